What follows belongs to an exercise in optimizing a design on an open flow for small area and a short achievable clock period; a production flow would make more cautious choices.
Where RTL was checked, it was by simulation tests only, not by an equivalence proof against the original.
Order is by start time. A run may have started before the one above it ended, and the first run may already hold edits.
Not every run is shown, and edits may drop behaviour that the tests do not exercise.
Function not checked in runs 16, 17, 24, 31, 33 and 36: the RTL went through the layout flow alone.
The clock port is modelled as an ideal driver; clocking choices that lean on that would not hold on a real chip.
Power and IR drop assume default switching activity.

`design/flow/constraint.sdc`:
```
create_clock -name core_clock -period 10.0 [get_ports {clk}]
set_input_delay 2.0000 -clock core_clock [delete_from_list [all_inputs] [get_ports {clk}]]
set_output_delay 2.0000 -clock core_clock [all_outputs]
set_load 0.01 [all_outputs]
```
`design/flow/config.mk`:
```
export PLATFORM = sky130hd
export DESIGN_NAME = Lowpass
export DESIGN_NICKNAME = Lowpass
export VERILOG_FILES = /design/flow/design.v
export SDC_FILE = /design/flow/constraint.sdc
export NUM_CORES = 4
export LEC_CHECK = 0
export CAP_MARGIN = 20
export CORE_MARGIN = 2
export CORE_UTILIZATION = 40
export SLEW_MARGIN = 20
```
`design/flow/design.v`:
```
module Lowpass(input clk, input rst, input en, input [15:0] in, output [15:0] out);
	reg [15:0] ff [31:0];
	reg [15:0] acc;
	assign out = en ? {6'b0, acc[15:6]} : 16'b0;
	integer i;
	always @(posedge clk or posedge rst) begin
		if (rst) begin
			for (i = 0; i < 32; i = i + 1)
				ff[i] <= 16'b0;
			acc <= 16'b0;
		end else if (en) begin
			ff[0] <= in;
			for (i = 1; i < 32; i = i + 1)
				ff[i] <= ff[i-1];
			acc <= acc + in - ff[31];
		end
	end
endmodule
```
`design/flow/run.sh`:
```
#!/bin/bash
# synth_recipe.tcl (not shown) runs the flow's synth.tcl, then flattens the netlist and writes it again
# the make line also repeats each setting of config.mk as NAME=value (left out here)
make -C /OpenROAD-flow-scripts/flow DESIGN_CONFIG=/design/flow/config.mk WORK_HOME=/design/flow/orfs CLKGATE_MAP_FILE= SYNTH_SCRIPT=/design/flow/synth_recipe.tcl finish
```
==> results of run 1 <==
[final cells by class]
| class | count | area [um^2] | area share, % |
|---|---|---|---|
| flip-flops and latches | 528 | 13200 | 56.1 |
| multi-input cells | 673 | 7040 | 29.9 |
| clock buffers | 82 | 1610 | 6.82 |
| well taps | 680 | 851 | 3.61 |
| repair buffers | 39 | 393 | 1.67 |
| inverters | 63 | 240 | 1.02 |
| clock inverters | 16 | 215 | 0.914 |
| diodes | 1 | 2.50 | 0.0106 |
[worst reg2reg max path, stage by stage (launching register included)]
cell,delay [ps]
sky130_fd_sc_hd__dfrtp_1,350
sky130_fd_sc_hd__inv_1,60
sky130_fd_sc_hd__fa_1,570
sky130_fd_sc_hd__inv_1,60
sky130_fd_sc_hd__ha_1,310
sky130_fd_sc_hd__a211oi_1,450
sky130_fd_sc_hd__o21ai_1,130
sky130_fd_sc_hd__a21oi_1,290
sky130_fd_sc_hd__o21ai_1,140
sky130_fd_sc_hd__xnor2_1,170
sky130_fd_sc_hd__mux2i_1,100
[through the flow]
step / setup slack, ps / utilization [%]
floorplan: 824 / -
global placement: 4080 / 42.4
detailed placement: 4040 / 42.4
CTS: 4040 / 45.9
global route: 3900 / 45.9
finish: 4140 / 45.9
[cells in the mapped netlist (all sizes together) (2+ instances only)]
master | number | area, um^2
a211o | 2 | 17.5
a211oi | 4 | 30.0
a21o | 9 | 67.6
a21oi | 10 | 53.8
buf | 31 | 165
clkbuf | 41 | 154
dfrtp | 528 | 13200
fa | 15 | 300
ha | 16 | 200
inv | 63 | 236
mux2 | 514 | 5790
mux2i | 2 | 20.0
nand2 | 17 | 63.8
nand3 | 3 | 15.0
nand4 | 4 | 25.0
nor2 | 20 | 75.1
nor2b | 2 | 12.5
nor3 | 5 | 25.0
o21a | 3 | 22.5
o21ai | 13 | 65.1
o31ai | 2 | 15.0
xnor2 | 5 | 43.8
xor2 | 5 | 43.8
[power groups by stage]
stage,Combinational [uW],Sequential (uW),Clock [uW]
floorplan,1330,3280,0
global placement,1520,3380,0
global route,1750,3480,2200
finish,1560,3360,2040
CTS,1580,3370,2110
detailed placement,1570,3410,0
[sequential cells by signal, summed over array words and instances, names as in the netlist]
| name | cells |
|---|---|
| ff | 512 |
| acc | 16 |
[final timing paths]
check                      slack, ps         end  depth (start not counted)
min                              480     acc[15]                          1
max                             4140      out[0]                          4
max in group asynchronous       6110  ff[17][11]                          4
max reg2reg                     7230      acc[9]                         10
min reg2reg                      480     acc[15]                          1
min in group asynchronous       1860   ff[14][1]                          2
[routing by layer]
metal / vias up / GRT usage (%) / wire [um] / share of wire [%]
met5: - / 0 / 0 / 0
met4: 0 / 4.47 / 860 / 2.9
met3: 62 / 2.23 / 1030 / 3.5
met2: 96 / 17.5 / 12900 / 44
met1: 5086 / 16.6 / 14600 / 50
li1: 4710 / - / - / -
[cell families after synthesis]
| family | synth area share [%] |
|---|---|
| other cells | 0.0180 |
| fa+ha+maj | 2.41 |
| simple gates | 1.19 |
| xor+xnor | 0.421 |
| mux | 27.9 |
| compound gates | 1.78 |
| flops | 63.6 |
| buf+inv | 2.67 |
==> metrics.md, run 1 <==
| Metric | Value |
|---|---|
| Grt total ovfl | 0 |
| Clock edge transition at the registers on the reported setup and hold paths | 60 ps |
| Final Net Count | 1409 |
| Slew margin rel. | 24.8% |
| Setup skew after layout | 13.9 ps |
| Period utilisation layout | 58.6% |
| Root Driver | sky130_fd_sc_hd__clkbuf_16 |
| Post-detailed-route count of antenna-violating nets | 0 |
| Post-route total power | 6950 uW |
| Source-to-sink clock delay at the later pin of the worst-skew pair | 580 ps |
| Max stage delay cell, worst path | sky130_fd_sc_hd__clkdlybuf4s50_1 |
| Boundary pin count | 35 |
| Global-route wire length before repair | 52500 um |
| Post-detailed-route via-to-cell ratio | 4.78 |
| Vias in the first global route | 10600 |
| Final Instance Count excl. Fillers | 2082 |
| Cell class contributing the biggest share of worst-path delay | buffers and inverters |
| Post-synthesis to final-layout area growth | 13.3% |
| Worst r2r src | acc[1] |
| Maximum frequency from static timing analysis | 171 MHz |
| Cell area power density | 295 nW/um^2 |
| Worst Hold Slack | 477 ps |
| Average cell area after synthesis | 15.6 um^2 |
| Via count | 9954 |
| Average routed wire per standard cell | 14.1 um |
| Clock network power share | 29.3% |
| YS warnings | 2 |
| Synthesized netlist cell count | 1331 |
| Largest net degree at the start of global routing | 206 |
| Maximum net fanout on the critical path | 116 |
| Most common flop cell mapped by yosys | sky130_fd_sc_hd__dfrtp_1 |
| RSZ-0062 raised after global routing | no |
| Portion of total power attributed to combinational logic | 22.4% |
| Startpoint of the most critical hold path | acc[15] |
| Number of antenna violations at the first check in global routing | 0 |
| Detailed Routing Iterations Pass 1 | 4 |
| Design area | 23600 um^2 |
| Count of final hold-check violations | 0 |
| Site Rows | 83 |
| Maximum root-to-sink buffer count | 3 |
| Cell-internal power | 5120 uW |
| CP Launch Type | input pin |
| Distinct cell type count of the synthesized netlist | 46 |
| Die Y-Extent | 232 um |
| Static leakage | 0.0107 uW |
| Post-synth design cell area | 20800 um^2 |
| Status | timing/DRC/antenna clean |
| Element type at the critical path end | output pin |
| Number of DRC markers in iteration 0 | 498 |
| Crit path time final | 5860 ps |
| # fillers | 4526 |
| Clock tree from TritonCTS | built |
| Gates resized, CTS repair | 0 |
| X dimension of the die | 232 um |
| Number of flops mapped to enable cells by yosys | 0 |
| Total buffers and inverters traversed by the critical path | 3 |
| Aggregate routed wire length | 29300 um |
| Final number of max-transition violations | 0 |
| Fraction of final layout cells with drive strength greater than 1 | 43.6% |
| Largest stage delay on the critical path | 550 ps |
| Transition time at the pin with the least slew margin | 1130 ps |
| Share of flip-flops with an asynchronous set or reset after synthesis | 100% |
| Most common library cell in the layout ignoring fill and taps | sky130_fd_sc_hd__dfrtp_1 |
| Number of CTS-inserted buffers | 54 |
| Total of max-cap violations | 0 |
| Classification of the worst setup path | in2out |
| Post-detailed-placement half-perimeter wirelength | 17300 um |
| Critical path, cell by cell | buf_8, inv_1, nor2_1, clkdlybuf4s50_1 |
| Core Region | 51300 um^2 |
| Required time reported for the critical path endpoint | 8000 ps |
| Flops & latches, synth | 528 |
| Worst setup path startpoint | en |
| IO buf count | 28 |
| Top library cells by usage in the layout, fill and taps aside | 528 x sky130_fd_sc_hd__dfrtp_1, 513 x sky130_fd_sc_hd__mux2_2, 62 x sky130_fd_sc_hd__inv_1 |
| Die footprint | 53800 um^2 |
| Final number of setup-violating endpoints | 0 |
| Placed instance area | 21700 um^2 |
| Starting Density | 40.5% |
| Number of levels in the clock H-tree | 2 |
| Setup Fix Bufs, Post-CTS | 0 |
| Total number of clock tree sinks | 528 |
| Post-synthesis sequential area ratio | 63.6% |
| Net switching fraction of the power | 26.3% |
| Count of placed standard cells including taps | 1983 |
| Maximum vdd drop | 0.000132 V |
| Type of the worst min-delay path | reg2reg |
| Gr usage total | 11.6% |
| Arrival time reported for the critical path endpoint | 3860 ps |
| Final estimated routing congestion in global placement | 0.792 |
| Accumulated negative setup slack | 0 ps |
| NetSw | 1830 uW |
| Number of remaining DRC errors | 0 |
| Number of hold buffers added after CTS | 0 |
| Flop pwr share | 48.3% |
==> run 2: changes to the inputs <==
==> design/flow/design.v (replaced) <==
module Lowpass(input clk, input rst, input en, input [15:0] in, output [15:0] out);
	reg [15:0] ff [31:0];
	reg [15:0] acc;
	reg [4:0]  cnt;
	reg        full;
	wire [15:0] old = full ? ff[31] : 16'b0;
	assign out = en ? {6'b0, acc[15:6]} : 16'b0;
	integer i;
	always @(posedge clk) begin
		if (en) begin
			ff[0] <= in;
			for (i = 1; i < 32; i = i + 1)
				ff[i] <= ff[i-1];
		end
	end
	always @(posedge clk or posedge rst) begin
		if (rst) begin
			acc  <= 16'b0;
			cnt  <= 5'b0;
			full <= 1'b0;
		end else if (en) begin
			acc <= acc + in - old;
			cnt <= cnt + 5'd1;
			if (cnt == 5'd31)
				full <= 1'b1;
		end
	end
endmodule
==> run 2 against run 1 <==
Effect of this change:
- clock skew rose by 6.1 ps
- area after synthesis is 15% lower
- via count down 32%
- first-iteration DRC count rose by 23%
- synthesized cell count is 40% lower
- critical path depth is the same
- critical path type unchanged
- utilization up 0.45 points
- fmax is 2.1% higher
==> metrics.md, run 2 <==
| Metric | Value |
|---|---|
| Registers with the most flip-flops | ff: 512 flops, acc: 16 flops, cnt: 5 flops |
| Crit path time final | 5730 ps |
| Aggregate routed wire length | 23400 um |
| Flip-flop count of the largest register after layout | 512 |
| Post-synthesis sequential area ratio | 89.9% |
| Fraction of final layout cells with drive strength greater than 1 | 8.97% |
| Final number of setup-violating endpoints | 0 |
| Maximum root-to-sink buffer count | 3 |
| Average routed wire per standard cell | 15.5 um |
| Element type at the critical path end | output pin |
| Accumulated negative setup slack | 0 ps |
| Type of the worst min-delay path | reg2reg |
| Post-detailed-route count of antenna-violating nets | 0 |
| Count of final hold-check violations | 0 |
| Final Net Count | 925 |
| Clock tree from TritonCTS | built |
| Starting Density | 40.3% |
| Yosys top cell area share | 86.8% |
| Most common flop cell mapped by yosys | sky130_fd_sc_hd__edfxtp_1 |
| Number of hold buffers added after CTS | 0 |
| YS warnings | 2 |
| Die Y-Extent | 214 um |
| Post-detailed-route via-to-cell ratio | 4.48 |
| Vias in the first global route | 6670 |
| Number of remaining DRC errors | 0 |
| Cell accounting for the most synthesized area | sky130_fd_sc_hd__edfxtp_1 |
| Transition time at the pin with the least slew margin | 1060 ps |
| Gates resized, CTS repair | 0 |
| Setup Fix Bufs, Post-CTS | 0 |
| CP Launch Type | input pin |
| Count leader, synth | sky130_fd_sc_hd__edfxtp_1 |
| IO buf count | 28 |
| Detailed Routing Iterations Pass 1 | 4 |
| X dimension of the die | 214 um |
| Total of max-cap violations | 0 |
| Number of antenna violations at the first check in global routing | 0 |
| Final estimated routing congestion in global placement | 0.705 |
| Slew margin rel. | 29.6% |
| Largest stage delay on the critical path | 550 ps |
| Post-detailed-placement half-perimeter wirelength | 11900 um |
| Gr usage total | 10.2% |
| Number of CTS-inserted buffers | 50 |
| Critical path, cell by cell | buf_8, inv_2, nor2_1, clkdlybuf4s50_1 |
| Synth top cells by count | 512 x sky130_fd_sc_hd__edfxtp_1, 64 x sky130_fd_sc_hd__inv_1, 22 x sky130_fd_sc_hd__dfrtp_1 |
| Maximum frequency from static timing analysis | 174 MHz |
| Total number of clock tree sinks | 534 |
| Top library cells by usage in the layout, fill and taps aside | 512 x sky130_fd_sc_hd__edfxtp_1, 63 x sky130_fd_sc_hd__inv_1, 51 x sky130_fd_sc_hd__clkbuf_16 |
| Top cells by area, synth | sky130_fd_sc_hd__edfxtp_1 87%, sky130_fd_sc_hd__dfrtp_1 3.1%, sky130_fd_sc_hd__fa_1 1.7%, sky130_fd_sc_hd__inv_1 1.4%, sky130_fd_sc_hd__ha_1 1.3% |
| Site Rows | 77 |
| Arrival time reported for the critical path endpoint | 3730 ps |
| Via count | 6745 |
| Static leakage | 0.00714 uW |
| Clock edge transition at the registers on the reported setup and hold paths | 60 ps |
| Number of levels in the clock H-tree | 2 |
| Average cell area after synthesis | 22.2 um^2 |
| Setup skew after layout | 20.0 ps |
| Layout Utilization | 46.4% |
| Boundary pin count | 35 |
| Maximum vdd drop | 0.000164 V |
| Largest net degree at the start of global routing | 189 |
| Status | timing/DRC/antenna clean |
| Grt total ovfl | 0 |
| Post-synthesis to final-layout area growth | 14.9% |
| Max stage delay cell, worst path | sky130_fd_sc_hd__clkdlybuf4s50_1 |
| Worst Hold Slack | 409 ps |
| Number of flops mapped to enable cells by yosys | 512 |
| Post-synth design cell area | 17700 um^2 |
| Maximum net fanout on the critical path | 96 |
| Most common library cell in the layout ignoring fill and taps | sky130_fd_sc_hd__edfxtp_1 |
| Distinct cell type count of the synthesized netlist | 47 |
| Core Region | 43900 um^2 |
| Classification of the worst setup path | in2out |
| Synthesized netlist cell count | 798 |
| Die footprint | 46000 um^2 |
| Cell area power density | 265 nW/um^2 |
| Number of antenna diodes | 0 |
| Source-to-sink clock delay at the later pin of the worst-skew pair | 570 ps |
| Period utilisation layout | 57.3% |
| Root Driver | sky130_fd_sc_hd__clkbuf_16 |
| Required time reported for the critical path endpoint | 8000 ps |
| Share of flip-flops with an asynchronous set or reset after synthesis | 4.12% |
| Number of DRC markers in iteration 0 | 614 |
| Global-route wire length before repair | 37100 um |
| Register with the most flip-flops | ff |
| Flops & latches, synth | 534 |
| Final number of max-transition violations | 0 |
| RSZ-0062 raised after global routing | no |
==> run 2: report_power, final <==
group | switching, uW | internal [uW] | total, uW
Combinational | 512 | 353 | 865
Sequential | 60.3 | 2640 | 2700
Clock | 765 | 1070 | 1840
==> run 2: kinds of logic (layout without fill, tap and decap cells) <==
logic type	count (synthesis)	count (layout)	share of synthesized area [%]
and+or+nand+nor	76	76	2.18
buffers and inverters	80	191	1.86
DFF	534	534	89.9
adders and majority gates	33	33	2.97
AOI/OAI and AO/OA	56	56	2.15
xor gates and xnor gates	12	12	0.593
muxes	6	6	0.353
other	1	6	0.0212
==> run 2: metrics by stage <==
step           area [um^2]  instances  total power [uW]  setup slack (ps)
6_report             20400       1506              5410              4270
5_1_grt              20400       1506              5700              4130
4_1_cts              20300       1505              5490              4240
3_5_place_dp         18700       1412              3610              4230
3_3_place_gp         18700       1412              3590              4280
2_1_floorplan        17700        803              3360              5260
==> run 2: area by class of cell <==
class	instances	area, um^2
Fill cell	3702	23600
Multi-Input combinational cell	189	1480
Clock buffer	65	1340
Inverter	65	244
Timing Repair Buffer	33	359
Tap cell	592	741
Sequential cell	534	15900
Clock inverter	28	278
==> run 2: worst paths after layout <==
path | from | end | slack [ps] | cells after the start
worst min-delay path | ff[30][4] | ff[31][4] | 410 | 0
min in group asynchronous | rst | acc[8] | 1810 | 2
worst min register to register | ff[30][4] | ff[31][4] | 410 | 0
max in group asynchronous | rst | cnt[3] | 7780 | 3
worst max register to register | full | acc[14] | 6510 | 10
worst max-delay path | en | out[6] | 4270 | 4
==> run 2: layer usage <==
| layer | vias to the layer above | track usage [%] | wire length [um] |
|---|---|---|---|
| met5 | - | 0 | 0 |
| met1 | 3435 | 16.1 | 12100 |
| met2 | 103 | 13.9 | 9940 |
| met3 | 44 | 2.26 | 892 |
| li1 | 3163 | - | - |
| met4 | 0 | 3.29 | 470 |
==> run 2: worst max-delay path: cells and delay by family <==
family	cells	cell delay (ps)
buffers and inverters	3	1490
AND/OR/NAND/NOR	1	200
==> run 3: changes to the inputs <==
--- a/design/flow/config.mk
+++ b/design/flow/config.mk
@@ -8,4 +8,5 @@
 export CAP_MARGIN = 20
 export CORE_MARGIN = 2
 export CORE_UTILIZATION = 40
+export SETUP_SLACK_MARGIN = 5
 export SLEW_MARGIN = 20
==> run 3 against run 2 <==
Effect of this change:
- power is essentially flat
- sequential power is essentially flat
- combinational power about the same
- die area stayed put
- setup slack gained 780 ps
- cell area increased by 0.47%
- clock-buffer cell count did not move
- synthesized cell count stayed put
- clock skew fell by 1.2 ps
==> metrics.md, run 3 <==
| Metric | Value |
|---|---|
| Number of antenna diodes | 0 |
| Starting Density | 40.3% |
| Distinct cell type count of the synthesized netlist | 47 |
| Accumulated negative setup slack | 0 ps |
| Aggregate routed wire length | 23600 um |
| Required time reported for the critical path endpoint | 8000 ps |
| Root Driver | sky130_fd_sc_hd__clkbuf_16 |
| Slew margin rel. | 29.0% |
| Element type at the critical path end | output pin |
| Number of hold buffers added after CTS | 0 |
| Post-route total power | 5410 uW |
| Storage cell area | 15900 um^2 |
| Total number of clock tree sinks | 534 |
| Post-detailed-route count of antenna-violating nets | 0 |
| Synthesized netlist cell count | 798 |
| Post-synthesis to final-layout area growth | 15.5% |
| Number of flops mapped to enable cells by yosys | 512 |
| Die footprint | 46000 um^2 |
| IO buf count | 28 |
| Count of final hold-check violations | 0 |
| Share of flip-flops with an asynchronous set or reset after synthesis | 4.12% |
| Clock tree from TritonCTS | built |
| Worst Setup Slack, final | 5050 ps |
| Top library cells by usage in the layout, fill and taps aside | 512 x sky130_fd_sc_hd__edfxtp_1, 63 x sky130_fd_sc_hd__inv_1, 51 x sky130_fd_sc_hd__clkbuf_16 |
| Synth top cells by count | 512 x sky130_fd_sc_hd__edfxtp_1, 64 x sky130_fd_sc_hd__inv_1, 22 x sky130_fd_sc_hd__dfrtp_1 |
| Most common flop cell mapped by yosys | sky130_fd_sc_hd__edfxtp_1 |
| Static leakage | 0.00724 uW |
| Period utilisation layout | 49.5% |
| RSZ-0062 raised after global routing | no |
| Post-synth design cell area | 17700 um^2 |
| Detailed Routing Iterations Pass 1 | 4 |
| Cell accounting for the most synthesized area | sky130_fd_sc_hd__edfxtp_1 |
| Most common library cell in the layout ignoring fill and taps | sky130_fd_sc_hd__edfxtp_1 |
| Total of max-cap violations | 0 |
| Number of levels in the clock H-tree | 2 |
| Yosys top cell area share | 86.8% |
| # fillers | 3687 |
| Largest net degree at the start of global routing | 189 |
| Average routed wire per standard cell | 15.7 um |
| Transition time at the pin with the least slew margin | 1060 ps |
| Die Y-Extent | 214 um |
| Number of antenna violations at the first check in global routing | 0 |
| Site Rows | 77 |
| Post-placement setup slack | 4230 ps |
| Arrival time reported for the critical path endpoint | 2950 ps |
| Count of placed standard cells including taps | 1412 |
| Grt total ovfl | 0 |
| Flops & latches, synth | 534 |
| Final estimated routing congestion in global placement | 0.705 |
| Post-detailed-placement half-perimeter wirelength | 11900 um |
| Number of CTS-inserted buffers | 50 |
| Maximum vdd drop | 0.000164 V |
| Flip-flop count of the largest register after layout | 512 |
| Clock edge transition at the registers on the reported setup and hold paths | 60 ps |
| Registers with the most flip-flops | ff: 512 flops, acc: 16 flops, cnt: 5 flops |
| Final Instance Count excl. Fillers | 1508 |
| Cell area power density | 264 nW/um^2 |
| Number of remaining DRC errors | 0 |
| Classification of the worst setup path | in2out |
| Maximum frequency from static timing analysis | 202 MHz |
| Boundary pin count | 35 |
| Maximum root-to-sink buffer count | 3 |
| Number of DRC markers in iteration 0 | 623 |
| Global-route wire length before repair | 37500 um |
| Final Net Count | 927 |
| Vias in the first global route | 6720 |
| Final number of setup-violating endpoints | 0 |
| Setup Fix Bufs, Post-CTS | 0 |
| Source-to-sink clock delay at the later pin of the worst-skew pair | 570 ps |
| Count leader, synth | sky130_fd_sc_hd__edfxtp_1 |
| Final number of max-transition violations | 0 |
| YS warnings | 2 |
| Crit path time final | 4950 ps |
| Post-detailed-route via-to-cell ratio | 4.50 |
| Top cells by area, synth | sky130_fd_sc_hd__edfxtp_1 87%, sky130_fd_sc_hd__dfrtp_1 3.1%, sky130_fd_sc_hd__fa_1 1.7%, sky130_fd_sc_hd__inv_1 1.4%, sky130_fd_sc_hd__ha_1 1.3% |
| Type of the worst min-delay path | reg2reg |
| Post-synthesis sequential area ratio | 89.9% |
| Area of combinational cells with multiple inputs | 1480 um^2 |
| Register with the most flip-flops | ff |
| CP Launch Type | input pin |
| Fraction of final layout cells with drive strength greater than 1 | 9.17% |
| X dimension of the die | 214 um |
| Status | timing/DRC/antenna clean |
| Setup skew after layout | 18.7 ps |
| Via count | 6792 |
| Core Region | 43900 um^2 |
| Average cell area after synthesis | 22.2 um^2 |
| Maximum net fanout on the critical path | 24 |
| Gr usage total | 10.3% |
[run 3: logic make-up after synthesis]
| group | count (synthesis) | share of synthesized area [%] |
|---|---|---|
| flip-flops | 534 | 89.9 |
| buffers and inverters | 80 | 1.86 |
| AND/OR/NAND/NOR | 76 | 2.18 |
| AO/OA/AOI/OAI | 56 | 2.15 |
| adder cells (fa/ha/maj) | 33 | 2.97 |
| XOR/XNOR | 12 | 0.593 |
| multiplexers | 6 | 0.353 |
| other | 1 | 0.0212 |
[run 3: path summary, 6_finish.rpt]
path | cells past startpoint | slack (ps) | start | endpoint
worst max-delay path | 4 | 5050 | en | out[1]
worst min register to register | 0 | 410 | ff[21][6] | ff[22][6]
min in group asynchronous | 2 | 1810 | rst | acc[8]
worst min-delay path | 0 | 410 | ff[21][6] | ff[22][6]
worst max register to register | 10 | 6530 | full | acc[14]
max in group asynchronous | 3 | 7790 | rst | cnt[3]
[run 3: area by class of cell]
| type | instances | share of cell area [%] |
|---|---|---|
| tap | 592 | 3.62 |
| timing repair buffer | 35 | 2.18 |
| inverter | 65 | 1.23 |
| sequential | 534 | 77.8 |
| clock buffer | 65 | 6.54 |
| clock inverter | 28 | 1.36 |
| multi-input combinational | 189 | 7.25 |
[run 3: power by group]
part | internal [uW] | switching (uW)
Combinational | 356 | 512
Sequential | 2640 | 60.1
Clock | 1070 | 765
[run 3: critical path, cell delays in order]
cell                              delay [ps]
sky130_fd_sc_hd__buf_16                  170
sky130_fd_sc_hd__inv_8                   100
sky130_fd_sc_hd__nor2_1                  120
sky130_fd_sc_hd__clkdlybuf4s50_1         530
[run 3: stage by stage]
| stage | hold slack [ps] | utilization, % | area [um^2] |
|---|---|---|---|
| after floorplan | 400 | - | 17700 |
| after global placement | 400 | 42.6 | 18700 |
| after detailed placement | 405 | 42.6 | 18700 |
| after CTS | 408 | 46.5 | 20400 |
| after global routing | 422 | 46.6 | 20500 |
| final | 409 | 46.6 | 20500 |
[run 3: per-layer routing]
layer,track usage [%],share of wire [%],up-vias
met1,16.2,51,3471
met3,2.26,3.9,42
li1,-,-,3171
met4,3.29,1.9,0
met2,14.2,43,108
met5,0,0,-
[run 3: repair_timing]
action                                 CTS  global route
setup endpoints to repair               10             9
pin swaps                                0             0
endpoints found under the hold margin    0             0
cloned                                   2             0
resized for setup                        4             5
==> run 4: changes to the inputs <==
--- a/design/flow/config.mk
+++ b/design/flow/config.mk
@@ -5,8 +5,10 @@
 export SDC_FILE = /design/flow/constraint.sdc
 export NUM_CORES = 4
 export LEC_CHECK = 0
+export ABC_CLOCK_PERIOD_IN_PS = 2000
 export CAP_MARGIN = 20
 export CORE_MARGIN = 2
-export CORE_UTILIZATION = 40
+export CORE_UTILIZATION = 60
+export CTS_BUF_LIST = sky130_fd_sc_hd__clkbuf_8
 export SETUP_SLACK_MARGIN = 5
 export SLEW_MARGIN = 20
==> run 4 against run 3 <==
Effect of this change:
- utilization up 23 points
- cell area is 1.8% lower
- clock power fell by 9%
- critical path type unchanged
- combinational power down 0.9%
- global-route usage increased by 5.7 points
- area after synthesis stayed put
- setup slack got worse by 8.8 ps
- via count rose by 1.9%
- worst hold slack worse by 9.7 ps
- die area down 33%
- flip-flop and latch count stayed put
- critical endpoint unchanged
- sequential share of layout area is 1.4 points higher
==> metrics.md, run 4 <==
| Metric | Value |
|---|---|
| Period utilisation layout | 49.6% |
| Number of hold buffers added after CTS | 0 |
| Post-detailed-route count of antenna-violating nets | 0 |
| Die Y-Extent | 176 um |
| Number of levels in the clock H-tree | 3 |
| Most common flop cell mapped by yosys | sky130_fd_sc_hd__edfxtp_1 |
| Cell accounting for the most synthesized area | sky130_fd_sc_hd__edfxtp_1 |
| Clock tree from TritonCTS | built |
| Portion of total power attributed to combinational logic | 16.4% |
| Root Driver | sky130_fd_sc_hd__clkbuf_8 |
| Crit path time final | 4960 ps |
| Max stage delay cell, worst path | sky130_fd_sc_hd__clkdlybuf4s50_1 |
| Flops & latches, synth | 534 |
| Classification of the worst setup path | in2out |
| IO buf count | 28 |
| Count of final hold-check violations | 0 |
| Maximum root-to-sink buffer count | 3 |
| Top library cells by usage in the layout, fill and taps aside | 512 x sky130_fd_sc_hd__edfxtp_1, 85 x sky130_fd_sc_hd__clkbuf_8, 81 x sky130_fd_sc_hd__inv_1 |
| Die footprint | 30900 um^2 |
| Layout Utilization | 69.6% |
| Register with the most flip-flops | ff |
| Post-synth design cell area | 17700 um^2 |
| Detailed Routing Iterations Pass 1 | 6 |
| Final number of max-transition violations | 0 |
| Required time reported for the critical path endpoint | 8000 ps |
| Synth top cells by count | 512 x sky130_fd_sc_hd__edfxtp_1, 64 x sky130_fd_sc_hd__inv_1, 22 x sky130_fd_sc_hd__dfrtp_1 |
| Largest stage delay on the critical path | 540 ps |
| Setup Fix Bufs, Post-CTS | 0 |
| Post-detailed-route via-to-cell ratio | 5.12 |
| Post-synthesis sequential area ratio | 89.9% |
| Number of antenna diodes | 0 |
| Aggregate routed wire length | 23500 um |
| Flop pwr share | 51.6% |
| Cell area power density | 261 nW/um^2 |
| Status | timing/DRC/antenna clean |
| Post-synthesis to final-layout area growth | 13.4% |
| Fraction of final layout cells with drive strength greater than 1 | 12.3% |
| Total of max-cap violations | 0 |
| RSZ-0062 raised after global routing | no |
| Count leader, synth | sky130_fd_sc_hd__edfxtp_1 |
| Grt total ovfl | 0 |
| Total number of clock tree sinks | 534 |
| NetSw | 1350 uW |
| Slew margin rel. | 27.8% |
| Post-detailed-placement half-perimeter wirelength | 11400 um |
| Number of DRC markers in iteration 0 | 611 |
| Setup skew after layout | 40.9 ps |
| Share of flip-flops with an asynchronous set or reset after synthesis | 4.12% |
| Maximum net fanout on the critical path | 25 |
| Number of CTS-inserted buffers | 81 |
| Accumulated negative setup slack | 0 ps |
| Boundary pin count | 35 |
| YS warnings | 2 |
| Number of flops mapped to enable cells by yosys | 512 |
| Final estimated routing congestion in global placement | 0.746 |
| Average routed wire per standard cell | 17.4 um |
| Most common library cell in the layout ignoring fill and taps | sky130_fd_sc_hd__edfxtp_1 |
| Distinct cell type count of the synthesized netlist | 47 |
| Clock edge transition at the registers on the reported setup and hold paths | 70 ps |
| Average cell area after synthesis | 22.2 um^2 |
| Final Net Count | 957 |
| Gr usage total | 16.0% |
| Synthesized netlist cell count | 798 |
| Flip-flop count of the largest register after layout | 512 |
| X dimension of the die | 176 um |
| Maximum vdd drop | 0.000165 V |
| Via count | 6918 |
| Number of antenna violations at the first check in global routing | 0 |
| Source-to-sink clock delay at the later pin of the worst-skew pair | 600 ps |
| Number of remaining DRC errors | 0 |
| Global-route wire length before repair | 37900 um |
| Largest net degree at the start of global routing | 208 |
| Vias in the first global route | 7117 |
| Starting Density | 61.4% |
| Critical path, cell by cell | buf_16, inv_6, nor2_1, clkdlybuf4s50_1 |
| Static leakage | 0.00731 uW |
| Maximum frequency from static timing analysis | 202 MHz |
| Transition time at the pin with the least slew margin | 1080 ps |
| Top cells by area, synth | sky130_fd_sc_hd__edfxtp_1 87%, sky130_fd_sc_hd__dfrtp_1 3.1%, sky130_fd_sc_hd__fa_1 1.7%, sky130_fd_sc_hd__inv_1 1.4%, sky130_fd_sc_hd__ha_1 1.3% |
| Site Rows | 62 |
| Element type at the critical path end | output pin |
| Cell-internal power | 3890 uW |
| Clock network power share | 32.0% |
| CP Launch Type | input pin |
| Arrival time reported for the critical path endpoint | 2960 ps |
| Core Region | 28900 um^2 |
| Type of the worst min-delay path | reg2reg |
| Registers with the most flip-flops | ff: 512 flops, acc: 16 flops, cnt: 5 flops |
| Final number of setup-violating endpoints | 0 |
| Yosys top cell area share | 86.8% |
| Net switching fraction of the power | 25.8% |
[run 4: cell count changes in the layout (fill, tap and decap cells not counted), sizes merged]
cell           before  now
bufinv              5    4
clkinv             23   33
clkdlybuf4s50      23   21
clkinvlp            1    2
clkbuf             65   85
dlygate4sd2         0    2
inv                64   85
buf                 6    5
[run 4: kinds of logic after synthesis]
kind of cell    count (synthesis)  share of synthesized area [%]
mux                             6                          0.353
flops                         534                           89.9
simple gates                   76                           2.18
other cells                     1                         0.0212
compound gates                 56                           2.15
fa+ha+maj                      33                           2.97
buf+inv                        80                           1.86
xor+xnor                       12                          0.593
[run 4: power by group through the flow]
stage,registers (uW),clock network [uW],logic (uW)
finish,2700,1680,860
global route,2720,1840,981
CTS,2710,1750,863
detailed placement,2750,0,853
global placement,2750,0,832
floorplan,2720,0,645
[run 4: final cells by class]
cell class,instances,area (um^2)
Clock buffer,85,1170
Clock inverter,59,372
Fill cell,1779,8760
Inverter,65,249
Multi-Input combinational cell,189,1480
Sequential cell,534,15900
Tap cell,384,480
Timing Repair Buffer,34,417
[run 4: timing repair]
item / CTS / global route
pin swaps: 0 / 0
gates cloned: 2 / 0
resized for setup: 6 / 4
setup endpoints to repair: 10 / 4
[run 4: final timing paths]
check | slack [ps] | depth (start not counted) | endpoint | start
max | 5040 | 4 | out[1] | en
min | 400 | 0 | ff[18][12] | ff[17][12]
max reg2reg | 6540 | 10 | acc[14] | full
min reg2reg | 400 | 0 | ff[18][12] | ff[17][12]
max in group asynchronous | 7380 | 2 | acc[5] | rst
min in group asynchronous | 2020 | 2 | acc[11] | rst
[run 4: worst max-delay path, delay by kind of cell]
kind / cells / cell delay (ps)
buffers and inverters: 3 / 820
and+or+nand+nor: 1 / 130
[run 4: stage by stage]
step | cells | power, uW | setup slack [ps] | hold WS (ps) | cell area, um^2
6_report | 1350 | 5240 | 5040 | 400 | 20100
4_1_cts | 1350 | 5320 | 5000 | 394 | 20100
3_3_place_gp | 1204 | 3580 | 4310 | 404 | 18500
3_5_place_dp | 1204 | 3600 | 4230 | 405 | 18500
5_1_grt | 1350 | 5550 | 5000 | 401 | 20100
2_1_floorplan | 803 | 3360 | 5260 | 400 | 17700
[run 4: metal layers]
metal | track usage [%] | up-vias | share of wire, %
met4 | 6.68 | 0 | 2.1
met2 | 21.9 | 149 | 44
met3 | 3.87 | 38 | 4.5
li1 | - | 3244 | -
met5 | 0 | - | 0
met1 | 25.1 | 3487 | 50
==> run 5: changes to the inputs <==
--- a/design/flow/config.mk
+++ b/design/flow/config.mk
@@ -5,10 +5,11 @@
 export SDC_FILE = /design/flow/constraint.sdc
 export NUM_CORES = 4
 export LEC_CHECK = 0
-export ABC_CLOCK_PERIOD_IN_PS = 2000
 export CAP_MARGIN = 20
 export CORE_MARGIN = 2
 export CORE_UTILIZATION = 60
 export CTS_BUF_LIST = sky130_fd_sc_hd__clkbuf_8
+export CTS_CLUSTER_DIAMETER = 60
+export CTS_CLUSTER_SIZE = 24
 export SETUP_SLACK_MARGIN = 5
 export SLEW_MARGIN = 20
==> run 5 against run 4 <==
Effect of this change:
- clock-buffer cell count is 46 lower
- die area unchanged
- worst hold slack improved by 3.2 ps
- wire length is 5.4% lower
- power is 11% lower
- still clean on timing, DRC and antenna
- utilization is 2.6 points lower
- largest power group unchanged
- critical path depth unchanged
- clock power shrank 34%
- critical endpoint unchanged
- cell area is 3.8% lower
- flip-flop and latch count did not move
- area after synthesis stayed put
==> metrics.md, run 5 <==
| Metric | Value |
|---|---|
| Share of flip-flops with an asynchronous set or reset after synthesis | 4.12% |
| Setup skew after layout | 25.5 ps |
| Global-route wire length before repair | 35700 um |
| Cell depth of the worst hold path | 0 |
| Period utilisation layout | 49.6% |
| Distinct cell type count of the synthesized netlist | 47 |
| Synthesized netlist cell count | 798 |
| Synth top cells by count | 512 x sky130_fd_sc_hd__edfxtp_1, 64 x sky130_fd_sc_hd__inv_1, 22 x sky130_fd_sc_hd__dfrtp_1 |
| Net switching fraction of the power | 26.5% |
| Clock edge transition at the registers on the reported setup and hold paths | 120 ps |
| Element type at the critical path end | output pin |
| Number of antenna diodes | 0 |
| Cell class contributing the biggest share of worst-path delay | buffers and inverters |
| Top library cells by usage in the layout, fill and taps aside | 512 x sky130_fd_sc_hd__edfxtp_1, 64 x sky130_fd_sc_hd__inv_1, 39 x sky130_fd_sc_hd__clkbuf_8 |
| Maximum root-to-sink buffer count | 3 |
| Number of flops mapped to enable cells by yosys | 512 |
| Design area | 19300 um^2 |
| Gr usage total | 14.9% |
| Final Net Count | 910 |
| NetSw | 1240 uW |
| Total of max-cap violations | 0 |
| Crit path time final | 4960 ps |
| Portion of total power attributed to combinational logic | 18.4% |
| Cell-internal power | 3430 uW |
| Registers with the most flip-flops | ff: 512 flops, acc: 16 flops, cnt: 5 flops |
| Number of remaining DRC errors | 0 |
| Maximum net fanout on the critical path | 25 |
| YS warnings | 2 |
| Final number of max-transition violations | 0 |
| Classification of the worst setup path | in2out |
| Root Driver | sky130_fd_sc_hd__clkbuf_8 |
| Destination of the worst register-to-register timing path | acc[14] |
| R2R cell count | 10 |
| Largest net degree at the start of global routing | 208 |
| Clock network power share | 23.8% |
| Average routed wire per standard cell | 17.6 um |
| Arrival time reported for the critical path endpoint | 2960 ps |
| Number of antenna violations at the first check in global routing | 0 |
| Accumulated negative setup slack | 0 ps |
| Detailed Routing Iterations Pass 1 | 5 |
| Aggregate routed wire length | 22200 um |
| Top cells by area, synth | sky130_fd_sc_hd__edfxtp_1 87%, sky130_fd_sc_hd__dfrtp_1 3.1%, sky130_fd_sc_hd__fa_1 1.7%, sky130_fd_sc_hd__inv_1 1.4%, sky130_fd_sc_hd__ha_1 1.3% |
| Grt total ovfl | 0 |
| Number of DRC markers in iteration 0 | 591 |
| Startpoint of the most critical hold path | ff[10][10] |
| Static leakage | 0.00685 uW |
| Count of final hold-check violations | 0 |
| Post-detailed-placement half-perimeter wirelength | 11400 um |
| Boundary pin count | 35 |
| Critical path, cell by cell | buf_16, inv_6, nor2_1, clkdlybuf4s50_1 |
| Source-to-sink clock delay at the later pin of the worst-skew pair | 560 ps |
| Max stage delay cell, worst path | sky130_fd_sc_hd__clkdlybuf4s50_1 |
| Reg-to-reg setup timing slack | 6560 ps |
| RSZ-0062 raised after global routing | no |
| Count leader, synth | sky130_fd_sc_hd__edfxtp_1 |
| Via count | 6627 |
| Post-detailed-route count of antenna-violating nets | 0 |
| Fraction of final layout cells with drive strength greater than 1 | 8.39% |
| Die footprint | 30900 um^2 |
| Register with the most flip-flops | ff |
| Final estimated routing congestion in global placement | 0.746 |
| Yosys top cell area share | 86.8% |
| Flops & latches, synth | 534 |
| Final number of setup-violating endpoints | 0 |
| Die Y-Extent | 176 um |
| Most common library cell in the layout ignoring fill and taps | sky130_fd_sc_hd__edfxtp_1 |
| Largest stage delay on the critical path | 540 ps |
| Hold-critical path endpoint | ff[11][10] |
| Cell area power density | 241 nW/um^2 |
| IO buf count | 28 |
| Vias in the first global route | 6522 |
| Total number of clock tree sinks | 534 |
| Status | timing/DRC/antenna clean |
| Transition time at the pin with the least slew margin | 1200 ps |
| Required time reported for the critical path endpoint | 8000 ps |
| Post-synthesis to final-layout area growth | 9.14% |
| Flip-flop count of the largest register after layout | 512 |
| Cell accounting for the most synthesized area | sky130_fd_sc_hd__edfxtp_1 |
| Slew margin rel. | 19.9% |
| Clock tree from TritonCTS | built |
| Placed instance area | 18500 um^2 |
| Core Region | 28900 um^2 |
| Number of levels in the clock H-tree | 2 |
| Maximum frequency from static timing analysis | 202 MHz |
| Site Rows | 62 |
| Average cell area after synthesis | 22.2 um^2 |
| CP Launch Type | input pin |
| Post-synth design cell area | 17700 um^2 |
| Post-detailed-route via-to-cell ratio | 5.23 |
| Maximum vdd drop | 0.000146 V |
| Starting Density | 61.4% |
| Most common flop cell mapped by yosys | sky130_fd_sc_hd__edfxtp_1 |
| Post-synthesis sequential area ratio | 89.9% |
| Total buffers and inverters traversed by the critical path | 3 |
| X dimension of the die | 176 um |
| Type of the worst min-delay path | reg2reg |
| Flop pwr share | 57.8% |
| Worst r2r src | full |
| Number of CTS-inserted buffers | 34 |
==> run 5: cell counts after synthesis <==
No cell type changed its count.
==> run 5: area by class of cell <==
type / count / area [um^2]
clock buffers: 39 / 537
repair buffers: 34 / 420
fillers: 1863 / 9520
clock inverters: 21 / 245
flip-flops and latches: 534 / 15900
inverters: 65 / 249
well taps: 384 / 480
multi-input cells: 189 / 1480
==> run 5: how the worst max path moves through the flow <==
stage / start / to / slack (ps) / cells after the start
after floorplan: en / out[9] / 5260 / 3
after global placement: en / out[2] / 4310 / 4
after detailed placement: en / out[3] / 4230 / 4
after CTS: en / out[6] / 5000 / 4
after global routing: en / out[1] / 5000 / 4
final: en / out[1] / 5040 / 4
==> run 5: routing by layer <==
layer | wire (um) | global-route usage, %
met5 | 0 | 0
met4 | 405 | 4.10
met3 | 883 | 2.81
met2 | 9720 | 21.0
met1 | 11200 | 24.6
==> run 5: through the flow <==
stage / total power (uW) / hold WS [ps] / setup WS (ps) / utilization [%] / cells
global placement: 3580 / 404 / 4310 / 64.0 / 1204
detailed placement: 3600 / 405 / 4230 / 64.0 / 1204
CTS: 4730 / 404 / 5000 / 67.0 / 1266
floorplan: 3360 / 400 / 5260 / - / 803
global route: 4940 / 402 / 5000 / 67.0 / 1266
finish: 4670 / 403 / 5040 / 67.0 / 1266
==> run 5: worst reg2reg max path: cells and delay by family (launching register included) <==
family,cells,cell delay [ps]
buffers and inverters,1,40
adders and majority gates,2,850
and+or+nand+nor,3,750
AOI/OAI and AO/OA,4,1080
DFF,1,600
==> run 5: logic make-up (layout without fill, tap and decap cells) <==
family	after synthesis	after routing	synth area share [%]
buffers and inverters	80	159	1.86
XOR/XNOR	12	12	0.593
AND/OR/NAND/NOR	76	76	2.18
flip-flops	534	534	89.9
AO/OA/AOI/OAI	56	56	2.15
multiplexers	6	6	0.353
adder cells (fa/ha/maj)	33	33	2.97
other	1	6	0.0212
==> run 5: power groups by stage <==
stage               Clock (uW)  Combinational (uW)  Sequential [uW]
floorplan                    0                 645             2720
global placement             0                 832             2750
detailed placement           0                 853             2750
CTS                       1160                 863             2700
global route              1240                 979             2720
finish                    1110                 859             2700
==> run 5: what timing repair did <==
item                                    in CTS  in global routing
hold buffers                                 0                  0
endpoints found under the setup margin      10                  5
resized for setup                            5                  5
buffers inserted                             0                  0
cloned                                       2                  0
==> run 6: changes to the inputs <==
--- a/design/flow/config.mk
+++ b/design/flow/config.mk
@@ -8,8 +8,8 @@
 export CAP_MARGIN = 20
 export CORE_MARGIN = 2
 export CORE_UTILIZATION = 60
-export CTS_BUF_LIST = sky130_fd_sc_hd__clkbuf_8
-export CTS_CLUSTER_DIAMETER = 60
-export CTS_CLUSTER_SIZE = 24
+export CTS_BUF_LIST = sky130_fd_sc_hd__clkbuf_4
+export CTS_CLUSTER_DIAMETER = 40
+export CTS_CLUSTER_SIZE = 12
 export SETUP_SLACK_MARGIN = 5
 export SLEW_MARGIN = 20
==> run 6 against run 5 <==
Effect of this change:
- still clean on timing, DRC and antenna
- utilization rose by 0.31 points
- clock skew rose by 9.4 ps
- worst hold slack improved by 12 ps
- power rose by 2.1%
- via count rose by 2.7%
- die area did not move
- sequential power barely moved
- flip-flop and latch count did not move
==> metrics.md, run 6 <==
| Metric | Value |
|---|---|
| Type of the worst min-delay path | reg2reg |
| Post-synth design cell area | 17700 um^2 |
| Required time reported for the critical path endpoint | 8000 ps |
| Flops & latches, synth | 534 |
| Setup Fix Bufs, Post-CTS | 0 |
| Distinct cell type count of the synthesized netlist | 47 |
| Slew margin rel. | 20.8% |
| Site Rows | 62 |
| Element type at the critical path end | output pin |
| Average cell area after synthesis | 22.2 um^2 |
| Cell accounting for the most synthesized area | sky130_fd_sc_hd__edfxtp_1 |
| Number of remaining DRC errors | 0 |
| Post-synthesis to final-layout area growth | 9.65% |
| Setup skew after layout | 34.9 ps |
| Arrival time reported for the critical path endpoint | 2960 ps |
| Number of CTS-inserted buffers | 56 |
| Most common flop cell mapped by yosys | sky130_fd_sc_hd__edfxtp_1 |
| Gr usage total | 15.5% |
| Number of hold buffers added after CTS | 0 |
| Aggregate routed wire length | 23000 um |
| Clock edge transition at the registers on the reported setup and hold paths | 120 ps |
| Flop pwr share | 56.6% |
| Average routed wire per standard cell | 17.6 um |
| Vias in the first global route | 6811 |
| CP Launch Type | input pin |
| Count leader, synth | sky130_fd_sc_hd__edfxtp_1 |
| Largest net degree at the start of global routing | 208 |
| Clock tree from TritonCTS | built |
| Number of flops mapped to enable cells by yosys | 512 |
| Synthesized netlist cell count | 798 |
| Total number of clock tree sinks | 534 |
| Core Region | 28900 um^2 |
| Die Y-Extent | 176 um |
| Yosys top cell area share | 86.8% |
| Number of DRC markers in iteration 0 | 651 |
| Root Driver | sky130_fd_sc_hd__clkbuf_4 |
| Status | timing/DRC/antenna clean |
| Cell-internal power | 3540 uW |
| Final Net Count | 932 |
| Static leakage | 0.00696 uW |
| Register with the most flip-flops | ff |
| Top library cells by usage in the layout, fill and taps aside | 512 x sky130_fd_sc_hd__edfxtp_1, 78 x sky130_fd_sc_hd__clkbuf_4, 64 x sky130_fd_sc_hd__inv_1 |
| Final estimated routing congestion in global placement | 0.746 |
| RSZ-0062 raised after global routing | no |
| Post-route total power | 4770 uW |
| Grt total ovfl | 0 |
| Starting Density | 61.4% |
| Maximum frequency from static timing analysis | 202 MHz |
| Crit path time final | 4960 ps |
| Total of max-cap violations | 0 |
| Number of levels in the clock H-tree | 2 |
| Synth top cells by count | 512 x sky130_fd_sc_hd__edfxtp_1, 64 x sky130_fd_sc_hd__inv_1, 22 x sky130_fd_sc_hd__dfrtp_1 |
| Post-synthesis sequential area ratio | 89.9% |
| Post-detailed-placement half-perimeter wirelength | 11400 um |
| Detailed Routing Iterations Pass 1 | 6 |
| Via count | 6803 |
| Fraction of final layout cells with drive strength greater than 1 | 11.9% |
| Die footprint | 30900 um^2 |
| IO buf count | 28 |
| Maximum root-to-sink buffer count | 3 |
| X dimension of the die | 176 um |
| Transition time at the pin with the least slew margin | 1190 ps |
| NetSw | 1230 uW |
| Flip-flop count of the largest register after layout | 512 |
| Boundary pin count | 35 |
| Global-route wire length before repair | 37000 um |
| Portion of total power attributed to combinational logic | 18.0% |
| Most common library cell in the layout ignoring fill and taps | sky130_fd_sc_hd__edfxtp_1 |
| Number of antenna violations at the first check in global routing | 1 |
| Final number of max-transition violations | 0 |
| Clock network power share | 25.4% |
| Cell area power density | 245 nW/um^2 |
| Final number of setup-violating endpoints | 0 |
| Classification of the worst setup path | in2out |
| Post-detailed-route via-to-cell ratio | 5.21 |
| Source-to-sink clock delay at the later pin of the worst-skew pair | 720 ps |
| Share of flip-flops with an asynchronous set or reset after synthesis | 4.12% |
| YS warnings | 2 |
| Maximum net fanout on the critical path | 25 |
| Registers with the most flip-flops | ff: 512 flops, acc: 16 flops, cnt: 5 flops |
| Count of final hold-check violations | 0 |
| Post-detailed-route count of antenna-violating nets | 0 |
| Maximum vdd drop | 0.000143 V |
| Net switching fraction of the power | 25.7% |
| Top cells by area, synth | sky130_fd_sc_hd__edfxtp_1 87%, sky130_fd_sc_hd__dfrtp_1 3.1%, sky130_fd_sc_hd__fa_1 1.7%, sky130_fd_sc_hd__inv_1 1.4%, sky130_fd_sc_hd__ha_1 1.3% |
| Accumulated negative setup slack | 0 ps |
| Period utilisation layout | 49.6% |
[run 6: cell count changes in the layout (fill, tap and decap cells not counted), moves of 2 or more]
cell and change:
sky130_fd_sc_hd__bufinv_16 +5, sky130_fd_sc_hd__clkbuf_4 +78, sky130_fd_sc_hd__clkbuf_8 -39, sky130_fd_sc_hd__clkinv_1 +3
sky130_fd_sc_hd__clkinv_8 -4, sky130_fd_sc_hd__clkinvlp_4 -3, sky130_fd_sc_hd__dlygate4sd2_1 +2, sky130_fd_sc_hd__inv_12 -2
sky130_fd_sc_hd__inv_6 -2
[run 6: layer usage]
layer | GRT usage (%) | up-vias | share of wire, %
met3 | 3.55 | 45 | 4.6
met5 | 0 | - | 0
met4 | 4.72 | 0 | 2.1
met1 | 24.9 | 3421 | 50
met2 | 21.8 | 138 | 43
li1 | - | 3199 | -
[run 6: worst max-delay path, stage by stage]
cell and delay [ps]:
sky130_fd_sc_hd__buf_16 170, sky130_fd_sc_hd__inv_6 120, sky130_fd_sc_hd__nor2_1 120, sky130_fd_sc_hd__clkdlybuf4s50_1 540
[run 6: worst paths after layout]
path	from	end	slack, ps	cells after the start
worst max register to register	full	acc[14]	6520	10
worst min register to register	ff[2][0]	ff[3][0]	410	0
min in group asynchronous	rst	acc[4]	1890	2
max in group asynchronous	rst	acc[3]	7530	2
worst min-delay path	ff[2][0]	ff[3][0]	410	0
worst max-delay path	en	out[7]	5040	4
[run 6: cells by family after synthesis]
group / count (synthesis) / share of synthesized area [%]
AO/OA/AOI/OAI: 56 / 2.15
XOR/XNOR: 12 / 0.593
adder cells (fa/ha/maj): 33 / 2.97
buffers and inverters: 80 / 1.86
flip-flops: 534 / 89.9
multiplexers: 6 / 0.353
other: 1 / 0.0212
AND/OR/NAND/NOR: 76 / 2.18
[run 6: power by group through the flow]
stage | logic [uW] | clock network (uW) | registers [uW]
floorplan | 645 | 0 | 2720
global placement | 832 | 0 | 2750
detailed placement | 853 | 0 | 2750
CTS | 863 | 1270 | 2700
global route | 981 | 1350 | 2720
finish | 859 | 1210 | 2700
[run 6: timing repair]
item                       in CTS  in global routing
hold endpoints to repair        0                  0
gates cloned                    2                  0
gates resized for setup         7                  4
setup endpoints to repair      10                  4
pin swaps                       0                  0
[run 6: layout make-up]
class	instances	area, um^2
inverter	65	249
multi-input combinational	189	1480
tap	384	480
clock inverter	21	289
clock buffer	78	586
timing repair buffer	34	415
sequential	534	15900
fill	1886	9430
antenna	1	2.50
[run 6: per-stage QoR]
| stage | std cells | hold slack (ps) | utilization (%) | setup WS [ps] | instance area, um^2 |
|---|---|---|---|---|---|
| 4_1_cts | 1305 | 409 | 67.3 | 5000 | 19400 |
| 3_5_place_dp | 1204 | 405 | 64.0 | 4230 | 18500 |
| 3_3_place_gp | 1204 | 404 | 64.0 | 4310 | 18500 |
| 2_1_floorplan | 803 | 400 | - | 5260 | 17700 |
| 6_report | 1306 | 415 | 67.3 | 5040 | 19400 |
| 5_1_grt | 1306 | 404 | 67.3 | 5000 | 19400 |
==> run 7: changes to the inputs <==
==> design/flow/flow/run.sh (new file) <==
#!/bin/bash
# The standard layout, with a larger setup margin for timing repair and
# stronger port buffers. make's output goes to flow_make.log.
set -euo pipefail
bash standard.sh SETUP_SLACK_MARGIN=6 "BUFFER_PORTS_ARGS=-buffer_cell sky130_fd_sc_hd__buf_2" finish > flow_make.log 2>&1
==> design/flow/standard.sh (new file) <==
#!/bin/bash
# synth_recipe.tcl (not shown) runs the flow's synth.tcl, then flattens the netlist and writes it again
# the make line also repeats each setting of config.mk as NAME=value (left out here)
make -C /OpenROAD-flow-scripts/flow DESIGN_CONFIG=/design/flow/config.mk WORK_HOME=/design/flow/orfs CLKGATE_MAP_FILE= SYNTH_SCRIPT=/design/flow/synth_recipe.tcl "${@:-finish}"
--- a/design/flow/config.mk
+++ b/design/flow/config.mk
@@ -8,8 +8,8 @@
 export CAP_MARGIN = 20
 export CORE_MARGIN = 2
 export CORE_UTILIZATION = 60
-export CTS_BUF_LIST = sky130_fd_sc_hd__clkbuf_4
-export CTS_CLUSTER_DIAMETER = 40
-export CTS_CLUSTER_SIZE = 12
+export CTS_BUF_LIST = sky130_fd_sc_hd__clkbuf_16
+export CTS_CLUSTER_DIAMETER = 60
+export CTS_CLUSTER_SIZE = 24
 export SETUP_SLACK_MARGIN = 5
 export SLEW_MARGIN = 20
removed: design/flow/run.sh
==> run 7 against run 6 <==
Effect of this change:
- setup slack improved by 460 ps
- die area did not move
- critical path depth did not move
- first-iteration DRC count down 0.46%
- global-route usage rose by 0.22 points
- cell count is 1.7% lower
- critical path type unchanged
==> metrics.md, run 7 <==
| Metric | Value |
|---|---|
| Top cells by area, synth | sky130_fd_sc_hd__edfxtp_1 87%, sky130_fd_sc_hd__dfrtp_1 3.1%, sky130_fd_sc_hd__fa_1 1.7%, sky130_fd_sc_hd__inv_1 1.4%, sky130_fd_sc_hd__ha_1 1.3% |
| RSZ-0062 raised after global routing | yes |
| Source-to-sink clock delay at the later pin of the worst-skew pair | 520 ps |
| Transition time at the pin with the least slew margin | 970 ps |
| Flip-flop count of the largest register after layout | 512 |
| Cell depth of the worst hold path | 0 |
| Layout Utilization | 69.2% |
| Final number of max-transition violations | 0 |
| Element type at the critical path end | output pin |
| Post-detailed-placement half-perimeter wirelength | 12100 um |
| Storage cell area | 15900 um^2 |
| YS warnings | 2 |
| Post-placement setup slack | 4130 ps |
| Global-route wire length before repair | 37200 um |
| Arrival time reported for the critical path endpoint | 2490 ps |
| Status | timing/DRC/antenna clean |
| Detailed Routing Iterations Pass 1 | 6 |
| Final number of setup-violating endpoints | 0 |
| Aggregate routed wire length | 23300 um |
| Final estimated routing congestion in global placement | 0.764 |
| Worst Setup Slack, final | 5510 ps |
| Registers with the most flip-flops | ff: 512 flops, acc: 16 flops, cnt: 5 flops |
| CP Launch Type | input pin |
| Cell accounting for the most synthesized area | sky130_fd_sc_hd__edfxtp_1 |
| Maximum vdd drop | 0.000152 V |
| Distinct cell type count of the synthesized netlist | 47 |
| Fraction of final layout cells with drive strength greater than 1 | 15.8% |
| Accumulated negative setup slack | 0 ps |
| Final Net Count | 926 |
| Slew margin rel. | 35.3% |
| Gr usage total | 15.8% |
| Number of antenna diodes | 0 |
| Synthesized netlist cell count | 798 |
| Grt total ovfl | 0 |
| Maximum root-to-sink buffer count | 3 |
| Crit path time final | 4490 ps |
| Number of remaining DRC errors | 0 |
| Site Rows | 62 |
| Area of combinational cells with multiple inputs | 1680 um^2 |
| Number of antenna violations at the first check in global routing | 0 |
| Synth top cells by count | 512 x sky130_fd_sc_hd__edfxtp_1, 64 x sky130_fd_sc_hd__inv_1, 22 x sky130_fd_sc_hd__dfrtp_1 |
| Period utilisation layout | 44.9% |
| Clock edge transition at the registers on the reported setup and hold paths | 80 ps |
| IO buf count | 28 |
| Vias in the first global route | 6744 |
| Die footprint | 30900 um^2 |
| Number of flops mapped to enable cells by yosys | 512 |
| Number of DRC markers in iteration 0 | 648 |
| Core Region | 28900 um^2 |
| Most common library cell in the layout ignoring fill and taps | sky130_fd_sc_hd__edfxtp_1 |
| Count leader, synth | sky130_fd_sc_hd__edfxtp_1 |
| Die Y-Extent | 176 um |
| Boundary pin count | 35 |
| Total of max-cap violations | 0 |
| Top library cells by usage in the layout, fill and taps aside | 512 x sky130_fd_sc_hd__edfxtp_1, 64 x sky130_fd_sc_hd__inv_1, 37 x sky130_fd_sc_hd__clkbuf_16 |
| Post-synth design cell area | 17700 um^2 |
| Register with the most flip-flops | ff |
| Maximum net fanout on the critical path | 4 |
| Count of final hold-check violations | 0 |
| X dimension of the die | 176 um |
| Number of hold buffers added after CTS | 0 |
| Root Driver | sky130_fd_sc_hd__clkbuf_16 |
| Post-synthesis sequential area ratio | 89.9% |
| Total number of clock tree sinks | 534 |
| # fillers | 1817 |
| Flops & latches, synth | 534 |
| Cell area power density | 259 nW/um^2 |
| Most common flop cell mapped by yosys | sky130_fd_sc_hd__edfxtp_1 |
| Classification of the worst setup path | in2out |
| Starting Density | 61.4% |
| Average routed wire per standard cell | 18.1 um |
| Post-detailed-route via-to-cell ratio | 5.23 |
| R2R cell count | 11 |
| Number of levels in the clock H-tree | 2 |
| Clock tree from TritonCTS | built |
| Yosys top cell area share | 86.8% |
| Maximum frequency from static timing analysis | 223 MHz |
| Setup skew after layout | 20.5 ps |
| Post-synthesis to final-layout area growth | 12.8% |
| Share of flip-flops with an asynchronous set or reset after synthesis | 4.12% |
| Static leakage | 0.00711 uW |
| Required time reported for the critical path endpoint | 8000 ps |
| Average cell area after synthesis | 22.2 um^2 |
| Largest net degree at the start of global routing | 102 |
| Number of CTS-inserted buffers | 35 |
| Post-detailed-route count of antenna-violating nets | 0 |
| Type of the worst min-delay path | reg2reg |
| Via count | 6718 |
-- run 7: cell count changes in the layout (fill, tap and decap cells not counted), moves of 7 or more --
cell and delta:
sky130_fd_sc_hd__buf_2 +25, sky130_fd_sc_hd__clkbuf_4 -78, sky130_fd_sc_hd__clkbuf_16 +37, sky130_fd_sc_hd__ha_1 -7, sky130_fd_sc_hd__clkdlybuf4s50_1 -20, sky130_fd_sc_hd__nor2_1 -9
sky130_fd_sc_hd__nor2_4 +9, sky130_fd_sc_hd__buf_4 +12
-- run 7: critical path: stages --
cell,delay [ps]
sky130_fd_sc_hd__buf_16,130
sky130_fd_sc_hd__buf_16,120
sky130_fd_sc_hd__and2_4,120
sky130_fd_sc_hd__buf_6,110
-- run 7: where the power goes --
| part | switching [uW] | total [uW] | internal (uW) | leakage, uW |
|---|---|---|---|---|
| clock network | 711 | 1440 | 726 | 0.000570 |
| registers | 55.7 | 2690 | 2640 | 0.00527 |
| logic | 588 | 1040 | 450 | 0.00127 |
| total | 1350 | 5170 | 3810 | 0.00711 |
-- run 7: logic make-up after synthesis --
group           synth area share, %
buf+inv                        1.86
fa+ha+maj                      2.97
compound gates                 2.15
xor+xnor                      0.593
flops                          89.9
simple gates                   2.18
other cells                  0.0212
mux                           0.353
-- run 7: cell type report --
cell class	count	area share, %
clock buffers	37	4.63
well taps	384	2.40
multi-input cells	189	8.38
flip-flops and latches	534	79.7
repair buffers	49	2.41
inverters	65	1.34
clock inverters	26	1.13
-- run 7: metal layers --
layer	track usage, %	share of wire (%)	wire, um	vias up
met5	0	0	0	-
met4	4.55	2.0	471	0
met3	2.81	3.8	896	35
met2	22.4	44	10200	132
met1	25.6	50	11800	3398
li1	-	-	-	3153
-- run 7: repair_timing --
item	in CTS	in global routing
resized for setup	21	5
setup buffers	8	2
pin swaps	9	3
cloned	5	0
endpoints found under the setup margin	111	13
-- run 7: metrics by stage --
step | instances | total power (uW) | hold WS, ps | area, um^2
CTS | 1282 | 5190 | 416 | 19900
global placement | 1206 | 3650 | 403 | 18500
global route | 1284 | 5440 | 424 | 20000
floorplan | 803 | 3440 | 400 | 17900
detailed placement | 1206 | 3690 | 405 | 18500
finish | 1284 | 5170 | 415 | 20000
-- run 7: worst paths after layout --
| kind | start | end | slack [ps] |
|---|---|---|---|
| max | en | out[9] | 5510 |
| min | ff[7][6] | ff[8][6] | 410 |
| max reg2reg | full | acc[14] | 6870 |
| min reg2reg | ff[7][6] | ff[8][6] | 410 |
| max in group asynchronous | rst | acc[2] | 7970 |
| min in group asynchronous | rst | acc[12] | 1580 |
==> run 8: changes to the inputs <==
--- a/design/flow/config.mk
+++ b/design/flow/config.mk
@@ -8,8 +8,8 @@
 export CAP_MARGIN = 20
 export CORE_MARGIN = 2
 export CORE_UTILIZATION = 60
-export CTS_BUF_LIST = sky130_fd_sc_hd__clkbuf_16
-export CTS_CLUSTER_DIAMETER = 60
-export CTS_CLUSTER_SIZE = 24
+export CTS_BUF_LIST = sky130_fd_sc_hd__clkbuf_8
+export CTS_CLUSTER_DIAMETER = 50
+export CTS_CLUSTER_SIZE = 16
 export SETUP_SLACK_MARGIN = 5
 export SLEW_MARGIN = 20
==> run 8 against run 7 <==
Effect of this change:
- still clean on timing, DRC and antenna
- power down 6.9%
- critical path depth is the same
- fmax about the same
- global-route usage is 0.079 points higher
- clock-buffer cell count grew 8
- sequential power is essentially flat
- via count grew 0.64%
- first-iteration DRC count decreased by 2.3%
- die area did not move
- utilization fell by 1.4 points
- combinational power hardly changed
- worst hold slack about the same
- largest cell class unchanged
- highest routed layer unchanged
==> metrics.md, run 8 <==
| Metric | Value |
|---|---|
| Registers with the most flip-flops | ff: 512 flops, acc: 16 flops, cnt: 5 flops |
| Number of DRC markers in iteration 0 | 633 |
| Final number of max-transition violations | 0 |
| Clock edge transition at the registers on the reported setup and hold paths | 100 ps |
| Boundary pin count | 35 |
| Average routed wire per standard cell | 18.3 um |
| Maximum frequency from static timing analysis | 223 MHz |
| Post-synth design cell area | 17700 um^2 |
| Cell accounting for the most synthesized area | sky130_fd_sc_hd__edfxtp_1 |
| Largest net degree at the start of global routing | 102 |
| Arrival time reported for the critical path endpoint | 2490 ps |
| Aggregate routed wire length | 23600 um |
| Number of flops mapped to enable cells by yosys | 512 |
| Share of flip-flops with an asynchronous set or reset after synthesis | 4.12% |
| X dimension of the die | 176 um |
| Synth top cells by count | 512 x sky130_fd_sc_hd__edfxtp_1, 64 x sky130_fd_sc_hd__inv_1, 22 x sky130_fd_sc_hd__dfrtp_1 |
| Area of combinational cells with multiple inputs | 1680 um^2 |
| Most common flop cell mapped by yosys | sky130_fd_sc_hd__edfxtp_1 |
| YS warnings | 2 |
| Final estimated routing congestion in global placement | 0.764 |
| Number of levels in the clock H-tree | 2 |
| Synthesized netlist cell count | 798 |
| # fillers | 1861 |
| Source-to-sink clock delay at the later pin of the worst-skew pair | 570 ps |
| IO buf count | 28 |
| Yosys top cell area share | 86.8% |
| Number of remaining DRC errors | 0 |
| Most common library cell in the layout ignoring fill and taps | sky130_fd_sc_hd__edfxtp_1 |
| Post-detailed-route count of antenna-violating nets | 0 |
| Core Region | 28900 um^2 |
| Element type at the critical path end | output pin |
| Via count | 6761 |
| Flip-flop count of the largest register after layout | 512 |
| Fraction of final layout cells with drive strength greater than 1 | 15.2% |
| Slew margin rel. | 36.0% |
| Storage cell area | 15900 um^2 |
| Crit path time final | 4490 ps |
| Top cells by area, synth | sky130_fd_sc_hd__edfxtp_1 87%, sky130_fd_sc_hd__dfrtp_1 3.1%, sky130_fd_sc_hd__fa_1 1.7%, sky130_fd_sc_hd__inv_1 1.4%, sky130_fd_sc_hd__ha_1 1.3% |
| Maximum net fanout on the critical path | 4 |
| Type of the worst min-delay path | reg2reg |
| Grt total ovfl | 0 |
| Detailed Routing Iterations Pass 1 | 4 |
| Static leakage | 0.00698 uW |
| Global-route wire length before repair | 37400 um |
| Startpoint of the most critical hold path | ff[1][3] |
| Worst setup path startpoint | en |
| R2R cell count | 11 |
| Largest stage delay on the critical path | 130 ps |
| CP Launch Type | input pin |
| Post-synthesis sequential area ratio | 89.9% |
| Starting Density | 61.4% |
| RSZ-0062 raised after global routing | yes |
| Final number of setup-violating endpoints | 0 |
| Worst r2r src | full |
| Classification of the worst setup path | in2out |
| Number of antenna violations at the first check in global routing | 0 |
| Flops & latches, synth | 534 |
| Site Rows | 62 |
| Total number of clock tree sinks | 534 |
| Transition time at the pin with the least slew margin | 960 ps |
| Number of antenna diodes | 0 |
| Die footprint | 30900 um^2 |
| Count leader, synth | sky130_fd_sc_hd__edfxtp_1 |
| Number of CTS-inserted buffers | 42 |
| Cell area power density | 246 nW/um^2 |
| Accumulated negative setup slack | 0 ps |
| Post-detailed-placement half-perimeter wirelength | 12100 um |
| Most repeated library cell on the critical path | sky130_fd_sc_hd__buf_16 |
| Period utilisation layout | 44.9% |
| Reg-to-reg setup timing slack | 6850 ps |
| Status | timing/DRC/antenna clean |
| Max stage delay cell, worst path | sky130_fd_sc_hd__buf_16 |
| Post-placement setup slack | 4130 ps |
| Distinct cell type count of the synthesized netlist | 47 |
| Post-detailed-route via-to-cell ratio | 5.24 |
| Root Driver | sky130_fd_sc_hd__clkbuf_8 |
| Gr usage total | 15.8% |
| Count of final hold-check violations | 0 |
| Setup skew after layout | 16.5 ps |
| Clock tree from TritonCTS | built |
| Critical path, cell by cell | buf_16, buf_16, and2_4, buf_6 |
| Maximum vdd drop | 0.000119 V |
| Die Y-Extent | 176 um |
| Vias in the first global route | 6830 |
| Average cell area after synthesis | 22.2 um^2 |
| Register with the most flip-flops | ff |
| Worst Setup Slack, final | 5510 ps |
| Cell depth of the worst hold path | 0 |
| Top library cells by usage in the layout, fill and taps aside | 512 x sky130_fd_sc_hd__edfxtp_1, 75 x sky130_fd_sc_hd__inv_1, 45 x sky130_fd_sc_hd__clkbuf_8 |
| Post-synthesis to final-layout area growth | 10.5% |
| Required time reported for the critical path endpoint | 8000 ps |
| Total of max-cap violations | 0 |
| Maximum root-to-sink buffer count | 3 |
| Final Net Count | 929 |
[run 8: changes by cell type in the layout (fill, tap and decap cells not counted), sizes merged]
cell / before / now
clkbuf: 37 / 45
clkinvlp: 5 / 2
inv: 77 / 83
buf: 44 / 40
[run 8: layer usage]
layer  global-route usage (%)  vias to the layer above  wire length, um
met4                     5.30                        0              549
met3                     2.92                       49              856
li1                         -                     3151                -
met1                     25.4                     3431            12000
met2                     22.4                      130            10200
met5                        0                        -                0
[run 8: final timing paths]
kind	to
max	out[9]
min	ff[2][3]
max reg2reg	acc[14]
min reg2reg	ff[2][3]
max in group asynchronous	acc[15]
min in group asynchronous	cnt[3]
[run 8: cell families after synthesis]
family / count (synthesis) / synth area share (%)
flip-flops: 534 / 89.9
buffers and inverters: 80 / 1.86
AND/OR/NAND/NOR: 76 / 2.18
AO/OA/AOI/OAI: 56 / 2.15
adder cells (fa/ha/maj): 33 / 2.97
XOR/XNOR: 12 / 0.593
multiplexers: 6 / 0.353
other: 1 / 0.0212
[run 8: per-stage QoR]
stage | hold slack, ps | utilization (%) | total power (uW) | instance area [um^2] | std cells
after floorplan | 400 | - | 3440 | 17900 | 803
after global placement | 403 | 64.1 | 3650 | 18500 | 1206
after detailed placement | 405 | 64.1 | 3690 | 18500 | 1206
after CTS | 417 | 67.8 | 4840 | 19600 | 1291
after global routing | 423 | 67.9 | 5070 | 19600 | 1291
final | 415 | 67.9 | 4810 | 19600 | 1291
[run 8: power breakdown]
| part | internal [uW] | total, uW | switching [uW] | leakage (uW) |
|---|---|---|---|---|
| Combinational | 430 | 1020 | 588 | 0.00125 |
| Clock | 451 | 1100 | 648 | 0.000458 |
| Sequential | 2640 | 2690 | 56.0 | 0.00527 |
| Total | 3520 | 4810 | 1290 | 0.00698 |
[run 8: layout make-up]
type / instances / area share (%)
Clock buffer: 45 / 3.16
Clock inverter: 29 / 0.843
Inverter: 65 / 1.37
Multi-Input combinational cell: 189 / 8.56
Sequential cell: 534 / 81.3
Tap cell: 384 / 2.45
Timing Repair Buffer: 45 / 2.31
[run 8: critical path, delay by kind of cell]
| family | cells | cell delay (ps) |
|---|---|---|
| and+or+nand+nor | 1 | 120 |
| buffers and inverters | 3 | 360 |
[run 8: what timing repair did]
| action | CTS | global route |
|---|---|---|
| cloned | 5 | 0 |
| resized for setup | 21 | 5 |
| setup endpoints to repair | 111 | 12 |
| hold buffers | 0 | 0 |
| buffers inserted | 6 | 0 |
| pin swaps | 9 | 2 |
==> run 9: changes to the inputs <==
--- a/design/flow/config.mk
+++ b/design/flow/config.mk
@@ -8,8 +8,8 @@
 export CAP_MARGIN = 20
 export CORE_MARGIN = 2
 export CORE_UTILIZATION = 60
-export CTS_BUF_LIST = sky130_fd_sc_hd__clkbuf_8
-export CTS_CLUSTER_DIAMETER = 50
-export CTS_CLUSTER_SIZE = 16
+export CTS_BUF_LIST = sky130_fd_sc_hd__clkbuf_16
+export CTS_CLUSTER_DIAMETER = 100
+export CTS_CLUSTER_SIZE = 30
 export SETUP_SLACK_MARGIN = 5
 export SLEW_MARGIN = 20
==> run 9 against run 8 <==
Effect of this change:
- die area unchanged
- combinational power hardly changed
- register-to-register slack better by 30 ps
- critical path depth is the same
- setup slack worse by 0.78 ps
- clock-buffer cell count shrank 24
- synthesized cell count is the same
- fmax is essentially flat
- sequential power about the same
==> metrics.md, run 9 <==
| Metric | Value |
|---|---|
| Slew margin rel. | 36.9% |
| Die Y-Extent | 176 um |
| Maximum root-to-sink buffer count | 3 |
| Cell accounting for the most synthesized area | sky130_fd_sc_hd__edfxtp_1 |
| Number of CTS-inserted buffers | 21 |
| Vias in the first global route | 6541 |
| Total of max-cap violations | 0 |
| Distinct cell type count of the synthesized netlist | 47 |
| Reg-to-reg setup timing slack | 6880 ps |
| Synthesized netlist cell count | 798 |
| Required time reported for the critical path endpoint | 8000 ps |
| Number of flops mapped to enable cells by yosys | 512 |
| Post-detailed-route count of antenna-violating nets | 0 |
| Site Rows | 62 |
| YS warnings | 2 |
| Boundary pin count | 35 |
| Final estimated routing congestion in global placement | 0.764 |
| Setup skew after layout | 17.3 ps |
| Final number of setup-violating endpoints | 0 |
| Largest net degree at the start of global routing | 102 |
| Aggregate routed wire length | 22800 um |
| Worst setup path startpoint | en |
| Critical path depth | 4 |
| Worst Hold Slack | 411 ps |
| R2R cell count | 11 |
| Number of antenna violations at the first check in global routing | 0 |
| Post-synthesis sequential area ratio | 89.9% |
| Register with the most flip-flops | ff |
| Accumulated negative setup slack | 0 ps |
| Worst r2r src | full |
| Grt total ovfl | 0 |
| Element type at the critical path end | output pin |
| Synth top cells by count | 512 x sky130_fd_sc_hd__edfxtp_1, 64 x sky130_fd_sc_hd__inv_1, 22 x sky130_fd_sc_hd__dfrtp_1 |
| Final Instance Count excl. Fillers | 1256 |
| Max stage delay cell, worst path | sky130_fd_sc_hd__buf_16 |
| Classification of the worst setup path | in2out |
| Flops & latches, synth | 534 |
| Source-to-sink clock delay at the later pin of the worst-skew pair | 540 ps |
| Maximum net fanout on the critical path | 4 |
| Top library cells by usage in the layout, fill and taps aside | 512 x sky130_fd_sc_hd__edfxtp_1, 73 x sky130_fd_sc_hd__inv_1, 24 x sky130_fd_sc_hd__buf_2 |
| Critical path, cell by cell | buf_16, buf_16, and2_4, buf_6 |
| Transition time at the pin with the least slew margin | 941 ps |
| Crit path time final | 4490 ps |
| Fraction of final layout cells with drive strength greater than 1 | 12.4% |
| Post-detailed-route via-to-cell ratio | 5.29 |
| Largest stage delay on the critical path | 130 ps |
| X dimension of the die | 176 um |
| Most common library cell in the layout ignoring fill and taps | sky130_fd_sc_hd__edfxtp_1 |
| Static leakage | 0.00688 uW |
| Average routed wire per standard cell | 18.1 um |
| Global-route wire length before repair | 36400 um |
| Setup crit end | out[9] |
| Destination of the worst register-to-register timing path | acc[14] |
| Maximum frequency from static timing analysis | 223 MHz |
| Die footprint | 30900 um^2 |
| Via count | 6643 |
| Final Net Count | 910 |
| CP Launch Type | input pin |
| Root Driver | sky130_fd_sc_hd__clkbuf_16 |
| Detailed Routing Iterations Pass 1 | 4 |
| Average cell area after synthesis | 22.2 um^2 |
| Arrival time reported for the critical path endpoint | 2490 ps |
| Count leader, synth | sky130_fd_sc_hd__edfxtp_1 |
| Most common flop cell mapped by yosys | sky130_fd_sc_hd__edfxtp_1 |
| Number of levels in the clock H-tree | 1 |
| Total number of clock tree sinks | 534 |
| Top cells by area, synth | sky130_fd_sc_hd__edfxtp_1 87%, sky130_fd_sc_hd__dfrtp_1 3.1%, sky130_fd_sc_hd__fa_1 1.7%, sky130_fd_sc_hd__inv_1 1.4%, sky130_fd_sc_hd__ha_1 1.3% |
| Share of flip-flops with an asynchronous set or reset after synthesis | 4.12% |
| Core Region | 28900 um^2 |
| Post-synth design cell area | 17700 um^2 |
| Clock tree from TritonCTS | built |
| IO buf count | 28 |
| Number of antenna diodes | 0 |
| Count of placed standard cells including taps | 1206 |
| Worst Setup Slack, final | 5510 ps |
| Yosys top cell area share | 86.8% |
| Registers with the most flip-flops | ff: 512 flops, acc: 16 flops, cnt: 5 flops |
| Layout Utilization | 67.3% |
| Final number of max-transition violations | 0 |
| Period utilisation layout | 44.9% |
| Maximum vdd drop | 0.000156 V |
| Post-detailed-placement half-perimeter wirelength | 12100 um |
| Cell area power density | 242 nW/um^2 |
| Type of the worst min-delay path | reg2reg |
| Post-placement setup slack | 4130 ps |
| Clock edge transition at the registers on the reported setup and hold paths | 110 ps |
| Flip-flop count of the largest register after layout | 512 |
| Status | timing/DRC/antenna clean |
| Most repeated library cell on the critical path | sky130_fd_sc_hd__buf_16 |
| RSZ-0062 raised after global routing | yes |
| Total buffers and inverters traversed by the critical path | 3 |
| Cell class contributing the biggest share of worst-path delay | buffers and inverters |
| Gr usage total | 15.3% |
| Post-synthesis to final-layout area growth | 9.53% |
| Number of DRC markers in iteration 0 | 587 |
| # fillers | 1872 |
| Count of final hold-check violations | 0 |
| Starting Density | 61.4% |
| Number of remaining DRC errors | 0 |
## run 9: cell counts after synthesis
No cell type changed its count.
## run 9: report_power, final
part	internal (uW)	switching (uW)	leakage [uW]	total, uW
clock network	390	581	0.000343	971
logic	442	589	0.00126	1030
registers	2640	55.5	0.00527	2690
## run 9: final cells by class
| cell class | count | area, um^2 | area share [%] |
|---|---|---|---|
| clock buffers | 21 | 526 | 2.71 |
| clock inverters | 16 | 65.1 | 0.335 |
| inverters | 65 | 268 | 1.38 |
| multi-input cells | 189 | 1680 | 8.64 |
| flip-flops and latches | 534 | 15900 | 82.0 |
| well taps | 384 | 480 | 2.48 |
| repair buffers | 47 | 469 | 2.42 |
## run 9: kinds of logic (layout without fill, tap and decap cells)
family | count (synthesis) | count (layout) | synth area share (%)
AOI/OAI and AO/OA | 56 | 56 | 2.15
muxes | 6 | 6 | 0.353
buffers and inverters | 80 | 149 | 1.86
DFF | 534 | 534 | 89.9
adders and majority gates | 33 | 33 | 2.97
and+or+nand+nor | 76 | 76 | 2.18
other | 1 | 6 | 0.0212
xor gates and xnor gates | 12 | 12 | 0.593
## run 9: metrics by stage
step,power (uW),area (um^2)
finish,4690,19400
global route,4950,19400
CTS,4720,19400
detailed placement,3690,18500
global placement,3650,18500
floorplan,3440,17900
## run 9: metal layers
layer | global-route usage [%] | part of all wire [%]
met1 | 25.3 | 50
met2 | 22.2 | 45
met3 | 2.12 | 2.8
met4 | 3.44 | 2.1
met5 | 0 | 0
## run 9: timing repair
action | 4_1_cts | 5_1_grt
gates resized for setup | 22 | 5
buffers inserted | 7 | 1
cloned | 5 | 0
hold buffers | 0 | 0
setup endpoints to repair | 111 | 12
pin swaps | 8 | 2
## run 9: worst min-delay path by stage
stage / startpoint / cells past startpoint / endpoint / slack, ps
6_report: ff[6][12] / 0 / ff[7][12] / 410
5_1_grt: ff[20][8] / 0 / ff[21][8] / 430
4_1_cts: ff[21][11] / 0 / ff[22][11] / 420
3_5_place_dp: ff[9][5] / 0 / ff[10][5] / 400
3_3_place_gp: ff[6][14] / 0 / ff[7][14] / 400
2_1_floorplan: ff[9][0] / 0 / ff[10][0] / 400
==> run 10: changes to the inputs <==
==> design/flow/config.mk (replaced) <==
export PLATFORM = sky130hd
export DESIGN_NAME = Lowpass
export DESIGN_NICKNAME = Lowpass
export VERILOG_FILES = /design/flow/design.v
export SDC_FILE = /design/flow/constraint.sdc
export NUM_CORES = 4
export LEC_CHECK = 0
export CAP_MARGIN = 10
export CORE_MARGIN = 2
export CORE_UTILIZATION = 75
export CTS_BUF_LIST = sky130_fd_sc_hd__clkbuf_16
export CTS_CLUSTER_DIAMETER = 100
export CTS_CLUSTER_SIZE = 30
export SETUP_SLACK_MARGIN = 5
export SLEW_MARGIN = 10
==> run 10 against run 9 <==
Effect of this change:
- combinational power up 7%
- sequential power is essentially flat
- die area down 20%
- clock skew grew 5.0 ps
- sequential share of layout area increased by 0.29 points
- cell count down 5.2%
- critical endpoint unchanged
- global-route usage rose by 6.2 points
- via count up 4.2%
- largest cell class unchanged
- utilization rose by 16 points
==> metrics.md, run 10 <==
| Metric | Value |
|---|---|
| CP Launch Type | input pin |
| Final estimated routing congestion in global placement | 0.839 |
| Clock network power share | 20.6% |
| R2R cell count | 10 |
| Core Region | 23300 um^2 |
| Clock edge transition at the registers on the reported setup and hold paths | 110 ps |
| Register with the most flip-flops | ff |
| Root Driver | sky130_fd_sc_hd__clkbuf_16 |
| Post-synthesis compound-gate area fraction | 2.15% |
| Boundary pin count | 35 |
| Status | timing/DRC/antenna clean |
| Post-detailed-route via-to-cell ratio | 5.81 |
| Largest stage delay on the critical path | 130 ps |
| Final Instance Count excl. Fillers | 1191 |
| Number of antenna violations at the first check in global routing | 2 |
| IO buf count | 28 |
| Largest family of logic cells by synthesized area | adder cells |
| Synth top cells by count | 512 x sky130_fd_sc_hd__edfxtp_1, 64 x sky130_fd_sc_hd__inv_1, 22 x sky130_fd_sc_hd__dfrtp_1 |
| Required time reported for the critical path endpoint | 8000 ps |
| Multiplexer area fraction after synthesis | 0.353% |
| Worst Hold Slack | 425 ps |
| Critical path depth | 4 |
| Source-to-sink clock delay at the later pin of the worst-skew pair | 540 ps |
| Slew margin rel. | 16.2% |
| Flip-flop count of the largest register after layout | 512 |
| Grt total ovfl | 0 |
| Final Net Count | 911 |
| Classification of the worst setup path | in2out |
| Registers with the most flip-flops | ff: 512 flops, acc: 16 flops, cnt: 5 flops |
| Synthesized netlist cell count | 798 |
| Maximum net fanout on the critical path | 4 |
| Die Y-Extent | 158 um |
| Number of hold buffers added after CTS | 0 |
| # fillers | 995 |
| NetSw | 1320 uW |
| Distinct cell type count of the synthesized netlist | 47 |
| X dimension of the die | 158 um |
| Crit path time final | 4520 ps |
| Average cell area after synthesis | 22.2 um^2 |
| Cell depth of the worst hold path | 0 |
| Number of DRC markers in iteration 0 | 748 |
| Post-detailed-route count of antenna-violating nets | 0 |
| Flop pwr share | 56.4% |
| Starting Density | 75.9% |
| Share of flip-flops with an asynchronous set or reset after synthesis | 4.12% |
| Final number of setup-violating endpoints | 0 |
| Post-detailed-placement half-perimeter wirelength | 12000 um |
| Site Rows | 56 |
| Top library cells by usage in the layout, fill and taps aside | 512 x sky130_fd_sc_hd__edfxtp_1, 75 x sky130_fd_sc_hd__inv_1, 24 x sky130_fd_sc_hd__buf_2 |
| Gr usage total | 21.4% |
| Vias in the first global route | 6580 |
| Arrival time reported for the critical path endpoint | 2520 ps |
| Maximum root-to-sink buffer count | 3 |
| Post-synthesis to final-layout area growth | 9.15% |
| Most common library cell in the layout ignoring fill and taps | sky130_fd_sc_hd__edfxtp_1 |
| Max stage delay cell, worst path | sky130_fd_sc_hd__buf_16 |
| Cell accounting for the most synthesized area | sky130_fd_sc_hd__edfxtp_1 |
| Portion of total power attributed to combinational logic | 22.9% |
| RSZ-0062 raised after global routing | yes |
| Number of flops mapped to enable cells by yosys | 512 |
| Largest net degree at the start of global routing | 227 |
| Cell class contributing the biggest share of worst-path delay | buffers and inverters |
| Number of remaining DRC errors | 0 |
| Global-route wire length before repair | 38700 um |
| Cell-internal power | 3490 uW |
| Die footprint | 24900 um^2 |
| Period utilisation layout | 45.2% |
| Total number of clock tree sinks | 534 |
| Count leader, synth | sky130_fd_sc_hd__edfxtp_1 |
| Via count | 6921 |
| Final number of max-transition violations | 0 |
| Worst setup path startpoint | en |
| Number of antenna diodes | 0 |
| Accumulated negative setup slack | 0 ps |
| Fraction of final layout cells with drive strength greater than 1 | 12.3% |
| Synthesized-area fraction occupied by adder cells | 2.97% |
| Static leakage | 0.00688 uW |
| Top cells by area, synth | sky130_fd_sc_hd__edfxtp_1 87%, sky130_fd_sc_hd__dfrtp_1 3.1%, sky130_fd_sc_hd__fa_1 1.7%, sky130_fd_sc_hd__inv_1 1.4%, sky130_fd_sc_hd__ha_1 1.3% |
| Post-Synth Simple-Gate Area | 2.18% |
| Critical path, cell by cell | buf_16, buf_16, and2_4, buf_6 |
| Post-synth design cell area | 17700 um^2 |
| Total of max-cap violations | 0 |
| Element type at the critical path end | output pin |
| Count of final hold-check violations | 0 |
| Yosys top cell area share | 86.8% |
| Total buffers and inverters traversed by the critical path | 3 |
| YS warnings | 2 |
| Detailed Routing Iterations Pass 1 | 5 |
| Worst r2r src | full |
| Transition time at the pin with the least slew margin | 1260 ps |
| Count of placed standard cells including taps | 1139 |
| Net switching fraction of the power | 27.4% |
| Cell area power density | 248 nW/um^2 |
| Most common flop cell mapped by yosys | sky130_fd_sc_hd__edfxtp_1 |
| Maximum frequency from static timing analysis | 221 MHz |
| Number of levels in the clock H-tree | 1 |
| Setup skew after layout | 22.3 ps |
| Flops & latches, synth | 534 |
| Type of the worst min-delay path | reg2reg |
| Clock tree from TritonCTS | built |
| Post-synthesis sequential area ratio | 89.9% |
| Most repeated library cell on the critical path | sky130_fd_sc_hd__buf_16 |
| Aggregate routed wire length | 27000 um |
| Maximum vdd drop | 0.000254 V |
| Share of the synthesized netlist area taken by xor and xnor gates | 0.593% |
| Startpoint of the most critical hold path | ff[30][7] |
| Number of CTS-inserted buffers | 21 |
| Average routed wire per standard cell | 22.7 um |
==> run 10: cell count changes in the layout (fill, tap and decap cells not counted) <==
cell | previous run | this run
sky130_fd_sc_hd__clkinv_1 | 1 | 0
sky130_fd_sc_hd__a21oi_1 | 14 | 15
sky130_fd_sc_hd__buf_12 | 0 | 1
sky130_fd_sc_hd__inv_1 | 73 | 75
sky130_fd_sc_hd__ha_1 | 12 | 11
sky130_fd_sc_hd__buf_6 | 3 | 2
sky130_fd_sc_hd__inv_2 | 4 | 2
sky130_fd_sc_hd__a21oi_4 | 1 | 0
sky130_fd_sc_hd__buf_4 | 13 | 14
sky130_fd_sc_hd__ha_4 | 4 | 5
==> run 10: layout make-up <==
| type | count | area (um^2) | area share [%] |
|---|---|---|---|
| clock buffers | 21 | 526 | 2.72 |
| clock inverters | 15 | 61.3 | 0.317 |
| inverters | 65 | 268 | 1.38 |
| multi-input cells | 189 | 1680 | 8.67 |
| flip-flops and latches | 534 | 15900 | 82.3 |
| well taps | 319 | 399 | 2.06 |
| repair buffers | 48 | 485 | 2.51 |
==> run 10: layer usage <==
metal | global-route usage [%] | part of all wire (%)
met1 | 31.4 | 43
met2 | 34.9 | 49
met3 | 3.34 | 4.9
met4 | 5.97 | 2.9
met5 | 0 | 0.10
==> run 10: what timing repair did <==
item | 4_1_cts | 5_1_grt
buffers inserted | 7 | 4
pin swaps | 7 | 3
gates cloned | 5 | 0
resized for setup | 19 | 4
setup endpoints to repair | 100 | 16
==> run 10: metrics by stage <==
stage          total power, uW  util [%]  cell area, um^2  setup slack (ps)
3_5_place_dp              3690      78.9            18400              4410
6_report                  4800      82.9            19300              5480
2_1_floorplan             3440         -            17900              5530
5_1_grt                   5000      82.9            19300              5480
3_3_place_gp              3640      78.9            18400              4480
4_1_cts                   4730      82.6            19300              5480
==> run 10: path summary, 6_finish.rpt <==
kind	to	slack, ps
setup / recovery	out[9]	5480
hold / removal	ff[31][7]	420
setup reg to reg	acc[14]	6650
hold reg to reg	ff[31][7]	420
max in group asynchronous	acc[4]	7740
min in group asynchronous	acc[14]	1660
==> run 10: power by group through the flow <==
stage	Sequential [uW]	Clock, uW	Combinational (uW)
3_3_place_gp	2750	0	891
5_1_grt	2730	1080	1200
6_report	2710	992	1100
2_1_floorplan	2720	0	724
3_5_place_dp	2750	0	942
4_1_cts	2710	1000	1020
==> run 10: cell families after synthesis <==
group | Yosys count
xor+xnor | 12
compound gates | 56
other cells | 1
buf+inv | 80
mux | 6
simple gates | 76
flops | 534
fa+ha+maj | 33
==> run 11: changes to the inputs <==
--- a/design/flow/design.v
+++ b/design/flow/design.v
@@ -19,7 +19,7 @@
 			cnt  <= 5'b0;
 			full <= 1'b0;
 		end else if (en) begin
-			acc <= acc + in - old;
+			acc <= acc + in + ~old + 16'd1;
 			cnt <= cnt + 5'd1;
 			if (cnt == 5'd31)
 				full <= 1'b1;
==> design/flow/config.mk (replaced) <==
export PLATFORM = sky130hd
export DESIGN_NAME = Lowpass
export DESIGN_NICKNAME = Lowpass
export VERILOG_FILES = /design/flow/design.v
export SDC_FILE = /design/flow/constraint.sdc
export NUM_CORES = 4
export LEC_CHECK = 0
export CAP_MARGIN = 20
export CORE_MARGIN = 2
export CORE_UTILIZATION = 60
export CTS_BUF_LIST = sky130_fd_sc_hd__clkbuf_16
export CTS_CLUSTER_DIAMETER = 100
export CTS_CLUSTER_SIZE = 30
export SETUP_SLACK_MARGIN = 5
export SLEW_MARGIN = 20
==> run 11 against run 10 <==
Effect of this change:
- still clean on timing, DRC and antenna
- non-clock buffer count up 4
- flip-flop and latch count unchanged
- clock skew down 8.2 ps
- synthesized cell count down 7.6%
- critical endpoint is now out[5]
- largest cell class unchanged
==> metrics.md, run 11 <==
| Metric | Value |
|---|---|
| Status | timing/DRC/antenna clean |
| Grt total ovfl | 0 |
| Average cell area after synthesis | 23.8 um^2 |
| Synth top cells by count | 512 x sky130_fd_sc_hd__edfxtp_1, 29 x sky130_fd_sc_hd__nand2_1, 22 x sky130_fd_sc_hd__dfrtp_1 |
| Max stage delay cell, worst path | sky130_fd_sc_hd__buf_16 |
| Via count | 6535 |
| Number of CTS-inserted buffers | 21 |
| Post-synth design cell area | 17600 um^2 |
| Critical path, cell by cell | buf_16, buf_16, and2_4, buf_6 |
| Vias in the first global route | 6498 |
| Maximum root-to-sink buffer count | 3 |
| Required time reported for the critical path endpoint | 8000 ps |
| Final estimated routing congestion in global placement | 0.848 |
| Most repeated library cell on the critical path | sky130_fd_sc_hd__buf_16 |
| Hold-critical path endpoint | ff[15][12] |
| Arrival time reported for the critical path endpoint | 2540 ps |
| NetSw | 1170 uW |
| Core Region | 28800 um^2 |
| Final number of setup-violating endpoints | 0 |
| Type of the worst min-delay path | reg2reg |
| Placed instance area | 18200 um^2 |
| Clock tree from TritonCTS | built |
| Die Y-Extent | 175 um |
| Number of DRC markers in iteration 0 | 566 |
| Critical path depth | 4 |
| Clock network power share | 21.4% |
| Post-placement setup slack | 4090 ps |
| Global-route wire length before repair | 36900 um |
| Synthesized netlist cell count | 737 |
| Average routed wire per standard cell | 19.3 um |
| Cell area power density | 238 nW/um^2 |
| Net switching fraction of the power | 25.4% |
| Design area | 19400 um^2 |
| Clock edge transition at the registers on the reported setup and hold paths | 110 ps |
| Static leakage | 0.00673 uW |
| Gr usage total | 15.7% |
| Maximum frequency from static timing analysis | 220 MHz |
| Top library cells by usage in the layout, fill and taps aside | 512 x sky130_fd_sc_hd__edfxtp_1, 29 x sky130_fd_sc_hd__nand2_1, 22 x sky130_fd_sc_hd__dfrtp_1 |
| Number of antenna violations at the first check in global routing | 0 |
| Die footprint | 30600 um^2 |
| Classification of the worst setup path | in2out |
| Accumulated negative setup slack | 0 ps |
| Startpoint of the most critical hold path | ff[14][12] |
| Post-detailed-placement half-perimeter wirelength | 11900 um |
| Total of max-cap violations | 0 |
| Post-synthesis to final-layout area growth | 10.3% |
| Boundary pin count | 35 |
| Post-detailed-route count of antenna-violating nets | 0 |
| Worst r2r src | full |
| Detailed Routing Iterations Pass 1 | 4 |
| Number of levels in the clock H-tree | 1 |
| CP Launch Type | input pin |
| Total number of clock tree sinks | 534 |
| Reg-to-reg setup timing slack | 6770 ps |
| Yosys top cell area share | 87.6% |
| Setup skew after layout | 14.1 ps |
| RSZ-0062 raised after global routing | yes |
| Destination of the worst register-to-register timing path | acc[12] |
| Source-to-sink clock delay at the later pin of the worst-skew pair | 560 ps |
| Cell accounting for the most synthesized area | sky130_fd_sc_hd__edfxtp_1 |
| Cell depth of the worst hold path | 0 |
| Maximum vdd drop | 0.000156 V |
| Maximum net fanout on the critical path | 7 |
| Most common flop cell mapped by yosys | sky130_fd_sc_hd__edfxtp_1 |
| Aggregate routed wire length | 23200 um |
| Final Net Count | 856 |
| Largest net degree at the start of global routing | 79 |
| Transition time at the pin with the least slew margin | 965 ps |
| Most common library cell in the layout ignoring fill and taps | sky130_fd_sc_hd__edfxtp_1 |
| Element type at the critical path end | output pin |
| Top cells by area, synth | sky130_fd_sc_hd__edfxtp_1 88%, sky130_fd_sc_hd__dfrtp_1 3.1%, sky130_fd_sc_hd__fa_1 1.7%, sky130_fd_sc_hd__ha_1 1.3%, sky130_fd_sc_hd__nand2_1 0.62% |
| R2R cell count | 9 |
| Count of final hold-check violations | 0 |
| Post-synthesis sequential area ratio | 90.7% |
| Starting Density | 61.0% |
| Total buffers and inverters traversed by the critical path | 3 |
| Number of remaining DRC errors | 0 |
| Fraction of final layout cells with drive strength greater than 1 | 13.2% |
| Flip-flop count of the largest register after layout | 512 |
| Number of flops mapped to enable cells by yosys | 512 |
| Post-detailed-route via-to-cell ratio | 5.43 |
| Distinct cell type count of the synthesized netlist | 52 |
| IO buf count | 28 |
| Count leader, synth | sky130_fd_sc_hd__edfxtp_1 |
| Cell-internal power | 3430 uW |
| Largest stage delay on the critical path | 150 ps |
| YS warnings | 2 |
| Flop pwr share | 59.3% |
| Site Rows | 62 |
| X dimension of the die | 175 um |
| Registers with the most flip-flops | ff: 512 flops, acc: 16 flops, cnt: 5 flops |
| Portion of total power attributed to combinational logic | 19.3% |
| Cell class contributing the biggest share of worst-path delay | buffers and inverters |
| Slew margin rel. | 35.6% |
| Share of flip-flops with an asynchronous set or reset after synthesis | 4.12% |
| Worst Setup Slack, final | 5460 ps |
| Crit path time final | 4540 ps |
| Number of hold buffers added after CTS | 0 |
| Final number of max-transition violations | 0 |
| Register with the most flip-flops | ff |
| Flops & latches, synth | 534 |
| Period utilisation layout | 45.4% |
| Number of antenna diodes | 0 |
| Root Driver | sky130_fd_sc_hd__clkbuf_16 |
-- run 11: kinds of logic (layout without fill, tap and decap cells) --
group,after synthesis,in the layout,share of synthesized area [%]
flops,534,534,90.7
simple gates,69,69,1.97
compound gates,48,48,1.81
fa+ha+maj,33,33,2.99
buf+inv,22,99,0.770
xor+xnor,15,15,0.749
mux,15,15,0.948
other cells,1,6,0.0214
-- run 11: area by class of cell --
class	instances	area, um^2
clock buffer	21	526
clock inverter	17	73.8
fill	1837	9430
inverter	9	36.3
multi-input combinational	186	1580
sequential	534	15900
tap	384	480
timing repair buffer	52	734
-- run 11: timing repair --
action	in CTS	in global routing
gates resized for setup	22	3
endpoints found under the setup margin	173	11
pin swaps	0	1
buffers inserted	6	1
cloned	11	0
-- run 11: worst max-delay path by stage --
| stage | start | endpoint | slack (ps) |
|---|---|---|---|
| 2_1_floorplan | en | out[2] | 5580 |
| 3_3_place_gp | en | out[2] | 4190 |
| 3_5_place_dp | en | out[3] | 4090 |
| 4_1_cts | en | out[1] | 5460 |
| 5_1_grt | en | out[7] | 5450 |
| 6_report | en | out[5] | 5460 |
-- run 11: through the flow --
stage,hold WS (ps),power (uW),utilization [%],instances
floorplan,400,3380,-,742
global placement,402,3580,63.3,1147
detailed placement,405,3610,63.3,1147
CTS,422,4640,67.2,1202
global route,424,4850,67.2,1203
finish,417,4600,67.2,1203
-- run 11: routing by layer --
metal | routed length [um] | vias up | GRT usage, %
li1 | - | 2976 | -
met1 | 11700 | 3420 | 25.8
met2 | 10300 | 101 | 22.8
met3 | 745 | 38 | 2.39
met4 | 501 | 0 | 3.68
met5 | 0 | - | 0
-- run 11: power groups by stage --
stage	registers [uW]	clock network (uW)	logic, uW
2_1_floorplan	2740	0	648
3_3_place_gp	2780	0	803
3_5_place_dp	2780	0	829
4_1_cts	2740	1030	875
5_1_grt	2750	1100	996
6_report	2730	986	887
==> run 12: changes to the inputs <==
==> design/flow/flow/run.sh (replaced) <==
#!/bin/bash
# The standard layout, with a larger setup margin for timing repair and
# stronger port buffers. make's output goes to flow_make.log.
set -euo pipefail
bash standard.sh SETUP_SLACK_MARGIN=7 "BUFFER_PORTS_ARGS=-buffer_cell sky130_fd_sc_hd__buf_2" finish > flow_make.log 2>&1
==> run 12 against run 11 <==
Effect of this change:
- worst hold slack improved by 0.60 ps
- fmax increased by 0.33%
- synthesized cell count unchanged
- combinational power increased by 38%
- global-route usage increased by 0.26 points
- via count decreased by 1.1%
- sequential power about the same
- flip-flop and latch count unchanged
- largest power group unchanged
==> metrics.md, run 12 <==
| Metric | Value |
|---|---|
| Number of antenna diodes | 0 |
| Share of flip-flops with an asynchronous set or reset after synthesis | 4.12% |
| Cell accounting for the most synthesized area | sky130_fd_sc_hd__edfxtp_1 |
| Max stage delay cell, worst path | sky130_fd_sc_hd__bufbuf_16 |
| Starting Density | 61.0% |
| Clock tree from TritonCTS | built |
| Cell area power density | 250 nW/um^2 |
| Site Rows | 62 |
| Maximum vdd drop | 0.000149 V |
| Gr usage total | 16.0% |
| Number of remaining DRC errors | 0 |
| Post-detailed-placement half-perimeter wirelength | 11900 um |
| Cell depth of the worst hold path | 0 |
| Final number of max-transition violations | 0 |
| Final estimated routing congestion in global placement | 0.788 |
| Most common flop cell mapped by yosys | sky130_fd_sc_hd__edfxtp_1 |
| Crit path time final | 4530 ps |
| Status | timing/DRC/antenna clean |
| Post-detailed-route count of antenna-violating nets | 0 |
| Type of the worst min-delay path | reg2reg |
| Number of CTS-inserted buffers | 21 |
| Arrival time reported for the critical path endpoint | 2530 ps |
| Area of combinational cells with multiple inputs | 1880 um^2 |
| Worst setup path startpoint | en |
| Register with the most flip-flops | ff |
| Detailed Routing Iterations Pass 1 | 4 |
| Number of flops mapped to enable cells by yosys | 512 |
| Top cells by area, synth | sky130_fd_sc_hd__edfxtp_1 88%, sky130_fd_sc_hd__dfrtp_1 3.1%, sky130_fd_sc_hd__fa_1 1.7%, sky130_fd_sc_hd__ha_1 1.3%, sky130_fd_sc_hd__nand2_1 0.62% |
| Classification of the worst setup path | in2out |
| Source-to-sink clock delay at the later pin of the worst-skew pair | 540 ps |
| Die Y-Extent | 175 um |
| Number of antenna violations at the first check in global routing | 0 |
| Worst r2r src | full |
| Count of final hold-check violations | 0 |
| X dimension of the die | 175 um |
| Cell class contributing the biggest share of worst-path delay | buffers and inverters |
| Final Net Count | 861 |
| Core Region | 28800 um^2 |
| Count leader, synth | sky130_fd_sc_hd__edfxtp_1 |
| Period utilisation layout | 45.3% |
| Yosys top cell area share | 87.6% |
| Average cell area after synthesis | 23.8 um^2 |
| Via count | 6460 |
| Grt total ovfl | 0 |
| Synthesized netlist cell count | 737 |
| Static leakage | 0.00677 uW |
| Transition time at the pin with the least slew margin | 1020 ps |
| Most common library cell in the layout ignoring fill and taps | sky130_fd_sc_hd__edfxtp_1 |
| Total of max-cap violations | 0 |
| Worst Hold Slack | 418 ps |
| Post-synthesis to final-layout area growth | 12.0% |
| Largest stage delay on the critical path | 270 ps |
| Aggregate routed wire length | 23400 um |
| Registers with the most flip-flops | ff: 512 flops, acc: 16 flops, cnt: 5 flops |
| Largest net degree at the start of global routing | 86 |
| Global-route wire length before repair | 37600 um |
| Total buffers and inverters traversed by the critical path | 2 |
| Post-synth design cell area | 17600 um^2 |
| YS warnings | 2 |
| Boundary pin count | 35 |
| R2R cell count | 9 |
| Root Driver | sky130_fd_sc_hd__clkbuf_16 |
| Critical path depth | 3 |
| Total number of clock tree sinks | 534 |
| Setup skew after layout | 23.7 ps |
| Final number of setup-violating endpoints | 0 |
| Distinct cell type count of the synthesized netlist | 52 |
| Vias in the first global route | 6608 |
| Number of levels in the clock H-tree | 1 |
| RSZ-0062 raised after global routing | yes |
| Flops & latches, synth | 534 |
| CP Launch Type | input pin |
| Critical path, cell by cell | bufbuf_16, and2_4, buf_6 |
| Element type at the critical path end | output pin |
| Clock edge transition at the registers on the reported setup and hold paths | 110 ps |
| Average routed wire per standard cell | 19.4 um |
| Synth top cells by count | 512 x sky130_fd_sc_hd__edfxtp_1, 29 x sky130_fd_sc_hd__nand2_1, 22 x sky130_fd_sc_hd__dfrtp_1 |
| Post-detailed-route via-to-cell ratio | 5.35 |
| IO buf count | 28 |
| Required time reported for the critical path endpoint | 8000 ps |
| Storage cell area | 15900 um^2 |
| Maximum net fanout on the critical path | 6 |
| Maximum frequency from static timing analysis | 221 MHz |
| Fraction of final layout cells with drive strength greater than 1 | 17.9% |
| Die footprint | 30600 um^2 |
| Flip-flop count of the largest register after layout | 512 |
| Slew margin rel. | 31.9% |
| Maximum root-to-sink buffer count | 3 |
| Number of DRC markers in iteration 0 | 605 |
| Top library cells by usage in the layout, fill and taps aside | 512 x sky130_fd_sc_hd__edfxtp_1, 27 x sky130_fd_sc_hd__nand2_1, 22 x sky130_fd_sc_hd__dfrtp_1 |
| Accumulated negative setup slack | 0 ps |
| Post-synthesis sequential area ratio | 90.7% |
| Startpoint of the most critical hold path | ff[17][12] |
| # fillers | 1785 |
==> run 12: cell counts after synthesis <==
Identical to the previous run, type by type.
==> run 12: final cells by class <==
class / count / area share, %
Sequential cell: 534 / 81.0
Multi-Input combinational cell: 186 / 9.59
Timing Repair Buffer: 57 / 3.75
Clock buffer: 21 / 2.67
Tap cell: 384 / 2.44
Clock inverter: 16 / 0.331
Inverter: 9 / 0.197
==> run 12: what timing repair did <==
item	CTS	global route
endpoints found under the hold margin	0	0
gates cloned	8	0
resized for setup	58	17
setup buffers	13	2
hold buffers	0	0
pin swaps	15	12
endpoints found under the setup margin	456	99
==> run 12: per-layer routing <==
layer  vias up  wire, um  track usage [%]  part of all wire (%)
li1       2996         -                -                     -
met3        23       902             2.31                   3.8
met5         -         0                0                     0
met2        82     10500             23.6                    45
met4         0       367             3.33                   1.6
met1      3359     11700             26.1                    50
==> run 12: where the power goes <==
part | total [uW] | internal [uW] | switching (uW) | leakage (uW)
Combinational | 1220 | 618 | 601 | 0.00116
Clock | 974 | 390 | 584 | 0.000343
Sequential | 2730 | 2640 | 93.0 | 0.00527
Total | 4920 | 3640 | 1280 | 0.00677
==> run 12: path summary, 6_finish.rpt <==
check / end / slack, ps
worst min register to register: ff[18][12] / 420
max in group asynchronous: acc[2] / 7990
worst min-delay path: ff[18][12] / 420
worst max register to register: acc[15] / 6820
min in group asynchronous: acc[11] / 1560
worst max-delay path: out[0] / 5470
==> run 12: stage by stage <==
| stage | utilization [%] | power (uW) | instances | instance area (um^2) | setup slack, ps |
|---|---|---|---|---|---|
| detailed placement | 63.6 | 3700 | 1147 | 18300 | 4230 |
| finish | 68.3 | 4920 | 1207 | 19700 | 5470 |
| global route | 68.3 | 5170 | 1207 | 19700 | 5470 |
| floorplan | - | 3470 | 742 | 17800 | 5580 |
| CTS | 68.0 | 4890 | 1205 | 19600 | 5480 |
| global placement | 63.6 | 3670 | 1147 | 18300 | 4340 |
==> run 12: cells by family (layout without fill, tap and decap cells) <==
| family | after synthesis | count (layout) | share of synthesized area (%) |
|---|---|---|---|
| DFF | 534 | 534 | 90.7 |
| and+or+nand+nor | 69 | 69 | 1.97 |
| AOI/OAI and AO/OA | 48 | 48 | 1.81 |
| adders and majority gates | 33 | 33 | 2.99 |
| buffers and inverters | 22 | 103 | 0.770 |
| xor gates and xnor gates | 15 | 15 | 0.749 |
| muxes | 15 | 15 | 0.948 |
| other | 1 | 6 | 0.0214 |
==> run 12: worst register-to-register path: cells and delay by family (launching register included) <==
kind            cells  cell delay (ps)
fa+ha+maj           2              880
simple gates        5              860
compound gates      2              550
flops               1              830
==> run 13: changes to the inputs <==
==> design/flow/flow/run.sh (replaced) <==
#!/bin/bash
# The standard layout, with a larger setup margin for timing repair and
# stronger port buffers. make's output goes to flow_make.log.
set -euo pipefail
bash standard.sh SETUP_SLACK_MARGIN=8 "BUFFER_PORTS_ARGS=-buffer_cell sky130_fd_sc_hd__buf_2" finish > flow_make.log 2>&1
==> run 13 against run 12 <==
Effect of this change:
- critical endpoint is now out[1]
- cell area grew 7.3%
- worst hold slack lost 5.6 ps
- largest power group unchanged
- flip-flop and latch count is the same
- largest cell class unchanged
- still clean on timing, DRC and antenna
- area after synthesis is the same
==> metrics.md, run 13 <==
| Metric | Value |
|---|---|
| Cell accounting for the most synthesized area | sky130_fd_sc_hd__edfxtp_1 |
| Post-synthesis sequential area ratio | 90.7% |
| Post-route total power | 5090 uW |
| Classification of the worst setup path | in2out |
| Average routed wire per standard cell | 20.6 um |
| Site Rows | 62 |
| Maximum frequency from static timing analysis | 221 MHz |
| Post-placement setup slack | 4330 ps |
| Cell area power density | 241 nW/um^2 |
| CP Launch Type | input pin |
| Number of CTS-inserted buffers | 21 |
| Grt total ovfl | 0 |
| Max stage delay cell, worst path | sky130_fd_sc_hd__buf_16 |
| Synthesized netlist cell count | 737 |
| Status | timing/DRC/antenna clean |
| Final Instance Count excl. Fillers | 1271 |
| Count of placed standard cells including taps | 1146 |
| Total buffers and inverters traversed by the critical path | 3 |
| X dimension of the die | 175 um |
| Flip-flop count of the largest register after layout | 512 |
| Post-detailed-placement half-perimeter wirelength | 11800 um |
| Transition time at the pin with the least slew margin | 748 ps |
| Number of antenna diodes | 0 |
| Final Net Count | 925 |
| Largest net degree at the start of global routing | 59 |
| Top cells by area, synth | sky130_fd_sc_hd__edfxtp_1 88%, sky130_fd_sc_hd__dfrtp_1 3.1%, sky130_fd_sc_hd__fa_1 1.7%, sky130_fd_sc_hd__ha_1 1.3%, sky130_fd_sc_hd__nand2_1 0.62% |
| IO buf count | 28 |
| Number of flops mapped to enable cells by yosys | 512 |
| Maximum root-to-sink buffer count | 3 |
| Post-detailed-route via-to-cell ratio | 5.41 |
| Worst Hold Slack | 412 ps |
| Gr usage total | 17.1% |
| Total of max-cap violations | 0 |
| Number of DRC markers in iteration 0 | 687 |
| Number of hold buffers added after CTS | 0 |
| Accumulated negative setup slack | 0 ps |
| Fraction of final layout cells with drive strength greater than 1 | 24.6% |
| Source-to-sink clock delay at the later pin of the worst-skew pair | 550 ps |
| Setup skew after layout | 23.5 ps |
| Yosys top cell area share | 87.6% |
| Most common library cell in the layout ignoring fill and taps | sky130_fd_sc_hd__edfxtp_1 |
| Most common flop cell mapped by yosys | sky130_fd_sc_hd__edfxtp_1 |
| Clock edge transition at the registers on the reported setup and hold paths | 100 ps |
| Arrival time reported for the critical path endpoint | 2530 ps |
| Total number of clock tree sinks | 534 |
| Die Y-Extent | 175 um |
| Synth top cells by count | 512 x sky130_fd_sc_hd__edfxtp_1, 29 x sky130_fd_sc_hd__nand2_1, 22 x sky130_fd_sc_hd__dfrtp_1 |
| Critical path, cell by cell | buf_16, buf_16, and2_4, buf_6 |
| Static leakage | 0.00748 uW |
| Flops & latches, synth | 534 |
| Required time reported for the critical path endpoint | 8000 ps |
| Count leader, synth | sky130_fd_sc_hd__edfxtp_1 |
| Detailed Routing Iterations Pass 1 | 6 |
| Most repeated library cell on the critical path | sky130_fd_sc_hd__buf_16 |
| Largest stage delay on the critical path | 140 ps |
| Post-synth design cell area | 17600 um^2 |
| Post-detailed-route count of antenna-violating nets | 0 |
| Final number of max-transition violations | 0 |
| Vias in the first global route | 6896 |
| Element type at the critical path end | output pin |
| Period utilisation layout | 45.3% |
| Worst Setup Slack, final | 5470 ps |
| Slew margin rel. | 50.1% |
| Number of antenna violations at the first check in global routing | 0 |
| RSZ-0062 raised after global routing | yes |
| Cell class contributing the biggest share of worst-path delay | buffers and inverters |
| Type of the worst min-delay path | reg2reg |
| Post-synthesis to final-layout area growth | 20.2% |
| Distinct cell type count of the synthesized netlist | 52 |
| Clock tree from TritonCTS | built |
| Core Region | 28800 um^2 |
| Top library cells by usage in the layout, fill and taps aside | 512 x sky130_fd_sc_hd__edfxtp_1, 29 x sky130_fd_sc_hd__buf_16, 27 x sky130_fd_sc_hd__clkbuf_16 |
| Maximum net fanout on the critical path | 6 |
| Number of levels in the clock H-tree | 1 |
| Global-route wire length before repair | 40000 um |
| Root Driver | sky130_fd_sc_hd__clkbuf_16 |
| Starting Density | 61.0% |
| Average cell area after synthesis | 23.8 um^2 |
| Number of remaining DRC errors | 0 |
| Crit path time final | 4530 ps |
| Via count | 6878 |
| Share of flip-flops with an asynchronous set or reset after synthesis | 4.12% |
| Register with the most flip-flops | ff |
| Final number of setup-violating endpoints | 0 |
| Aggregate routed wire length | 26200 um |
| Final estimated routing congestion in global placement | 0.826 |
| Maximum vdd drop | 0.000153 V |
| Count of final hold-check violations | 0 |
| Die footprint | 30600 um^2 |
| YS warnings | 2 |
| Boundary pin count | 35 |
| Registers with the most flip-flops | ff: 512 flops, acc: 16 flops, cnt: 5 flops |
run 13: cell counts after synthesis:
No cell type changed its count.
run 13: report_power, final:
group	switching (uW)	leakage [uW]	internal [uW]
clock	597	0.000343	390
sequential	97.1	0.00527	2640
combinational	660	0.00187	713
run 13: stage by stage:
| step | util, % | area [um^2] |
|---|---|---|
| 2_1_floorplan | - | 17800 |
| 3_3_place_gp | 63.6 | 18300 |
| 3_5_place_dp | 63.6 | 18300 |
| 4_1_cts | 71.4 | 20600 |
| 5_1_grt | 73.3 | 21100 |
| 6_report | 73.3 | 21100 |
run 13: final timing paths:
check | from | to | slack, ps | cells after the start
max | en | out[1] | 5470 | 4
min | ff[9][11] | ff[10][11] | 410 | 0
max reg2reg | full | acc[15] | 6760 | 9
min reg2reg | ff[9][11] | ff[10][11] | 410 | 0
max in group asynchronous | rst | cnt[4] | 8160 | 2
min in group asynchronous | rst | acc[15] | 1490 | 2
run 13: metal layers:
layer  vias to the layer above  global-route usage, %  share of wire [%]
met1                      3587                   27.4                 47
met5                         -                      0                  0
met3                        33                   2.20                3.1
met4                         0                   4.51                2.4
met2                       121                   25.5                 47
li1                       3137                      -                  -
run 13: cells by family after synthesis:
logic type	synth area share [%]
AOI/OAI and AO/OA	1.81
xor gates and xnor gates	0.749
adders and majority gates	2.99
buffers and inverters	0.770
DFF	90.7
muxes	0.948
other	0.0214
and+or+nand+nor	1.97
run 13: cell type report:
type,count,area (um^2)
clock buffer,21,526
clock inverter,16,65.1
fill,1613,7680
inverter,9,42.5
multi-input combinational,186,1920
sequential,534,15900
tap,384,480
timing repair buffer,121,2150
run 13: what timing repair did:
action,CTS,global route
cloned,34,7
buffers inserted,28,19
endpoints found under the setup margin,544,528
pin swaps,22,18
gates resized for setup,90,48
==> run 14: changes to the inputs <==
==> design/flow/flow/run.sh (replaced) <==
#!/bin/bash
# The standard layout, with a larger setup margin for timing repair, stronger
# port buffers, and flow/fix_en.tcl run after CTS (see that file).
# make's output goes to flow_make.log; each step's log is under orfs/logs.
set -euo pipefail
bash standard.sh SETUP_SLACK_MARGIN=6 "BUFFER_PORTS_ARGS=-buffer_cell sky130_fd_sc_hd__buf_2" "POST_CTS_TCL=$PWD/flow/fix_en.tcl" finish > flow_make.log 2>&1
==> design/flow/flow/fix_en.tcl (new file) <==
# Run as ORFS's POST_CTS_TCL hook, after CTS and its timing repair.
# The output gates out = en & sum are the only loads of en on the critical
# en -> out path. Timing repair leaves them behind buffers of the large en
# fanout tree; here they are moved onto the net that the en port buffer
# drives, where only non-inverting buffers stand between.
set block [ord::get_db_block]
set en_net [[$block findBTerm en] getNet]
set ibuf ""
foreach it [$en_net getITerms] {
  set inst [$it getInst]
  if {[string match input* [$inst getName]]} { set ibuf $inst }
}
if {$ibuf eq ""} { puts "fix_en: no port buffer on en"; return }
set root_net ""
foreach it [$ibuf getITerms] { if {[$it isOutputSignal]} { set root_net [$it getNet] } }
puts "fix_en: port buffer [$ibuf getName], net [$root_net getName]"

proc is_plain_buf {inst} {
  set m [[$inst getMaster] getName]
  return [regexp {__(buf|bufbuf|clkbuf)_[0-9]+$} $m]
}
# walk back from a net through plain buffers; return 1 if it reaches root_net
proc from_root {net root_net} {
  for {set k 0} {$k < 10} {incr k} {
    if {$net eq $root_net} { return 1 }
    set drv ""
    foreach it [$net getITerms] { if {[$it isOutputSignal]} { set drv [$it getInst] } }
    if {$drv eq "" || ![is_plain_buf $drv]} { return 0 }
    foreach it [$drv getITerms] { if {[$it isInputSignal]} { set net [$it getNet] } }
  }
  return 0
}
set moved 0
set touched {}
foreach bt [$block getBTerms] {
  if {![string match out* [$bt getName]]} continue
  set onet [$bt getNet]
  set obuf ""
  foreach it [$onet getITerms] { if {[$it isOutputSignal]} { set obuf [$it getInst] } }
  if {$obuf eq "" || ![is_plain_buf $obuf]} continue
  set gnet ""
  foreach it [$obuf getITerms] { if {[$it isInputSignal]} { set gnet [$it getNet] } }
  set gate ""
  foreach it [$gnet getITerms] { if {[$it isOutputSignal]} { set gate [$it getInst] } }
  if {$gate eq ""} continue
  foreach it [$gate getITerms] {
    if {![$it isInputSignal]} continue
    set n [$it getNet]
    if {$n eq "NULL" || $n eq $root_net} continue
    if {[from_root $n $root_net]} {
      foreach d [$n getITerms] { if {[$d isOutputSignal]} { lappend touched [$d getInst] } }
      $it disconnect
      $it connect $root_net
      incr moved
    }
  }
}
puts "fix_en: moved $moved gate inputs onto the port buffer's net"
# remove buffers left without loads
foreach inst [lsort -unique $touched] {
  set out ""
  foreach it [$inst getITerms] { if {[$it isOutputSignal]} { set out [$it getNet] } }
  if {$out ne "" && [llength [$out getITerms]] == 1 && [llength [$out getBTerms]] == 0} {
    puts "fix_en: removing unloaded [$inst getName]"
    foreach it [$inst getITerms] { $it disconnect }
    odb::dbInst_destroy $inst
    odb::dbNet_destroy $out
  }
}
estimate_parasitics -placement
report_checks -path_delay max -format end -group_path_count 5
repair_timing -setup -setup_margin $::env(SETUP_SLACK_MARGIN) -skip_last_gasp
detailed_placement
check_placement -verbose
estimate_parasitics -placement
report_checks -path_delay max -fields {fanout cap slew} -digits 3
==> run 14 against run 13 <==
Effect of this change:
- wire length shrank 11%
- via count shrank 4.7%
- clock-buffer cell count is the same
- critical path type unchanged
- area after synthesis is the same
- still clean on timing, DRC and antenna
- sequential power is essentially flat
- combinational power shrank 35%
- cell count shrank 4.9%
- cell area shrank 7.9%
- global-route usage shrank 1.2 points
- sequential share of layout area grew 6.4 points
- non-clock buffer count shrank 63
==> metrics.md, run 14 <==
| Metric | Value |
|---|---|
| Status | timing/DRC/antenna clean |
| IO buf count | 28 |
| Net switching fraction of the power | 25.4% |
| Die Y-Extent | 175 um |
| Required time reported for the critical path endpoint | 8000 ps |
| Maximum vdd drop | 0.000157 V |
| Largest net degree at the start of global routing | 79 |
| Most common flop cell mapped by yosys | sky130_fd_sc_hd__edfxtp_1 |
| Count of final hold-check violations | 0 |
| Top library cells by usage in the layout, fill and taps aside | 512 x sky130_fd_sc_hd__edfxtp_1, 29 x sky130_fd_sc_hd__nand2_1, 22 x sky130_fd_sc_hd__dfrtp_1 |
| Period utilisation layout | 45.2% |
| Static leakage | 0.00677 uW |
| Accumulated negative setup slack | 0 ps |
| Cell class contributing the biggest share of worst-path delay | buffers and inverters |
| Transition time at the pin with the least slew margin | 947 ps |
| Total number of clock tree sinks | 534 |
| Design area | 19400 um^2 |
| Gr usage total | 15.9% |
| Worst Hold Slack | 418 ps |
| Final Net Count | 862 |
| Top cells by area, synth | sky130_fd_sc_hd__edfxtp_1 88%, sky130_fd_sc_hd__dfrtp_1 3.1%, sky130_fd_sc_hd__fa_1 1.7%, sky130_fd_sc_hd__ha_1 1.3%, sky130_fd_sc_hd__nand2_1 0.62% |
| Detailed Routing Iterations Pass 1 | 4 |
| Crit path time final | 4520 ps |
| Setup skew after layout | 13.5 ps |
| Placed instance area | 18200 um^2 |
| Vias in the first global route | 6510 |
| Critical path, cell by cell | buf_16, buf_12, and2_4, buf_6 |
| Number of DRC markers in iteration 0 | 543 |
| Registers with the most flip-flops | ff: 512 flops, acc: 16 flops, cnt: 5 flops |
| Core Region | 28800 um^2 |
| Site Rows | 62 |
| Max stage delay cell, worst path | sky130_fd_sc_hd__buf_16 |
| Total buffers and inverters traversed by the critical path | 3 |
| YS warnings | 2 |
| Count leader, synth | sky130_fd_sc_hd__edfxtp_1 |
| Final Instance Count excl. Fillers | 1209 |
| Final number of max-transition violations | 0 |
| Distinct cell type count of the synthesized netlist | 52 |
| Flop pwr share | 59.2% |
| Boundary pin count | 35 |
| Source-to-sink clock delay at the later pin of the worst-skew pair | 550 ps |
| Number of flops mapped to enable cells by yosys | 512 |
| Post-synthesis sequential area ratio | 90.7% |
| Fraction of final layout cells with drive strength greater than 1 | 13.8% |
| RSZ-0062 raised after global routing | yes |
| Average routed wire per standard cell | 19.4 um |
| Starting Density | 61.0% |
| Most common library cell in the layout ignoring fill and taps | sky130_fd_sc_hd__edfxtp_1 |
| Maximum frequency from static timing analysis | 221 MHz |
| Average cell area after synthesis | 23.8 um^2 |
| Slew margin rel. | 36.5% |
| NetSw | 1170 uW |
| Post-synth design cell area | 17600 um^2 |
| Synth top cells by count | 512 x sky130_fd_sc_hd__edfxtp_1, 29 x sky130_fd_sc_hd__nand2_1, 22 x sky130_fd_sc_hd__dfrtp_1 |
| Clock tree from TritonCTS | built |
| Cell area power density | 237 nW/um^2 |
| Number of antenna violations at the first check in global routing | 0 |
| Clock network power share | 21.4% |
| Element type at the critical path end | output pin |
| Maximum net fanout on the critical path | 8 |
| Via count | 6555 |
| Global-route wire length before repair | 37200 um |
| Die footprint | 30600 um^2 |
| Portion of total power attributed to combinational logic | 19.4% |
| CP Launch Type | input pin |
| Post-detailed-route count of antenna-violating nets | 0 |
| Flip-flop count of the largest register after layout | 512 |
| Type of the worst min-delay path | reg2reg |
| Final number of setup-violating endpoints | 0 |
| Flops & latches, synth | 534 |
| Classification of the worst setup path | in2out |
| Share of flip-flops with an asynchronous set or reset after synthesis | 4.12% |
| Register with the most flip-flops | ff |
| Number of antenna diodes | 0 |
| Yosys top cell area share | 87.6% |
| X dimension of the die | 175 um |
| Grt total ovfl | 0 |
| Count of placed standard cells including taps | 1147 |
| Post-synthesis to final-layout area growth | 10.8% |
| Total of max-cap violations | 0 |
| Synthesized netlist cell count | 737 |
| Largest stage delay on the critical path | 130 ps |
| Post-detailed-placement half-perimeter wirelength | 11900 um |
| Cell-internal power | 3440 uW |
| Final estimated routing congestion in global placement | 0.848 |
| Clock edge transition at the registers on the reported setup and hold paths | 110 ps |
| Number of remaining DRC errors | 0 |
| Arrival time reported for the critical path endpoint | 2520 ps |
| Post-detailed-route via-to-cell ratio | 5.42 |
| Aggregate routed wire length | 23400 um |
| Cell accounting for the most synthesized area | sky130_fd_sc_hd__edfxtp_1 |
-- run 14: cell counts after synthesis --
No cell type changed its count.
-- run 14: area by class of cell --
class	count	area (um^2)
clock buffer	21	526
tap	384	480
sequential	534	15900
timing repair buffer	58	821
fill	1826	9340
clock inverter	17	73.8
inverter	9	36.3
multi-input combinational	186	1580
-- run 14: metal layers --
layer  global-route usage (%)  share of wire, %
met1                     26.2                50
met2                     23.0                44
met3                     2.39               3.9
met4                     3.51               2.0
met5                        0                 0
-- run 14: kinds of logic after synthesis --
kind of cell,count (synthesis),synth area share [%]
AOI/OAI and AO/OA,48,1.81
other,1,0.0214
adders and majority gates,33,2.99
buffers and inverters,22,0.770
xor gates and xnor gates,15,0.749
DFF,534,90.7
muxes,15,0.948
and+or+nand+nor,69,1.97
-- run 14: metrics by stage --
| stage | utilization [%] | power [uW] | setup slack (ps) |
|---|---|---|---|
| after floorplan | - | 3380 | 5580 |
| after global placement | 63.3 | 3580 | 4190 |
| after detailed placement | 63.3 | 3610 | 4090 |
| after global routing | 67.5 | 4860 | 5480 |
| final | 67.5 | 4610 | 5480 |
-- run 14: power by group through the flow --
stage / clock network, uW / logic (uW) / registers [uW]
6_report: 987 / 894 / 2730
2_1_floorplan: 0 / 648 / 2740
3_3_place_gp: 0 / 803 / 2780
3_5_place_dp: 0 / 829 / 2780
5_1_grt: 1110 / 1000 / 2750
-- run 14: final timing paths --
check	from	to	slack, ps	depth (start not counted)
worst min-delay path	ff[14][12]	ff[15][12]	420	0
max in group asynchronous	rst	acc[8]	8030	2
min in group asynchronous	rst	cnt[0]	1530	2
worst max-delay path	en	out[5]	5480	4
worst min register to register	ff[14][12]	ff[15][12]	420	0
worst max register to register	full	acc[12]	6770	9
==> run 15: changes to the inputs <==
==> design/flow/flow/run.sh (replaced) <==
#!/bin/bash
# The standard layout, with a larger setup margin for timing repair, stronger
# port buffers, and flow/fix_en.tcl run after CTS (see that file).
# make's output goes to flow_make.log; each step's log is under orfs/logs.
set -euo pipefail
bash standard.sh SETUP_SLACK_MARGIN=6 "BUFFER_PORTS_ARGS=-buffer_cell sky130_fd_sc_hd__buf_2" "POST_CTS_TCL=$PWD/flow/fix_en.tcl" FIX_EN_BUF=sky130_fd_sc_hd__buf_8 finish > flow_make.log 2>&1
--- a/design/flow/flow/fix_en.tcl
+++ b/design/flow/flow/fix_en.tcl
@@ -67,10 +67,41 @@
     odb::dbNet_destroy $out
   }
 }
-estimate_parasitics -placement
-report_checks -path_delay max -format end -group_path_count 5
-repair_timing -setup -setup_margin $::env(SETUP_SLACK_MARGIN) -skip_last_gasp
+# Everything else on the port buffer's net goes behind one new buffer, so
+# that the port buffer drives only the output gates and that buffer.
+set others {}
+set gates {}
+foreach it [$root_net getITerms] {
+  if {[$it isOutputSignal]} continue
+  set inst [$it getInst]
+  set drives_out 0
+  foreach o [$inst getITerms] {
+    if {[$o isOutputSignal] && [$o getNet] ne "NULL"} {
+      foreach l [[$o getNet] getITerms] {
+        if {[$l isInputSignal] && [is_plain_buf [$l getInst]]} {
+          foreach lo [[$l getInst] getITerms] {
+            if {[$lo isOutputSignal] && [$lo getNet] ne "NULL" && [llength [[$lo getNet] getBTerms]] > 0} { set drives_out 1 }
+          }
+        }
+      }
+    }
+  }
+  if {$drives_out} { lappend gates $it } else { lappend others $it }
+}
+puts "fix_en: [llength $gates] output gates, [llength $others] other loads"
+if {[llength $others] > 1} {
+  set master [[ord::get_db] findMaster $::env(FIX_EN_BUF)]
+  set b [odb::dbInst_create $block $master fix_en_buf]
+  set bnet [odb::dbNet_create $block fix_en_net]
+  [$b findITerm A] connect $root_net
+  [$b findITerm X] connect $bnet
+  foreach it $others { $it disconnect; $it connect $bnet }
+  set loc [$ibuf getLocation]
+  $b setLocation [lindex $loc 0] [lindex $loc 1]
+  $b setPlacementStatus PLACED
+  global_connect
+}
 detailed_placement
 check_placement -verbose
 estimate_parasitics -placement
-report_checks -path_delay max -fields {fanout cap slew} -digits 3
+report_checks -path_delay max -fields {fanout cap slew} -digits 3 -group_path_count 3
==> run 15 against run 14 <==
Effect of this change:
- sequential power is essentially flat
- global-route usage grew 0.14 points
- area after synthesis is the same
- largest cell class unchanged
- clock skew is essentially flat
- first-iteration DRC count grew 16%
- sequential share of layout area is essentially flat
- cell count is essentially flat
- worst hold slack is essentially flat
- synthesized cell count is the same
- power shrank 0.14%
==> metrics.md, run 15 <==
| Metric | Value |
|---|---|
| Average routed wire per standard cell | 19.5 um |
| Number of antenna violations at the first check in global routing | 0 |
| Flip-flop count of the largest register after layout | 512 |
| Accumulated negative setup slack | 0 ps |
| Number of DRC markers in iteration 0 | 631 |
| Classification of the worst setup path | in2out |
| Crit path time final | 4510 ps |
| Register with the most flip-flops | ff |
| Site Rows | 62 |
| Maximum net fanout on the critical path | 5 |
| Die footprint | 30600 um^2 |
| Flops & latches, synth | 534 |
| Final Net Count | 863 |
| Starting Density | 61.0% |
| Final estimated routing congestion in global placement | 0.848 |
| Cell area power density | 237 nW/um^2 |
| Clock tree from TritonCTS | built |
| Core Region | 28800 um^2 |
| Arrival time reported for the critical path endpoint | 2510 ps |
| Top cells by area, synth | sky130_fd_sc_hd__edfxtp_1 88%, sky130_fd_sc_hd__dfrtp_1 3.1%, sky130_fd_sc_hd__fa_1 1.7%, sky130_fd_sc_hd__ha_1 1.3%, sky130_fd_sc_hd__nand2_1 0.62% |
| Maximum vdd drop | 0.000157 V |
| Net switching fraction of the power | 25.3% |
| Most common library cell in the layout ignoring fill and taps | sky130_fd_sc_hd__edfxtp_1 |
| Number of remaining DRC errors | 0 |
| Slew margin rel. | 36.0% |
| Final number of setup-violating endpoints | 0 |
| GR met3 Demand/Resource | 2.39% |
| Met2 track demand over resource | 23.3% |
| Static leakage | 0.00678 uW |
| NetSw | 1170 uW |
| Cell depth of the worst hold path | 0 |
| Synth top cells by count | 512 x sky130_fd_sc_hd__edfxtp_1, 29 x sky130_fd_sc_hd__nand2_1, 22 x sky130_fd_sc_hd__dfrtp_1 |
| Count of final hold-check violations | 0 |
| Largest net degree at the start of global routing | 79 |
| Post-detailed-placement half-perimeter wirelength | 11900 um |
| Fraction of final layout cells with drive strength greater than 1 | 13.9% |
| Post-detailed-route count of antenna-violating nets | 0 |
| Required time reported for the critical path endpoint | 8000 ps |
| YS warnings | 2 |
| Distinct cell type count of the synthesized netlist | 52 |
| Type of the worst min-delay path | reg2reg |
| Transition time at the pin with the least slew margin | 959 ps |
| Flop pwr share | 59.3% |
| Gr usage total | 16.0% |
| Element type at the critical path end | output pin |
| Post-synthesis to final-layout area growth | 10.7% |
| Source-to-sink clock delay at the later pin of the worst-skew pair | 550 ps |
| Final number of max-transition violations | 0 |
| Top library cells by usage in the layout, fill and taps aside | 512 x sky130_fd_sc_hd__edfxtp_1, 29 x sky130_fd_sc_hd__nand2_1, 22 x sky130_fd_sc_hd__dfrtp_1 |
| IO buf count | 28 |
| Average cell area after synthesis | 23.8 um^2 |
| Setup skew after layout | 13.0 ps |
| Met1 demand-to-capacity share in global routing | 26.3% |
| Post-synth design cell area | 17600 um^2 |
| Clock edge transition at the registers on the reported setup and hold paths | 110 ps |
| Aggregate routed wire length | 23600 um |
| Registers with the most flip-flops | ff: 512 flops, acc: 16 flops, cnt: 5 flops |
| CP Launch Type | input pin |
| R2R cell count | 9 |
| Total number of clock tree sinks | 534 |
| Number of antenna diodes | 0 |
| Share of flip-flops with an asynchronous set or reset after synthesis | 4.12% |
| Grt total ovfl | 0 |
| Die Y-Extent | 175 um |
| Number of flops mapped to enable cells by yosys | 512 |
| Period utilisation layout | 45.1% |
| Detailed Routing Iterations Pass 1 | 4 |
| Maximum frequency from static timing analysis | 222 MHz |
| Portion of total power attributed to combinational logic | 19.3% |
| Total of max-cap violations | 0 |
| Layout Utilization | 67.5% |
| Synthesized netlist cell count | 737 |
| Most common flop cell mapped by yosys | sky130_fd_sc_hd__edfxtp_1 |
| Count leader, synth | sky130_fd_sc_hd__edfxtp_1 |
| RSZ-0062 raised after global routing | yes |
| Cell accounting for the most synthesized area | sky130_fd_sc_hd__edfxtp_1 |
| Yosys top cell area share | 87.6% |
| Post-detailed-route via-to-cell ratio | 5.39 |
| GRT busiest layer | met1 |
| Clock network power share | 21.4% |
| Boundary pin count | 35 |
| Post-synthesis sequential area ratio | 90.7% |
| Global-route wire length before repair | 37300 um |
| Vias in the first global route | 6502 |
| Cell-internal power | 3440 uW |
| X dimension of the die | 175 um |
| Via count | 6517 |
| Status | timing/DRC/antenna clean |
[run 15: area by class of cell, clock buffers not listed]
class	count	area, um^2
multi-input combinational	186	1580
fill	1829	9350
tap	384	480
clock inverter	17	73.8
inverter	9	43.8
sequential	534	15900
buffer	1	20.0
timing repair buffer	58	787
[run 15: metrics by stage]
| step | std cells | total power [uW] | hold WS (ps) | instance area [um^2] | setup WS (ps) |
|---|---|---|---|---|---|
| 2_1_floorplan | 742 | 3380 | 400 | 17700 | 5580 |
| 3_3_place_gp | 1147 | 3580 | 402 | 18200 | 4190 |
| 3_5_place_dp | 1147 | 3610 | 405 | 18200 | 4090 |
| 5_1_grt | 1210 | 4860 | 424 | 19400 | 5480 |
| 6_report | 1210 | 4600 | 418 | 19400 | 5490 |
[run 15: routing by layer]
| metal | share of wire [%] | vias to the layer above |
|---|---|---|
| li1 | - | 2992 |
| met1 | 49 | 3392 |
| met2 | 44 | 100 |
| met3 | 4.4 | 33 |
| met4 | 2.0 | 0 |
| met5 | 0 | - |
[run 15: critical path, cell delays in order]
cell and delay [ps]:
sky130_fd_sc_hd__buf_16 110, sky130_fd_sc_hd__buf_6 140, sky130_fd_sc_hd__and2_4 140, sky130_fd_sc_hd__buf_6 110
[run 15: final timing paths]
check                      slack, ps  startpoint         end
min                              420  ff[14][12]  ff[15][12]
max                             5490          en      out[5]
max in group asynchronous       7750         rst     acc[12]
min reg2reg                      420  ff[14][12]  ff[15][12]
min in group asynchronous       1660         rst      cnt[0]
max reg2reg                     6790        full     acc[12]
[run 15: cells by family after synthesis]
family          after synthesis  synth area share, %
flops                       534                 90.7
xor+xnor                     15                0.749
other cells                   1               0.0214
buf+inv                      22                0.770
compound gates               48                 1.81
fa+ha+maj                    33                 2.99
mux                          15                0.948
simple gates                 69                 1.97
[run 15: power by group through the flow]
stage	combinational, uW	sequential, uW	clock, uW
6_report	890	2730	984
5_1_grt	1000	2750	1110
3_5_place_dp	829	2780	0
3_3_place_gp	803	2780	0
2_1_floorplan	648	2740	0
==> run 16: changes to the inputs <==
==> design/flow/design.v (replaced) <==
module Lowpass(input clk, input rst, input en, input [15:0] in, output [15:0] out);
	reg [15:0] ff [31:0];
	reg [15:0] acc;
	reg [4:0]  cnt;
	reg        full;
	wire [15:0] ina = in & {16{en}};
	wire [15:0] old = ff[31] & {16{en & full}};
	assign out = en ? {6'b0, acc[15:6]} : 16'b0;
	integer i;
	always @(posedge clk) begin
		if (en) begin
			ff[0] <= in;
			for (i = 1; i < 32; i = i + 1)
				ff[i] <= ff[i-1];
		end
	end
	always @(posedge clk or posedge rst) begin
		if (rst) begin
			acc  <= 16'b0;
			cnt  <= 5'b0;
			full <= 1'b0;
		end else begin
			acc <= acc + ina + ~old + 16'd1;
			if (en) begin
				cnt <= cnt + 5'd1;
				if (cnt == 5'd31)
					full <= 1'b1;
			end
		end
	end
endmodule
==> design/flow/flow/run.sh (replaced) <==
#!/bin/bash
# The standard layout, with a larger setup margin for timing repair, stronger
# port buffers, and flow/fix_en.tcl run before CTS (see that file).
# make's output goes to flow_make.log; each step's log is under orfs/logs.
set -euo pipefail
bash standard.sh SETUP_SLACK_MARGIN=6 "BUFFER_PORTS_ARGS=-buffer_cell sky130_fd_sc_hd__buf_2" \
  "PRE_CTS_TCL=$PWD/flow/fix_en.tcl" FIX_EN_BUF=sky130_fd_sc_hd__buf_4 FIX_EN_INV=sky130_fd_sc_hd__inv_4 \
  finish > flow_make.log 2>&1
==> design/flow/flow/fix_en.tcl (replaced) <==
# Run as ORFS's PRE_CTS_TCL hook, on the placed design before CTS.
# en reaches the output through one gate (out = en & sum), but the gates sit
# deep in en's large fanout tree (the enables of all window registers), and
# timing repair then grows that whole tree to speed up the en -> out path.
# Here the gates' en inputs are taken from the en port buffer directly (or
# from one inverter on it, where the gate wants en inverted), and everything
# else the port buffer drove is put behind one new buffer.
set block [ord::get_db_block]
set en_net [[$block findBTerm en] getNet]
set ibuf ""
foreach it [$en_net getITerms] {
  if {[string match input* [[$it getInst] getName]]} { set ibuf [$it getInst] }
}
if {$ibuf eq ""} { puts "fix_en: no port buffer on en"; return }
set root_net [[$ibuf findITerm X] getNet]
puts "fix_en: port buffer [$ibuf getName], net [$root_net getName]"

proc master_of {inst} { return [[$inst getMaster] getName] }
proc is_buf {inst} { return [regexp {__(buf|bufbuf|clkbuf)_[0-9]+$} [master_of $inst]] }
proc is_inv {inst} { return [regexp {__(inv|clkinv)_[0-9]+$} [master_of $inst]] }
proc in_net {inst} {
  foreach it [$inst getITerms] { if {[$it isInputSignal]} { return [$it getNet] } }
  return ""
}
proc out_net {inst} {
  foreach it [$inst getITerms] { if {[$it isOutputSignal]} { return [$it getNet] } }
  return ""
}
proc driver {net} {
  foreach it [$net getITerms] { if {[$it isOutputSignal]} { return [$it getInst] } }
  return ""
}
# parity of inversions from root_net to net through buffers and inverters, or -1
proc parity {net root_net} {
  set par 0
  for {set k 0} {$k < 12} {incr k} {
    if {$net eq $root_net} { return $par }
    set d [driver $net]
    if {$d eq ""} { return -1 }
    if {[is_inv $d]} { set par [expr {1 - $par}] } elseif {![is_buf $d]} { return -1 }
    set net [in_net $d]
    if {$net eq "" || $net eq "NULL"} { return -1 }
  }
  return -1
}

set loc [$ibuf getLocation]
set inv_net ""
set gates {}
set old_drivers {}
foreach bt [$block getBTerms] {
  if {![string match out* [$bt getName]]} continue
  set obuf [driver [$bt getNet]]
  if {$obuf eq "" || ![is_buf $obuf]} continue
  set gate [driver [in_net $obuf]]
  if {$gate eq "" || [is_buf $gate] || [is_inv $gate]} continue
  foreach it [$gate getITerms] {
    if {![$it isInputSignal]} continue
    set n [$it getNet]
    if {$n eq "NULL" || $n eq $root_net} continue
    set par [parity $n $root_net]
    if {$par < 0} continue
    lappend old_drivers [driver $n]
    $it disconnect
    if {$par == 0} {
      $it connect $root_net
    } else {
      if {$inv_net eq ""} {
        set inv [odb::dbInst_create $block [[ord::get_db] findMaster $::env(FIX_EN_INV)] fix_en_inv]
        set inv_net [odb::dbNet_create $block fix_en_inv_net]
        [$inv findITerm A] connect $root_net
        [$inv findITerm Y] connect $inv_net
        $inv setLocation [lindex $loc 0] [lindex $loc 1]
        $inv setPlacementStatus PLACED
      }
      $it connect $inv_net
    }
    lappend gates [$gate getName]
  }
}
puts "fix_en: [llength $gates] output gate inputs moved: $gates"

# remove buffers and inverters left without loads (repeatedly, up the tree);
# instances are tracked by name, since a removed one must not be touched
set names [lsort -unique [lmap d $old_drivers {$d getName}]]
set again 1
while {$again} {
  set again 0
  foreach name $names {
    set d [$block findInst $name]
    if {$d eq "NULL" || $d eq ""} continue
    if {![is_buf $d] && ![is_inv $d]} continue
    if {$name eq [$ibuf getName]} continue
    set o [out_net $d]
    if {$o ne "" && $o ne "NULL" && [llength [$o getITerms]] == 1 && [llength [$o getBTerms]] == 0} {
      puts "fix_en: removing unloaded $name"
      set up [driver [in_net $d]]
      foreach it [$d getITerms] { $it disconnect }
      odb::dbInst_destroy $d
      odb::dbNet_destroy $o
      if {$up ne ""} { lappend names [$up getName] }
      set again 1
    }
  }
  set names [lsort -unique $names]
}

# everything else on root_net goes behind one new buffer
set others {}
foreach it [$root_net getITerms] {
  if {[$it isOutputSignal]} continue
  set inst [$it getInst]
  if {[lsearch -exact $gates [$inst getName]] >= 0} continue
  if {$inv_net ne "" && [$inst getName] eq "fix_en_inv"} continue
  lappend others $it
}
puts "fix_en: [llength $others] other loads go behind a new buffer"
if {[llength $others] > 0} {
  set b [odb::dbInst_create $block [[ord::get_db] findMaster $::env(FIX_EN_BUF)] fix_en_buf]
  set bnet [odb::dbNet_create $block fix_en_net]
  [$b findITerm A] connect $root_net
  [$b findITerm X] connect $bnet
  foreach it $others { $it disconnect; $it connect $bnet }
  $b setLocation [lindex $loc 0] [lindex $loc 1]
  $b setPlacementStatus PLACED
}
global_connect
detailed_placement
estimate_parasitics -placement
report_checks -path_delay max -fields {fanout cap slew} -digits 3 -group_path_count 2
==> run 16 against run 15 <==
Effect of this change:
- cell count down 0.17%
- clock skew up 9.3 ps
- area after synthesis down 0.80%
- synthesized cell count down 1.9%
- critical path depth unchanged
- flip-flop and latch count unchanged
==> metrics.md, run 16 <==
| Metric | Value |
|---|---|
| Aggregate routed wire length | 23800 um |
| Post-detailed-placement half-perimeter wirelength | 11800 um |
| Storage cell area | 15900 um^2 |
| Register with the most flip-flops | ff |
| Number of antenna violations at the first check in global routing | 0 |
| Number of flops mapped to enable cells by yosys | 512 |
| Core Region | 28600 um^2 |
| Most repeated library cell on the critical path | sky130_fd_sc_hd__buf_16 |
| Distinct cell type count of the synthesized netlist | 39 |
| Element type at the critical path end | output pin |
| Static leakage | 0.00680 uW |
| Largest family of logic cells by synthesized area | adder cells |
| Portion of total power attributed to combinational logic | 26.3% |
| Largest stage delay on the critical path | 150 ps |
| Top library cells by usage in the layout, fill and taps aside | 512 x sky130_fd_sc_hd__edfxtp_1, 22 x sky130_fd_sc_hd__nand2_1, 22 x sky130_fd_sc_hd__inv_1, 22 x sky130_fd_sc_hd__dfrtp_1, 22 x sky130_fd_sc_hd__clkbuf_16 |
| Classification of the worst setup path | in2out |
| Fraction of final layout cells with drive strength greater than 1 | 19.8% |
| Crit path time final | 4530 ps |
| Count leader, synth | sky130_fd_sc_hd__edfxtp_1 |
| Cell-internal power | 3700 uW |
| Post-route total power | 5010 uW |
| Length of routed wiring on met1 | 11600 um |
| Net switching fraction of the power | 26.1% |
| Share of flip-flops with an asynchronous set or reset after synthesis | 4.12% |
| Gr usage total | 15.5% |
| Maximum vdd drop | 0.000163 V |
| Post-Synth Simple-Gate Area | 2.16% |
| Post-detailed-route via-to-cell ratio | 5.36 |
| Total of max-cap violations | 0 |
| Cell area power density | 254 nW/um^2 |
| Via count | 6471 |
| Maximum frequency from static timing analysis | 221 MHz |
| # fillers | 1742 |
| Accumulated negative setup slack | 0 ps |
| Flop pwr share | 54.4% |
| Max stage delay cell, worst path | sky130_fd_sc_hd__and2_4 |
| Grt total ovfl | 0 |
| Post-synthesis compound-gate area fraction | 1.80% |
| Number of DRC markers in iteration 0 | 433 |
| NetSw | 1310 uW |
| Synthesized netlist cell count | 723 |
| Global-route wire length before repair | 36000 um |
| Most common library cell in the layout ignoring fill and taps | sky130_fd_sc_hd__edfxtp_1 |
| Number of hold buffers added after CTS | 0 |
| Starting Density | 60.8% |
| Required time reported for the critical path endpoint | 8000 ps |
| Transition time at the pin with the least slew margin | 1090 ps |
| Total number of clock tree sinks | 534 |
| X dimension of the die | 174 um |
| Average cell area after synthesis | 24.1 um^2 |
| IO buf count | 28 |
| Largest net degree at the start of global routing | 91 |
| Clock tree from TritonCTS | built |
| Critical path, cell by cell | buf_16, buf_16, and2_4, buf_6 |
| DR WL met3 | 806 um |
| Clock network power share | 19.4% |
| Post-synthesis to final-layout area growth | 13.4% |
| Final number of max-transition violations | 0 |
| Site Rows | 62 |
| Flip-flop count of the largest register after layout | 512 |
| Most common flop cell mapped by yosys | sky130_fd_sc_hd__edfxtp_1 |
| RSZ-0062 raised after global routing | yes |
| Post-detailed-route count of antenna-violating nets | 0 |
| Final Net Count | 862 |
| Die Y-Extent | 174 um |
| Length of routed met2 wiring | 11000 um |
| Synth top cells by count | 512 x sky130_fd_sc_hd__edfxtp_1, 27 x sky130_fd_sc_hd__nand2_1, 25 x sky130_fd_sc_hd__and2_1 |
| Maximum net fanout on the critical path | 5 |
| YS warnings | 2 |
| Post-synthesis sequential area ratio | 91.5% |
| Die footprint | 30400 um^2 |
| Number of CTS-inserted buffers | 21 |
| Number of remaining DRC errors | 0 |
| Detailed Routing Iterations Pass 1 | 4 |
| Multiplexer area fraction after synthesis | 0.129% |
| Flops & latches, synth | 534 |
| Arrival time reported for the critical path endpoint | 2530 ps |
| Registers with the most flip-flops | ff: 512 flops, acc: 16 flops, cnt: 5 flops |
| Final estimated routing congestion in global placement | 0.856 |
| Post-synth design cell area | 17400 um^2 |
| Cell accounting for the most synthesized area | sky130_fd_sc_hd__edfxtp_1 |
| Count of final hold-check violations | 0 |
| Uppermost routed layer | met4 |
| Number of antenna diodes | 0 |
| Type of the worst min-delay path | reg2reg |
| Boundary pin count | 35 |
| CP Launch Type | input pin |
| Share of the synthesized netlist area taken by xor and xnor gates | 0.855% |
| Slew margin rel. | 27.4% |
| Vias in the first global route | 6294 |
| Status | timing/DRC/antenna clean |
| Yosys top cell area share | 88.3% |
| Average routed wire per standard cell | 19.7 um |
| Top cells by area, synth | sky130_fd_sc_hd__edfxtp_1 88%, sky130_fd_sc_hd__dfrtp_1 3.2%, sky130_fd_sc_hd__fa_1 1.7%, sky130_fd_sc_hd__ha_1 1.3%, sky130_fd_sc_hd__and2_1 0.90% |
| Setup skew after layout | 22.3 ps |
| Source-to-sink clock delay at the later pin of the worst-skew pair | 540 ps |
| Clock edge transition at the registers on the reported setup and hold paths | 110 ps |
| Area of combinational cells with multiple inputs | 1830 um^2 |
| Synthesized-area fraction occupied by adder cells | 3.02% |
| Period utilisation layout | 45.3% |
| Final number of setup-violating endpoints | 0 |
## run 16: cell types whose count changed in the layout (fill, tap and decap cells not counted), sizes merged, moves of 3 or more
| cell | before | now |
|---|---|---|
| nand2 | 30 | 27 |
| mux2 | 13 | 2 |
| and2 | 11 | 26 |
| a21oi | 17 | 14 |
| nor2 | 10 | 7 |
| a31oi | 0 | 3 |
| o21bai | 4 | 0 |
| inv | 25 | 22 |
| bufbuf | 11 | 4 |
| buf | 48 | 66 |
## run 16: worst max-delay path, delay by kind of cell
family        cells  cell delay, ps
buf+inv           3             380
simple gates      1             150
## run 16: layout make-up, clock buffers not listed
cell class / count / share of cell area (%)
clock inverter: 16 / 0.330
sequential: 534 / 80.7
tap: 384 / 2.43
buffer: 1 / 0.139
timing repair buffer: 70 / 4.34
inverter: 7 / 0.133
multi-input combinational: 175 / 9.29
## run 16: logic make-up (layout without fill, tap and decap cells)
group                      count (synthesis)  after routing
other                                      1              6
adders and majority gates                 33             33
and+or+nand+nor                           74             74
muxes                                      2              2
DFF                                      534            534
AOI/OAI and AO/OA                         43             43
buffers and inverters                     19            115
xor gates and xnor gates                  17             17
## run 16: what timing repair did
| action | in CTS | in global routing |
|---|---|---|
| endpoints found under the setup margin | 203 | 20 |
| setup buffers | 21 | 8 |
| gates cloned | 6 | 1 |
| resized for setup | 47 | 51 |
| pin swaps | 15 | 28 |
## run 16: final timing paths
check / startpoint / endpoint / slack [ps] / cells past startpoint
max: en / out[1] / 5470 / 4
min: ff[7][13] / ff[8][13] / 410 / 0
max reg2reg: full / acc[15] / 7200 / 11
min reg2reg: ff[7][13] / ff[8][13] / 410 / 0
max in group asynchronous: rst / cnt[1] / 7750 / 2
min in group asynchronous: rst / acc[14] / 1660 / 2
## run 16: per-layer routing
metal  vias up  GRT usage [%]
li1       2971              -
met1      3386           24.9
met2        88           23.4
met3        26           2.32
met4         0           2.77
met5         -              0
## run 16: power by group through the flow
stage / sequential, uW / combinational, uW / clock [uW]
after global routing: 2740 / 1410 / 1080
final: 2720 / 1310 / 970
after floorplan: 2740 / 673 / 0
after CTS: 2730 / 1050 / 1000
after detailed placement: 2770 / 857 / 0
after global placement: 2770 / 819 / 0
## run 16: metrics by stage
stage / util [%] / std cells / instance area, um^2 / setup slack, ps / hold WS (ps)
2_1_floorplan: - / 728 / 17600 / 5730 / 400
3_3_place_gp: 63.5 / 1134 / 18200 / 4230 / 402
3_5_place_dp: 63.5 / 1134 / 18200 / 4100 / 405
4_1_cts: 67.7 / 1199 / 19400 / 5480 / 411
5_1_grt: 69.0 / 1208 / 19700 / 5470 / 424
6_report: 69.0 / 1208 / 19700 / 5470 / 412
==> run 17: changes to the inputs <==
--- a/design/flow/design.v
+++ b/design/flow/design.v
@@ -5,6 +5,52 @@
 	reg        full;
 	wire [15:0] ina = in & {16{en}};
 	wire [15:0] old = ff[31] & {16{en & full}};
+	wire [15:0] nold = ~old;
+	wire [15:0] csa_s = acc ^ ina ^ nold;
+	wire [15:0] csa_c = (acc & ina) | (acc & nold) | (ina & nold);
+	wire [15:0] pa = csa_s;
+	wire [15:0] pb = {csa_c[14:0], 1'b1};
+	wire [15:0] g0 = pa & pb;
+	wire [15:0] p0 = pa ^ pb;
+	wire gg1 = g0[1] | (p0[1] & g0[0]);
+	wire gg2 = g0[3] | (p0[3] & g0[2]);
+	wire pp2 = p0[3] & p0[2];
+	wire gg3 = g0[5] | (p0[5] & g0[4]);
+	wire pp3 = p0[5] & p0[4];
+	wire gg4 = g0[7] | (p0[7] & g0[6]);
+	wire pp4 = p0[7] & p0[6];
+	wire gg5 = g0[9] | (p0[9] & g0[8]);
+	wire pp5 = p0[9] & p0[8];
+	wire gg6 = g0[11] | (p0[11] & g0[10]);
+	wire pp6 = p0[11] & p0[10];
+	wire gg7 = g0[13] | (p0[13] & g0[12]);
+	wire pp7 = p0[13] & p0[12];
+	wire gg8 = g0[15] | (p0[15] & g0[14]);
+	wire pp8 = p0[15] & p0[14];
+	wire gg9 = gg2 | (pp2 & gg1);
+	wire gg10 = gg4 | (pp4 & gg3);
+	wire pp10 = pp4 & pp3;
+	wire gg11 = gg6 | (pp6 & gg5);
+	wire pp11 = pp6 & pp5;
+	wire gg12 = gg8 | (pp8 & gg7);
+	wire pp12 = pp8 & pp7;
+	wire gg13 = gg10 | (pp10 & gg9);
+	wire gg14 = gg12 | (pp12 & gg11);
+	wire pp14 = pp12 & pp11;
+	wire gg15 = gg14 | (pp14 & gg13);
+	wire gg16 = gg11 | (pp11 & gg13);
+	wire gg17 = gg3 | (pp3 & gg9);
+	wire gg18 = gg5 | (pp5 & gg13);
+	wire gg19 = gg7 | (pp7 & gg16);
+	wire gg20 = g0[2] | (p0[2] & gg1);
+	wire gg21 = g0[4] | (p0[4] & gg9);
+	wire gg22 = g0[6] | (p0[6] & gg17);
+	wire gg23 = g0[8] | (p0[8] & gg13);
+	wire gg24 = g0[10] | (p0[10] & gg18);
+	wire gg25 = g0[12] | (p0[12] & gg16);
+	wire gg26 = g0[14] | (p0[14] & gg19);
+	wire [15:0] cy = {gg26, gg19, gg25, gg16, gg24, gg18, gg23, gg13, gg22, gg17, gg21, gg9, gg20, gg1, g0[0], 1'b0};
+	wire [15:0] rsum = p0 ^ cy;
 	assign out = en ? {6'b0, acc[15:6]} : 16'b0;
 	integer i;
 	always @(posedge clk) begin
@@ -20,7 +66,7 @@
 			cnt  <= 5'b0;
 			full <= 1'b0;
 		end else begin
-			acc <= acc + ina + ~old + 16'd1;
+			acc <= rsum;
 			if (en) begin
 				cnt <= cnt + 5'd1;
 				if (cnt == 5'd31)
==> run 17 against run 16 <==
Effect of this change:
- utilization shrank 2.2 points
- combinational power shrank 49%
- synthesized cell count shrank 0.97%
- cell area shrank 3.5%
- fmax shrank 3.9%
- critical endpoint is now out[0]
==> metrics.md, run 17 <==
| Metric | Value |
|---|---|
| Count of final hold-check violations | 0 |
| Post-detailed-placement half-perimeter wirelength | 10500 um |
| Arrival time reported for the critical path endpoint | 2720 ps |
| Via count | 6096 |
| Cell area power density | 228 nW/um^2 |
| Cell accounting for the most synthesized area | sky130_fd_sc_hd__edfxtp_1 |
| Largest stage delay on the critical path | 290 ps |
| Maximum vdd drop | 0.000162 V |
| Area of combinational cells with multiple inputs | 1240 um^2 |
| Total of max-cap violations | 0 |
| Global-route wire length before repair | 34400 um |
| Cell class contributing the biggest share of worst-path delay | buffers and inverters |
| Portion of total power attributed to combinational logic | 15.3% |
| Final number of max-transition violations | 0 |
| Number of remaining DRC errors | 0 |
| Fraction of final layout cells with drive strength greater than 1 | 11.6% |
| Post-synthesis sequential area ratio | 91.8% |
| Storage cell area | 15900 um^2 |
| Worst Hold Slack | 416 ps |
| Total buffers and inverters traversed by the critical path | 3 |
| CP Launch Type | input pin |
| X dimension of the die | 174 um |
| Top cells by area, synth | sky130_fd_sc_hd__edfxtp_1 89%, sky130_fd_sc_hd__dfrtp_1 3.2%, sky130_fd_sc_hd__fa_1 2.7%, sky130_fd_sc_hd__inv_1 1.0%, sky130_fd_sc_hd__ha_1 1.0% |
| Largest net degree at the start of global routing | 179 |
| Starting Density | 60.8% |
| Flop pwr share | 62.6% |
| Setup skew after layout | 17.2 ps |
| Final estimated routing congestion in global placement | 0.707 |
| Transition time at the pin with the least slew margin | 935 ps |
| Site Rows | 62 |
| Core Region | 28500 um^2 |
| Register with the most flip-flops | ff |
| NetSw | 1000 uW |
| Post-synth design cell area | 17300 um^2 |
| Maximum net fanout on the critical path | 7 |
| Status | timing/DRC/antenna clean |
| Number of flops mapped to enable cells by yosys | 512 |
| Final Net Count | 836 |
| Die Y-Extent | 174 um |
| Classification of the worst setup path | in2out |
| Accumulated negative setup slack | 0 ps |
| Detailed Routing Iterations Pass 1 | 4 |
| Number of CTS-inserted buffers | 21 |
| Net switching fraction of the power | 23.1% |
| Final number of setup-violating endpoints | 0 |
| Share of flip-flops with an asynchronous set or reset after synthesis | 4.12% |
| Post-detailed-route via-to-cell ratio | 5.18 |
| Post-detailed-route count of antenna-violating nets | 0 |
| Critical path, cell by cell | buf_16, bufbuf_16, and2_4, buf_2 |
| Synth top cells by count | 512 x sky130_fd_sc_hd__edfxtp_1, 48 x sky130_fd_sc_hd__inv_1, 23 x sky130_fd_sc_hd__fa_1 |
| Yosys top cell area share | 88.7% |
| Synthesized netlist cell count | 716 |
| Cell-internal power | 3350 uW |
| Die footprint | 30300 um^2 |
| Number of DRC markers in iteration 0 | 530 |
| Post-synthesis to final-layout area growth | 9.81% |
| Slew margin rel. | 37.6% |
| Count leader, synth | sky130_fd_sc_hd__edfxtp_1 |
| Maximum frequency from static timing analysis | 212 MHz |
| Design area | 19000 um^2 |
| Registers with the most flip-flops | ff: 512 flops, acc: 16 flops, cnt: 5 flops |
| Max stage delay cell, worst path | sky130_fd_sc_hd__bufbuf_16 |
| Gr usage total | 14.8% |
| Clock network power share | 22.1% |
| Number of hold buffers added after CTS | 0 |
| Grt total ovfl | 0 |
| Clock tree from TritonCTS | built |
| Clock edge transition at the registers on the reported setup and hold paths | 100 ps |
| Vias in the first global route | 6069 |
| Post-route total power | 4350 uW |
| Average routed wire per standard cell | 18.4 um |
| Boundary pin count | 35 |
| Most common library cell in the layout ignoring fill and taps | sky130_fd_sc_hd__edfxtp_1 |
| Number of antenna diodes | 0 |
| Flops & latches, synth | 534 |
| Number of antenna violations at the first check in global routing | 0 |
| RSZ-0062 raised after global routing | yes |
| Type of the worst min-delay path | reg2reg |
| YS warnings | 2 |
| Period utilisation layout | 47.2% |
| Element type at the critical path end | output pin |
| Flip-flop count of the largest register after layout | 512 |
| Distinct cell type count of the synthesized netlist | 29 |
| Most common flop cell mapped by yosys | sky130_fd_sc_hd__edfxtp_1 |
| Aggregate routed wire length | 21700 um |
| Placed instance area | 18000 um^2 |
| Crit path time final | 4720 ps |
| Top library cells by usage in the layout, fill and taps aside | 512 x sky130_fd_sc_hd__edfxtp_1, 61 x sky130_fd_sc_hd__inv_1, 24 x sky130_fd_sc_hd__buf_2 |
| Static leakage | 0.00679 uW |
| Required time reported for the critical path endpoint | 8000 ps |
| IO buf count | 28 |
| Total number of clock tree sinks | 534 |
| Source-to-sink clock delay at the later pin of the worst-skew pair | 530 ps |
| Average cell area after synthesis | 24.2 um^2 |
| # fillers | 1866 |
==> run 17: cell count changes after synthesis, sizes merged, moves of 7 or more <==
| cell | before | now |
|---|---|---|
| inv | 7 | 48 |
| nand2 | 27 | 19 |
| nor2 | 7 | 0 |
| and2 | 26 | 12 |
| fa | 15 | 23 |
| and3 | 4 | 15 |
| a21oi | 14 | 6 |
==> run 17: layout make-up, clock buffers not listed <==
type	instances	area share, %
well taps	384	2.52
inverters	48	0.946
clock inverters	15	0.322
plain buffers	1	0.145
repair buffers	47	3.17
flip-flops and latches	534	83.6
multi-input cells	127	6.52
==> run 17: layer usage <==
layer | track usage, % | up-vias | share of wire [%]
li1 | - | 2817 | -
met3 | 1.97 | 24 | 2.9
met1 | 24.3 | 3181 | 50
met4 | 3.61 | 0 | 1.7
met5 | 0 | - | 0
met2 | 21.9 | 74 | 45
==> run 17: cells by family (layout without fill, tap and decap cells) <==
kind of cell,after synthesis,count (layout),share of synthesized area (%)
xor+xnor,13,13,0.657
mux,2,2,0.130
fa+ha+maj,37,37,3.66
other cells,1,6,0.0216
buf+inv,60,132,1.44
flops,534,534,91.8
compound gates,19,19,0.750
simple gates,50,50,1.52
==> run 17: through the flow <==
stage          setup slack (ps)  cells  utilization (%)
2_1_floorplan              4990    721                -
3_3_place_gp               3810   1124             63.1
3_5_place_dp               3700   1124             63.1
4_1_cts                    5230   1175             66.5
5_1_grt                    5170   1177             66.7
6_report                   5280   1177             66.7
==> run 17: worst paths after layout <==
path / cells after the start / slack (ps) / startpoint / end
max: 4 / 5280 / en / out[0]
min: 0 / 420 / ff[16][13] / ff[17][13]
max reg2reg: 12 / 6260 / full / acc[15]
min reg2reg: 0 / 420 / ff[16][13] / ff[17][13]
max in group asynchronous: 2 / 7750 / rst / acc[15]
min in group asynchronous: 2 / 1670 / rst / cnt[0]
==> run 17: what timing repair did <==
| item | CTS | global route |
|---|---|---|
| gates cloned | 9 | 0 |
| buffers inserted | 5 | 2 |
| setup endpoints to repair | 370 | 19 |
| gates resized for setup | 16 | 10 |
| pin swaps | 11 | 8 |
==> run 17: power groups by stage <==
stage | combinational (uW) | sequential (uW) | clock [uW]
3_3_place_gp | 568 | 2770 | 0
2_1_floorplan | 452 | 2730 | 0
4_1_cts | 651 | 2730 | 1000
5_1_grt | 758 | 2740 | 1070
3_5_place_dp | 609 | 2770 | 0
6_report | 666 | 2720 | 962
==> run 18: changes to the inputs <==
==> design/flow/design.v (replaced) <==
module Lowpass(input clk, input rst, input en, input [15:0] in, output [15:0] out);
	reg [15:0] ff [31:0];
	reg [15:0] acc;
	reg [4:0]  cnt;
	reg        full;
	wire [15:0] old = full ? ff[31] : 16'b0;
	assign out = en ? {6'b0, acc[15:6]} : 16'b0;
	integer i;
	always @(posedge clk) begin
		if (en) begin
			ff[0] <= in;
			for (i = 1; i < 32; i = i + 1)
				ff[i] <= ff[i-1];
		end
	end
	always @(posedge clk or posedge rst) begin
		if (rst) begin
			acc  <= 16'b0;
			cnt  <= 5'b0;
			full <= 1'b0;
		end else if (en) begin
			acc <= acc + in + ~old + 16'd1;
			cnt <= cnt + 5'd1;
			if (cnt == 5'd31)
				full <= 1'b1;
		end
	end
endmodule
==> run 18 against run 17 <==
Effect of this change:
- clock power is 0.7% higher
- combinational power is about 30% higher
- cell area fell by 0.33%
- worst hold slack worse by 8.9 ps
- global-route usage rose by 0.39 points
- power is 5.0% higher
- setup slack better by 300 ps
- critical path type unchanged
- die area up 1.2%
==> metrics.md, run 18 <==
| Metric | Value |
|---|---|
| Status | timing/DRC/antenna clean |
| Multiplexer area fraction after synthesis | 0.948% |
| Aggregate routed wire length | 22500 um |
| Count of final hold-check violations | 0 |
| Maximum vdd drop | 0.000154 V |
| Total number of clock tree sinks | 534 |
| Post-synthesis to final-layout area growth | 8.16% |
| Required time reported for the critical path endpoint | 8000 ps |
| Most common flop cell mapped by yosys | sky130_fd_sc_hd__edfxtp_1 |
| Number of antenna diodes | 0 |
| Number of remaining DRC errors | 0 |
| Largest stage delay on the critical path | 130 ps |
| Vias in the first global route | 6328 |
| Final estimated routing congestion in global placement | 0.848 |
| Number of hold buffers added after CTS | 0 |
| Period utilisation layout | 44.1% |
| Most common library cell in the layout ignoring fill and taps | sky130_fd_sc_hd__edfxtp_1 |
| Fraction of final layout cells with drive strength greater than 1 | 11.6% |
| Number of flops mapped to enable cells by yosys | 512 |
| Boundary pin count | 35 |
| Maximum frequency from static timing analysis | 227 MHz |
| Classification of the worst setup path | in2out |
| Registers with the most flip-flops | ff: 512 flops, acc: 16 flops, cnt: 5 flops |
| Post-synthesis compound-gate area fraction | 1.81% |
| Cell depth of the worst hold path | 0 |
| Number of CTS-inserted buffers | 21 |
| Via count | 6380 |
| Final number of setup-violating endpoints | 0 |
| CP Launch Type | input pin |
| Startpoint of the most critical hold path | ff[21][14] |
| Count of placed standard cells including taps | 1147 |
| Hold-critical path endpoint | ff[22][14] |
| Type of the worst min-delay path | reg2reg |
| Global-route wire length before repair | 35800 um |
| Reg-to-reg setup timing slack | 6770 ps |
| Critical path, cell by cell | buf_16, inv_6, nor2_4, buf_6 |
| Element type at the critical path end | output pin |
| Synthesized netlist cell count | 737 |
| Largest net degree at the start of global routing | 97 |
| Synth top cells by count | 512 x sky130_fd_sc_hd__edfxtp_1, 29 x sky130_fd_sc_hd__nand2_1, 22 x sky130_fd_sc_hd__dfrtp_1 |
| Max stage delay cell, worst path | sky130_fd_sc_hd__buf_16 |
| Post-synth design cell area | 17600 um^2 |
| Share of the synthesized netlist area taken by xor and xnor gates | 0.749% |
| Slew margin rel. | 36.7% |
| Flip-flop count of the largest register after layout | 512 |
| Die footprint | 30600 um^2 |
| Number of antenna violations at the first check in global routing | 2 |
| Post-detailed-route count of antenna-violating nets | 0 |
| Destination of the worst register-to-register timing path | acc[12] |
| RSZ-0062 raised after global routing | yes |
| Crit path time final | 4410 ps |
| Die Y-Extent | 175 um |
| YS warnings | 2 |
| X dimension of the die | 175 um |
| Final number of max-transition violations | 0 |
| Transition time at the pin with the least slew margin | 943 ps |
| Accumulated negative setup slack | 0 ps |
| IO buf count | 28 |
| Yosys top cell area share | 87.6% |
| Register with the most flip-flops | ff |
| Site Rows | 62 |
| Number of DRC markers in iteration 0 | 547 |
| Gr usage total | 15.2% |
| Core Region | 28800 um^2 |
| Static leakage | 0.00650 uW |
| Average cell area after synthesis | 23.8 um^2 |
| Cell accounting for the most synthesized area | sky130_fd_sc_hd__edfxtp_1 |
| Grt total ovfl | 0 |
| Top cells by area, synth | sky130_fd_sc_hd__edfxtp_1 88%, sky130_fd_sc_hd__dfrtp_1 3.1%, sky130_fd_sc_hd__fa_1 1.7%, sky130_fd_sc_hd__ha_1 1.3%, sky130_fd_sc_hd__nand2_1 0.62% |
| Cell class contributing the biggest share of worst-path delay | buffers and inverters |
| Setup skew after layout | 22.4 ps |
| # fillers | 1874 |
| Detailed Routing Iterations Pass 1 | 4 |
| Worst Setup Slack, final | 5590 ps |
| Post-synthesis sequential area ratio | 90.7% |
| Total buffers and inverters traversed by the critical path | 3 |
| Worst r2r src | full |
| Synthesized-area fraction occupied by adder cells | 2.99% |
| Largest family of logic cells by synthesized area | adder cells |
| R2R cell count | 9 |
| Average routed wire per standard cell | 18.9 um |
| Flops & latches, synth | 534 |
| Post-detailed-route via-to-cell ratio | 5.37 |
| Total of max-cap violations | 0 |
| Post-placement setup slack | 4090 ps |
| Maximum net fanout on the critical path | 6 |
| Starting Density | 61.0% |
| Post-route total power | 4570 uW |
| Distinct cell type count of the synthesized netlist | 52 |
| Share of flip-flops with an asynchronous set or reset after synthesis | 4.12% |
| Post-Synth Simple-Gate Area | 1.97% |
| Cell area power density | 241 nW/um^2 |
| Clock tree from TritonCTS | built |
| Post-detailed-placement half-perimeter wirelength | 11900 um |
| Top library cells by usage in the layout, fill and taps aside | 512 x sky130_fd_sc_hd__edfxtp_1, 29 x sky130_fd_sc_hd__nand2_1, 22 x sky130_fd_sc_hd__dfrtp_1 |
| Clock edge transition at the registers on the reported setup and hold paths | 110 ps |
| Source-to-sink clock delay at the later pin of the worst-skew pair | 540 ps |
| Count leader, synth | sky130_fd_sc_hd__edfxtp_1 |
| Arrival time reported for the critical path endpoint | 2410 ps |
| Final Instance Count excl. Fillers | 1188 |
| Final Net Count | 842 |
[run 18: cell types whose count changed after synthesis, moves of 3 or more]
cell,delta
sky130_fd_sc_hd__nor2_1,+10
sky130_fd_sc_hd__and3_1,-12
sky130_fd_sc_hd__o21ai_1,+3
sky130_fd_sc_hd__mux2_2,+7
sky130_fd_sc_hd__a21oi_1,+10
sky130_fd_sc_hd__fa_1,-8
sky130_fd_sc_hd__mux2_1,+4
sky130_fd_sc_hd__inv_1,-40
sky130_fd_sc_hd__nand2_1,+10
sky130_fd_sc_hd__a21o_1,+5
sky130_fd_sc_hd__o21bai_1,+4
sky130_fd_sc_hd__ha_1,+4
[run 18: repair_timing]
action                                  CTS  global route
buffers inserted                          1             0
pin swaps                                 0             1
endpoints found under the setup margin  225           145
resized for setup                        22            10
cloned                                    1             0
[run 18: worst max-delay path by stage]
stage                     startpoint  slack (ps)  cells past startpoint  endpoint
final                             en        5590                      4    out[9]
after global placement            en        4190                      4    out[2]
after CTS                         en        5580                      4    out[9]
after detailed placement          en        4090                      4    out[3]
after floorplan                   en        5580                      3    out[2]
after global routing              en        5560                      4    out[9]
[run 18: worst register-to-register path, cell delays in order, from the launching register on]
cell,delay [ps]
sky130_fd_sc_hd__dfrtp_1,780
sky130_fd_sc_hd__nand2_1,190
sky130_fd_sc_hd__fa_1,560
sky130_fd_sc_hd__fa_2,380
sky130_fd_sc_hd__a21o_1,180
sky130_fd_sc_hd__a21oi_2,180
sky130_fd_sc_hd__o21a_2,210
sky130_fd_sc_hd__o21ai_2,90
sky130_fd_sc_hd__and4b_1,220
sky130_fd_sc_hd__o32a_1,330
[run 18: final cells by class, clock buffers not listed]
cell class                      instances  area, um^2  area share, %
Sequential cell                       534       15900           83.9
Multi-Input combinational cell        186        1580           8.31
Buffer                                  1        15.0         0.0791
Inverter                               10        45.0          0.237
Timing Repair Buffer                   36         348           1.83
Clock inverter                         16        65.1          0.343
Tap cell                              384         480           2.53
[run 18: logic make-up after synthesis]
kind of cell / after synthesis
XOR/XNOR: 15
AND/OR/NAND/NOR: 69
other: 1
flip-flops: 534
multiplexers: 15
AO/OA/AOI/OAI: 48
buffers and inverters: 22
adder cells (fa/ha/maj): 33
[run 18: layer usage]
metal | track usage, % | share of wire (%) | up-vias
met5 | 0 | 0 | -
met4 | 4.27 | 2.2 | 0
met3 | 2.22 | 4.4 | 37
met2 | 22.0 | 44 | 96
met1 | 24.8 | 49 | 3300
li1 | - | - | 2947
[run 18: per-stage QoR]
stage / cell area (um^2) / utilization, % / hold slack, ps
after floorplan: 17700 / - / 400
after global placement: 18200 / 63.3 / 402
after detailed placement: 18200 / 63.3 / 405
after CTS: 19000 / 65.8 / 409
after global routing: 19000 / 66.0 / 419
final: 19000 / 66.0 / 407
[run 18: where the power goes]
part | leakage [uW] | total (uW) | switching (uW) | internal [uW]
Combinational | 0.000886 | 868 | 479 | 389
Sequential | 0.00527 | 2730 | 91.3 | 2640
Clock | 0.000343 | 969 | 580 | 389
Total | 0.00650 | 4570 | 1150 | 3420
==> run 19: changes to the inputs <==
--- a/design/flow/config.mk
+++ b/design/flow/config.mk
@@ -9,7 +9,7 @@
 export CORE_MARGIN = 2
 export CORE_UTILIZATION = 60
 export CTS_BUF_LIST = sky130_fd_sc_hd__clkbuf_16
-export CTS_CLUSTER_DIAMETER = 100
-export CTS_CLUSTER_SIZE = 30
+export CTS_CLUSTER_DIAMETER = 120
+export CTS_CLUSTER_SIZE = 36
 export SETUP_SLACK_MARGIN = 5
 export SLEW_MARGIN = 20
==> run 19 against run 18 <==
Effect of this change:
- still clean on timing, DRC and antenna
- setup slack got worse by 8.3 ps
- clock power shrank 4.4%
- worst hold slack better by 6.5 ps
- sequential power barely moved
- utilization decreased by 0.23 points
- register-to-register slack hardly changed
- largest cell class unchanged
- largest power group unchanged
==> metrics.md, run 19 <==
| Metric | Value |
|---|---|
| Status | timing/DRC/antenna clean |
| Source-to-sink clock delay at the later pin of the worst-skew pair | 540 ps |
| NetSw | 1140 uW |
| Yosys top cell area share | 87.6% |
| Storage cell area | 15900 um^2 |
| Cell-internal power | 3380 uW |
| Element type at the critical path end | output pin |
| # fillers | 1870 |
| Count of final hold-check violations | 0 |
| YS warnings | 2 |
| Total number of clock tree sinks | 534 |
| Number of CTS-inserted buffers | 18 |
| Fraction of final layout cells with drive strength greater than 1 | 11.4% |
| Maximum frequency from static timing analysis | 226 MHz |
| Top library cells by usage in the layout, fill and taps aside | 512 x sky130_fd_sc_hd__edfxtp_1, 29 x sky130_fd_sc_hd__nand2_1, 22 x sky130_fd_sc_hd__dfrtp_1 |
| Global-route wire length before repair | 35400 um |
| Site Rows | 62 |
| Setup skew after layout | 16.1 ps |
| Synth top cells by count | 512 x sky130_fd_sc_hd__edfxtp_1, 29 x sky130_fd_sc_hd__nand2_1, 22 x sky130_fd_sc_hd__dfrtp_1 |
| Number of DRC markers in iteration 0 | 554 |
| Maximum vdd drop | 0.000163 V |
| Arrival time reported for the critical path endpoint | 2420 ps |
| Post-detailed-placement half-perimeter wirelength | 11900 um |
| Average cell area after synthesis | 23.8 um^2 |
| Final estimated routing congestion in global placement | 0.848 |
| Classification of the worst setup path | in2out |
| Average routed wire per standard cell | 19.0 um |
| CP Launch Type | input pin |
| Most common flop cell mapped by yosys | sky130_fd_sc_hd__edfxtp_1 |
| Cell accounting for the most synthesized area | sky130_fd_sc_hd__edfxtp_1 |
| Count leader, synth | sky130_fd_sc_hd__edfxtp_1 |
| Most common library cell in the layout ignoring fill and taps | sky130_fd_sc_hd__edfxtp_1 |
| Final number of max-transition violations | 0 |
| Transition time at the pin with the least slew margin | 978 ps |
| Detailed Routing Iterations Pass 1 | 5 |
| Largest net degree at the start of global routing | 97 |
| Cell area power density | 239 nW/um^2 |
| Placed instance area | 18200 um^2 |
| Flip-flop count of the largest register after layout | 512 |
| Total of max-cap violations | 0 |
| Flop pwr share | 60.3% |
| Area of combinational cells with multiple inputs | 1580 um^2 |
| Number of hold buffers added after CTS | 0 |
| Static leakage | 0.00646 uW |
| Post-detailed-route count of antenna-violating nets | 0 |
| Portion of total power attributed to combinational logic | 19.2% |
| Cell depth of the worst hold path | 0 |
| Via count | 6415 |
| Required time reported for the critical path endpoint | 8000 ps |
| R2R cell count | 9 |
| Accumulated negative setup slack | 0 ps |
| Vias in the first global route | 6294 |
| Post-synth design cell area | 17600 um^2 |
| Clock tree from TritonCTS | built |
| Net switching fraction of the power | 25.3% |
| Starting Density | 61.0% |
| Type of the worst min-delay path | reg2reg |
| Layout Utilization | 65.7% |
| Post-detailed-route via-to-cell ratio | 5.43 |
| Boundary pin count | 35 |
| Core Region | 28800 um^2 |
| Period utilisation layout | 44.2% |
| Number of antenna diodes | 0 |
| Synthesized netlist cell count | 737 |
| Gr usage total | 15.0% |
| IO buf count | 28 |
| Crit path time final | 4420 ps |
| Top cells by area, synth | sky130_fd_sc_hd__edfxtp_1 88%, sky130_fd_sc_hd__dfrtp_1 3.1%, sky130_fd_sc_hd__fa_1 1.7%, sky130_fd_sc_hd__ha_1 1.3%, sky130_fd_sc_hd__nand2_1 0.62% |
| Clock network power share | 20.5% |
| Grt total ovfl | 0 |
| Post-synthesis sequential area ratio | 90.7% |
| Maximum net fanout on the critical path | 6 |
| RSZ-0062 raised after global routing | yes |
| Final number of setup-violating endpoints | 0 |
| Flops & latches, synth | 534 |
| Register with the most flip-flops | ff |
| Design area | 18900 um^2 |
| Die Y-Extent | 175 um |
| Slew margin rel. | 34.7% |
| Post-synthesis to final-layout area growth | 7.79% |
| Clock edge transition at the registers on the reported setup and hold paths | 120 ps |
| Die footprint | 30600 um^2 |
| Number of antenna violations at the first check in global routing | 1 |
| Number of flops mapped to enable cells by yosys | 512 |
| Number of remaining DRC errors | 0 |
| Aggregate routed wire length | 22500 um |
| Final Net Count | 839 |
| X dimension of the die | 175 um |
| Share of flip-flops with an asynchronous set or reset after synthesis | 4.12% |
| Registers with the most flip-flops | ff: 512 flops, acc: 16 flops, cnt: 5 flops |
| Distinct cell type count of the synthesized netlist | 52 |
## run 19: cell types whose count changed in the layout (fill, tap and decap cells not counted), sizes merged
cell    before  now
inv         24   21
clkinv       2    1
clkbuf      21   19
## run 19: logic make-up after synthesis
group,after synthesis,share of synthesized area (%)
multiplexers,15,0.948
XOR/XNOR,15,0.749
other,1,0.0214
buffers and inverters,22,0.770
flip-flops,534,90.7
AO/OA/AOI/OAI,48,1.81
adder cells (fa/ha/maj),33,2.99
AND/OR/NAND/NOR,69,1.97
## run 19: final cells by class, clock buffers not listed
type,instances,area share [%]
sequential,534,84.2
multi-input combinational,186,8.34
tap,384,2.54
timing repair buffer,36,1.84
clock inverter,12,0.265
inverter,10,0.238
buffer,1,0.0794
## run 19: per-stage QoR
stage               hold WS (ps)  setup slack (ps)  total power (uW)  std cells
floorplan                    400              5580              3380        742
global placement             402              4190              3580       1147
detailed placement           405              4090              3610       1147
CTS                          425              5580              4560       1182
global route                 428              5560              4770       1182
finish                       414              5580              4520       1182
## run 19: power groups by stage
stage	combinational [uW]	clock [uW]	sequential (uW)
after floorplan	648	0	2740
after global placement	803	0	2780
after detailed placement	829	0	2780
after CTS	858	965	2740
after global routing	976	1040	2750
final	870	926	2730
## run 19: metal layers
metal  share of wire (%)  vias to the layer above  wire, um  GRT usage, %
met5                   0                        -         0             0
met4                 1.5                        0       327          3.37
met3                 4.7                       25      1050          2.33
met2                  45                      112     10000          22.0
met1                  49                     3339     11100          24.5
li1                    -                     2939         -             -
## run 19: critical path, stage by stage
cell and delay [ps]:
sky130_fd_sc_hd__buf_16 130, sky130_fd_sc_hd__inv_6 50, sky130_fd_sc_hd__nor2_4 110, sky130_fd_sc_hd__buf_6 120
## run 19: what timing repair did
| item | 4_1_cts | 5_1_grt |
|---|---|---|
| gates cloned | 1 | 0 |
| setup endpoints to repair | 228 | 117 |
| buffers inserted | 1 | 0 |
| pin swaps | 0 | 1 |
| endpoints found under the hold margin | 0 | 0 |
| resized for setup | 22 | 10 |
## run 19: final timing paths
| kind | startpoint | to | slack, ps |
|---|---|---|---|
| min | ff[13][0] | ff[14][0] | 410 |
| max reg2reg | full | acc[12] | 6770 |
| max | en | out[9] | 5580 |
| min reg2reg | ff[13][0] | ff[14][0] | 410 |
| min in group asynchronous | rst | cnt[3] | 1670 |
| max in group asynchronous | rst | acc[1] | 7730 |
==> run 20: changes to the inputs <==
==> design/flow/config.mk (replaced) <==
export PLATFORM = sky130hd
export DESIGN_NAME = Lowpass
export DESIGN_NICKNAME = Lowpass
export VERILOG_FILES = /design/flow/design.v
export SDC_FILE = /design/flow/constraint.sdc
export NUM_CORES = 4
export LEC_CHECK = 0
export CAP_MARGIN = 10
export CORE_MARGIN = 2
export CORE_UTILIZATION = 70
export CTS_BUF_LIST = sky130_fd_sc_hd__clkbuf_16
export CTS_CLUSTER_DIAMETER = 100
export CTS_CLUSTER_SIZE = 30
export SETUP_SLACK_MARGIN = 5
export SLEW_MARGIN = 10
==> run 20 against run 19 <==
Effect of this change:
- critical path depth did not move
- utilization rose by 12 points
- flip-flop and latch count did not move
- still clean on timing, DRC and antenna
- largest cell class unchanged
- synthesized cell count did not move
- setup slack got worse by 110 ps
- first-iteration DRC count rose by 4.7%
==> metrics.md, run 20 <==
| Metric | Value |
|---|---|
| Registers with the most flip-flops | ff: 512 flops, acc: 16 flops, cnt: 5 flops |
| Post-synthesis sequential area ratio | 90.7% |
| Final number of setup-violating endpoints | 0 |
| Area of combinational cells with multiple inputs | 1570 um^2 |
| Number of flops mapped to enable cells by yosys | 512 |
| Post-route total power | 4570 uW |
| Average cell area after synthesis | 23.8 um^2 |
| Number of antenna diodes | 0 |
| Layout Utilization | 77.7% |
| Count of final hold-check violations | 0 |
| Final Net Count | 850 |
| Grt total ovfl | 0 |
| Cell accounting for the most synthesized area | sky130_fd_sc_hd__edfxtp_1 |
| Maximum vdd drop | 0.000233 V |
| Register with the most flip-flops | ff |
| Cell class contributing the biggest share of worst-path delay | buffers and inverters |
| Clock edge transition at the registers on the reported setup and hold paths | 100 ps |
| Largest net degree at the start of global routing | 147 |
| Flip-flop count of the largest register after layout | 512 |
| Classification of the worst setup path | in2out |
| Number of CTS-inserted buffers | 21 |
| Core Region | 24500 um^2 |
| Total of max-cap violations | 0 |
| RSZ-0062 raised after global routing | yes |
| Period utilisation layout | 45.3% |
| Synth top cells by count | 512 x sky130_fd_sc_hd__edfxtp_1, 29 x sky130_fd_sc_hd__nand2_1, 22 x sky130_fd_sc_hd__dfrtp_1 |
| Die Y-Extent | 162 um |
| Maximum net fanout on the critical path | 8 |
| Post-synth design cell area | 17600 um^2 |
| Die footprint | 26400 um^2 |
| IO buf count | 28 |
| Hold-critical path endpoint | ff[17][15] |
| Most common library cell in the layout ignoring fill and taps | sky130_fd_sc_hd__edfxtp_1 |
| Startpoint of the most critical hold path | ff[16][15] |
| Final Instance Count excl. Fillers | 1136 |
| Status | timing/DRC/antenna clean |
| Final number of max-transition violations | 0 |
| Yosys top cell area share | 87.6% |
| Number of antenna violations at the first check in global routing | 0 |
| Maximum frequency from static timing analysis | 221 MHz |
| Average routed wire per standard cell | 21.1 um |
| Storage cell area | 15900 um^2 |
| Count of placed standard cells including taps | 1086 |
| Number of hold buffers added after CTS | 0 |
| Count leader, synth | sky130_fd_sc_hd__edfxtp_1 |
| Slew margin rel. | 29.7% |
| Source-to-sink clock delay at the later pin of the worst-skew pair | 530 ps |
| Max stage delay cell, worst path | sky130_fd_sc_hd__buf_16 |
| Worst r2r src | full |
| YS warnings | 2 |
| Post-synthesis to final-layout area growth | 8.28% |
| X dimension of the die | 162 um |
| Static leakage | 0.00658 uW |
| Synthesized netlist cell count | 737 |
| Fraction of final layout cells with drive strength greater than 1 | 12.3% |
| Top library cells by usage in the layout, fill and taps aside | 512 x sky130_fd_sc_hd__edfxtp_1, 29 x sky130_fd_sc_hd__nand2_1, 22 x sky130_fd_sc_hd__dfrtp_1 |
| Cell area power density | 240 nW/um^2 |
| Arrival time reported for the critical path endpoint | 2530 ps |
| Largest stage delay on the critical path | 140 ps |
| Total buffers and inverters traversed by the critical path | 3 |
| Accumulated negative setup slack | 0 ps |
| Transition time at the pin with the least slew margin | 1050 ps |
| Reg-to-reg setup timing slack | 6670 ps |
| Clock tree from TritonCTS | built |
| Setup skew after layout | 11.9 ps |
| Most repeated library cell on the critical path | sky130_fd_sc_hd__buf_16 |
| Destination of the worst register-to-register timing path | acc[12] |
| Crit path time final | 4530 ps |
| R2R cell count | 9 |
| Vias in the first global route | 6391 |
| Number of DRC markers in iteration 0 | 580 |
| Cell depth of the worst hold path | 0 |
| Final estimated routing congestion in global placement | 0.852 |
| Most common flop cell mapped by yosys | sky130_fd_sc_hd__edfxtp_1 |
| Global-route wire length before repair | 36700 um |
| Detailed Routing Iterations Pass 1 | 4 |
| Distinct cell type count of the synthesized netlist | 52 |
| Type of the worst min-delay path | reg2reg |
| Worst Hold Slack | 421 ps |
| Site Rows | 57 |
| Post-detailed-placement half-perimeter wirelength | 12000 um |
| Top cells by area, synth | sky130_fd_sc_hd__edfxtp_1 88%, sky130_fd_sc_hd__dfrtp_1 3.1%, sky130_fd_sc_hd__fa_1 1.7%, sky130_fd_sc_hd__ha_1 1.3%, sky130_fd_sc_hd__nand2_1 0.62% |
| Critical path, cell by cell | buf_16, buf_16, and2_4, buf_6 |
| Boundary pin count | 35 |
| Share of flip-flops with an asynchronous set or reset after synthesis | 4.12% |
| CP Launch Type | input pin |
| Post-detailed-route via-to-cell ratio | 5.69 |
| Post-detailed-route count of antenna-violating nets | 0 |
| Via count | 6461 |
| # fillers | 1205 |
| Element type at the critical path end | output pin |
| Aggregate routed wire length | 23900 um |
| Required time reported for the critical path endpoint | 8000 ps |
| Gr usage total | 18.7% |
| Number of remaining DRC errors | 0 |
| Total number of clock tree sinks | 534 |
| Flops & latches, synth | 534 |
| Starting Density | 71.7% |
run 20: cell types whose count changed in the layout (fill, tap and decap cells not counted), sizes merged:
cell,before,now
buf,37,42
inv,21,25
bufbuf,0,3
clkbuf,19,21
run 20: cell families after synthesis:
group | Yosys count | share of synthesized area (%)
flops | 534 | 90.7
simple gates | 69 | 1.97
compound gates | 48 | 1.81
fa+ha+maj | 33 | 2.99
buf+inv | 22 | 0.770
xor+xnor | 15 | 0.749
mux | 15 | 0.948
other cells | 1 | 0.0214
run 20: how the worst max path moves through the flow:
stage,slack [ps],startpoint,depth (start not counted),to
4_1_cts,5480,en,4,out[3]
2_1_floorplan,5580,en,3,out[2]
3_3_place_gp,4360,en,4,out[1]
3_5_place_dp,4290,en,4,out[6]
5_1_grt,5460,en,4,out[0]
6_report,5470,en,4,out[3]
run 20: report_power, final:
group          switching [uW]  leakage [uW]  internal, uW  total, uW
clock network             577      0.000343           390        967
registers                99.2       0.00527          2640       2740
logic                     469      0.000964           393        863
total                    1150       0.00658          3420       4570
run 20: timing repair:
action / CTS / global route
setup endpoints to repair: 164 / 10
hold endpoints to repair: 0 / 0
setup buffers: 7 / 1
gates cloned: 3 / 0
resized for setup: 16 / 0
run 20: cell type report, clock buffers not listed:
cell class	instances	area share (%)
inverter	10	0.224
timing repair buffer	44	2.34
sequential	534	83.8
buffer	1	0.145
clock inverter	16	0.342
multi-input combinational	186	8.24
tap	324	2.13
run 20: stage by stage:
step                      area [um^2]  worst slack [ps]
final                           19000              5470
after global routing            19000              5460
after CTS                       19000              5480
after detailed placement        18100              4290
after global placement          18100              4360
after floorplan                 17700              5580
run 20: routing by layer:
| layer | global-route usage (%) | part of all wire (%) |
|---|---|---|
| met1 | 29.6 | 47 |
| met4 | 3.54 | 1.4 |
| met2 | 29.7 | 48 |
| met3 | 2.42 | 3.6 |
| met5 | 0 | 0 |
==> run 21: changes to the inputs <==
==> design/flow/flow/run.sh (replaced) <==
#!/bin/bash
# The standard layout, with a larger setup margin for timing repair, stronger
# port buffers, and flow/fix_en.tcl run before CTS (see that file).
# make's output goes to flow_make.log; each step's log is under orfs/logs.
set -euo pipefail
bash standard.sh SETUP_SLACK_MARGIN=5.7 "BUFFER_PORTS_ARGS=-buffer_cell sky130_fd_sc_hd__buf_2" \
  "PRE_CTS_TCL=$PWD/flow/fix_en.tcl" FIX_EN_BUF=sky130_fd_sc_hd__buf_4 FIX_EN_INV=sky130_fd_sc_hd__inv_4 \
  finish > flow_make.log 2>&1
==> design/flow/config.mk (replaced) <==
export PLATFORM = sky130hd
export DESIGN_NAME = Lowpass
export DESIGN_NICKNAME = Lowpass
export VERILOG_FILES = /design/flow/design.v
export SDC_FILE = /design/flow/constraint.sdc
export NUM_CORES = 4
export LEC_CHECK = 0
export CAP_MARGIN = 20
export CORE_MARGIN = 2
export CORE_UTILIZATION = 60
export CTS_BUF_LIST = sky130_fd_sc_hd__clkbuf_16
export CTS_CLUSTER_DIAMETER = 100
export CTS_CLUSTER_SIZE = 30
export SETUP_SLACK_MARGIN = 5
export SLEW_MARGIN = 20
==> run 21 against run 20 <==
Effect of this change:
- cell count is 4.9% higher
- area after synthesis stayed put
- wire length fell by 8.2%
- flip-flop and latch count is the same
- clock skew fell by 4.5 ps
- worst hold slack better by 3.1 ps
- fmax is essentially flat
- critical path type unchanged
==> metrics.md, run 21 <==
| Metric | Value |
|---|---|
| Number of antenna diodes | 0 |
| Global-route wire length before repair | 34900 um |
| Number of hold buffers added after CTS | 0 |
| Share of flip-flops with an asynchronous set or reset after synthesis | 4.12% |
| Flop pwr share | 60.1% |
| Average routed wire per standard cell | 18.4 um |
| Flip-flop count of the largest register after layout | 512 |
| Status | timing/DRC/antenna clean |
| Final number of setup-violating endpoints | 0 |
| Core Region | 28800 um^2 |
| Final estimated routing congestion in global placement | 0.810 |
| Maximum frequency from static timing analysis | 221 MHz |
| Synthesized netlist cell count | 737 |
| Slew margin rel. | 32.3% |
| Worst Setup Slack, final | 5470 ps |
| Number of flops mapped to enable cells by yosys | 512 |
| Distinct cell type count of the synthesized netlist | 52 |
| Gr usage total | 14.7% |
| GRT busiest layer | met1 |
| Post-synth design cell area | 17600 um^2 |
| Post-placement setup slack | 4180 ps |
| Top library cells by usage in the layout, fill and taps aside | 512 x sky130_fd_sc_hd__edfxtp_1, 29 x sky130_fd_sc_hd__nand2_1, 23 x sky130_fd_sc_hd__inv_1 |
| Classification of the worst setup path | in2out |
| Final Net Count | 846 |
| Detailed Routing Iterations Pass 1 | 4 |
| Synth top cells by count | 512 x sky130_fd_sc_hd__edfxtp_1, 29 x sky130_fd_sc_hd__nand2_1, 22 x sky130_fd_sc_hd__dfrtp_1 |
| Portion of total power attributed to combinational logic | 18.6% |
| Die footprint | 30600 um^2 |
| Starting Density | 61.0% |
| Most repeated library cell on the critical path | sky130_fd_sc_hd__buf_16 |
| Clock network power share | 21.3% |
| Die Y-Extent | 175 um |
| Maximum net fanout on the critical path | 8 |
| Count of final hold-check violations | 0 |
| Net switching fraction of the power | 24.8% |
| Site Rows | 62 |
| Registers with the most flip-flops | ff: 512 flops, acc: 16 flops, cnt: 5 flops |
| CP Launch Type | input pin |
| Average cell area after synthesis | 23.8 um^2 |
| Count leader, synth | sky130_fd_sc_hd__edfxtp_1 |
| Number of antenna violations at the first check in global routing | 1 |
| Startpoint of the most critical hold path | ff[13][5] |
| Period utilisation layout | 45.3% |
| Static leakage | 0.00657 uW |
| Accumulated negative setup slack | 0 ps |
| Yosys top cell area share | 87.6% |
| Clock tree from TritonCTS | built |
| Transition time at the pin with the least slew margin | 1020 ps |
| Cell accounting for the most synthesized area | sky130_fd_sc_hd__edfxtp_1 |
| Source-to-sink clock delay at the later pin of the worst-skew pair | 530 ps |
| Most common library cell in the layout ignoring fill and taps | sky130_fd_sc_hd__edfxtp_1 |
| RSZ-0062 raised after global routing | yes |
| X dimension of the die | 175 um |
| Critical path, cell by cell | buf_16, buf_16, and2_4, buf_6 |
| Largest stage delay on the critical path | 140 ps |
| Storage cell area | 15900 um^2 |
| Post-synthesis sequential area ratio | 90.7% |
| Flops & latches, synth | 534 |
| Met2 track demand over resource | 22.0% |
| Cell class contributing the biggest share of worst-path delay | buffers and inverters |
| Largest net degree at the start of global routing | 169 |
| Crit path time final | 4530 ps |
| NetSw | 1120 uW |
| Post-synthesis to final-layout area growth | 8.48% |
| Worst setup path startpoint | en |
| Top cells by area, synth | sky130_fd_sc_hd__edfxtp_1 88%, sky130_fd_sc_hd__dfrtp_1 3.1%, sky130_fd_sc_hd__fa_1 1.7%, sky130_fd_sc_hd__ha_1 1.3%, sky130_fd_sc_hd__nand2_1 0.62% |
| Area of combinational cells with multiple inputs | 1540 um^2 |
| Most common flop cell mapped by yosys | sky130_fd_sc_hd__edfxtp_1 |
| Number of remaining DRC errors | 0 |
| Boundary pin count | 35 |
| Register with the most flip-flops | ff |
| Cell area power density | 238 nW/um^2 |
| Number of CTS-inserted buffers | 21 |
| Total of max-cap violations | 0 |
| Post-detailed-placement half-perimeter wirelength | 11300 um |
| Grt total ovfl | 0 |
| Arrival time reported for the critical path endpoint | 2530 ps |
| IO buf count | 28 |
| Required time reported for the critical path endpoint | 8000 ps |
| Via count | 6314 |
| Vias in the first global route | 6333 |
| Aggregate routed wire length | 22000 um |
| Type of the worst min-delay path | reg2reg |
| Post-detailed-route via-to-cell ratio | 5.30 |
| # fillers | 1830 |
| Post-detailed-route count of antenna-violating nets | 0 |
| Total buffers and inverters traversed by the critical path | 3 |
| Placed instance area | 18200 um^2 |
| Element type at the critical path end | output pin |
| Design area | 19000 um^2 |
| Total number of clock tree sinks | 534 |
| Worst r2r src | full |
| Max stage delay cell, worst path | sky130_fd_sc_hd__buf_16 |
| Maximum vdd drop | 0.000156 V |
| Fraction of final layout cells with drive strength greater than 1 | 11.3% |
| Cell-internal power | 3410 uW |
| Number of DRC markers in iteration 0 | 614 |
| YS warnings | 2 |
| Final number of max-transition violations | 0 |
| Met1 demand-to-capacity share in global routing | 23.5% |
| Worst Hold Slack | 424 ps |
| GR met3 Demand/Resource | 2.31% |
| Setup skew after layout | 7.36 ps |
| Clock edge transition at the registers on the reported setup and hold paths | 100 ps |
-- run 21: cell counts after synthesis --
Identical to the previous run, type by type.
-- run 21: final timing paths --
check                       endpoint  slack (ps)  depth (start not counted)
hold reg to reg            ff[14][5]         420                          0
hold / removal             ff[14][5]         420                          0
max in group asynchronous     acc[9]        7770                          2
setup / recovery              out[0]        5470                          4
min in group asynchronous     cnt[4]        1670                          2
setup reg to reg             acc[12]        6720                          9
-- run 21: metrics by stage --
step	utilization [%]	total power, uW	cells
finish	66.2	4540	1192
detailed placement	63.1	3600	1145
global route	66.2	4780	1192
floorplan	-	3380	742
global placement	63.1	3570	1145
CTS	66.1	4590	1192
-- run 21: logic make-up (layout without fill, tap and decap cells) --
| logic type | count (synthesis) | count (layout) | share of synthesized area [%] |
|---|---|---|---|
| flip-flops | 534 | 534 | 90.7 |
| AND/OR/NAND/NOR | 69 | 69 | 1.97 |
| AO/OA/AOI/OAI | 48 | 48 | 1.81 |
| adder cells (fa/ha/maj) | 33 | 33 | 2.99 |
| buffers and inverters | 22 | 88 | 0.770 |
| XOR/XNOR | 15 | 15 | 0.749 |
| multiplexers | 15 | 15 | 0.948 |
| other | 1 | 6 | 0.0214 |
-- run 21: area by class of cell, clock buffers not listed --
class,instances,area share (%)
repair buffers,40,2.27
multi-input cells,186,8.08
well taps,384,2.52
flip-flops and latches,534,83.6
plain buffers,1,0.145
clock inverters,16,0.342
inverters,10,0.237
-- run 21: routing by layer --
metal / part of all wire [%] / up-vias
li1: - / 2954
met1: 50 / 3257
met2: 45 / 64
met3: 3.4 / 37
met4: 1.7 / 2
met5: 0.073 / -
-- run 21: timing repair --
item / CTS / global route
pin swaps: 1 / 1
setup endpoints to repair: 196 / 10
gates cloned: 3 / 0
endpoints found under the hold margin: 0 / 0
buffers inserted: 5 / 0
resized for setup: 18 / 0
-- run 21: power groups by stage --
stage               clock, uW  combinational (uW)  sequential [uW]
floorplan                   0                 644             2730
global placement            0                 795             2780
detailed placement          0                 819             2780
CTS                      1010                 850             2740
global route             1080                 949             2750
finish                    966                 843             2730
==> run 22: changes to the inputs <==
==> design/flow/flow/run.sh (replaced) <==
#!/bin/bash
# The standard layout, with a larger setup margin for timing repair, stronger
# port buffers, and flow/fix_en.tcl run before CTS (see that file).
# make's output goes to flow_make.log; each step's log is under orfs/logs.
set -euo pipefail
bash standard.sh SETUP_SLACK_MARGIN=7 "BUFFER_PORTS_ARGS=-buffer_cell sky130_fd_sc_hd__buf_2" \
  "PRE_CTS_TCL=$PWD/flow/fix_en.tcl" FIX_EN_BUF=sky130_fd_sc_hd__buf_4 FIX_EN_INV=sky130_fd_sc_hd__inv_4 \
  finish > flow_make.log 2>&1
==> run 22 against run 21 <==
Effect of this change:
- power increased by 8.2%
- combinational power increased by 41%
- critical path depth unchanged
- cell count increased by 1.3%
- largest cell class unchanged
- highest routed layer is now met4
==> metrics.md, run 22 <==
| Metric | Value |
|---|---|
| Status | timing/DRC/antenna clean |
| Maximum vdd drop | 0.000157 V |
| Share of flip-flops with an asynchronous set or reset after synthesis | 4.12% |
| Period utilisation layout | 45.2% |
| Slew margin rel. | 32.2% |
| Die Y-Extent | 175 um |
| CP Launch Type | input pin |
| Storage cell area | 15900 um^2 |
| Classification of the worst setup path | in2out |
| Reg-to-reg setup timing slack | 6830 ps |
| Global-route wire length before repair | 37300 um |
| Worst Hold Slack | 422 ps |
| Flip-flop count of the largest register after layout | 512 |
| Starting Density | 61.0% |
| Number of antenna diodes | 0 |
| Fraction of final layout cells with drive strength greater than 1 | 18.1% |
| Via count | 6472 |
| Max stage delay cell, worst path | sky130_fd_sc_hd__buf_16 |
| Crit path time final | 4520 ps |
| Average routed wire per standard cell | 19.3 um |
| Maximum net fanout on the critical path | 7 |
| Number of antenna violations at the first check in global routing | 1 |
| Flops & latches, synth | 534 |
| X dimension of the die | 175 um |
| Number of hold buffers added after CTS | 0 |
| Area of combinational cells with multiple inputs | 1850 um^2 |
| Post-detailed-route count of antenna-violating nets | 0 |
| Critical path, cell by cell | buf_16, buf_16, and2_4, buf_6 |
| Yosys top cell area share | 87.6% |
| Synthesized netlist cell count | 737 |
| Final Net Count | 862 |
| Core Region | 28800 um^2 |
| RSZ-0062 raised after global routing | yes |
| Total number of clock tree sinks | 534 |
| Largest net degree at the start of global routing | 86 |
| Most common library cell in the layout ignoring fill and taps | sky130_fd_sc_hd__edfxtp_1 |
| Most common flop cell mapped by yosys | sky130_fd_sc_hd__edfxtp_1 |
| Final number of max-transition violations | 0 |
| Number of remaining DRC errors | 0 |
| Static leakage | 0.00678 uW |
| Post-detailed-placement half-perimeter wirelength | 11900 um |
| Post-synth design cell area | 17600 um^2 |
| Number of DRC markers in iteration 0 | 635 |
| Cell area power density | 249 nW/um^2 |
| Die footprint | 30600 um^2 |
| Average cell area after synthesis | 23.8 um^2 |
| Register with the most flip-flops | ff |
| Final number of setup-violating endpoints | 0 |
| Distinct cell type count of the synthesized netlist | 52 |
| Cell accounting for the most synthesized area | sky130_fd_sc_hd__edfxtp_1 |
| Gr usage total | 15.9% |
| Post-synthesis sequential area ratio | 90.7% |
| Type of the worst min-delay path | reg2reg |
| Source-to-sink clock delay at the later pin of the worst-skew pair | 530 ps |
| Most repeated library cell on the critical path | sky130_fd_sc_hd__buf_16 |
| Transition time at the pin with the least slew margin | 1020 ps |
| Element type at the critical path end | output pin |
| Site Rows | 62 |
| Synth top cells by count | 512 x sky130_fd_sc_hd__edfxtp_1, 29 x sky130_fd_sc_hd__nand2_1, 22 x sky130_fd_sc_hd__dfrtp_1 |
| Accumulated negative setup slack | 0 ps |
| Detailed Routing Iterations Pass 1 | 7 |
| Final estimated routing congestion in global placement | 0.788 |
| Setup skew after layout | 12.0 ps |
| Vias in the first global route | 6555 |
| Number of CTS-inserted buffers | 21 |
| Count leader, synth | sky130_fd_sc_hd__edfxtp_1 |
| Count of final hold-check violations | 0 |
| Clock edge transition at the registers on the reported setup and hold paths | 100 ps |
| Aggregate routed wire length | 23300 um |
| Clock tree from TritonCTS | built |
| Required time reported for the critical path endpoint | 8000 ps |
| Post-detailed-route via-to-cell ratio | 5.36 |
| YS warnings | 2 |
| Number of flops mapped to enable cells by yosys | 512 |
| Top cells by area, synth | sky130_fd_sc_hd__edfxtp_1 88%, sky130_fd_sc_hd__dfrtp_1 3.1%, sky130_fd_sc_hd__fa_1 1.7%, sky130_fd_sc_hd__ha_1 1.3%, sky130_fd_sc_hd__nand2_1 0.62% |
| # fillers | 1757 |
| Top library cells by usage in the layout, fill and taps aside | 512 x sky130_fd_sc_hd__edfxtp_1, 28 x sky130_fd_sc_hd__nand2_1, 22 x sky130_fd_sc_hd__dfrtp_1 |
| Largest stage delay on the critical path | 140 ps |
| Grt total ovfl | 0 |
| Arrival time reported for the critical path endpoint | 2520 ps |
| Maximum frequency from static timing analysis | 221 MHz |
| Registers with the most flip-flops | ff: 512 flops, acc: 16 flops, cnt: 5 flops |
| Post-synthesis to final-layout area growth | 12.1% |
| IO buf count | 28 |
| Total of max-cap violations | 0 |
| Boundary pin count | 35 |
[run 22: cell counts after synthesis]
No cell type changed its count.
[run 22: critical path, delay by kind of cell]
family	cells	cell delay (ps)
buffers and inverters	3	360
AND/OR/NAND/NOR	1	140
[run 22: kinds of logic (layout without fill, tap and decap cells)]
| kind of cell | after synthesis | after routing | share of synthesized area [%] |
|---|---|---|---|
| compound gates | 48 | 48 | 1.81 |
| xor+xnor | 15 | 15 | 0.749 |
| fa+ha+maj | 33 | 33 | 2.99 |
| buf+inv | 22 | 104 | 0.770 |
| flops | 534 | 534 | 90.7 |
| mux | 15 | 15 | 0.948 |
| other cells | 1 | 6 | 0.0214 |
| simple gates | 69 | 69 | 1.97 |
[run 22: area by class of cell, clock buffers not listed]
cell class | instances | area share [%]
Clock inverter | 16 | 0.439
Tap cell | 384 | 2.44
Inverter | 10 | 0.254
Multi-Input combinational cell | 186 | 9.38
Timing Repair Buffer | 56 | 3.77
Sequential cell | 534 | 80.9
Buffer | 1 | 0.140
[run 22: repair_timing]
action	in CTS	in global routing
setup buffers	14	1
setup endpoints to repair	469	91
gates cloned	7	0
pin swaps	18	2
gates resized for setup	66	11
[run 22: stage by stage]
stage	power, uW	setup slack (ps)	utilization (%)	instance area [um^2]	instances
after CTS	4910	5480	68.2	19600	1207
after global placement	3670	4340	63.6	18300	1147
after detailed placement	3700	4230	63.6	18300	1147
final	4910	5480	68.4	19700	1208
after floorplan	3470	5580	-	17800	742
after global routing	5170	5470	68.4	19700	1208
[run 22: routing by layer]
metal / GRT usage (%) / wire, um / up-vias
li1: - / - / 2993
met1: 25.9 / 11400 / 3362
met2: 23.7 / 10600 / 97
met3: 2.11 / 918 / 20
met4: 3.47 / 310 / 0
met5: 0 / 0 / -
[run 22: power breakdown]
part | internal, uW | switching [uW] | total [uW]
logic | 604 | 589 | 1190
registers | 2640 | 93.2 | 2730
clock network | 414 | 573 | 987
total | 3650 | 1260 | 4910
[run 22: final timing paths]
kind                           start        end  depth (start not counted)
hold reg to reg            ff[20][1]  ff[21][1]                          0
max in group asynchronous        rst     acc[7]                          2
min in group asynchronous        rst    acc[14]                          2
setup reg to reg                full    acc[12]                          9
setup / recovery                  en     out[4]                          4
hold / removal             ff[20][1]  ff[21][1]                          0
==> run 23: changes to the inputs <==
==> design/flow/flow/run.sh (replaced) <==
#!/bin/bash
# The standard layout, with a larger setup margin for timing repair, stronger
# port buffers, and flow/fix_en.tcl run before CTS (see that file).
# make's output goes to flow_make.log; each step's log is under orfs/logs.
set -euo pipefail
bash standard.sh SETUP_SLACK_MARGIN=6.5 "BUFFER_PORTS_ARGS=-buffer_cell sky130_fd_sc_hd__buf_2" \
  "PRE_CTS_TCL=$PWD/flow/fix_en.tcl" FIX_EN_BUF=sky130_fd_sc_hd__buf_4 FIX_EN_INV=sky130_fd_sc_hd__inv_4 \
  finish > flow_make.log 2>&1
==> run 23 against run 22 <==
Effect of this change:
- still clean
- synthesized cell count did not move
- worst hold slack got worse by 9.4 ps
- sequential share of layout area is 0.65 points higher
- fmax about the same
- combinational power is essentially flat
- die area unchanged
- setup slack worse by 2.9 ps
- critical path depth did not move
- first-iteration DRC count grew 5.7%
- largest cell class unchanged
- highest routed layer unchanged
==> metrics.md, run 23 <==
| Metric | Value |
|---|---|
| Via count | 6456 |
| Die footprint | 30600 um^2 |
| Number of antenna diodes | 0 |
| Starting Density | 61.0% |
| Cell accounting for the most synthesized area | sky130_fd_sc_hd__edfxtp_1 |
| Source-to-sink clock delay at the later pin of the worst-skew pair | 530 ps |
| Net switching fraction of the power | 26.0% |
| Share of flip-flops with an asynchronous set or reset after synthesis | 4.12% |
| Cell area power density | 251 nW/um^2 |
| R2R cell count | 10 |
| Number of hold buffers added after CTS | 0 |
| Worst r2r src | full |
| Synthesized netlist cell count | 737 |
| Number of antenna violations at the first check in global routing | 0 |
| Final number of max-transition violations | 0 |
| Classification of the worst setup path | in2out |
| RSZ-0062 raised after global routing | yes |
| Startpoint of the most critical hold path | ff[19][0] |
| IO buf count | 28 |
| Final estimated routing congestion in global placement | 0.843 |
| Crit path time final | 4520 ps |
| Cell-internal power | 3630 uW |
| Type of the worst min-delay path | reg2reg |
| Transition time at the pin with the least slew margin | 950 ps |
| Critical path, cell by cell | buf_16, buf_16, and2_4, buf_6 |
| Portion of total power attributed to combinational logic | 24.6% |
| Clock edge transition at the registers on the reported setup and hold paths | 100 ps |
| Registers with the most flip-flops | ff: 512 flops, acc: 16 flops, cnt: 5 flops |
| Average cell area after synthesis | 23.8 um^2 |
| Post-synthesis sequential area ratio | 90.7% |
| Most common library cell in the layout ignoring fill and taps | sky130_fd_sc_hd__edfxtp_1 |
| X dimension of the die | 175 um |
| Element type at the critical path end | output pin |
| Largest net degree at the start of global routing | 98 |
| Grt total ovfl | 0 |
| Most common flop cell mapped by yosys | sky130_fd_sc_hd__edfxtp_1 |
| Flops & latches, synth | 534 |
| Clock tree from TritonCTS | built |
| Boundary pin count | 35 |
| Post-synthesis to final-layout area growth | 11.3% |
| Total buffers and inverters traversed by the critical path | 3 |
| Count leader, synth | sky130_fd_sc_hd__edfxtp_1 |
| Top cells by area, synth | sky130_fd_sc_hd__edfxtp_1 88%, sky130_fd_sc_hd__dfrtp_1 3.1%, sky130_fd_sc_hd__fa_1 1.7%, sky130_fd_sc_hd__ha_1 1.3%, sky130_fd_sc_hd__nand2_1 0.62% |
| Register with the most flip-flops | ff |
| Destination of the worst register-to-register timing path | acc[10] |
| YS warnings | 2 |
| Post-detailed-placement half-perimeter wirelength | 11800 um |
| Global-route wire length before repair | 36400 um |
| Yosys top cell area share | 87.6% |
| Fraction of final layout cells with drive strength greater than 1 | 17.4% |
| Final Instance Count excl. Fillers | 1207 |
| Gr usage total | 15.5% |
| Aggregate routed wire length | 23400 um |
| Accumulated negative setup slack | 0 ps |
| Max stage delay cell, worst path | sky130_fd_sc_hd__buf_16 |
| Cell depth of the worst hold path | 0 |
| Core Region | 28800 um^2 |
| Site Rows | 62 |
| Count of final hold-check violations | 0 |
| Distinct cell type count of the synthesized netlist | 52 |
| Vias in the first global route | 6417 |
| Clock network power share | 19.8% |
| Total of max-cap violations | 0 |
| Required time reported for the critical path endpoint | 8000 ps |
| CP Launch Type | input pin |
| Setup skew after layout | 14.4 ps |
| Status | timing/DRC/antenna clean |
| Average routed wire per standard cell | 19.4 um |
| Number of CTS-inserted buffers | 21 |
| Post-detailed-route count of antenna-violating nets | 0 |
| Count of placed standard cells including taps | 1147 |
| Synth top cells by count | 512 x sky130_fd_sc_hd__edfxtp_1, 29 x sky130_fd_sc_hd__nand2_1, 22 x sky130_fd_sc_hd__dfrtp_1 |
| Top library cells by usage in the layout, fill and taps aside | 512 x sky130_fd_sc_hd__edfxtp_1, 27 x sky130_fd_sc_hd__nand2_1, 22 x sky130_fd_sc_hd__dfrtp_1 |
| Die Y-Extent | 175 um |
| Flop pwr share | 55.6% |
| Period utilisation layout | 45.2% |
| Cell class contributing the biggest share of worst-path delay | buffers and inverters |
| Number of flops mapped to enable cells by yosys | 512 |
| Maximum frequency from static timing analysis | 221 MHz |
| Hold-critical path endpoint | ff[20][0] |
| Number of remaining DRC errors | 0 |
| Static leakage | 0.00672 uW |
| Maximum net fanout on the critical path | 5 |
| Flip-flop count of the largest register after layout | 512 |
| Slew margin rel. | 36.3% |
| Number of DRC markers in iteration 0 | 671 |
| Final number of setup-violating endpoints | 0 |
| Most repeated library cell on the critical path | sky130_fd_sc_hd__buf_16 |
| Largest stage delay on the critical path | 140 ps |
| Total number of clock tree sinks | 534 |
| Arrival time reported for the critical path endpoint | 2520 ps |
| NetSw | 1280 uW |
| Post-synth design cell area | 17600 um^2 |
| Detailed Routing Iterations Pass 1 | 4 |
| Final Net Count | 861 |
| Post-detailed-route via-to-cell ratio | 5.35 |
| Maximum vdd drop | 0.000161 V |
| Reg-to-reg setup timing slack | 6720 ps |
run 23: cell count changes in the layout (fill, tap and decap cells not counted), moves of 2 or more:
cell | before | now
sky130_fd_sc_hd__ha_2 | 4 | 2
sky130_fd_sc_hd__buf_6 | 13 | 17
sky130_fd_sc_hd__buf_2 | 14 | 12
sky130_fd_sc_hd__a21oi_2 | 9 | 7
sky130_fd_sc_hd__buf_8 | 1 | 3
sky130_fd_sc_hd__bufbuf_16 | 7 | 4
sky130_fd_sc_hd__inv_1 | 18 | 20
sky130_fd_sc_hd__ha_1 | 4 | 7
sky130_fd_sc_hd__nand2_4 | 1 | 3
sky130_fd_sc_hd__buf_16 | 6 | 2
run 23: metrics by stage:
stage | cell area (um^2) | util [%] | power, uW | setup WS (ps) | hold WS [ps]
2_1_floorplan | 17700 | - | 3470 | 5580 | 400
3_3_place_gp | 18300 | 63.6 | 3660 | 4190 | 402
3_5_place_dp | 18300 | 63.6 | 3700 | 4070 | 405
4_1_cts | 19400 | 67.4 | 4830 | 5480 | 422
5_1_grt | 19500 | 67.8 | 5150 | 5460 | 426
6_report | 19500 | 67.8 | 4910 | 5480 | 412
run 23: cell type report, clock buffers not listed:
type / count / area [um^2]
well taps: 384 / 480
repair buffers: 55 / 627
inverters: 10 / 45.0
flip-flops and latches: 534 / 15900
plain buffers: 1 / 27.5
clock inverters: 16 / 65.1
fillers: 1802 / 9250
multi-input cells: 186 / 1830
run 23: cells by family after synthesis:
group / after synthesis / share of synthesized area [%]
adders and majority gates: 33 / 2.99
DFF: 534 / 90.7
and+or+nand+nor: 69 / 1.97
xor gates and xnor gates: 15 / 0.749
muxes: 15 / 0.948
AOI/OAI and AO/OA: 48 / 1.81
other: 1 / 0.0214
buffers and inverters: 22 / 0.770
run 23: repair_timing:
action,CTS,global route
resized for setup,45,28
gates cloned,4,0
setup endpoints to repair,433,29
setup buffers,13,4
pin swaps,13,23
run 23: how the worst max path moves through the flow:
stage,from,endpoint,slack (ps),cells after the start
2_1_floorplan,en,out[2],5580,3
3_3_place_gp,en,out[6],4190,4
3_5_place_dp,en,out[3],4070,4
4_1_cts,en,out[0],5480,4
5_1_grt,en,out[0],5460,4
6_report,en,out[8],5480,4
run 23: metal layers:
| metal | vias up | track usage (%) | share of wire [%] | wire (um) |
|---|---|---|---|---|
| met5 | - | 0 | 0 | 0 |
| met4 | 0 | 3.89 | 2.2 | 505 |
| met3 | 37 | 2.46 | 3.4 | 799 |
| met2 | 82 | 22.9 | 45 | 10500 |
| met1 | 3349 | 24.7 | 49 | 11600 |
| li1 | 2988 | - | - | - |
run 23: power by group through the flow:
| stage | combinational [uW] | clock (uW) | sequential (uW) |
|---|---|---|---|
| final | 1210 | 972 | 2730 |
| after global routing | 1310 | 1090 | 2750 |
| after CTS | 1080 | 1010 | 2740 |
| after detailed placement | 921 | 0 | 2780 |
| after global placement | 884 | 0 | 2780 |
| after floorplan | 735 | 0 | 2740 |
==> run 24: changes to the inputs <==
--- a/design/flow/design.v
+++ b/design/flow/design.v
@@ -4,6 +4,52 @@
 	reg [4:0]  cnt;
 	reg        full;
 	wire [15:0] old = full ? ff[31] : 16'b0;
+	wire [15:0] nold = ~old;
+	wire [15:0] csa_s = acc ^ in ^ nold;
+	wire [15:0] csa_c = (acc & in) | (acc & nold) | (in & nold);
+	wire [15:0] pa = csa_s;
+	wire [15:0] pb = {csa_c[14:0], 1'b1};
+	wire [15:0] g0 = pa & pb;
+	wire [15:0] p0 = pa ^ pb;
+	wire gg1 = g0[1] | (p0[1] & g0[0]);
+	wire gg2 = g0[3] | (p0[3] & g0[2]);
+	wire pp2 = p0[3] & p0[2];
+	wire gg3 = g0[5] | (p0[5] & g0[4]);
+	wire pp3 = p0[5] & p0[4];
+	wire gg4 = g0[7] | (p0[7] & g0[6]);
+	wire pp4 = p0[7] & p0[6];
+	wire gg5 = g0[9] | (p0[9] & g0[8]);
+	wire pp5 = p0[9] & p0[8];
+	wire gg6 = g0[11] | (p0[11] & g0[10]);
+	wire pp6 = p0[11] & p0[10];
+	wire gg7 = g0[13] | (p0[13] & g0[12]);
+	wire pp7 = p0[13] & p0[12];
+	wire gg8 = g0[15] | (p0[15] & g0[14]);
+	wire pp8 = p0[15] & p0[14];
+	wire gg9 = gg2 | (pp2 & gg1);
+	wire gg10 = gg4 | (pp4 & gg3);
+	wire pp10 = pp4 & pp3;
+	wire gg11 = gg6 | (pp6 & gg5);
+	wire pp11 = pp6 & pp5;
+	wire gg12 = gg8 | (pp8 & gg7);
+	wire pp12 = pp8 & pp7;
+	wire gg13 = gg10 | (pp10 & gg9);
+	wire gg14 = gg12 | (pp12 & gg11);
+	wire pp14 = pp12 & pp11;
+	wire gg15 = gg14 | (pp14 & gg13);
+	wire gg16 = gg11 | (pp11 & gg13);
+	wire gg17 = gg3 | (pp3 & gg9);
+	wire gg18 = gg5 | (pp5 & gg13);
+	wire gg19 = gg7 | (pp7 & gg16);
+	wire gg20 = g0[2] | (p0[2] & gg1);
+	wire gg21 = g0[4] | (p0[4] & gg9);
+	wire gg22 = g0[6] | (p0[6] & gg17);
+	wire gg23 = g0[8] | (p0[8] & gg13);
+	wire gg24 = g0[10] | (p0[10] & gg18);
+	wire gg25 = g0[12] | (p0[12] & gg16);
+	wire gg26 = g0[14] | (p0[14] & gg19);
+	wire [15:0] cy = {gg26, gg19, gg25, gg16, gg24, gg18, gg23, gg13, gg22, gg17, gg21, gg9, gg20, gg1, g0[0], 1'b0};
+	wire [15:0] rsum = p0 ^ cy;
 	assign out = en ? {6'b0, acc[15:6]} : 16'b0;
 	integer i;
 	always @(posedge clk) begin
@@ -19,7 +65,7 @@
 			cnt  <= 5'b0;
 			full <= 1'b0;
 		end else if (en) begin
-			acc <= acc + in + ~old + 16'd1;
+			acc <= rsum;
 			cnt <= cnt + 5'd1;
 			if (cnt == 5'd31)
 				full <= 1'b1;
==> design/flow/flow/run.sh (replaced) <==
#!/bin/bash
# The standard layout, with a larger setup margin for timing repair, stronger
# port buffers, and flow/fix_en.tcl run before CTS (see that file).
# make's output goes to flow_make.log; each step's log is under orfs/logs.
set -euo pipefail
bash standard.sh SETUP_SLACK_MARGIN=6 "BUFFER_PORTS_ARGS=-buffer_cell sky130_fd_sc_hd__buf_2" \
  "PRE_CTS_TCL=$PWD/flow/fix_en.tcl" FIX_EN_BUF=sky130_fd_sc_hd__buf_4 FIX_EN_INV=sky130_fd_sc_hd__inv_4 \
  finish > flow_make.log 2>&1
==> run 24 against run 23 <==
Effect of this change:
- still clean
- via count decreased by 3.7%
- sequential share of layout area up 1.4 points
- die area fell by 0.52%
- wire length down 8.8%
- largest power group unchanged
- highest routed layer unchanged
==> metrics.md, run 24 <==
| Metric | Value |
|---|---|
| Count of placed standard cells including taps | 1154 |
| Synth top cells by count | 512 x sky130_fd_sc_hd__edfxtp_1, 62 x sky130_fd_sc_hd__inv_1, 25 x sky130_fd_sc_hd__and2_1 |
| Required time reported for the critical path endpoint | 8000 ps |
| Detailed Routing Iterations Pass 1 | 4 |
| Final number of max-transition violations | 0 |
| Arrival time reported for the critical path endpoint | 2540 ps |
| Global-route wire length before repair | 33600 um |
| Cell class contributing the biggest share of worst-path delay | buffers and inverters |
| Number of flops mapped to enable cells by yosys | 512 |
| Register with the most flip-flops | ff |
| Share of flip-flops with an asynchronous set or reset after synthesis | 4.12% |
| YS warnings | 2 |
| Post-detailed-route count of antenna-violating nets | 0 |
| Final number of setup-violating endpoints | 0 |
| Average routed wire per standard cell | 17.7 um |
| Accumulated negative setup slack | 0 ps |
| Design area | 19200 um^2 |
| Largest stage delay on the critical path | 150 ps |
| X dimension of the die | 175 um |
| Total buffers and inverters traversed by the critical path | 3 |
| Cell accounting for the most synthesized area | sky130_fd_sc_hd__edfxtp_1 |
| Core Region | 28700 um^2 |
| Element type at the critical path end | output pin |
| Number of antenna diodes | 0 |
| Distinct cell type count of the synthesized netlist | 25 |
| Area of combinational cells with multiple inputs | 1390 um^2 |
| Transition time at the pin with the least slew margin | 999 ps |
| Die footprint | 30500 um^2 |
| Max stage delay cell, worst path | sky130_fd_sc_hd__and2_4 |
| Total of max-cap violations | 0 |
| Slew margin rel. | 33.4% |
| Maximum net fanout on the critical path | 7 |
| Grt total ovfl | 0 |
| Critical path, cell by cell | buf_16, buf_16, and2_4, buf_6 |
| Via count | 6214 |
| Starting Density | 60.8% |
| GR met3 Demand/Resource | 2.42% |
| Count leader, synth | sky130_fd_sc_hd__edfxtp_1 |
| Final Instance Count excl. Fillers | 1209 |
| Classification of the worst setup path | in2out |
| GRT busiest layer | met1 |
| Site Rows | 62 |
| Gr usage total | 14.2% |
| Most common library cell in the layout ignoring fill and taps | sky130_fd_sc_hd__edfxtp_1 |
| Post-detailed-route via-to-cell ratio | 5.14 |
| Flops & latches, synth | 534 |
| Registers with the most flip-flops | ff: 512 flops, acc: 16 flops, cnt: 5 flops |
| Type of the worst min-delay path | reg2reg |
| Worst Setup Slack, final | 5460 ps |
| Layout Utilization | 66.9% |
| Period utilisation layout | 45.4% |
| Maximum vdd drop | 0.000159 V |
| Static leakage | 0.00681 uW |
| Count of final hold-check violations | 0 |
| Top cells by area, synth | sky130_fd_sc_hd__edfxtp_1 88%, sky130_fd_sc_hd__dfrtp_1 3.2%, sky130_fd_sc_hd__fa_1 2.6%, sky130_fd_sc_hd__inv_1 1.3%, sky130_fd_sc_hd__ha_1 1.0% |
| Aggregate routed wire length | 21400 um |
| Source-to-sink clock delay at the later pin of the worst-skew pair | 550 ps |
| Number of DRC markers in iteration 0 | 498 |
| CP Launch Type | input pin |
| Boundary pin count | 35 |
| Die Y-Extent | 175 um |
| Top library cells by usage in the layout, fill and taps aside | 512 x sky130_fd_sc_hd__edfxtp_1, 64 x sky130_fd_sc_hd__inv_1, 22 x sky130_fd_sc_hd__dfrtp_1 |
| Cell area power density | 235 nW/um^2 |
| Post-synth design cell area | 17500 um^2 |
| Final Net Count | 866 |
| Fraction of final layout cells with drive strength greater than 1 | 14.3% |
| Final estimated routing congestion in global placement | 0.712 |
| Crit path time final | 4540 ps |
| IO buf count | 28 |
| Setup skew after layout | 14.1 ps |
| Most common flop cell mapped by yosys | sky130_fd_sc_hd__edfxtp_1 |
| Average cell area after synthesis | 23.5 um^2 |
| Number of antenna violations at the first check in global routing | 0 |
| # fillers | 1881 |
| Total number of clock tree sinks | 534 |
| Placed instance area | 18200 um^2 |
| Clock tree from TritonCTS | built |
| Flip-flop count of the largest register after layout | 512 |
| Storage cell area | 15900 um^2 |
| Maximum frequency from static timing analysis | 220 MHz |
| Most repeated library cell on the critical path | sky130_fd_sc_hd__buf_16 |
| Post-detailed-placement half-perimeter wirelength | 11100 um |
| Post-synthesis to final-layout area growth | 9.96% |
| Yosys top cell area share | 88.1% |
| Status | timing/DRC/antenna clean |
| Largest net degree at the start of global routing | 91 |
| Met2 track demand over resource | 20.5% |
| Clock edge transition at the registers on the reported setup and hold paths | 100 ps |
| RSZ-0062 raised after global routing | yes |
| Vias in the first global route | 6093 |
| Post-synthesis sequential area ratio | 91.2% |
| Post-placement setup slack | 4280 ps |
| Number of remaining DRC errors | 0 |
| Met1 demand-to-capacity share in global routing | 23.4% |
| Synthesized netlist cell count | 743 |
| Number of CTS-inserted buffers | 21 |
run 24: cell types whose count changed after synthesis, moves of 4 or more:
cell                       change
sky130_fd_sc_hd__a21oi_1       -5
sky130_fd_sc_hd__and2_1       +14
sky130_fd_sc_hd__clkbuf_1      +4
sky130_fd_sc_hd__fa_1          +8
sky130_fd_sc_hd__ha_1          -4
sky130_fd_sc_hd__inv_1        +54
sky130_fd_sc_hd__mux2_1        -4
sky130_fd_sc_hd__mux2_2        -7
sky130_fd_sc_hd__nand2_1      -14
sky130_fd_sc_hd__o21ai_0       +7
sky130_fd_sc_hd__o21bai_1      -4
run 24: area by class of cell, clock buffers not listed:
| type | count | share of cell area [%] |
|---|---|---|
| buffer | 1 | 0.143 |
| clock inverter | 17 | 0.385 |
| inverter | 62 | 1.33 |
| multi-input combinational | 140 | 7.25 |
| sequential | 534 | 83.0 |
| tap | 384 | 2.50 |
| timing repair buffer | 50 | 2.69 |
run 24: logic make-up after synthesis:
family,count (synthesis),synth area share (%)
other cells,1,0.0215
mux,2,0.129
flops,534,91.2
buf+inv,74,1.72
compound gates,33,1.12
simple gates,50,1.46
fa+ha+maj,37,3.64
xor+xnor,12,0.681
run 24: what timing repair did:
action,CTS,global route
buffers inserted,10,3
pin swaps,12,12
gates cloned,3,0
endpoints found under the hold margin,0,0
gates resized for setup,28,19
hold buffers,0,0
setup endpoints to repair,316,21
run 24: final timing paths:
| path | cells past startpoint | endpoint | startpoint | slack (ps) |
|---|---|---|---|---|
| worst min register to register | 0 | ff[4][9] | ff[3][9] | 410 |
| worst min-delay path | 0 | ff[4][9] | ff[3][9] | 410 |
| worst max-delay path | 4 | out[9] | en | 5460 |
| worst max register to register | 13 | acc[15] | full | 6390 |
| max in group asynchronous | 2 | acc[0] | rst | 8130 |
| min in group asynchronous | 2 | acc[9] | rst | 1490 |
run 24: per-layer routing:
metal	up-vias	wire (um)
li1	2892	-
met1	3234	10900
met2	59	9390
met3	29	754
met4	0	373
met5	-	0
run 24: per-stage QoR:
step | power (uW) | hold WS, ps
floorplan | 3250 | 400
global placement | 3420 | 400
detailed placement | 3460 | 405
CTS | 4530 | 417
global route | 4770 | 423
finish | 4510 | 412
run 24: report_power, final:
part           internal [uW]  switching, uW  total, uW
clock                    391            590        981
sequential              2640           74.1       2710
combinational            406            415        821
total                   3430           1080       4510
==> run 25: changes to the inputs <==
==> design/flow/design.v (replaced) <==
module Lowpass(input clk, input rst, input en, input [15:0] in, output [15:0] out);
	reg [15:0] ff [31:0];
	reg [15:0] acc;
	reg [4:0]  cnt;
	reg        full;
	wire [15:0] old = full ? ff[31] : 16'b0;
	assign out = en ? {6'b0, acc[15:6]} : 16'b0;
	integer i;
	always @(posedge clk) begin
		if (en) begin
			ff[0] <= in;
			for (i = 1; i < 32; i = i + 1)
				ff[i] <= ff[i-1];
		end
	end
	always @(posedge clk or posedge rst) begin
		if (rst) begin
			acc  <= 16'b0;
			cnt  <= 5'b0;
			full <= 1'b0;
		end else if (en) begin
			acc <= acc + in + ~old + 16'd1;
			cnt <= cnt + 5'd1;
			if (cnt == 5'd31)
				full <= 1'b1;
		end
	end
endmodule
==> design/flow/flow/run.sh (replaced) <==
#!/bin/bash
# The standard layout, with a larger setup margin for timing repair, stronger
# port buffers, and flow/fix_en.tcl run before CTS and after CTS's timing
# repair (see that file); the repair after global routing is skipped so that
# it keeps that structure. make's output goes to flow_make.log; each step's
# log is under orfs/logs.
set -euo pipefail
bash standard.sh SETUP_SLACK_MARGIN=6 "BUFFER_PORTS_ARGS=-buffer_cell sky130_fd_sc_hd__buf_2" \
  "PRE_CTS_TCL=$PWD/flow/fix_en.tcl" "POST_CTS_TCL=$PWD/flow/fix_en.tcl" SKIP_INCREMENTAL_REPAIR=1 \
  FIX_EN_BUF=sky130_fd_sc_hd__buf_4 FIX_EN_INV=sky130_fd_sc_hd__inv_4 \
  finish > flow_make.log 2>&1
--- a/design/flow/flow/fix_en.tcl
+++ b/design/flow/flow/fix_en.tcl
@@ -1,4 +1,5 @@
-# Run as ORFS's PRE_CTS_TCL hook, on the placed design before CTS.
+# Run as ORFS's PRE_CTS_TCL hook, on the placed design before CTS, and again
+# as its POST_CTS_TCL hook, after CTS's timing repair.
 # en reaches the output through one gate (out = en & sum), but the gates sit
 # deep in en's large fanout tree (the enables of all window registers), and
 # timing repair then grows that whole tree to speed up the en -> out path.
@@ -15,6 +16,13 @@
 set root_net [[$ibuf findITerm X] getNet]
 puts "fix_en: port buffer [$ibuf getName], net [$root_net getName]"
 
+# a name not yet used in the block
+proc fresh {kind base} {
+  set block [ord::get_db_block]
+  set k 0
+  while {[$block find$kind ${base}_$k] ne "NULL"} { incr k }
+  return ${base}_$k
+}
 proc master_of {inst} { return [[$inst getMaster] getName] }
 proc is_buf {inst} { return [regexp {__(buf|bufbuf|clkbuf)_[0-9]+$} [master_of $inst]] }
 proc is_inv {inst} { return [regexp {__(inv|clkinv)_[0-9]+$} [master_of $inst]] }
@@ -66,8 +74,8 @@
       $it connect $root_net
     } else {
       if {$inv_net eq ""} {
-        set inv [odb::dbInst_create $block [[ord::get_db] findMaster $::env(FIX_EN_INV)] fix_en_inv]
-        set inv_net [odb::dbNet_create $block fix_en_inv_net]
+        set inv [odb::dbInst_create $block [[ord::get_db] findMaster $::env(FIX_EN_INV)] [fresh Inst fix_en_inv]]
+        set inv_net [odb::dbNet_create $block [fresh Net fix_en_inv_net]]
         [$inv findITerm A] connect $root_net
         [$inv findITerm Y] connect $inv_net
         $inv setLocation [lindex $loc 0] [lindex $loc 1]
@@ -111,13 +119,13 @@
   if {[$it isOutputSignal]} continue
   set inst [$it getInst]
   if {[lsearch -exact $gates [$inst getName]] >= 0} continue
-  if {$inv_net ne "" && [$inst getName] eq "fix_en_inv"} continue
+  if {$inv_net ne "" && $inst eq $inv} continue
   lappend others $it
 }
 puts "fix_en: [llength $others] other loads go behind a new buffer"
 if {[llength $others] > 0} {
-  set b [odb::dbInst_create $block [[ord::get_db] findMaster $::env(FIX_EN_BUF)] fix_en_buf]
-  set bnet [odb::dbNet_create $block fix_en_net]
+  set b [odb::dbInst_create $block [[ord::get_db] findMaster $::env(FIX_EN_BUF)] [fresh Inst fix_en_buf]]
+  set bnet [odb::dbNet_create $block [fresh Net fix_en_net]]
   [$b findITerm A] connect $root_net
   [$b findITerm X] connect $bnet
   foreach it $others { $it disconnect; $it connect $bnet }
==> run 25 against run 24 <==
Effect of this change:
- wire length up 4.7%
- flip-flop and latch count did not move
- cell area down 1.3%
- area after synthesis grew 0.54%
- setup slack worse by 41 ps
- sequential share of layout area rose by 1.1 points
- clock power down 1%
- via count increased by 3.5%
- combinational power increased by 4.1%
- sequential power is essentially flat
==> metrics.md, run 25 <==
| Metric | Value |
|---|---|
| Status | timing/DRC/antenna clean |
| Top library cells by usage in the layout, fill and taps aside | 512 x sky130_fd_sc_hd__edfxtp_1, 29 x sky130_fd_sc_hd__nand2_1, 22 x sky130_fd_sc_hd__dfrtp_1 |
| Final number of setup-violating endpoints | 0 |
| Via count | 6430 |
| Element type at the critical path end | output pin |
| Count leader, synth | sky130_fd_sc_hd__edfxtp_1 |
| Aggregate routed wire length | 22400 um |
| Type of the worst min-delay path | reg2reg |
| Average routed wire per standard cell | 18.8 um |
| Most common flop cell mapped by yosys | sky130_fd_sc_hd__edfxtp_1 |
| Static leakage | 0.00650 uW |
| Post-placement setup slack | 4090 ps |
| Register with the most flip-flops | ff |
| Arrival time reported for the critical path endpoint | 2580 ps |
| Post-synthesis to final-layout area growth | 8.01% |
| Die footprint | 30600 um^2 |
| Total of max-cap violations | 0 |
| Boundary pin count | 35 |
| Yosys top cell area share | 87.6% |
| Post-detailed-route count of antenna-violating nets | 0 |
| Die Y-Extent | 175 um |
| Number of antenna violations at the first check in global routing | 2 |
| CP Launch Type | input pin |
| Total number of clock tree sinks | 534 |
| Maximum vdd drop | 0.000154 V |
| Fraction of final layout cells with drive strength greater than 1 | 11.6% |
| Critical path, cell by cell | buf_16, buf_4, and2_4, buf_6 |
| Largest net degree at the start of global routing | 97 |
| Distinct cell type count of the synthesized netlist | 52 |
| Post-synthesis sequential area ratio | 90.7% |
| Slew margin rel. | 35.0% |
| Detailed Routing Iterations Pass 1 | 4 |
| Vias in the first global route | 6329 |
| Post-detailed-placement half-perimeter wirelength | 11900 um |
| Clock edge transition at the registers on the reported setup and hold paths | 110 ps |
| Period utilisation layout | 45.8% |
| Source-to-sink clock delay at the later pin of the worst-skew pair | 540 ps |
| Design area | 19000 um^2 |
| Final Instance Count excl. Fillers | 1189 |
| Share of flip-flops with an asynchronous set or reset after synthesis | 4.12% |
| Synth top cells by count | 512 x sky130_fd_sc_hd__edfxtp_1, 29 x sky130_fd_sc_hd__nand2_1, 22 x sky130_fd_sc_hd__dfrtp_1 |
| Top cells by area, synth | sky130_fd_sc_hd__edfxtp_1 88%, sky130_fd_sc_hd__dfrtp_1 3.1%, sky130_fd_sc_hd__fa_1 1.7%, sky130_fd_sc_hd__ha_1 1.3%, sky130_fd_sc_hd__nand2_1 0.62% |
| IO buf count | 28 |
| Cell area power density | 240 nW/um^2 |
| Gr usage total | 15.2% |
| Most common library cell in the layout ignoring fill and taps | sky130_fd_sc_hd__edfxtp_1 |
| Final estimated routing congestion in global placement | 0.848 |
| Classification of the worst setup path | in2out |
| Largest stage delay on the critical path | 220 ps |
| X dimension of the die | 175 um |
| Maximum net fanout on the critical path | 5 |
| Final Net Count | 843 |
| Post-synth design cell area | 17600 um^2 |
| Max stage delay cell, worst path | sky130_fd_sc_hd__buf_4 |
| Number of DRC markers in iteration 0 | 545 |
| Starting Density | 61.0% |
| Required time reported for the critical path endpoint | 8000 ps |
| Flops & latches, synth | 534 |
| Post-route total power | 4550 uW |
| Cell accounting for the most synthesized area | sky130_fd_sc_hd__edfxtp_1 |
| Core Region | 28800 um^2 |
| Maximum frequency from static timing analysis | 218 MHz |
| Clock tree from TritonCTS | built |
| Number of antenna diodes | 0 |
| Final number of max-transition violations | 0 |
| Count of placed standard cells including taps | 1147 |
| Registers with the most flip-flops | ff: 512 flops, acc: 16 flops, cnt: 5 flops |
| Transition time at the pin with the least slew margin | 975 ps |
| Worst Setup Slack, final | 5420 ps |
| Flip-flop count of the largest register after layout | 512 |
| Grt total ovfl | 0 |
| Site Rows | 62 |
| Count of final hold-check violations | 0 |
| YS warnings | 2 |
| Average cell area after synthesis | 23.8 um^2 |
| Accumulated negative setup slack | 0 ps |
| Synthesized netlist cell count | 737 |
| Setup skew after layout | 21.6 ps |
| Placed instance area | 18200 um^2 |
| Number of flops mapped to enable cells by yosys | 512 |
| Number of remaining DRC errors | 0 |
| Post-detailed-route via-to-cell ratio | 5.41 |
| Global-route wire length before repair | 35800 um |
| Crit path time final | 4580 ps |
==> run 25: routing by layer <==
layer | share of wire, % | GRT usage (%) | vias to the layer above
met2 | 45 | 22.1 | 117
met3 | 4.1 | 2.22 | 33
met1 | 49 | 24.9 | 3331
met5 | 0 | 0 | -
met4 | 2.1 | 4.27 | 0
li1 | - | - | 2949
==> run 25: logic make-up after synthesis <==
family / after synthesis / synth area share (%)
DFF: 534 / 90.7
xor gates and xnor gates: 15 / 0.749
buffers and inverters: 22 / 0.770
adders and majority gates: 33 / 2.99
and+or+nand+nor: 69 / 1.97
AOI/OAI and AO/OA: 48 / 1.81
other: 1 / 0.0214
muxes: 15 / 0.948
==> run 25: through the flow <==
step,hold WS (ps),util (%)
global route,419,65.9
finish,409,65.9
global placement,402,63.3
detailed placement,405,63.3
floorplan,400,-
==> run 25: final timing paths <==
check                           cells past startpoint  slack, ps    endpoint        from
worst max-delay path                                4       5420      out[7]          en
worst max register to register                      9       6760     acc[12]        full
max in group asynchronous                           2       7730     acc[12]         rst
min in group asynchronous                           2       1670      cnt[3]         rst
worst min register to register                      0        410  ff[22][14]  ff[21][14]
worst min-delay path                                0        410  ff[22][14]  ff[21][14]
==> run 25: area by class of cell, clock buffers not listed <==
cell class	count	area, um^2
Multi-Input combinational cell	186	1570
Inverter	10	42.5
Clock inverter	16	65.1
Fill cell	1876	9820
Sequential cell	534	15900
Timing Repair Buffer	36	328
Buffer	2	22.5
Tap cell	384	480
==> run 25: report_power, final <==
part	internal [uW]	switching [uW]	total [uW]	leakage, uW
clock network	389	579	968	0.000343
registers	2640	91.8	2730	0.00527
logic	386	468	855	0.000887
==> run 25: critical path: cells and delay by family <==
kind          cells  cell delay [ps]
simple gates      1              180
buf+inv           3              390
==> run 26: changes to the inputs <==
--- a/design/flow/flow/fix_en.tcl
+++ b/design/flow/flow/fix_en.tcl
@@ -65,7 +65,9 @@
   foreach it [$gate getITerms] {
     if {![$it isInputSignal]} continue
     set n [$it getNet]
-    if {$n eq "NULL" || $n eq $root_net} continue
+    if {$n eq "NULL"} continue
+    if {$n eq $root_net} { lappend gates [$gate getName]; continue }
+    if {$inv_net ne "" && $n eq $inv_net} { lappend gates [$gate getName]; continue }
     set par [parity $n $root_net]
     if {$par < 0} continue
     lappend old_drivers [driver $n]
@@ -123,7 +125,7 @@
   lappend others $it
 }
 puts "fix_en: [llength $others] other loads go behind a new buffer"
-if {[llength $others] > 0} {
+if {[llength $others] > 1} {
   set b [odb::dbInst_create $block [[ord::get_db] findMaster $::env(FIX_EN_BUF)] [fresh Inst fix_en_buf]]
   set bnet [odb::dbNet_create $block [fresh Net fix_en_net]]
   [$b findITerm A] connect $root_net
==> run 26 against run 25 <==
Effect of this change:
- still clean on timing, DRC and antenna
- power is essentially flat
- cell count is essentially flat
- clock power is essentially flat
- critical path depth is the same
- worst hold slack gained 1.9 ps
- synthesized cell count is the same
- via count shrank 0.81%
- setup slack gained 160 ps
- combinational power is essentially flat
- cell area is essentially flat
- area after synthesis is the same
- register-to-register slack is essentially flat
- critical endpoint is now out[9]
==> metrics.md, run 26 <==
| Metric | Value |
|---|---|
| Status | timing/DRC/antenna clean |
| Count of final hold-check violations | 0 |
| Count leader, synth | sky130_fd_sc_hd__edfxtp_1 |
| Multiplexer area fraction after synthesis | 0.948% |
| Cell accounting for the most synthesized area | sky130_fd_sc_hd__edfxtp_1 |
| Element type at the critical path end | output pin |
| Crit path time final | 4420 ps |
| CP Launch Type | input pin |
| Maximum net fanout on the critical path | 6 |
| Flip-flop count of the largest register after layout | 512 |
| X dimension of the die | 175 um |
| Yosys top cell area share | 87.6% |
| Starting Density | 61.0% |
| Final estimated routing congestion in global placement | 0.848 |
| Layout Utilization | 65.8% |
| Via count | 6378 |
| Post-synthesis sequential area ratio | 90.7% |
| Type of the worst min-delay path | reg2reg |
| Largest net degree at the start of global routing | 97 |
| Classification of the worst setup path | in2out |
| Total number of clock tree sinks | 534 |
| Distinct cell type count of the synthesized netlist | 52 |
| Die Y-Extent | 175 um |
| Synthesized-area fraction occupied by adder cells | 2.99% |
| Transition time at the pin with the least slew margin | 975 ps |
| IO buf count | 28 |
| Vias in the first global route | 6328 |
| Post-synthesis compound-gate area fraction | 1.81% |
| Gr usage total | 15.2% |
| Flops & latches, synth | 534 |
| Most common library cell in the layout ignoring fill and taps | sky130_fd_sc_hd__edfxtp_1 |
| Register with the most flip-flops | ff |
| Setup skew after layout | 19.8 ps |
| Top cells by area, synth | sky130_fd_sc_hd__edfxtp_1 88%, sky130_fd_sc_hd__dfrtp_1 3.1%, sky130_fd_sc_hd__fa_1 1.7%, sky130_fd_sc_hd__ha_1 1.3%, sky130_fd_sc_hd__nand2_1 0.62% |
| Boundary pin count | 35 |
| Startpoint of the most critical hold path | ff[21][14] |
| Number of antenna violations at the first check in global routing | 2 |
| YS warnings | 2 |
| Post-synth design cell area | 17600 um^2 |
| Post-detailed-route via-to-cell ratio | 5.37 |
| Synth top cells by count | 512 x sky130_fd_sc_hd__edfxtp_1, 29 x sky130_fd_sc_hd__nand2_1, 22 x sky130_fd_sc_hd__dfrtp_1 |
| Most common flop cell mapped by yosys | sky130_fd_sc_hd__edfxtp_1 |
| GR met3 Demand/Resource | 2.22% |
| Final Net Count | 842 |
| Maximum frequency from static timing analysis | 226 MHz |
| Maximum vdd drop | 0.000155 V |
| Share of the synthesized netlist area taken by xor and xnor gates | 0.749% |
| Met2 track demand over resource | 22.1% |
| Number of antenna diodes | 0 |
| Post-synthesis to final-layout area growth | 7.96% |
| Site Rows | 62 |
| Clock edge transition at the registers on the reported setup and hold paths | 100 ps |
| GRT busiest layer | met1 |
| Met1 demand-to-capacity share in global routing | 24.8% |
| Share of flip-flops with an asynchronous set or reset after synthesis | 4.12% |
| Post-detailed-route count of antenna-violating nets | 0 |
| Accumulated negative setup slack | 0 ps |
| Cell area power density | 240 nW/um^2 |
| Detailed Routing Iterations Pass 1 | 6 |
| Average cell area after synthesis | 23.8 um^2 |
| Arrival time reported for the critical path endpoint | 2420 ps |
| Synthesized netlist cell count | 737 |
| Clock tree from TritonCTS | built |
| Slew margin rel. | 34.9% |
| Largest family of logic cells by synthesized area | adder cells |
| Source-to-sink clock delay at the later pin of the worst-skew pair | 540 ps |
| Die footprint | 30600 um^2 |
| Period utilisation layout | 44.2% |
| Core Region | 28800 um^2 |
| Registers with the most flip-flops | ff: 512 flops, acc: 16 flops, cnt: 5 flops |
| Grt total ovfl | 0 |
| Top library cells by usage in the layout, fill and taps aside | 512 x sky130_fd_sc_hd__edfxtp_1, 29 x sky130_fd_sc_hd__nand2_1, 22 x sky130_fd_sc_hd__dfrtp_1 |
| Required time reported for the critical path endpoint | 8000 ps |
| Worst setup path startpoint | en |
| Worst r2r src | full |
| Static leakage | 0.00650 uW |
| Post-detailed-placement half-perimeter wirelength | 11900 um |
| Total of max-cap violations | 0 |
| Aggregate routed wire length | 22400 um |
| Global-route wire length before repair | 35800 um |
| Final number of setup-violating endpoints | 0 |
| Number of DRC markers in iteration 0 | 533 |
| Post-Synth Simple-Gate Area | 1.97% |
| Fraction of final layout cells with drive strength greater than 1 | 11.4% |
| Number of remaining DRC errors | 0 |
| Final number of max-transition violations | 0 |
| Number of flops mapped to enable cells by yosys | 512 |
| Average routed wire per standard cell | 18.8 um |
==> run 26: layout make-up, clock buffers not listed <==
cell class	count	area [um^2]
flip-flops and latches	534	15900
fillers	1876	9830
multi-input cells	186	1570
well taps	384	480
repair buffers	36	328
clock inverters	16	65.1
inverters	10	42.5
plain buffers	1	15.0
==> run 26: final timing paths <==
kind | to | depth (start not counted) | slack [ps]
worst max-delay path | out[9] | 4 | 5580
worst min-delay path | ff[22][14] | 0 | 410
worst max register to register | acc[12] | 9 | 6770
worst min register to register | ff[22][14] | 0 | 410
max in group asynchronous | acc[12] | 2 | 7730
min in group asynchronous | cnt[3] | 2 | 1670
==> run 26: logic make-up after synthesis <==
group | Yosys count
adder cells (fa/ha/maj) | 33
flip-flops | 534
XOR/XNOR | 15
other | 1
multiplexers | 15
buffers and inverters | 22
AND/OR/NAND/NOR | 69
AO/OA/AOI/OAI | 48
==> run 26: routing by layer <==
layer  routed length [um]  part of all wire (%)  vias to the layer above
met2                 9880                    44                       99
met1                10900                    49                     3300
li1                     -                     -                     2944
met3                 1070                   4.8                       35
met5                    0                     0                        -
met4                  490                   2.2                        0
==> run 26: power breakdown <==
group	switching, uW	total (uW)	leakage [uW]	internal, uW
combinational	468	854	0.000883	386
clock	581	971	0.000343	389
sequential	91.5	2730	0.00527	2640
total	1140	4550	0.00650	3410
==> run 26: metrics by stage <==
stage / total power [uW] / setup WS (ps) / hold slack (ps) / std cells / instance area [um^2]
floorplan: 3380 / 5580 / 400 / 742 / 17700
global placement: 3580 / 4190 / 402 / 1147 / 18200
detailed placement: 3610 / 4090 / 405 / 1147 / 18200
global route: 4810 / 5550 / 419 / 1188 / 18900
finish: 4550 / 5580 / 410 / 1188 / 18900
==> run 26: critical path, cell delays in order <==
cell                     delay [ps]
sky130_fd_sc_hd__buf_16         130
sky130_fd_sc_hd__inv_4           60
sky130_fd_sc_hd__nor2_4         110
sky130_fd_sc_hd__buf_6          110
==> run 27: changes to the inputs <==
==> design/flow/flow/run.sh (replaced) <==
#!/bin/bash
# The standard layout, with a larger setup margin for timing repair, stronger
# port buffers, the en and out pins placed together (flow/pins.tcl), and
# flow/fix_en.tcl run before CTS and after CTS's timing repair (see that
# file); the repair after global routing is skipped so that it keeps that
# structure. make's output goes to flow_make.log; each step's log is under
# orfs/logs.
set -euo pipefail
bash standard.sh SETUP_SLACK_MARGIN=6 "BUFFER_PORTS_ARGS=-buffer_cell sky130_fd_sc_hd__buf_2" \
  "PRE_IO_PLACEMENT_TCL=$PWD/flow/pins.tcl" \
  "PRE_CTS_TCL=$PWD/flow/fix_en.tcl" "POST_CTS_TCL=$PWD/flow/fix_en.tcl" SKIP_INCREMENTAL_REPAIR=1 \
  FIX_EN_BUF=sky130_fd_sc_hd__buf_4 FIX_EN_INV=sky130_fd_sc_hd__inv_4 \
  finish > flow_make.log 2>&1
==> design/flow/flow/pins.tcl (new file) <==
# Run as ORFS's PRE_IO_PLACEMENT_TCL hook, before place_pins: keep the en pin
# and the pins of out[9:0], which en gates, together on the die's edge, so the
# en -> out wires stay short.
set_io_pin_constraint -group -order -pin_names {out[0] out[1] out[2] out[3] out[4] en out[5] out[6] out[7] out[8] out[9]}
==> run 27 against run 26 <==
Effect of this change:
- still clean on timing, DRC and antenna
- first-iteration DRC count increased by 11%
- sequential power about the same
- clock skew decreased by 3.2 ps
- worst hold slack improved by 2.2 ps
- power decreased by 0.20%
- synthesized cell count unchanged
- die area unchanged
- wire length decreased by 3.6%
- sequential share of layout area increased by 0.095 points
- cell count about the same
- combinational power decreased by 1%
- area after synthesis unchanged
- largest cell class unchanged
- highest routed layer unchanged
==> metrics.md, run 27 <==
| Metric | Value |
|---|---|
| Portion of total power attributed to combinational logic | 18.6% |
| Arrival time reported for the critical path endpoint | 2350 ps |
| Registers with the most flip-flops | ff: 512 flops, acc: 16 flops, cnt: 5 flops |
| Static leakage | 0.00649 uW |
| Startpoint of the most critical hold path | ff[11][3] |
| Site Rows | 62 |
| Boundary pin count | 35 |
| Post-synth design cell area | 17600 um^2 |
| Maximum net fanout on the critical path | 5 |
| Type of the worst min-delay path | reg2reg |
| Status | timing/DRC/antenna clean |
| NetSw | 1130 uW |
| Post-synthesis sequential area ratio | 90.7% |
| Destination of the worst register-to-register timing path | acc[14] |
| Largest net degree at the start of global routing | 139 |
| Reg-to-reg setup timing slack | 6840 ps |
| Detailed Routing Iterations Pass 1 | 4 |
| Placed instance area | 18200 um^2 |
| Average routed wire per standard cell | 18.2 um |
| Synthesized netlist cell count | 737 |
| Accumulated negative setup slack | 0 ps |
| Required time reported for the critical path endpoint | 8000 ps |
| Max stage delay cell, worst path | sky130_fd_sc_hd__and2_4 |
| Post-synthesis to final-layout area growth | 7.84% |
| Total of max-cap violations | 0 |
| Yosys top cell area share | 87.6% |
| Worst Hold Slack | 413 ps |
| Number of antenna diodes | 0 |
| Net switching fraction of the power | 24.9% |
| Number of antenna violations at the first check in global routing | 0 |
| X dimension of the die | 175 um |
| Worst r2r src | full |
| Period utilisation layout | 43.5% |
| Post-placement setup slack | 4730 ps |
| Post-synthesis compound-gate area fraction | 1.81% |
| Final Net Count | 840 |
| Post-Synth Simple-Gate Area | 1.97% |
| CP Launch Type | input pin |
| Cell accounting for the most synthesized area | sky130_fd_sc_hd__edfxtp_1 |
| Die footprint | 30600 um^2 |
| Transition time at the pin with the least slew margin | 1090 ps |
| Distinct cell type count of the synthesized netlist | 52 |
| Layout Utilization | 65.8% |
| Count leader, synth | sky130_fd_sc_hd__edfxtp_1 |
| Global-route wire length before repair | 34100 um |
| Setup skew after layout | 16.6 ps |
| Number of remaining DRC errors | 0 |
| Cell area power density | 240 nW/um^2 |
| Synth top cells by count | 512 x sky130_fd_sc_hd__edfxtp_1, 29 x sky130_fd_sc_hd__nand2_1, 22 x sky130_fd_sc_hd__dfrtp_1 |
| Starting Density | 61.0% |
| Post-detailed-route via-to-cell ratio | 5.36 |
| Maximum vdd drop | 0.000150 V |
| Worst Setup Slack, final | 5650 ps |
| Flops & latches, synth | 534 |
| Top library cells by usage in the layout, fill and taps aside | 512 x sky130_fd_sc_hd__edfxtp_1, 29 x sky130_fd_sc_hd__nand2_1, 22 x sky130_fd_sc_hd__dfrtp_1 |
| Hold-critical path endpoint | ff[12][3] |
| Source-to-sink clock delay at the later pin of the worst-skew pair | 550 ps |
| YS warnings | 2 |
| Largest family of logic cells by synthesized area | adder cells |
| Number of DRC markers in iteration 0 | 590 |
| R2R cell count | 9 |
| Design area | 18900 um^2 |
| Final estimated routing congestion in global placement | 0.820 |
| Final number of setup-violating endpoints | 0 |
| Cell depth of the worst hold path | 0 |
| Count of final hold-check violations | 0 |
| Die Y-Extent | 175 um |
| Vias in the first global route | 6132 |
| IO buf count | 28 |
| Top cells by area, synth | sky130_fd_sc_hd__edfxtp_1 88%, sky130_fd_sc_hd__dfrtp_1 3.1%, sky130_fd_sc_hd__fa_1 1.7%, sky130_fd_sc_hd__ha_1 1.3%, sky130_fd_sc_hd__nand2_1 0.62% |
| Core Region | 28800 um^2 |
| Multiplexer area fraction after synthesis | 0.948% |
| Total number of clock tree sinks | 534 |
| Cell class contributing the biggest share of worst-path delay | buffers and inverters |
| Clock tree from TritonCTS | built |
| Post-detailed-route count of antenna-violating nets | 0 |
| Classification of the worst setup path | in2out |
| Post-detailed-placement half-perimeter wirelength | 11900 um |
| Share of flip-flops with an asynchronous set or reset after synthesis | 4.12% |
| Fraction of final layout cells with drive strength greater than 1 | 11.3% |
| Gr usage total | 14.4% |
| Total buffers and inverters traversed by the critical path | 2 |
| Clock edge transition at the registers on the reported setup and hold paths | 110 ps |
| Slew margin rel. | 27.4% |
| Crit path time final | 4350 ps |
| Via count | 6357 |
| Share of the synthesized netlist area taken by xor and xnor gates | 0.749% |
| Most common flop cell mapped by yosys | sky130_fd_sc_hd__edfxtp_1 |
| Register with the most flip-flops | ff |
| Final number of max-transition violations | 0 |
| Most common library cell in the layout ignoring fill and taps | sky130_fd_sc_hd__edfxtp_1 |
| Critical path, cell by cell | buf_16, and2_4, buf_6 |
| Clock network power share | 21.3% |
| Maximum frequency from static timing analysis | 230 MHz |
| Flip-flop count of the largest register after layout | 512 |
| Number of flops mapped to enable cells by yosys | 512 |
| Grt total ovfl | 0 |
| Flop pwr share | 60.1% |
| Aggregate routed wire length | 21600 um |
| Synthesized-area fraction occupied by adder cells | 2.99% |
| Element type at the critical path end | output pin |
| Average cell area after synthesis | 23.8 um^2 |
| Cell-internal power | 3410 uW |
| Largest stage delay on the critical path | 130 ps |
[run 27: cell counts after synthesis]
Identical to the previous run, type by type.
[run 27: cells by family (layout without fill, tap and decap cells)]
logic type / after synthesis / in the layout
flip-flops: 534 / 534
AND/OR/NAND/NOR: 69 / 69
AO/OA/AOI/OAI: 48 / 48
adder cells (fa/ha/maj): 33 / 33
buffers and inverters: 22 / 83
XOR/XNOR: 15 / 15
multiplexers: 15 / 15
other: 1 / 6
[run 27: layout make-up, clock buffers not listed]
| class | count | area, um^2 |
|---|---|---|
| Sequential cell | 534 | 15900 |
| Fill cell | 1839 | 9850 |
| Multi-Input combinational cell | 186 | 1570 |
| Tap cell | 384 | 480 |
| Timing Repair Buffer | 34 | 294 |
| Clock inverter | 17 | 73.8 |
| Inverter | 10 | 42.5 |
| Buffer | 1 | 18.8 |
[run 27: stage by stage]
step	instances	total power (uW)
final	1187	4540
after global routing	1187	4790
after detailed placement	1146	3600
after floorplan	742	3380
after global placement	1146	3580
[run 27: worst max path at each step]
stage	cells past startpoint	slack, ps	startpoint	endpoint
global placement	4	4810	en	out[9]
global route	5	5550	en	acc[4]
detailed placement	4	4730	en	out[9]
floorplan	3	5580	en	out[2]
finish	3	5650	en	out[3]
[run 27: power groups by stage]
stage	clock, uW	combinational (uW)	sequential [uW]
after global routing	1080	956	2750
after global placement	0	796	2780
final	969	845	2730
after detailed placement	0	823	2780
after floorplan	0	648	2740
[run 27: routing by layer]
layer | routed length, um | share of wire (%) | track usage (%) | up-vias
li1 | - | - | - | 2953
met2 | 9020 | 42 | 19.8 | 112
met1 | 11200 | 52 | 24.4 | 3265
met3 | 754 | 3.5 | 2.05 | 27
met5 | 0 | 0 | 0 | -
met4 | 605 | 2.8 | 4.24 | 0
==> run 28: changes to the inputs <==
--- a/design/flow/config.mk
+++ b/design/flow/config.mk
@@ -11,5 +11,6 @@
 export CTS_BUF_LIST = sky130_fd_sc_hd__clkbuf_16
 export CTS_CLUSTER_DIAMETER = 100
 export CTS_CLUSTER_SIZE = 30
+export PLACE_DENSITY = 0.8
 export SETUP_SLACK_MARGIN = 5
 export SLEW_MARGIN = 20
==> run 28 against run 27 <==
Effect of this change:
- still clean
- first-iteration DRC count is 0.17% lower
- clock skew decreased by 2.2 ps
- cell count about the same
==> metrics.md, run 28 <==
| Metric | Value |
|---|---|
| Distinct cell type count of the synthesized netlist | 52 |
| Cell accounting for the most synthesized area | sky130_fd_sc_hd__edfxtp_1 |
| Final number of max-transition violations | 0 |
| Slew margin rel. | 35.1% |
| Met2 track demand over resource | 21.4% |
| Post-synthesis to final-layout area growth | 7.94% |
| Total of max-cap violations | 0 |
| YS warnings | 2 |
| Register with the most flip-flops | ff |
| Flip-flop count of the largest register after layout | 512 |
| Top library cells by usage in the layout, fill and taps aside | 512 x sky130_fd_sc_hd__edfxtp_1, 29 x sky130_fd_sc_hd__nand2_1, 22 x sky130_fd_sc_hd__dfrtp_1 |
| Die Y-Extent | 175 um |
| Global-route wire length before repair | 34500 um |
| Average cell area after synthesis | 23.8 um^2 |
| Startpoint of the most critical hold path | ff[1][1] |
| Maximum net fanout on the critical path | 6 |
| Number of DRC markers in iteration 0 | 589 |
| Reg-to-reg setup timing slack | 6690 ps |
| Cell area power density | 241 nW/um^2 |
| Most common library cell in the layout ignoring fill and taps | sky130_fd_sc_hd__edfxtp_1 |
| CP Launch Type | input pin |
| Post-synthesis sequential area ratio | 90.7% |
| Post-detailed-route via-to-cell ratio | 5.37 |
| Count of final hold-check violations | 0 |
| R2R cell count | 9 |
| Share of flip-flops with an asynchronous set or reset after synthesis | 4.12% |
| Largest stage delay on the critical path | 140 ps |
| Flops & latches, synth | 534 |
| Count of placed standard cells including taps | 1146 |
| Number of remaining DRC errors | 0 |
| Most common flop cell mapped by yosys | sky130_fd_sc_hd__edfxtp_1 |
| Element type at the critical path end | output pin |
| Max stage delay cell, worst path | sky130_fd_sc_hd__and2_4 |
| Fraction of final layout cells with drive strength greater than 1 | 11.3% |
| Met1 demand-to-capacity share in global routing | 24.6% |
| Transition time at the pin with the least slew margin | 973 ps |
| Maximum vdd drop | 0.000186 V |
| Number of antenna diodes | 0 |
| Clock tree from TritonCTS | built |
| Synthesized netlist cell count | 737 |
| Source-to-sink clock delay at the later pin of the worst-skew pair | 540 ps |
| Grt total ovfl | 0 |
| Hold-critical path endpoint | ff[2][1] |
| Post-detailed-placement half-perimeter wirelength | 12400 um |
| Destination of the worst register-to-register timing path | acc[14] |
| Classification of the worst setup path | in2out |
| Final estimated routing congestion in global placement | 0.829 |
| Top cells by area, synth | sky130_fd_sc_hd__edfxtp_1 88%, sky130_fd_sc_hd__dfrtp_1 3.1%, sky130_fd_sc_hd__fa_1 1.7%, sky130_fd_sc_hd__ha_1 1.3%, sky130_fd_sc_hd__nand2_1 0.62% |
| Number of flops mapped to enable cells by yosys | 512 |
| Period utilisation layout | 43.7% |
| Clock edge transition at the registers on the reported setup and hold paths | 100 ps |
| Number of antenna violations at the first check in global routing | 0 |
| Post-synth design cell area | 17600 um^2 |
| Site Rows | 62 |
| Required time reported for the critical path endpoint | 8000 ps |
| GRT busiest layer | met1 |
| Gr usage total | 14.8% |
| Static leakage | 0.00649 uW |
| Core Region | 28800 um^2 |
| Synth top cells by count | 512 x sky130_fd_sc_hd__edfxtp_1, 29 x sky130_fd_sc_hd__nand2_1, 22 x sky130_fd_sc_hd__dfrtp_1 |
| GR met3 Demand/Resource | 2.00% |
| Final number of setup-violating endpoints | 0 |
| Status | timing/DRC/antenna clean |
| Final Instance Count excl. Fillers | 1186 |
| Final Net Count | 841 |
| Post-detailed-route count of antenna-violating nets | 0 |
| Boundary pin count | 35 |
| Maximum frequency from static timing analysis | 229 MHz |
| Registers with the most flip-flops | ff: 512 flops, acc: 16 flops, cnt: 5 flops |
| Via count | 6363 |
| Detailed Routing Iterations Pass 1 | 5 |
| Vias in the first global route | 6102 |
| Accumulated negative setup slack | 0 ps |
| Crit path time final | 4370 ps |
| Type of the worst min-delay path | reg2reg |
| Largest net degree at the start of global routing | 141 |
| Cell depth of the worst hold path | 0 |
| Critical path, cell by cell | buf_12, and2_4, buf_6 |
| Total number of clock tree sinks | 534 |
| Count leader, synth | sky130_fd_sc_hd__edfxtp_1 |
| Average routed wire per standard cell | 19.0 um |
| Arrival time reported for the critical path endpoint | 2370 ps |
| X dimension of the die | 175 um |
| Die footprint | 30600 um^2 |
| Setup skew after layout | 14.3 ps |
| Worst r2r src | full |
| IO buf count | 28 |
| Yosys top cell area share | 87.6% |
| Aggregate routed wire length | 22500 um |
| Starting Density | 61.0% |
==> run 28: layout make-up, clock buffers not listed <==
cell class                      instances  area [um^2]
Multi-Input combinational cell        186         1570
Inverter                               10         42.5
Timing Repair Buffer                   35          323
Clock inverter                         15         61.3
Fill cell                            1743         9840
Buffer                                  1         20.0
Sequential cell                       534        15900
Tap cell                              384          480
==> run 28: cell families (layout without fill, tap and decap cells) <==
kind of cell / after synthesis / after routing / synth area share, %
flip-flops: 534 / 534 / 90.7
AND/OR/NAND/NOR: 69 / 69 / 1.97
AO/OA/AOI/OAI: 48 / 48 / 1.81
adder cells (fa/ha/maj): 33 / 33 / 2.99
buffers and inverters: 22 / 82 / 0.770
XOR/XNOR: 15 / 15 / 0.749
multiplexers: 15 / 15 / 0.948
other: 1 / 6 / 0.0214
==> run 28: worst max-delay path, delay by kind of cell <==
kind / cells / cell delay [ps]
AND/OR/NAND/NOR: 1 / 140
buffers and inverters: 2 / 230
==> run 28: layer usage <==
metal	wire (um)	share of wire (%)
met1	11200	50
met2	9910	44
met3	969	4.3
met4	412	1.8
met5	0	0
==> run 28: worst max path at each step <==
stage	end	slack [ps]	from
6_report	out[1]	5630	en
5_1_grt	out[3]	5630	en
3_5_place_dp	ff[24][8]	4040	en
3_3_place_gp	ff[24][8]	4220	en
2_1_floorplan	out[2]	5580	en
==> run 28: per-stage QoR <==
stage                     util (%)  setup WS [ps]  cell area [um^2]  power (uW)  hold WS [ps]
after floorplan                  -           5580             17700        3380           400
after global placement        63.2           4220             18200        3570           401
after detailed placement      63.2           4040             18200        3620           405
after global routing          65.8           5630             18900        4780           423
final                         65.8           5630             18900        4560           416
==> run 28: report_power, final <==
group / switching [uW] / total [uW] / internal (uW) / leakage (uW)
combinational: 479 / 865 / 387 / 0.000881
clock: 571 / 960 / 388 / 0.000337
sequential: 100 / 2740 / 2640 / 0.00527
total: 1150 / 4560 / 3410 / 0.00649
==> run 29: changes to the inputs <==
--- a/design/flow/config.mk
+++ b/design/flow/config.mk
@@ -10,7 +10,7 @@
 export CORE_UTILIZATION = 60
 export CTS_BUF_LIST = sky130_fd_sc_hd__clkbuf_16
 export CTS_CLUSTER_DIAMETER = 100
-export CTS_CLUSTER_SIZE = 30
+export CTS_CLUSTER_SIZE = 36
 export PLACE_DENSITY = 0.8
 export SETUP_SLACK_MARGIN = 5
 export SLEW_MARGIN = 20
==> run 29 against run 28 <==
Effect of this change:
- still clean
- register-to-register slack improved by 90 ps
- area after synthesis did not move
- clock skew fell by 0.73 ps
- cell area fell by 0.19%
- worst hold slack improved by 5.4 ps
- wire length fell by 2.0%
- power fell by 0.54%
- die area did not move
- highest routed layer unchanged
==> metrics.md, run 29 <==
| Metric | Value |
|---|---|
| Grt total ovfl | 0 |
| Most common library cell in the layout ignoring fill and taps | sky130_fd_sc_hd__edfxtp_1 |
| Source-to-sink clock delay at the later pin of the worst-skew pair | 540 ps |
| Post-synthesis to final-layout area growth | 7.73% |
| Detailed Routing Iterations Pass 1 | 5 |
| Fraction of final layout cells with drive strength greater than 1 | 11.2% |
| Die Y-Extent | 175 um |
| Post-route total power | 4540 uW |
| Count of placed standard cells including taps | 1146 |
| Type of the worst min-delay path | reg2reg |
| Flip-flop count of the largest register after layout | 512 |
| Final Net Count | 838 |
| Layout Utilization | 65.7% |
| # fillers | 1733 |
| Number of antenna violations at the first check in global routing | 0 |
| Registers with the most flip-flops | ff: 512 flops, acc: 16 flops, cnt: 5 flops |
| Average cell area after synthesis | 23.8 um^2 |
| Static leakage | 0.00646 uW |
| Vias in the first global route | 6062 |
| Final number of setup-violating endpoints | 0 |
| Synth top cells by count | 512 x sky130_fd_sc_hd__edfxtp_1, 29 x sky130_fd_sc_hd__nand2_1, 22 x sky130_fd_sc_hd__dfrtp_1 |
| Gr usage total | 14.6% |
| Die footprint | 30600 um^2 |
| Largest stage delay on the critical path | 130 ps |
| Boundary pin count | 35 |
| Period utilisation layout | 43.6% |
| Core Region | 28800 um^2 |
| Clock tree from TritonCTS | built |
| Net switching fraction of the power | 25.0% |
| Share of flip-flops with an asynchronous set or reset after synthesis | 4.12% |
| Total buffers and inverters traversed by the critical path | 2 |
| Portion of total power attributed to combinational logic | 19.1% |
| Yosys top cell area share | 87.6% |
| Synthesized netlist cell count | 737 |
| Final estimated routing congestion in global placement | 0.829 |
| Arrival time reported for the critical path endpoint | 2360 ps |
| Final number of max-transition violations | 0 |
| Post-detailed-placement half-perimeter wirelength | 12400 um |
| Critical path, cell by cell | buf_16, and2_4, buf_6 |
| Count leader, synth | sky130_fd_sc_hd__edfxtp_1 |
| Largest net degree at the start of global routing | 141 |
| Post-synth design cell area | 17600 um^2 |
| Post-detailed-route count of antenna-violating nets | 0 |
| Total number of clock tree sinks | 534 |
| Number of flops mapped to enable cells by yosys | 512 |
| Top library cells by usage in the layout, fill and taps aside | 512 x sky130_fd_sc_hd__edfxtp_1, 29 x sky130_fd_sc_hd__nand2_1, 22 x sky130_fd_sc_hd__dfrtp_1 |
| X dimension of the die | 175 um |
| Flop pwr share | 60.3% |
| Maximum frequency from static timing analysis | 229 MHz |
| YS warnings | 2 |
| Aggregate routed wire length | 22000 um |
| Post-placement setup slack | 4040 ps |
| Final Instance Count excl. Fillers | 1182 |
| Global-route wire length before repair | 34100 um |
| Post-synthesis sequential area ratio | 90.7% |
| Max stage delay cell, worst path | sky130_fd_sc_hd__and2_4 |
| Maximum vdd drop | 0.000219 V |
| Average routed wire per standard cell | 18.6 um |
| Element type at the critical path end | output pin |
| Accumulated negative setup slack | 0 ps |
| CP Launch Type | input pin |
| Cell class contributing the biggest share of worst-path delay | buffers and inverters |
| Slew margin rel. | 39.4% |
| Cell accounting for the most synthesized area | sky130_fd_sc_hd__edfxtp_1 |
| Classification of the worst setup path | in2out |
| Required time reported for the critical path endpoint | 8000 ps |
| Crit path time final | 4360 ps |
| Transition time at the pin with the least slew margin | 908 ps |
| Setup skew after layout | 13.6 ps |
| Top cells by area, synth | sky130_fd_sc_hd__edfxtp_1 88%, sky130_fd_sc_hd__dfrtp_1 3.1%, sky130_fd_sc_hd__fa_1 1.7%, sky130_fd_sc_hd__ha_1 1.3%, sky130_fd_sc_hd__nand2_1 0.62% |
| Most common flop cell mapped by yosys | sky130_fd_sc_hd__edfxtp_1 |
| Flops & latches, synth | 534 |
| IO buf count | 28 |
| Starting Density | 61.0% |
| Maximum net fanout on the critical path | 5 |
| Clock network power share | 20.6% |
| Total of max-cap violations | 0 |
| Number of antenna diodes | 0 |
| Number of remaining DRC errors | 0 |
| Post-detailed-route via-to-cell ratio | 5.36 |
| Worst Setup Slack, final | 5640 ps |
| Site Rows | 62 |
| Distinct cell type count of the synthesized netlist | 52 |
| Status | timing/DRC/antenna clean |
| NetSw | 1140 uW |
| Via count | 6341 |
| Cell-internal power | 3400 uW |
| Register with the most flip-flops | ff |
| Clock edge transition at the registers on the reported setup and hold paths | 120 ps |
| Number of DRC markers in iteration 0 | 648 |
| Cell area power density | 240 nW/um^2 |
| Count of final hold-check violations | 0 |
-- run 29: cells by family after synthesis --
group / after synthesis / synth area share [%]
flops: 534 / 90.7
simple gates: 69 / 1.97
compound gates: 48 / 1.81
fa+ha+maj: 33 / 2.99
buf+inv: 22 / 0.770
xor+xnor: 15 / 0.749
mux: 15 / 0.948
other cells: 1 / 0.0214
-- run 29: worst paths after layout --
kind                            start         end  slack [ps]  depth (start not counted)
setup / recovery                   en      out[3]        5640                          3
hold / removal             ff[15][15]  ff[16][15]         420                          0
setup reg to reg                 full     acc[12]        6780                          9
hold reg to reg            ff[15][15]  ff[16][15]         420                          0
max in group asynchronous         rst      acc[0]        7770                          2
min in group asynchronous         rst      acc[7]        1670                          2
-- run 29: per-stage QoR --
stage	instance area, um^2	hold WS (ps)
detailed placement	18200	405
global route	18900	431
finish	18900	421
floorplan	17700	400
global placement	18200	401
-- run 29: worst register-to-register path, cell delays in order, from the launching register on --
cell                      delay [ps]
sky130_fd_sc_hd__dfrtp_1         780
sky130_fd_sc_hd__nand2_1         170
sky130_fd_sc_hd__fa_1            560
sky130_fd_sc_hd__fa_2            380
sky130_fd_sc_hd__a21o_1          190
sky130_fd_sc_hd__a21oi_2         200
sky130_fd_sc_hd__o21a_2          210
sky130_fd_sc_hd__o21ai_2          90
sky130_fd_sc_hd__and4b_1         210
sky130_fd_sc_hd__o32a_1          340
-- run 29: area by class of cell, clock buffers not listed --
| cell class | count | area, um^2 | area share [%] |
|---|---|---|---|
| Buffer | 1 | 20.0 | 0.106 |
| Multi-Input combinational cell | 186 | 1570 | 8.28 |
| Timing Repair Buffer | 35 | 323 | 1.71 |
| Clock inverter | 13 | 75.1 | 0.397 |
| Inverter | 10 | 42.5 | 0.225 |
| Sequential cell | 534 | 15900 | 84.2 |
| Tap cell | 384 | 480 | 2.54 |
-- run 29: power by group through the flow --
stage                     registers [uW]  clock network [uW]  logic, uW
after floorplan                     2740                   0        648
after global placement              2780                   0        788
after detailed placement            2780                   0        831
after global routing                2760                1030        971
final                               2740                 936        866
-- run 29: metal layers --
metal	track usage, %	vias to the layer above	wire length, um
li1	-	2943	-
met1	24.3	3224	10800
met2	20.9	150	9610
met3	2.52	24	1240
met4	2.95	0	350
met5	0	-	0
==> run 30: changes to the inputs <==
--- a/design/flow/flow/run.sh
+++ b/design/flow/flow/run.sh
@@ -6,7 +6,7 @@
 # structure. make's output goes to flow_make.log; each step's log is under
 # orfs/logs.
 set -euo pipefail
-bash standard.sh SETUP_SLACK_MARGIN=6 "BUFFER_PORTS_ARGS=-buffer_cell sky130_fd_sc_hd__buf_2" \
+bash standard.sh SETUP_SLACK_MARGIN=5.65 "BUFFER_PORTS_ARGS=-buffer_cell sky130_fd_sc_hd__buf_2" \
   "PRE_IO_PLACEMENT_TCL=$PWD/flow/pins.tcl" \
   "PRE_CTS_TCL=$PWD/flow/fix_en.tcl" "POST_CTS_TCL=$PWD/flow/fix_en.tcl" SKIP_INCREMENTAL_REPAIR=1 \
   FIX_EN_BUF=sky130_fd_sc_hd__buf_4 FIX_EN_INV=sky130_fd_sc_hd__inv_4 \
--- a/design/flow/config.mk
+++ b/design/flow/config.mk
@@ -10,7 +10,6 @@
 export CORE_UTILIZATION = 60
 export CTS_BUF_LIST = sky130_fd_sc_hd__clkbuf_16
 export CTS_CLUSTER_DIAMETER = 100
-export CTS_CLUSTER_SIZE = 36
-export PLACE_DENSITY = 0.8
+export CTS_CLUSTER_SIZE = 30
 export SETUP_SLACK_MARGIN = 5
 export SLEW_MARGIN = 20
==> run 30 against run 29 <==
Effect of this change:
- cell count is 0.34% higher
- area after synthesis stayed put
- utilization is 0.065 points higher
- worst hold slack worse by 2.5 ps
- setup slack better by 5.0 ps
- sequential share of layout area is 0.084 points lower
- synthesized cell count stayed put
- wire length is 3.4% lower
- critical path type unchanged
- largest cell class unchanged
- highest routed layer unchanged
==> metrics.md, run 30 <==
| Metric | Value |
|---|---|
| Share of flip-flops with an asynchronous set or reset after synthesis | 4.12% |
| Met1 demand-to-capacity share in global routing | 23.8% |
| Cell area power density | 240 nW/um^2 |
| Maximum frequency from static timing analysis | 229 MHz |
| Most common library cell in the layout ignoring fill and taps | sky130_fd_sc_hd__edfxtp_1 |
| Die Y-Extent | 175 um |
| Count leader, synth | sky130_fd_sc_hd__edfxtp_1 |
| Average routed wire per standard cell | 18.0 um |
| Final estimated routing congestion in global placement | 0.819 |
| Placed instance area | 18200 um^2 |
| Portion of total power attributed to combinational logic | 18.7% |
| Global-route wire length before repair | 34200 um |
| Registers with the most flip-flops | ff: 512 flops, acc: 16 flops, cnt: 5 flops |
| Post-detailed-route count of antenna-violating nets | 0 |
| GRT busiest layer | met1 |
| IO buf count | 28 |
| Grt total ovfl | 0 |
| Flop pwr share | 60.0% |
| Final number of setup-violating endpoints | 0 |
| Total of max-cap violations | 0 |
| Post-placement setup slack | 4690 ps |
| Element type at the critical path end | output pin |
| Number of flops mapped to enable cells by yosys | 512 |
| YS warnings | 2 |
| Yosys top cell area share | 87.6% |
| Accumulated negative setup slack | 0 ps |
| Average cell area after synthesis | 23.8 um^2 |
| Net switching fraction of the power | 24.9% |
| Post-detailed-placement half-perimeter wirelength | 11100 um |
| Flip-flop count of the largest register after layout | 512 |
| Type of the worst min-delay path | reg2reg |
| Setup skew after layout | 13.2 ps |
| Post-synthesis to final-layout area growth | 7.84% |
| Startpoint of the most critical hold path | ff[16][11] |
| Clock tree from TritonCTS | built |
| Core Region | 28800 um^2 |
| Post-synth design cell area | 17600 um^2 |
| Arrival time reported for the critical path endpoint | 2360 ps |
| Final number of max-transition violations | 0 |
| Top cells by area, synth | sky130_fd_sc_hd__edfxtp_1 88%, sky130_fd_sc_hd__dfrtp_1 3.1%, sky130_fd_sc_hd__fa_1 1.7%, sky130_fd_sc_hd__ha_1 1.3%, sky130_fd_sc_hd__nand2_1 0.62% |
| Worst Setup Slack, final | 5640 ps |
| CP Launch Type | input pin |
| Register with the most flip-flops | ff |
| Number of DRC markers in iteration 0 | 497 |
| Synth top cells by count | 512 x sky130_fd_sc_hd__edfxtp_1, 29 x sky130_fd_sc_hd__nand2_1, 22 x sky130_fd_sc_hd__dfrtp_1 |
| Met2 track demand over resource | 20.3% |
| Required time reported for the critical path endpoint | 8000 ps |
| Detailed Routing Iterations Pass 1 | 5 |
| Aggregate routed wire length | 21300 um |
| Period utilisation layout | 43.6% |
| GR met3 Demand/Resource | 2.11% |
| Flops & latches, synth | 534 |
| Design area | 18900 um^2 |
| X dimension of the die | 175 um |
| Final Net Count | 839 |
| Clock network power share | 21.3% |
| Static leakage | 0.00651 uW |
| Site Rows | 62 |
| Transition time at the pin with the least slew margin | 1150 ps |
| Starting Density | 61.0% |
| NetSw | 1130 uW |
| Number of antenna violations at the first check in global routing | 0 |
| Cell accounting for the most synthesized area | sky130_fd_sc_hd__edfxtp_1 |
| Fraction of final layout cells with drive strength greater than 1 | 10.6% |
| Count of final hold-check violations | 0 |
| Vias in the first global route | 6173 |
| Maximum net fanout on the critical path | 5 |
| Worst setup path startpoint | en |
| Most common flop cell mapped by yosys | sky130_fd_sc_hd__edfxtp_1 |
| Post-synthesis sequential area ratio | 90.7% |
| Largest net degree at the start of global routing | 140 |
| Status | timing/DRC/antenna clean |
| Synthesized netlist cell count | 737 |
| Number of remaining DRC errors | 0 |
| Total number of clock tree sinks | 534 |
| Maximum vdd drop | 0.000163 V |
| Slew margin rel. | 23.1% |
| Number of antenna diodes | 0 |
| # fillers | 1865 |
| Clock edge transition at the registers on the reported setup and hold paths | 110 ps |
| Worst r2r src | full |
| Post-detailed-route via-to-cell ratio | 5.34 |
| Top library cells by usage in the layout, fill and taps aside | 512 x sky130_fd_sc_hd__edfxtp_1, 29 x sky130_fd_sc_hd__nand2_1, 23 x sky130_fd_sc_hd__inv_1 |
| Classification of the worst setup path | in2out |
| Gr usage total | 14.3% |
| Via count | 6339 |
| Crit path time final | 4360 ps |
| Boundary pin count | 35 |
| Die footprint | 30600 um^2 |
| Distinct cell type count of the synthesized netlist | 52 |
| Source-to-sink clock delay at the later pin of the worst-skew pair | 540 ps |
| Cell-internal power | 3410 uW |
==> run 30: cell counts after synthesis <==
No cell type changed its count.
==> run 30: logic make-up after synthesis <==
family                   Yosys count  share of synthesized area [%]
adder cells (fa/ha/maj)           33                           2.99
buffers and inverters             22                          0.770
flip-flops                       534                           90.7
multiplexers                      15                          0.948
other                              1                         0.0214
AND/OR/NAND/NOR                   69                           1.97
AO/OA/AOI/OAI                     48                           1.81
XOR/XNOR                          15                          0.749
==> run 30: metrics by stage <==
step / instances / hold WS, ps / util [%] / total power, uW
floorplan: 742 / 400 / - / 3380
global placement: 1144 / 402 / 63.1 / 3560
detailed placement: 1144 / 405 / 63.1 / 3600
global route: 1186 / 431 / 65.8 / 4780
finish: 1186 / 419 / 65.8 / 4540
==> run 30: cell type report, clock buffers not listed <==
cell class / count / area [um^2] / area share [%]
sequential: 534 / 15900 / 84.1
multi-input combinational: 186 / 1540 / 8.13
tap: 384 / 480 / 2.54
timing repair buffer: 33 / 324 / 1.71
clock inverter: 17 / 73.8 / 0.390
inverter: 10 / 40.0 / 0.212
buffer: 1 / 18.8 / 0.0992
==> run 30: power groups by stage <==
stage / combinational [uW] / clock, uW / sequential [uW]
detailed placement: 824 / 0 / 2780
global route: 946 / 1090 / 2750
floorplan: 643 / 0 / 2730
finish: 849 / 969 / 2730
global placement: 787 / 0 / 2780
==> run 30: worst paths after layout <==
| kind | endpoint | slack, ps | cells past startpoint |
|---|---|---|---|
| setup / recovery | out[2] | 5640 | 3 |
| hold / removal | ff[17][11] | 420 | 0 |
| setup reg to reg | acc[12] | 6680 | 9 |
| hold reg to reg | ff[17][11] | 420 | 0 |
| max in group asynchronous | acc[11] | 7720 | 2 |
| min in group asynchronous | cnt[0] | 1680 | 2 |
==> run 30: worst max-delay path, stage by stage <==
cell                     delay (ps)
sky130_fd_sc_hd__buf_16         110
sky130_fd_sc_hd__and2_4         130
sky130_fd_sc_hd__buf_6          120
==> run 30: layer usage <==
metal | vias to the layer above | routed length, um
met4 | 0 | 480
met2 | 72 | 9380
met3 | 37 | 674
met1 | 3284 | 10800
li1 | 2946 | -
met5 | - | 0
==> run 31: changes to the inputs <==
--- a/design/flow/design.v
+++ b/design/flow/design.v
@@ -4,6 +4,52 @@
 	reg [4:0]  cnt;
 	reg        full;
 	wire [15:0] old = full ? ff[31] : 16'b0;
+	wire [15:0] nold = ~old;
+	wire [15:0] csa_s = acc ^ in ^ nold;
+	wire [15:0] csa_c = (acc & in) | (acc & nold) | (in & nold);
+	wire [15:0] pa = csa_s;
+	wire [15:0] pb = {csa_c[14:0], 1'b1};
+	wire [15:0] g0 = pa & pb;
+	wire [15:0] p0 = pa ^ pb;
+	wire gg1 = g0[1] | (p0[1] & g0[0]);
+	wire gg2 = g0[3] | (p0[3] & g0[2]);
+	wire pp2 = p0[3] & p0[2];
+	wire gg3 = g0[5] | (p0[5] & g0[4]);
+	wire pp3 = p0[5] & p0[4];
+	wire gg4 = g0[7] | (p0[7] & g0[6]);
+	wire pp4 = p0[7] & p0[6];
+	wire gg5 = g0[9] | (p0[9] & g0[8]);
+	wire pp5 = p0[9] & p0[8];
+	wire gg6 = g0[11] | (p0[11] & g0[10]);
+	wire pp6 = p0[11] & p0[10];
+	wire gg7 = g0[13] | (p0[13] & g0[12]);
+	wire pp7 = p0[13] & p0[12];
+	wire gg8 = g0[15] | (p0[15] & g0[14]);
+	wire pp8 = p0[15] & p0[14];
+	wire gg9 = gg2 | (pp2 & gg1);
+	wire gg10 = gg4 | (pp4 & gg3);
+	wire pp10 = pp4 & pp3;
+	wire gg11 = gg6 | (pp6 & gg5);
+	wire pp11 = pp6 & pp5;
+	wire gg12 = gg8 | (pp8 & gg7);
+	wire pp12 = pp8 & pp7;
+	wire gg13 = gg10 | (pp10 & gg9);
+	wire gg14 = gg12 | (pp12 & gg11);
+	wire pp14 = pp12 & pp11;
+	wire gg15 = gg14 | (pp14 & gg13);
+	wire gg16 = gg11 | (pp11 & gg13);
+	wire gg17 = gg3 | (pp3 & gg9);
+	wire gg18 = gg5 | (pp5 & gg13);
+	wire gg19 = gg7 | (pp7 & gg16);
+	wire gg20 = g0[2] | (p0[2] & gg1);
+	wire gg21 = g0[4] | (p0[4] & gg9);
+	wire gg22 = g0[6] | (p0[6] & gg17);
+	wire gg23 = g0[8] | (p0[8] & gg13);
+	wire gg24 = g0[10] | (p0[10] & gg18);
+	wire gg25 = g0[12] | (p0[12] & gg16);
+	wire gg26 = g0[14] | (p0[14] & gg19);
+	wire [15:0] cy = {gg26, gg19, gg25, gg16, gg24, gg18, gg23, gg13, gg22, gg17, gg21, gg9, gg20, gg1, g0[0], 1'b0};
+	wire [15:0] rsum = p0 ^ cy;
 	assign out = en ? {6'b0, acc[15:6]} : 16'b0;
 	integer i;
 	always @(posedge clk) begin
@@ -19,7 +65,7 @@
 			cnt  <= 5'b0;
 			full <= 1'b0;
 		end else if (en) begin
-			acc <= acc + in + ~old + 16'd1;
+			acc <= rsum;
 			cnt <= cnt + 5'd1;
 			if (cnt == 5'd31)
 				full <= 1'b1;
==> run 31 against run 30 <==
Effect of this change:
- now fails the layout checks on max-capacitance violations, max-slew violations
- utilization fell by 0.11 points
- via count down 4.0%
- critical path depth grew 11
- fmax down 0.12%
- global-route usage down 0.65 points
==> metrics.md, run 31 <==
| Metric | Value |
|---|---|
| Status | failed layout checks |
| Layout violations | max-capacitance violations, max-slew violations |
| Required time reported for the critical path endpoint | 10460 ps |
| Site Rows | 62 |
| Number of flops mapped to enable cells by yosys | 512 |
| Arrival time reported for the critical path endpoint | 4830 ps |
| Post-detailed-placement half-perimeter wirelength | 10400 um |
| Detailed Routing Iterations Pass 1 | 6 |
| IO buf count | 28 |
| Core Region | 28700 um^2 |
| Met2 track demand over resource | 19.5% |
| Post-detailed-route count of antenna-violating nets | 0 |
| Hold-critical path endpoint | ff[31][7] |
| Post-synthesis sequential area ratio | 91.2% |
| Post-synth design cell area | 17500 um^2 |
| Final estimated routing congestion in global placement | 0.719 |
| Post-detailed-route via-to-cell ratio | 5.11 |
| Maximum vdd drop | 0.000200 V |
| Worst Hold Slack | 411 ps |
| Element type at the critical path end | flop |
| Vias in the first global route | 5928 |
| Final Net Count | 848 |
| Cell area power density | 231 nW/um^2 |
| Most common library cell in the layout ignoring fill and taps | sky130_fd_sc_hd__edfxtp_1 |
| Static leakage | 0.00666 uW |
| Aggregate routed wire length | 20200 um |
| Destination of the worst register-to-register timing path | acc[15] |
| Post-route total power | 4360 uW |
| Flops & latches, synth | 534 |
| Gr usage total | 13.6% |
| Source-to-sink clock delay at the later pin of the worst-skew pair | 540 ps |
| Reg-to-reg setup timing slack | 6310 ps |
| # fillers | 1911 |
| Grt total ovfl | 0 |
| Largest net degree at the start of global routing | 241 |
| Cell accounting for the most synthesized area | sky130_fd_sc_hd__edfxtp_1 |
| Worst r2r src | full |
| Yosys top cell area share | 88.1% |
| Setup skew after layout | 20.3 ps |
| Maximum net fanout on the critical path | 4 |
| Number of DRC markers in iteration 0 | 523 |
| Cell depth of the worst hold path | 0 |
| Fraction of final layout cells with drive strength greater than 1 | 9.68% |
| R2R cell count | 13 |
| Startpoint of the most critical hold path | ff[30][7] |
| Slew margin rel. | -8.11% |
| Distinct cell type count of the synthesized netlist | 25 |
| Via count | 6084 |
| Flip-flop count of the largest register after layout | 512 |
| GR met3 Demand/Resource | 2.15% |
| Accumulated negative setup slack | 0 ps |
| Top cells by area, synth | sky130_fd_sc_hd__edfxtp_1 88%, sky130_fd_sc_hd__dfrtp_1 3.2%, sky130_fd_sc_hd__fa_1 2.6%, sky130_fd_sc_hd__inv_1 1.3%, sky130_fd_sc_hd__ha_1 1.0% |
| Number of remaining DRC errors | 0 |
| YS warnings | 2 |
| X dimension of the die | 175 um |
| Average cell area after synthesis | 23.5 um^2 |
| Registers with the most flip-flops | ff: 512 flops, acc: 16 flops, cnt: 5 flops |
| Final number of max-transition violations | 135 |
| Type of the worst min-delay path | reg2reg |
| Period utilisation layout | 43.6% |
| Total of max-cap violations | 1 |
| Maximum frequency from static timing analysis | 229 MHz |
| Synthesized netlist cell count | 743 |
| Final number of setup-violating endpoints | 0 |
| Clock edge transition at the registers on the reported setup and hold paths | 110 ps |
| Clock tree from TritonCTS | built |
| Top library cells by usage in the layout, fill and taps aside | 512 x sky130_fd_sc_hd__edfxtp_1, 72 x sky130_fd_sc_hd__inv_1, 22 x sky130_fd_sc_hd__dfrtp_1 |
| Boundary pin count | 35 |
| Crit path time final | 4360 ps |
| GRT busiest layer | met1 |
| Number of antenna diodes | 0 |
| Global-route wire length before repair | 32600 um |
| CP Launch Type | input pin |
| Count of final hold-check violations | 0 |
| Die Y-Extent | 175 um |
| Average routed wire per standard cell | 17.0 um |
| Synth top cells by count | 512 x sky130_fd_sc_hd__edfxtp_1, 62 x sky130_fd_sc_hd__inv_1, 25 x sky130_fd_sc_hd__and2_1 |
| Met1 demand-to-capacity share in global routing | 22.8% |
| Total number of clock tree sinks | 534 |
| Number of antenna violations at the first check in global routing | 0 |
| Die footprint | 30500 um^2 |
| Post-synthesis to final-layout area growth | 7.95% |
| Starting Density | 60.8% |
| Classification of the worst setup path | in2reg |
| Share of flip-flops with an asynchronous set or reset after synthesis | 4.12% |
| Transition time at the pin with the least slew margin | 1620 ps |
| Most common flop cell mapped by yosys | sky130_fd_sc_hd__edfxtp_1 |
| Register with the most flip-flops | ff |
| Count leader, synth | sky130_fd_sc_hd__edfxtp_1 |
==> run 31: cell types whose count changed in the layout (fill, tap and decap cells not counted), sizes merged, moves of 4 or more <==
cell,before,now
o21bai,4,0
nand2,30,15
fa,15,23
mux2,13,2
inv,26,77
and2,11,25
ha,18,14
a21oi,17,11
==> run 31: area by class of cell, clock buffers not listed <==
cell class	instances	area (um^2)	share of cell area [%]
repair buffers	32	274	1.45
plain buffers	1	7.51	0.0398
well taps	384	480	2.55
clock inverters	16	65.1	0.345
multi-input cells	140	1320	7.01
flip-flops and latches	534	15900	84.5
inverters	62	245	1.30
==> run 31: kinds of logic (layout without fill, tap and decap cells) <==
kind of cell    Yosys count  in the layout  share of synthesized area (%)
compound gates           33             33                           1.12
buf+inv                  74            132                           1.72
xor+xnor                 12             12                          0.681
simple gates             50             50                           1.46
flops                   534            534                           91.2
mux                       2              2                          0.129
fa+ha+maj                37             37                           3.64
other cells               1              6                         0.0215
==> run 31: critical path: stages <==
cell and delay (ps):
sky130_fd_sc_hd__buf_2 90, sky130_fd_sc_hd__inv_1 90, sky130_fd_sc_hd__fa_1 550, sky130_fd_sc_hd__inv_1 50, sky130_fd_sc_hd__ha_1 350, sky130_fd_sc_hd__o21a_1 140, sky130_fd_sc_hd__o211ai_1 100, sky130_fd_sc_hd__a211o_1 300
sky130_fd_sc_hd__a32oi_1 250, sky130_fd_sc_hd__fa_2 250, sky130_fd_sc_hd__xor2_1 180, sky130_fd_sc_hd__xnor3_1 230, sky130_fd_sc_hd__nand2_1 90, sky130_fd_sc_hd__xnor2_1 150
==> run 31: power breakdown <==
group / total (uW) / switching (uW) / leakage [uW] / internal [uW]
registers: 2710 / 73.6 / 0.00527 / 2640
logic: 683 / 367 / 0.00105 / 315
clock network: 968 / 578 / 0.000343 / 389
total: 4360 / 1020 / 0.00666 / 3340
==> run 31: stage by stage <==
stage	std cells	cell area [um^2]	setup slack (ps)	util (%)
finish	1190	18800	5640	65.7
global route	1190	18800	5430	65.7
detailed placement	1151	18100	4820	63.2
global placement	1151	18100	4910	63.2
floorplan	748	17600	5480	-
==> run 31: per-layer routing <==
metal | up-vias | share of wire [%]
li1 | 2847 | -
met2 | 59 | 45
met3 | 27 | 2.9
met5 | - | 0
met4 | 0 | 1.6
met1 | 3151 | 51
==> run 31: how the worst max path moves through the flow <==
stage / cells after the start / start / to
after detailed placement: 3 / en / out[1]
after floorplan: 13 / in[1] / acc[15]
after global placement: 3 / en / out[1]
final: 14 / in[7] / acc[15]
after global routing: 5 / en / cnt[3]
==> run 32: changes to the inputs <==
==> design/flow/design.v (replaced) <==
module Lowpass(input clk, input rst, input en, input [15:0] in, output [15:0] out);
	reg [15:0] ff [31:0];
	reg [15:0] acc;
	reg [4:0]  cnt;
	reg        full;
	wire [15:0] old = full ? ff[31] : 16'b0;
	assign out = en ? {6'b0, acc[15:6]} : 16'b0;
	integer i;
	always @(posedge clk) begin
		if (en) begin
			ff[0] <= in;
			for (i = 1; i < 32; i = i + 1)
				ff[i] <= ff[i-1];
		end
	end
	always @(posedge clk or posedge rst) begin
		if (rst) begin
			acc  <= 16'b0;
			cnt  <= 5'b0;
			full <= 1'b0;
		end else if (en) begin
			acc <= acc + in + ~old + 16'd1;
			cnt <= cnt + 5'd1;
			if (cnt == 5'd31)
				full <= 1'b1;
		end
	end
endmodule
--- a/design/flow/flow/fix_en.tcl
+++ b/design/flow/flow/fix_en.tcl
@@ -135,6 +135,8 @@
   $b setPlacementStatus PLACED
 }
 global_connect
+estimate_parasitics -placement
+repair_design -slew_margin $::env(SLEW_MARGIN) -cap_margin $::env(CAP_MARGIN)
 detailed_placement
 estimate_parasitics -placement
 report_checks -path_delay max -fields {fanout cap slew} -digits 3 -group_path_count 2
==> run 32 against run 31 <==
Effect of this change:
- the run now finishes clean
- flip-flop and latch count unchanged
- combinational power up 25%
- utilization up 0.23 points
- largest cell class unchanged
- area after synthesis up 0.54%
- critical endpoint is now out[2]
- fmax up 0.10%
- clock skew down 6.0 ps
- global-route usage up 0.73 points
- cell area up 0.62%
- sequential power about the same
==> metrics.md, run 32 <==
| Metric | Value |
|---|---|
| X dimension of the die | 175 um |
| Final number of setup-violating endpoints | 0 |
| Detailed Routing Iterations Pass 1 | 4 |
| Number of DRC markers in iteration 0 | 540 |
| Source-to-sink clock delay at the later pin of the worst-skew pair | 540 ps |
| Critical path depth | 3 |
| Max stage delay cell, worst path | sky130_fd_sc_hd__and2_4 |
| Clock tree from TritonCTS | built |
| Setup crit end | out[2] |
| Worst setup path startpoint | en |
| Largest stage delay on the critical path | 130 ps |
| Top cells by area, synth | sky130_fd_sc_hd__edfxtp_1 88%, sky130_fd_sc_hd__dfrtp_1 3.1%, sky130_fd_sc_hd__fa_1 1.7%, sky130_fd_sc_hd__ha_1 1.3%, sky130_fd_sc_hd__nand2_1 0.62% |
| Arrival time reported for the critical path endpoint | 2360 ps |
| Post-synthesis sequential area ratio | 90.7% |
| Final Net Count | 841 |
| Gr usage total | 14.4% |
| Total number of clock tree sinks | 534 |
| Most common flop cell mapped by yosys | sky130_fd_sc_hd__edfxtp_1 |
| Number of antenna diodes | 0 |
| Site Rows | 62 |
| Slew margin rel. | 34.2% |
| Worst r2r src | full |
| Accumulated negative setup slack | 0 ps |
| Clock edge transition at the registers on the reported setup and hold paths | 110 ps |
| Cell area power density | 240 nW/um^2 |
| Setup skew after layout | 14.3 ps |
| Required time reported for the critical path endpoint | 8000 ps |
| Average cell area after synthesis | 23.8 um^2 |
| Starting Density | 61.0% |
| Maximum net fanout on the critical path | 5 |
| Core Region | 28800 um^2 |
| Cell class contributing the biggest share of worst-path delay | buffers and inverters |
| CP Launch Type | input pin |
| Registers with the most flip-flops | ff: 512 flops, acc: 16 flops, cnt: 5 flops |
| Startpoint of the most critical hold path | ff[16][11] |
| Average routed wire per standard cell | 18.0 um |
| Static leakage | 0.00652 uW |
| Register with the most flip-flops | ff |
| Count leader, synth | sky130_fd_sc_hd__edfxtp_1 |
| Global-route wire length before repair | 34300 um |
| Distinct cell type count of the synthesized netlist | 52 |
| Share of flip-flops with an asynchronous set or reset after synthesis | 4.12% |
| Reg-to-reg setup timing slack | 6720 ps |
| Die footprint | 30600 um^2 |
| Post-placement setup slack | 4690 ps |
| Flops & latches, synth | 534 |
| Transition time at the pin with the least slew margin | 986 ps |
| Flip-flop count of the largest register after layout | 512 |
| Number of remaining DRC errors | 0 |
| Grt total ovfl | 0 |
| Via count | 6379 |
| Period utilisation layout | 43.6% |
| Fraction of final layout cells with drive strength greater than 1 | 10.8% |
| Post-synth design cell area | 17600 um^2 |
| Boundary pin count | 35 |
| Crit path time final | 4360 ps |
| Top library cells by usage in the layout, fill and taps aside | 512 x sky130_fd_sc_hd__edfxtp_1, 29 x sky130_fd_sc_hd__nand2_1, 23 x sky130_fd_sc_hd__inv_1 |
| Largest net degree at the start of global routing | 111 |
| Synth top cells by count | 512 x sky130_fd_sc_hd__edfxtp_1, 29 x sky130_fd_sc_hd__nand2_1, 22 x sky130_fd_sc_hd__dfrtp_1 |
| Final number of max-transition violations | 0 |
| Total of max-cap violations | 0 |
| Worst Setup Slack, final | 5640 ps |
| Post-detailed-route via-to-cell ratio | 5.37 |
| Cell accounting for the most synthesized area | sky130_fd_sc_hd__edfxtp_1 |
| Number of flops mapped to enable cells by yosys | 512 |
| Post-detailed-route count of antenna-violating nets | 0 |
| Post-synthesis to final-layout area growth | 8.03% |
| IO buf count | 28 |
| Total buffers and inverters traversed by the critical path | 2 |
| Synthesized netlist cell count | 737 |
| Count of final hold-check violations | 0 |
| Critical path, cell by cell | buf_16, and2_4, buf_6 |
| Most common library cell in the layout ignoring fill and taps | sky130_fd_sc_hd__edfxtp_1 |
| Element type at the critical path end | output pin |
| Maximum frequency from static timing analysis | 229 MHz |
| Vias in the first global route | 6202 |
| Maximum vdd drop | 0.000163 V |
| Final estimated routing congestion in global placement | 0.819 |
| YS warnings | 2 |
| Number of antenna violations at the first check in global routing | 0 |
| Classification of the worst setup path | in2out |
| Die Y-Extent | 175 um |
| R2R cell count | 9 |
| Status | timing/DRC/antenna clean |
| Type of the worst min-delay path | reg2reg |
| Post-detailed-placement half-perimeter wirelength | 11100 um |
| Yosys top cell area share | 87.6% |
| Destination of the worst register-to-register timing path | acc[12] |
| Aggregate routed wire length | 21400 um |
## run 32: per-stage QoR
step                      cell area, um^2  hold WS (ps)  std cells  utilization, %  total power (uW)
final                               19000           418       1188            65.9              4550
after global routing                19000           431       1188            65.9              4780
after detailed placement            18200           405       1144            63.1              3600
after global placement              18200           402       1144            63.1              3560
after floorplan                     17600           400        742               -              3380
## run 32: area by class of cell, clock buffers not listed
class                   count  area (um^2)
inverters                  10         40.0
fillers                  1861         9820
multi-input cells         186         1540
repair buffers             35          363
clock inverters            17         73.8
plain buffers               1         13.8
well taps                 384          480
flip-flops and latches    534        15900
## run 32: logic make-up after synthesis
kind of cell	synth area share [%]
xor+xnor	0.749
flops	90.7
fa+ha+maj	2.99
simple gates	1.97
buf+inv	0.770
compound gates	1.81
mux	0.948
other cells	0.0214
## run 32: how the worst min path moves through the flow
stage,endpoint,depth (start not counted),slack [ps]
2_1_floorplan,ff[10][0],0,400
3_3_place_gp,ff[14][9],0,400
3_5_place_dp,ff[11][11],0,400
5_1_grt,ff[16][11],0,430
6_report,ff[17][11],0,420
## run 32: layer usage
layer  global-route usage, %  routed length, um  up-vias
li1                        -                  -     2947
met1                    23.8              10700     3302
met2                    20.6               9480       89
met3                    2.11                689       41
met4                    3.58                468        0
met5                       0                  0        -
## run 32: power by group
group / internal, uW / total, uW / switching [uW]
logic: 386 / 851 / 465
clock network: 391 / 971 / 580
registers: 2640 / 2720 / 87.4
total: 3410 / 4550 / 1130
==> run 33: changes to the inputs <==
--- a/design/flow/design.v
+++ b/design/flow/design.v
@@ -4,6 +4,52 @@
 	reg [4:0]  cnt;
 	reg        full;
 	wire [15:0] old = full ? ff[31] : 16'b0;
+	wire [15:0] nold = ~old;
+	wire [15:0] csa_s = acc ^ in ^ nold;
+	wire [15:0] csa_c = (acc & in) | (acc & nold) | (in & nold);
+	wire [15:0] pa = csa_s;
+	wire [15:0] pb = {csa_c[14:0], 1'b1};
+	wire [15:0] g0 = pa & pb;
+	wire [15:0] p0 = pa ^ pb;
+	wire gg1 = g0[1] | (p0[1] & g0[0]);
+	wire gg2 = g0[3] | (p0[3] & g0[2]);
+	wire pp2 = p0[3] & p0[2];
+	wire gg3 = g0[5] | (p0[5] & g0[4]);
+	wire pp3 = p0[5] & p0[4];
+	wire gg4 = g0[7] | (p0[7] & g0[6]);
+	wire pp4 = p0[7] & p0[6];
+	wire gg5 = g0[9] | (p0[9] & g0[8]);
+	wire pp5 = p0[9] & p0[8];
+	wire gg6 = g0[11] | (p0[11] & g0[10]);
+	wire pp6 = p0[11] & p0[10];
+	wire gg7 = g0[13] | (p0[13] & g0[12]);
+	wire pp7 = p0[13] & p0[12];
+	wire gg8 = g0[15] | (p0[15] & g0[14]);
+	wire pp8 = p0[15] & p0[14];
+	wire gg9 = gg2 | (pp2 & gg1);
+	wire gg10 = gg4 | (pp4 & gg3);
+	wire pp10 = pp4 & pp3;
+	wire gg11 = gg6 | (pp6 & gg5);
+	wire pp11 = pp6 & pp5;
+	wire gg12 = gg8 | (pp8 & gg7);
+	wire pp12 = pp8 & pp7;
+	wire gg13 = gg10 | (pp10 & gg9);
+	wire gg14 = gg12 | (pp12 & gg11);
+	wire pp14 = pp12 & pp11;
+	wire gg15 = gg14 | (pp14 & gg13);
+	wire gg16 = gg11 | (pp11 & gg13);
+	wire gg17 = gg3 | (pp3 & gg9);
+	wire gg18 = gg5 | (pp5 & gg13);
+	wire gg19 = gg7 | (pp7 & gg16);
+	wire gg20 = g0[2] | (p0[2] & gg1);
+	wire gg21 = g0[4] | (p0[4] & gg9);
+	wire gg22 = g0[6] | (p0[6] & gg17);
+	wire gg23 = g0[8] | (p0[8] & gg13);
+	wire gg24 = g0[10] | (p0[10] & gg18);
+	wire gg25 = g0[12] | (p0[12] & gg16);
+	wire gg26 = g0[14] | (p0[14] & gg19);
+	wire [15:0] cy = {gg26, gg19, gg25, gg16, gg24, gg18, gg23, gg13, gg22, gg17, gg21, gg9, gg20, gg1, g0[0], 1'b0};
+	wire [15:0] rsum = p0 ^ cy;
 	assign out = en ? {6'b0, acc[15:6]} : 16'b0;
 	integer i;
 	always @(posedge clk) begin
@@ -19,7 +65,7 @@
 			cnt  <= 5'b0;
 			full <= 1'b0;
 		end else if (en) begin
-			acc <= acc + in + ~old + 16'd1;
+			acc <= rsum;
 			cnt <= cnt + 5'd1;
 			if (cnt == 5'd31)
 				full <= 1'b1;
==> run 33 against run 32 <==
Effect of this change:
- via count decreased by 4.4%
- power down 4.3%
- setup slack got worse by 8.2 ps
- flip-flop and latch count did not move
==> metrics.md, run 33 <==
| Metric | Value |
|---|---|
| R2R cell count | 13 |
| IO buf count | 28 |
| Post-synthesis sequential area ratio | 91.2% |
| Vias in the first global route | 5927 |
| Number of flops mapped to enable cells by yosys | 512 |
| Final number of max-transition violations | 0 |
| Cell class contributing the biggest share of worst-path delay | buffers and inverters |
| Transition time at the pin with the least slew margin | 1270 ps |
| Die Y-Extent | 175 um |
| Most common flop cell mapped by yosys | sky130_fd_sc_hd__edfxtp_1 |
| Maximum net fanout on the critical path | 6 |
| Source-to-sink clock delay at the later pin of the worst-skew pair | 540 ps |
| Average routed wire per standard cell | 17.0 um |
| YS warnings | 2 |
| X dimension of the die | 175 um |
| Largest net degree at the start of global routing | 241 |
| Total number of clock tree sinks | 534 |
| Number of antenna diodes | 0 |
| Via count | 6096 |
| Required time reported for the critical path endpoint | 8000 ps |
| Top library cells by usage in the layout, fill and taps aside | 512 x sky130_fd_sc_hd__edfxtp_1, 72 x sky130_fd_sc_hd__inv_1, 22 x sky130_fd_sc_hd__dfrtp_1, 22 x sky130_fd_sc_hd__buf_2 |
| Number of remaining DRC errors | 0 |
| Gr usage total | 13.6% |
| Post-synthesis to final-layout area growth | 7.98% |
| Crit path time final | 4370 ps |
| Starting Density | 60.8% |
| Type of the worst min-delay path | reg2reg |
| Count leader, synth | sky130_fd_sc_hd__edfxtp_1 |
| Arrival time reported for the critical path endpoint | 2370 ps |
| Post-synth design cell area | 17500 um^2 |
| Worst r2r src | full |
| Slew margin rel. | 15.7% |
| Site Rows | 62 |
| Grt total ovfl | 0 |
| Post-detailed-placement half-perimeter wirelength | 10400 um |
| Die footprint | 30500 um^2 |
| Boundary pin count | 35 |
| Top cells by area, synth | sky130_fd_sc_hd__edfxtp_1 88%, sky130_fd_sc_hd__dfrtp_1 3.2%, sky130_fd_sc_hd__fa_1 2.6%, sky130_fd_sc_hd__inv_1 1.3%, sky130_fd_sc_hd__ha_1 1.0% |
| Flip-flop count of the largest register after layout | 512 |
| Final estimated routing congestion in global placement | 0.719 |
| Post-detailed-route via-to-cell ratio | 5.11 |
| Synth top cells by count | 512 x sky130_fd_sc_hd__edfxtp_1, 62 x sky130_fd_sc_hd__inv_1, 25 x sky130_fd_sc_hd__and2_1 |
| Aggregate routed wire length | 20200 um |
| Synthesized netlist cell count | 743 |
| Cell accounting for the most synthesized area | sky130_fd_sc_hd__edfxtp_1 |
| Worst Hold Slack | 412 ps |
| Distinct cell type count of the synthesized netlist | 25 |
| Register with the most flip-flops | ff |
| Count of placed standard cells including taps | 1151 |
| Max stage delay cell, worst path | sky130_fd_sc_hd__buf_2 |
| Startpoint of the most critical hold path | ff[30][7] |
| Reg-to-reg setup timing slack | 6340 ps |
| Destination of the worst register-to-register timing path | acc[15] |
| Status | timing/DRC/antenna clean |
| Design area | 18900 um^2 |
| Fraction of final layout cells with drive strength greater than 1 | 9.41% |
| Total of max-cap violations | 0 |
| Hold-critical path endpoint | ff[31][7] |
| Cell depth of the worst hold path | 0 |
| Yosys top cell area share | 88.1% |
| Core Region | 28700 um^2 |
| Maximum vdd drop | 0.000199 V |
| Critical path, cell by cell | buf_12, and2_1, buf_2 |
| Average cell area after synthesis | 23.5 um^2 |
| Element type at the critical path end | output pin |
| Clock tree from TritonCTS | built |
| Final number of setup-violating endpoints | 0 |
| Count of final hold-check violations | 0 |
| Maximum frequency from static timing analysis | 229 MHz |
| Clock edge transition at the registers on the reported setup and hold paths | 110 ps |
| Registers with the most flip-flops | ff: 512 flops, acc: 16 flops, cnt: 5 flops |
| Placed instance area | 18100 um^2 |
| Share of flip-flops with an asynchronous set or reset after synthesis | 4.12% |
| CP Launch Type | input pin |
| Detailed Routing Iterations Pass 1 | 4 |
| Number of antenna violations at the first check in global routing | 0 |
| Largest stage delay on the critical path | 140 ps |
| Total buffers and inverters traversed by the critical path | 2 |
| Flops & latches, synth | 534 |
| Accumulated negative setup slack | 0 ps |
| Classification of the worst setup path | in2out |
| Global-route wire length before repair | 32600 um |
| Final Net Count | 850 |
| Period utilisation layout | 43.7% |
| Setup skew after layout | 21.2 ps |
| Post-detailed-route count of antenna-violating nets | 0 |
| Number of DRC markers in iteration 0 | 537 |
| Cell area power density | 231 nW/um^2 |
| Final Instance Count excl. Fillers | 1192 |
| Most common library cell in the layout ignoring fill and taps | sky130_fd_sc_hd__edfxtp_1 |
| Layout Utilization | 65.7% |
| Static leakage | 0.00667 uW |
run 33: cell count changes after synthesis, sizes merged, moves of 6 or more:
cell / change
inv: +53
nand2: -15
and2: +14
mux2: -11
fa: +8
a21oi: -6
run 33: worst max path at each step:
stage | start | to | slack, ps | depth (start not counted)
3_5_place_dp | en | out[1] | 4820 | 3
5_1_grt | in[7] | acc[15] | 5490 | 14
2_1_floorplan | in[1] | acc[15] | 5480 | 13
3_3_place_gp | en | out[1] | 4910 | 3
6_report | en | out[7] | 5630 | 3
run 33: power breakdown:
group | internal (uW) | switching [uW]
registers | 2640 | 73.9
logic | 308 | 366
clock network | 389 | 579
run 33: through the flow:
step	power (uW)	setup WS (ps)
finish	4350	5630
global route	4610	5490
detailed placement	3440	4820
global placement	3400	4910
floorplan	3230	5480
run 33: layout make-up, clock buffers not listed:
class,count,area (um^2)
sequential,534,15900
fill,1910,9850
multi-input combinational,140,1310
tap,384,480
timing repair buffer,34,284
inverter,62,245
clock inverter,16,65.1
buffer,1,13.8
run 33: worst register-to-register path, cell delays in order, from the launching register on:
cell	delay [ps]
sky130_fd_sc_hd__dfrtp_1	620
sky130_fd_sc_hd__and2_1	280
sky130_fd_sc_hd__fa_1	570
sky130_fd_sc_hd__inv_1	60
sky130_fd_sc_hd__fa_2	350
sky130_fd_sc_hd__a211oi_2	220
sky130_fd_sc_hd__o21a_2	210
sky130_fd_sc_hd__a211o_1	150
sky130_fd_sc_hd__a32oi_1	130
sky130_fd_sc_hd__fa_2	360
sky130_fd_sc_hd__xor2_1	170
sky130_fd_sc_hd__xnor3_1	230
sky130_fd_sc_hd__nand2_1	90
sky130_fd_sc_hd__xnor2_1	130
run 33: layer usage:
layer / wire length [um] / track usage, % / up-vias / part of all wire (%)
li1: - / - / 2852 / -
met1: 10400 / 22.8 / 3161 / 51
met2: 8970 / 19.5 / 56 / 44
met3: 577 / 2.15 / 27 / 2.9
met4: 326 / 3.02 / 0 / 1.6
met5: 0 / 0 / - / 0
run 33: cell families (layout without fill, tap and decap cells):
kind of cell | after synthesis | count (layout) | synth area share, %
other | 1 | 6 | 0.0215
flip-flops | 534 | 534 | 91.2
buffers and inverters | 74 | 134 | 1.72
XOR/XNOR | 12 | 12 | 0.681
AND/OR/NAND/NOR | 50 | 50 | 1.46
AO/OA/AOI/OAI | 33 | 33 | 1.12
adder cells (fa/ha/maj) | 37 | 37 | 3.64
multiplexers | 2 | 2 | 0.129
==> run 34: changes to the inputs <==
==> design/flow/design.v (replaced) <==
module Lowpass(input clk, input rst, input en, input [15:0] in, output [15:0] out);
	reg [15:0] ff [31:0];
	reg [15:0] acc;
	reg [4:0]  cnt;
	reg        full;
	wire [15:0] old = full ? ff[31] : 16'b0;
	assign out = en ? {6'b0, acc[15:6]} : 16'b0;
	integer i;
	always @(posedge clk) begin
		if (en) begin
			ff[0] <= in;
			for (i = 1; i < 32; i = i + 1)
				ff[i] <= ff[i-1];
		end
	end
	always @(posedge clk or posedge rst) begin
		if (rst) begin
			acc  <= 16'b0;
			cnt  <= 5'b0;
			full <= 1'b0;
		end else if (en) begin
			acc <= acc + in + ~old + 16'd1;
			cnt <= cnt + 5'd1;
			if (cnt == 5'd31)
				full <= 1'b1;
		end
	end
endmodule
--- a/design/flow/config.mk
+++ b/design/flow/config.mk
@@ -9,7 +9,8 @@
 export CORE_MARGIN = 2
 export CORE_UTILIZATION = 60
 export CTS_BUF_LIST = sky130_fd_sc_hd__clkbuf_16
-export CTS_CLUSTER_DIAMETER = 100
-export CTS_CLUSTER_SIZE = 30
+export CTS_CLUSTER_DIAMETER = 80
+export CTS_CLUSTER_SIZE = 32
+export PLACE_DENSITY = 0.8
 export SETUP_SLACK_MARGIN = 5
 export SLEW_MARGIN = 20
==> run 34 against run 33 <==
Effect of this change:
- highest routed layer unchanged
- worst hold slack improved by 2.1 ps
- critical path depth did not move
- clock skew fell by 1.2 ps
- sequential share of layout area is 0.44 points lower
==> metrics.md, run 34 <==
| Metric | Value |
|---|---|
| Portion of total power attributed to combinational logic | 19.0% |
| YS warnings | 2 |
| Count of placed standard cells including taps | 1144 |
| Aggregate routed wire length | 22000 um |
| Most common library cell in the layout ignoring fill and taps | sky130_fd_sc_hd__edfxtp_1 |
| Required time reported for the critical path endpoint | 8000 ps |
| Placed instance area | 18200 um^2 |
| Clock tree from TritonCTS | built |
| Cell class contributing the biggest share of worst-path delay | buffers and inverters |
| Maximum net fanout on the critical path | 5 |
| Grt total ovfl | 0 |
| Die Y-Extent | 175 um |
| Flops & latches, synth | 534 |
| Clock network power share | 21.1% |
| Number of antenna violations at the first check in global routing | 0 |
| Accumulated negative setup slack | 0 ps |
| Post-detailed-route via-to-cell ratio | 5.33 |
| Final number of setup-violating endpoints | 0 |
| Worst Setup Slack, final | 5640 ps |
| Met2 track demand over resource | 22.3% |
| Slew margin rel. | 37.7% |
| Yosys top cell area share | 87.6% |
| Site Rows | 62 |
| Period utilisation layout | 43.6% |
| Cell accounting for the most synthesized area | sky130_fd_sc_hd__edfxtp_1 |
| GRT busiest layer | met1 |
| Final estimated routing congestion in global placement | 0.801 |
| Post-placement setup slack | 4700 ps |
| Post-synthesis to final-layout area growth | 7.96% |
| Static leakage | 0.00651 uW |
| Post-synthesis sequential area ratio | 90.7% |
| Most common flop cell mapped by yosys | sky130_fd_sc_hd__edfxtp_1 |
| Core Region | 28800 um^2 |
| Net switching fraction of the power | 25.1% |
| Maximum frequency from static timing analysis | 230 MHz |
| Share of the synthesized netlist area taken by xor and xnor gates | 0.749% |
| Element type at the critical path end | output pin |
| Die footprint | 30600 um^2 |
| Arrival time reported for the critical path endpoint | 2360 ps |
| Registers with the most flip-flops | ff: 512 flops, acc: 16 flops, cnt: 5 flops |
| Multiplexer area fraction after synthesis | 0.948% |
| Number of remaining DRC errors | 0 |
| Max stage delay cell, worst path | sky130_fd_sc_hd__and2_4 |
| Status | timing/DRC/antenna clean |
| Post-synthesis compound-gate area fraction | 1.81% |
| CP Launch Type | input pin |
| Synthesized-area fraction occupied by adder cells | 2.99% |
| X dimension of the die | 175 um |
| Critical path, cell by cell | buf_16, and2_4, buf_6 |
| Maximum vdd drop | 0.000217 V |
| Cell area power density | 241 nW/um^2 |
| Synthesized netlist cell count | 737 |
| Cell-internal power | 3410 uW |
| Top cells by area, synth | sky130_fd_sc_hd__edfxtp_1 88%, sky130_fd_sc_hd__dfrtp_1 3.1%, sky130_fd_sc_hd__fa_1 1.7%, sky130_fd_sc_hd__ha_1 1.3%, sky130_fd_sc_hd__nand2_1 0.62% |
| Total buffers and inverters traversed by the critical path | 2 |
| Vias in the first global route | 6106 |
| Post-detailed-route count of antenna-violating nets | 0 |
| Total number of clock tree sinks | 534 |
| Met1 demand-to-capacity share in global routing | 23.3% |
| Setup skew after layout | 20.0 ps |
| Count of final hold-check violations | 0 |
| Clock edge transition at the registers on the reported setup and hold paths | 120 ps |
| Count leader, synth | sky130_fd_sc_hd__edfxtp_1 |
| Largest stage delay on the critical path | 130 ps |
| Average routed wire per standard cell | 18.5 um |
| Number of DRC markers in iteration 0 | 655 |
| Global-route wire length before repair | 34200 um |
| Design area | 18900 um^2 |
| Distinct cell type count of the synthesized netlist | 52 |
| Transition time at the pin with the least slew margin | 933 ps |
| GR met3 Demand/Resource | 1.87% |
| Post-Synth Simple-Gate Area | 1.97% |
| Flip-flop count of the largest register after layout | 512 |
| Classification of the worst setup path | in2out |
| Final Instance Count excl. Fillers | 1186 |
| Source-to-sink clock delay at the later pin of the worst-skew pair | 540 ps |
| Synth top cells by count | 512 x sky130_fd_sc_hd__edfxtp_1, 29 x sky130_fd_sc_hd__nand2_1, 22 x sky130_fd_sc_hd__dfrtp_1 |
| Average cell area after synthesis | 23.8 um^2 |
| Crit path time final | 4360 ps |
| Number of flops mapped to enable cells by yosys | 512 |
| Type of the worst min-delay path | reg2reg |
| Fraction of final layout cells with drive strength greater than 1 | 10.7% |
| IO buf count | 28 |
| Share of flip-flops with an asynchronous set or reset after synthesis | 4.12% |
| Via count | 6323 |
| Largest net degree at the start of global routing | 110 |
| NetSw | 1150 uW |
| Post-synth design cell area | 17600 um^2 |
| Gr usage total | 14.6% |
| Detailed Routing Iterations Pass 1 | 4 |
| Boundary pin count | 35 |
| Total of max-cap violations | 0 |
| Final number of max-transition violations | 0 |
| Top library cells by usage in the layout, fill and taps aside | 512 x sky130_fd_sc_hd__edfxtp_1, 29 x sky130_fd_sc_hd__nand2_1, 22 x sky130_fd_sc_hd__inv_1, 22 x sky130_fd_sc_hd__dfrtp_1, 21 x sky130_fd_sc_hd__clkbuf_16 |
| Register with the most flip-flops | ff |
| Post-detailed-placement half-perimeter wirelength | 11700 um |
| Flop pwr share | 59.9% |
| Starting Density | 61.0% |
| Number of antenna diodes | 0 |
| Largest family of logic cells by synthesized area | adder cells |
| Final Net Count | 840 |
## run 34: cell types whose count changed in the layout (fill, tap and decap cells not counted), sizes merged, moves of 4 or more
cell,delta
inv,-52
o21bai,+4
nand2,+15
and2,-14
fa,-8
a21oi,+6
mux2,+11
ha,+4
## run 34: layout make-up, clock buffers not listed
cell class / instances / area (um^2)
clock inverters: 15 / 63.8
plain buffers: 1 / 11.3
inverters: 10 / 40.0
fillers: 1781 / 9830
flip-flops and latches: 534 / 15900
repair buffers: 35 / 363
well taps: 384 / 480
multi-input cells: 186 / 1540
## run 34: power by group through the flow
stage / Sequential [uW] / Clock (uW) / Combinational [uW]
floorplan: 2730 / 0 / 643
global placement: 2780 / 0 / 788
detailed placement: 2780 / 0 / 823
global route: 2750 / 1060 / 963
finish: 2730 / 960 / 867
## run 34: worst register-to-register path: cells and delay by family (launching register included)
kind                       cells  cell delay (ps)
AOI/OAI and AO/OA              5             1040
and+or+nand+nor                2              350
DFF                            1              860
adders and majority gates      2             1010
## run 34: worst paths after layout
kind / startpoint / endpoint / slack, ps / cells past startpoint
max: en / out[1] / 5640 / 3
min: ff[8][8] / ff[9][8] / 410 / 0
max reg2reg: full / acc[12] / 6660 / 9
min reg2reg: ff[8][8] / ff[9][8] / 410 / 0
max in group asynchronous: rst / acc[6] / 7770 / 2
min in group asynchronous: rst / acc[14] / 1650 / 2
## run 34: stage by stage
step | total power (uW) | hold WS (ps) | utilization [%]
2_1_floorplan | 3380 | 400 | -
3_3_place_gp | 3570 | 402 | 63.1
3_5_place_dp | 3610 | 405 | 63.1
5_1_grt | 4780 | 428 | 65.8
6_report | 4560 | 414 | 65.8
## run 34: kinds of logic after synthesis
group	count (synthesis)
AOI/OAI and AO/OA	48
adders and majority gates	33
xor gates and xnor gates	15
DFF	534
other	1
muxes	15
buffers and inverters	22
and+or+nand+nor	69
## run 34: per-layer routing
metal | part of all wire (%) | wire, um
met1 | 48 | 10600
met3 | 3.3 | 716
met4 | 1.9 | 424
met2 | 47 | 10300
met5 | 0 | 0
==> run 35: changes to the inputs <==
==> design/flow/config.mk (replaced) <==
export PLATFORM = sky130hd
export DESIGN_NAME = Lowpass
export DESIGN_NICKNAME = Lowpass
export VERILOG_FILES = /design/flow/design.v
export SDC_FILE = /design/flow/constraint.sdc
export NUM_CORES = 4
export LEC_CHECK = 0
export CAP_MARGIN = 20
export CORE_MARGIN = 2
export CORE_UTILIZATION = 70
export CTS_BUF_LIST = sky130_fd_sc_hd__clkbuf_16
export CTS_CLUSTER_DIAMETER = 100
export CTS_CLUSTER_SIZE = 30
export SETUP_SLACK_MARGIN = 5
export SLEW_MARGIN = 20
==> run 35 against run 34 <==
Effect of this change:
- still clean
- utilization up 11 points
- power up 0.55%
- register-to-register slack better by 20 ps
- area after synthesis unchanged
- global-route usage up 2.9 points
- flip-flop and latch count unchanged
- sequential power about the same
- sequential share of layout area up 0.49 points
- largest power group unchanged
==> metrics.md, run 35 <==
| Metric | Value |
|---|---|
| Synthesized netlist cell count | 737 |
| Top cells by area, synth | sky130_fd_sc_hd__edfxtp_1 88%, sky130_fd_sc_hd__dfrtp_1 3.1%, sky130_fd_sc_hd__fa_1 1.7%, sky130_fd_sc_hd__ha_1 1.3%, sky130_fd_sc_hd__nand2_1 0.62% |
| Number of remaining DRC errors | 0 |
| Final number of max-transition violations | 0 |
| Yosys top cell area share | 87.6% |
| Post-synthesis sequential area ratio | 90.7% |
| Reg-to-reg setup timing slack | 6680 ps |
| Register with the most flip-flops | ff |
| Setup skew after layout | 31.4 ps |
| Global-route wire length before repair | 34800 um |
| Clock network power share | 21.2% |
| Site Rows | 57 |
| Crit path time final | 4360 ps |
| Number of antenna diodes | 0 |
| Count leader, synth | sky130_fd_sc_hd__edfxtp_1 |
| Maximum frequency from static timing analysis | 229 MHz |
| Average cell area after synthesis | 23.8 um^2 |
| Worst Setup Slack, final | 5640 ps |
| Clock edge transition at the registers on the reported setup and hold paths | 110 ps |
| Worst r2r src | full |
| Die Y-Extent | 162 um |
| Largest net degree at the start of global routing | 219 |
| Number of flops mapped to enable cells by yosys | 512 |
| Startpoint of the most critical hold path | ff[10][11] |
| Cell-internal power | 3410 uW |
| Final Net Count | 839 |
| Number of DRC markers in iteration 0 | 732 |
| Detailed Routing Iterations Pass 1 | 4 |
| Cell accounting for the most synthesized area | sky130_fd_sc_hd__edfxtp_1 |
| Classification of the worst setup path | in2out |
| Vias in the first global route | 6356 |
| Type of the worst min-delay path | reg2reg |
| Number of antenna violations at the first check in global routing | 0 |
| Period utilisation layout | 43.6% |
| IO buf count | 28 |
| Post-route total power | 4580 uW |
| Via count | 6334 |
| Element type at the critical path end | output pin |
| Total number of clock tree sinks | 534 |
| Post-detailed-route via-to-cell ratio | 5.63 |
| Most common flop cell mapped by yosys | sky130_fd_sc_hd__edfxtp_1 |
| Share of flip-flops with an asynchronous set or reset after synthesis | 4.12% |
| Fraction of final layout cells with drive strength greater than 1 | 10.6% |
| Arrival time reported for the critical path endpoint | 2360 ps |
| Accumulated negative setup slack | 0 ps |
| Flop pwr share | 59.7% |
| Grt total ovfl | 0 |
| Post-detailed-placement half-perimeter wirelength | 11500 um |
| Net switching fraction of the power | 25.5% |
| YS warnings | 2 |
| Most common library cell in the layout ignoring fill and taps | sky130_fd_sc_hd__edfxtp_1 |
| Slew margin rel. | 18.4% |
| Final estimated routing congestion in global placement | 0.808 |
| CP Launch Type | input pin |
| R2R cell count | 9 |
| Die footprint | 26400 um^2 |
| Post-detailed-route count of antenna-violating nets | 0 |
| Distinct cell type count of the synthesized netlist | 52 |
| Maximum net fanout on the critical path | 5 |
| Top library cells by usage in the layout, fill and taps aside | 512 x sky130_fd_sc_hd__edfxtp_1, 29 x sky130_fd_sc_hd__nand2_1, 23 x sky130_fd_sc_hd__inv_1 |
| Transition time at the pin with the least slew margin | 1220 ps |
| Core Region | 24500 um^2 |
| Total of max-cap violations | 0 |
| Starting Density | 71.7% |
| X dimension of the die | 162 um |
| Average routed wire per standard cell | 20.1 um |
| Aggregate routed wire length | 22700 um |
| Flip-flop count of the largest register after layout | 512 |
| Required time reported for the critical path endpoint | 8000 ps |
| Static leakage | 0.00649 uW |
| NetSw | 1170 uW |
| Count of final hold-check violations | 0 |
| Post-placement setup slack | 4620 ps |
| Portion of total power attributed to combinational logic | 19.1% |
| Final number of setup-violating endpoints | 0 |
| Source-to-sink clock delay at the later pin of the worst-skew pair | 550 ps |
| Flops & latches, synth | 534 |
| Worst setup path startpoint | en |
| Clock tree from TritonCTS | built |
| # fillers | 1232 |
| Registers with the most flip-flops | ff: 512 flops, acc: 16 flops, cnt: 5 flops |
| Status | timing/DRC/antenna clean |
| Gr usage total | 17.5% |
| Synth top cells by count | 512 x sky130_fd_sc_hd__edfxtp_1, 29 x sky130_fd_sc_hd__nand2_1, 22 x sky130_fd_sc_hd__dfrtp_1 |
| Post-synthesis to final-layout area growth | 7.34% |
| Cell area power density | 243 nW/um^2 |
| Post-synth design cell area | 17600 um^2 |
| Boundary pin count | 35 |
| Maximum vdd drop | 0.000220 V |
| Cell depth of the worst hold path | 0 |
==> run 35: cells by family after synthesis <==
kind of cell             synth area share, %
AO/OA/AOI/OAI                           1.81
XOR/XNOR                               0.749
adder cells (fa/ha/maj)                 2.99
buffers and inverters                  0.770
flip-flops                              90.7
multiplexers                           0.948
other                                 0.0214
AND/OR/NAND/NOR                         1.97
==> run 35: metrics by stage <==
stage	util [%]	area, um^2	hold WS [ps]	std cells
2_1_floorplan	-	17600	400	742
3_3_place_gp	73.9	18100	401	1084
3_5_place_dp	73.9	18100	405	1084
5_1_grt	77.0	18800	422	1126
6_report	77.0	18800	412	1126
==> run 35: area by class of cell, clock buffers not listed <==
type | instances | area (um^2) | share of cell area, %
Buffer | 1 | 11.3 | 0.0598
Clock inverter | 17 | 73.8 | 0.392
Inverter | 10 | 40.0 | 0.213
Multi-Input combinational cell | 186 | 1540 | 8.17
Sequential cell | 534 | 15900 | 84.5
Tap cell | 324 | 405 | 2.15
Timing Repair Buffer | 33 | 319 | 1.69
==> run 35: final timing paths <==
check	end
min in group asynchronous	acc[14]
max in group asynchronous	acc[2]
worst max register to register	acc[12]
worst min register to register	ff[11][11]
worst max-delay path	out[6]
worst min-delay path	ff[11][11]
==> run 35: routing by layer <==
| layer | global-route usage (%) | share of wire [%] | routed length (um) |
|---|---|---|---|
| met4 | 4.71 | 2.3 | 518 |
| met2 | 27.6 | 47 | 10700 |
| met5 | 0 | 0 | 0 |
| met3 | 2.29 | 3.9 | 882 |
| met1 | 27.2 | 47 | 10600 |
==> run 35: worst max-delay path: stages <==
cell	delay (ps)
sky130_fd_sc_hd__buf_16	110
sky130_fd_sc_hd__and2_4	140
sky130_fd_sc_hd__buf_6	110
==> run 35: power groups by stage <==
| stage | registers [uW] | logic, uW | clock network (uW) |
|---|---|---|---|
| global placement | 2780 | 784 | 0 |
| global route | 2760 | 967 | 1070 |
| detailed placement | 2780 | 826 | 0 |
| finish | 2740 | 875 | 974 |
| floorplan | 2730 | 643 | 0 |
==> run 36: changes to the inputs <==
==> design/flow/design.v (replaced) <==
module Lowpass(input clk, input rst, input en, input [15:0] in, output [15:0] out);
	reg [15:0] ff [31:0];
	reg [15:0] acc;
	reg [4:0]  cnt;
	reg        full;
	wire [15:0] ina = in & {16{en}};
	wire [15:0] old = ff[31] & {16{en & full}};
	assign out = en ? {6'b0, acc[15:6]} : 16'b0;
	integer i;
	always @(posedge clk) begin
		if (en) begin
			ff[0] <= in;
			for (i = 1; i < 32; i = i + 1)
				ff[i] <= ff[i-1];
		end
	end
	always @(posedge clk or posedge rst) begin
		if (rst) begin
			acc  <= 16'b0;
			cnt  <= 5'b0;
			full <= 1'b0;
		end else begin
			acc <= acc + ina + ~old + 16'd1;
			if (en) begin
				cnt <= cnt + 5'd1;
				if (cnt == 5'd31)
					full <= 1'b1;
			end
		end
	end
endmodule
--- a/design/flow/config.mk
+++ b/design/flow/config.mk
@@ -7,7 +7,7 @@
 export LEC_CHECK = 0
 export CAP_MARGIN = 20
 export CORE_MARGIN = 2
-export CORE_UTILIZATION = 70
+export CORE_UTILIZATION = 60
 export CTS_BUF_LIST = sky130_fd_sc_hd__clkbuf_16
 export CTS_CLUSTER_DIAMETER = 100
 export CTS_CLUSTER_SIZE = 30
==> run 36 against run 35 <==
Effect of this change:
- still clean
- wire length down 4.4%
- fmax down 0.87%
- power down 2.4%
- utilization shrank 11 points
- flip-flop and latch count is the same
- setup slack lost 38 ps
- clock power down 0.4%
- synthesized cell count down 1.9%
- via count down 1.5%
- area after synthesis decreased by 0.80%
- clock skew decreased by 14 ps
- sequential power is essentially flat
- critical path type is now in2reg
- critical endpoint is now acc[9]
- largest power group unchanged
==> metrics.md, run 36 <==
| Metric | Value |
|---|---|
| Status | timing/DRC/antenna clean |
| Slew margin rel. | 29.2% |
| Fraction of final layout cells with drive strength greater than 1 | 9.71% |
| Classification of the worst setup path | in2reg |
| Design area | 18900 um^2 |
| Final estimated routing congestion in global placement | 0.808 |
| Worst r2r src | full |
| Type of the worst min-delay path | reg2reg |
| Post-synthesis sequential area ratio | 91.5% |
| Detailed Routing Iterations Pass 1 | 4 |
| Largest net degree at the start of global routing | 90 |
| Synthesized netlist cell count | 723 |
| Cell depth of the worst hold path | 0 |
| Number of remaining DRC errors | 0 |
| Final Net Count | 831 |
| Count of final hold-check violations | 0 |
| Post-synthesis to final-layout area growth | 8.58% |
| Flop pwr share | 60.9% |
| IO buf count | 28 |
| Cell-internal power | 3370 uW |
| Cell class contributing the biggest share of worst-path delay | simple AND/OR/NAND/NOR gates |
| Clock edge transition at the registers on the reported setup and hold paths | 110 ps |
| Gr usage total | 14.4% |
| Static leakage | 0.00651 uW |
| Global-route wire length before repair | 34000 um |
| Post-detailed-route via-to-cell ratio | 5.30 |
| Total number of clock tree sinks | 534 |
| Distinct cell type count of the synthesized netlist | 39 |
| Core Region | 28600 um^2 |
| Die Y-Extent | 174 um |
| Starting Density | 60.8% |
| Required time reported for the critical path endpoint | 10480 ps |
| Clock tree from TritonCTS | built |
| Most common library cell in the layout ignoring fill and taps | sky130_fd_sc_hd__edfxtp_1 |
| Synth top cells by count | 512 x sky130_fd_sc_hd__edfxtp_1, 27 x sky130_fd_sc_hd__nand2_1, 25 x sky130_fd_sc_hd__and2_1 |
| Final number of max-transition violations | 0 |
| Arrival time reported for the critical path endpoint | 4880 ps |
| Crit path time final | 4400 ps |
| Element type at the critical path end | flop |
| X dimension of the die | 174 um |
| Post-placement setup slack | 4110 ps |
| Number of antenna diodes | 0 |
| Post-route total power | 4470 uW |
| Period utilisation layout | 44.0% |
| Portion of total power attributed to combinational logic | 17.4% |
| Most repeated library cell on the critical path | sky130_fd_sc_hd__buf_16 |
| Share of flip-flops with an asynchronous set or reset after synthesis | 4.12% |
| Final number of setup-violating endpoints | 0 |
| R2R cell count | 9 |
| Top cells by area, synth | sky130_fd_sc_hd__edfxtp_1 88%, sky130_fd_sc_hd__dfrtp_1 3.2%, sky130_fd_sc_hd__fa_1 1.7%, sky130_fd_sc_hd__ha_1 1.3%, sky130_fd_sc_hd__and2_1 0.90% |
| Via count | 6242 |
| Number of antenna violations at the first check in global routing | 1 |
| Number of flops mapped to enable cells by yosys | 512 |
| Maximum net fanout on the critical path | 62 |
| Net switching fraction of the power | 24.6% |
| Top library cells by usage in the layout, fill and taps aside | 512 x sky130_fd_sc_hd__edfxtp_1, 27 x sky130_fd_sc_hd__nand2_1, 22 x sky130_fd_sc_hd__inv_1, 22 x sky130_fd_sc_hd__dfrtp_1, 21 x sky130_fd_sc_hd__clkbuf_16 |
| Storage cell area | 15900 um^2 |
| Destination of the worst register-to-register timing path | acc[12] |
| # fillers | 1831 |
| Register with the most flip-flops | ff |
| Most common flop cell mapped by yosys | sky130_fd_sc_hd__edfxtp_1 |
| Total of max-cap violations | 0 |
| Post-detailed-route count of antenna-violating nets | 0 |
| Total buffers and inverters traversed by the critical path | 3 |
| Average cell area after synthesis | 24.1 um^2 |
| Cell area power density | 237 nW/um^2 |
| Uppermost routed layer | met4 |
| Source-to-sink clock delay at the later pin of the worst-skew pair | 540 ps |
| Setup skew after layout | 17.7 ps |
| DR WL met3 | 696 um |
| Number of DRC markers in iteration 0 | 564 |
| Die footprint | 30400 um^2 |
| Boundary pin count | 35 |
| Critical path, cell by cell | buf_16, buf_16, buf_16, and2_1, fa_1, ha_1, nand2_1, o31ai_4, a31oi_4, or4b_1, nand4_1 |
| Layout Utilization | 66.0% |
| Count leader, synth | sky130_fd_sc_hd__edfxtp_1 |
| CP Launch Type | input pin |
| Max stage delay cell, worst path | sky130_fd_sc_hd__or4b_1 |
| Length of routed met2 wiring | 9630 um |
| NetSw | 1100 uW |
| Post-detailed-placement half-perimeter wirelength | 11500 um |
| YS warnings | 2 |
| Post-synth design cell area | 17400 um^2 |
| Average routed wire per standard cell | 18.4 um |
| Site Rows | 62 |
| Startpoint of the most critical hold path | ff[8][11] |
| Registers with the most flip-flops | ff: 512 flops, acc: 16 flops, cnt: 5 flops |
| Yosys top cell area share | 88.3% |
| Maximum vdd drop | 0.000216 V |
| Vias in the first global route | 6048 |
| Clock network power share | 21.7% |
| Placed instance area | 18000 um^2 |
| Grt total ovfl | 0 |
| Cell accounting for the most synthesized area | sky130_fd_sc_hd__edfxtp_1 |
| Transition time at the pin with the least slew margin | 1060 ps |
| Length of routed wiring on met1 | 10800 um |
| Aggregate routed wire length | 21700 um |
| Worst Setup Slack, final | 5600 ps |
| Area of combinational cells with multiple inputs | 1430 um^2 |
| Reg-to-reg setup timing slack | 7220 ps |
| Largest stage delay on the critical path | 500 ps |
| Flops & latches, synth | 534 |
| Flip-flop count of the largest register after layout | 512 |
| Maximum frequency from static timing analysis | 227 MHz |
| Accumulated negative setup slack | 0 ps |
| Hold-critical path endpoint | ff[9][11] |
run 36: final cells by class, clock buffers not listed:
type	instances	area share [%]
Sequential cell	534	84.2
Multi-Input combinational cell	175	7.57
Tap cell	384	2.54
Timing Repair Buffer	39	2.24
Clock inverter	16	0.344
Buffer	1	0.146
Inverter	7	0.139
run 36: metrics by stage:
stage          instances  hold WS, ps
2_1_floorplan        728          400
3_3_place_gp        1132          403
3_5_place_dp        1132          405
5_1_grt             1177          430
6_report            1177          422
run 36: routing by layer:
layer | global-route usage, % | vias up
li1 | - | 2907
met2 | 20.7 | 75
met1 | 23.7 | 3222
met3 | 2.03 | 38
met4 | 4.13 | 0
met5 | 0 | -
run 36: cells by family (layout without fill, tap and decap cells):
family | after synthesis | count (layout) | share of synthesized area [%]
multiplexers | 2 | 2 | 0.129
XOR/XNOR | 17 | 17 | 0.855
buffers and inverters | 19 | 84 | 0.546
adder cells (fa/ha/maj) | 33 | 33 | 3.02
AO/OA/AOI/OAI | 43 | 43 | 1.80
other | 1 | 6 | 0.0215
AND/OR/NAND/NOR | 74 | 74 | 2.16
flip-flops | 534 | 534 | 91.5
run 36: power groups by stage:
stage	Combinational, uW	Clock [uW]	Sequential [uW]
after floorplan	568	0	2740
after global routing	865	1090	2750
after global placement	715	0	2770
final	781	970	2720
after detailed placement	745	0	2770
run 36: worst max-delay path by stage:
stage	startpoint	to	cells after the start
5_1_grt	en	acc[13]	11
3_5_place_dp	en	out[5]	4
3_3_place_gp	en	out[5]	4
2_1_floorplan	en	acc[9]	10
6_report	en	acc[9]	11
==> run 37: changes to the inputs <==
==> design/flow/design.v (replaced) <==
module Lowpass(input clk, input rst, input en, input [15:0] in, output [15:0] out);
	reg [15:0] ff [31:0];
	reg [15:0] acc;
	reg [4:0]  cnt;
	reg        full;
	wire [15:0] old = full ? ff[31] : 16'b0;
	assign out = en ? {6'b0, acc[15:6]} : 16'b0;
	integer i;
	always @(posedge clk) begin
		if (en) begin
			ff[0] <= in;
			for (i = 1; i < 32; i = i + 1)
				ff[i] <= ff[i-1];
		end
	end
	always @(posedge clk or posedge rst) begin
		if (rst) begin
			acc  <= 16'b0;
			cnt  <= 5'b0;
			full <= 1'b0;
		end else if (en) begin
			acc <= acc + in + ~old + 16'd1;
			cnt <= cnt + 5'd1;
			if (cnt == 5'd31)
				full <= 1'b1;
		end
	end
endmodule
--- a/design/flow/flow/run.sh
+++ b/design/flow/flow/run.sh
@@ -6,7 +6,7 @@
 # structure. make's output goes to flow_make.log; each step's log is under
 # orfs/logs.
 set -euo pipefail
-bash standard.sh SETUP_SLACK_MARGIN=5.65 "BUFFER_PORTS_ARGS=-buffer_cell sky130_fd_sc_hd__buf_2" \
+bash standard.sh SETUP_SLACK_MARGIN=6 "BUFFER_PORTS_ARGS=-buffer_cell sky130_fd_sc_hd__buf_2" \
   "PRE_IO_PLACEMENT_TCL=$PWD/flow/pins.tcl" \
   "PRE_CTS_TCL=$PWD/flow/fix_en.tcl" "POST_CTS_TCL=$PWD/flow/fix_en.tcl" SKIP_INCREMENTAL_REPAIR=1 \
   FIX_EN_BUF=sky130_fd_sc_hd__buf_4 FIX_EN_INV=sky130_fd_sc_hd__inv_4 \
--- a/design/flow/flow/fix_en.tcl
+++ b/design/flow/flow/fix_en.tcl
@@ -135,8 +135,6 @@
   $b setPlacementStatus PLACED
 }
 global_connect
-estimate_parasitics -placement
-repair_design -slew_margin $::env(SLEW_MARGIN) -cap_margin $::env(CAP_MARGIN)
 detailed_placement
 estimate_parasitics -placement
 report_checks -path_delay max -fields {fanout cap slew} -digits 3 -group_path_count 2
--- a/design/flow/config.mk
+++ b/design/flow/config.mk
@@ -8,7 +8,7 @@
 export CAP_MARGIN = 20
 export CORE_MARGIN = 2
 export CORE_UTILIZATION = 60
-export CTS_BUF_LIST = sky130_fd_sc_hd__clkbuf_16
+export CTS_BUF_LIST = sky130_fd_sc_hd__clkbuf_8 sky130_fd_sc_hd__clkbuf_16
 export CTS_CLUSTER_DIAMETER = 100
 export CTS_CLUSTER_SIZE = 30
 export SETUP_SLACK_MARGIN = 5
==> run 37 against run 36 <==
Effect of this change:
- cell count increased by 0.85%
- setup slack gained 48 ps
- area after synthesis up 0.80%
- cell area rose by 0.12%
- fmax up 1.1%
- worst hold slack lost 9.4 ps
- wire length fell by 0.61%
- register-to-register slack lost 380 ps
- combinational power grew 8.2%
- first-iteration DRC count up 4.6%
==> metrics.md, run 37 <==
| Metric | Value |
|---|---|
| Flop pwr share | 60.1% |
| Number of antenna violations at the first check in global routing | 0 |
| Registers with the most flip-flops | ff: 512 flops, acc: 16 flops, cnt: 5 flops |
| Clock network power share | 21.3% |
| Post-synthesis to final-layout area growth | 7.84% |
| Worst r2r src | full |
| Cell area power density | 240 nW/um^2 |
| Design area | 18900 um^2 |
| Status | timing/DRC/antenna clean |
| Flip-flop count of the largest register after layout | 512 |
| Core Region | 28800 um^2 |
| Die Y-Extent | 175 um |
| Average cell area after synthesis | 23.8 um^2 |
| Critical path, cell by cell | buf_16, and2_4, buf_6 |
| Cell accounting for the most synthesized area | sky130_fd_sc_hd__edfxtp_1 |
| Top library cells by usage in the layout, fill and taps aside | 512 x sky130_fd_sc_hd__edfxtp_1, 29 x sky130_fd_sc_hd__nand2_1, 22 x sky130_fd_sc_hd__dfrtp_1 |
| Grt total ovfl | 0 |
| Maximum frequency from static timing analysis | 230 MHz |
| Flops & latches, synth | 534 |
| Clock edge transition at the registers on the reported setup and hold paths | 110 ps |
| Largest stage delay on the critical path | 130 ps |
| Post-synth design cell area | 17600 um^2 |
| Hold-critical path endpoint | ff[12][3] |
| Number of flops mapped to enable cells by yosys | 512 |
| Synth top cells by count | 512 x sky130_fd_sc_hd__edfxtp_1, 29 x sky130_fd_sc_hd__nand2_1, 22 x sky130_fd_sc_hd__dfrtp_1 |
| Boundary pin count | 35 |
| Storage cell area | 15900 um^2 |
| Max stage delay cell, worst path | sky130_fd_sc_hd__and2_4 |
| Layout Utilization | 65.8% |
| Total number of clock tree sinks | 534 |
| Global-route wire length before repair | 34100 um |
| Post-detailed-route via-to-cell ratio | 5.36 |
| Final Net Count | 840 |
| Fraction of final layout cells with drive strength greater than 1 | 11.3% |
| Via count | 6357 |
| Top cells by area, synth | sky130_fd_sc_hd__edfxtp_1 88%, sky130_fd_sc_hd__dfrtp_1 3.1%, sky130_fd_sc_hd__fa_1 1.7%, sky130_fd_sc_hd__ha_1 1.3%, sky130_fd_sc_hd__nand2_1 0.62% |
| Worst Hold Slack | 413 ps |
| # fillers | 1839 |
| Worst Setup Slack, final | 5650 ps |
| Startpoint of the most critical hold path | ff[11][3] |
| Type of the worst min-delay path | reg2reg |
| Final number of setup-violating endpoints | 0 |
| Die footprint | 30600 um^2 |
| Final number of max-transition violations | 0 |
| Arrival time reported for the critical path endpoint | 2350 ps |
| Crit path time final | 4350 ps |
| Site Rows | 62 |
| CP Launch Type | input pin |
| Post-detailed-route count of antenna-violating nets | 0 |
| NetSw | 1130 uW |
| Count of final hold-check violations | 0 |
| Starting Density | 61.0% |
| Detailed Routing Iterations Pass 1 | 4 |
| Distinct cell type count of the synthesized netlist | 52 |
| X dimension of the die | 175 um |
| Synthesized netlist cell count | 737 |
| Destination of the worst register-to-register timing path | acc[14] |
| YS warnings | 2 |
| Post-synthesis sequential area ratio | 90.7% |
| Required time reported for the critical path endpoint | 8000 ps |
| Final estimated routing congestion in global placement | 0.820 |
| Cell-internal power | 3410 uW |
| Register with the most flip-flops | ff |
| Static leakage | 0.00649 uW |
| Aggregate routed wire length | 21600 um |
| Post-detailed-placement half-perimeter wirelength | 11900 um |
| Most common flop cell mapped by yosys | sky130_fd_sc_hd__edfxtp_1 |
| Post-placement setup slack | 4730 ps |
| Classification of the worst setup path | in2out |
| Setup skew after layout | 16.6 ps |
| Share of flip-flops with an asynchronous set or reset after synthesis | 4.12% |
| Number of antenna diodes | 0 |
| Reg-to-reg setup timing slack | 6840 ps |
| Yosys top cell area share | 87.6% |
| Cell depth of the worst hold path | 0 |
| Total of max-cap violations | 0 |
| Count leader, synth | sky130_fd_sc_hd__edfxtp_1 |
| Number of DRC markers in iteration 0 | 590 |
| Clock tree from TritonCTS | built |
| Portion of total power attributed to combinational logic | 18.6% |
| Element type at the critical path end | output pin |
| Accumulated negative setup slack | 0 ps |
| Slew margin rel. | 27.4% |
| R2R cell count | 9 |
| Gr usage total | 14.4% |
| Area of combinational cells with multiple inputs | 1570 um^2 |
| Number of remaining DRC errors | 0 |
| Placed instance area | 18200 um^2 |
| Net switching fraction of the power | 24.9% |
| Average routed wire per standard cell | 18.2 um |
| Largest net degree at the start of global routing | 139 |
| Most common library cell in the layout ignoring fill and taps | sky130_fd_sc_hd__edfxtp_1 |
| IO buf count | 28 |
| Maximum vdd drop | 0.000150 V |
| Period utilisation layout | 43.5% |
| Maximum net fanout on the critical path | 5 |
| Transition time at the pin with the least slew margin | 1090 ps |
| Vias in the first global route | 6132 |
| Source-to-sink clock delay at the later pin of the worst-skew pair | 550 ps |
==> run 37: cell types whose count changed in the layout (fill, tap and decap cells not counted), sizes merged, moves of 3 or more <==
cell | before | now
a21oi | 14 | 17
o21bai | 0 | 4
mux2 | 2 | 13
inv | 22 | 26
a31oi | 3 | 0
and2 | 26 | 11
nor2 | 7 | 10
buf | 37 | 34
nand2 | 27 | 30
==> run 37: cell families after synthesis <==
kind of cell    count (synthesis)  synth area share (%)
flops                         534                  90.7
simple gates                   69                  1.97
compound gates                 48                  1.81
fa+ha+maj                      33                  2.99
buf+inv                        22                 0.770
xor+xnor                       15                 0.749
mux                            15                 0.948
other cells                     1                0.0214
==> run 37: power by group through the flow <==
stage | logic, uW | clock network (uW) | registers (uW)
detailed placement | 823 | 0 | 2780
finish | 845 | 969 | 2730
global placement | 796 | 0 | 2780
floorplan | 648 | 0 | 2740
global route | 956 | 1080 | 2750
==> run 37: layout make-up, clock buffers not listed <==
cell class	count	share of cell area, %
flip-flops and latches	534	84.1
multi-input cells	186	8.28
clock inverters	17	0.390
inverters	10	0.225
well taps	384	2.54
repair buffers	34	1.55
plain buffers	1	0.0992
==> run 37: metrics by stage <==
step	cells	total power, uW
after detailed placement	1146	3600
after floorplan	742	3380
after global placement	1146	3580
after global routing	1187	4790
final	1187	4540
==> run 37: how the worst max path moves through the flow <==
stage,slack (ps),depth (start not counted),start,to
2_1_floorplan,5580,3,en,out[2]
3_3_place_gp,4810,4,en,out[9]
3_5_place_dp,4730,4,en,out[9]
5_1_grt,5550,5,en,acc[4]
6_report,5650,3,en,out[3]
==> run 37: layer usage <==
metal	global-route usage, %	wire, um
met1	24.4	11200
met3	2.05	754
met5	0	0
met4	4.24	605
met2	19.8	9020
==> run 37: critical path: cells and delay by family <==
| family | cells | cell delay [ps] |
|---|---|---|
| AND/OR/NAND/NOR | 1 | 130 |
| buffers and inverters | 2 | 220 |

==> re-timing with driven ports <==
The results above use ideal ports. As a check the final layouts listed here were re-extracted and re-timed, cells and wires unchanged. Step 1 sets driving cells, clkbuf_16 on the clock port and buf_2 on the other inputs (assumed; they add their load-dependent delay and slew). Step 2 also shifts input and output timing later by t, the mid clock arrival at the registers, as if the neighbouring blocks saw the same clock. Slacks: ideal ports / drivers / drivers and shift; pairs: ideal ports / drivers.
| run | t (ns) | slack for setup (ns) | hold slack, ns | worst setup path at the end | slew at the worst register clock pin (ns) |
|---|---|---|---|---|---|
| run 1 | 0.626 | 4.144 / 4.093 / 4.093 | 0.477 / 0.477 / 0.477 | input to output | 0.06 / 0.06 |
| run 2 | 0.603 | 4.267 / 4.220 / 4.220 | 0.409 / 0.409 / 0.409 | input to output | 0.06 / 0.06 |
| run 3 | 0.603 | 5.051 / 4.898 / 4.695 | 0.409 / 0.409 / 0.409 | input to register | 0.06 / 0.06 |
| run 4 | 0.621 | 5.043 / 4.829 / 4.731 | 0.400 / 0.400 / 0.400 | input to register | 0.07 / 0.07 |
| run 5 | 0.595 | 5.043 / 4.813 / 4.746 | 0.403 / 0.403 / 0.403 | input to register | 0.13 / 0.13 |
| run 6 | 0.744 | 5.043 / 4.810 / 4.737 | 0.415 / 0.415 / 0.415 | input to register | 0.12 / 0.12 |
| run 7 | 0.557 | 5.508 / 5.361 / 5.361 | 0.415 / 0.415 / 0.415 | input to output | 0.09 / 0.09 |
| run 8 | 0.609 | 5.511 / 5.382 / 5.382 | 0.415 / 0.415 / 0.415 | input to output | 0.10 / 0.10 |
| run 9 | 0.577 | 5.511 / 5.376 / 5.376 | 0.411 / 0.411 / 0.411 | input to output | 0.11 / 0.11 |
| run 10 | 0.583 | 5.479 / 5.298 / 5.298 | 0.425 / 0.425 / 0.425 | input to output | 0.11 / 0.11 |
| run 11 | 0.591 | 5.458 / 5.269 / 5.269 | 0.417 / 0.417 / 0.417 | input to output | 0.11 / 0.11 |
| run 12 | 0.577 | 5.473 / 5.171 / 5.171 | 0.418 / 0.418 / 0.418 | input to output | 0.11 / 0.11 |
| run 13 | 0.589 | 5.470 / 5.307 / 5.307 | 0.412 / 0.412 / 0.412 | input to output | 0.11 / 0.11 |
| run 14 | 0.589 | 5.485 / 5.306 / 5.306 | 0.418 / 0.418 / 0.418 | input to output | 0.11 / 0.11 |
| run 15 | 0.590 | 5.490 / 5.283 / 5.283 | 0.418 / 0.418 / 0.418 | input to output | 0.11 / 0.11 |
| run 16 | 0.583 | 5.469 / 5.410 / 5.094 | 0.412 / 0.412 / 0.412 | input to register | 0.12 / 0.12 |
| run 17 | 0.574 | 5.284 / 5.200 / 4.696 | 0.416 / 0.416 / 0.416 | input to register | 0.11 / 0.11 |
| run 18 | 0.583 | 5.588 / 5.391 / 5.391 | 0.407 / 0.407 / 0.407 | input to output | 0.12 / 0.12 |
| run 19 | 0.580 | 5.579 / 5.383 / 5.383 | 0.414 / 0.414 / 0.414 | input to output | 0.12 / 0.12 |
| run 20 | 0.569 | 5.469 / 5.408 / 5.408 | 0.421 / 0.421 / 0.421 | input to output | 0.11 / 0.11 |
| run 21 | 0.577 | 5.467 / 5.400 / 5.400 | 0.424 / 0.424 / 0.424 | input to output | 0.11 / 0.11 |
| run 22 | 0.578 | 5.485 / 5.425 / 5.425 | 0.422 / 0.422 / 0.422 | input to output | 0.11 / 0.11 |
| run 23 | 0.578 | 5.482 / 5.420 / 5.420 | 0.412 / 0.412 / 0.412 | input to output | 0.11 / 0.11 |
| run 24 | 0.585 | 5.458 / 5.398 / 5.173 | 0.412 / 0.412 / 0.412 | input to register | 0.11 / 0.11 |
| run 25 | 0.583 | 5.417 / 5.223 / 5.223 | 0.409 / 0.409 / 0.409 | input to output | 0.12 / 0.12 |
| run 26 | 0.583 | 5.581 / 5.384 / 5.233 | 0.410 / 0.410 / 0.410 | input to register | 0.12 / 0.12 |
| run 27 | 0.589 | 5.646 / 5.541 / 5.055 | 0.413 / 0.413 / 0.413 | input to register | 0.11 / 0.11 |
| run 28 | 0.571 | 5.632 / 5.530 / 5.230 | 0.416 / 0.416 / 0.416 | input to register | 0.11 / 0.11 |
| run 29 | 0.573 | 5.635 / 5.521 / 5.232 | 0.421 / 0.421 / 0.421 | input to register | 0.12 / 0.12 |
| run 30 | 0.583 | 5.641 / 5.537 / 5.057 | 0.419 / 0.419 / 0.419 | input to register | 0.11 / 0.11 |
| run 31 | 0.577 | 5.635 / 5.534 / 5.013 | 0.411 / 0.411 / 0.411 | input to register | 0.11 / 0.11 |
| run 32 | 0.583 | 5.640 / 5.538 / 5.060 | 0.418 / 0.418 / 0.418 | input to register | 0.11 / 0.11 |
| run 33 | 0.577 | 5.631 / 5.541 / 5.099 | 0.412 / 0.412 / 0.412 | input to register | 0.11 / 0.11 |
| run 34 | 0.576 | 5.643 / 5.532 / 5.118 | 0.414 / 0.414 / 0.414 | input to register | 0.12 / 0.12 |
| run 35 | 0.581 | 5.636 / 5.528 / 5.086 | 0.412 / 0.412 / 0.412 | input to register | 0.11 / 0.11 |
| run 36 | 0.581 | 5.598 / 5.503 / 4.923 | 0.422 / 0.422 / 0.422 | input to register | 0.11 / 0.11 |
| run 37 | 0.589 | 5.646 / 5.541 / 5.055 | 0.413 / 0.413 / 0.413 | input to register | 0.11 / 0.11 |
For run 36, which loses most, drivers alone change the setup slack by -0.095 ns; drivers and shift together by -0.675 ns.
